This design comes from an exercise in tuning for small area and a short achievable clock period on the open sky130 flow, not from production work.
Where RTL was checked, it was by simulation tests only, not by an equivalence proof against the original.
Runs are listed by start time; runs that overlapped did not see each other's results, and the first one shown may already differ from the original design.
Not every run is shown, and edits may drop behaviour that the tests do not exercise.
Function not checked in runs 2 to 7, 16, 19, 20, 28, 36, 38, 40 and 44: the RTL went through the layout flow alone.
No activity file was given, so power comes from the tool's default toggle rates.

[flow/constraint.sdc]
create_clock -name core_clock -period 8.5 [get_ports {clk}]
set_input_delay 1.7000 -clock core_clock [delete_from_list [all_inputs] [get_ports {clk}]]
set_output_delay 1.7000 -clock core_clock [all_outputs]
set_load 0.01 [all_outputs]
[flow/config.mk]
export PLATFORM = sky130hd
export DESIGN_NAME = xcore
export DESIGN_NICKNAME = xcore
export VERILOG_FILES = /design/flow/design.v
export SDC_FILE = /design/flow/constraint.sdc
export NUM_CORES = 4
export LEC_CHECK = 0
export CAP_MARGIN = 20
export CORE_MARGIN = 2
export CORE_UTILIZATION = 40
export SLEW_MARGIN = 20
[flow/design.v]
`timescale 1ns / 1ps
module xctrl (
	      input                    clk,
	      input                    rst,
	      output reg [10-2:0] pc,
	      input [32-1:0]     instruction,
	      output                   mem_sel,
	      output                   mem_we,
	      output reg [10-1:0] mem_addr,
	      input [32-1:0]      mem_data_from,
	      output [32-1:0]     mem_data_to
	      );
   wire [4-1 :0] 		  opcode;
   wire signed [32-1:0] 		  imm;
   reg [32-1:0] 			  operand;
   reg [32-1:0] 			  regA;
   reg [32-1:0] 			  regB;
   reg [2:0]                              regC;
   reg [32-1:0]                      alu_result;
   reg                                    alu_carry;
   reg                                    alu_overflow;
   reg                                    alu_negative;
   wire                                   load_imm_ops = (opcode == 6 || opcode == 7);
   wire                                   load_mem_ops = (opcode == 8 || opcode == 10);
   wire                                   load_ops = load_imm_ops | load_mem_ops;
   wire                                   store_mem_ops = (opcode == 9 || opcode == 11);
   wire                                   alu_imm_ops = (opcode == 0 || opcode == 3);
   wire                                   alu_arith_ops  = (opcode == 0 || opcode == 1 || opcode == 2);
   wire                                   alu_logic_ops  = (opcode == 4 || opcode == 5);
   wire                                   alu_mem_ops  = (alu_arith_ops && opcode != 0) || alu_logic_ops;
   wire                                   alu_ops  = alu_imm_ops | alu_logic_ops | alu_arith_ops ;
   wire                                   imm_ops = load_imm_ops | alu_imm_ops;
   wire                                   branch_ops = (opcode == 12 || opcode == 14 || opcode == 13 || opcode == 15);
   assign opcode  = instruction[32-1 -: 4];
   assign imm  = (opcode == 7)?                 
                 {instruction[32/2-1:0], regA[32/2-1:0]} :
                 { { (32-28) {instruction[28-1]} }, instruction[28-1:0]};
   assign mem_sel = (store_mem_ops | load_mem_ops | alu_mem_ops) && mem_addr != (512+2**4) && mem_addr != (512+2**4+1);
   assign mem_we = store_mem_ops;
   assign mem_data_to = regA;
   always @ * begin
      if(opcode == 10 || opcode == 11)
        mem_addr = regB[10-1:0];
      else
        mem_addr = imm[10-1:0];
   end
   always @ * begin
      operand = 0;
      if(load_ops || alu_ops) begin
         if (mem_addr == ((512+2**4)))
           operand = regB;
         else if (mem_addr == ((512+2**4+1)))
	   operand = regC | 0;
         else if (imm_ops)
           operand = imm;
         else if (mem_sel)
           operand = mem_data_from;
      end
   end
   always @(posedge clk, posedge rst)
      if(rst)
        pc  <= 0;
      else begin
         pc <= pc + 1'b1;
         if (opcode == 12 && regA == 0) begin 
	    pc <= imm[10-1:0];
         end else if (opcode == 14 && regA != 0) begin
	    pc <= imm[10-1:0];
         end else if (opcode == 13 && regA == 0) begin 
	    pc <= regB[10-1:0];
         end else if (opcode == 15 && regA != 0) begin
	    pc <= regB[10-1:0];
         end
      end
   always @(posedge clk, posedge rst)
      if(rst)
        regA <= 0;
      else if (load_ops)
	regA <= operand;
      else if(alu_ops)
	regA <= alu_result;
      else if(branch_ops)
        regA <= regA-1'b1;
   always @(posedge clk, posedge rst)
     if(rst)
       regB <= 0;
     else if (mem_addr == (512+2**4) && mem_we) 
       regB <= regA;
   always @(posedge clk, posedge rst)
      if(rst)
        regC <= 3'b0;
      else if (alu_ops)
        regC <= {alu_negative, alu_overflow, alu_carry};
   reg [32-1:0] carry_res_n_1;
   reg               carry_res_n;
   reg [32-1:0] adder_res;
   always @*
     if(opcode == 2)
       carry_res_n_1 = {1'b0, regA[32-2:0]} - {1'b0,operand[32-2:0]};
     else
       carry_res_n_1 = {1'b0, regA[32-2:0]} + {1'b0,operand[32-2:0]};
   always @*
     if(opcode == 2)
       carry_res_n = (regA[32-1] & ~operand[32-1]) +  (regA[32-1] ^ ~operand[32-1]) & carry_res_n_1[32-1];
     else
       carry_res_n = (regA[32-1] & operand[32-1]) +  (regA[32-1] ^ operand[32-1]) & carry_res_n_1[32-1];
   always @*
     if(opcode == 2)
       adder_res = carry_res_n_1 + {regA[32-1], {32-1{1'b0}}} - {operand[32-1],{32-1{1'b0}}};
     else
       adder_res = carry_res_n_1 + {regA[32-1], {32-1{1'b0}}} + {operand[32-1],{32-1{1'b0}}};
   wire [32-1:0] and_res = regA & operand;
   wire [32-1:0] xor_res = regA ^ operand;
   always @* begin
      alu_result = 0;
      alu_carry = 0;
      alu_negative = 0;
      alu_overflow = 0;
      if(alu_arith_ops) begin
         alu_result = adder_res[32-1:0];
         alu_carry = carry_res_n;
         alu_overflow = carry_res_n ^ carry_res_n_1[32-1];
         alu_negative = adder_res[32-1];
      end else if(opcode == 3)
        if(operand[32-1]) begin  
           alu_result = regA << 1;
           alu_carry = regA[32-1];
           alu_overflow = regA[32-1] ^ regA[32-2];
           alu_negative = regA[32-2];
        end else begin  
           alu_result = {regA[32-1], regA[32-1:1]};
           alu_carry = 0;
           alu_overflow = 0;
           alu_negative = regA[32-1];
        end
      else if(opcode == 4) begin
         alu_result = and_res;
         alu_carry = 0;
         alu_negative = and_res[32-1];
         alu_overflow = 0;
      end
      else if(opcode == 5) begin
         alu_result = xor_res;
         alu_carry = 0;
         alu_negative = xor_res[32-1];
         alu_overflow = 0;
      end   
   end
endmodule
`timescale 1ns / 1ps
module xregf (
	      input                    clk,
	      input                    sel,
	      input                    we,
	      input [4-1:0] addr,
	      input [32-1:0]      data_in,
	      output [32-1:0]     data_out
	      );
   reg [32-1:0]                   regf [2**4-1:0];
   assign data_out = sel? regf[addr] : 32'h0;
   always @ (posedge clk)
      if (sel && we)
	 regf[addr] <= data_in;
endmodule
`timescale 1ns / 1ps
module xaddr_decoder (
	              input [10-1:0] addr,
                      input               sel,
	              output reg          mem_sel,
                input [31:0]        mem_data_to_rd,
	              output reg          regf_sel,
                input [31:0]        regf_data_to_rd,
                output reg          trap_sel,
                output reg [31:0]   data_to_rd
                     );
   always @* begin
      mem_sel = 1'b0;
      regf_sel = 1'b0;
      trap_sel = 1'b0;
      if ( (addr & {  {10-9{1'b1}}, {9{1'b0}}  }) == 0)
        mem_sel = sel;
      else if ( (addr & {  {10-4{1'b1}}, {4{1'b0}}  }) == 512)
        regf_sel = sel;
      else
          trap_sel = sel;
   end
   always @(*) begin
      data_to_rd = 32'd0;
      if(mem_sel)
        data_to_rd = mem_data_to_rd;
      else if(regf_sel)
        data_to_rd = regf_data_to_rd;
   end
endmodule
`timescale 1ns / 1ps
module xcore (
      input                 clk,
      input                 rst,
      output [10-2:0]  pc,
      input [32-1:0]  instruction,
      output                ram_sel,
      output                ram_we,
      output [10-2:0]  ram_addr,
      output [32-1:0]  ram_wdata,
      input [32-1:0]   ram_rdata,
      output                trap
      );
   wire                   data_sel;
   wire                   data_we;
   wire [10-1:0]     data_addr;
   wire [32-1:0]     data_to_rd;
   wire [32-1:0]     data_to_wr;
   wire                   mem_sel;
   wire                   regf_sel;
   wire [32-1:0]     regf_data_to_rd;
   xctrl controller (
                     .clk(clk),
                     .rst(rst),
                     .pc(pc),
                     .instruction(instruction),
                     .mem_sel(data_sel),
                     .mem_we (data_we),
                     .mem_addr(data_addr),
                     .mem_data_from(data_to_rd),
                     .mem_data_to(data_to_wr)
                     );
   assign ram_sel   = mem_sel;
   assign ram_we    = data_we;
   assign ram_addr  = data_addr[10-2 : 0];
   assign ram_wdata = data_to_wr;
   xregf regf (
               .clk(clk),
               .sel(regf_sel),
               .we(data_we),
               .addr(data_addr[4-1:0]),
               .data_in(data_to_wr),
               .data_out(regf_data_to_rd)
               );
   xaddr_decoder addr_decoder (
                               .sel(data_sel),
                               .addr(data_addr),
                               .mem_sel(mem_sel),
                               .mem_data_to_rd(ram_rdata),
                               .regf_sel(regf_sel),
                               .regf_data_to_rd(regf_data_to_rd),
                               .trap_sel(trap),
                               .data_to_rd(data_to_rd)
                               );
endmodule
[flow/run.sh]
#!/bin/bash
# synth_recipe.tcl (not shown) runs the flow's synth.tcl, then flattens the netlist and writes it again
# the make line also repeats each setting of config.mk as NAME=value (left out here)
make -C /OpenROAD-flow-scripts/flow DESIGN_CONFIG=/design/flow/config.mk WORK_HOME=/design/flow/orfs CLKGATE_MAP_FILE= SYNTH_SCRIPT=/design/flow/synth_recipe.tcl finish
==> run notes, run 1 <==
The run finished with no timing, DRC or antenna violations. On the final layout, the worst hold slack is 0.510 ns. The tightest min-delay check is of the flop to flop type.

The run gives 37.9% as the met1 layer usage reported by global route. For the leakage component of the power, the log shows 0.0147 uW. The largest individual stage delay along the critical path comes from the cell a21oi_1.

The origin of the worst min-delay path was controller.regB[26]. In this run the critical register-to-register path is launched from controller.regA[1]. Data on the critical path is required at its endpoint by 9.03 ns. Yosys mapped a number of flops with a built-in enable equal to 512. The die covers 84,000 um^2. TritonCTS built the clock tree. The count of nets left with antenna violations once routing finished came out at 0.

Measured along the y axis, the die boundary spans 290 um. For this block, the via count after detailed routing is 27,305. The max-capacitance violation count is 0. Yosys attributes the largest share of cell area to edfxtp_1 47%, dfrtp_1 5.8%, mux4_2 4.3%. For this run, design rule violations remaining after detail routing come to 0. For this design the top-level I/O count stands at 119. The count of buffers added on input and output ports is 118. Maximum achievable frequency: 125 MHz.

The worst hold path terminates at controller.regB[26]. Synthesis inferred 588 register bits. The fraction of the yosys area taken by sequential cells is 52.8%, and the power density normalized to cell area is 226 nW/um^2. The number of cells on the worst hold path is 1. The most repeated library cell on the critical path was buf_4.

Synthesis produced 2,784 cells. The clock arrives with 0.0322 ns of skew. For this run, the slowest stage of the critical path takes 0.39 ns.

The area of the mapped netlist came out at 32,700 um^2. During synthesis, Yosys emitted a total of 3 warnings. In the synthesized netlist the async set-or-reset flop fraction comes to 12.9%.

The worst pin sits at a relative slew slack of 28.2%. Depth of the worst register-to-register path: 32. Global routing used 28.9% of the available tracks across all layers. Yosys instantiated no cell more often than edfxtp_1. The finished cells cover 40,200 um^2. The initial utilization of the core area, before any placement, comes to 40.5%. Setup repair after global routing left no endpoint under its margin. Summed over all instances, the cell type with the most area after synthesis is edfxtp_1. The top cell type by area accounts for 47.0% of the synthesized area. The total routed wirelength came out at 124,000 um. The count of endpoints failing hold in the final timing report is 0.

The per-cell via count in the routed design was 6.30; the fraction of final layout cells with drive strength greater than 1 was 24.5%. The tools report the final weighted congestion in routability-driven placement as 0.976. The clock net in this run drives a total of 588 sinks. The run gives 0.143 mV as the largest vdd supply drop.

Counting both buffers and inverters, the worst setup path holds a total of 8. A synthesized cell averages 11.7 um^2. The first global-routing pass estimated 181,000 um of wire.

In this run the number of H-tree levels came out at 3. The share of the clock period used by the worst path was 94.2%; the setup slack of the most critical reg-to-reg path was 1.04 ns. Buffers inserted during clock tree synthesis total 66. The largest net degree at the start of global routing is 56, and the clock-pin slew on the worst setup and hold paths is 0.06 ns. The commonest cells after synthesis are 512 x edfxtp_1, 228 x nand2_1, 206 x nor2_1, 159 x a21oi_1, 139 x nor3_1. In the final design database the tool counted 3,354 nets.

Buffers inserted to repair hold after CTS numbered 0. The number of buffers between clock root and the deepest sink was 3; the number of standard-cell rows in the floorplan was 104. The tools report the sort of element at the start of the critical path as an input pin. On the critical path the largest part of the delay comes from compound AO/OA/AOI/OAI gates. The number of antenna violations at the first check in global routing was 5; the area added between synthesis and finish was 22.9%. The logs give 45.5% for the routing usage on met2 and 7,161 for the count of filler cells inserted in the layout. The largest fanout on the critical path is 10.

For this run, global-route usage on met3 was measured as 5.61%. Dividing the detail-routed wire length by the instance count gives 28.6 um. For this run, the detailed router's first-pass iteration total came to 8. The post-placement cell area was 38,000 um^2. The final critical-path required period works out to 8.01 ns. STA classifies the critical path endpoint as a flop.

The violation count after the first detailed-route iteration came out at 3,150. Top flip-flop cell by instance count after synthesis: edfxtp_1. The type of the worst setup path is input pin to flop. For the pin with the worst max-slew slack, the measured transition is 1.08 ns. The residual overflow from global routing was 0; the final-report setup violation count was 0.

The root buffer cell chosen for the clock tree is clkbuf_16. The tools report the number of max-slew violations in the final report as 0. The endpoint identified for the worst register-to-register timing path is controller.regA[31]. In this run the most used layer during global routing was met2. For the via count of the first global-routing pass, the log shows 27,132. At the later pin of the worst-skew pair, clock insertion delay measures 0.63 ns.

The run gives 109 as the count of cell types in the netlist. Total power for the finished layout comes to 9070 uW. Detailed placement finished with a half-perimeter wire length of 85,800 um. In this run the horizontal extent of the chip is 290 um. Data on the critical path arrives at its endpoint at 8.53 ns.

In this run the standard cell core region covers 80,700 um^2.
[area by class of cell]
type / instances / area [um^2] / area share (%)
Sequential cell: 588 / 17300 / 43.0
Multi-Input combinational cell: 1934 / 14400 / 35.8
Timing Repair Buffer: 580 / 4910 / 12.2
Clock buffer: 81 / 1780 / 4.43
Tap cell: 1060 / 1330 / 3.30
Clock inverter: 40 / 298 / 0.741
Inverter: 48 / 186 / 0.464
Antenna cell: 1 / 2.50 / 0.00623
[cell usage in the layout (no fill, tap or decap), types with 11 or more instances in the layout]
cell	Yosys	final
edfxtp_1	512	512
buf_4	23	442
nand2_1	228	228
nor2_1	206	186
a21oi_1	159	155
nor3_1	139	135
clkdlybuf4s50_1	0	114
mux2i_1	109	109
o22ai_1	103	103
dfrtp_1	76	73
mux2_2	72	72
o21ai_0	73	72
ha_1	69	69
clkbuf_16	0	68
xnor2_1	63	63
mux4_2	62	62
nand3_1	46	45
inv_1	45	44
a221oi_1	44	43
nand2b_1	32	32
xor2_1	32	32
a21o_1	28	28
or3_1	29	28
o31ai_1	31	28
o41ai_1	27	26
o2bb2ai_1	21	21
a31oi_1	22	21
nor2_4	1	18
buf_12	2	18
o22a_1	16	16
a211oi_1	16	16
o211ai_1	16	16
o21ai_1	16	15
clkinv_1	0	15
nand4_1	13	13
nor4_1	15	13
and3_1	13	13
o41a_1	11	11
clkinv_2	0	11
[per-stage QoR]
step / cells / util (%) / setup slack, ns / setup TNS (ns)
final: 4332 / 49.8 / 0.494 / 0
after global routing: 4331 / 49.8 / 0.170 / 0
after CTS: 4330 / 49.6 / 0.0468 / 0
after detailed placement: 4209 / 47.0 / -0.894 / -4.25
after global placement: 4207 / 47.0 / -0.857 / -4.33
after floorplan: 2784 / - / 0.642 / 0
[cell families (layout without fill, tap and decap cells)]
group,count (synthesis),count (layout),share of synthesized area (%)
AND/OR/NAND/NOR,790,790,11.7
flip-flops,588,588,52.8
XOR/XNOR,97,97,2.66
buffers and inverters,262,749,4.19
multiplexers,247,247,10.3
other,0,1,0
adder cells (fa/ha/maj),70,70,2.70
AO/OA/AOI/OAI,730,730,15.6
[repair_timing]
item,CTS,global route
pin swaps,0,3
cloned,0,0
endpoints found under the setup margin,2,7
gates resized for setup,3,22
setup buffers,0,0
[registers in the layout, summed over array words and instances, names as in the netlist]
register         count
controller.pc        9
regf.regf          512
controller.regB     32
controller.regA     32
controller.regC      3
[how the worst max path moves through the flow]
stage / from / to / slack, ns / cells after the start
2_1_floorplan: instruction[30] / controller.regA[31] / 0.64 / 28
3_3_place_gp: instruction[30] / controller.regA[31] / -0.86 / 28
3_5_place_dp: instruction[30] / controller.regA[31] / -0.89 / 29
4_1_cts: instruction[30] / controller.regA[31] / 0.05 / 30
5_1_grt: instruction[6] / controller.regA[31] / 0.17 / 32
6_report: instruction[28] / controller.regA[31] / 0.49 / 35
[layer usage]
layer  wire, um  share of wire, %
met1      49400                40
met2      56400                45
met3      11500               9.3
met4       6730               5.4
met5         43             0.035
[report_power, final]
group	internal (uW)	switching (uW)
sequential	3410	167
clock	1560	1210
combinational	1160	1570
total	6130	2950
==> run 2, diff against run 1 <==
==> flow/design.v (replaced) <==
`timescale 1ns / 1ps
module xcore (
      input             clk,
      input             rst,
      output reg [8:0]  pc,
      input [31:0]      instruction,
      output            ram_sel,
      output            ram_we,
      output [8:0]      ram_addr,
      output [31:0]     ram_wdata,
      input [31:0]      ram_rdata,
      output            trap
      );
   reg [31:0] regA, regB;
   reg [2:0]  regC;
   reg [31:0] regf [0:15];
   wire [3:0] op = instruction[31:28];
   wire op_addi = op == 4'd0;
   wire op_sub  = op == 4'd2;
   wire op_shft = op == 4'd3;
   wire op_and  = op == 4'd4;
   wire op_xor  = op == 4'd5;
   wire op_ldih = op == 4'd7;
   wire arith   = op == 4'd0 || op == 4'd1 || op == 4'd2;
   wire alu     = op[3:1] == 3'b000 || op[3:1] == 3'b001 || op[3:1] == 3'b010;   
   wire load    = op == 4'd6 || op == 4'd7 || op == 4'd8 || op == 4'd10;
   wire store   = op == 4'd9 || op == 4'd11;
   wire branch  = op[3:2] == 2'b11;
   wire immop   = op == 4'd0 || op == 4'd3 || op == 4'd6 || op == 4'd7;
   wire busop   = op == 4'd1 || op == 4'd2 || op == 4'd4 || op == 4'd5 || op[3:2] == 2'b10;
   wire viab    = op[3:1] == 3'b101;   
   wire [9:0] addr = viab ? regB[9:0] : (op_ldih ? regA[9:0] : instruction[9:0]);
   wire hi      = addr[9] && addr[8:5] == 4'd0;
   wire is_rf   = hi && !addr[4];
   wire is_rb   = hi && addr[4:0] == 5'd16;
   wire is_rc   = hi && addr[4:0] == 5'd17;
   wire is_trap = addr[9] && !hi || hi && addr[4] && addr[3:1] != 3'd0;
   assign ram_sel   = busop && !addr[9];
   assign trap      = busop && is_trap;
   assign ram_we    = store;
   assign ram_addr  = addr[8:0];
   assign ram_wdata = regA;
   wire [31:0] imm = op_ldih ? {instruction[15:0], regA[15:0]} : {{4{instruction[27]}}, instruction[27:0]};
   wire [31:0] rf_rd = regf[addr[3:0]];
   reg  [31:0] operand;
   always @* begin
      if (is_rb)
        operand = regB;
      else if (is_rc)
        operand = {29'd0, regC};
      else if (immop)
        operand = imm;
      else if (busop && !addr[9])
        operand = ram_rdata;
      else if (busop && is_rf)
        operand = rf_rd;
      else
        operand = 32'd0;
   end
   wire [31:0] bx = op_sub ? ~operand : operand;
   wire [31:0] sum = regA + bx + {31'd0, op_sub};
   wire k31 = sum[31] ^ regA[31] ^ bx[31];
   wire c31 = k31 ^ op_sub;
   wire ac  = (regA[31] | bx[31]) & c31;
   reg [31:0] res;
   reg [2:0]  flags;
   always @* begin
      if (arith) begin
         res = sum;
         flags = {sum[31], ac ^ c31, ac};
      end else if (op_shft) begin
         if (operand[31]) begin
            res = {regA[30:0], 1'b0};
            flags = {regA[30], regA[31] ^ regA[30], regA[31]};
         end else begin
            res = {regA[31], regA[31:1]};
            flags = {regA[31], 2'b00};
         end
      end else if (op_and) begin
         res = regA & operand;
         flags = {res[31], 2'b00};
      end else begin
         res = regA ^ operand;
         flags = {res[31], 2'b00};
      end
   end
   wire a_zero = regA == 32'd0;
   wire taken = branch && (op[1] ? !a_zero : a_zero);
   always @(posedge clk, posedge rst)
     if (rst) begin
        pc <= 9'd0;
        regA <= 32'd0;
        regB <= 32'd0;
        regC <= 3'd0;
     end else begin
        pc <= taken ? (op[0] ? regB[8:0] : instruction[8:0]) : pc + 9'd1;
        if (load)
          regA <= operand;
        else if (alu)
          regA <= res;
        else if (branch)
          regA <= regA - 32'd1;
        if (alu)
          regC <= flags;
        if (store && is_rb)
          regB <= regA;
     end
   always @(posedge clk)
     if (store && is_rf)
       regf[addr[3:0]] <= regA;
endmodule
==> run 2 against run 1 <==
Cell count down 11%; synthesized area down 9.4%; critical endpoint is now regA[28]; utilization down 2.3 points; register-to-register slack better by 1.2 ns; sequential power up 1%; fmax up 3.7%; first-iteration DRC count down 7.4%.
==> run notes, run 2 <==
The cell at the root of the clock tree was clkbuf_16. The initial core utilization is 40.5% (-0.045 points). The tools report the post-cts hold buffer count as 0 (unchanged). The flip-flop count of the largest register after layout is 512 (unchanged), and the via count of the first global-routing pass is 22,443 (-17%). The run gives 4 (-1) as the number of antenna violations at the first check in global routing. The power density normalized to cell area works out to 255 nW/um^2 (+13%). The half-perimeter wire length after placement is 66,800 um (-22%), and the violation count after the first detailed-route iteration is 2,918 (-7.4%). The run gives 0.0131 uW (-11%) as the leakage component of the power. The clock-pin slew on the worst setup and hold paths works out to 0.06 ns (about the same). The per-cell via count in the routed design works out to 6.10 (-3.2%).

Counting instances in the post-synthesis netlist gives the leading cell types as 564 x nand2_1, 512 x edfxtp_1, 226 x a21oi_1, 187 x nand3_1, 114 x clkbuf_1. The tightest min-delay check is of the flop to flop type. In the post-synthesis netlist, the biggest area contributors are edfxtp_1 52%, nand2_1 7.1%, dfrtp_1 6.4%.

TritonCTS built the clock tree. The logs give 0.199 mV (+39%) for the largest vdd supply drop and 1 (-2) for the count of warnings emitted by yosys. The mean cell area of the mapped netlist works out to 10.9 um^2 (-7.1%).

The number of standard-cell rows in the floorplan was 99 (-4.8%). Among all flip-flop cells after synthesis, the most frequent one is edfxtp_1. The number of synthesized flops with an enable pin was 512 (unchanged); the largest fanout on the critical path was 25 (+15). Fraction of registers with async set or reset after synthesis: 12.9% (unchanged). Die footprint: 76,300 um^2 (-9.2%). The residual DRC count is 0 (unchanged), and the number of flip-flops and latches in the synthesized netlist is 588 (unchanged). The count of endpoints failing hold in the final timing report was 0 (unchanged); the total via count in the routed design was 23,509 (-14%).

The run gives 73,200 um^2 (-9.3%) as the core area. For the maximum level of the CTS H-tree, the log shows 3 (unchanged). The largest stage delay on the critical path was 0.60 ns (+0.21 ns); the maximum achievable frequency was 130 MHz (+3.7%).

The number of nets in the layout was 2,981 (-11%); the die extent in x was 276 um (-4.7%). The number of buffers between clock root and the deepest sink is 3 (unchanged), and the number of clock sinks seen by CTS is 588 (unchanged). The height of the die is 276 um (-4.7%), and the largest net degree at the start of global routing is 109 (+95%). The tools report the number of max-slew violations in the final report as 0 (unchanged).

End-of-flow core utilization: 47.6% (-2.3 points). For the count of cell types in the netlist, the log shows 84 (-23%). Share of the clock period used by the worst path: 90.8% (-3.4 points).

The final critical-path required period was 7.72 ns (-0.286 ns); the final-report setup violation count was 0 (unchanged). The run gives 0 (unchanged) as the post-CTS setup buffer count. Critical path arrival: 8.22 ns (-0.31 ns). The run gives 0.65 ns (+0.02 ns) as the clock latency on the worst-skew pair. The required time at the endpoint of the critical path is 9.00 ns (-0.03 ns), and the count of filler cells inserted in the layout is 6,541 (-8.7%). For the residual overflow from global routing, the log shows 0 (unchanged). The summed negative setup slack over all endpoints came out at 0 ns (unchanged). Fraction of final layout cells with drive strength greater than 1: 12.1% (-12 points).

In the layout the commonest cells are 564 x nand2_1, 512 x edfxtp_1, 225 x a21oi_1. Clock tree skew after final layout: 0.0465 ns (+0.0143 ns). The share of Yosys cell area claimed by the top area cell type came out at 51.9% (+4.9 points). Yosys instantiated no cell more often than nand2_1. In this design, the critical path's most frequently occurring cell is a21oi_1. The signal on the critical path passes through clkdlybuf4s50_1 > buf_4 > and3b_1 > and3_1 > a31oi_4 > a21oi_1 > or4_1 > o21ai_0 > buf_4 > xnor2_1 > inv_1 > fa_1 > nor2b_1 > o21ai_0 > a21boi_0 > o31ai_1 > a21oi_1 > o41a_1 > a21oi_1 > nor2b_1 > and3b_1 > o31ai_1 > a31oi_1 > a221o_1. STA classifies the critical path startpoint as an input pin. Type of the worst setup path: input pin to flop.

The run gives 6 (-2) as the length of the first detailed-routing pass in iterations. Compared with the post-synthesis result, the final layout area differs by 17.5%. The tools report the instance count after placement with tap cells included as 3,739 (-11%). The fraction of the yosys area taken by sequential cells is 58.3% (+5.5 points).

Critical-path cell with the highest stage delay: or4_1. The actual slew at the worst max-slew pin was 1.16 ns (+0.0859 ns). Most common cell after layout, fill and taps aside: nand2_1. The total routed wirelength is 104,000 um (-16%). STA classifies the critical path endpoint as a flop. The tools report the overall track demand over capacity in global routing as 26.6% (-2.3 points). Final weighted congestion in routability-driven placement: 0.992 (+1.7%).

For the CTS buffer count, the log shows 66 (unchanged). The count of instances resized after the clock tree is built was 0 (-3). The logs give 29,600 um^2 (-9.4%) for the area of the mapped netlist and 22.2% (-5.9 points) for the headroom to the max-slew limit. Number of port buffers: 118 (unchanged). The flow ran to the end and the layout has no timing, DRC or antenna violations. Max-capacitance violation count: 0 (unchanged).

The gate count after technology mapping was 2,717 (-2.4%). The tools report the antenna diode count as 0 (-1). The per-cell routed wire length is 27.0 um (-5.9%), and the number of top-level pins is 119 (unchanged). Post-layout instance count excluding filler cells: 3,855 (-11%). Setup repair after global routing left no endpoint under its margin. The logs give 151,000 um (-16%) for the wire length of the first global-routing pass and 0 (unchanged) for the remaining antenna violation count after routing. edfxtp_1 takes more of the synthesized area than any other cell.
[run 2: cell types whose count changed in the layout (fill, tap and decap cells not counted), sizes merged, moves of 49 or more]
| cell | change |
|---|---|
| nand3 | +141 |
| mux2i | -49 |
| nor2 | -104 |
| a21oi | +63 |
| nor3 | -122 |
| o22ai | -82 |
| nand2 | +335 |
| buf | -328 |
[run 2: logic make-up (layout without fill, tap and decap cells)]
group / after synthesis / after routing / share of synthesized area, %
and+or+nand+nor: 1022 / 1022 / 15.4
DFF: 588 / 588 / 58.3
AOI/OAI and AO/OA: 583 / 583 / 12.1
buffers and inverters: 239 / 418 / 3.31
muxes: 131 / 131 / 5.40
xor gates and xnor gates: 87 / 87 / 2.62
adders and majority gates: 67 / 67 / 2.85
[run 2: routing by layer]
metal  part of all wire, %  vias to the layer above  global-route usage [%]
li1                      -                    10240                       -
met1                    43                    11823                    37.7
met2                    45                     1237                    41.1
met3                   8.7                      207                    4.37
met4                   3.9                        2                    9.81
met5                 0.013                        -                       0
[run 2: cell type report]
class / count / area [um^2] / area share, %
flip-flops and latches: 588 / 17300 / 49.6
multi-input cells: 1890 / 11600 / 33.4
repair buffers: 254 / 2310 / 6.64
clock buffers: 79 / 1720 / 4.94
well taps: 959 / 1200 / 3.45
clock inverters: 37 / 482 / 1.38
inverters: 48 / 189 / 0.543
[run 2: final timing paths]
| check | startpoint | to | slack (ns) | cells after the start |
|---|---|---|---|---|
| worst max-delay path | instruction[30] | regA[28] | 0.78 | 24 |
| max in group asynchronous | rst | regA[27] | 5.88 | 3 |
| worst min register to register | regB[19] | regB[19] | 0.50 | 1 |
| worst min-delay path | regB[19] | regB[19] | 0.50 | 1 |
| min in group asynchronous | rst | pc[8] | 1.33 | 2 |
| worst max register to register | regA[3] | regA[28] | 2.28 | 22 |
[run 2: stage by stage]
step / worst slack (ns) / cell area, um^2 / power (uW) / hold slack [ns]
3_3_place_gp: 0.284 / 32600 / 5940 / 0.483
2_1_floorplan: 1.41 / 29600 / 4990 / 0.467
5_1_grt: 0.556 / 34800 / 9200 / 0.516
4_1_cts: 0.888 / 34800 / 8870 / 0.500
3_5_place_dp: 0.298 / 32600 / 5990 / 0.487
6_report: 0.780 / 34800 / 8880 / 0.499
[run 2: power by group]
part / internal, uW / switching [uW] / total, uW
registers: 3450 / 166 / 3610
clock network: 1660 / 1240 / 2900
logic: 861 / 1510 / 2370
[run 2: critical path: cells and delay by family]
family	cells	cell delay (ns)
simple gates	6	1.59
xor+xnor	1	0.10
compound gates	12	3.29
buf+inv	4	1.30
fa+ha+maj	1	0.22
==> run 3, diff against run 2 <==
--- a/flow/config.mk
+++ b/flow/config.mk
@@ -6,6 +6,8 @@
 export NUM_CORES = 4
 export LEC_CHECK = 0
+export ABC_CLOCK_PERIOD_IN_PS = 4000
 export CAP_MARGIN = 20
 export CORE_MARGIN = 2
 export CORE_UTILIZATION = 40
+export SETUP_SLACK_MARGIN = 4.0
 export SLEW_MARGIN = 20
==> run 3 against run 2 <==
Still clean on timing, DRC and antenna; register-to-register slack improved by 0.49 ns; worst setup slack improved by 1.2 ns; hold slack gained 0.0058 ns; fmax grew 18%; via count rose by 5.5%; non-clock buffer count is 173 higher; clock skew fell by 0.023 ns; wire length rose by 11%; power grew 6.5%; cell area up 10%; combinational power up 26%; largest power group unchanged; highest routed layer unchanged.
==> run notes, run 3 <==
The count of filler cells inserted in the layout is 6,266 (-4.2%). The core area is 73,200 um^2 (unchanged). The tools report the overall track demand over capacity in global routing as 29.1% (+2.5 points). The final critical-path required period was 6.52 ns (-1.20 ns).

The maximum achievable frequency was 153 MHz (+18%); the number of port buffers was 118 (unchanged). Wire length of the first global-routing pass: 164,000 um (+8.3%). Per-cell routed wire length: 28.6 um (+6.2%).

For the net switching power, the log shows 3160 uW (+8.5%). The per-cell via count in the routed design was 6.14 (+0.71%). The slowest stage of the critical path belongs to the cell a2111o_2. Length of the first detailed-routing pass in iterations: 7 (+1). The max-capacitance violation count was 0 (unchanged); the fraction of registers with async set or reset after synthesis was 12.9% (unchanged). The share of the clock period used by the worst path is 76.7% (-14 points), and the residual DRC count is 0 (unchanged). The tools report the critical path arrival as 7.01 ns (-1.21 ns). Most common cell after layout, fill and taps aside: nand2_1. The number of synthesized flops with an enable pin is 512 (unchanged). For hold timing, the worst endpoint is regB[15]. The mean cell area of the mapped netlist was 10.9 um^2 (unchanged); the CTS buffer count was 66 (unchanged). The run gives 1.01 (+1.9%) as the final weighted congestion in routability-driven placement. For the share of power burned in the clock network, the log shows 30.1% (-2.6 points). The number of max-slew violations in the final report was 0 (unchanged). The final-report setup violation count was 0 (unchanged); the die extent in x was 276 um (unchanged). The actual slew at the worst max-slew pin works out to 1.17 ns (+0.00419 ns).

The largest total area in the synthesized netlist belongs to edfxtp_1. The run gives 588 (unchanged) as the number of clock sinks seen by CTS. The required time at the endpoint of the critical path is 8.99 ns (about the same).

The tools report the clock tree skew after final layout as 0.0236 ns (-0.0228 ns). Largest fanout on the critical path: 5 (-80%). In this run the critical register-to-register path is launched from regB[8]. The endpoint identified for the worst register-to-register timing path is regA[28]. TritonCTS built the clock tree.

The most frequent cell after synthesis is nand2_1. The run gives 31.5% (+4.9 points) as the combinational cell fraction of total power. The min-delay analysis places its worst path in the category flop to flop.

For the half-perimeter wire length after placement, the log shows 68,100 um (+2.0%). By count the netlist is led by 564 x nand2_1, 512 x edfxtp_1, 226 x a21oi_1, 187 x nand3_1, 114 x clkbuf_1. The tools report the count of endpoints failing hold in the final timing report as 0 (unchanged).

The logs give 23,435 (+4.4%) for the via count of the first global-routing pass and 0.218 mV (+9.7%) for the largest vdd supply drop. The logs give 0.61 ns (-0.04 ns) for the clock latency on the worst-skew pair and 1 (unchanged) for the count of warnings emitted by yosys. The design area is 38,400 um^2 (+10%). Sequential standard cell area: 17,300 um^2 (about the same). The worst setup path is of the input pin to flop kind.

The cell-internal power was 6300 uW (+5.6%); the height of the die was 276 um (unchanged). The power density normalized to cell area was 246 nW/um^2 (-3.5%). The most repeated library cell on the critical path was a21o_1. The run gives 52 (-52%) as the largest net degree at the start of global routing.

Setup repair after global routing could not meet its margin everywhere. The run gives 116,000 um (+11%) as the total routed wirelength. The run gives 9460 uW (+6.5%) as the total power. For the number of nets in the layout, the log shows 3,158 (+5.9%). Residual overflow from global routing: 0 (unchanged).

Number of cells on the worst hold path: 1 (unchanged). The number of antenna violations at the first check in global routing was 4 (unchanged). The sort of element at the end of the critical path is a flop. The number of top-level pins is 119 (unchanged). The logs give 24,794 (+5.5%) for the total via count in the routed design and 0 (unchanged) for the post-cts hold buffer count. The area added between synthesis and finish is 29.7%, and the post-placement cell area is 32,900 um^2 (+1.0%). Largest stage delay on the critical path: 0.62 ns (+0.02 ns). The depth of the worst register-to-register path was 20 (-9.1%); the maximum level of the CTS H-tree was 3 (unchanged). The leakage component of the power is 0.0147 uW (+12%), and the violation count after the first detailed-route iteration is 2,904 (-0.48%). The worst setup path is launched from an input pin. The gate count after technology mapping was 2,717 (unchanged); the fraction of power consumed by sequential logic was 38.4% (-2.3 points). The clock-pin slew on the worst setup and hold paths works out to 0.07 ns (about the same).

The setup slack of the most critical reg-to-reg path was 2.77 ns (+0.49 ns). The most used flip-flop cell after synthesis is edfxtp_1. The switching share of power was 33.4% (+0.61 points).

The die footprint is 76,300 um^2 (unchanged), and the fraction of final layout cells with drive strength greater than 1 is 23.5% (+11 points). The logs give 58.3% (unchanged) for the fraction of the yosys area taken by sequential cells and 84 (unchanged) for the count of cell types in the netlist. The tools report the origin of the worst min-delay path as regB[15].

The headroom to the max-slew limit is 21.4% (-0.81 points). The share of Yosys cell area claimed by the top area cell type works out to 51.9% (unchanged). The area of the mapped netlist was 29,600 um^2 (unchanged). The area used by multi-input combinational logic is 12,900 um^2 (+11%). The tree is rooted in a clkbuf_16.

In the post-synthesis netlist, the biggest area contributors are edfxtp_1 52%, nand2_1 7.1%, dfrtp_1 6.4%. For the number of buffers between clock root and the deepest sink, the log shows 3 (unchanged). The signal on the critical path passes through buf_8 > buf_6 > nand2b_4 > or3b_4 > or4_4 > a2111o_2 > buf_6 > a2111oi_4 > a211oi_2 > xnor2_1 > ha_1 > a21o_1 > a21o_1 > a21o_1 > a211oi_2 > a21oi_2 > o41a_1 > a21oi_2 > nor2b_1 > and3b_1 > o31ai_2 > a31oi_1 > a221o_1. The logs give 0 (unchanged) for the remaining antenna violation count after routing and 40.5% (unchanged) for the initial core utilization. The number of flip-flops and latches in the synthesized netlist works out to 588 (unchanged). The run finished with no timing, DRC or antenna violations. The number of standard-cell rows in the floorplan is 99 (unchanged). The top cell types in the final layout, fill and taps aside, are 555 x nand2_1, 512 x edfxtp_1, 206 x buf_4. Flip-flop count of the largest register after layout: 512 (unchanged).
run 3: cells by family after synthesis:
| logic type | synth area share, % |
|---|---|
| AND/OR/NAND/NOR | 15.4 |
| XOR/XNOR | 2.62 |
| AO/OA/AOI/OAI | 12.1 |
| adder cells (fa/ha/maj) | 2.85 |
| buffers and inverters | 3.31 |
| multiplexers | 5.40 |
| flip-flops | 58.3 |
run 3: layout make-up:
cell class                 count  share of cell area, %
sequential                   588                   44.9
clock buffer                  79                   4.59
timing repair buffer         427                   12.2
clock inverter                41                  0.967
antenna                        1                0.00651
tap                          959                   3.12
timing repair inverter         2                 0.0521
multi-input combinational   1892                   33.5
inverter                      48                  0.583
run 3: critical path: cells and delay by family:
family	cells	cell delay (ns)
buffers and inverters	3	0.37
AND/OR/NAND/NOR	5	1.13
adder cells (fa/ha/maj)	1	0.30
AO/OA/AOI/OAI	13	3.35
XOR/XNOR	1	0.16
run 3: how the worst max path moves through the flow:
stage | start | end | cells past startpoint
global route | instruction[29] | regA[28] | 23
detailed placement | instruction[30] | regA[28] | 23
floorplan | instruction[28] | regA[28] | 25
CTS | instruction[31] | regA[30] | 23
global placement | instruction[29] | regA[28] | 22
finish | instruction[29] | regA[28] | 23
run 3: repair_timing:
action,in CTS,in global routing
gates resized for setup,271,124
buffers inserted,101,43
gates cloned,21,8
endpoints found under the setup margin,588,134
pin swaps,65,83
run 3: stage by stage:
| stage | std cells | setup WS [ns] | hold slack (ns) | util, % | setup TNS, ns |
|---|---|---|---|---|---|
| 2_1_floorplan | 2717 | 2.00 | 0.467 | - | 0 |
| 3_3_place_gp | 3743 | -0.305 | 0.481 | 45.0 | -0.488 |
| 3_5_place_dp | 3743 | -0.0359 | 0.491 | 45.0 | -0.0359 |
| 4_1_cts | 3985 | 2.16 | 0.505 | 51.0 | 0 |
| 5_1_grt | 4036 | 1.88 | 0.523 | 52.5 | 0 |
| 6_report | 4037 | 1.98 | 0.505 | 52.5 | 0 |
run 3: power groups by stage:
stage               logic (uW)  clock network [uW]  registers (uW)
detailed placement        2400                   0            3680
finish                    2980                2850            3630
global route              3150                2990            3640
global placement          2360                   0            3670
CTS                       2700                2870            3620
floorplan                 1340                   0            3750
run 3: metal layers:
| metal | up-vias | GRT usage [%] | routed length [um] |
|---|---|---|---|
| met1 | 12485 | 40.4 | 46700 |
| met5 | - | 0 | 10 |
| met2 | 1418 | 45.6 | 53100 |
| met4 | 2 | 11.8 | 4850 |
| li1 | 10638 | - | - |
| met3 | 251 | 4.86 | 11000 |
==> run 4, diff against run 3 <==
==> flow/design.v (replaced) <==
`timescale 1ns / 1ps
module xcore (
      input             clk,
      input             rst,
      output reg [8:0]  pc,
      input [31:0]      instruction,
      output            ram_sel,
      output            ram_we,
      output [8:0]      ram_addr,
      output [31:0]     ram_wdata,
      input [31:0]      ram_rdata,
      output            trap
      );
   reg [31:0] regA, regB;
   reg [2:0]  regC;
   reg [31:0] regf [0:15];
   wire [3:0] op = instruction[31:28];
   wire op_add  = op == 4'd0 || op == 4'd1;
   wire op_sub  = op == 4'd2;
   wire op_shft = op == 4'd3;
   wire op_and  = op == 4'd4;
   wire op_xor  = op == 4'd5;
   wire op_ldih = op == 4'd7;
   wire alu     = op[3:1] == 3'b000 || op[3:1] == 3'b001 || op[3:1] == 3'b010;   
   wire load    = op == 4'd6 || op == 4'd7 || op == 4'd8 || op == 4'd10;
   wire store   = op == 4'd9 || op == 4'd11;
   wire branch  = op[3:2] == 2'b11;
   wire immop   = op == 4'd0 || op == 4'd3 || op == 4'd6 || op == 4'd7;
   wire busop   = op == 4'd1 || op == 4'd2 || op == 4'd4 || op == 4'd5 || op[3:2] == 2'b10;
   wire viab    = op[3:1] == 3'b101;   
   wire [9:0] ai = op_ldih ? regA[9:0] : instruction[9:0];
   wire [9:0] ab = regB[9:0];
   wire ai_hi = ai[9] && ai[8:5] == 4'd0;
   wire ab_hi = ab[9] && ab[8:5] == 4'd0;
   wire ai_rf = ai_hi && !ai[4];
   wire ab_rf = ab_hi && !ab[4];
   wire ai_rb = ai_hi && ai[4:0] == 5'd16;
   wire ab_rb = ab_hi && ab[4:0] == 5'd16;
   wire ai_rc = ai_hi && ai[4:0] == 5'd17;
   wire ab_rc = ab_hi && ab[4:0] == 5'd17;
   wire ai_tr = ai[9] && !ai_hi || ai_hi && ai[4] && ai[3:1] != 3'd0;
   wire ab_tr = ab[9] && !ab_hi || ab_hi && ab[4] && ab[3:1] != 3'd0;
   wire is_rf  = viab ? ab_rf : ai_rf;
   wire is_rb  = viab ? ab_rb : ai_rb;
   wire is_rc  = viab ? ab_rc : ai_rc;
   wire is_ram = viab ? !ab[9] : !instruction[9];
   assign ram_sel   = busop && is_ram;
   assign trap      = busop && (viab ? ab_tr : ai_tr);
   assign ram_we    = store;
   assign ram_addr  = viab ? ab[8:0] : instruction[8:0];
   assign ram_wdata = regA;
   wire [31:0] imm = op_ldih ? {instruction[15:0], regA[15:0]} : {{4{instruction[27]}}, instruction[27:0]};
   wire [3:0]  ra = viab ? regB[3:0] : instruction[3:0];
   wire [31:0] rf_rd = regf[ra];
   wire s_rb  = is_rb;
   wire s_rc  = is_rc;
   wire s_imm = immop && !is_rb && !is_rc;
   wire s_ram = busop && is_ram;
   wire s_rf  = busop && is_rf;
   wire [31:0] operand = ({32{s_rb}} & regB) | ({32{s_rc}} & {29'd0, regC}) |
                         ({32{s_imm}} & imm) | ({32{s_ram}} & ram_rdata) |
                         ({32{s_rf}} & rf_rd) | {32{branch}};
   wire [31:0] aa  = load ? 32'd0 : (op_sub ? ~regA : regA);
   wire [31:0] s   = aa + operand;
   wire c31 = s[31] ^ aa[31] ^ operand[31];    
   wire ac  = (op_sub ? ~(aa[31] & operand[31]) : (aa[31] | operand[31])) & c31;
   reg [31:0] nA;
   reg [2:0]  flags;
   always @* begin
      flags = {s[31] ^ op_sub, ac ^ c31, ac};
      if (op_shft) begin
         if (operand[31]) begin
            nA = {regA[30:0], 1'b0};
            flags = {regA[30], regA[31] ^ regA[30], regA[31]};
         end else begin
            nA = {regA[31], regA[31:1]};
            flags = {regA[31], 2'b00};
         end
      end else if (op_and) begin
         nA = regA & operand;
         flags = {nA[31], 2'b00};
      end else if (op_xor) begin
         nA = regA ^ operand;
         flags = {nA[31], 2'b00};
      end else if (store)
         nA = regA;
      else if (op_sub)
         nA = ~s;
      else
         nA = s;
   end
   wire a_zero = regA == 32'd0;
   wire taken = branch && (op[1] ? !a_zero : a_zero);
   always @(posedge clk, posedge rst)
     if (rst) begin
        pc <= 9'd0;
        regA <= 32'd0;
        regB <= 32'd0;
        regC <= 3'd0;
     end else begin
        pc <= taken ? (op[0] ? regB[8:0] : instruction[8:0]) : pc + 9'd1;
        regA <= nA;
        if (alu)
          regC <= flags;
        if (store && is_rb)
          regB <= regA;
     end
   always @(posedge clk)
     if (store && is_rf)
       regf[ra] <= regA;
endmodule
--- a/flow/config.mk
+++ b/flow/config.mk
@@ -6,5 +6,5 @@
 export NUM_CORES = 4
 export LEC_CHECK = 0
-export ABC_CLOCK_PERIOD_IN_PS = 4000
+export ABC_AREA = 1
 export CAP_MARGIN = 20
 export CORE_MARGIN = 2
==> run 4 against run 3 <==
Utilization is 1.8 points higher; sequential cell count stayed put; sequential share of layout area is 0.43 points lower; wire length is 3.9% higher; highest routed layer unchanged; register-to-register slack better by 0.76 ns; critical path type unchanged.
==> run notes, run 4 <==
The tools report the residual DRC count as 0 (unchanged). The run gives 5.49% (+0.63 points) as the met3 track utilization from global routing. The fraction of power consumed by sequential logic was 36.7% (-1.7 points); the max-capacitance violation count was 0 (unchanged).

The tools report the core area as 71,500 um^2 (-2.4%). The combinational cell fraction of total power is 36.8% (+5.3 points). The number of standard-cell rows in the floorplan was 98 (-1.0%). The flow ran to the end and the layout has no timing, DRC or antenna violations. The overall track demand over capacity in global routing came out at 31.4% (+2.3 points). The share of the clock period used by the worst path was 63.0% (-14 points).

The fraction of final layout cells with drive strength greater than 1 works out to 26.9% (+3.4 points). The worst register-to-register path ends at regA[16]. The number of clock sinks seen by CTS came out at 588 (unchanged).

The compound-gate portion of the synthesized area is 12.2% (+0.10 points), and the power density normalized to cell area is 269 nW/um^2 (+9.3%). For the half-perimeter wire length after placement, the log shows 69,800 um (+2.5%). The kind of cell with the highest combined delay along the critical path is simple AND/OR/NAND/NOR gates. For the gate count after technology mapping, the log shows 2,838 (+4.5%). The worst setup path is captured at a flop. The share of power burned in the clock network was 26.4% (-3.7 points); the via count of the first global-routing pass was 24,538 (+4.7%). For the final weighted congestion in routability-driven placement, the log shows 0.965 (-4.5%). Count of endpoints failing hold in the final timing report: 0 (unchanged). The number of top-level pins was 119 (unchanged); the number of flip-flops and latches in the synthesized netlist was 588 (unchanged). The run gives 0 (unchanged) as the final-report setup violation count. The per-cell via count in the routed design is 6.09 (-0.79%). The tools report the count of filler cells inserted in the layout as 6,077 (-3.0%). The dominant combinational cell family by area after synthesis is simple AND/OR/NAND/NOR gates. The die extent in x is 273 um (-1.3%).

The maximum level of the CTS H-tree came out at 3 (unchanged). Per-cell routed wire length: 28.4 um (-0.74%). The height of the die came out at 273 um (-1.3%).

For the count of warnings emitted by yosys, the log shows 1 (unchanged). After synthesis, the cell types taking the most area are edfxtp_1 53%, dfrtp_1 6.6%, nand2_1 6.4%. The number of buffer and inverter instances along the worst setup path came out at 9 (+6). The flip-flop count of the largest register after layout was 512 (unchanged).

The clock latency on the worst-skew pair was 0.63 ns (+0.02 ns); the share of synthesized area spent on multiplexers was 0.0781% (-5.3 points). The clock tree skew after final layout was 0.0398 ns (+0.0162 ns); the total via count in the routed design was 25,750 (+3.9%). The logs give 3,847 (+2.8%) for the instance count after placement with tap cells included and 0.0148 uW (+0.58%) for the leakage component of the power.

The slowest stage of the critical path belongs to the cell fa_2. The run gives 3,351 (+15%) as the violation count after the first detailed-route iteration. The worst setup path is launched from an input pin. The logs give 74,300 um^2 (-2.6%) for the die footprint and 8.98 ns (about the same) for the required time at the endpoint of the critical path.

The mean cell area of the mapped netlist is 10.2 um^2 (-6.8%). The most common cell after layout, fill and taps aside is edfxtp_1. Final critical-path required period: 5.36 ns (-1.16 ns). The tree is rooted in a clkbuf_16.

Remaining antenna violation count after routing: 0 (unchanged). The largest net degree at the start of global routing came out at 68 (+31%). For the initial core utilization, the log shows 40.4% (-0.13 points). The maximum achievable frequency was 187 MHz (+22%).

The biggest area contributor in the post-synthesis netlist is edfxtp_1. The number of max-slew violations in the final report was 0 (unchanged); the number of port buffers was 118 (unchanged). For the total routed wirelength, the log shows 120,000 um (+3.9%).

The number of cells on the worst hold path was 2 (+1); the headroom to the max-slew limit was 23.4% (+1.9 points). The critical path depth in cells came out at 31 (+35%). The largest stage delay on the critical path was 0.38 ns (-0.24 ns); the largest vdd supply drop was 0.248 mV (+14%).

By count the netlist is led by 512 x edfxtp_1, 494 x nand2_1, 262 x nor3_1, 197 x nor2_1, 193 x inv_1. The logs give 3.53 ns (+0.76 ns) for the setup slack of the most critical reg-to-reg path and 8 (+1) for the length of the first detailed-routing pass in iterations. For the post-layout instance count excluding filler cells, the log shows 4,226 (+4.7%). The area of the mapped netlist is 28,800 um^2 (-2.7%).

The met1 layer usage reported by global route was 41.3% (+0.91 points). The origin of the worst min-delay path is regB[16]. The xor/xnor cell area share of the yosys netlist is 1.46% (-1.2 points), and the depth of the worst register-to-register path is 25 (+25%). The switching share of power is 36.6% (+3.1 points). Setup repair after global routing could not meet its margin everywhere.

The clock-pin slew on the worst setup and hold paths was 0.07 ns (about the same); the share of Yosys cell area claimed by the top area cell type was 53.3% (+1.4 points). The number of nets in the layout is 3,360 (+6.4%), and the net switching power is 3820 uW (+21%). The fraction of registers with async set or reset after synthesis was 12.9% (unchanged); the number of antenna violations at the first check in global routing was 4 (unchanged). The fraction of the yosys area taken by sequential cells was 59.9% (+1.6 points); the critical path arrival was 5.84 ns (-1.17 ns). The end-of-flow core utilization was 54.3% (+1.8 points).

The startpoint identified for the worst register-to-register timing path is regA[4]. TritonCTS built the clock tree. The wire length of the first global-routing pass came out at 169,000 um (+3.4%).

edfxtp_1 is the most common cell in the netlist. The largest fanout on the critical path was 7 (+2); the adder-cell area share of the yosys netlist was 2.98% (+0.12 points). The routing usage on met2 came out at 50.3% (+4.7 points).

The path category of the worst min-delay check was flop to flop. The run gives 31,900 um^2 (-3.2%) as the post-placement cell area. The simple-gate share of the synthesized area works out to 18.2% (+2.8 points). The run gives 6620 uW (+5.1%) as the cell-internal power. The design area came out at 38,800 um^2 (+0.98%). The top flip-flop cell by instance count after synthesis is edfxtp_1. The path with the worst hold slack has its endpoint at regB[16].

The residual overflow from global routing came out at 0 (unchanged). Layer with the highest usage after global routing: met2. The top cell types in the final layout, fill and taps aside, are 512 x edfxtp_1, 421 x nand2_1, 254 x buf_4.

The area added between synthesis and finish is 34.6%, and the CTS buffer count is 66 (unchanged). The summed negative setup slack over all endpoints came out at 0 ns (unchanged). The critical path in this run is classified as input pin to flop. The number of synthesized flops with an enable pin is 512 (unchanged). The run gives 57 (-32%) as the count of cell types in the netlist. The actual slew at the worst max-slew pin is 1.15 ns (-0.0183 ns), and the number of buffers between clock root and the deepest sink is 3 (unchanged).
[run 4: timing repair]
item                                    in CTS  in global routing
buffers inserted                           161                 62
pin swaps                                  194                139
endpoints found under the setup margin     589                 50
hold buffers                                 0                  0
resized for setup                          418                165
gates cloned                                32                  6
[run 4: layout make-up]
type / count / area, um^2 / area share [%]
clock inverter: 32 / 304 / 0.783
antenna: 2 / 5.00 / 0.0129
timing repair inverter: 4 / 40.0 / 0.103
sequential: 588 / 17300 / 44.5
tap: 950 / 1190 / 3.06
clock buffer: 84 / 1760 / 4.54
inverter: 206 / 838 / 2.16
multi-input combinational: 1893 / 12500 / 32.1
timing repair buffer: 467 / 4930 / 12.7
[run 4: power groups by stage]
stage / Sequential [uW] / Combinational, uW / Clock, uW
after global routing: 3850 / 4080 / 2900
after CTS: 3830 / 3520 / 2780
after global placement: 3880 / 2910 / 0
after floorplan: 4030 / 1480 / 0
after detailed placement: 3890 / 2940 / 0
final: 3840 / 3840 / 2760
[run 4: cells by family after synthesis]
kind of cell	count (synthesis)
xor gates and xnor gates	48
AOI/OAI and AO/OA	591
buffers and inverters	368
muxes	2
adders and majority gates	68
DFF	588
and+or+nand+nor	1173
[run 4: routing by layer]
layer	vias to the layer above	routed length, um	share of wire [%]
met2	1624	55400	46
met4	2	7350	6.1
met3	381	11900	9.9
met5	-	8	0.0067
met1	12694	45500	38
li1	11049	-	-
[run 4: worst max-delay path by stage]
stage	from	endpoint	slack, ns
global route	instruction[30]	regA[24]	3.02
detailed placement	instruction[31]	regC[2]	0.80
finish	instruction[30]	regA[18]	3.14
global placement	instruction[31]	regC[2]	0.91
floorplan	instruction[31]	regA[30]	3.41
CTS	instruction[30]	regC[2]	3.32
[run 4: worst reg2reg max path, stage by stage (launching register included)]
cell and delay (ns):
dfrtp_1 0.93, inv_1 0.37, o21ai_4 0.37, nand2_1 0.14
nor2_4 0.14, nand3_2 0.12, nand3_4 0.16, nor2_4 0.10
buf_8 0.16, nand2_2 0.07, o21ai_2 0.06, a21oi_2 0.19
nand3_4 0.16, ha_4 0.29, buf_4 0.14, a21oi_4 0.13
o21ai_4 0.09, a21boi_4 0.21, buf_12 0.16, o21ai_4 0.08
buf_4 0.15, a21oi_2 0.13, xor2_1 0.21, nand2_1 0.08
a21oi_1 0.15, a21oi_1 0.07
[run 4: stage by stage]
| stage | hold slack [ns] | power, uW | setup slack, ns |
|---|---|---|---|
| 4_1_cts | 0.496 | 10100 | 3.32 |
| 6_report | 0.495 | 10400 | 3.14 |
| 3_5_place_dp | 0.481 | 6830 | 0.805 |
| 2_1_floorplan | 0.453 | 5520 | 3.41 |
| 5_1_grt | 0.523 | 10800 | 3.02 |
| 3_3_place_gp | 0.468 | 6790 | 0.913 |
==> run 5, diff against run 4 <==
--- a/flow/config.mk
+++ b/flow/config.mk
@@ -6,5 +6,4 @@
 export NUM_CORES = 4
 export LEC_CHECK = 0
-export ABC_AREA = 1
 export CAP_MARGIN = 20
 export CORE_MARGIN = 2
==> run 5 against run 4 <==
Worst setup slack worse by 0.71 ns; first-iteration DRC count is 4.1% lower; sequential cell count stayed put; sequential share of layout area is 1.9 points higher; still clean on timing, DRC and antenna; wire length is 1.9% lower; cell area is 4.2% lower; synthesized area is 1.2% higher; utilization is 3.1 points lower; highest routed layer unchanged; count of clock-buffer cells in the layout is 3 higher; register-to-register slack worse by 0.44 ns; power is 3.6% lower.
==> run notes, run 5 <==
The depth of the worst register-to-register path is 16 (-36%), and the area added between synthesis and finish is 27.4%. The per-cell routed wire length was 30.4 um (+7.0%). The count of cell types in the netlist came out at 82 (+44%). Critical-path cell with the highest stage delay: a2111o_1. The origin of the worst min-delay path was regB[18]. The clock-pin slew on the worst setup and hold paths came out at 0.06 ns (about the same). The max-capacitance violation count was 0 (unchanged). The number of antenna violations at the first check in global routing was 5 (+1). The share of the clock period used by the worst path was 71.4% (+8.4 points).

The layer flagged by global routing as most heavily used is met2. The logs give 2,998 (-11%) for the number of nets in the layout and 28.7% (+2.3 points) for the share of power burned in the clock network. The core area came out at 72,600 um^2 (+1.5%). For the number of standard-cell rows in the floorplan, the log shows 99 (+1.0%). The remaining antenna violation count after routing is 0 (unchanged). The minimum hold slack was 0.509 ns (+0.0147 ns). For hold timing, the worst endpoint is regB[18]. Length of the first detailed-routing pass in iterations: 6 (-2). In this run the critical register-to-register path is launched from regA[1]. The area of the mapped netlist was 29,200 um^2 (+1.2%); the headroom to the max-slew limit was 25.0% (+1.7 points). The routing usage on met2 was 47.4% (-2.9 points). The mean cell area of the mapped netlist works out to 11.3 um^2 (+11%). Sort of element at the end of the critical path: a flop.

Final critical-path required period: 6.07 ns (+0.711 ns). The die footprint was 75,200 um^2 (+1.2%). The number of synthesized flops with an enable pin is 512 (unchanged). Setup repair after global routing could not meet its margin everywhere. The run gives 3460 uW (-9.2%) as the net switching power. The final weighted congestion in routability-driven placement came out at 0.974 (+0.86%). The logs give 0 (unchanged) for the number of max-slew violations in the final report and 0.63 ns (about the same) for the clock latency on the worst-skew pair. The biggest area contributor in the post-synthesis netlist is edfxtp_1. Sorting the synthesized cells by area gives the leading types as edfxtp_1 53%, nand2_1 7.2%, dfrtp_1 6.5%. The tools report the total via count in the routed design as 24,542 (-4.7%).

The count of endpoints failing hold in the final timing report is 0 (unchanged), and the cell-internal power is 6600 uW (-0.28%). For the number of clock sinks seen by CTS, the log shows 588 (unchanged). The total routed wirelength was 118,000 um (-1.9%); the combinational cell fraction of total power was 33.3% (-3.5 points). The fraction of registers with async set or reset after synthesis is 12.9% (unchanged), and the count of filler cells inserted in the layout is 6,343 (+4.4%). For this run, the leading register cell type out of synthesis is edfxtp_1.

The worst setup path is launched from an input pin. The fraction of final layout cells with drive strength greater than 1 was 21.3% (-5.6 points). Cell at the root of the clock tree: clkbuf_16. CTS buffer count: 68 (+3.0%).

The tools report the violation count after the first detailed-route iteration as 3,213 (-4.1%). The total power came out at 10,100 uW (-3.6%). Largest fanout on the critical path: 20 (+13). The fraction of the yosys area taken by sequential cells was 59.2% (-0.72 points); the height of the die was 274 um (+0.60%). The run gives 41.6% (+0.29 points) as the met1 layer usage reported by global route.

The per-cell via count in the routed design was 6.33 (+3.9%). The largest net degree at the start of global routing came out at 50 (-26%). The share of Yosys cell area claimed by the top area cell type was 52.7% (-0.64 points). The flip-flop count of the largest register after layout is 512 (unchanged). Leaving out fill and tap cells, the most frequent cell in the layout is nand2_1.

The power density normalized to cell area came out at 271 nW/um^2 (+0.65%). For the gate count after technology mapping, the log shows 2,578 (-9.2%). The final-report setup violation count was 0 (unchanged). The met3 track utilization from global routing was 5.67% (+0.18 points); the initial core utilization was 40.2% (-0.13 points).

The logs give 6.57 ns (+0.73 ns) for the critical path arrival and 0 (unchanged) for the residual DRC count. In the layout the commonest cells are 560 x nand2_1, 512 x edfxtp_1, 179 x buf_4. The run gives 1 (unchanged) as the count of warnings emitted by yosys.

The largest vdd supply drop was 0.171 mV (-31%); the setup slack of the most critical reg-to-reg path was 3.09 ns (-0.44 ns). The die extent in x is 274 um (+0.60%). The flow ran to the end and the layout has no timing, DRC or antenna violations. The via count of the first global-routing pass was 23,064 (-6.0%). Number of flip-flops and latches in the synthesized netlist: 588 (unchanged). The largest stage delay on the critical path works out to 0.47 ns (+0.09 ns). By instance count, the leading cell after synthesis is nand2_1. The number of cells on the worst hold path was 1 (-1); the required time at the endpoint of the critical path was 9.00 ns (+0.02 ns). The switching share of power is 34.4% (-2.2 points), and the summed negative setup slack over all endpoints is 0 ns (unchanged). Fraction of power consumed by sequential logic: 38.0% (+1.3 points). The logs give 165 MHz (-12%) for the maximum achievable frequency and 3 (unchanged) for the number of buffers between clock root and the deepest sink. The residual overflow from global routing was 0 (unchanged). The signal on the critical path passes through clkdlybuf4s15_2 > nor4_2 > mux2_2 > o21ai_2 > o2bb2ai_2 > buf_4 > nand2b_4 > buf_12 > nor3_2 > buf_4 > nand4b_1 > ha_1 > a21o_1 > a2111o_1 > a41oi_2 > o211ai_1 > a41oi_2 > xnor3_1 > a221o_1 > mux2_4. The maximum level of the CTS H-tree came out at 3 (unchanged). The actual slew at the worst max-slew pin works out to 1.12 ns (-0.0263 ns).

The overall track demand over capacity in global routing is 30.5% (-0.91 points). The half-perimeter wire length after placement was 63,600 um (-8.9%). The clock tree skew after final layout came out at 0.0268 ns (-0.0130 ns).

TritonCTS built the clock tree. The commonest cells after synthesis are 562 x nand2_1, 512 x edfxtp_1, 137 x clkbuf_1, 135 x and3_1, 128 x a311oi_1. The path category of the worst min-delay check was flop to flop.

The number of top-level pins is 119 (unchanged). The number of port buffers was 118 (unchanged). The run gives 166,000 um (-2.2%) as the wire length of the first global-routing pass.

The worst register-to-register path ends at regA[31]. The type of the worst setup path is input pin to flop. For the antenna diode count, the log shows 0 (-2).

The leakage component of the power is 0.0139 uW (-6.0%).
==> run 5: cell types whose count changed in the layout (fill, tap and decap cells not counted), moves of 104 or more <==
| cell | before | now |
|---|---|---|
| a311oi_1 | 0 | 107 |
| and3_1 | 0 | 129 |
| inv_1 | 167 | 26 |
| nand2_1 | 421 | 560 |
| nor3_1 | 240 | 60 |
| o22ai_1 | 113 | 9 |
==> run 5: worst max path at each step <==
stage / startpoint / end / cells past startpoint
2_1_floorplan: instruction[31] / regA[31] / 21
3_3_place_gp: instruction[30] / regA[30] / 22
3_5_place_dp: instruction[30] / regA[18] / 22
4_1_cts: instruction[30] / regA[31] / 22
5_1_grt: instruction[30] / regA[31] / 21
6_report: instruction[7] / regA[31] / 20
==> run 5: area by class of cell <==
class                      instances  area (um^2)  share of cell area (%)
timing repair buffer             387         4200                    11.3
clock buffer                      87         1800                    4.85
clock inverter                    35          348                   0.935
timing repair inverter             8          150                   0.404
multi-input combinational       1776        12000                    32.3
tap                              959         1200                    3.23
inverter                          35          183                   0.491
sequential                       588        17300                    46.5
==> run 5: cell families (layout without fill, tap and decap cells) <==
family	count (synthesis)	after routing	synth area share, %
simple gates	1024	1034	16.1
buf+inv	224	552	3.08
compound gates	479	479	12.1
fa+ha+maj	68	68	2.94
flops	588	588	59.2
xor+xnor	97	97	3.00
mux	98	98	3.62
==> run 5: timing repair <==
action	4_1_cts	5_1_grt
gates cloned	36	6
endpoints found under the setup margin	573	266
resized for setup	267	102
buffers inserted	123	22
pin swaps	67	67
hold buffers	0	0
==> run 5: critical path, delay by kind of cell <==
kind	cells	cell delay, ns
adder cells (fa/ha/maj)	1	0.25
AO/OA/AOI/OAI	8	2.09
multiplexers	2	0.50
XOR/XNOR	1	0.26
buffers and inverters	4	0.90
AND/OR/NAND/NOR	4	0.85
==> run 5: power groups by stage <==
stage,logic (uW),registers [uW],clock network [uW]
after floorplan,1470,4050,0
after global placement,2820,3870,0
after detailed placement,2850,3880,0
after CTS,3110,3820,2920
after global routing,3550,3840,3020
final,3350,3830,2890
==> run 5: metal layers <==
metal	vias to the layer above	share of wire, %
li1	10273	-
met1	12332	40
met2	1588	45
met3	345	10
met4	4	5.2
met5	-	0.023
==> run 5: through the flow <==
step / instance area, um^2 / util (%) / worst slack [ns] / std cells
after CTS: 36400 / 50.2 / 2.47 / 3847
final: 37200 / 51.2 / 2.43 / 3875
after global placement: 31900 / 43.9 / 0.644 / 3566
after floorplan: 29600 / - / 2.55 / 2578
after detailed placement: 31900 / 43.9 / 0.624 / 3566
after global routing: 37200 / 51.2 / 2.44 / 3875
==> run 6, diff against run 5 <==
--- a/flow/design.v
+++ b/flow/design.v
@@ -62,6 +62,20 @@
                          ({32{s_rf}} & rf_rd) | {32{branch}};
    wire [31:0] aa  = load ? 32'd0 : (op_sub ? ~regA : regA);
-   wire [31:0] s   = aa + operand;
-   wire c31 = s[31] ^ aa[31] ^ operand[31];    
+   wire [31:0] pg_p = aa ^ operand;
+   wire [31:0] pg_g = aa & operand;
+   reg  [31:0] gk, pk;
+   integer l, j;
+   always @* begin
+      gk = pg_g;
+      pk = pg_p;
+      for (l = 1; l < 32; l = l * 2)
+        for (j = 31; j >= l; j = j - 1) begin
+           gk[j] = gk[j] | (pk[j] & gk[j-l]);
+           pk[j] = pk[j] & pk[j-l];
+        end
+   end
+   wire [31:0] cin_v = {gk[30:0], 1'b0};    
+   wire [31:0] s   = pg_p ^ cin_v;
+   wire c31 = cin_v[31];    
    wire ac  = (op_sub ? ~(aa[31] & operand[31]) : (aa[31] | operand[31])) & c31;
    reg [31:0] nA;
--- a/flow/config.mk
+++ b/flow/config.mk
@@ -6,7 +6,8 @@
 export NUM_CORES = 4
 export LEC_CHECK = 0
+export ABC_AREA = 1
 export CAP_MARGIN = 20
 export CORE_MARGIN = 2
-export CORE_UTILIZATION = 40
+export CORE_UTILIZATION = 60
 export SETUP_SLACK_MARGIN = 4.0
 export SLEW_MARGIN = 20
==> run 6 against run 5 <==
Cell count down 5.3%; combinational power up 2%; clock skew up 0.044 ns; wire length up 6.4%; critical path depth up 5; power down 0.33%; synthesized area down 3.5%; non-clock buffer count up 72; global-route usage up 16 points; still clean.
==> run notes, run 6 <==
The run finished with no timing, DRC or antenna violations. For the count of endpoints failing hold in the final timing report, the log shows 0 (unchanged). The worst path setup slack after routing came out at 3.11 ns (+0.680 ns). Setup repair after global routing could not meet its margin everywhere. The number of clock sinks seen by CTS was 588 (unchanged); the remaining antenna violation count after routing was 0 (unchanged). The per-cell routed wire length was 34.2 um (+12%). The run gives 119 (unchanged) as the number of top-level pins. The run gives 0 (unchanged) as the residual DRC count. The die footprint was 48,700 um^2 (-35%).

The violation count after the first detailed-route iteration is 5,365 (+67%). By area the synthesized netlist is led by edfxtp_1 55%, dfrtp_1 6.8%, nand2_1 4.6%. The sequential standard cell area came out at 17,300 um^2 (unchanged). The number of flip-flops and latches in the synthesized netlist was 588 (unchanged); the fraction of the yosys area taken by sequential cells was 61.3% (+2.2 points).

By startpoint and endpoint, the worst setup path is classified as input pin to flop. The path class of the tightest hold or removal check is flop to flop. The tools report the overall track demand over capacity in global routing as 46.4% (+16 points). The run gives 0 (unchanged) as the number of max-slew violations in the final report. The number of buffer and inverter instances along the worst setup path is 9 (+5), and the clock latency on the worst-skew pair is 0.68 ns (+0.05 ns).

The clock-pin slew on the worst setup and hold paths was 0.06 ns (about the same). For the area used by multi-input combinational logic, the log shows 11,700 um^2 (-2.7%). Largest fanout on the critical path: 13 (-35%). The flip-flop count of the largest register after layout is 512 (unchanged). The run gives 0.0140 uW (+0.67%) as the leakage component of the power. The fraction of final layout cells with drive strength greater than 1 was 26.7% (+5.4 points). Among cell families on the critical path, the largest total delay comes from simple AND/OR/NAND/NOR gates. The switching share of power came out at 36.8% (+2.4 points). The wire length of the first global-routing pass was 161,000 um (-2.7%). TritonCTS built the clock tree.

The logs give 9 (+3) for the length of the first detailed-routing pass in iterations and 63,400 um (-0.23%) for the half-perimeter wire length after placement. The residual overflow from global routing was 0 (unchanged); the number of synthesized flops with an enable pin was 512 (unchanged). The fraction of registers with async set or reset after synthesis works out to 12.9% (unchanged).

The tools report the total routed wirelength as 126,000 um (+6.4%). For the worst setup slack before clock tree synthesis, the log shows 1.16 ns (+0.535 ns). The mean cell area of the mapped netlist works out to 10.7 um^2 (-5.5%). The tools report the final-report setup violation count as 0 (unchanged). Depth of the worst register-to-register path: 20 (+4).

The tools report the CTS buffer count as 57 (-16%). For the gate count after technology mapping, the log shows 2,632 (+2.1%). Among all stages on the critical path, the largest delay is contributed by nand4_1. The clock tree skew after final layout was 0.0704 ns (+0.0436 ns); the number of cells on the worst hold path was 2 (+1). By count the netlist is led by 512 x edfxtp_1, 348 x nand2_1, 262 x nor2_1, 144 x inv_1. The share of the clock period used by the worst path works out to 63.4% (-8.0 points). The power density normalized to cell area was 269 nW/um^2 (-0.51%); the count of filler cells inserted in the layout was 2,575 (-59%). The post-cts hold buffer count is 0 (unchanged), and the final critical-path required period is 5.39 ns (-0.680 ns). The die extent in x came out at 221 um (-20%).

The run gives 0 ns (unchanged) as the summed negative setup slack over all endpoints. The total power came out at 10,000 uW (-0.33%). The fraction of power consumed by sequential logic was 39.7% (+1.7 points); the via count of the first global-routing pass was 24,429 (+5.9%).

The net switching power came out at 3700 uW (+6.7%). STA classifies the critical path endpoint as a flop. The tools report the largest vdd supply drop as 0.278 mV (+62%). Most repeated library cell on the critical path: buf_12.

The tools report the number of nets in the layout as 3,154 (+5.2%). The sort of element at the start of the critical path is an input pin. The count of cell types in the netlist is 51 (-38%), and the actual slew at the worst max-slew pin is 1.29 ns (+0.169 ns).

The maximum achievable frequency came out at 186 MHz (+13%). For the share of power burned in the clock network, the log shows 26.1% (-2.6 points). The largest net degree at the start of global routing is 77 (+54%). The run gives 6340 uW (-4.0%) as the cell-internal power. The run gives 60.6% (+20 points) as the initial core utilization. In the synthesized netlist the dominant register cell turns out to be edfxtp_1. For the critical path arrival, the log shows 5.89 ns (-0.68 ns). Most common cell after layout, fill and taps aside: edfxtp_1. The combinational cell fraction of total power is 34.1% (+0.8 points), and the number of buffers between clock root and the deepest sink is 3 (unchanged). Critical path depth in cells: 25 (+25%). The post-placement cell area is 30,500 um^2 (-4.4%). The logs give 0 (unchanged) for the max-capacitance violation count and 27,035 (+10%) for the total via count in the routed design. The height of the die works out to 221 um (-20%).

The top cell types in the final layout, fill and taps aside, are 512 x edfxtp_1, 286 x nand2_1, 237 x buf_4. Number of port buffers: 118 (unchanged). The largest stage delay on the critical path came out at 0.47 ns (about the same). Cell at the root of the clock tree: clkbuf_16. The run gives 1.05 (+7.6%) as the final weighted congestion in routability-driven placement.

The logs give 2 (-1) for the maximum level of the CTS H-tree and 6 (+1) for the number of antenna violations at the first check in global routing. The area added between synthesis and finish is 32.3%, and the area of the mapped netlist is 28,200 um^2 (-3.5%). The tools report the core area as 46,500 um^2 (-36%).

The logs give 79 (-20%) for the number of standard-cell rows in the floorplan and 9.00 ns (about the same) for the required time at the endpoint of the critical path. The per-cell via count in the routed design was 7.37 (+16%). For the headroom to the max-slew limit, the log shows 13.5% (-12 points).

The most frequent cell after synthesis was edfxtp_1. The synthesized design spends more area on one cell type than any other, namely edfxtp_1. The share of Yosys cell area claimed by the top area cell type is 54.6% (+1.9 points), and the design area is 37,300 um^2 (+0.18%). The run gives 1 (unchanged) as the count of warnings emitted by yosys.
run 6: changes by cell type after synthesis, moves of 113 or more:
cell / before / now
a311oi_1: 128 / 0
nand2_1: 562 / 348
o31ai_1: 6 / 124
inv_1: 31 / 144
nand3_1: 14 / 143
and3_1: 135 / 4
nor2_1: 125 / 262
run 6: metal layers:
layer / up-vias / global-route usage (%) / part of all wire [%]
met1: 12577 / 57.5 / 31
met4: 4 / 32.7 / 10
met5: - / 0 / 0.018
met2: 2976 / 70.6 / 42
li1: 10498 / - / -
met3: 980 / 12.9 / 16
run 6: final cells by class:
class / count / area share, %
sequential: 588 / 46.4
antenna: 3 / 0.0201
multi-input combinational: 1748 / 31.4
inverter: 158 / 1.74
timing repair inverter: 1 / 0.0168
clock inverter: 36 / 0.913
clock buffer: 70 / 4.04
timing repair buffer: 459 / 13.4
tap: 607 / 2.04
run 6: power by group through the flow:
stage	clock network (uW)	registers, uW	logic [uW]
final	2620	3990	3430
after global routing	2680	3990	3570
after CTS	2520	3940	2940
after detailed placement	0	4000	2480
after global placement	0	3990	2450
after floorplan	0	4010	1300
run 6: final timing paths:
check / startpoint / end / slack (ns)
worst max-delay path: instruction[30] / regA[21] / 3.11
worst min-delay path: regB[16] / regB[16] / 0.49
worst max register to register: regA[4] / regA[21] / 3.51
worst min register to register: regB[16] / regB[16] / 0.49
max in group asynchronous: rst / regB[23] / 6.27
min in group asynchronous: rst / regB[8] / 1.54
run 6: worst min-delay path, delay by kind of cell (launching register included):
family | cells | cell delay [ns]
flip-flops | 1 | 0.35
AO/OA/AOI/OAI | 1 | 0.06
AND/OR/NAND/NOR | 1 | 0.05
run 6: repair_timing:
| item | in CTS | in global routing |
|---|---|---|
| endpoints found under the setup margin | 591 | 273 |
| pin swaps | 135 | 140 |
| gates cloned | 31 | 8 |
| setup buffers | 133 | 97 |
| gates resized for setup | 347 | 197 |
run 6: metrics by stage:
step           utilization, %  hold WS (ns)  std cells
5_1_grt                  80.2         0.504       3667
4_1_cts                  76.0         0.489       3562
3_3_place_gp             65.6         0.467       3292
6_report                 80.2         0.488       3670
2_1_floorplan               -         0.453       2632
3_5_place_dp             65.6         0.476       3292
run 6: cells by family after synthesis:
family | Yosys count | share of synthesized area, %
and+or+nand+nor | 985 | 15.3
AOI/OAI and AO/OA | 624 | 14.1
DFF | 588 | 61.3
buffers and inverters | 311 | 4.38
adders and majority gates | 75 | 3.36
xor gates and xnor gates | 48 | 1.49
muxes | 1 | 0.0355
==> run 7, diff against run 6 <==
--- a/flow/config.mk
+++ b/flow/config.mk
@@ -9,5 +9,5 @@
 export CAP_MARGIN = 20
 export CORE_MARGIN = 2
-export CORE_UTILIZATION = 60
+export CORE_UTILIZATION = 40
 export SETUP_SLACK_MARGIN = 4.0
 export SLEW_MARGIN = 20
==> run 7 against run 6 <==
Via count shrank 7.3%; fmax grew 5.1%; count of clock-buffer cells in the layout grew 14; critical path depth grew 1; sequential share of layout area shrank 2.4 points; hold slack gained 0.0040 ns; die area grew 49%; clock skew shrank 0.031 ns; sequential cell count is the same; still clean on timing, DRC and antenna; global-route usage shrank 15 points.
==> run notes, run 7 <==
The run finished with no timing, DRC or antenna violations. The number of buffers between clock root and the deepest sink is 3 (unchanged). The run gives 3.37 ns (+0.260 ns) as the worst path setup slack after routing. The per-cell routed wire length works out to 29.5 um (-14%). The logs give 1 (unchanged) for the count of warnings emitted by yosys and 11.1% (-2.3 points) for the headroom to the max-slew limit. The number of max-slew violations in the final report was 0 (unchanged). The fraction of registers with async set or reset after synthesis is 12.9% (unchanged). The clock tree skew after final layout was 0.0398 ns (-0.0307 ns). Number of synthesized flops with an enable pin: 512 (unchanged). By area the synthesized netlist is led by edfxtp_1 55%, dfrtp_1 6.8%, nand2_1 4.6%. The logs give 97 (+23%) for the number of standard-cell rows in the floorplan and 40.3% (-20 points) for the initial core utilization.

The share of Yosys cell area claimed by the top area cell type works out to 54.6% (unchanged). TritonCTS built the clock tree. The tools report the antenna diode count as 0 (-3).

Path category of the worst min-delay check: flop to flop. The per-cell via count in the routed design is 6.17 (-16%), and the total via count in the routed design is 25,049 (-7.3%). CTS buffer count: 66 (+16%). The startpoint of the lowest-slack register-to-register path was regA[4]. Among all stages on the critical path, the largest delay is contributed by a221oi_4.

The number of flip-flops and latches in the synthesized netlist came out at 588 (unchanged). The tools report the number of antenna violations at the first check in global routing as 3 (-3). The clock-pin slew on the worst setup and hold paths is 0.06 ns (about the same). The wire length of the first global-routing pass was 167,000 um (+3.8%). The setup path with the least slack is of type input pin to flop.

The area added between synthesis and finish is 39.5%, and the power density normalized to cell area is 270 nW/um^2 (+0.17%). The endpoint with the worst hold slack was regB[26]. The die extent in x is 269 um (+22%).

The largest fanout on the critical path was 9 (-4); the number of cells on the worst hold path was 2 (unchanged). The logs give 5.62 ns (-0.27 ns) for the critical path arrival and 30,900 um^2 (+1.5%) for the post-placement cell area. The flip-flop count of the largest register after layout was 512 (unchanged). The final critical-path required period was 5.13 ns (-0.260 ns); the gate count after technology mapping was 2,632 (unchanged). The tools report the core area as 69,900 um^2 (+50%).

The length of the first detailed-routing pass in iterations was 6 (-3); the residual overflow from global routing was 0 (unchanged). For the area of the mapped netlist, the log shows 28,200 um^2 (unchanged). The max-capacitance violation count was 0 (unchanged); the violation count after the first detailed-route iteration was 3,708 (-31%). Share of the clock period used by the worst path: 60.4% (-3.1 points). The actual slew at the worst max-slew pin was 1.33 ns (+0.0394 ns).

The tools report the number of nets in the layout as 3,212 (+1.8%). The maximum level of the CTS H-tree is 3 (+1), and the design area is 39,300 um^2 (+5.5%). For the minimum hold slack, the log shows 0.492 ns (+0.00404 ns).

The tools report the largest net degree at the start of global routing as 65 (-16%). Setup repair after global routing could not meet its margin everywhere. The post-layout instance count excluding filler cells is 4,061 (+11%), and the residual DRC count is 0 (unchanged). Worst setup slack before clock tree synthesis: 0.744 ns (-0.415 ns). The total routed wirelength came out at 120,000 um (-4.4%). The number of clock sinks seen by CTS was 588 (unchanged); the depth of the worst register-to-register path was 25 (+25%). The worst setup path is launched from an input pin. The largest stage delay on the critical path is 0.33 ns (-0.14 ns).

The instance count after placement with tap cells included is 3,626 (+10%), and the height of the die is 269 um (+22%). The fraction of the yosys area taken by sequential cells came out at 61.3% (unchanged). The most used flip-flop cell after synthesis is edfxtp_1.

In this run the critical register-to-register path is captured at regA[19]. The required time at the endpoint of the critical path was 8.99 ns (about the same). Origin of the worst min-delay path: regB[26].

Setup slack of the most critical reg-to-reg path: 3.62 ns (+0.11 ns). STA classifies the critical path endpoint as a flop. The tools report the maximum achievable frequency as 195 MHz (+5.1%). The biggest area consumer among synthesized cells was edfxtp_1. In the layout the commonest cells are 512 x edfxtp_1, 274 x nand2_1, 255 x buf_4.

The tools report the cell at the root of the clock tree as clkbuf_16. The library cell used most frequently in the layout, excluding fill and tap cells, is edfxtp_1. Number of top-level pins: 119 (unchanged). The cell family contributing the most delay on the critical path is compound AO/OA/AOI/OAI gates. The logs give 0.167 mV (-40%) for the largest vdd supply drop and 0 (unchanged) for the remaining antenna violation count after routing. The overall track demand over capacity in global routing was 31.4% (-15 points). By instance count, the leading cell after synthesis is edfxtp_1. Clock latency on the worst-skew pair: 0.63 ns (-0.05 ns).

The number of port buffers is 118 (unchanged). The commonest cells after synthesis are 512 x edfxtp_1, 348 x nand2_1, 262 x nor2_1, 144 x inv_1. The mean cell area of the mapped netlist is 10.7 um^2 (unchanged), and the half-perimeter wire length after placement is 67,800 um (+6.9%). The fraction of final layout cells with drive strength greater than 1 works out to 30.3% (+3.6 points). The count of cell types in the netlist was 51 (unchanged); the summed negative setup slack over all endpoints was 0 ns (unchanged). For the final-report setup violation count, the log shows 0 (unchanged). The via count of the first global-routing pass is 23,689 (-3.0%), and the leakage component of the power is 0.0147 uW (+5.4%). The tools report the count of endpoints failing hold in the final timing report as 0 (unchanged).

The number of buffer and inverter instances along the worst setup path was 10 (+1); the die footprint was 72,600 um^2 (+49%). For the final weighted congestion in routability-driven placement, the log shows 0.999 (-4.7%).
## run 7: report_power, final
part | total, uW | leakage [uW] | internal (uW) | switching [uW]
Sequential | 4010 | 0.00557 | 3620 | 390
Combinational | 3700 | 0.00809 | 1500 | 2200
Clock | 2900 | 0.00106 | 1690 | 1210
## run 7: worst max path at each step
stage / from / to / slack (ns) / cells after the start
final: instruction[30] / regA[17] / 3.37 / 26
after floorplan: instruction[29] / regA[30] / 3.68 / 29
after global placement: instruction[29] / regA[29] / 0.83 / 26
after detailed placement: instruction[29] / regA[29] / 0.74 / 26
after global routing: instruction[30] / regA[30] / 3.27 / 28
after CTS: instruction[30] / trap / 3.51 / 13
## run 7: stage by stage
stage | util, % | total power [uW]
after floorplan | - | 5310
after CTS | 53.8 | 10200
after global routing | 56.2 | 10900
final | 56.2 | 10600
after detailed placement | 44.3 | 6540
after global placement | 44.2 | 6510
## run 7: cells by family after synthesis
kind of cell | count (synthesis) | synth area share [%]
simple gates | 985 | 15.3
compound gates | 624 | 14.1
fa+ha+maj | 75 | 3.36
mux | 1 | 0.0355
xor+xnor | 48 | 1.49
flops | 588 | 61.3
buf+inv | 311 | 4.38
## run 7: final cells by class
class                           instances  area, um^2
Timing Repair inverter                  2        13.8
Inverter                              158         636
Clock buffer                           84        1800
Timing Repair Buffer                  509        5670
Fill cell                            5802       30600
Multi-Input combinational cell       1746       12400
Tap cell                              940        1180
Sequential cell                       588       17300
Clock inverter                         34         367
## run 7: worst min-delay path, delay by kind of cell (launching register included)
| kind | cells | cell delay (ns) |
|---|---|---|
| flops | 1 | 0.35 |
| compound gates | 1 | 0.06 |
| simple gates | 1 | 0.05 |
## run 7: what timing repair did
action	4_1_cts	5_1_grt
hold buffers	0	0
pin swaps	202	187
gates cloned	32	10
gates resized for setup	512	195
setup buffers	197	77
endpoints found under the setup margin	589	185
## run 7: routing by layer
layer / vias up / track usage [%] / wire length, um
met2: 1639 / 50.2 / 55600
met1: 12435 / 42.7 / 46400
met5: - / 0 / 13
met4: 2 / 13.1 / 5920
li1: 10640 / - / -
met3: 333 / 5.16 / 12000
==> run 8, diff against run 7 <==
==> flow/design.v (replaced) <==
`timescale 1ns / 1ps
module xcore (
      input             clk,
      input             rst,
      output reg [8:0]  pc,
      input [31:0]      instruction,
      output            ram_sel,
      output            ram_we,
      output [8:0]      ram_addr,
      output [31:0]     ram_wdata,
      input [31:0]      ram_rdata,
      output            trap
      );
   reg [31:0] regA, regB;
   reg [2:0]  regC;
   reg [31:0] regf [0:15];
   wire [3:0] op = instruction[31:28];
   wire op_sub  = op == 4'd2;
   wire op_shft = op == 4'd3;
   wire op_and  = op == 4'd4;
   wire op_xor  = op == 4'd5;
   wire op_ldih = op == 4'd7;
   wire alu     = op[3:1] == 3'b000 || op[3:1] == 3'b001 || op[3:1] == 3'b010;   
   wire load    = op == 4'd6 || op == 4'd7 || op == 4'd8 || op == 4'd10;
   wire store   = op == 4'd9 || op == 4'd11;
   wire branch  = op[3:2] == 2'b11;
   wire immop   = op == 4'd0 || op == 4'd3 || op == 4'd6 || op == 4'd7;
   wire busop   = op == 4'd1 || op == 4'd2 || op == 4'd4 || op == 4'd5 || op[3:2] == 2'b10;
   wire viab    = op[3:1] == 3'b101;   
   wire sumop   = !(op_shft || op_and || op_xor || store);   
   function [4:0] dec;    
      input [9:0] a;
      reg hi;
      begin
         hi = a[9] && a[8:5] == 4'd0;
         dec = {a[9] && !hi || hi && a[4] && a[3:1] != 3'd0,
                hi && !a[4], hi && a[4:0] == 5'd16, hi && a[4:0] == 5'd17, hi};
      end
   endfunction
   wire [4:0] di = dec(instruction[9:0]);
   wire [4:0] dh = dec(regA[9:0]);
   wire [4:0] db = dec(regB[9:0]);
   assign ram_sel   = viab ? !regB[9] : busop && !instruction[9];
   assign trap      = viab ? db[4] : busop && di[4];
   assign ram_we    = store;
   assign ram_addr  = viab ? regB[8:0] : instruction[8:0];
   assign ram_wdata = regA;
   wire is_rf = viab ? db[3] : di[3];
   wire is_rb = viab ? db[2] : op_ldih ? dh[2] : di[2];
   wire is_rc = viab ? db[1] : op_ldih ? dh[1] : di[1];
   wire [31:0] imm = op_ldih ? {instruction[15:0], regA[15:0]} : {{4{instruction[27]}}, instruction[27:0]};
   wire [3:0]  ra = viab ? regB[3:0] : instruction[3:0];
   wire [31:0] m0 = ra[3] ? (ra[2] ? regf[12] : regf[8]) : (ra[2] ? regf[4] : regf[0]);
   wire [31:0] m1 = ra[3] ? (ra[2] ? regf[13] : regf[9]) : (ra[2] ? regf[5] : regf[1]);
   wire [31:0] m2 = ra[3] ? (ra[2] ? regf[14] : regf[10]) : (ra[2] ? regf[6] : regf[2]);
   wire [31:0] m3 = ra[3] ? (ra[2] ? regf[15] : regf[11]) : (ra[2] ? regf[7] : regf[3]);
   wire [31:0] rf_rd = ra[1] ? (ra[0] ? m3 : m2) : (ra[0] ? m1 : m0);
   wire s_imm = immop && !is_rb && !is_rc;
   wire s_ram = ram_sel;
   wire s_rf  = busop && is_rf;
   wire [31:0] operand = ({32{is_rb}} & regB) | ({32{is_rc}} & {29'd0, regC}) |
                         ({32{s_imm}} & imm) | ({32{s_ram}} & ram_rdata) |
                         ({32{s_rf}} & rf_rd) | {32{branch}};
   wire [31:0] aa = load ? 32'd0 : (op_sub ? ~regA : regA);
   wire [31:0] p  = aa ^ operand;
   wire [31:0] g  = aa & operand;
   reg  [31:0] gk, pk;
   integer l, j;
   always @* begin
      gk = g;
      pk = p;
      for (l = 1; l < 32; l = l * 2)
        for (j = 31; j >= l; j = j - 1) begin
           gk[j] = gk[j] | (pk[j] & gk[j-l]);
           pk[j] = pk[j] & pk[j-l];
        end
   end
   wire [31:0] c = {gk[30:0], 1'b0};    
   wire [31:0] ps = p ^ {32{op_sub}};
   wire shl = is_rb ? regB[31] : !is_rc && instruction[27];    
   reg [31:0] e;
   always @* begin
      if (op_shft)
        e = shl ? {regA[30:0], 1'b0} : {regA[31], regA[31:1]};
      else if (op_and)
        e = g;
      else if (op_xor)
        e = p;
      else
        e = regA;
   end
   wire [31:0] x0 = sumop ? ps : e;
   wire [31:0] x1 = sumop ? ~ps : e;
   wire [31:0] nA;
   genvar k;
   generate for (k = 0; k < 32; k = k + 1) begin : sel
      assign nA[k] = c[k] ? x1[k] : x0[k];
   end endgenerate
   wire fx = op_sub ? ~(aa[31] & operand[31]) : (aa[31] | operand[31]);
   wire [2:0] fa0 = {ps[31], 2'b00};
   wire [2:0] fa1 = {~ps[31], ~fx, fx};
   wire [2:0] farith = c[31] ? fa1 : fa0;
   reg  [2:0] flags;
   always @* begin
      if (op_shft)
        flags = shl ? {regA[30], regA[31] ^ regA[30], regA[31]} : {regA[31], 2'b00};
      else if (op_and)
        flags = {g[31], 2'b00};
      else if (op_xor)
        flags = {p[31], 2'b00};
      else
        flags = farith;
   end
   wire a_zero = regA == 32'd0;
   wire taken = branch && (op[1] ? !a_zero : a_zero);
   always @(posedge clk, posedge rst)
     if (rst) begin
        pc <= 9'd0;
        regA <= 32'd0;
        regB <= 32'd0;
        regC <= 3'd0;
     end else begin
        pc <= taken ? (op[0] ? regB[8:0] : instruction[8:0]) : pc + 9'd1;
        regA <= nA;
        if (alu)
          regC <= flags;
        if (store && is_rb)
          regB <= regA;
     end
   always @(posedge clk)
     if (store && is_rf)
       regf[ra] <= regA;
endmodule
--- a/flow/config.mk
+++ b/flow/config.mk
@@ -9,5 +9,6 @@
 export CAP_MARGIN = 20
 export CORE_MARGIN = 2
-export CORE_UTILIZATION = 40
+export CORE_UTILIZATION = 55
 export SETUP_SLACK_MARGIN = 4.0
 export SLEW_MARGIN = 20
+export TNS_END_PERCENT = 5
==> run 8 against run 7 <==
Largest power group unchanged; global-route usage is 9.1 points higher; combinational power fell by 14%; critical path depth stayed put; sequential share of layout area grew 5.3 points; still clean.
==> run notes, run 8 <==
The mean cell area of the mapped netlist was 10.3 um^2 (-3.6%). The final critical-path required period is 4.82 ns (-0.306 ns), and the minimum hold slack is 0.490 ns (-0.00194 ns). The largest vdd supply drop came out at 0.197 mV (+18%). Residual DRC count: 0 (unchanged).

Setup repair after global routing could not meet its margin everywhere. The number of top-level pins is 119 (unchanged). The largest total area in the synthesized netlist belongs to edfxtp_1.

The run gives 23,714 (-5.3%) as the total via count in the routed design. The number of synthesized flops with an enable pin was 512 (unchanged). The post-cts hold buffer count is 0 (unchanged), and the fraction of the yosys area taken by sequential cells is 62.1% (+0.81 points).

The worst setup path is captured at a flop. The tools report the overall track demand over capacity in global routing as 40.6% (+9.1 points). The headroom to the max-slew limit came out at 21.8% (+11 points). The run gives 0.0130 uW (-12%) as the leakage component of the power. The total routed wirelength is 108,000 um (-10%), and the per-cell via count in the routed design is 6.49 (+5.2%). Number of standard-cell rows in the floorplan: 82 (-15%). The summed negative setup slack over all endpoints was 0 ns (unchanged); the share of Yosys cell area claimed by the top area cell type was 55.3% (+0.72 points). The clock-pin slew on the worst setup and hold paths was 0.06 ns (about the same); the final-report setup violation count was 0 (unchanged). Count of warnings emitted by yosys: 1 (unchanged). The worst hold path belongs to the class flop to flop.

The run gives 0 (unchanged) as the max-capacitance violation count. Leaving out fill and tap cells, the most frequent cell in the layout is edfxtp_1. The most used flip-flop cell after synthesis is edfxtp_1. The fraction of final layout cells with drive strength greater than 1 came out at 20.2% (-10 points). The actual slew at the worst max-slew pin is 1.17 ns (-0.161 ns). The die footprint is 52,400 um^2 (-28%). The flow ran to the end and the layout has no timing, DRC or antenna violations.

The violation count after the first detailed-route iteration was 3,424 (-7.7%); the number of antenna violations at the first check in global routing was 2 (-1). The post-placement cell area came out at 29,700 um^2 (-3.9%). The core area was 50,100 um^2 (-28%); the die extent in x was 229 um (-15%). The number of port buffers came out at 118 (unchanged).

The setup slack of the most critical reg-to-reg path was 4.13 ns (+0.51 ns); the residual overflow from global routing was 0 (unchanged). The final weighted congestion in routability-driven placement is 0.988 (-1.1%), and the power density normalized to cell area is 286 nW/um^2 (+6.2%). The initial core utilization was 55.5% (+15 points). The number of cells on the worst hold path was 2 (unchanged); the length of the first detailed-routing pass in iterations was 6 (unchanged). The per-cell routed wire length was 29.5 um (-0.20%).

CTS placed an instance of clkbuf_16 at the clock tree root. The largest fanout on the critical path is 8 (-1), and the half-perimeter wire length after placement is 62,400 um (-8.0%). The tools report the end-of-flow core utilization as 70.1% (+14 points). The maximum level of the CTS H-tree came out at 2 (-1). The run gives 0 (unchanged) as the antenna diode count. The depth of the worst register-to-register path was 22 (-12%). STA classifies the critical path startpoint as an input pin. The largest net degree at the start of global routing is 68 (+4.6%), and the number of nets in the layout is 3,036 (-5.5%).

The share of the clock period used by the worst path is 56.8% (-3.6 points), and the clock latency on the worst-skew pair is 0.64 ns (about the same). The flip-flop count of the largest register after layout was 512 (unchanged). The path with the worst hold slack has its endpoint at regB[12].

TritonCTS built the clock tree. The run gives 9.06 ns (+0.07 ns) as the required time at the endpoint of the critical path. Area of the mapped netlist: 27,800 um^2 (-1.3%).

Number of max-slew violations in the final report: 0 (unchanged). The number of buffers between clock root and the deepest sink is 3 (unchanged). The fraction of registers with async set or reset after synthesis is 12.9% (unchanged).

Most frequent cell after synthesis: nand2_1. For the remaining antenna violation count after routing, the log shows 0 (unchanged). Ranked by instance count, the synthesized netlist is headed by 513 x nand2_1, 512 x edfxtp_1, 411 x nor2_1, 153 x o22ai_1, 140 x o21ai_0. The critical path arrival is 5.38 ns (-0.24 ns), and the design area is 35,100 um^2 (-11%). The count of endpoints failing hold in the final timing report is 0 (unchanged), and the count of cell types in the netlist is 56 (+9.8%). The maximum achievable frequency was 207 MHz (+6.3%); the height of the die was 229 um (-15%). The worst register-to-register path begins at regA[4]. The area added between synthesis and finish was 26.3%. Via count of the first global-routing pass: 22,784 (-3.8%).

Leaving out fill and tap cells, the most frequent cells in the layout are 512 x edfxtp_1, 443 x nand2_1, 356 x nor2_1. The critical path is of the input pin to flop type. The endpoint of the worst register-to-register path was regC[2]. The run gives 59 (-11%) as the CTS buffer count. After synthesis, the cell types taking the most area are edfxtp_1 55%, nand2_1 6.9%, dfrtp_1 6.8%. In this run the most critical hold path is launched from regB[12]. For the wire length of the first global-routing pass, the log shows 154,000 um (-7.9%). The run gives 588 (unchanged) as the number of clock sinks seen by CTS. The number of flip-flops and latches in the synthesized netlist came out at 588 (unchanged). The most critical setup path has its startpoint at instruction[30]. The gate count after technology mapping was 2,695 (+2.4%). The clock tree skew after final layout was 0.0114 ns (-0.0283 ns).
[run 8: changes by cell type after synthesis, moves of 24 or more]
cell,before,now
nand2_1,348,513
nor2_1,262,411
o31ai_1,124,4
nor3_1,134,34
o22a_1,0,52
clkbuf_1,101,50
ha_1,74,36
nand3_1,143,113
o22ai_1,124,153
xnor2_1,35,6
xor2_1,13,42
o221ai_1,1,29
nand4_1,57,33
[run 8: worst max-delay path by stage]
stage / slack (ns) / depth (start not counted) / endpoint
3_3_place_gp: 1.41 / 26 / regC[2]
6_report: 3.68 / 26 / regA[23]
3_5_place_dp: 1.39 / 24 / regA[18]
2_1_floorplan: 3.66 / 9 / regf[4][0]
4_1_cts: 3.85 / 5 / ram_we
5_1_grt: 3.57 / 28 / regC[2]
[run 8: what timing repair did]
action | 4_1_cts | 5_1_grt
pin swaps | 125 | 39
setup buffers | 95 | 16
gates cloned | 26 | 2
gates resized for setup | 473 | 48
endpoints found under the setup margin | 548 | 97
[run 8: logic make-up after synthesis]
group,after synthesis,synth area share [%]
and+or+nand+nor,1154,17.2
DFF,588,62.1
AOI/OAI and AO/OA,583,12.8
buffers and inverters,285,4.61
xor gates and xnor gates,48,1.51
adders and majority gates,36,1.62
muxes,1,0.0360
[run 8: report_power, final]
group	internal [uW]	switching (uW)	leakage, uW
combinational	1240	1950	0.00646
clock	1490	1150	0.000973
sequential	3670	565	0.00554
[run 8: layout make-up]
cell class,count,area (um^2)
timing repair buffer,302,3300
sequential,588,17300
timing repair inverter,7,70.1
clock inverter,40,372
fill,3690,15000
inverter,147,659
multi-input combinational,1829,11000
tap,672,841
clock buffer,71,1590
[run 8: stage by stage]
step / setup WS (ns) / power, uW / instances
floorplan: 3.66 / 5440 / 2695
global placement: 1.41 / 6610 / 3405
detailed placement: 1.39 / 6630 / 3405
CTS: 3.85 / 9860 / 3637
global route: 3.57 / 10400 / 3656
finish: 3.68 / 10100 / 3656
[run 8: worst max-delay path: stages]
cell     delay [ns]
buf_12         0.11
inv_8          0.06
nand3_4        0.20
buf_4          0.21
buf_6          0.11
nor2_2         0.14
a21oi_4        0.08
inv_2          0.13
nor2_4         0.05
buf_4          0.16
buf_6          0.15
a21oi_1        0.14
nand4_1        0.35
nand2_1        0.24
ha_4           0.25
a21o_1         0.24
a21oi_2        0.14
nand2_2        0.13
nand2_2        0.12
nand2_4        0.08
buf_4          0.14
nand2_2        0.05
nand2_2        0.05
o21ai_1        0.13
a21oi_1        0.05
a21oi_1        0.12
[run 8: layer usage]
layer	track usage (%)	share of wire, %
met5	0	0
met4	21.4	6.2
met3	8.21	12
met2	63.4	45
met1	53.9	36
==> run 9, diff against run 8 <==
--- a/flow/config.mk
+++ b/flow/config.mk
@@ -10,5 +10,5 @@
 export CORE_MARGIN = 2
 export CORE_UTILIZATION = 55
-export SETUP_SLACK_MARGIN = 4.0
+export SETUP_SLACK_MARGIN = 3.0
 export SLEW_MARGIN = 20
 export TNS_END_PERCENT = 5
==> run 9 against run 8 <==
Cell area is 6.7% lower; sequential cell count did not move; utilization fell by 4.7 points; worst setup slack got worse by 0.56 ns; clock power about the same; clock skew is 0.0061 ns higher.
==> run notes, run 9 <==
The logs give 2,973 (-13%) for the violation count after the first detailed-route iteration and 24.8% (+3.0 points) for the headroom to the max-slew limit. The net switching power came out at 3370 uW (-7.7%). The library cell used most frequently in the layout, excluding fill and tap cells, is edfxtp_1. The instance count after placement with tap cells included was 3,405 (unchanged). The endpoint identified for the worst register-to-register timing path is regA[26]. The number of max-slew violations in the final report is 0 (unchanged).

The clock latency on the worst-skew pair was 0.64 ns (about the same); the number of buffers between clock root and the deepest sink was 3 (unchanged). The half-perimeter wire length after placement came out at 62,400 um (unchanged). Setup repair after global routing left no endpoint under its margin. The flip-flop count of the largest register after layout is 512 (unchanged), and the number of nets in the layout is 2,945 (-3.0%).

The depth of the worst register-to-register path works out to 21 (-4.5%). The count of warnings emitted by yosys was 1 (unchanged); the combinational cell fraction of total power was 27.3% (-4.3 points). Largest fanout on the critical path: 15 (+7).

For the leakage component of the power, the log shows 0.0121 uW (-6.5%). By count the netlist is led by 513 x nand2_1, 512 x edfxtp_1, 411 x nor2_1, 153 x o22ai_1, 140 x o21ai_0. Switching share of power: 35.7% (-0.62 points). The run finished with no timing, DRC or antenna violations.

Largest stage delay on the critical path: 0.51 ns (+0.16 ns). The mean cell area of the mapped netlist came out at 10.3 um^2 (unchanged). Final weighted congestion in routability-driven placement: 0.988 (unchanged). The fraction of power consumed by sequential logic is 44.8% (+2.7 points), and the final critical-path required period is 5.38 ns (+0.557 ns). The actual slew at the worst max-slew pin came out at 1.13 ns (-0.0449 ns).

The path category of the worst min-delay check was flop to flop. The tools report the residual overflow from global routing as 0 (unchanged). The die footprint was 52,400 um^2 (unchanged); the fraction of the yosys area taken by sequential cells was 62.1% (unchanged).

The required time at the endpoint of the critical path was 6.80 ns (-2.26 ns); the antenna diode count was 0 (unchanged). The summed negative setup slack over all endpoints was 0 ns (unchanged); the via count of the first global-routing pass was 21,739 (-4.6%). The fraction of final layout cells with drive strength greater than 1 is 11.3% (-8.9 points), and the length of the first detailed-routing pass in iterations is 6 (unchanged). The tools report the final-report setup violation count as 0 (unchanged). Largest vdd supply drop: 0.193 mV (-2.2%). The signal on the critical path passes through clkbuf_4 > inv_1 > nand2_2 > nor2_4 > buf_12 > inv_6 > nand2_2 > o21ai_1 > nand3_2 > nand3_4 > clkinvlp_4 > clkdlybuf4s50_1. The sort of element at the end of the critical path is an output pin.

nand2_1 is the most common cell in the netlist. edfxtp_1 takes more of the synthesized area than any other cell. The power density normalized to cell area is 288 nW/um^2 (+0.64%). Tracing the worst setup path back leads to its startpoint at instruction[31]. For the post-layout instance count excluding filler cells, the log shows 3,565 (-2.5%). The share of Yosys cell area claimed by the top area cell type was 55.3% (unchanged).

TritonCTS built the clock tree. The run gives 56 (unchanged) as the count of cell types in the netlist. The run gives 0 (unchanged) as the post-cts hold buffer count. The run gives 0.0175 ns (+0.00609 ns) as the clock tree skew after final layout. The number of standard-cell rows in the floorplan is 82 (unchanged).

The library cells used most frequently in the layout, excluding fill and tap cells, are 512 x edfxtp_1, 501 x nand2_1, 381 x nor2_1. The run gives 186 MHz (-10%) as the maximum achievable frequency. The worst register-to-register path begins at regA[4].

The number of clock sinks seen by CTS was 588 (unchanged); the share of power burned in the clock network was 27.9% (+1.7 points). The number of port buffers came out at 118 (unchanged). The cell-internal power was 6070 uW (-5.2%); the share of the clock period used by the worst path was 63.3% (+6.6 points).

Yosys attributes the largest share of cell area to edfxtp_1 55%, nand2_1 6.9%, dfrtp_1 6.8%. Number of antenna violations at the first check in global routing: 4 (+2). The total via count in the routed design was 22,822 (-3.8%).

The maximum level of the CTS H-tree is 2 (unchanged). The height of the die works out to 229 um (unchanged). The worst setup path is launched from an input pin. The CTS buffer count is 59 (unchanged). The overall track demand over capacity in global routing is 37.6% (-3.0 points). The core area was 50,100 um^2 (unchanged). The number of cells on the worst hold path is 2 (unchanged). Among the stages of the critical path, the cell type that occurs most often is nand2_2.

The most critical setup path has its endpoint at ram_sel. Fraction of registers with async set or reset after synthesis: 12.9% (unchanged). For this run, the leading register cell type out of synthesis is edfxtp_1. The critical path arrival is 3.68 ns (-1.70 ns), and the total power is 9440 uW (-6.1%). The area added between synthesis and finish works out to 17.8%. The number of top-level pins was 119 (unchanged); the minimum hold slack was 0.490 ns (-0.000329 ns).

The per-cell via count in the routed design works out to 6.40 (-1.3%). The run gives 0 (unchanged) as the count of endpoints failing hold in the final timing report. The die extent in x is 229 um (unchanged). The number of synthesized flops with an enable pin came out at 512 (unchanged).

The area of the mapped netlist was 27,800 um^2 (unchanged); the clock-pin slew on the worst setup and hold paths was 0.06 ns (about the same). The remaining antenna violation count after routing is 0 (unchanged), and the wire length of the first global-routing pass is 144,000 um (-6.6%). Gate count after technology mapping: 2,695 (unchanged). The per-cell routed wire length works out to 28.6 um (-3.1%). The cell sitting at the root of the clock tree is a clkbuf_16. Among all stages on the critical path, the largest delay is contributed by clkdlybuf4s50_1. The total routed wirelength was 102,000 um (-5.5%); the number of flip-flops and latches in the synthesized netlist was 588 (unchanged). For the setup slack of the most critical reg-to-reg path, the log shows 3.77 ns (-0.36 ns). The max-capacitance violation count is 0 (unchanged), and the initial core utilization is 55.5% (unchanged). The residual DRC count came out at 0 (unchanged).

The tools report the largest net degree at the start of global routing as 68 (unchanged). By startpoint and endpoint, the worst setup path is classified as input pin to output pin.
-- run 9: power groups by stage --
stage / Clock (uW) / Sequential [uW] / Combinational (uW)
after floorplan: 0 / 4090 / 1350
after CTS: 2650 / 4200 / 2430
after global placement: 0 / 4250 / 2370
after global routing: 2760 / 4250 / 2770
final: 2640 / 4230 / 2580
after detailed placement: 0 / 4260 / 2370
-- run 9: timing repair --
action	4_1_cts	5_1_grt
endpoints found under the setup margin	67	30
pin swaps	7	22
hold endpoints to repair	0	0
gates cloned	6	8
setup buffers	18	15
resized for setup	50	82
-- run 9: worst max-delay path: cells and delay by family --
kind                   cells  cell delay (ns)
AND/OR/NAND/NOR            5             0.62
AO/OA/AOI/OAI              1             0.14
buffers and inverters      6             1.22
-- run 9: layer usage --
layer	wire [um]	global-route usage, %	share of wire [%]
met1	38300	49.5	38
met2	46800	60.0	46
met3	11200	7.77	11
met4	5420	18.1	5.3
met5	32	0	0.031
-- run 9: worst min path at each step --
stage	slack, ns	end	start
final	0.49	regB[25]	regB[25]
after global routing	0.52	regB[13]	regB[13]
after CTS	0.49	regB[12]	regB[12]
after detailed placement	0.47	regB[12]	regB[12]
after global placement	0.47	regB[15]	regB[15]
after floorplan	0.45	regB[10]	regB[10]
-- run 9: layout make-up --
| type | count | area [um^2] |
|---|---|---|
| multi-input cells | 1827 | 9750 |
| fillers | 3977 | 17300 |
| inverters | 147 | 641 |
| clock inverters | 40 | 372 |
| clock buffers | 71 | 1590 |
| well taps | 672 | 841 |
| repair buffers | 217 | 2250 |
| flip-flops and latches | 588 | 17300 |
| repair inverters | 3 | 25.0 |
-- run 9: cell families (layout without fill, tap and decap cells) --
group,after synthesis,after routing,synth area share (%)
buffers and inverters,285,478,4.61
adder cells (fa/ha/maj),36,36,1.62
multiplexers,1,1,0.0360
AO/OA/AOI/OAI,583,583,12.8
flip-flops,588,588,62.1
XOR/XNOR,48,48,1.51
AND/OR/NAND/NOR,1154,1159,17.2
-- run 9: per-stage QoR --
step / util [%] / setup slack [ns] / area, um^2
after detailed placement: 59.4 / 1.39 / 29700
after global routing: 65.4 / 3.01 / 32700
after floorplan: - / 3.66 / 27800
final: 65.4 / 3.12 / 32700
after CTS: 64.2 / 2.84 / 32200
after global placement: 59.4 / 1.41 / 29700
==> run 10, diff against run 9 <==
--- a/flow/config.mk
+++ b/flow/config.mk
@@ -10,5 +10,5 @@
 export CORE_MARGIN = 2
 export CORE_UTILIZATION = 55
-export SETUP_SLACK_MARGIN = 3.0
+export SETUP_SLACK_MARGIN = 3.8
 export SLEW_MARGIN = 20
-export TNS_END_PERCENT = 5
+export TNS_END_PERCENT = 100
==> run 10 against run 9 <==
Still clean on timing, DRC and antenna; utilization rose by 4.7 points; power rose by 6.0%; global-route usage grew 2.3 points; sequential cell count unchanged; clock skew increased by 0.028 ns; synthesized area is the same; non-clock buffer count is 92 higher; critical path type is now input pin to flop; largest cell class unchanged.
==> run notes, run 10 <==
The depth of the worst register-to-register path came out at 21 (unchanged). The number of antenna violations at the first check in global routing was 3 (-1); the max-capacitance violation count was 0 (unchanged). The actual slew at the worst max-slew pin works out to 1.18 ns (+0.0570 ns).

Setup repair after global routing could not meet its margin everywhere. The via count of the first global-routing pass was 22,653 (+4.2%); the initial core utilization was 55.5% (unchanged). From synthesis to final layout, the design area changed by 26.3%. The overall track demand over capacity in global routing was 39.9% (+2.3 points); the clock latency on the worst-skew pair was 0.66 ns (+0.02 ns). The run gives 3,650 (-8.2%) as the count of filler cells inserted in the layout. The final-report setup violation count was 0 (unchanged).

For the required time at the endpoint of the critical path, the log shows 9.01 ns (+2.21 ns). The final weighted congestion in routability-driven placement is 1.00 (+1.4%), and the sequential standard cell area is 17,300 um^2 (unchanged). The die extent in x came out at 229 um (unchanged).

The worst register-to-register path ends at regA[27]. The residual DRC count was 0 (unchanged); the post-placement cell area was 29,900 um^2 (+0.50%). Total via count in the routed design: 23,665 (+3.7%). The logs give 70.2% (+4.7 points) for the end-of-flow core utilization and 0 (unchanged) for the residual overflow from global routing. The maximum level of the CTS H-tree was 2 (unchanged). The logs give 208 MHz (+12%) for the maximum achievable frequency and 0 (unchanged) for the remaining antenna violation count after routing. Sorting the synthesized cells by how often they occur yields 513 x nand2_1, 512 x edfxtp_1, 411 x nor2_1, 153 x o22ai_1, 140 x o21ai_0. Half-perimeter wire length after placement: 63,400 um (+1.6%).

Power density normalized to cell area: 285 nW/um^2 (-1.2%). The run finished with no timing, DRC or antenna violations. The count of warnings emitted by yosys was 1 (unchanged); the count of endpoints failing hold in the final timing report was 0 (unchanged). The CTS buffer count was 60 (+1.7%). The total routed wirelength came out at 108,000 um (+6.0%). The final critical-path required period came out at 4.81 ns (-0.572 ns).

Fraction of final layout cells with drive strength greater than 1: 20.3% (+9.0 points). STA classifies the critical path endpoint as a flop. The clock-pin slew on the worst setup and hold paths works out to 0.07 ns (about the same). The tools report the area used by multi-input combinational logic as 10,900 um^2 (+12%). The number of clock sinks seen by CTS is 588 (unchanged), and the per-cell routed wire length is 29.5 um (+3.2%).

The number of synthesized flops with an enable pin works out to 512 (unchanged). The run gives 0.0459 ns (+0.0284 ns) as the clock tree skew after final layout. The gate count after technology mapping came out at 2,695 (unchanged). Yosys attributes the largest share of cell area to edfxtp_1 55%, nand2_1 6.9%, dfrtp_1 6.8%. The path category of the worst min-delay check was flop to flop. The summed negative setup slack over all endpoints is 0 ns (unchanged).

The number of nets in the layout is 3,042 (+3.3%), and the die footprint is 52,400 um^2 (unchanged). The run gives 0 (unchanged) as the number of max-slew violations in the final report. The cell at the root of the clock tree is clkbuf_16.

Most common cell after layout, fill and taps aside: edfxtp_1. The logs give 6 (unchanged) for the length of the first detailed-routing pass in iterations and 0.197 mV (+2.0%) for the largest vdd supply drop. The number of flip-flops and latches in the synthesized netlist was 588 (unchanged); the number of cells on the worst hold path was 2 (unchanged).

Fraction of the yosys area taken by sequential cells: 62.1% (unchanged). The logs give 35,100 um^2 (+7.3%) for the design area and 50,100 um^2 (unchanged) for the core area. Yosys instantiated no cell more often than nand2_1. TritonCTS built the clock tree.

Number of top-level pins: 119 (unchanged). For the antenna diode count, the log shows 0 (unchanged). The tools report the setup slack of the most critical reg-to-reg path as 4.15 ns (+0.38 ns). The wire length of the first global-routing pass came out at 152,000 um (+5.4%). The logs give 82 (unchanged) for the number of standard-cell rows in the floorplan and 0 (unchanged) for the post-cts hold buffer count. The library cells used most frequently in the layout, excluding fill and tap cells, are 512 x edfxtp_1, 447 x nand2_1, 351 x nor2_1. The type of the worst setup path was input pin to flop. The tools report the largest net degree at the start of global routing as 66 (-2.9%).

The critical path arrival was 5.32 ns (+1.64 ns). Largest fanout on the critical path: 9 (-6). The height of the die was 229 um (unchanged).

Summed over all instances, the cell type with the most area after synthesis is edfxtp_1. The worst hold path terminates at regB[13]. Startpoint of the lowest-slack register-to-register path: regA[3]. The share of the clock period used by the worst path is 56.6% (-6.7 points), and the area of the mapped netlist is 27,800 um^2 (unchanged). Origin of the worst min-delay path: regB[13]. The violation count after the first detailed-route iteration came out at 3,274 (+10%). The fraction of registers with async set or reset after synthesis was 12.9% (unchanged). The number of buffers between clock root and the deepest sink is 3 (unchanged). Sort of element at the start of the critical path: an input pin. The leakage component of the power came out at 0.0130 uW (+6.8%). The headroom to the max-slew limit was 20.9% (-3.8 points); the mean cell area of the mapped netlist was 10.3 um^2 (unchanged). For the count of cell types in the netlist, the log shows 56 (unchanged).

The flip-flop count of the largest register after layout was 512 (unchanged). The top flip-flop cell by instance count after synthesis is edfxtp_1. The number of port buffers was 118 (unchanged). The share of Yosys cell area claimed by the top area cell type is 55.3% (unchanged), and the per-cell via count in the routed design is 6.46 (+0.95%).
==> run 10: worst max-delay path by stage <==
stage / start / end
2_1_floorplan: instruction[29] / regf[4][0]
3_5_place_dp: instruction[29] / regA[22]
5_1_grt: instruction[30] / regA[18]
6_report: instruction[31] / regA[27]
3_3_place_gp: instruction[29] / regA[22]
4_1_cts: instruction[30] / regA[24]
==> run 10: cell families (layout without fill, tap and decap cells) <==
family / count (synthesis) / in the layout / share of synthesized area, %
AND/OR/NAND/NOR: 1154 / 1160 / 17.2
flip-flops: 588 / 588 / 62.1
AO/OA/AOI/OAI: 583 / 583 / 12.8
buffers and inverters: 285 / 574 / 4.61
XOR/XNOR: 48 / 48 / 1.51
adder cells (fa/ha/maj): 36 / 36 / 1.62
multiplexers: 1 / 1 / 0.0360
==> run 10: layout make-up <==
| cell class | count | area share, % |
|---|---|---|
| clock inverter | 35 | 0.965 |
| sequential | 588 | 49.2 |
| multi-input combinational | 1828 | 31.1 |
| timing repair buffer | 309 | 9.75 |
| clock buffer | 77 | 4.55 |
| inverter | 147 | 1.86 |
| tap | 672 | 2.39 |
| timing repair inverter | 6 | 0.160 |
==> run 10: per-stage QoR <==
| stage | setup slack (ns) | power [uW] | std cells | hold slack (ns) |
|---|---|---|---|---|
| detailed placement | 1.47 | 6640 | 3412 | 0.478 |
| global placement | 1.58 | 6620 | 3408 | 0.469 |
| global route | 3.62 | 10300 | 3662 | 0.526 |
| floorplan | 3.66 | 5440 | 2695 | 0.453 |
| CTS | 3.70 | 9580 | 3606 | 0.494 |
| finish | 3.69 | 10000 | 3662 | 0.497 |
==> run 10: where the power goes <==
| group | switching, uW | leakage, uW | total, uW | internal (uW) |
|---|---|---|---|---|
| combinational | 1950 | 0.00648 | 3180 | 1230 |
| sequential | 541 | 0.00554 | 4210 | 3670 |
| clock | 1160 | 0.000933 | 2610 | 1460 |
==> run 10: layer usage <==
metal,track usage (%),wire [um],vias up
met5,0,0,-
met4,19.0,5990,0
met3,7.19,12900,342
met2,63.8,49500,1735
met1,53.3,39500,11473
li1,-,-,10115
==> run 10: what timing repair did <==
action	4_1_cts	5_1_grt
pin swaps	58	105
setup endpoints to repair	537	70
cloned	22	5
buffers inserted	60	51
gates resized for setup	271	227
==> run 10: critical path, stage by stage <==
cell and delay (ns):
buf_8 0.13, nand3_4 0.19, inv_4 0.05, buf_4 0.13, or2_1 0.24, o21ai_4 0.12
inv_2 0.11, nor2_4 0.25, buf_8 0.21, buf_4 0.14, nand2_1 0.05, nand4_1 0.26
nand2_1 0.15, ha_4 0.34, nand2_2 0.09, inv_1 0.10, nand4_1 0.12, nand2_2 0.16
nand2_1 0.08, nand2_2 0.11, nand4_1 0.18, nand2_1 0.10, nand2_1 0.06, a21oi_2 0.16
a21oi_1 0.07
==> run 11, diff against run 10 <==
==> flow/flow/run.sh (new file) <==
#!/bin/bash
# The standard ORFS layout (standard.sh), with extra ORFS settings:
# plain buffers on the ports, power/area recovery after global routing,
# and no dummy loads in the clock tree. make's output goes to flow_make.log;
# each ORFS step keeps its own log under orfs/logs/.
set -euo pipefail
bash standard.sh \
  "BUFFER_PORTS_ARGS=-buffer_cell sky130_fd_sc_hd__buf_2" \
  "RECOVER_POWER=100" \
  "CTS_ARGS=-sink_clustering_enable -repair_clock_nets -dont_use_dummy_load" \
  finish > flow_make.log 2>&1
==> flow/standard.sh (new file) <==
#!/bin/bash
# synth_recipe.tcl (not shown) runs the flow's synth.tcl, then flattens the netlist and writes it again
# the make line also repeats each setting of config.mk as NAME=value (left out here)
make -C /OpenROAD-flow-scripts/flow DESIGN_CONFIG=/design/flow/config.mk WORK_HOME=/design/flow/orfs CLKGATE_MAP_FILE= SYNTH_SCRIPT=/design/flow/synth_recipe.tcl "${@:-finish}"
--- a/flow/config.mk
+++ b/flow/config.mk
@@ -10,5 +10,5 @@
 export CORE_MARGIN = 2
 export CORE_UTILIZATION = 55
-export SETUP_SLACK_MARGIN = 3.8
+export SETUP_SLACK_MARGIN = 3.5
 export SLEW_MARGIN = 20
-export TNS_END_PERCENT = 100
+export TNS_END_PERCENT = 5
removed: flow/run.sh
==> run 11 against run 10 <==
Now fails the layout checks on max-capacitance violations, max-slew violations; clock skew is 0.024 ns higher; cell count is 2.8% lower; first-iteration DRC count shrank 2.9%; largest power group unchanged; highest routed layer unchanged.
==> run notes, run 11 <==
The area of the mapped netlist came out at 27,800 um^2 (unchanged). STA classifies the critical path endpoint as a flop. Count of filler cells inserted in the layout: 4,069 (+11%). The switching share of power was 36.8% (+0.36 points); the largest fanout on the critical path was 27 (+18). The path category of the worst min-delay check was flop to flop. Per-cell routed wire length: 29.9 um (+1.5%). Maximum achievable frequency: 153 MHz (-26%).

The number of flip-flops and latches in the synthesized netlist was 588 (unchanged). For the headroom to the max-slew limit, the log shows -94.3% (-120 points). Residual overflow from global routing: 0 (unchanged). The sequential standard cell area was 17,300 um^2 (unchanged). The number of max-slew violations in the final report is 173 (+173). The share of power burned in the clock network was 24.2% (-1.9 points); the share of Yosys cell area claimed by the top area cell type was 55.3% (unchanged). The setup slack of the most critical reg-to-reg path is 2.68 ns (-1.47 ns). The run finished, with violations left. Compared with the post-synthesis result, the final layout area differs by 16.9%. The count of warnings emitted by yosys was 1 (unchanged); the final weighted congestion in routability-driven placement was 1.02 (+2.3%).

The endpoint identified for the worst register-to-register timing path is regA[22]. The fraction of final layout cells with drive strength greater than 1 came out at 15.4% (-4.9 points). The number of port buffers was 118 (unchanged); the leakage component of the power was 0.0119 uW (-8.1%). The type of the worst setup path is input pin to flop.

The total routed wirelength was 106,000 um (-1.4%); the depth of the worst register-to-register path was 22 (+4.8%). The tools report the core area as 50,100 um^2 (unchanged). The overall track demand over capacity in global routing was 38.7% (-1.2 points); the max-capacitance violation count was 5 (+5). The tools report the count of cell types in the netlist as 56 (unchanged). Ranked by instance count, the synthesized netlist is headed by 513 x nand2_1, 512 x edfxtp_1, 411 x nor2_1, 153 x o22ai_1, 140 x o21ai_0.

The tools report the net switching power as 3370 uW (-7.6%). The logs give 82 (unchanged) for the number of standard-cell rows in the floorplan and 6.69 ns (+1.37 ns) for the critical path arrival. For this run, the leading register cell type out of synthesis is edfxtp_1. The worst setup path is launched from an input pin.

In this run the clock root is driven by a clkbuf_16. The number of nets in the layout is 2,988 (-1.8%). The logs give 30.4% (-1.4 points) for the combinational cell fraction of total power and 588 (unchanged) for the number of clock sinks seen by CTS. For hold timing, the worst endpoint is regB[25].

The summed negative setup slack over all endpoints was 0 ns (unchanged). The CTS buffer count is 59 (-1.7%), and the worst setup slack before clock tree synthesis is 1.70 ns (+0.230 ns). The final-report setup violation count was 0 (unchanged); the initial core utilization was 55.5% (unchanged).

Yosys instantiated no cell more often than nand2_1. The wire length of the first global-routing pass was 148,000 um (-2.7%). The die extent in x works out to 229 um (unchanged). The remaining antenna violation count after routing came out at 0 (unchanged).

The count of endpoints failing hold in the final timing report is 0 (unchanged). Actual slew at the worst max-slew pin: 2.92 ns (+1.73 ns). Violation count after the first detailed-route iteration: 3,179 (-2.9%). Most common cell after layout, fill and taps aside: edfxtp_1.

Clock latency on the worst-skew pair: 0.64 ns (-0.02 ns). The tools report the fraction of the yosys area taken by sequential cells as 62.1% (unchanged). Origin of the worst min-delay path: regB[25]. The tools report the minimum hold slack as 0.483 ns (-0.0133 ns). TritonCTS built the clock tree.

The residual DRC count is 0 (unchanged). The share of the clock period used by the worst path is 76.9% (+20 points), and the via count of the first global-routing pass is 21,819 (-3.7%). The run gives 8.65 ns (-0.36 ns) as the required time at the endpoint of the critical path. The height of the die came out at 229 um (unchanged).

The number of buffers between clock root and the deepest sink is 3 (unchanged), and the fraction of registers with async set or reset after synthesis is 12.9% (unchanged). Setup repair after global routing could not meet its margin everywhere. The largest vdd supply drop is 0.232 mV (+18%), and the flip-flop count of the largest register after layout is 512 (unchanged). Total power: 9150 uW (-8.5%).

The logs give 2,695 (unchanged) for the gate count after technology mapping and 10,300 um^2 (-5.9%) for the area used by multi-input combinational logic. The biggest area consumer among synthesized cells was edfxtp_1. The reasons given for failing layout checks are max-capacitance violations, max-slew violations. The number of top-level pins is 119 (unchanged). The maximum level of the CTS H-tree was 2 (unchanged); the power density normalized to cell area was 282 nW/um^2 (-1.1%). For the total via count in the routed design, the log shows 23,245 (-1.8%).

The run gives 0.0702 ns (+0.0243 ns) as the clock tree skew after final layout. After synthesis, the cell types taking the most area are edfxtp_1 55%, nand2_1 6.9%, dfrtp_1 6.8%. For the largest net degree at the start of global routing, the log shows 50 (-24%). The tools report the half-perimeter wire length after placement as 62,400 um (-1.5%). For the die footprint, the log shows 52,400 um^2 (unchanged). Worst path setup slack after routing: 1.96 ns (-1.73 ns).

The fraction of power consumed by sequential logic is 45.4% (+3.3 points), and the length of the first detailed-routing pass in iterations is 5 (-1). In the layout the commonest cells are 512 x edfxtp_1, 485 x nand2_1, 380 x nor2_1. The number of antenna violations at the first check in global routing was 5 (+2); the number of synthesized flops with an enable pin was 512 (unchanged). The mean cell area of the mapped netlist was 10.3 um^2 (unchanged); the clock-pin slew on the worst setup and hold paths was 0.06 ns (about the same).

The final critical-path required period came out at 6.54 ns (+1.73 ns). The startpoint identified for the worst register-to-register timing path is regA[1]. The per-cell via count in the routed design is 6.53 (+1.1%). The cell-internal power was 5780 uW (-9.0%). The number of cells on the worst hold path is 2 (unchanged).
-- run 11: cell counts after synthesis --
Identical to the previous run, type by type.
-- run 11: stage by stage --
step	cell area, um^2	utilization (%)	std cells
3_3_place_gp	29200	58.3	3412
4_1_cts	31600	63.1	3521
2_1_floorplan	27800	-	2695
3_5_place_dp	29200	58.3	3412
5_1_grt	32500	64.9	3556
6_report	32500	64.9	3559
-- run 11: cells by family (layout without fill, tap and decap cells) --
| family | after synthesis | count (layout) | share of synthesized area (%) |
|---|---|---|---|
| and+or+nand+nor | 1154 | 1165 | 17.2 |
| DFF | 588 | 588 | 62.1 |
| AOI/OAI and AO/OA | 583 | 583 | 12.8 |
| buffers and inverters | 285 | 463 | 4.61 |
| xor gates and xnor gates | 48 | 48 | 1.51 |
| adders and majority gates | 36 | 36 | 1.62 |
| muxes | 1 | 1 | 0.0360 |
| other | 0 | 3 | 0 |
-- run 11: critical path, cell delays in order --
cell,delay (ns)
clkbuf_4,0.14
clkinvlp_2,0.19
nand3_1,0.47
o21ai_0,0.28
clkdlybuf4s25_1,0.34
nor2_1,0.34
clkbuf_1,0.45
nand4_1,0.41
nor2_1,0.65
clkbuf_1,1.69
-- run 11: area by class of cell --
class                   count  share of cell area, %
diodes                      3                 0.0231
clock buffers              59                   4.54
inverters                 147                   1.99
multi-input cells        1833                   31.7
flip-flops and latches    588                   53.2
well taps                 672                   2.59
repair buffers            249                   5.77
repair inverters            8                  0.258
-- run 11: power by group through the flow --
stage,clock (uW),combinational (uW),sequential (uW)
final,2210,2780,4160
after CTS,2220,2480,4120
after floorplan,0,1350,4090
after global placement,0,2350,4170
after detailed placement,0,2350,4180
after global routing,2320,2960,4180
-- run 11: worst max path at each step --
| stage | startpoint | end | slack (ns) | cells past startpoint |
|---|---|---|---|---|
| 2_1_floorplan | instruction[29] | regf[4][0] | 3.66 | 9 |
| 3_3_place_gp | instruction[28] | regC[2] | 1.62 | 27 |
| 3_5_place_dp | instruction[28] | regC[2] | 1.70 | 27 |
| 4_1_cts | instruction[30] | regA[29] | 3.46 | 26 |
| 5_1_grt | instruction[30] | regC[2] | 1.73 | 26 |
| 6_report | instruction[30] | regf[13][14] | 1.96 | 10 |
-- run 11: per-layer routing --
| metal | share of wire, % | track usage (%) | vias to the layer above |
|---|---|---|---|
| met5 | 0 | 0 | - |
| met4 | 4.8 | 16.5 | 0 |
| met3 | 11 | 7.16 | 315 |
| met2 | 47 | 62.3 | 1538 |
| met1 | 38 | 52.0 | 11430 |
| li1 | - | - | 9962 |
-- run 11: timing repair --
item | 4_1_cts | 5_1_grt
pin swaps | 19 | 41
gates cloned | 12 | 13
gates resized for setup | 101 | 182
hold buffers | 0 | 0
endpoints found under the setup margin | 33 | 27
setup buffers | 38 | 22
==> run 12, diff against run 11 <==
==> flow/run.sh (new file) <==
#!/bin/bash
# synth_recipe.tcl (not shown) runs the flow's synth.tcl, then flattens the netlist and writes it again
# the make line also repeats each setting of config.mk as NAME=value (left out here)
make -C /OpenROAD-flow-scripts/flow DESIGN_CONFIG=/design/flow/config.mk WORK_HOME=/design/flow/orfs CLKGATE_MAP_FILE= SYNTH_SCRIPT=/design/flow/synth_recipe.tcl finish
--- a/flow/config.mk
+++ b/flow/config.mk
@@ -10,4 +10,5 @@
 export CORE_MARGIN = 2
 export CORE_UTILIZATION = 55
+export CTS_BUF_LIST = sky130_fd_sc_hd__clkbuf_8
 export SETUP_SLACK_MARGIN = 3.5
 export SLEW_MARGIN = 20
removed: flow/flow/run.sh
removed: flow/standard.sh
==> run 12 against run 11 <==
Combinational power rose by 3%; global-route usage is 0.37 points higher; hold slack improved by 0.0073 ns; highest routed layer unchanged; worst setup slack improved by 1.5 ns; non-clock buffer count grew 3; cell count is 2.9% higher; die area unchanged; count of clock-buffer cells in the layout up 44; synthesized cell count unchanged; via count grew 1.8%; critical path type is now input pin to output pin; now clean on timing, DRC and antenna; critical endpoint is now ram_sel; utilization up 2.5 points.
==> run notes, run 12 <==
Among all stages on the critical path, the largest delay is contributed by dlygate4sd2_1. The number of synthesized flops with an enable pin came out at 512 (unchanged). Mean cell area of the mapped netlist: 10.3 um^2 (unchanged). The actual slew at the worst max-slew pin came out at 1.16 ns (-1.76 ns).

Largest fanout on the critical path: 15 (-44%). STA classifies the critical path startpoint as an input pin. The max-capacitance violation count is 0 (-5). On the critical path the largest part of the delay comes from buffers and inverters. The total routed wirelength was 105,000 um (-0.90%).

The number of antenna violations at the first check in global routing was 4 (-1); the residual overflow from global routing was 0 (unchanged). The fraction of the yosys area taken by sequential cells came out at 62.1% (unchanged). The number of standard-cell rows in the floorplan was 82 (unchanged). The tools report the count of cell types in the netlist as 56 (unchanged).

The number of port buffers was 118 (unchanged). The power density normalized to cell area is 280 nW/um^2 (-0.44%). Setup repair after global routing could not meet its margin everywhere. Initial core utilization: 55.5% (unchanged).

The fraction of registers with async set or reset after synthesis came out at 12.9% (unchanged). The routing usage on met2 is 60.7% (-1.6 points). The worst hold path begins at regB[12].

Area of the mapped netlist: 27,800 um^2 (unchanged). The run gives 6.80 ns (-1.85 ns) as the required time at the endpoint of the critical path. The biggest area contributor in the post-synthesis netlist is edfxtp_1. The share of the clock period used by the worst path is 59.6% (-17 points). The top flip-flop cell by instance count after synthesis was edfxtp_1.

The critical path arrival is 3.37 ns (-3.32 ns), and the clock-pin slew on the worst setup and hold paths is 0.06 ns (about the same). The clock tree skew after final layout is 0.0335 ns (-0.0368 ns). The maximum level of the CTS H-tree is 3 (+1), and the final weighted congestion in routability-driven placement is 0.988 (-3.6%). The area added between synthesis and finish was 21.4%; the setup slack of the most critical reg-to-reg path was 3.98 ns (+1.30 ns). The met3 track utilization from global routing was 8.48% (+1.3 points).

The die extent in x works out to 229 um (unchanged). Height of the die: 229 um (unchanged). Per-cell via count in the routed design: 6.46 (-1.1%). Met1 layer usage reported by global route: 51.8% (-0.16 points). The layer with the highest usage after global routing was met2.

The core area is 50,100 um^2 (unchanged). The most common cell after layout, fill and taps aside was edfxtp_1. The largest net degree at the start of global routing was 68 (+36%). By area the synthesized netlist is led by edfxtp_1 55%, nand2_1 6.9%, dfrtp_1 6.8%.

The antenna diode count came out at 0 (-3). CTS placed an instance of clkbuf_8 at the clock tree root. The largest vdd supply drop was 0.270 mV (+16%); the flip-flop count of the largest register after layout was 512 (unchanged).

The run finished with no timing, DRC or antenna violations. The run gives 0.0125 uW (+5.4%) as the leakage component of the power. The total via count in the routed design was 23,658 (+1.8%). The per-cell routed wire length was 28.8 um (-3.7%); the die footprint was 52,400 um^2 (unchanged). Largest stage delay on the critical path: 0.32 ns (-1.37 ns).

The run gives 0 (unchanged) as the final-report setup violation count. The number of cells on the worst hold path was 2 (unchanged). The worst hold path belongs to the class flop to flop. The commonest cells after synthesis are 513 x nand2_1, 512 x edfxtp_1, 411 x nor2_1, 153 x o22ai_1, 140 x o21ai_0.

The summed negative setup slack over all endpoints is 0 ns (unchanged), and the fraction of final layout cells with drive strength greater than 1 is 16.1% (+0.79 points). The cell that appears most often on the critical path is nand2_2. The sort of element at the end of the critical path is an output pin. In the post-synthesis netlist, the cell with the most instances is nand2_1. The gate count after technology mapping came out at 2,695 (unchanged). The clock latency on the worst-skew pair was 0.70 ns (+0.06 ns); the residual DRC count was 0 (unchanged). The overall track demand over capacity in global routing is 39.1% (+0.37 points). The run gives 62,400 um (about the same) as the half-perimeter wire length after placement. Number of buffers between clock root and the deepest sink: 3 (unchanged).

The library cells used most frequently in the layout, excluding fill and tap cells, are 512 x edfxtp_1, 473 x nand2_1, 371 x nor2_1. The via count of the first global-routing pass is 22,268 (+2.1%), and the count of warnings emitted by yosys is 1 (unchanged). The number of top-level pins is 119 (unchanged), and the headroom to the max-slew limit is 22.8% (+120 points).

The signal on the critical path passes through buf_4 > inv_1 > nand2_2 > nor2_4 > buf_12 > inv_6 > nand2_2 > o21ai_2 > nand3_2 > nand3_4 > clkinvlp_4 > dlygate4sd2_1. The end-of-flow core utilization is 67.4% (+2.5 points), and the final critical-path required period is 5.07 ns (-1.47 ns). The number of buffer and inverter instances along the worst setup path was 6 (+1); the share of Yosys cell area claimed by the top area cell type was 55.3% (unchanged). The endpoint of the worst register-to-register path is regA[17].

The count of endpoints failing hold in the final timing report was 0 (unchanged). The number of max-slew violations in the final report came out at 0 (-100%). Length of the first detailed-routing pass in iterations: 6 (+1). The path with the worst hold slack has its endpoint at regB[12]. The remaining antenna violation count after routing is 0 (unchanged).

The worst register-to-register path begins at regA[4]. The number of clock sinks seen by CTS is 588 (unchanged). The post-cts hold buffer count came out at 0 (unchanged). The depth of the worst register-to-register path is 23 (+4.5%). By startpoint and endpoint, the worst setup path is classified as input pin to output pin. The number of flip-flops and latches in the synthesized netlist came out at 588 (unchanged). The tools report the CTS buffer count as 92 (+56%). The tools report the wire length of the first global-routing pass as 148,000 um (+0.63%). For the number of nets in the layout, the log shows 3,019 (+1.0%). The tools report the violation count after the first detailed-route iteration as 3,475 (+9.3%). The run gives 197 MHz (+29%) as the maximum achievable frequency.

TritonCTS built the clock tree.
run 12: cell counts after synthesis:
Identical to the previous run, type by type.
run 12: worst reg2reg max path, stage by stage, from the launching register on:
cell and delay [ns]:
dfrtp_1 0.99, nand2_1 0.13, nor2_1 0.39, nand3_1 0.22, nand3_1 0.13, nand2_2 0.12, nand3_4 0.14, buf_6 0.21
a21oi_1 0.06, nor2_1 0.32, nand2_2 0.13, ha_4 0.26, buf_4 0.15, a21oi_4 0.19, inv_1 0.07, a21oi_2 0.17
o21ai_2 0.10, nand2b_4 0.18, nand2_1 0.07, nand2_1 0.11, nand2_1 0.09, nand2_1 0.05, nor2_1 0.10, a21oi_1 0.05
run 12: repair_timing:
item / CTS / global route
setup buffers: 29 / 37
setup endpoints to repair: 349 / 40
gates cloned: 15 / 8
pin swaps: 25 / 53
gates resized for setup: 154 / 140
run 12: how the worst max path moves through the flow:
stage / start / endpoint / slack (ns) / cells past startpoint
6_report: instruction[31] / ram_sel / 3.43 / 12
5_1_grt: instruction[31] / ram_sel / 3.36 / 12
4_1_cts: instruction[30] / ram_addr[8] / 3.33 / 6
3_5_place_dp: instruction[29] / regA[18] / 1.39 / 24
3_3_place_gp: instruction[29] / regC[2] / 1.41 / 26
2_1_floorplan: instruction[29] / regf[4][0] / 3.66 / 9
run 12: per-layer routing:
metal  wire (um)  part of all wire [%]
met1       38700                    37
met2       47800                    45
met3       12600                    12
met4        6450                   6.1
met5           0                     0
run 12: area by class of cell:
| class | instances | area [um^2] |
|---|---|---|
| inverters | 147 | 643 |
| multi-input cells | 1828 | 10400 |
| fillers | 3912 | 16300 |
| flip-flops and latches | 588 | 17300 |
| well taps | 672 | 841 |
| repair inverters | 8 | 78.8 |
| clock buffers | 103 | 1420 |
| clock inverters | 65 | 384 |
| repair buffers | 252 | 2700 |
run 12: cell families (layout without fill, tap and decap cells):
| kind of cell | after synthesis | count (layout) | share of synthesized area, % |
|---|---|---|---|
| simple gates | 1154 | 1160 | 17.2 |
| flops | 588 | 588 | 62.1 |
| compound gates | 583 | 583 | 12.8 |
| buf+inv | 285 | 575 | 4.61 |
| xor+xnor | 48 | 48 | 1.51 |
| fa+ha+maj | 36 | 36 | 1.62 |
| mux | 1 | 1 | 0.0360 |
run 12: stage by stage:
step	total power [uW]	setup WS [ns]	cells	area, um^2	hold WS (ns)
after detailed placement	6630	1.39	3405	29700	0.475
after floorplan	5440	3.66	2695	27800	0.453
after CTS	9120	3.33	3617	32600	0.489
after global placement	6610	1.41	3405	29700	0.470
final	9460	3.43	3663	33700	0.491
after global routing	9800	3.36	3663	33700	0.515
run 12: power breakdown:
group | switching, uW | internal, uW
logic | 1800 | 1070
clock network | 1140 | 1210
registers | 561 | 3670
==> run 13, diff against run 12 <==
--- a/flow/config.mk
+++ b/flow/config.mk
@@ -10,5 +10,4 @@
 export CORE_MARGIN = 2
 export CORE_UTILIZATION = 55
-export CTS_BUF_LIST = sky130_fd_sc_hd__clkbuf_8
 export SETUP_SLACK_MARGIN = 3.5
 export SLEW_MARGIN = 20
==> run 13 against run 12 <==
Cell count decreased by 1.7%; sequential power about the same; via count fell by 2.3%; worst setup slack improved by 0.082 ns; combinational power shrank 4%; sequential share of layout area up 0.27 points; sequential cell count did not move; non-clock buffer count shrank 4; synthesized area unchanged; clock skew fell by 0.019 ns; count of clock-buffer cells in the layout is 32 lower; critical path depth rose by 14; largest cell class unchanged; largest power group unchanged.
==> run notes, run 13 <==
The run finished with no timing, DRC or antenna violations. The flip-flop count of the largest register after layout was 512 (unchanged). The critical-path cell with the highest stage delay is bufbuf_16.

Instance count after placement with tap cells included: 3,405 (unchanged). The run gives 0 (unchanged) as the count of endpoints failing hold in the final timing report. TritonCTS built the clock tree.

The area added between synthesis and finish is 20.7%, and the max-capacitance violation count is 0 (unchanged). The maximum level of the CTS H-tree came out at 2 (-1). Origin of the worst min-delay path: regB[25]. STA classifies the critical path endpoint as a flop. The tools report the fraction of power consumed by sequential logic as 43.9% (-0.8 points). The path category of the worst min-delay check was flop to flop. The critical path arrival was 5.50 ns (+2.13 ns); the met3 track utilization from global routing was 7.73% (-0.75 points). The worst register-to-register path begins at regA[4]. The number of cells on the worst hold path works out to 2 (unchanged).

The library cell used most frequently in the layout, excluding fill and tap cells, is edfxtp_1. The die footprint is 52,400 um^2 (unchanged), and the setup slack of the most critical reg-to-reg path is 4.07 ns (+0.09 ns). The tools report the cell-internal power as 6180 uW (+3.8%). The tools report the largest vdd supply drop as 0.194 mV (-28%). The run gives 201 MHz (+1.7%) as the maximum achievable frequency. The tools report the number of top-level pins as 119 (unchanged).

The sort of element at the start of the critical path is an input pin. The depth of the worst register-to-register path was 22 (-4.3%). Setup repair after global routing could not meet its margin everywhere.

The most repeated library cell on the critical path was nand2_1. The per-cell routed wire length was 28.9 um (+0.38%); the routing usage on met2 was 61.0% (+0.25 points). The run gives 0 (unchanged) as the residual DRC count. The power density normalized to cell area is 287 nW/um^2 (+2.4%), and the initial core utilization is 55.5% (unchanged). The number of clock sinks seen by CTS is 588 (unchanged), and the fraction of registers with async set or reset after synthesis is 12.9% (unchanged). The largest fanout on the critical path came out at 14 (-1). Layer with the highest usage after global routing: met2. The share of the clock period used by the worst path was 58.6% (-0.97 points). The required time at the endpoint of the critical path is 9.02 ns (+2.22 ns), and the summed negative setup slack over all endpoints is 0 ns (unchanged). Largest net degree at the start of global routing: 68 (unchanged).

The logs give 6 (unchanged) for the length of the first detailed-routing pass in iterations and 0.0149 ns (-0.0186 ns) for the clock tree skew after final layout. For the count of warnings emitted by yosys, the log shows 1 (unchanged). The violation count after the first detailed-route iteration is 3,392 (-2.4%), and the total routed wirelength is 104,000 um (-1.3%).

The residual overflow from global routing was 0 (unchanged). For the sequential standard cell area, the log shows 17,300 um^2 (unchanged). The number of max-slew violations in the final report is 0 (unchanged). The tree is rooted in a clkbuf_16.

The die extent in x works out to 229 um (unchanged). The synthesized design spends more area on one cell type than any other, namely edfxtp_1. The area used by multi-input combinational logic was 10,200 um^2 (-2.2%). The number of flip-flops and latches in the synthesized netlist is 588 (unchanged), and the fraction of the yosys area taken by sequential cells is 62.1% (unchanged).

The largest stage delay on the critical path came out at 0.30 ns (-0.02 ns). Number of standard-cell rows in the floorplan: 82 (unchanged). The post-layout instance count excluding filler cells came out at 3,600 (-1.7%). The logs give 22,076 (-0.86%) for the via count of the first global-routing pass and 3.52 ns (+0.0823 ns) for the worst path setup slack after routing.

For the headroom to the max-slew limit, the log shows 22.6% (-0.23 points). The number of port buffers is 118 (unchanged), and the area of the mapped netlist is 27,800 um^2 (unchanged). The run gives 149,000 um (+0.12%) as the wire length of the first global-routing pass. The logs give 1.39 ns (unchanged) for the worst setup slack before clock tree synthesis and 52.2% (+0.39 points) for the met1 layer usage reported by global route.

The mean cell area of the mapped netlist works out to 10.3 um^2 (unchanged). The half-perimeter wire length after placement came out at 62,400 um (unchanged). The share of Yosys cell area claimed by the top area cell type came out at 55.3% (unchanged). The final critical-path required period came out at 4.98 ns (-0.0823 ns).

Ranked by instance count, the synthesized netlist is headed by 513 x nand2_1, 512 x edfxtp_1, 411 x nor2_1, 153 x o22ai_1, 140 x o21ai_0. The number of buffer and inverter instances along the worst setup path was 7 (+1). The actual slew at the worst max-slew pin is 1.16 ns (+0.00346 ns), and the number of nets in the layout is 2,979 (-1.3%). The overall track demand over capacity in global routing was 39.1% (about the same); the leakage component of the power was 0.0125 uW (-0.60%). The count of filler cells inserted in the layout was 3,912 (unchanged); the height of the die was 229 um (unchanged). Sorting the synthesized cells by area gives the leading types as edfxtp_1 55%, nand2_1 6.9%, dfrtp_1 6.8%. In the synthesized netlist the dominant register cell turns out to be edfxtp_1. The number of synthesized flops with an enable pin works out to 512 (unchanged).

The endpoint identified for the worst register-to-register timing path is regC[2]. For the number of buffers between clock root and the deepest sink, the log shows 3 (unchanged). CTS buffer count: 59 (-36%). Endpoint with the worst hold slack: regB[25]. The logs give 0 (unchanged) for the final-report setup violation count and 3450 uW (-1.5%) for the net switching power.

The tools report the count of cell types in the netlist as 56 (unchanged). The critical path in this run is classified as input pin to flop. The cell family with the largest share of critical-path delay is simple AND/OR/NAND/NOR gates.

The clock-pin slew on the worst setup and hold paths came out at 0.06 ns (about the same). For the total via count in the routed design, the log shows 23,111 (-2.3%). The per-cell via count in the routed design was 6.42 (-0.60%); the share of power burned in the clock network was 27.4% (+2.5 points). The remaining antenna violation count after routing came out at 0 (unchanged).

The library cells used most frequently in the layout, excluding fill and tap cells, are 512 x edfxtp_1, 482 x nand2_1, 370 x nor2_1. The combinational cell fraction of total power was 28.7% (-1.7 points). The final weighted congestion in routability-driven placement was 0.988 (unchanged); the minimum hold slack was 0.490 ns (-0.000298 ns). The core area is 50,100 um^2 (unchanged). Most frequent cell after synthesis: nand2_1.

The switching share of power is 35.8% (-1.2 points), and the clock latency on the worst-skew pair is 0.64 ns (-0.06 ns). The fraction of final layout cells with drive strength greater than 1 was 14.9% (-1.3 points); the total power was 9630 uW (+1.8%). The number of antenna violations at the first check in global routing is 2 (-2), and the gate count after technology mapping is 2,695 (unchanged).
## run 13: power by group through the flow
stage / clock network [uW] / logic (uW) / registers (uW)
finish: 2640 / 2760 / 4230
global route: 2750 / 2950 / 4250
CTS: 2650 / 2590 / 4200
detailed placement: 0 / 2370 / 4260
global placement: 0 / 2370 / 4250
floorplan: 0 / 1350 / 4090
## run 13: per-layer routing
| metal | up-vias | wire length, um | part of all wire [%] |
|---|---|---|---|
| met2 | 1627 | 47100 | 45 |
| met5 | - | 0 | 0 |
| met4 | 0 | 6240 | 6.0 |
| li1 | 9991 | - | - |
| met3 | 303 | 11800 | 11 |
| met1 | 11190 | 38800 | 37 |
## run 13: worst max-delay path by stage
stage | cells past startpoint | startpoint | end | slack, ns
after floorplan | 9 | instruction[29] | regf[4][0] | 3.66
after global placement | 26 | instruction[29] | regC[2] | 1.41
after detailed placement | 24 | instruction[29] | regA[18] | 1.39
after CTS | 11 | instruction[30] | ram_sel | 3.36
after global routing | 28 | instruction[30] | regC[2] | 3.39
final | 26 | instruction[30] | regA[27] | 3.52
## run 13: logic make-up after synthesis
kind of cell             Yosys count  synth area share, %
flip-flops                       588                 62.1
multiplexers                       1               0.0360
buffers and inverters            285                 4.61
XOR/XNOR                          48                 1.51
AND/OR/NAND/NOR                 1154                 17.2
AO/OA/AOI/OAI                    583                 12.8
adder cells (fa/ha/maj)           36                 1.62
## run 13: what timing repair did
| item | CTS | global route |
|---|---|---|
| gates resized for setup | 174 | 91 |
| hold buffers | 0 | 0 |
| gates cloned | 17 | 1 |
| setup buffers | 47 | 16 |
| setup endpoints to repair | 397 | 39 |
| pin swaps | 20 | 33 |
## run 13: stage by stage
stage | util [%] | instance area, um^2
finish | 67.0 | 33600
detailed placement | 59.4 | 29700
CTS | 66.0 | 33000
global placement | 59.4 | 29700
floorplan | - | 27800
global route | 67.0 | 33600
## run 13: tightest hold or removal path: stages, from the launching register on
cell and delay (ns):
dfrtp_1 0.34, nand2_1 0.05, o21ai_0 0.06
## run 13: area by class of cell
class                           instances  area share [%]
Clock inverter                         40            1.11
Inverter                              147            1.92
Tap cell                              672            2.51
Antenna cell                            1         0.00746
Timing Repair Buffer                  248            7.78
Multi-Input combinational cell       1827            30.3
Clock buffer                           71            4.75
Sequential cell                       588            51.5
Timing Repair inverter                  6           0.160
==> run 14, diff against run 13 <==
==> flow/flow/run.sh (new file) <==
#!/bin/bash
# The standard ORFS layout (standard.sh), with extra ORFS settings:
# synthesis with flow/synth.tcl (synth_recipe.tcl with another ABC script),
# plain buffers on the ports and no dummy loads in the clock tree.
# make's output goes to flow_make.log; each ORFS step keeps its own log
# under orfs/logs/.
set -euo pipefail
here=$(pwd)
export OWN_ABC_SCRIPT=$here/flow/abc.script
bash standard.sh \
  "SYNTH_SCRIPT=$here/flow/synth.tcl" \
  "BUFFER_PORTS_ARGS=-buffer_cell sky130_fd_sc_hd__buf_2" \
  "CTS_ARGS=-sink_clustering_enable -repair_clock_nets -dont_use_dummy_load -buf_list sky130_fd_sc_hd__clkbuf_8" \
  finish > flow_make.log 2>&1
==> flow/flow/abc.script (new file) <==
&get -n
&st
&dch
&nf
&put
buffer -c
topo
stime -c
upsize -c
dnsize -c
==> flow/flow/synth.tcl (new file) <==
# synth_recipe.tcl (the standard synthesis), with ABC's mapping script replaced
# by flow/abc.script. Registers are mapped before ABC runs, so they are the
# standard synthesis's.
proc synth {args} { yosys synth -nofsm -noshare {*}$args }
proc abc {args} {
  set i [lsearch -exact $args -script]
  if {$i >= 0} { lset args [expr {$i+1}] $::env(OWN_ABC_SCRIPT) }
  yosys abc {*}$args
}
source $::env(SCRIPTS_DIR)/synth.tcl
# left out here: clear keep_hierarchy, flatten, clean up, hide names made inside functions, write 1_2_yosys.v
==> flow/standard.sh (new file) <==
#!/bin/bash
# synth_recipe.tcl (not shown) runs the flow's synth.tcl, then flattens the netlist and writes it again
# the make line also repeats each setting of config.mk as NAME=value (left out here)
make -C /OpenROAD-flow-scripts/flow DESIGN_CONFIG=/design/flow/config.mk WORK_HOME=/design/flow/orfs CLKGATE_MAP_FILE= SYNTH_SCRIPT=/design/flow/synth_recipe.tcl "${@:-finish}"
--- a/flow/config.mk
+++ b/flow/config.mk
@@ -6,5 +6,4 @@
 export NUM_CORES = 4
 export LEC_CHECK = 0
-export ABC_AREA = 1
 export CAP_MARGIN = 20
 export CORE_MARGIN = 2
removed: flow/run.sh
==> run 14 against run 13 <==
Synthesized cell count down 22%; largest power group unchanged; count of clock-buffer cells in the layout is 24 higher; worst setup slack worse by 0.32 ns; clock power decreased by 26%; critical endpoint is now regA[28].
==> run notes, run 14 <==
Sequential standard cell area: 17,300 um^2 (unchanged). The height of the die is 223 um (-2.4%). The highest routed metal layer is met4.

The fraction of registers with async set or reset after synthesis came out at 12.9% (unchanged). edfxtp_1 is the most common cell in the netlist. Largest stage delay on the critical path: 0.36 ns (+0.06 ns). The logs give 10,200 um (-14%) for the length of routed met3 wiring and 3 (unchanged) for the number of buffers between clock root and the deepest sink.

The number of synthesized flops with an enable pin is 512 (unchanged). The maximum achievable frequency is 188 MHz (-6.1%), and the remaining antenna violation count after routing is 0 (unchanged). The tightest min-delay check is of the flop to flop type.

The CTS buffer count was 95 (+61%). The post-cts hold buffer count was 0 (unchanged). The tools report the clock tree skew after final layout as 0.0363 ns (+0.0214 ns). The tools report the die footprint as 49,900 um^2 (-4.8%). The tools report the headroom to the max-slew limit as 30.1% (+7.5 points).

Ranked by total cell area, the synthesized netlist is headed by edfxtp_1 58%, dfrtp_1 7.2%, o22ai_1 6.4%. For the final weighted congestion in routability-driven placement, the log shows 0.941 (-4.7%). The final critical-path required period was 5.31 ns (+0.322 ns); the number of flip-flops and latches in the synthesized netlist was 588 (unchanged).

The run gives 80 (-2.4%) as the number of standard-cell rows in the floorplan. Leakage component of the power: 0.0110 uW (-12%). The most common cell after layout, fill and taps aside is edfxtp_1. Residual overflow from global routing: 0 (unchanged).

The met2 wire length is 43,900 um (-6.8%). On the critical path, the stage with the largest delay is an instance of ha_1. STA classifies the critical path startpoint as an input pin.

Relative to the synthesized area, the layout overhead comes to 18.6%. The run gives 3,568 (-8.8%) as the count of filler cells inserted in the layout. Walking the worst path, the cells encountered are buf_4 > and4b_2 > a21oi_4 > clkinvlp_4 > nand2_8 > buf_12 > buf_16 > o22ai_1 > o21ai_0 > and3_1 > nand3_1 > nand3_1 > ha_1 > a21oi_1 > o21a_1 > o21ai_0 > a31oi_1 > o41ai_2 > xnor2_1 > mux2_2. The share of Yosys cell area claimed by the top area cell type is 58.1% (+2.8 points), and the wire length of the first global-routing pass is 137,000 um (-8.1%). The area used by multi-input combinational logic was 9350 um^2 (-8.0%). The mean cell area of the mapped netlist was 12.6 um^2 (+22%); the clock latency on the worst-skew pair was 0.67 ns (+0.03 ns). In the layout the commonest cells are 512 x edfxtp_1, 268 x o22ai_1, 188 x o21ai_0.

The run gives 0 (unchanged) as the number of max-slew violations in the final report. The number of clock sinks seen by CTS is 588 (unchanged). The share of the clock period used by the worst path is 62.4% (+3.8 points).

Type of the worst setup path: input pin to flop. The core area came out at 47,600 um^2 (-4.8%). The overall track demand over capacity in global routing was 38.3% (-0.79 points). The tools report the largest vdd supply drop as 0.204 mV (+5.4%). The total routed wirelength was 95,900 um (-7.8%); the flip-flop count of the largest register after layout was 512 (unchanged).

The residual DRC count was 0 (unchanged); the wire length on met1 was 37,600 um (-3.1%). Via count of the first global-routing pass: 19,726 (-11%). The clock-pin slew on the worst setup and hold paths came out at 0.05 ns (about the same). The max-capacitance violation count is 0 (unchanged). Setup repair after global routing could not meet its margin everywhere. The actual slew at the worst max-slew pin was 1.05 ns (-0.113 ns). Power density normalized to cell area: 279 nW/um^2 (-2.9%). The largest fanout on the critical path came out at 15 (+1).

The summed negative setup slack over all endpoints came out at 0 ns (unchanged). The fraction of final layout cells with drive strength greater than 1 is 24.8% (+9.9 points). Die extent in x: 223 um (-2.4%). The per-cell routed wire length works out to 32.5 um (+12%). The area of the mapped netlist is 26,400 um^2 (-4.9%).

The cell at the root of the clock tree was clkbuf_8. The required time at the endpoint of the critical path is 9.04 ns (+0.02 ns). Summed over all instances, the cell type with the most area after synthesis is edfxtp_1. The number of top-level pins was 119 (unchanged).

The flow ran to the end and the layout has no timing, DRC or antenna violations. The count of cell types in the netlist is 70 (+25%), and the half-perimeter wire length after placement is 53,200 um (-15%). Gate count after technology mapping: 2,104 (-22%). The tools report the number of antenna violations at the first check in global routing as 1 (-1). The final-report setup violation count was 0 (unchanged); the maximum level of the CTS H-tree was 3 (+1). Number of port buffers: 118 (unchanged).

TritonCTS built the clock tree. The end-of-flow core utilization was 65.8% (-1.2 points); the total via count in the routed design was 20,593 (-11%). For the largest net degree at the start of global routing, the log shows 55 (-19%). The number of nets in the layout is 2,439 (-18%). The per-cell via count in the routed design is 6.98 (+8.7%), and the length of the first detailed-routing pass in iterations is 6 (unchanged). The initial core utilization was 55.5% (about the same). STA classifies the critical path endpoint as a flop.

The top flip-flop cell by instance count after synthesis is edfxtp_1. After synthesis, the most frequently instantiated cells are 512 x edfxtp_1, 269 x o22ai_1, 201 x o21ai_0, 144 x nand2_1, 136 x nor2_1. The run gives 0 (unchanged) as the count of endpoints failing hold in the final timing report.

The logs give 1 (unchanged) for the count of warnings emitted by yosys and 2,629 (-22%) for the violation count after the first detailed-route iteration. The run gives 5.85 ns (+0.35 ns) as the critical path arrival. The fraction of the yosys area taken by sequential cells is 65.3% (+3.2 points).
-- run 14: changes by cell type after synthesis, moves of 23 or more --
| cell | previous run | this run |
|---|---|---|
| nor3_1 | 34 | 9 |
| nand3_1 | 113 | 58 |
| nand2_1 | 513 | 144 |
| nor2_1 | 411 | 136 |
| o22ai_1 | 153 | 269 |
| mux2_2 | 0 | 36 |
| o22a_1 | 52 | 9 |
| clkbuf_1 | 50 | 73 |
| inv_1 | 136 | 13 |
| xor2_1 | 42 | 15 |
| nand4_1 | 33 | 10 |
| a21oi_1 | 134 | 86 |
| o21ai_0 | 140 | 201 |
| xnor2_1 | 6 | 41 |
-- run 14: layout make-up --
class / instances / area share [%]
timing repair buffer: 286 / 8.25
multi-input combinational: 1351 / 29.8
tap: 615 / 2.45
inverter: 15 / 0.211
clock buffer: 95 / 4.17
antenna: 1 / 0.00798
sequential: 588 / 55.1
-- run 14: what timing repair did --
action	4_1_cts	5_1_grt
pin swaps	52	18
resized for setup	170	29
gates cloned	21	1
endpoints found under the setup margin	33	28
setup buffers	77	6
-- run 14: critical path, delay by kind of cell --
family	cells	cell delay, ns
muxes	1	0.27
adders and majority gates	1	0.36
AOI/OAI and AO/OA	8	1.45
xor gates and xnor gates	1	0.15
buffers and inverters	4	0.72
and+or+nand+nor	5	1.17
-- run 14: kinds of logic after synthesis --
| family | after synthesis | share of synthesized area, % |
|---|---|---|
| AND/OR/NAND/NOR | 425 | 7.37 |
| flip-flops | 588 | 65.3 |
| AO/OA/AOI/OAI | 759 | 17.8 |
| adder cells (fa/ha/maj) | 36 | 1.70 |
| multiplexers | 67 | 2.94 |
| buffers and inverters | 173 | 2.99 |
| XOR/XNOR | 56 | 1.85 |
-- run 14: power breakdown --
group	switching [uW]	total (uW)	leakage (uW)	internal [uW]
clock	984	1960	0.000683	980
combinational	1660	2680	0.00478	1020
sequential	418	4100	0.00554	3680
total	3060	8740	0.0110	5680
-- run 14: stage by stage --
step | setup slack (ns) | cells | hold WS (ns) | instance area (um^2) | total power (uW)
finish | 3.19 | 2951 | 0.510 | 31400 | 8740
global route | 3.14 | 2951 | 0.526 | 31400 | 9060
CTS | 3.38 | 2943 | 0.509 | 31100 | 8630
detailed placement | 1.59 | 2750 | 0.492 | 27900 | 6410
global placement | 1.69 | 2750 | 0.467 | 27900 | 6370
floorplan | 3.30 | 2104 | 0.450 | 26500 | 5450
-- run 14: worst paths after layout --
path	slack (ns)	end	depth (start not counted)	start
worst max-delay path	3.19	regA[28]	20	instruction[29]
worst min-delay path	0.51	regB[17]	1	regB[17]
worst max register to register	3.37	regA[29]	24	regA[1]
worst min register to register	0.51	regB[17]	1	regB[17]
max in group asynchronous	6.23	pc[3]	3	rst
min in group asynchronous	1.06	regB[16]	2	rst
-- run 14: layer usage --
metal,global-route usage [%],vias to the layer above
met4,16.0,0
met3,8.85,224
li1,-,8713
met2,59.1,1360
met5,0,-
met1,52.8,10296
==> run 15, diff against run 14 <==
==> flow/flow/run.sh (replaced) <==
#!/bin/bash
# The standard ORFS layout (standard.sh), with extra ORFS settings:
# plain buffers on the ports and no dummy loads in the clock tree.
# make's output goes to flow_make.log; each ORFS step keeps its own log
# under orfs/logs/.
set -euo pipefail
bash standard.sh \
  "BUFFER_PORTS_ARGS=-buffer_cell sky130_fd_sc_hd__buf_2" \
  "CTS_ARGS=-sink_clustering_enable -repair_clock_nets -dont_use_dummy_load -buf_list sky130_fd_sc_hd__clkbuf_8 -sink_clustering_size 18 -sink_clustering_max_diameter 60" \
  finish > flow_make.log 2>&1
--- a/flow/config.mk
+++ b/flow/config.mk
@@ -6,4 +6,5 @@
 export NUM_CORES = 4
 export LEC_CHECK = 0
+export ABC_AREA = 1
 export CAP_MARGIN = 20
 export CORE_MARGIN = 2
removed: flow/flow/abc.script
removed: flow/flow/synth.tcl
==> run 15 against run 14 <==
Clock power shrank about 30%; non-clock buffer count fell by 37; sequential share of layout area is 0.56 points lower; global-route usage grew 0.19 points; sequential power rose by 1%; cell area is 1.0% higher; utilization shrank 2.5 points; largest cell class unchanged; largest power group unchanged.
==> run notes, run 15 <==
The run finished with no timing, DRC or antenna violations. The final critical-path required period came out at 4.96 ns (-0.344 ns). The worst register-to-register path begins at regA[3]. The run gives 23,044 (+12%) as the total via count in the routed design.

The tools report the area of the mapped netlist as 27,800 um^2 (+5.1%). Path category of the worst min-delay check: flop to flop. The initial core utilization came out at 55.5% (about the same). The clock latency on the worst-skew pair was 0.71 ns (+0.04 ns). The number of clock sinks seen by CTS is 588 (unchanged).

The logs give 0 (unchanged) for the remaining antenna violation count after routing and 0.220 mV (+7.6%) for the largest vdd supply drop. The number of port buffers works out to 118 (unchanged). Via count of the first global-routing pass: 21,595 (+9.5%). The actual slew at the worst max-slew pin came out at 1.05 ns (+0.00575 ns).

The residual DRC count came out at 0 (unchanged). The count of endpoints failing hold in the final timing report is 0 (unchanged), and the number of standard-cell rows in the floorplan is 82 (+2.5%). Among all cell types in the netlist, the one instantiated most often is nand2_1.

The residual overflow from global routing is 0 (unchanged). The per-cell via count in the routed design was 6.50 (-6.8%). The sort of element at the end of the critical path was a flop.

For the violation count after the first detailed-route iteration, the log shows 3,188 (+21%). The worst setup slack before clock tree synthesis was 1.70 ns (+0.106 ns); the height of the die was 229 um (+2.5%). The number of flip-flops and latches in the synthesized netlist is 588 (unchanged).

STA classifies the critical path startpoint as an input pin. The critical-path cell with the highest stage delay is ha_2. For the number of max-slew violations in the final report, the log shows 0 (unchanged). The run gives 50,100 um^2 (+5.1%) as the core area. The die extent in x was 229 um (+2.5%); the gate count after technology mapping was 2,695 (+28%). The run gives 8260 uW (-5.6%) as the total power. The count of warnings emitted by yosys came out at 1 (unchanged). The summed negative setup slack over all endpoints was 0 ns (unchanged). The critical path arrival was 5.48 ns (-0.37 ns); the flip-flop count of the largest register after layout was 512 (unchanged). Leaving out fill and tap cells, the most frequent cells in the layout are 512 x edfxtp_1, 490 x nand2_1, 375 x nor2_1. The logs give 46 (-52%) for the CTS buffer count and 50 (-9.1%) for the largest net degree at the start of global routing. The number of buffer and inverter instances along the worst setup path is 6 (+2), and the post-cts hold buffer count is 0 (unchanged). The count of cell types in the netlist was 56 (-20%). The final-report setup violation count came out at 0 (unchanged). Final weighted congestion in routability-driven placement: 1.02 (+8.9%). Counting stages on the worst path, the most repeated cell is nand2_1.

The fraction of final layout cells with drive strength greater than 1 works out to 17.0% (-7.8 points). The tools report the die footprint as 52,400 um^2 (+5.0%). Yosys attributes the largest share of cell area to edfxtp_1 55%, nand2_1 6.9%, dfrtp_1 6.8%. The clock-pin slew on the worst setup and hold paths works out to 0.06 ns (about the same).

The commonest cells after synthesis are 513 x nand2_1, 512 x edfxtp_1, 411 x nor2_1, 153 x o22ai_1, 140 x o21ai_0. For the setup slack of the most critical reg-to-reg path, the log shows 3.97 ns (+0.60 ns). Largest stage delay on the critical path: 0.40 ns (+0.04 ns). Setup repair after global routing could not meet its margin everywhere. For the number of antenna violations at the first check in global routing, the log shows 4 (+3).

TritonCTS built the clock tree. The power density normalized to cell area works out to 261 nW/um^2 (-6.5%). The most used flip-flop cell after synthesis is edfxtp_1. The run gives 62,400 um (+17%) as the half-perimeter wire length after placement. The logs give 0.0117 uW (+6.4%) for the leakage component of the power and 105,000 um (+9.2%) for the total routed wirelength.

The count of filler cells inserted in the layout is 4,128 (+16%), and the per-cell routed wire length is 29.6 um (-9.0%). The max-capacitance violation count came out at 0 (unchanged). The number of nets in the layout is 2,973 (+22%), and the fraction of registers with async set or reset after synthesis is 12.9% (unchanged). Overall track demand over capacity in global routing: 38.5% (+0.19 points). The cell family contributing the most delay on the critical path is simple AND/OR/NAND/NOR gates. The mean cell area of the mapped netlist works out to 10.3 um^2 (-18%). The endpoint with the worst hold slack was regB[25]. The critical path is of the input pin to flop type. The number of top-level pins is 119 (unchanged), and the fraction of the yosys area taken by sequential cells is 62.1% (-3.2 points).

Share of Yosys cell area claimed by the top area cell type: 55.3% (-2.8 points). The number of cells on the worst hold path is 2 (+1), and the wire length of the first global-routing pass is 147,000 um (+7.3%). The headroom to the max-slew limit was 29.9% (-0.13 points); the area added between synthesis and finish was 14.0%. The share of the clock period used by the worst path is 58.4% (-4.1 points).

The depth of the worst register-to-register path came out at 25 (+4.2%). The worst register-to-register path ends at regC[2]. In this run the most critical hold path is launched from regB[25]. The most common cell after layout, fill and taps aside is edfxtp_1.

The cell at the root of the clock tree is clkbuf_8. The tools report the required time at the endpoint of the critical path as 9.02 ns (-0.02 ns). The tools report the maximum level of the CTS H-tree as 2 (-1).

The maximum achievable frequency came out at 201 MHz (+6.9%). The run gives 3.54 ns (+0.344 ns) as the worst path setup slack after routing. The number of synthesized flops with an enable pin is 512 (unchanged). The length of the first detailed-routing pass in iterations was 9 (+3). The clock tree skew after final layout came out at 0.0981 ns (+0.0617 ns).

Biggest area consumer among synthesized cells: edfxtp_1. The number of buffers between clock root and the deepest sink was 3 (unchanged); the largest fanout on the critical path was 22 (+7).
[run 15: worst max-delay path by stage]
stage | endpoint | from | cells after the start
floorplan | regf[4][0] | instruction[29] | 9
global placement | regC[2] | instruction[28] | 27
detailed placement | regC[2] | instruction[28] | 27
CTS | regA[29] | instruction[30] | 26
global route | regC[2] | instruction[30] | 28
finish | regC[2] | instruction[30] | 28
[run 15: area by class of cell]
class	instances	area [um^2]	area share (%)
multi-input combinational	1833	10200	32.1
tap	672	841	2.65
inverter	147	661	2.08
antenna	2	5.00	0.0158
timing repair buffer	249	2040	6.45
timing repair inverter	6	58.8	0.186
sequential	588	17300	54.5
clock buffer	46	633	2.00
[run 15: kinds of logic (layout without fill, tap and decap cells)]
kind of cell,Yosys count,count (layout),share of synthesized area (%)
AO/OA/AOI/OAI,583,583,12.8
XOR/XNOR,48,48,1.51
adder cells (fa/ha/maj),36,36,1.62
buffers and inverters,285,448,4.61
flip-flops,588,588,62.1
multiplexers,1,1,0.0360
other,0,2,0
AND/OR/NAND/NOR,1154,1165,17.2
[run 15: repair_timing]
item	CTS	global route
resized for setup	88	137
endpoints found under the setup margin	33	27
setup buffers	29	32
cloned	12	10
pin swaps	16	34
[run 15: worst register-to-register path: cells and delay by family, from the launching register on]
kind,cells,cell delay [ns]
flops,1,0.65
compound gates,1,0.06
simple gates,19,2.53
fa+ha+maj,1,0.40
buf+inv,4,0.76
[run 15: through the flow]
stage	cells	instance area [um^2]	hold slack, ns	utilization (%)
global route	3541	31700	0.512	63.3
CTS	3499	30600	0.487	61.2
finish	3543	31700	0.484	63.3
detailed placement	3412	29200	0.473	58.3
floorplan	2695	27800	0.453	-
global placement	3412	29200	0.470	58.3
[run 15: power by group]
part	switching (uW)	internal [uW]
clock network	898	484
registers	478	3670
logic	1840	892
[run 15: metal layers]
layer / routed length [um] / global-route usage, %
met1: 39600 / 51.9
met2: 48800 / 61.4
met3: 11600 / 7.71
met4: 4840 / 16.3
met5: 13 / 0
==> run 16, diff against run 15 <==
--- a/flow/design.v
+++ b/flow/design.v
@@ -1,2 +1,19 @@
+`timescale 1ns / 1ps
+module xregf (
+      input [3:0]    ra,
+      input [511:0]  words,
+      output [31:0]  q
+      );
+   wire [31:0] w [0:15];
+   genvar i;
+   generate for (i = 0; i < 16; i = i + 1) begin : unpack
+      assign w[i] = words[32*i +: 32];
+   end endgenerate
+   wire [31:0] m0 = ra[3] ? (ra[2] ? w[12] : w[8]) : (ra[2] ? w[4] : w[0]);
+   wire [31:0] m1 = ra[3] ? (ra[2] ? w[13] : w[9]) : (ra[2] ? w[5] : w[1]);
+   wire [31:0] m2 = ra[3] ? (ra[2] ? w[14] : w[10]) : (ra[2] ? w[6] : w[2]);
+   wire [31:0] m3 = ra[3] ? (ra[2] ? w[15] : w[11]) : (ra[2] ? w[7] : w[3]);
+   assign q = ra[1] ? (ra[0] ? m3 : m2) : (ra[0] ? m1 : m0);
+endmodule
 `timescale 1ns / 1ps
 module xcore (
@@ -51,9 +68,8 @@
    wire [31:0] imm = op_ldih ? {instruction[15:0], regA[15:0]} : {{4{instruction[27]}}, instruction[27:0]};
    wire [3:0]  ra = viab ? regB[3:0] : instruction[3:0];
-   wire [31:0] m0 = ra[3] ? (ra[2] ? regf[12] : regf[8]) : (ra[2] ? regf[4] : regf[0]);
-   wire [31:0] m1 = ra[3] ? (ra[2] ? regf[13] : regf[9]) : (ra[2] ? regf[5] : regf[1]);
-   wire [31:0] m2 = ra[3] ? (ra[2] ? regf[14] : regf[10]) : (ra[2] ? regf[6] : regf[2]);
-   wire [31:0] m3 = ra[3] ? (ra[2] ? regf[15] : regf[11]) : (ra[2] ? regf[7] : regf[3]);
-   wire [31:0] rf_rd = ra[1] ? (ra[0] ? m3 : m2) : (ra[0] ? m1 : m0);
+   wire [31:0] rf_rd;
+   xregf rdport (.ra(ra), .q(rf_rd),
+                 .words({regf[15], regf[14], regf[13], regf[12], regf[11], regf[10], regf[9], regf[8],
+                         regf[7], regf[6], regf[5], regf[4], regf[3], regf[2], regf[1], regf[0]}));
    wire s_imm = immop && !is_rb && !is_rc;
    wire s_ram = ram_sel;
==> flow/flow/run.sh (replaced) <==
#!/bin/bash
# The standard ORFS layout (standard.sh), with extra ORFS settings:
# synthesis with flow/synth.tcl (synth_recipe.tcl with ABC run per module),
# plain buffers on the ports and no dummy loads in the clock tree.
# make's output goes to flow_make.log; each ORFS step keeps its own log
# under orfs/logs/.
set -euo pipefail
here=$(pwd)
export ABC_SCRIPT_RF=$FLOW_HOME/scripts/abc_speed.script
export ABC_SCRIPT_TOP=$FLOW_HOME/scripts/abc_area.script
bash standard.sh \
  "SYNTH_SCRIPT=$here/flow/synth.tcl" \
  "SYNTH_KEEP_MODULES=xregf" \
  "BUFFER_PORTS_ARGS=-buffer_cell sky130_fd_sc_hd__buf_2" \
  "CTS_ARGS=-sink_clustering_enable -repair_clock_nets -dont_use_dummy_load -buf_list sky130_fd_sc_hd__clkbuf_8" \
  finish > flow_make.log 2>&1
==> flow/flow/synth.tcl (new file) <==
# synth_recipe.tcl (the standard synthesis), with ABC run per module: the register
# file read port (xregf, kept as a module until ABC has run) with the speed
# script and the rest with the area script. Registers are mapped before ABC
# runs and all live in xcore, so they are the standard synthesis's.
proc synth {args} { yosys synth -nofsm -noshare {*}$args }
proc abc {args} {
  set i [lsearch -exact $args -script]
  set a1 $args; lset a1 [expr {$i+1}] $::env(ABC_SCRIPT_RF)
  set a2 $args; lset a2 [expr {$i+1}] $::env(ABC_SCRIPT_TOP)
  yosys abc {*}$a1 xregf
  yosys abc {*}$a2 xcore
}
source $::env(SCRIPTS_DIR)/synth.tcl
# left out here: clear keep_hierarchy, flatten, clean up, hide names made inside functions, write 1_2_yosys.v
==> run 16 against run 15 <==
Highest routed layer is now met4; cell area increased by 4.7%; largest power group unchanged; clock skew decreased by 0.023 ns; critical endpoint is now regA[28]; largest cell class unchanged; count of clock-buffer cells in the layout increased by 48; wire length decreased by 14%; worst setup slack got worse by 0.23 ns.
==> run notes, run 16 <==
The tools report the count of warnings emitted by yosys as 2 (+1). The run finished with no timing, DRC or antenna violations. The mean cell area of the mapped netlist is 12.4 um^2 (+20%), and the depth of the worst register-to-register path is 24 (-4.0%). The share of power burned in the clock network is 22.3% (+5.6 points), and the setup slack of the most critical reg-to-reg path is 3.94 ns (-0.03 ns). The largest fanout on the critical path was 12 (-45%); the clock-pin slew on the worst setup and hold paths was 0.06 ns (about the same). The total via count in the routed design is 20,241 (-12%). For the required time at the endpoint of the critical path, the log shows 9.06 ns (+0.04 ns).

The largest vdd supply drop was 0.185 mV (-16%); the count of filler cells inserted in the layout was 3,761 (-8.9%). The path with the worst hold slack has its endpoint at regB[10]. The top flip-flop cell by instance count after synthesis is edfxtp_1.

The clock tree skew after final layout was 0.0755 ns (-0.0225 ns). The largest stage delay on the critical path is 0.50 ns (+0.10 ns). For the fraction of the yosys area taken by sequential cells, the log shows 62.3% (+0.15 points). The slowest stage of the critical path belongs to the cell mux4_2. The flip-flop count of the largest register after layout works out to 512 (unchanged). The power density normalized to cell area works out to 266 nW/um^2 (+2.0%).

The die extent in x came out at 229 um (-0.12%). The total power was 8820 uW (+6.8%). The combinational cell fraction of total power was 29.5% (-3.6 points). The run gives 5680 uW (+13%) as the cell-internal power.

Remaining antenna violation count after routing: 0 (unchanged). After synthesis, the cell types taking the most area are edfxtp_1 55%, mux4_2 10%, nand2_1 6.9%. The clock latency on the worst-skew pair is 0.70 ns (about the same).

The largest total area in the synthesized netlist belongs to edfxtp_1. The share of Yosys cell area claimed by the top area cell type was 55.4% (+0.14 points). The number of buffer and inverter instances along the worst setup path was 6 (unchanged); the switching share of power was 35.6% (-3.3 points).

The number of clock sinks seen by CTS was 588 (unchanged). The number of port buffers works out to 118 (unchanged). The logs give 3 (+1) for the maximum level of the CTS H-tree and 2,953 (-13%) for the instance count after placement with tap cells included. The violation count after the first detailed-route iteration is 2,229 (-30%).

The leakage component of the power came out at 0.0122 uW (+3.8%). The residual overflow from global routing came out at 0 (unchanged). In this run the critical register-to-register path is captured at regA[27].

The actual slew at the worst max-slew pin is 1.06 ns (+0.00845 ns), and the count of cell types in the netlist is 50 (-11%). The fraction of final layout cells with drive strength greater than 1 was 31.0% (+14 points). The tools report the critical path arrival as 5.76 ns (+0.28 ns).

The design area came out at 33,200 um^2 (+4.7%). The cell that appears most often on the critical path is nand2_1. The number of cells on the worst hold path was 2 (unchanged). In this run the most critical hold path is launched from regB[10].

The area growth from synthesis to layout is 19.7%. The run gives 82 (unchanged) as the number of standard-cell rows in the floorplan. The number of buffers between clock root and the deepest sink came out at 3 (unchanged). The net switching power is 3140 uW (-2.3%), and the post-layout instance count excluding filler cells is 3,152 (-11%). The gate count after technology mapping was 2,236 (-17%). Setup repair after global routing could not meet its margin everywhere. Most common cell after layout, fill and taps aside: edfxtp_1. For the headroom to the max-slew limit, the log shows 29.2% (-0.73 points). The tools report the number of max-slew violations in the final report as 0 (unchanged).

The run gives 52,200 um^2 (-0.24%) as the die footprint. TritonCTS built the clock tree. In the layout the commonest cells are 512 x edfxtp_1, 443 x nand2_1, 128 x mux4_2. The per-cell via count in the routed design was 6.42 (-1.3%); the post-cts hold buffer count was 0 (unchanged).

Maximum achievable frequency: 192 MHz (-4.5%). The length of the first detailed-routing pass in iterations came out at 6 (-3). Among all cell types in the netlist, the one instantiated most often is edfxtp_1. The number of antenna violations at the first check in global routing is 0 (-4). The fraction of registers with async set or reset after synthesis was 12.9% (unchanged); the final weighted congestion in routability-driven placement was 1.02 (-0.24%).

The initial core utilization is 55.5% (about the same), and the number of synthesized flops with an enable pin is 512 (unchanged). For the post-placement cell area, the log shows 29,300 um^2 (+0.37%). The worst setup path is of the input pin to flop kind. The worst setup path is launched from an input pin. Path category of the worst min-delay check: flop to flop. Startpoint of the lowest-slack register-to-register path: regA[2].

The logs give 66.4% (+3.1 points) for the end-of-flow core utilization and 11,000 um^2 (+8.2%) for the area used by multi-input combinational logic. Number of flip-flops and latches in the synthesized netlist: 588 (unchanged). The sort of element at the end of the critical path was a flop. Residual DRC count: 0 (unchanged). The antenna diode count is 0 (-2). The tools report the sequential standard cell area as 17,300 um^2 (unchanged). The share of the clock period used by the worst path came out at 61.1% (+2.7 points). For the largest net degree at the start of global routing, the log shows 65 (+30%).

Wire length of the first global-routing pass: 131,000 um (-11%). The run gives 52,400 um (-16%) as the half-perimeter wire length after placement. In the synthesized netlist, the cells that appear most often are 512 x edfxtp_1, 507 x nand2_1, 155 x a21oi_1, 146 x nor2_1, 128 x mux4_2. The core area was 50,000 um^2 (-0.20%); the total routed wirelength was 90,200 um (-14%). The cell at the root of the clock tree was clkbuf_8.

The run gives 2,584 (-13%) as the number of nets in the layout. The area of the mapped netlist was 27,700 um^2 (-0.25%). The CTS buffer count is 94 (+100%).

The height of the die works out to 229 um (-0.12%). The final-report setup violation count is 0 (unchanged), and the per-cell routed wire length is 28.6 um (-3.3%). For the summed negative setup slack over all endpoints, the log shows 0 ns (unchanged).

The logs give 34.6% (-3.9 points) for the overall track demand over capacity in global routing and 48.1% (-2.1 points) for the fraction of power consumed by sequential logic. The via count of the first global-routing pass was 19,731 (-8.6%). Max-capacitance violation count: 0 (unchanged). Cell family with the largest share of critical-path delay: simple AND/OR/NAND/NOR gates. The tools report the number of top-level pins as 119 (unchanged).

The final critical-path required period came out at 5.20 ns (+0.233 ns). The count of endpoints failing hold in the final timing report is 0 (unchanged).
## run 16: changes by cell type after synthesis, moves of 21 or more
cell | previous run | this run
nor2_1 | 411 | 146
o22ai_1 | 153 | 2
mux4_2 | 0 | 128
a22oi_1 | 0 | 64
o22a_1 | 52 | 0
o21ai_0 | 140 | 89
buf_2 | 62 | 25
inv_1 | 136 | 106
nor3_1 | 34 | 10
a21oi_1 | 134 | 155
## run 16: power by group through the flow
stage	Sequential [uW]	Combinational, uW	Clock (uW)
after detailed placement	4280	2020	0
after floorplan	4080	1370	0
final	4250	2610	1970
after global placement	4250	2010	0
after CTS	4220	2300	1990
after global routing	4280	2820	2110
## run 16: layout make-up
| class | instances | share of cell area [%] |
|---|---|---|
| Sequential cell | 588 | 52.1 |
| Multi-Input combinational cell | 1424 | 33.1 |
| Timing Repair Buffer | 254 | 6.58 |
| Clock buffer | 94 | 3.90 |
| Tap cell | 672 | 2.53 |
| Inverter | 114 | 1.47 |
| Timing Repair inverter | 6 | 0.317 |
## run 16: logic make-up after synthesis
family                     Yosys count  synth area share [%]
muxes                              135                  10.6
DFF                                588                  62.3
AOI/OAI and AO/OA                  395                  8.50
xor gates and xnor gates            49                  1.55
buffers and inverters              228                  3.47
and+or+nand+nor                    805                  11.9
adders and majority gates           36                  1.62
## run 16: how the worst max path moves through the flow
stage               slack, ns  endpoint  depth (start not counted)       startpoint
floorplan                3.39   regC[2]                         27  instruction[31]
global placement         1.64  regA[28]                         28  instruction[30]
detailed placement       1.61  regA[28]                         28  instruction[30]
CTS                      3.37  regA[28]                         28  instruction[31]
global route             3.14   regC[2]                         27  instruction[30]
finish                   3.30  regA[28]                         25  instruction[30]
## run 16: worst min-delay path, stage by stage, from the launching register on
cell and delay [ns]:
dfrtp_1 0.34, nand2_1 0.05, o21ai_0 0.06
## run 16: stage by stage
stage	hold slack (ns)	setup slack, ns
after detailed placement	0.473	1.61
after global placement	0.465	1.64
final	0.483	3.30
after CTS	0.487	3.37
after floorplan	0.453	3.39
after global routing	0.509	3.14
## run 16: layer usage
metal,track usage (%),wire [um],vias up
li1,-,-,8688
met1,49.4,36200,10229
met2,53.8,41900,1151
met3,6.54,9090,173
met4,12.4,2910,0
met5,0,0,-
## run 16: what timing repair did
item,4_1_cts,5_1_grt
cloned,18,2
pin swaps,50,94
buffers inserted,54,30
setup endpoints to repair,40,32
resized for setup,161,168
## run 16: Yosys stat by module (local to each module, per instance)
module,cells inside,times used,cell area [um^2]
xcore,1965,1,24000
xregf,271,1,3730
==> run 17, diff against run 16 <==
--- a/flow/design.v
+++ b/flow/design.v
@@ -1,19 +1,2 @@
-`timescale 1ns / 1ps
-module xregf (
-      input [3:0]    ra,
-      input [511:0]  words,
-      output [31:0]  q
-      );
-   wire [31:0] w [0:15];
-   genvar i;
-   generate for (i = 0; i < 16; i = i + 1) begin : unpack
-      assign w[i] = words[32*i +: 32];
-   end endgenerate
-   wire [31:0] m0 = ra[3] ? (ra[2] ? w[12] : w[8]) : (ra[2] ? w[4] : w[0]);
-   wire [31:0] m1 = ra[3] ? (ra[2] ? w[13] : w[9]) : (ra[2] ? w[5] : w[1]);
-   wire [31:0] m2 = ra[3] ? (ra[2] ? w[14] : w[10]) : (ra[2] ? w[6] : w[2]);
-   wire [31:0] m3 = ra[3] ? (ra[2] ? w[15] : w[11]) : (ra[2] ? w[7] : w[3]);
-   assign q = ra[1] ? (ra[0] ? m3 : m2) : (ra[0] ? m1 : m0);
-endmodule
 `timescale 1ns / 1ps
 module xcore (
@@ -68,8 +51,9 @@
    wire [31:0] imm = op_ldih ? {instruction[15:0], regA[15:0]} : {{4{instruction[27]}}, instruction[27:0]};
    wire [3:0]  ra = viab ? regB[3:0] : instruction[3:0];
-   wire [31:0] rf_rd;
-   xregf rdport (.ra(ra), .q(rf_rd),
-                 .words({regf[15], regf[14], regf[13], regf[12], regf[11], regf[10], regf[9], regf[8],
-                         regf[7], regf[6], regf[5], regf[4], regf[3], regf[2], regf[1], regf[0]}));
+   wire [31:0] m0 = ra[3] ? (ra[2] ? regf[12] : regf[8]) : (ra[2] ? regf[4] : regf[0]);
+   wire [31:0] m1 = ra[3] ? (ra[2] ? regf[13] : regf[9]) : (ra[2] ? regf[5] : regf[1]);
+   wire [31:0] m2 = ra[3] ? (ra[2] ? regf[14] : regf[10]) : (ra[2] ? regf[6] : regf[2]);
+   wire [31:0] m3 = ra[3] ? (ra[2] ? regf[15] : regf[11]) : (ra[2] ? regf[7] : regf[3]);
+   wire [31:0] rf_rd = ra[1] ? (ra[0] ? m3 : m2) : (ra[0] ? m1 : m0);
    wire s_imm = immop && !is_rb && !is_rc;
    wire s_ram = ram_sel;
==> flow/flow/run.sh (replaced) <==
#!/bin/bash
# The standard ORFS layout (standard.sh), with extra ORFS settings:
# plain buffers on the ports and no dummy loads in the clock tree.
# make's output goes to flow_make.log; each ORFS step keeps its own log
# under orfs/logs/.
set -euo pipefail
bash standard.sh \
  "BUFFER_PORTS_ARGS=-buffer_cell sky130_fd_sc_hd__buf_2" \
  "CTS_ARGS=-sink_clustering_enable -repair_clock_nets -dont_use_dummy_load -buf_list sky130_fd_sc_hd__clkbuf_8" \
  finish > flow_make.log 2>&1
--- a/flow/config.mk
+++ b/flow/config.mk
@@ -9,5 +9,5 @@
 export CAP_MARGIN = 20
 export CORE_MARGIN = 2
-export CORE_UTILIZATION = 55
+export CORE_UTILIZATION = 62
 export SETUP_SLACK_MARGIN = 3.5
 export SLEW_MARGIN = 20
removed: flow/flow/synth.tcl
==> run 17 against run 16 <==
First-iteration DRC count up 52%; fmax increased by 3.2%; sequential cell count is the same; sequential share of layout area rose by 2.1 points; count of clock-buffer cells in the layout shrank 3; hold slack improved by 0.0056 ns; synthesized area is 0.25% higher; cell area is 3.9% lower; sequential power is essentially flat; register-to-register slack improved by 0.03 ns; critical endpoint is now regA[21]; largest cell class unchanged.
==> run notes, run 17 <==
The critical path arrival came out at 5.58 ns (-0.18 ns). In this run the critical register-to-register path is captured at regA[26]. The height of the die is 216 um (-5.6%). The startpoint identified for the worst register-to-register timing path is regA[3]. Setup repair after global routing could not meet its margin everywhere.

In the layout the commonest cells are 512 x edfxtp_1, 494 x nand2_1, 370 x nor2_1. By area the synthesized netlist is led by edfxtp_1 55%, nand2_1 6.9%, dfrtp_1 6.8%. The count of filler cells inserted in the layout was 3,150 (-16%); the depth of the worst register-to-register path was 24 (unchanged).

For this run, the leading register cell type out of synthesis is edfxtp_1. The initial core utilization was 62.9% (+7.4 points); the number of flip-flops and latches in the synthesized netlist was 588 (unchanged). The endpoint with the worst hold slack was regB[17].

Overall track demand over capacity in global routing: 41.6% (+7.0 points). Sort of element at the start of the critical path: an input pin. The run gives 10,000 um^2 (-8.8%) as the area used by multi-input combinational logic.

The number of buffers between clock root and the deepest sink was 3 (unchanged); the end-of-flow core utilization was 72.1% (+5.7 points). For the required time at the endpoint of the critical path, the log shows 9.04 ns (-0.02 ns). The largest net degree at the start of global routing is 52 (-20%), and the clock latency on the worst-skew pair is 0.68 ns (-0.02 ns). The clock-pin slew on the worst setup and hold paths was 0.05 ns (about the same).

The run gives 77 (-6.1%) as the number of standard-cell rows in the floorplan. The residual DRC count was 0 (unchanged); the fraction of the yosys area taken by sequential cells was 62.1% (-0.15 points). The run finished with no timing, DRC or antenna violations. The logs give 0 ns (unchanged) for the summed negative setup slack over all endpoints and 1.05 (+2.4%) for the final weighted congestion in routability-driven placement.

The per-cell via count in the routed design works out to 6.70 (+4.3%). The tools report the cell at the root of the clock tree as clkbuf_8. Total via count in the routed design: 23,358 (+15%). The flip-flop count of the largest register after layout is 512 (unchanged), and the leakage component of the power is 0.0119 uW (-1.7%). The number of synthesized flops with an enable pin works out to 512 (unchanged). The min-delay analysis places its worst path in the category flop to flop. For the violation count after the first detailed-route iteration, the log shows 3,389 (+52%). The number of top-level pins was 119 (unchanged).

Number of nets in the layout: 2,997 (+16%). The actual slew at the worst max-slew pin was 1.06 ns (+0.00517 ns). The setup slack of the most critical reg-to-reg path was 3.97 ns (+0.03 ns); the power density normalized to cell area was 274 nW/um^2 (+3.0%). Post-placement cell area: 29,100 um^2 (-0.92%). For the area of the mapped netlist, the log shows 27,800 um^2 (+0.25%). The run gives 0 (unchanged) as the number of max-slew violations in the final report. The most common cell after layout, fill and taps aside is edfxtp_1. The setup path with the least slack is of type input pin to flop. The count of endpoints failing hold in the final timing report was 0 (unchanged). The count of warnings emitted by yosys was 1 (-1); the share of Yosys cell area claimed by the top area cell type was 55.3% (-0.14 points). The final-report setup violation count came out at 0 (unchanged). The half-perimeter wire length after placement was 58,800 um (+12%). Among all cell types in the netlist, the one instantiated most often is nand2_1. The run gives 44,200 um^2 (-11%) as the core area. CTS buffer count: 91 (-3.2%). The fraction of final layout cells with drive strength greater than 1 was 17.5% (-14 points). The die extent in x was 216 um (-5.6%). The wire length of the first global-routing pass is 141,000 um (+7.5%).

The largest total area in the synthesized netlist belongs to edfxtp_1. The fraction of registers with async set or reset after synthesis is 12.9% (unchanged). The clock tree skew after final layout is 0.0674 ns (-0.00808 ns), and the largest fanout on the critical path is 13 (+1). For the maximum achievable frequency, the log shows 199 MHz (+3.2%). The number of clock sinks seen by CTS was 588 (unchanged); the design area was 31,900 um^2 (-3.9%). For the maximum level of the CTS H-tree, the log shows 3 (unchanged). The run gives 7 (+1) as the length of the first detailed-routing pass in iterations.

The commonest cells after synthesis are 513 x nand2_1, 512 x edfxtp_1, 411 x nor2_1, 153 x o22ai_1, 140 x o21ai_0. The per-cell routed wire length was 28.8 um (+0.60%). The sort of element at the end of the critical path is a flop. The largest vdd supply drop is 0.243 mV (+31%). The number of cells on the worst hold path was 2 (unchanged). The sequential standard cell area is 17,300 um^2 (unchanged), and the share of the clock period used by the worst path is 59.2% (-1.9 points).

The via count of the first global-routing pass came out at 22,257 (+13%). For the die footprint, the log shows 46,600 um^2 (-11%). The residual overflow from global routing is 0 (unchanged), and the headroom to the max-slew limit is 29.0% (-0.17 points). The count of cell types in the netlist came out at 56 (+12%). The final critical-path required period works out to 5.03 ns (-0.162 ns). Origin of the worst min-delay path: regB[17]. The area added between synthesis and finish came out at 14.7%. The mean cell area of the mapped netlist was 10.3 um^2 (-17%); the remaining antenna violation count after routing was 0 (unchanged). The max-capacitance violation count is 0 (unchanged), and the number of port buffers is 118 (unchanged). TritonCTS built the clock tree.

The total routed wirelength is 100,000 um (+11%), and the number of antenna violations at the first check in global routing is 4 (+4). The run gives 2,695 (+21%) as the gate count after technology mapping.
-- run 17: cell types whose count changed after synthesis, moves of 10 or more --
cell and change:
nand4_1 +17, a21oi_1 -21, o21ai_0 +51, nand3_1 +13, buf_2 +37, clkbuf_1 -10, o22ai_1 +151, a211oi_1 +14
nor3_1 +24, inv_1 +30, mux4_2 -128, nor2_1 +265, o22a_1 +52, a22oi_1 -64
-- run 17: worst max-delay path by stage --
stage	slack, ns	from	to	cells after the start
CTS	3.50	instruction[30]	regC[2]	30
detailed placement	1.98	instruction[29]	regC[2]	24
finish	3.47	instruction[30]	regA[21]	26
global placement	2.01	instruction[29]	regC[2]	24
floorplan	3.66	instruction[29]	regf[4][0]	9
global route	3.32	instruction[30]	regC[2]	27
-- run 17: cells by family after synthesis --
logic type / synth area share (%)
xor+xnor: 1.51
mux: 0.0360
buf+inv: 4.61
compound gates: 12.8
fa+ha+maj: 1.62
flops: 62.1
simple gates: 17.2
-- run 17: critical path, cell delays in order --
cell	delay (ns)
buf_2	0.14
clkinv_4	0.09
nand3_4	0.19
buf_4	0.24
nor2_2	0.17
a21oi_4	0.09
nor2_4	0.17
buf_12	0.21
clkinvlp_4	0.10
buf_4	0.20
buf_4	0.17
nor2_1	0.13
nor2_1	0.07
nand3_2	0.16
nand2_1	0.08
ha_2	0.39
nand2_1	0.16
nor2_2	0.18
inv_1	0.08
nor2_1	0.24
nand3_1	0.14
nand2_1	0.14
nand2_1	0.06
inv_1	0.05
nor2_1	0.04
a21oi_1	0.15
-- run 17: what timing repair did --
item / 4_1_cts / 5_1_grt
buffers inserted: 28 / 21
gates resized for setup: 76 / 133
endpoints found under the setup margin: 32 / 29
hold buffers: 0 / 0
cloned: 10 / 8
pin swaps: 17 / 37
-- run 17: layout make-up --
type	count	share of cell area, %
repair inverters	5	0.141
clock buffers	91	3.93
multi-input cells	1829	31.5
flip-flops and latches	588	54.2
repair buffers	233	5.90
inverters	147	2.04
well taps	592	2.32
diodes	2	0.0157
-- run 17: metal layers --
metal / wire [um] / vias to the layer above / GRT usage (%) / share of wire, %
li1: - / 9941 / - / -
met1: 34800 / 11150 / 54.0 / 35
met2: 45700 / 1867 / 64.9 / 46
met3: 13300 / 396 / 8.94 / 13
met4: 6490 / 4 / 25.0 / 6.5
met5: 17 / - / 0 / 0.017
-- run 17: where the power goes --
group | leakage, uW | switching [uW] | internal [uW]
Combinational | 0.00575 | 1700 | 858
Sequential | 0.00554 | 561 | 3670
Clock | 0.000654 | 996 | 942
Total | 0.0119 | 3260 | 5470
-- run 17: through the flow --
step | total power (uW) | instances | worst slack, ns | hold slack [ns]
4_1_cts | 8430 | 3456 | 3.50 | 0.486
3_3_place_gp | 6420 | 3327 | 2.01 | 0.468
6_report | 8730 | 3487 | 3.47 | 0.489
3_5_place_dp | 6460 | 3327 | 1.98 | 0.474
2_1_floorplan | 5440 | 2695 | 3.66 | 0.453
5_1_grt | 9020 | 3486 | 3.32 | 0.496
==> run 18, diff against run 17 <==
--- a/flow/config.mk
+++ b/flow/config.mk
@@ -9,5 +9,5 @@
 export CAP_MARGIN = 20
 export CORE_MARGIN = 2
-export CORE_UTILIZATION = 62
+export CORE_UTILIZATION = 48
 export SETUP_SLACK_MARGIN = 3.5
 export SLEW_MARGIN = 20
==> run 18 against run 17 <==
Largest power group unchanged; still clean; global-route usage fell by 5.6 points; cell area rose by 2.6%; clock skew fell by 0.00082 ns; sequential power fell by 0.9%; largest cell class unchanged; first-iteration DRC count fell by 17%; critical path type unchanged; combinational power rose by 9.0%; utilization fell by 15 points.
==> run notes, run 18 <==
The post-cts hold buffer count is 0 (unchanged). The fraction of the yosys area taken by sequential cells was 62.1% (unchanged). By area the synthesized netlist is led by edfxtp_1 55%, nand2_1 6.9%, dfrtp_1 6.8%.

The area of the mapped netlist was 27,800 um^2 (unchanged); the maximum achievable frequency was 201 MHz (+1.3%). The most common cell after layout, fill and taps aside was edfxtp_1. The via count of the first global-routing pass was 21,918 (-1.5%); the number of clock sinks seen by CTS was 588 (unchanged). The number of flip-flops and latches in the synthesized netlist was 588 (unchanged); the half-perimeter wire length after placement was 66,900 um (+14%). The tools report the final weighted congestion in routability-driven placement as 0.987 (-5.7%). The run gives 88 (+14%) as the number of standard-cell rows in the floorplan. Overall track demand over capacity in global routing: 36.0% (-5.6 points). Final-report setup violation count: 0 (unchanged). The end-of-flow core utilization was 56.9% (-15 points); the length of the first detailed-routing pass in iterations was 6 (-1). The headroom to the max-slew limit was 30.6% (+1.6 points); the fraction of registers with async set or reset after synthesis was 12.9% (unchanged).

The largest fanout on the critical path came out at 8 (-5). The switching share of power was 37.6% (+0.25 points). The tools report the count of filler cells inserted in the layout as 5,043 (+60%). The maximum level of the CTS H-tree was 3 (unchanged); the final critical-path required period was 4.97 ns (-0.0633 ns). The highest routed metal layer is met5. Die extent in x: 245 um (+13%). The actual slew at the worst max-slew pin is 1.04 ns (-0.0242 ns), and the required time at the endpoint of the critical path is 9.04 ns (about the same).

The tools report the origin of the worst min-delay path as regB[30]. The max-capacitance violation count came out at 0 (unchanged). The tools report the met2 wire length as 53,200 um (+16%). The fraction of power consumed by sequential logic is 46.7% (-1.8 points), and the share of Yosys cell area claimed by the top area cell type is 55.3% (unchanged). The summed negative setup slack over all endpoints was 0 ns (unchanged). Clock-pin slew on the worst setup and hold paths: 0.05 ns (about the same). The run gives 0.173 mV (-29%) as the largest vdd supply drop.

The fraction of final layout cells with drive strength greater than 1 came out at 20.0% (+2.5 points). The critical path is of the input pin to flop type. The run gives 48.4% (-14 points) as the initial core utilization.

The wire length of the first global-routing pass is 154,000 um (+9.7%). Violation count after the first detailed-route iteration: 2,822 (-17%). The critical path arrival is 5.51 ns (-0.07 ns), and the share of the clock period used by the worst path is 58.5% (-0.74 points).

The leakage component of the power was 0.0122 uW (+2.2%). The count of warnings emitted by yosys was 1 (unchanged). The mean cell area of the mapped netlist works out to 10.3 um^2 (unchanged).

The launching instance or port of the critical path is instruction[30]. The sort of element at the start of the critical path was an input pin. TritonCTS built the clock tree. The residual DRC count came out at 0 (unchanged). For the combinational cell fraction of total power, the log shows 31.0% (+1.7 points). The most frequent cell after synthesis was nand2_1. The per-cell via count in the routed design came out at 6.25 (-6.7%). Number of buffers between clock root and the deepest sink: 3 (unchanged). The residual overflow from global routing was 0 (unchanged).

The CTS buffer count is 96 (+5.5%), and the cell-internal power is 5620 uW (+2.6%). The number of nets in the layout is 3,036 (+1.3%), and the number of antenna violations at the first check in global routing is 4 (unchanged). The flow ran to the end and the layout has no timing, DRC or antenna violations. The flip-flop count of the largest register after layout was 512 (unchanged); the per-cell routed wire length was 30.0 um (+4.4%). The number of max-slew violations in the final report came out at 0 (unchanged). The run gives 0 (unchanged) as the count of endpoints failing hold in the final timing report.

The sort of element at the end of the critical path was a flop. The tightest min-delay check is of the flop to flop type. The commonest cells after synthesis are 513 x nand2_1, 512 x edfxtp_1, 411 x nor2_1, 153 x o22ai_1, 140 x o21ai_0.

Setup repair after global routing could not meet its margin everywhere. Wire length on met1: 43,100 um (+24%). CTS placed an instance of clkbuf_8 at the clock tree root.

The power density normalized to cell area is 275 nW/um^2 (+0.43%). The run gives 57,500 um^2 (+30%) as the core area. Leaving out fill and tap cells, the most frequent cells in the layout are 512 x edfxtp_1, 480 x nand2_1, 370 x nor2_1. The total via count in the routed design was 23,125 (-1.0%). The tools report the clock tree skew after final layout as 0.0666 ns (-0.000821 ns). The net switching power was 3380 uW (+3.7%); the number of synthesized flops with an enable pin was 512 (unchanged). Number of top-level pins: 119 (unchanged). The clock latency on the worst-skew pair was 0.70 ns (+0.02 ns). For the largest net degree at the start of global routing, the log shows 71 (+37%).

The number of port buffers was 118 (unchanged). The height of the die is 245 um (+13%). The share of power burned in the clock network is 22.3% (about the same). The run gives 111,000 um (+11%) as the total routed wirelength. The startpoint of the lowest-slack register-to-register path is regA[3]. The run gives 0 (unchanged) as the remaining antenna violation count after routing. edfxtp_1 takes more of the synthesized area than any other cell. The tools report the die footprint as 59,900 um^2 (+29%). The gate count after technology mapping was 2,695 (unchanged). The top flip-flop cell by instance count after synthesis was edfxtp_1.

The count of cell types in the netlist was 56 (unchanged). The length of routed met3 wiring is 10,100 um (-24%), and the area added between synthesis and finish is 17.7%.
run 18: changes by cell type in the layout (fill, tap and decap cells not counted), moves of 4 or more:
cell | previous run | this run
clkbuf_8 | 91 | 96
buf_16 | 4 | 8
buf_4 | 83 | 105
ha_2 | 10 | 17
nand2_1 | 494 | 480
ha_1 | 17 | 8
a21oi_2 | 13 | 18
o21ai_0 | 128 | 122
o21ai_1 | 26 | 31
nand2_2 | 21 | 34
a21oi_1 | 121 | 114
inv_2 | 2 | 6
run 18: cell families after synthesis:
logic type,count (synthesis),share of synthesized area [%]
AOI/OAI and AO/OA,583,12.8
muxes,1,0.0360
DFF,588,62.1
and+or+nand+nor,1154,17.2
adders and majority gates,36,1.62
buffers and inverters,285,4.61
xor gates and xnor gates,48,1.51
run 18: final timing paths:
kind / slack (ns) / depth (start not counted) / end
max: 3.53 / 27 / regA[26]
max in group asynchronous: 6.58 / 3 / regA[24]
min in group asynchronous: 0.90 / 2 / pc[8]
max reg2reg: 4.09 / 21 / regA[24]
min: 0.48 / 2 / regB[30]
min reg2reg: 0.48 / 2 / regB[30]
run 18: layout make-up:
cell class | count | area (um^2) | area share (%)
repair buffers | 264 | 2230 | 6.82
repair inverters | 8 | 76.3 | 0.233
clock buffers | 96 | 1320 | 4.04
diodes | 3 | 7.51 | 0.0229
inverters | 147 | 637 | 1.95
flip-flops and latches | 588 | 17300 | 52.8
well taps | 765 | 957 | 2.93
multi-input cells | 1829 | 10200 | 31.2
run 18: timing repair:
action	4_1_cts	5_1_grt
resized for setup	108	156
cloned	14	10
setup buffers	34	36
endpoints found under the setup margin	33	28
pin swaps	28	46
run 18: critical path, stage by stage:
cell and delay [ns]:
buf_2 0.14, clkinv_4 0.08, nand3_4 0.14, buf_6 0.18, o21ai_4 0.24, buf_6 0.15
nor2_4 0.05, bufinv_16 0.25, buf_16 0.16, nor2_1 0.04, nor2_1 0.10, nand2_1 0.08
a21oi_1 0.14, nand4_1 0.32, nand2_1 0.23, ha_4 0.25, a21oi_2 0.20, o21a_1 0.16
nand2_2 0.13, nand2_2 0.09, nand2_2 0.08, nand4_1 0.18, o211ai_1 0.13, nand2_1 0.08
nand2_1 0.05, nand2_1 0.08, nand2_1 0.06
run 18: per-stage QoR:
stage	area, um^2	power, uW	std cells	hold WS (ns)	setup slack [ns]
floorplan	27800	5440	2695	0.453	3.66
detailed placement	29300	6560	3507	0.475	1.82
global route	32700	9350	3699	0.505	3.41
global placement	29300	6540	3507	0.470	1.80
finish	32700	9000	3700	0.485	3.53
CTS	31600	8690	3651	0.488	3.43
run 18: power groups by stage:
stage | logic [uW] | clock network (uW) | registers (uW)
2_1_floorplan | 1350 | 0 | 4090
3_3_place_gp | 2330 | 0 | 4210
3_5_place_dp | 2320 | 0 | 4240
4_1_cts | 2480 | 2020 | 4180
5_1_grt | 2990 | 2140 | 4230
6_report | 2790 | 2010 | 4200
run 18: routing by layer:
| layer | up-vias | track usage [%] |
|---|---|---|
| li1 | 10028 | - |
| met1 | 11478 | 48.1 |
| met2 | 1377 | 58.5 |
| met3 | 240 | 5.40 |
| met4 | 2 | 16.3 |
| met5 | - | 0 |
==> run 19, diff against run 18 <==
--- a/flow/design.v
+++ b/flow/design.v
@@ -70,9 +70,15 @@
       gk = g;
       pk = p;
-      for (l = 1; l < 32; l = l * 2)
-        for (j = 31; j >= l; j = j - 1) begin
+      for (j = 1; j < 32; j = j + 2) begin
+         gk[j] = gk[j] | (pk[j] & gk[j-1]);
+         pk[j] = pk[j] & pk[j-1];
+      end
+      for (l = 2; l < 32; l = l * 2)
+        for (j = 31; j >= l + 1; j = j - 2) begin
            gk[j] = gk[j] | (pk[j] & gk[j-l]);
            pk[j] = pk[j] & pk[j-l];
         end
+      for (j = 2; j < 32; j = j + 2)
+        gk[j] = gk[j] | (pk[j] & gk[j-1]);
    end
    wire [31:0] c = {gk[30:0], 1'b0};    
--- a/flow/config.mk
+++ b/flow/config.mk
@@ -9,5 +9,5 @@
 export CAP_MARGIN = 20
 export CORE_MARGIN = 2
-export CORE_UTILIZATION = 48
+export CORE_UTILIZATION = 55
 export SETUP_SLACK_MARGIN = 3.5
 export SLEW_MARGIN = 20
==> run 19 against run 18 <==
Still clean; power is 0.50% lower; global-route usage is 2.6 points higher; synthesized area hardly changed; utilization is 11 points higher; wire length is 2.5% lower; combinational power hardly changed; critical endpoint is now regf[14][19]; largest cell class unchanged.
==> run notes, run 19 <==
Relative to the synthesized area, the layout overhead comes to 21.8%. The top flip-flop cell by instance count after synthesis was edfxtp_1. CTS placed an instance of clkbuf_8 at the clock tree root. The required time at the endpoint of the critical path was 8.87 ns (-0.17 ns). The actual slew at the worst max-slew pin works out to 1.11 ns (+0.0675 ns). The launching instance or port of the critical path was instruction[28]. The share of Yosys cell area claimed by the top area cell type is 55.3% (about the same). The tools report the violation count after the first detailed-route iteration as 3,817 (+35%). The run gives 82 (-6.8%) as the number of standard-cell rows in the floorplan.

The die footprint was 52,300 um^2 (-13%); the number of flip-flops and latches in the synthesized netlist was 588 (unchanged). The fraction of registers with async set or reset after synthesis was 12.9% (unchanged); the number of synthesized flops with an enable pin was 512 (unchanged). TritonCTS built the clock tree. The logs give 0.0712 ns (+0.00453 ns) for the clock tree skew after final layout and 0 (unchanged) for the residual overflow from global routing. For the maximum level of the CTS H-tree, the log shows 3 (unchanged). The tools report the via count of the first global-routing pass as 22,409 (+2.2%). The per-cell routed wire length is 29.6 um (-1.5%).

Core area: 50,000 um^2 (-13%). The fraction of final layout cells with drive strength greater than 1 is 21.5% (+1.6 points), and the count of warnings emitted by yosys is 1 (unchanged). The logs give 119 (unchanged) for the number of top-level pins and 8 (+2) for the length of the first detailed-routing pass in iterations. The run gives 0 (-4) as the number of antenna violations at the first check in global routing. The logs give 0 (unchanged) for the remaining antenna violation count after routing and 55.6% (+7.2 points) for the initial core utilization.

The design area was 33,800 um^2 (+3.4%); the compound-gate portion of the synthesized area was 13.3% (+0.46 points). The per-cell via count in the routed design was 6.62 (+5.9%). STA classifies the critical path startpoint as an input pin. Worst setup slack before clock tree synthesis: 1.62 ns (-0.202 ns). Yosys attributes the largest share of cell area to edfxtp_1 55%, nand2_1 7.8%, dfrtp_1 6.8%. Overall track demand over capacity in global routing: 38.6% (+2.6 points).

The setup slack of the most critical reg-to-reg path was 3.88 ns (-0.21 ns); the final weighted congestion in routability-driven placement was 1.04 (+5.6%). Setup repair after global routing could not meet its margin everywhere. The xor/xnor cell area share of the yosys netlist is 1.17% (-0.35 points), and the worst path setup slack after routing is 3.22 ns (-0.306 ns). Count of cell types in the netlist: 46 (-18%). The number of buffers between clock root and the deepest sink is 3 (unchanged). The run finished with no timing, DRC or antenna violations. The critical path arrival is 5.65 ns (+0.14 ns), and the max-capacitance violation count is 0 (unchanged). The logs give 24,239 (+4.8%) for the total via count in the routed design and 10,700 um^2 (+4.5%) for the area used by multi-input combinational logic. The adder-cell area share of the yosys netlist is 1.58% (-0.044 points), and the half-perimeter wire length after placement is 58,500 um (-13%).

The power density normalized to cell area was 265 nW/um^2 (-3.8%). The antenna diode count was 0 (-3). STA classifies the critical path endpoint as a flop. The run gives 0.215 mV (+25%) as the largest vdd supply drop. The wire length of the first global-routing pass is 148,000 um (-4.3%), and the number of clock sinks seen by CTS is 588 (unchanged). The commonest cells after synthesis are 577 x nand2_1, 512 x edfxtp_1, 329 x nor2_1, 156 x o21ai_0, 154 x a21oi_1. The number of port buffers is 118 (unchanged), and the end-of-flow core utilization is 67.7% (+11 points).

The share of synthesized area spent on multiplexers is 0.0360% (about the same). The run gives 3,093 (+1.9%) as the number of nets in the layout. The most frequent cell after synthesis is nand2_1. The tools report the area of the mapped netlist as 27,800 um^2 (about the same). The tightest min-delay check is of the flop to flop type. The headroom to the max-slew limit was 26.1% (-4.5 points); the post-cts hold buffer count was 0 (unchanged). The die extent in x is 229 um (-6.5%). The clock latency on the worst-skew pair was 0.72 ns (+0.02 ns); the height of the die was 229 um (-6.5%).

The maximum achievable frequency is 190 MHz (-5.8%), and the count of endpoints failing hold in the final timing report is 0 (unchanged). The fraction of the yosys area taken by sequential cells came out at 62.2% (about the same). For the final-report setup violation count, the log shows 0 (unchanged). Summed over all instances, the cell type with the most area after synthesis is edfxtp_1. In the layout the commonest cells are 523 x nand2_1, 512 x edfxtp_1, 295 x nor2_1. The count of filler cells inserted in the layout is 3,866 (-23%), and the largest fanout on the critical path is 20 (+12). The simple-gate share of the synthesized area is 17.5% (+0.26 points). The worst hold path begins at regB[30].

By area, the combinational part of the netlist is dominated by simple AND/OR/NAND/NOR gates. The post-placement cell area is 29,200 um^2 (-0.40%), and the residual DRC count is 0 (unchanged). The final critical-path required period came out at 5.28 ns (+0.306 ns). The type of the worst setup path was input pin to flop.

Flip-flop count of the largest register after layout: 512 (unchanged). The tools report the sequential standard cell area as 17,300 um^2 (unchanged). The summed negative setup slack over all endpoints was 0 ns (unchanged). The CTS buffer count was 95 (-1.0%). The logs give 2,725 (+1.1%) for the gate count after technology mapping and 0.0127 uW (+4.3%) for the leakage component of the power.

The tools report the startpoint of the lowest-slack register-to-register path as regA[6]. The mean cell area of the mapped netlist is 10.2 um^2 (-1.2%), and the share of the clock period used by the worst path is 62.1% (+3.6 points). The number of max-slew violations in the final report was 0 (unchanged). For the total routed wirelength, the log shows 108,000 um (-2.5%).

Leaving out fill and tap cells, the most frequent cell in the layout is nand2_1. The clock-pin slew on the worst setup and hold paths was 0.05 ns (about the same); the largest net degree at the start of global routing was 68 (-4.2%).
==> run 19: cell count changes in the layout (fill, tap and decap cells not counted), moves of 21 or more <==
cell | previous run | this run
nand2_1 | 480 | 523
buf_12 | 16 | 37
xor2_1 | 42 | 21
o221ai_1 | 29 | 62
o22ai_1 | 151 | 82
nand4_1 | 33 | 9
o22a_1 | 52 | 0
nor2_1 | 370 | 295
o31ai_1 | 4 | 39
o21a_1 | 8 | 39
nor3_1 | 32 | 93
o21ai_0 | 122 | 147
==> run 19: power breakdown <==
part | switching (uW) | internal [uW] | total, uW
registers | 457 | 3680 | 4140
logic | 1800 | 1010 | 2810
clock network | 1030 | 980 | 2010
==> run 19: area by class of cell <==
class | count | share of cell area (%)
Multi-Input combinational cell | 1860 | 31.5
Clock buffer | 95 | 3.87
Timing Repair inverter | 2 | 0.0370
Sequential cell | 588 | 51.1
Tap cell | 672 | 2.49
Timing Repair Buffer | 315 | 9.35
Inverter | 130 | 1.66
==> run 19: path summary, 6_finish.rpt <==
check | end | depth (start not counted)
worst min-delay path | regB[30] | 2
min in group asynchronous | regA[18] | 2
worst max-delay path | regf[14][19] | 8
max in group asynchronous | regB[4] | 3
worst max register to register | regA[14] | 22
worst min register to register | regB[30] | 2
==> run 19: per-stage QoR <==
step	hold slack, ns	cells	total power, uW
after floorplan	0.453	2725	5370
after global placement	0.471	3415	6320
after detailed placement	0.477	3415	6350
after CTS	0.489	3574	8440
after global routing	0.514	3662	9280
final	0.497	3662	8950
==> run 19: logic make-up (layout without fill, tap and decap cells) <==
kind of cell,Yosys count,in the layout
simple gates,1171,1181
compound gates,606,606
flops,588,588
buf+inv,287,542
xor+xnor,37,37
fa+ha+maj,35,35
mux,1,1
==> run 19: metal layers <==
layer	vias to the layer above	GRT usage [%]	share of wire (%)
met5	-	0	0
met4	0	19.8	6.5
met3	392	8.36	12
met2	1900	57.4	43
met1	11750	53.7	38
li1	10197	-	-
==> run 19: what timing repair did <==
item	4_1_cts	5_1_grt
endpoints found under the hold margin	0	0
gates cloned	18	19
setup endpoints to repair	158	284
pin swaps	20	64
resized for setup	95	207
setup buffers	46	68
==> run 19: critical path, stage by stage <==
cell and delay, ns:
buf_4 0.21, inv_1 0.17, nor2_1 0.63, inv_1 0.21, nor2_1 0.69, nand3_1 0.71
nor2_4 0.91, buf_4 0.37
==> run 20, diff against run 19 <==
--- a/flow/design.v
+++ b/flow/design.v
@@ -70,15 +70,14 @@
       gk = g;
       pk = p;
-      for (j = 1; j < 32; j = j + 2) begin
-         gk[j] = gk[j] | (pk[j] & gk[j-1]);
-         pk[j] = pk[j] & pk[j-1];
-      end
-      for (l = 2; l < 32; l = l * 2)
-        for (j = 31; j >= l + 1; j = j - 2) begin
+      for (l = 1; l < 32; l = l * 2)
+        for (j = 2*l-1; j < 32; j = j + 2*l) begin
            gk[j] = gk[j] | (pk[j] & gk[j-l]);
            pk[j] = pk[j] & pk[j-l];
         end
-      for (j = 2; j < 32; j = j + 2)
-        gk[j] = gk[j] | (pk[j] & gk[j-1]);
+      for (l = 8; l >= 1; l = l / 2)
+        for (j = 3*l-1; j < 32; j = j + 2*l) begin
+           gk[j] = gk[j] | (pk[j] & gk[j-l]);
+           pk[j] = pk[j] & pk[j-l];
+        end
    end
    wire [31:0] c = {gk[30:0], 1'b0};    
==> run 20 against run 19 <==
Combinational power is 13% lower; non-clock buffer count is 36 lower; sequential share of layout area increased by 3.8 points; largest cell class unchanged; synthesized cell count shrank 15%; global-route usage up 0.52 points; utilization down 1.4 points; critical endpoint is now regA[14]; still clean on timing, DRC and antenna; count of clock-buffer cells in the layout did not move; cell count down 13%; first-iteration DRC count decreased by 23%; critical path type unchanged; highest routed layer unchanged.
==> run notes, run 20 <==
The clock tree skew after final layout came out at 0.0590 ns (-0.0122 ns). The area of the mapped netlist was 26,200 um^2 (-5.6%). The number of nets in the layout came out at 2,671 (-14%). Wire length of the first global-routing pass: 139,000 um (-6.1%). The number of antenna violations at the first check in global routing is 0 (unchanged), and the cell-internal power is 5530 uW (-2.5%).

The switching share of power was 35.4% (-1.3 points). Largest stage delay on the critical path: 0.39 ns (-0.52 ns). The critical path arrival was 5.57 ns (-0.08 ns). Summed negative setup slack over all endpoints: 0 ns (unchanged). Endpoint with the worst hold slack: regB[12]. Length of the first detailed-routing pass in iterations: 6 (-2). The largest vdd supply drop was 0.231 mV (+7.4%); the number of flip-flops and latches in the synthesized netlist was 588 (unchanged). The run gives 21,495 (-11%) as the total via count in the routed design. The cell at the root of the clock tree is clkbuf_8.

The area added between synthesis and finish is 20.0%, and the mean cell area of the mapped netlist is 11.4 um^2 (+12%). The minimum hold slack was 0.495 ns (-0.00266 ns). The core area is 47,400 um^2 (-5.0%), and the power density normalized to cell area is 272 nW/um^2 (+2.7%). Total power: 8550 uW (-4.4%). The run gives 49 (+6.5%) as the count of cell types in the netlist.

For the remaining antenna violation count after routing, the log shows 0 (unchanged). The tools report the endpoint of the worst register-to-register path as regA[14]. The logs give 3 (unchanged) for the maximum level of the CTS H-tree and 1.55 ns (-0.0712 ns) for the worst setup slack before clock tree synthesis. The number of buffers between clock root and the deepest sink was 3 (unchanged). In this design, the largest share of critical-path delay is due to simple AND/OR/NAND/NOR gates.

Ranked by total cell area, the synthesized netlist is headed by edfxtp_1 59%, dfrtp_1 7.3%, o22ai_1 6.2%. The per-cell via count in the routed design was 6.75 (+2.0%). The top flip-flop cell by instance count after synthesis is edfxtp_1. The clock-pin slew on the worst setup and hold paths was 0.06 ns (about the same). STA classifies the critical path endpoint as a flop. The gate count after technology mapping is 2,307 (-15%), and the maximum achievable frequency is 199 MHz (+5.1%). The tools report the combinational cell fraction of total power as 28.5% (-2.8 points).

The most common cell in the synthesized netlist is edfxtp_1. STA classifies the critical path startpoint as an input pin. The share of Yosys cell area claimed by the top area cell type works out to 58.6% (+3.3 points). In this run the critical register-to-register path is launched from regA[1]. The number of top-level pins was 119 (unchanged); the end-of-flow core utilization was 66.3% (-1.4 points).

The top cell types in the final layout, fill and taps aside, are 512 x edfxtp_1, 336 x nand2_1, 244 x o22ai_1. The number of max-slew violations in the final report came out at 0 (unchanged). The tools report the max-capacitance violation count as 0 (unchanged). The residual DRC count came out at 0 (unchanged).

The number of clock sinks seen by CTS is 588 (unchanged), and the violation count after the first detailed-route iteration is 2,932 (-23%). The count of filler cells inserted in the layout is 3,615 (-6.5%), and the final weighted congestion in routability-driven placement is 0.934 (-10%). Setup repair after global routing could not meet its margin everywhere.

The residual overflow from global routing is 0 (unchanged). The total routed wirelength was 99,800 um (-8.0%). The count of warnings emitted by yosys is 1 (unchanged).

The clock latency on the worst-skew pair came out at 0.70 ns (-0.02 ns). The run gives 23.2% (+0.8 points) as the share of power burned in the clock network. Leaving out fill and tap cells, the most frequent cell in the layout is edfxtp_1. The worst path setup slack after routing came out at 3.48 ns (+0.257 ns). CTS buffer count: 95 (unchanged).

The run gives 49,500 um^2 (-5.5%) as the die footprint. The setup slack of the most critical reg-to-reg path was 3.98 ns (+0.10 ns); the net switching power was 3030 uW (-7.8%). The run gives 65 (-4.4%) as the largest net degree at the start of global routing. The fraction of registers with async set or reset after synthesis works out to 12.9% (unchanged). Number of cells on the worst hold path: 2 (unchanged).

Number of synthesized flops with an enable pin: 512 (unchanged). The leakage component of the power is 0.0115 uW (-9.9%), and the half-perimeter wire length after placement is 55,300 um (-5.6%). The critical path is of the input pin to flop type. The fraction of power consumed by sequential logic is 48.3% (+2.1 points). The tools report the headroom to the max-slew limit as 7.75% (-18 points). The largest total area in the synthesized netlist belongs to edfxtp_1. The height of the die is 222 um (-2.8%). The path category of the worst min-delay check is flop to flop. The tools report the overall track demand over capacity in global routing as 39.1% (+0.52 points). The slowest stage of the critical path is the ha_2 cell.

Die extent in x: 222 um (-2.8%). The actual slew at the worst max-slew pin is 1.38 ns (+0.274 ns), and the fraction of final layout cells with drive strength greater than 1 is 23.4% (+1.9 points). The number of standard-cell rows in the floorplan was 80 (-2.4%).

The largest fanout on the critical path came out at 22 (+10%). Depth of the worst register-to-register path: 25 (+14%). The number of port buffers is 118 (unchanged). Fraction of the yosys area taken by sequential cells: 65.9% (+3.7 points). Counting stages on the worst path, the most repeated cell is nand2_1.

Via count of the first global-routing pass: 19,881 (-11%). The worst hold path begins at regB[12]. The run finished with no timing, DRC or antenna violations. The share of the clock period used by the worst path is 59.0% (-3.0 points), and the per-cell routed wire length is 31.3 um (+5.9%). The initial core utilization is 55.3% (-0.32 points), and the final critical-path required period is 5.02 ns (-0.257 ns). The number of buffer and inverter instances along the worst setup path came out at 4 (unchanged).

The commonest cells after synthesis are 512 x edfxtp_1, 373 x nand2_1, 261 x o22ai_1, 251 x o21ai_0, 135 x inv_1. The final-report setup violation count came out at 0 (unchanged). The required time at the endpoint of the critical path is 9.05 ns (+0.18 ns), and the flip-flop count of the largest register after layout is 512 (unchanged). TritonCTS built the clock tree.

The run gives 0 (unchanged) as the count of endpoints failing hold in the final timing report.
run 20: cell types whose count changed after synthesis, moves of 19 or more:
cell,before,now
o31ai_1,45,1
nand2_1,577,373
nor3_1,95,9
nand3_1,109,79
o21a_1,39,1
nor2_1,329,106
clkbuf_1,86,64
o221ai_1,63,23
nand3b_1,23,4
o21ai_0,156,251
o22ai_1,82,261
a21oi_1,154,121
a221oi_1,0,29
run 20: worst reg2reg max path: stages, from the launching register on:
cell and delay (ns):
dfrtp_1 0.88, inv_1 0.26, nand3_1 0.20, nor2_1 0.06, nand2_1 0.08, nand2_1 0.07
nand2_1 0.08, nand2_1 0.04, nand2_1 0.11, inv_1 0.12, a221oi_1 0.51, o221ai_2 0.18
ha_1 0.34, nand2_1 0.08, inv_1 0.04, nand2_2 0.06, nand2_4 0.08, nand2_2 0.09
a21oi_1 0.07, or2_2 0.32, nand3_2 0.09, nand3_2 0.09, xor2_1 0.18, or2_2 0.28
nand3_1 0.07, nand2_1 0.05
run 20: layout make-up:
cell class / count / area, um^2 / share of cell area (%)
Multi-Input combinational cell: 1455 / 9030 / 28.7
Timing Repair Buffer: 279 / 2360 / 7.50
Antenna cell: 1 / 2.50 / 0.00795
Clock buffer: 95 / 1310 / 4.15
Tap cell: 615 / 769 / 2.44
Sequential cell: 588 / 17300 / 54.9
Timing Repair inverter: 9 / 108 / 0.342
Inverter: 142 / 623 / 1.98
run 20: stage by stage:
step,area [um^2],instances
2_1_floorplan,26200,2307
3_3_place_gp,27600,2965
3_5_place_dp,27600,2965
4_1_cts,30300,3132
5_1_grt,31500,3183
6_report,31500,3184
run 20: cell families after synthesis:
kind of cell               synth area share, %
xor gates and xnor gates                  1.40
and+or+nand+nor                           9.55
adders and majority gates                 1.67
AOI/OAI and AO/OA                         17.0
DFF                                       65.9
buffers and inverters                     4.47
run 20: power groups by stage:
stage	combinational (uW)	clock, uW	sequential, uW
2_1_floorplan	1120	0	4090
3_3_place_gp	1930	0	4150
3_5_place_dp	1960	0	4160
4_1_cts	2170	1990	4110
5_1_grt	2610	2100	4150
6_report	2440	1980	4130
run 20: timing repair:
item / CTS / global route
cloned: 20 / 7
gates resized for setup: 143 / 191
hold buffers: 0 / 0
buffers inserted: 52 / 44
setup endpoints to repair: 34 / 31
pin swaps: 63 / 116
run 20: how the worst max path moves through the flow:
stage          cells past startpoint            start  slack, ns       end
6_report                          25  instruction[30]       3.48  regA[14]
5_1_grt                           28  instruction[30]       3.34  regA[31]
4_1_cts                           30  instruction[31]       3.47  regA[22]
3_5_place_dp                      31  instruction[28]       1.55  regA[31]
3_3_place_gp                      31  instruction[28]       1.68  regA[31]
2_1_floorplan                     26  instruction[29]       3.51  regA[14]
run 20: routing by layer:
| metal | GRT usage (%) | part of all wire (%) | vias to the layer above |
|---|---|---|---|
| li1 | - | - | 9097 |
| met1 | 55.1 | 39 | 10603 |
| met2 | 58.9 | 44 | 1546 |
| met3 | 8.70 | 12 | 249 |
| met4 | 17.2 | 5.1 | 0 |
| met5 | 0 | 0 | - |
==> run 21, diff against run 20 <==
--- a/flow/design.v
+++ b/flow/design.v
@@ -71,10 +71,5 @@
       pk = p;
       for (l = 1; l < 32; l = l * 2)
-        for (j = 2*l-1; j < 32; j = j + 2*l) begin
-           gk[j] = gk[j] | (pk[j] & gk[j-l]);
-           pk[j] = pk[j] & pk[j-l];
-        end
-      for (l = 8; l >= 1; l = l / 2)
-        for (j = 3*l-1; j < 32; j = j + 2*l) begin
+        for (j = 31; j >= l; j = j - 1) begin
            gk[j] = gk[j] | (pk[j] & gk[j-l]);
            pk[j] = pk[j] & pk[j-l];
==> run 21 against run 20 <==
Clock power barely moved; cell area rose by 2.1%; register-to-register slack got worse by 0.09 ns; non-clock buffer count fell by 43; synthesized cell count rose by 17%; power rose by 3.4%; cell count rose by 12%; utilization fell by 2.1 points; worst setup slack improved by 0.061 ns.
==> run notes, run 21 <==
The remaining antenna violation count after routing came out at 0 (unchanged). The die extent in x works out to 229 um (+2.9%). The max-capacitance violation count came out at 0 (unchanged). The run gives 4,103 (+13%) as the count of filler cells inserted in the layout. The tools report the count of cell types in the netlist as 56 (+14%).

The share of Yosys cell area claimed by the top area cell type came out at 55.3% (-3.3 points). The fraction of final layout cells with drive strength greater than 1 works out to 18.2% (-5.2 points). The path category of the worst min-delay check is flop to flop.

For the minimum hold slack, the log shows 0.486 ns (-0.00897 ns). The number of port buffers came out at 118 (unchanged). STA classifies the critical path startpoint as an input pin. The height of the die was 229 um (+2.9%); the number of cells on the worst hold path was 2 (unchanged). Leaving out fill and tap cells, the most frequent cell in the layout is edfxtp_1. The initial core utilization is 55.5% (+0.25 points), and the per-cell via count in the routed design is 6.48 (-4.0%).

The final critical-path required period was 4.96 ns (-0.0608 ns). The run gives 0.0120 uW (+4.3%) as the leakage component of the power. The setup slack of the most critical reg-to-reg path is 3.89 ns (-0.09 ns), and the fraction of registers with async set or reset after synthesis is 12.9% (unchanged). By startpoint and endpoint, the worst setup path is classified as input pin to output pin. The clock latency on the worst-skew pair is 0.70 ns (about the same). The number of flip-flops and latches in the synthesized netlist works out to 588 (unchanged).

The logs give 3.54 ns (+0.0608 ns) for the worst path setup slack after routing and 29,200 um^2 (+5.9%) for the post-placement cell area. Number of buffer and inverter instances along the worst setup path: 6 (+2). The startpoint identified for the worst hold timing path is regB[25]. The die footprint is 52,400 um^2 (+5.9%), and the wire length of the first global-routing pass is 147,000 um (+6.1%).

For the final-report setup violation count, the log shows 0 (unchanged). The residual DRC count was 0 (unchanged); the length of the first detailed-routing pass in iterations was 6 (unchanged). The per-cell routed wire length works out to 29.0 um (-7.4%).

For the largest vdd supply drop, the log shows 0.223 mV (-3.3%). Overall track demand over capacity in global routing: 38.7% (-0.37 points). The count of endpoints failing hold in the final timing report is 0 (unchanged), and the maximum level of the CTS H-tree is 3 (unchanged).

For the number of nets in the layout, the log shows 3,006 (+13%). The signal on the critical path passes through buf_4 > inv_1 > nand2_2 > nor2_4 > buf_12 > inv_12 > nand2_2 > o21ai_2 > nand3_2 > buf_4 > a32o_1 > buf_2. The CTS buffer count is 95 (unchanged), and the final weighted congestion in routability-driven placement is 1.02 (+9.7%). The power density normalized to cell area was 275 nW/um^2 (+1.2%); the post-cts hold buffer count was 0 (unchanged). The number of standard-cell rows in the floorplan was 82 (+2.5%); the core area was 50,100 um^2 (+5.5%).

The half-perimeter wire length after placement was 62,400 um (+13%); the clock tree skew after final layout was 0.0892 ns (+0.0302 ns). The critical path arrival is 3.26 ns (-2.31 ns). The tools report the design area as 32,100 um^2 (+2.1%). Setup repair after global routing could not meet its margin everywhere.

The tree is rooted in a clkbuf_8. The clock-pin slew on the worst setup and hold paths was 0.06 ns (about the same). The flow ran to the end and the layout has no timing, DRC or antenna violations.

For the number of antenna violations at the first check in global routing, the log shows 4 (+4). In this run the critical register-to-register path is captured at regC[2]. The headroom to the max-slew limit was 29.4% (+22 points); the gate count after technology mapping was 2,695 (+17%). The biggest area consumer among synthesized cells was edfxtp_1.

Critical-path cell with the highest stage delay: a32o_1. After synthesis, the most frequently instantiated cells are 513 x nand2_1, 512 x edfxtp_1, 411 x nor2_1, 153 x o22ai_1, 140 x o21ai_0. The sequential standard cell area was 17,300 um^2 (unchanged).

The area added between synthesis and finish was 15.6%; the share of the clock period used by the worst path was 58.3% (-0.72 points). Number of clock sinks seen by CTS: 588 (unchanged). The number of synthesized flops with an enable pin is 512 (unchanged), and the flip-flop count of the largest register after layout is 512 (unchanged).

The number of max-slew violations in the final report was 0 (unchanged); the fraction of the yosys area taken by sequential cells was 62.1% (-3.7 points). Launching instance or port of the critical path: instruction[31]. The run gives 3,017 (+2.9%) as the violation count after the first detailed-route iteration.

Largest net degree at the start of global routing: 50 (-23%). The depth of the worst register-to-register path was 25 (unchanged). The largest stage delay on the critical path is 0.23 ns (-0.16 ns).

The tools report the sort of element at the end of the critical path as an output pin. For hold timing, the worst endpoint is regB[25]. The area used by multi-input combinational logic came out at 10,100 um^2 (+12%). Sorting the synthesized cells by area gives the leading types as edfxtp_1 55%, nand2_1 6.9%, dfrtp_1 6.8%. Most frequent cell after synthesis: nand2_1.

The maximum achievable frequency came out at 202 MHz (+1.2%). The required time at the endpoint of the critical path was 6.80 ns (-2.25 ns). The area of the mapped netlist is 27,800 um^2 (+6.0%).

The number of top-level pins came out at 119 (unchanged). Cell family with the largest share of critical-path delay: buffers and inverters. The largest fanout on the critical path is 15 (-32%). The residual overflow from global routing is 0 (unchanged), and the number of buffers between clock root and the deepest sink is 3 (unchanged).

TritonCTS built the clock tree. The via count of the first global-routing pass is 21,911 (+10%). The tools report the total routed wirelength as 104,000 um (+4.0%). Leaving out fill and tap cells, the most frequent cells in the layout are 512 x edfxtp_1, 488 x nand2_1, 371 x nor2_1. The mean cell area of the mapped netlist works out to 10.3 um^2 (-9.3%). The tools report the total via count in the routed design as 23,159 (+7.7%). The count of warnings emitted by yosys is 1 (unchanged), and the actual slew at the worst max-slew pin is 1.06 ns (-0.325 ns). Top flip-flop cell by instance count after synthesis: edfxtp_1.

The summed negative setup slack over all endpoints was 0 ns (unchanged); the worst setup slack before clock tree synthesis was 1.70 ns (+0.147 ns). Startpoint of the lowest-slack register-to-register path: regA[3].
==> run 21: layout make-up <==
class                           instances  area share [%]
Sequential cell                       588            53.7
Multi-Input combinational cell       1831            31.5
Timing Repair Buffer                  236            5.83
Clock buffer                           95            4.07
Tap cell                              672            2.62
Inverter                              147            2.04
Timing Repair inverter                  5           0.140
Antenna cell                            1         0.00778
==> run 21: metrics by stage <==
step / utilization [%] / power [uW] / std cells
6_report: 64.2 / 8840 / 3575
3_5_place_dp: 58.3 / 6540 / 3412
3_3_place_gp: 58.3 / 6510 / 3412
5_1_grt: 64.2 / 9190 / 3574
4_1_cts: 62.5 / 8560 / 3549
2_1_floorplan: - / 5440 / 2695
==> run 21: power breakdown <==
part	switching, uW	total, uW	internal (uW)
combinational	1840	2720	881
sequential	473	4150	3670
clock	996	1980	979
total	3310	8840	5530
==> run 21: logic make-up after synthesis <==
| logic type | after synthesis | synth area share [%] |
|---|---|---|
| AOI/OAI and AO/OA | 583 | 12.8 |
| xor gates and xnor gates | 48 | 1.51 |
| adders and majority gates | 36 | 1.62 |
| buffers and inverters | 285 | 4.61 |
| DFF | 588 | 62.1 |
| muxes | 1 | 0.0360 |
| and+or+nand+nor | 1154 | 17.2 |
==> run 21: worst register-to-register path, delay by kind of cell, from the launching register on <==
kind,cells,cell delay [ns]
adder cells (fa/ha/maj),1,0.44
buffers and inverters,4,0.72
flip-flops,1,0.82
AND/OR/NAND/NOR,20,2.54
==> run 21: worst max path at each step <==
stage | to | depth (start not counted)
2_1_floorplan | regf[4][0] | 9
3_3_place_gp | regC[2] | 27
3_5_place_dp | regC[2] | 27
4_1_cts | regC[2] | 29
5_1_grt | regC[2] | 29
6_report | trap | 12
==> run 21: what timing repair did <==
item	CTS	global route
gates cloned	12	5
endpoints found under the setup margin	33	27
gates resized for setup	86	140
buffers inserted	30	20
pin swaps	15	33
==> run 21: per-layer routing <==
metal / routed length (um) / GRT usage [%]
met5: 0 / 0
met1: 39700 / 52.1
met3: 10900 / 7.65
met2: 48600 / 62.1
met4: 4610 / 16.2
==> run 22, diff against run 21 <==
--- a/flow/config.mk
+++ b/flow/config.mk
@@ -12,3 +12,3 @@
 export SETUP_SLACK_MARGIN = 3.5
 export SLEW_MARGIN = 20
-export TNS_END_PERCENT = 5
+export TNS_END_PERCENT = 100
==> run 22 against run 21 <==
Still clean; synthesized cell count unchanged; clock skew up 0.0047 ns; sequential share of layout area is 0.21 points lower; sequential cell count did not move; hold slack hardly changed; highest routed layer unchanged.
==> run notes, run 22 <==
The run gives 105,000 um (+0.92%) as the total routed wirelength. Leaving out fill and tap cells, the most frequent cell in the layout is edfxtp_1. The residual DRC count was 0 (unchanged); the fraction of the yosys area taken by sequential cells was 62.1% (unchanged).

The share of the clock period used by the worst path is 58.6% (+0.29 points), and the wire length of the first global-routing pass is 148,000 um (+0.13%). The violation count after the first detailed-route iteration is 2,975 (-1.4%), and the fraction of registers with async set or reset after synthesis is 12.9% (unchanged). The met2 wire length came out at 48,900 um (+0.52%). For the remaining antenna violation count after routing, the log shows 0 (unchanged). The largest net degree at the start of global routing came out at 50 (unchanged). The largest fanout on the critical path is 16 (+1). The initial core utilization came out at 55.5% (unchanged). The tools report the leakage component of the power as 0.0120 uW (+0.50%). By area, the combinational part of the netlist is dominated by simple AND/OR/NAND/NOR gates.

The die footprint came out at 52,400 um^2 (unchanged). The logs give 9.08 ns (+2.28 ns) for the required time at the endpoint of the critical path and 30.7% (about the same) for the combinational cell fraction of total power. For the number of top-level pins, the log shows 119 (unchanged). The number of cells on the worst hold path works out to 2 (unchanged). The wire length on met1 was 39,800 um (+0.24%). The residual overflow from global routing is 0 (unchanged). The mean cell area of the mapped netlist was 10.3 um^2 (unchanged); the fraction of power consumed by sequential logic was 46.9% (about the same). The tools report the cell-internal power as 5540 uW (+0.12%). The power density normalized to cell area works out to 274 nW/um^2 (-0.42%).

The number of buffers between clock root and the deepest sink came out at 3 (unchanged). The clock latency on the worst-skew pair came out at 0.69 ns (about the same). Broken down by cell family, the worst path's largest delay share belongs to compound AO/OA/AOI/OAI gates. The simple-gate share of the synthesized area is 17.2% (unchanged). The instance count after placement with tap cells included is 3,412 (unchanged). The highest metal layer carrying signal wires in the routed design is met4. Net switching power: 3300 uW (-0.26%). The compound-gate portion of the synthesized area is 12.8% (unchanged), and the gate count after technology mapping is 2,695 (unchanged). The share of Yosys cell area claimed by the top area cell type is 55.3% (unchanged). The via count of the first global-routing pass is 21,923 (+0.055%). The share of synthesized area spent on multiplexers is 0.0360% (unchanged), and the length of the first detailed-routing pass in iterations is 7 (+1).

The critical path arrival was 5.57 ns (+2.31 ns); the count of endpoints failing hold in the final timing report was 0 (unchanged). The final-report setup violation count was 0 (unchanged). The maximum achievable frequency is 201 MHz (-0.49%), and the height of the die is 229 um (unchanged). The tools report the CTS buffer count as 95 (unchanged). Count of cell types in the netlist: 56 (unchanged). The critical-path cell with the highest stage delay is ha_1. The run gives 0 (unchanged) as the number of max-slew violations in the final report. CTS placed an instance of clkbuf_8 at the clock tree root. The per-cell routed wire length is 29.2 um (+0.67%), and the post-layout instance count excluding filler cells is 3,584 (+0.25%). In the synthesized netlist, the cells that appear most often are 513 x nand2_1, 512 x edfxtp_1, 411 x nor2_1, 153 x o22ai_1, 140 x o21ai_0.

The run gives 50,100 um^2 (unchanged) as the core area. For the half-perimeter wire length after placement, the log shows 62,400 um (unchanged). The clock-pin slew on the worst setup and hold paths was 0.06 ns (about the same); the clock tree skew after final layout was 0.0939 ns (+0.00467 ns). The length of routed met3 wiring came out at 11,300 um (+4.2%).

For the number of standard-cell rows in the floorplan, the log shows 82 (unchanged). The path class of the tightest hold or removal check is flop to flop. The share of power burned in the clock network is 22.3% (about the same). The logs give 0 ns (unchanged) for the summed negative setup slack over all endpoints and 0 (unchanged) for the post-cts hold buffer count. The switching share of power is 37.3% (-0.088 points). The final critical-path required period came out at 4.98 ns (+0.0244 ns). The xor/xnor cell area share of the yosys netlist was 1.51% (unchanged); the headroom to the max-slew limit was 30.7% (+1.3 points). The number of synthesized flops with an enable pin works out to 512 (unchanged). The actual slew at the worst max-slew pin works out to 1.04 ns (-0.0189 ns). Per-cell via count in the routed design: 6.48 (about the same). Die extent in x: 229 um (unchanged). The area of the mapped netlist was 27,800 um^2 (unchanged).

The max-capacitance violation count was 0 (unchanged); the maximum level of the CTS H-tree was 3 (unchanged). Setup repair after global routing could not meet its margin everywhere. The biggest area contributor in the post-synthesis netlist is edfxtp_1.

The largest stage delay on the critical path is 0.39 ns (+0.16 ns), and the number of flip-flops and latches in the synthesized netlist is 588 (unchanged). Ranked by total cell area, the synthesized netlist is headed by edfxtp_1 55%, nand2_1 6.9%, dfrtp_1 6.8%. The tools report the total via count in the routed design as 23,216 (+0.25%). The flow ran to the end and the layout has no timing, DRC or antenna violations. The overall track demand over capacity in global routing came out at 38.8% (+0.048 points).

TritonCTS built the clock tree. The run gives 5 (+1) as the number of antenna violations at the first check in global routing. The signal on the critical path passes through buf_2 > clkinv_4 > nand3_4 > buf_4 > nor2_2 > a21oi_4 > inv_4 > nor2_4 > buf_12 > clkbuf_16 > o21ai_0 > nand4_1 > nand2_1 > ha_1 > a21oi_1 > nor2_1 > nor2_1 > o21ai_1 > a21oi_1 > nand2_1 > o21ai_0 > nor2_1 > a21oi_1. The critical path depth in cells was 23 (+11).

The number of buffer and inverter instances along the worst setup path came out at 6 (unchanged). The critical path is of the input pin to flop type. The worst setup path is captured at a flop. The final weighted congestion in routability-driven placement is 1.02 (unchanged), and the number of port buffers is 118 (unchanged). nand2_1 is the most common cell in the netlist. Depth of the worst register-to-register path: 24 (-4.0%). The fraction of final layout cells with drive strength greater than 1 was 18.1% (-0.12 points). The run gives 3,014 (+0.27%) as the number of nets in the layout. Adder-cell area share of the yosys netlist: 1.62% (unchanged). In the layout the commonest cells are 512 x edfxtp_1, 492 x nand2_1, 375 x nor2_1. The flip-flop count of the largest register after layout is 512 (unchanged), and the count of warnings emitted by yosys is 1 (unchanged). Top flip-flop cell by instance count after synthesis: edfxtp_1. The run gives 588 (unchanged) as the number of clock sinks seen by CTS. STA classifies the critical path startpoint as an input pin. Largest vdd supply drop: 0.225 mV (+0.81%). Compared with the post-synthesis result, the final layout area differs by 16.1%.
run 22: cell counts after synthesis:
No cell type changed its count.
run 22: stage by stage:
stage	power [uW]	utilization, %	worst slack [ns]	hold slack [ns]	instance area [um^2]
3_3_place_gp	6510	58.3	1.62	0.470	29200
6_report	8840	64.5	3.52	0.486	32300
4_1_cts	8570	62.6	3.50	0.489	31300
3_5_place_dp	6540	58.3	1.70	0.473	29200
2_1_floorplan	5440	-	3.66	0.453	27800
5_1_grt	9180	64.5	3.43	0.513	32300
run 22: what timing repair did:
action	CTS	global route
setup buffers	32	23
setup endpoints to repair	33	27
gates cloned	12	8
gates resized for setup	89	132
hold endpoints to repair	0	0
pin swaps	15	31
run 22: path summary, 6_finish.rpt:
path / from / to / slack [ns]
worst max-delay path: instruction[30] / regA[21] / 3.52
worst min-delay path: regB[25] / regB[25] / 0.49
worst max register to register: regA[3] / regC[2] / 3.95
worst min register to register: regB[25] / regB[25] / 0.49
max in group asynchronous: rst / regA[13] / 6.15
min in group asynchronous: rst / pc[8] / 1.14
run 22: cell type report:
type	instances	area, um^2
Antenna cell	2	5.00
Clock buffer	95	1310
Fill cell	4092	17800
Inverter	147	658
Multi-Input combinational cell	1832	10100
Sequential cell	588	17300
Tap cell	672	841
Timing Repair Buffer	242	1990
Timing Repair inverter	6	53.8
run 22: per-layer routing:
layer  global-route usage [%]  up-vias
met1                     51.8    11389
li1                         -     9997
met3                     7.98      297
met5                        0        -
met4                     16.6        0
met2                     62.1     1533
run 22: logic make-up after synthesis:
family | Yosys count
compound gates | 583
xor+xnor | 48
fa+ha+maj | 36
buf+inv | 285
flops | 588
mux | 1
simple gates | 1154
run 22: worst register-to-register path: cells and delay by family, from the launching register on:
family	cells	cell delay (ns)
buffers and inverters	5	0.90
AO/OA/AOI/OAI	1	0.39
adder cells (fa/ha/maj)	1	0.40
flip-flops	1	0.65
AND/OR/NAND/NOR	17	2.13
run 22: power groups by stage:
| stage | Combinational [uW] | Sequential (uW) | Clock [uW] |
|---|---|---|---|
| after floorplan | 1350 | 4090 | 0 |
| after global placement | 2350 | 4170 | 0 |
| after detailed placement | 2350 | 4180 | 0 |
| after CTS | 2450 | 4130 | 1990 |
| after global routing | 2910 | 4170 | 2100 |
| final | 2710 | 4150 | 1980 |
==> run 23, diff against run 22 <==
--- a/flow/config.mk
+++ b/flow/config.mk
@@ -10,5 +10,5 @@
 export CORE_MARGIN = 2
 export CORE_UTILIZATION = 55
-export SETUP_SLACK_MARGIN = 3.5
+export SETUP_SLACK_MARGIN = 3.3
 export SLEW_MARGIN = 20
 export TNS_END_PERCENT = 100
==> run 23 against run 22 <==
Still clean on timing, DRC and antenna; non-clock buffer count is 22 lower; global-route usage decreased by 0.66 points; synthesized area unchanged; power decreased by 1.9%; die area unchanged; wire length decreased by 2.3%; sequential power barely moved; cell area decreased by 2.3%; sequential share of layout area is 1.3 points higher; combinational power down 6%; largest power group unchanged.
==> run notes, run 23 <==
The count of cell types in the netlist came out at 56 (unchanged). The clock latency on the worst-skew pair came out at 0.70 ns (about the same). Sorting the synthesized cells by area gives the leading types as edfxtp_1 55%, nand2_1 6.9%, dfrtp_1 6.8%. The max-capacitance violation count was 0 (unchanged). After synthesis, the most frequently instantiated cells are 513 x nand2_1, 512 x edfxtp_1, 411 x nor2_1, 153 x o22ai_1, 140 x o21ai_0. The die footprint was 52,400 um^2 (unchanged).

The clock-pin slew on the worst setup and hold paths was 0.06 ns (about the same); the core area was 50,100 um^2 (unchanged). The share of Yosys cell area claimed by the top area cell type came out at 55.3% (unchanged). The logs give 0 (unchanged) for the remaining antenna violation count after routing and 82 (unchanged) for the number of standard-cell rows in the floorplan. Number of synthesized flops with an enable pin: 512 (unchanged).

The depth of the worst register-to-register path works out to 24 (unchanged). The flip-flop count of the largest register after layout is 512 (unchanged), and the residual overflow from global routing is 0 (unchanged). TritonCTS built the clock tree. The final-report setup violation count came out at 0 (unchanged). Violation count after the first detailed-route iteration: 3,093 (+4.0%). The largest vdd supply drop came out at 0.226 mV (+0.72%). The logs give 194 MHz (-3.4%) for the maximum achievable frequency and 145,000 um (-1.4%) for the wire length of the first global-routing pass.

Fraction of registers with async set or reset after synthesis: 12.9% (unchanged). The number of antenna violations at the first check in global routing came out at 4 (-1). The run gives 31,500 um^2 (-2.3%) as the design area.

The run gives 0.486 ns (-0.000637 ns) as the minimum hold slack. Per-cell routed wire length: 28.7 um (-1.6%). The cell sitting at the root of the clock tree is a clkbuf_8. The summed negative setup slack over all endpoints came out at 0 ns (unchanged). In the layout the commonest cells are 512 x edfxtp_1, 500 x nand2_1, 385 x nor2_1. The mean cell area of the mapped netlist was 10.3 um^2 (unchanged); the gate count after technology mapping was 2,695 (unchanged). The initial core utilization was 55.5% (unchanged); the number of max-slew violations in the final report was 0 (unchanged). For the setup slack of the most critical reg-to-reg path, the log shows 3.87 ns (-0.08 ns).

The path class of the tightest hold or removal check is flop to flop. The largest fanout on the critical path was 33 (+17). The headroom to the max-slew limit was 32.9% (+2.2 points); the maximum level of the CTS H-tree was 3 (unchanged).

Biggest area consumer among synthesized cells: edfxtp_1. Overall track demand over capacity in global routing: 38.1% (-0.66 points). The final weighted congestion in routability-driven placement was 1.02 (unchanged).

The number of port buffers works out to 118 (unchanged). Launching instance or port of the critical path: instruction[30]. The run finished with no timing, DRC or antenna violations. The run gives 3,412 (unchanged) as the instance count after placement with tap cells included. The area added between synthesis and finish was 13.4%; the fraction of final layout cells with drive strength greater than 1 was 15.6% (-2.5 points). Power density normalized to cell area: 275 nW/um^2 (+0.44%). The per-cell via count in the routed design came out at 6.45 (-0.43%).

The sort of element at the start of the critical path is an input pin. The critical path ends at regC[2]. The startpoint identified for the worst register-to-register timing path is regA[3]. The run gives 0.0928 ns (-0.00109 ns) as the clock tree skew after final layout. For the largest net degree at the start of global routing, the log shows 55 (+10%). The tools report the number of nets in the layout as 2,989 (-0.83%). The number of flip-flops and latches in the synthesized netlist is 588 (unchanged), and the fraction of the yosys area taken by sequential cells is 62.1% (unchanged). The area of the mapped netlist is 27,800 um^2 (unchanged), and the post-placement cell area is 29,200 um^2 (unchanged). The run gives 22,956 (-1.1%) as the total via count in the routed design. In this run the most critical hold path is launched from regB[25].

The run gives 0 (unchanged) as the residual DRC count. The share of the clock period used by the worst path was 60.7% (+2.0 points). STA classifies the critical path endpoint as a flop. The tools report the number of buffers between clock root and the deepest sink as 3 (unchanged).

Leakage component of the power: 0.0118 uW (-1.7%). Setup repair after global routing could not meet its margin everywhere. The final critical-path required period was 5.16 ns (+0.173 ns); the required time at the endpoint of the critical path was 9.02 ns (-0.06 ns). For the critical path arrival, the log shows 5.67 ns (+0.10 ns). Number of top-level pins: 119 (unchanged).

The most frequent cell after synthesis was nand2_1. The die extent in x works out to 229 um (unchanged). For the length of the first detailed-routing pass in iterations, the log shows 8 (+1). The most used flip-flop cell after synthesis is edfxtp_1. The half-perimeter wire length after placement was 62,400 um (unchanged).

The via count of the first global-routing pass came out at 21,780 (-0.65%). Most common cell after layout, fill and taps aside: edfxtp_1. The count of endpoints failing hold in the final timing report came out at 0 (unchanged). Actual slew at the worst max-slew pin: 1.01 ns (-0.0326 ns). The critical path is of the input pin to flop type.

For the post-layout instance count excluding filler cells, the log shows 3,559 (-0.70%). The tools report the number of clock sinks seen by CTS as 588 (unchanged). The height of the die was 229 um (unchanged).

The count of warnings emitted by yosys came out at 1 (unchanged). The total routed wirelength is 102,000 um (-2.3%), and the post-cts hold buffer count is 0 (unchanged). The endpoint identified for the worst register-to-register timing path is regC[2].

CTS buffer count: 95 (unchanged).
[run 23: cell type report]
type / count / area [um^2]
Clock buffer: 95 / 1310
Fill cell: 4162 / 18500
Antenna cell: 2 / 5.00
Timing Repair Buffer: 220 / 1650
Tap cell: 672 / 841
Multi-Input combinational cell: 1830 / 9770
Inverter: 147 / 643
Timing Repair inverter: 5 / 42.5
Sequential cell: 588 / 17300
[run 23: cells by family (layout without fill, tap and decap cells)]
kind of cell	count (synthesis)	count (layout)	share of synthesized area (%)
simple gates	1154	1162	17.2
flops	588	588	62.1
compound gates	583	583	12.8
buf+inv	285	467	4.61
xor+xnor	48	48	1.51
fa+ha+maj	36	36	1.62
mux	1	1	0.0360
other cells	0	2	0
[run 23: power breakdown]
group,internal (uW),leakage [uW],total (uW),switching [uW]
Combinational,801,0.00560,2560,1760
Clock,979,0.000683,1970,992
Sequential,3670,0.00554,4150,471
Total,5450,0.0118,8680,3220
[run 23: worst min path at each step]
stage                     endpoint  slack, ns  cells after the start
after global placement    regB[11]       0.47                      2
after CTS                 regB[25]       0.49                      2
after floorplan           regB[10]       0.45                      2
after global routing      regB[25]       0.51                      2
after detailed placement  regB[25]       0.47                      2
final                     regB[25]       0.49                      2
[run 23: routing by layer]
layer	global-route usage, %	part of all wire [%]	up-vias
met5	0	0	-
met4	16.6	4.7	0
met3	7.61	11	285
met2	61.0	47	1532
met1	51.1	38	11210
li1	-	-	9929
[run 23: repair_timing]
| item | CTS | global route |
|---|---|---|
| buffers inserted | 18 | 18 |
| resized for setup | 59 | 68 |
| cloned | 7 | 7 |
| pin swaps | 10 | 18 |
| endpoints found under the setup margin | 31 | 25 |
| endpoints found under the hold margin | 0 | 0 |
[run 23: per-stage QoR]
step / setup WS (ns) / total power [uW] / util [%]
finish: 3.34 / 8680 / 63.0
global placement: 1.62 / 6510 / 58.3
global route: 3.23 / 9030 / 63.0
detailed placement: 1.70 / 6540 / 58.3
floorplan: 3.66 / 5440 / -
CTS: 3.26 / 8530 / 62.0
[run 23: critical path: stages]
cell	delay (ns)
buf_2	0.14
inv_4	0.12
nand3_4	0.19
buf_4	0.22
a21oi_4	0.25
inv_2	0.17
nor2_2	0.19
buf_12	0.26
o21ai_0	0.16
nand4_1	0.28
nand2_1	0.10
ha_1	0.42
nand2_1	0.18
inv_1	0.13
nand4_1	0.15
nand2_2	0.17
nand2_1	0.08
nand2_2	0.13
nand3_2	0.14
nand2_2	0.11
nand2_1	0.07
nand3_1	0.07
nand3_1	0.09
nand2_1	0.07
inv_1	0.03
==> run 24, diff against run 23 <==
--- a/flow/design.v
+++ b/flow/design.v
@@ -12,7 +12,57 @@
       output            trap
       );
-   reg [31:0] regA, regB;
-   reg [2:0]  regC;
+   reg [31:0] regB;
    reg [31:0] regf [0:15];
+   reg [31:0] aa, pB;
+   reg [2:0]  pC;
+   reg        k_sub, k_shft, k_and, k_xor, k_hold, k_flags;
+   wire [31:0] p  = aa ^ pB;
+   wire [31:0] g  = aa & pB;
+   reg  [31:0] gk, pk;
+   integer l, j;
+   always @* begin
+      gk = g;
+      pk = p;
+      for (l = 1; l < 32; l = l * 2)
+        for (j = 31; j >= l; j = j - 1) begin
+           gk[j] = gk[j] | (pk[j] & gk[j-l]);
+           pk[j] = pk[j] & pk[j-l];
+        end
+   end
+   wire [31:0] c  = {gk[30:0], 1'b0};    
+   wire [31:0] ps = p ^ {32{k_sub}};     
+   wire shl = pB[31];                    
+   reg [31:0] e;
+   always @* begin
+      if (k_shft)
+        e = shl ? {aa[30:0], 1'b0} : {aa[31], aa[31:1]};
+      else if (k_and)
+        e = g;
+      else if (k_xor)
+        e = p;
+      else
+        e = aa;
+   end
+   wire sumop = !(k_shft || k_and || k_xor || k_hold);
+   wire [31:0] x0 = sumop ? ps : e;
+   wire [31:0] x1 = sumop ? ~ps : e;
+   wire [31:0] regA;
+   genvar k;
+   generate for (k = 0; k < 32; k = k + 1) begin : sel
+      assign regA[k] = c[k] ? x1[k] : x0[k];
+   end endgenerate
+   wire fx = k_sub ? ~(aa[31] & pB[31]) : (aa[31] | pB[31]);
+   reg  [2:0] flags;
+   always @* begin
+      if (k_shft)
+        flags = shl ? {aa[30], aa[31] ^ aa[30], aa[31]} : {aa[31], 2'b00};
+      else if (k_and)
+        flags = {g[31], 2'b00};
+      else if (k_xor)
+        flags = {p[31], 2'b00};
+      else
+        flags = c[31] ? {~ps[31], ~fx, fx} : {ps[31], 2'b00};
+   end
+   wire [2:0] regC = k_flags ? flags : pC;
    wire [3:0] op = instruction[31:28];
    wire op_sub  = op == 4'd2;
@@ -28,5 +78,4 @@
    wire busop   = op == 4'd1 || op == 4'd2 || op == 4'd4 || op == 4'd5 || op[3:2] == 2'b10;
    wire viab    = op[3:1] == 3'b101;   
-   wire sumop   = !(op_shft || op_and || op_xor || store);   
    function [4:0] dec;    
       input [9:0] a;
@@ -62,54 +111,4 @@
                          ({32{s_imm}} & imm) | ({32{s_ram}} & ram_rdata) |
                          ({32{s_rf}} & rf_rd) | {32{branch}};
-   wire [31:0] aa = load ? 32'd0 : (op_sub ? ~regA : regA);
-   wire [31:0] p  = aa ^ operand;
-   wire [31:0] g  = aa & operand;
-   reg  [31:0] gk, pk;
-   integer l, j;
-   always @* begin
-      gk = g;
-      pk = p;
-      for (l = 1; l < 32; l = l * 2)
-        for (j = 31; j >= l; j = j - 1) begin
-           gk[j] = gk[j] | (pk[j] & gk[j-l]);
-           pk[j] = pk[j] & pk[j-l];
-        end
-   end
-   wire [31:0] c = {gk[30:0], 1'b0};    
-   wire [31:0] ps = p ^ {32{op_sub}};
-   wire shl = is_rb ? regB[31] : !is_rc && instruction[27];    
-   reg [31:0] e;
-   always @* begin
-      if (op_shft)
-        e = shl ? {regA[30:0], 1'b0} : {regA[31], regA[31:1]};
-      else if (op_and)
-        e = g;
-      else if (op_xor)
-        e = p;
-      else
-        e = regA;
-   end
-   wire [31:0] x0 = sumop ? ps : e;
-   wire [31:0] x1 = sumop ? ~ps : e;
-   wire [31:0] nA;
-   genvar k;
-   generate for (k = 0; k < 32; k = k + 1) begin : sel
-      assign nA[k] = c[k] ? x1[k] : x0[k];
-   end endgenerate
-   wire fx = op_sub ? ~(aa[31] & operand[31]) : (aa[31] | operand[31]);
-   wire [2:0] fa0 = {ps[31], 2'b00};
-   wire [2:0] fa1 = {~ps[31], ~fx, fx};
-   wire [2:0] farith = c[31] ? fa1 : fa0;
-   reg  [2:0] flags;
-   always @* begin
-      if (op_shft)
-        flags = shl ? {regA[30], regA[31] ^ regA[30], regA[31]} : {regA[31], 2'b00};
-      else if (op_and)
-        flags = {g[31], 2'b00};
-      else if (op_xor)
-        flags = {p[31], 2'b00};
-      else
-        flags = farith;
-   end
    wire a_zero = regA == 32'd0;
    wire taken = branch && (op[1] ? !a_zero : a_zero);
@@ -117,12 +116,20 @@
      if (rst) begin
         pc <= 9'd0;
-        regA <= 32'd0;
         regB <= 32'd0;
-        regC <= 3'd0;
+        aa <= 32'd0;
+        pB <= 32'd0;
+        pC <= 3'd0;
+        {k_sub, k_shft, k_and, k_xor, k_hold, k_flags} <= 6'd0;
      end else begin
         pc <= taken ? (op[0] ? regB[8:0] : instruction[8:0]) : pc + 9'd1;
-        regA <= nA;
-        if (alu)
-          regC <= flags;
+        aa <= load ? 32'd0 : op_sub ? ~regA : regA;
+        pB <= operand;
+        pC <= regC;
+        k_sub   <= op_sub;
+        k_shft  <= op_shft;
+        k_and   <= op_and;
+        k_xor   <= op_xor;
+        k_hold  <= store;
+        k_flags <= alu;
         if (store && is_rb)
           regB <= regA;
--- a/flow/config.mk
+++ b/flow/config.mk
@@ -10,5 +10,5 @@
 export CORE_MARGIN = 2
 export CORE_UTILIZATION = 55
-export SETUP_SLACK_MARGIN = 3.3
+export SETUP_SLACK_MARGIN = 4.0
 export SLEW_MARGIN = 20
-export TNS_END_PERCENT = 100
+export TNS_END_PERCENT = 5
==> run 24 against run 23 <==
Still clean; global-route usage grew 0.42 points; sequential cell count increased by 38; combinational power is 96% higher; worst setup slack improved by 0.56 ns; critical path depth fell by 19; count of clock-buffer cells in the layout is 5 higher; via count is 7.2% higher; cell count rose by 8.1%; cell area is 11% higher; sequential power is 2% higher; critical endpoint is now ram_addr[5]; largest cell class unchanged; largest power group is now combinational cells.
==> run notes, run 24 <==
The flow ran to the end and the layout has no timing, DRC or antenna violations. Number of port buffers: 118 (unchanged). The count of filler cells inserted in the layout was 4,090 (-1.7%); the area of the mapped netlist was 29,300 um^2 (+5.2%). The largest net degree at the start of global routing is 73 (+33%), and the residual overflow from global routing is 0 (unchanged).

The biggest area contributor in the post-synthesis netlist is edfxtp_1. The tools report the number of top-level pins as 119 (unchanged). The per-cell routed wire length came out at 28.3 um (-1.6%). The fraction of registers with async set or reset after synthesis was 18.2% (+5.3 points). The library cell used most frequently in the layout, excluding fill and tap cells, is nand2_1. The largest stage delay on the critical path was 0.45 ns (+0.03 ns). The share of Yosys cell area claimed by the top area cell type works out to 52.5% (-2.8 points). Leakage component of the power: 0.0136 uW (+15%). Setup repair after global routing could not meet its margin everywhere. The largest fanout on the critical path works out to 6 (-82%). TritonCTS built the clock tree.

Number of standard-cell rows in the floorplan: 84 (+2.4%). The number of flip-flops and latches in the synthesized netlist is 626 (+6.5%), and the maximum level of the CTS H-tree is 3 (unchanged). The number of buffer and inverter instances along the worst setup path is 3 (-4), and the required time at the endpoint of the critical path is 6.80 ns (-2.22 ns). The top flip-flop cell by instance count after synthesis is edfxtp_1.

The clock latency on the worst-skew pair was 0.69 ns (about the same). Total routed wirelength: 109,000 um (+6.4%). For the number of buffers between clock root and the deepest sink, the log shows 3 (unchanged). The area added between synthesis and finish works out to 19.8%. Residual DRC count: 0 (unchanged).

CTS placed an instance of clkbuf_8 at the clock tree root. The area used by multi-input combinational logic was 11,000 um^2 (+13%); the count of endpoints failing hold in the final timing report was 0 (unchanged). The per-cell via count in the routed design came out at 6.40 (-0.81%). The tools report the sequential standard cell area as 18,200 um^2 (+5.6%). The top cell types in the final layout, fill and taps aside, are 615 x nand2_1, 512 x edfxtp_1, 246 x o22ai_1. Sorting the synthesized cells by area gives the leading types as edfxtp_1 53%, dfrtp_1 9.8%, nand2_1 8.9%.

The final weighted congestion in routability-driven placement is 1.14 (+11%). The tools report the critical path arrival as 2.90 ns (-2.77 ns). Wire length of the first global-routing pass: 155,000 um (+6.6%). The run gives 2 (-2) as the number of antenna violations at the first check in global routing. The worst hold path belongs to the class flop to flop. Among all cell types in the netlist, the one instantiated most often is nand2_1. The number of max-slew violations in the final report is 0 (unchanged), and the number of synthesized flops with an enable pin is 512 (unchanged). The end-of-flow core utilization is 66.7% (+3.7 points), and the gate count after technology mapping is 2,913 (+8.1%). The total via count in the routed design is 24,612 (+7.2%), and the flip-flop count of the largest register after layout is 512 (unchanged). Type of the worst setup path: input pin to output pin.

The violation count after the first detailed-route iteration is 3,559 (+15%), and the fraction of final layout cells with drive strength greater than 1 is 21.0% (+5.4 points). The tools report the count of warnings emitted by yosys as 1 (unchanged). The worst setup path is captured at an output pin. The die extent in x works out to 235 um (+2.5%). The height of the die is 235 um (+2.5%), and the fraction of the yosys area taken by sequential cells is 62.3% (+0.16 points). The share of the clock period used by the worst path was 54.1% (-6.6 points). The tools report the initial core utilization as 55.7% (+0.15 points). The logs give 0 (unchanged) for the remaining antenna violation count after routing and 0.0513 ns (-0.0415 ns) for the clock tree skew after final layout. The actual slew at the worst max-slew pin works out to 1.15 ns (+0.144 ns). After synthesis, the most frequently instantiated cells are 691 x nand2_1, 512 x edfxtp_1, 248 x o22ai_1, 225 x inv_1, 199 x o21ai_0. The half-perimeter wire length after placement came out at 65,500 um (+4.9%). CTS buffer count: 100 (+5.3%).

The run gives 6 (-2) as the length of the first detailed-routing pass in iterations. The die footprint was 55,100 um^2 (+5.1%); the final-report setup violation count was 0 (unchanged). The cell family with the largest share of critical-path delay is buffers and inverters. The maximum achievable frequency was 218 MHz (+12%). Clock-pin slew on the worst setup and hold paths: 0.06 ns (about the same).

The post-cts hold buffer count came out at 0 (unchanged). The via count of the first global-routing pass was 22,908 (+5.2%). For the count of cell types in the netlist, the log shows 45 (-20%). The tools report the minimum hold slack as 0.494 ns (+0.00884 ns). The largest vdd supply drop came out at 0.217 mV (-4.1%). Headroom to the max-slew limit: 23.2% (-9.7 points). The logs give 626 (+6.5%) for the number of clock sinks seen by CTS and 52,600 um^2 (+5.0%) for the core area. For the summed negative setup slack over all endpoints, the log shows 0 ns (unchanged). The mean cell area of the mapped netlist works out to 10.0 um^2 (-2.6%). The overall track demand over capacity in global routing was 38.6% (+0.42 points); the final critical-path required period was 4.60 ns (-0.560 ns). The critical-path cell with the highest stage delay was o21ai_0. The worst setup path is launched from an input pin.

The number of nets in the layout was 3,261 (+9.1%). Traced cell by cell, the critical path runs through buf_8 > clkinvlp_4 > nand2_4 > nor2_4 > o21ai_0 > buf_2. The power density normalized to cell area is 325 nW/um^2 (+18%). Max-capacitance violation count: 0 (unchanged).
==> run 24: cell types whose count changed in the layout (fill, tap and decap cells not counted), sizes merged, moves of 16 or more <==
cell,delta
inv,+83
dfrtp,+38
nor3,-24
o21ai,+124
nand2,+182
o221ai,-29
o22ai,+95
buf,+46
a21oi,+51
xnor2,+16
o22a,-47
xor2,-21
nor2,-222
==> run 24: cell type report <==
type,instances,area share (%)
inverters,236,2.84
multi-input cells,1918,31.4
repair inverters,1,0.0250
repair buffers,277,7.24
flip-flops and latches,626,52.1
diodes,1,0.00714
well taps,688,2.46
clock buffers,100,3.93
==> run 24: worst register-to-register path, delay by kind of cell, from the launching register on <==
family                 cells  cell delay (ns)
and+or+nand+nor           13             2.00
AOI/OAI and AO/OA          2             0.50
DFF                        1             0.43
buffers and inverters      5             0.98
==> run 24: timing repair <==
item                                    4_1_cts  5_1_grt
endpoints found under the setup margin      428       67
setup buffers                                55       31
resized for setup                           322       98
cloned                                       25        2
pin swaps                                    44       44
==> run 24: report_power, final <==
| part | leakage [uW] | total, uW | internal, uW | switching [uW] |
|---|---|---|---|---|
| Clock | 0.000719 | 2090 | 1030 | 1060 |
| Sequential | 0.00605 | 4250 | 4080 | 169 |
| Combinational | 0.00679 | 5030 | 1680 | 3350 |
==> run 24: final timing paths <==
kind	slack, ns	to	start	cells after the start
max in group asynchronous	5.97	pB[31]	rst	3
hold / removal	0.49	regB[30]	regB[30]	2
min in group asynchronous	1.21	pc[5]	rst	2
setup reg to reg	4.48	pB[4]	k_xor	20
hold reg to reg	0.49	regB[30]	regB[30]	2
setup / recovery	3.90	ram_addr[5]	instruction[30]	6
==> run 24: per-layer routing <==
| layer | part of all wire [%] | global-route usage [%] |
|---|---|---|
| met1 | 37 | 51.8 |
| met4 | 6.7 | 22.5 |
| met2 | 44 | 57.6 |
| met5 | 0.011 | 0 |
| met3 | 12 | 9.09 |
==> run 24: per-stage QoR <==
stage | instances | worst slack, ns | instance area [um^2] | total power [uW]
after floorplan | 2913 | 3.70 | 29300 | 6240
after global placement | 3630 | 2.87 | 30600 | 7660
after detailed placement | 3630 | 2.79 | 30600 | 7720
after CTS | 3810 | 3.91 | 34300 | 10900
after global routing | 3846 | 3.90 | 35000 | 11800
final | 3847 | 3.90 | 35000 | 11400
==> run 24: cell families after synthesis <==
family	synth area share, %
buffers and inverters	5.55
and+or+nand+nor	15.1
DFF	62.3
xor gates and xnor gates	1.29
AOI/OAI and AO/OA	14.1
adders and majority gates	1.50
muxes	0.103
==> run 25, diff against run 24 <==
--- a/flow/config.mk
+++ b/flow/config.mk
@@ -10,5 +10,5 @@
 export CORE_MARGIN = 2
 export CORE_UTILIZATION = 55
-export SETUP_SLACK_MARGIN = 4.0
+export SETUP_SLACK_MARGIN = 4.3
 export SLEW_MARGIN = 20
-export TNS_END_PERCENT = 5
+export TNS_END_PERCENT = 20
==> run 25 against run 24 <==
Count of clock-buffer cells in the layout fell by 8; critical path depth rose by 3; largest power group unchanged; combinational power rose by 32%; sequential cell count did not move; die area did not move; highest routed layer unchanged; still clean; fmax rose by 2.7%.
==> run notes, run 25 <==
The total via count in the routed design was 25,514 (+3.7%). The maximum achievable frequency was 223 MHz (+2.7%). The height of the die works out to 235 um (unchanged).

Critical-path cell with the highest stage delay: nor2_4. Number of max-slew violations in the final report: 0 (unchanged). The per-cell routed wire length was 29.0 um (+2.7%). The remaining antenna violation count after routing was 0 (unchanged). For the gate count after technology mapping, the log shows 2,913 (unchanged). The tools report the required time at the endpoint of the critical path as 6.80 ns (about the same). The top cell types in the final layout, fill and taps aside, are 520 x nand2_1, 512 x edfxtp_1, 246 x o22ai_1. The residual overflow from global routing was 0 (unchanged).

The max-capacitance violation count came out at 0 (unchanged). The number of standard-cell rows in the floorplan came out at 84 (unchanged). Most common cell after layout, fill and taps aside: nand2_1.

The run gives 0.218 mV (+0.23%) as the largest vdd supply drop. The headroom to the max-slew limit was 26.9% (+3.7 points); the mean cell area of the mapped netlist was 10.0 um^2 (unchanged). The tools report the sort of element at the end of the critical path as an output pin. The flow ran to the end and the layout has no timing, DRC or antenna violations. The tools report the final-report setup violation count as 0 (unchanged). The number of top-level pins came out at 119 (unchanged). The critical path arrival is 2.77 ns (-0.13 ns), and the die footprint is 55,100 um^2 (unchanged). The total routed wirelength was 115,000 um (+5.9%); the share of Yosys cell area claimed by the top area cell type was 52.5% (unchanged). The fraction of registers with async set or reset after synthesis works out to 18.2% (unchanged). By instance count, the leading cell after synthesis is nand2_1. The summed negative setup slack over all endpoints is 0 ns (unchanged), and the per-cell via count in the routed design is 6.43 (+0.50%). The power density normalized to cell area is 343 nW/um^2 (+5.7%), and the fraction of final layout cells with drive strength greater than 1 is 29.9% (+8.9 points). The area added between synthesis and finish works out to 28.0%. Walking the worst path, the cells encountered are buf_12 > inv_6 > nor2_4 > nor3_4 > inv_1 > nand2_2 > o22ai_4 > buf_12 > buf_6. The tightest min-delay check is of the flop to flop type. The cell sitting at the root of the clock tree is a clkbuf_8.

The fraction of the yosys area taken by sequential cells was 62.3% (unchanged). Largest stage delay on the critical path: 0.24 ns (-0.21 ns). The clock latency on the worst-skew pair is 0.70 ns (about the same), and the clock-pin slew on the worst setup and hold paths is 0.06 ns (about the same). The most used flip-flop cell after synthesis is edfxtp_1. The number of flip-flops and latches in the synthesized netlist is 626 (unchanged), and the area of the mapped netlist is 29,300 um^2 (unchanged).

The share of the clock period used by the worst path is 52.6% (-1.4 points). The flip-flop count of the largest register after layout works out to 512 (unchanged). The leakage component of the power was 0.0147 uW (+8.3%). The die extent in x works out to 235 um (unchanged). The maximum level of the CTS H-tree is 3 (unchanged).

The run gives 3,579 (+0.56%) as the violation count after the first detailed-route iteration. Core area: 52,600 um^2 (unchanged). The initial core utilization was 55.7% (unchanged); the half-perimeter wire length after placement was 64,900 um (-0.89%). Setup repair after global routing could not meet its margin everywhere. The run gives 0 (unchanged) as the residual DRC count. For the length of the first detailed-routing pass in iterations, the log shows 6 (unchanged). The critical path is of the input pin to output pin type. For the clock tree skew after final layout, the log shows 0.0648 ns (+0.0135 ns). By instance count, the cell type seen most on the critical path is buf_12. The CTS buffer count came out at 92 (-8.0%). The number of synthesized flops with an enable pin is 512 (unchanged), and the largest fanout on the critical path is 6 (unchanged). The biggest area consumer among synthesized cells was edfxtp_1.

TritonCTS built the clock tree. The overall track demand over capacity in global routing came out at 40.3% (+1.8 points). By area the synthesized netlist is led by edfxtp_1 53%, dfrtp_1 9.8%, nand2_1 8.9%. The count of warnings emitted by yosys was 1 (unchanged). The actual slew at the worst max-slew pin is 1.09 ns (-0.0561 ns), and the number of nets in the layout is 3,379 (+3.6%). Ranked by instance count, the synthesized netlist is headed by 691 x nand2_1, 512 x edfxtp_1, 248 x o22ai_1, 225 x inv_1, 199 x o21ai_0. The largest net degree at the start of global routing was 77 (+5.5%). The run gives 6 (+4) as the number of antenna violations at the first check in global routing. The run gives 45 (unchanged) as the count of cell types in the netlist. The number of buffers between clock root and the deepest sink was 3 (unchanged); the post-placement cell area was 30,700 um^2 (+0.36%). The tools report the count of endpoints failing hold in the final timing report as 0 (unchanged). The minimum hold slack is 0.488 ns (-0.00671 ns), and the final weighted congestion in routability-driven placement is 1.05 (-7.6%). The worst setup path is launched from an input pin. Via count of the first global-routing pass: 24,390 (+6.5%).

The wire length of the first global-routing pass is 162,000 um (+4.5%), and the design area is 37,400 um^2 (+6.8%). For the number of clock sinks seen by CTS, the log shows 626 (unchanged). The final critical-path required period is 4.47 ns (-0.121 ns).

The number of port buffers works out to 118 (unchanged). The setup slack of the most critical reg-to-reg path is 4.76 ns (+0.28 ns).
run 25: cell counts after synthesis:
No cell type changed its count.
run 25: what timing repair did:
item                       in CTS  in global routing
hold buffers                    0                  0
pin swaps                     155                116
gates resized for setup       620                161
gates cloned                   31                  3
buffers inserted              149                 56
setup endpoints to repair     462                232
run 25: path summary, 6_finish.rpt:
check,depth (start not counted),end,startpoint
worst max-delay path,9,ram_sel,instruction[31]
worst min-delay path,1,pC[0],pC[0]
worst max register to register,17,pB[5],pB[2]
worst min register to register,1,pC[0],pC[0]
max in group asynchronous,3,aa[2],rst
min in group asynchronous,2,pc[7],rst
run 25: routing by layer:
metal	up-vias	part of all wire, %	track usage, %
li1	10943	-	-
met1	12341	36	52.9
met2	1797	45	61.5
met3	427	12	9.68
met4	6	6.6	23.5
met5	-	0.023	0
run 25: area by class of cell:
type	instances	area, um^2
fillers	3804	15100
multi-input cells	1916	11900
diodes	4	10.0
repair buffers	402	4020
clock buffers	92	1270
flip-flops and latches	626	18300
well taps	688	861
inverters	236	1050
repair inverters	4	26.3
run 25: power breakdown:
group | internal, uW | switching, uW
clock network | 952 | 1010
logic | 2630 | 4000
registers | 4080 | 165
total | 7660 | 5180
run 25: cell families after synthesis:
| group | after synthesis | synth area share [%] |
|---|---|---|
| multiplexers | 3 | 0.103 |
| buffers and inverters | 381 | 5.55 |
| AND/OR/NAND/NOR | 1077 | 15.1 |
| flip-flops | 626 | 62.3 |
| XOR/XNOR | 43 | 1.29 |
| adder cells (fa/ha/maj) | 35 | 1.50 |
| AO/OA/AOI/OAI | 748 | 14.1 |
run 25: critical path: cells and delay by family:
kind	cells	cell delay (ns)
compound gates	1	0.16
buf+inv	5	0.49
simple gates	3	0.41
run 25: per-stage QoR:
step,power (uW),cells,util [%],setup slack (ns)
after CTS,12100,3904,69.1,4.07
after global routing,13200,3964,71.2,3.97
after global placement,7710,3626,58.2,2.34
after detailed placement,7780,3632,58.4,2.39
after floorplan,6240,2913,-,3.79
final,12800,3968,71.2,4.03
==> run 26, diff against run 25 <==
--- a/flow/config.mk
+++ b/flow/config.mk
@@ -10,5 +10,5 @@
 export CORE_MARGIN = 2
 export CORE_UTILIZATION = 55
-export SETUP_SLACK_MARGIN = 4.3
+export SETUP_SLACK_MARGIN = 3.8
 export SLEW_MARGIN = 20
-export TNS_END_PERCENT = 20
+export TNS_END_PERCENT = 5
==> run 26 against run 25 <==
Sequential power about the same; critical path depth rose by 2; utilization shrank 8.2 points; count of clock-buffer cells in the layout grew 8; wire length decreased by 12%; clock skew decreased by 0.0093 ns; fmax is 9.3% lower; sequential cell count is the same; synthesized area unchanged; largest power group is now registers.
==> run notes, run 26 <==
The flow ran to the end and the layout has no timing, DRC or antenna violations. Leakage component of the power: 0.0128 uW (-13%). The fraction of the yosys area taken by sequential cells was 62.3% (unchanged); the summed negative setup slack over all endpoints was 0 ns (unchanged). The mean cell area of the mapped netlist was 10.0 um^2 (unchanged).

Post-layout instance count excluding filler cells: 3,768 (-5.0%). Setup repair after global routing could not meet its margin everywhere. The most used flip-flop cell after synthesis is edfxtp_1.

The tools report the number of antenna violations at the first check in global routing as 4 (-2). The count of cell types in the netlist was 45 (unchanged). Number of standard-cell rows in the floorplan: 84 (unchanged). The violation count after the first detailed-route iteration was 3,313 (-7.4%); the residual DRC count was 0 (unchanged).

The height of the die is 235 um (unchanged), and the die footprint is 55,100 um^2 (unchanged). The type of the worst setup path is input pin to output pin. Sort of element at the start of the critical path: an input pin. Leaving out fill and tap cells, the most frequent cells in the layout are 660 x nand2_1, 512 x edfxtp_1, 246 x o22ai_1.

The cell-internal power was 6210 uW (-19%). The number of flip-flops and latches in the synthesized netlist is 626 (unchanged). The final weighted congestion in routability-driven placement was 1.14 (+8.2%); the actual slew at the worst max-slew pin was 1.13 ns (+0.0408 ns). The gate count after technology mapping is 2,913 (unchanged), and the worst path setup slack after routing is 3.57 ns (-0.460 ns). The run gives 24.2% (-2.7 points) as the headroom to the max-slew limit.

The combinational cell fraction of total power came out at 38.8% (-13 points). Yosys attributes the largest share of cell area to edfxtp_1 53%, dfrtp_1 9.8%, nand2_1 8.9%. The area of the mapped netlist is 29,300 um^2 (unchanged). Share of the clock period used by the worst path: 58.1% (+5.4 points).

The synthesized design spends more area on one cell type than any other, namely edfxtp_1. For the instance count after placement with tap cells included, the log shows 3,630 (-0.055%). The number of nets in the layout came out at 3,180 (-5.9%). Clock tree synthesis selected as its root buffer the cell clkbuf_8. For the remaining antenna violation count after routing, the log shows 0 (unchanged). The initial core utilization is 55.7% (unchanged), and the number of port buffers is 118 (unchanged).

The worst setup slack before clock tree synthesis was 2.79 ns (+0.406 ns); the number of top-level pins was 119 (unchanged). The sequential standard cell area is 18,200 um^2 (-0.16%). For the overall track demand over capacity in global routing, the log shows 36.3% (-4.0 points). The total routed wirelength was 102,000 um (-12%); the max-capacitance violation count was 0 (unchanged). The fraction of registers with async set or reset after synthesis works out to 18.2% (unchanged).

The tools report the total via count in the routed design as 23,717 (-7.0%). The per-cell routed wire length is 27.1 um (-6.9%). The minimum hold slack was 0.488 ns (+0.000531 ns).

The worst setup path is captured at an output pin. The library cell used most frequently in the layout, excluding fill and tap cells, is nand2_1. The length of the first detailed-routing pass in iterations was 6 (unchanged); the required time at the endpoint of the critical path was 6.80 ns (about the same).

The maximum achievable frequency was 203 MHz (-9.3%); the share of power burned in the clock network was 20.2% (+4.9 points). Power density normalized to cell area: 311 nW/um^2 (-9.3%). The largest net degree at the start of global routing is 73 (-5.2%), and the fraction of power consumed by sequential logic is 41.0% (+7.9 points). The run gives 65,500 um (+0.90%) as the half-perimeter wire length after placement. The share of Yosys cell area claimed by the top area cell type is 52.5% (unchanged), and the wire length of the first global-routing pass is 147,000 um (-9.3%).

The count of warnings emitted by yosys is 1 (unchanged), and the count of endpoints failing hold in the final timing report is 0 (unchanged). Number of max-slew violations in the final report: 0 (unchanged). The final-report setup violation count came out at 0 (unchanged).

The fraction of final layout cells with drive strength greater than 1 works out to 15.0% (-15 points). In the synthesized netlist, the cells that appear most often are 691 x nand2_1, 512 x edfxtp_1, 248 x o22ai_1, 225 x inv_1, 199 x o21ai_0. The die extent in x works out to 235 um (unchanged).

The worst hold path belongs to the class flop to flop. The via count of the first global-routing pass was 22,232 (-8.8%). The per-cell via count in the routed design is 6.29 (-2.1%). The most frequent cell after synthesis was nand2_1.

For the core area, the log shows 52,600 um^2 (unchanged). Clock tree skew after final layout: 0.0555 ns (-0.00927 ns). Residual overflow from global routing: 0 (unchanged).

Net switching power: 4100 uW (-21%). The switching share of power is 39.8% (-0.56 points). The critical path arrival was 3.23 ns (+0.46 ns); the maximum level of the CTS H-tree was 3 (unchanged).

The flip-flop count of the largest register after layout is 512 (unchanged). Compared with the post-synthesis result, the final layout area differs by 13.3%. The number of synthesized flops with an enable pin came out at 512 (unchanged). The area used by multi-input combinational logic came out at 10,200 um^2 (-15%).

The number of clock sinks seen by CTS was 626 (unchanged). The clock-pin slew on the worst setup and hold paths came out at 0.06 ns (about the same). TritonCTS built the clock tree. The total power was 10,300 uW (-20%); the count of filler cells inserted in the layout was 4,338 (+14%). The largest fanout on the critical path is 33 (+27). The CTS buffer count is 100 (+8.7%). The final critical-path required period was 4.93 ns (+0.460 ns). The clock latency on the worst-skew pair is 0.69 ns (about the same), and the largest vdd supply drop is 0.217 mV (-0.50%). The run gives 3 (unchanged) as the number of buffers between clock root and the deepest sink.
## run 26: cell counts after synthesis
No cell type changed its count.
## run 26: timing repair
item	in CTS	in global routing
hold buffers	0	0
resized for setup	129	43
setup endpoints to repair	230	109
pin swaps	12	3
setup buffers	19	1
cloned	12	0
## run 26: final timing paths
kind / from / end / slack, ns / cells past startpoint
min: regB[30] / regB[30] / 0.49 / 2
min reg2reg: regB[30] / regB[30] / 0.49 / 2
max in group asynchronous: rst / k_sub / 5.97 / 3
max: instruction[31] / ram_sel / 3.57 / 11
min in group asynchronous: rst / regB[27] / 1.20 / 2
max reg2reg: k_xor / pB[4] / 4.37 / 17
## run 26: power by group through the flow
stage               clock network [uW]  logic (uW)  registers (uW)
global placement                     0        3390            4260
global route                      2230        4290            4230
finish                            2090        4000            4220
CTS                               2100        3830            4210
detailed placement                   0        3460            4270
floorplan                            0        2020            4220
## run 26: cells by family after synthesis
kind of cell	Yosys count	share of synthesized area, %
adders and majority gates	35	1.50
xor gates and xnor gates	43	1.29
AOI/OAI and AO/OA	748	14.1
buffers and inverters	381	5.55
and+or+nand+nor	1077	15.1
DFF	626	62.3
muxes	3	0.103
## run 26: routing by layer
layer  global-route usage [%]  vias to the layer above  wire length (um)
li1                         -                    10539                 -
met1                     48.3                    11467             38700
met2                     56.0                     1412             46500
met3                     7.78                      299             10400
met4                     19.9                        0              6320
met5                        0                        -                 0
## run 26: through the flow
stage	util [%]	area [um^2]
after floorplan	-	29300
after global placement	58.2	30600
after detailed placement	58.2	30600
after CTS	62.6	32900
after global routing	63.0	33100
final	63.1	33100
## run 26: area by class of cell
| class | count | share of cell area (%) |
|---|---|---|
| Antenna cell | 3 | 0.0227 |
| Clock buffer | 100 | 4.15 |
| Inverter | 236 | 2.85 |
| Multi-Input combinational cell | 1912 | 30.7 |
| Sequential cell | 626 | 55.0 |
| Tap cell | 688 | 2.60 |
| Timing Repair Buffer | 202 | 4.67 |
| Timing Repair inverter | 1 | 0.0264 |
## run 26: critical path, cell delays in order
cell and delay [ns]:
buf_2 0.14, nor2_1 0.25, nand2_1 0.17, buf_12 0.15, clkinv_1 0.07, nor3_4 0.04
inv_1 0.06, nand2_1 0.09, o22ai_4 0.16, buf_12 0.22, buf_2 0.16
==> run 27, diff against run 26 <==
--- a/flow/config.mk
+++ b/flow/config.mk
@@ -10,5 +10,5 @@
 export CORE_MARGIN = 2
 export CORE_UTILIZATION = 55
-export SETUP_SLACK_MARGIN = 3.8
+export SETUP_SLACK_MARGIN = 3.9
 export SLEW_MARGIN = 20
-export TNS_END_PERCENT = 5
+export TNS_END_PERCENT = 100
==> run 27 against run 26 <==
Still clean; global-route usage increased by 1.5 points; synthesized area unchanged; power is 5.0% higher; cell area is 3.8% higher; register-to-register slack got worse by 0.20 ns.
==> run notes, run 27 <==
Critical path arrival: 2.96 ns (-0.27 ns). The critical path goes through buf_12 > clkinv_8 > nor2_4 > nand2_2 > buf_12 > clkinv_8 > buf_12 > nor3_4 > inv_2 > nand2_4 > o22ai_4 > buf_12 > buf_6. The number of clock sinks seen by CTS was 626 (unchanged). By count the netlist is led by 691 x nand2_1, 512 x edfxtp_1, 248 x o22ai_1, 225 x inv_1, 199 x o21ai_0. For the die footprint, the log shows 55,100 um^2 (unchanged). The die extent in x was 235 um (unchanged). The required time at the endpoint of the critical path came out at 6.80 ns (about the same).

The total routed wirelength came out at 108,000 um (+5.9%). Mean cell area of the mapped netlist: 10.0 um^2 (unchanged). The share of power burned in the clock network was 18.9% (-1.3 points). Combinational cell fraction of total power: 42.1% (+3.3 points). The maximum level of the CTS H-tree came out at 3 (unchanged). The count of cell types in the netlist is 45 (unchanged), and the maximum achievable frequency is 215 MHz (+6.0%). The cell-internal power is 6440 uW (+3.7%).

The remaining antenna violation count after routing was 0 (unchanged). The most frequent cell after synthesis is nand2_1. The tools report the fraction of power consumed by sequential logic as 39.1% (-1.9 points). The initial core utilization is 55.7% (unchanged), and the share of Yosys cell area claimed by the top area cell type is 52.5% (unchanged). The number of synthesized flops with an enable pin was 512 (unchanged); the number of standard-cell rows in the floorplan was 84 (unchanged).

Leaving out fill and tap cells, the most frequent cell in the layout is nand2_1. The number of max-slew violations in the final report came out at 0 (unchanged). The actual slew at the worst max-slew pin is 0.834 ns (-0.301 ns). Design area: 34,400 um^2 (+3.8%). The logs give 1.08 (-5.5%) for the final weighted congestion in routability-driven placement and 0 ns (unchanged) for the summed negative setup slack over all endpoints.

TritonCTS built the clock tree. The number of port buffers came out at 118 (unchanged). The headroom to the max-slew limit was 44.4% (+20 points). The power density normalized to cell area is 315 nW/um^2 (+1.1%).

Fraction of final layout cells with drive strength greater than 1: 18.8% (+3.8 points). Setup repair after global routing could not meet its margin everywhere. The largest stage delay on the critical path came out at 0.19 ns (-0.06 ns).

The tools report the half-perimeter wire length after placement as 64,800 um (-1.0%). Final critical-path required period: 4.66 ns (-0.279 ns). The number of flip-flops and latches in the synthesized netlist was 626 (unchanged). The logs give 2,913 (unchanged) for the gate count after technology mapping and 0 (unchanged) for the max-capacitance violation count. The core area was 52,600 um^2 (unchanged); the number of antenna violations at the first check in global routing was 3 (-1).

The post-placement cell area is 30,700 um^2 (+0.38%), and the height of the die is 235 um (unchanged). The via count of the first global-routing pass is 22,991 (+3.4%), and the per-cell via count in the routed design is 6.35 (+0.82%). Area of the mapped netlist: 29,300 um^2 (unchanged). The cell at the root of the clock tree is clkbuf_8. STA classifies the critical path endpoint as an output pin.

The flip-flop count of the largest register after layout works out to 512 (unchanged). Area used by multi-input combinational logic: 10,600 um^2 (+4.8%). The fraction of registers with async set or reset after synthesis was 18.2% (unchanged); the largest vdd supply drop was 0.208 mV (-4.1%). The largest fanout on the critical path was 3 (-91%); the count of warnings emitted by yosys was 1 (unchanged). The flow ran to the end and the layout has no timing, DRC or antenna violations.

The tools report the number of buffers between clock root and the deepest sink as 3 (unchanged). In the synthesized netlist the dominant register cell turns out to be edfxtp_1. Overall track demand over capacity in global routing: 37.7% (+1.5 points). The most repeated library cell on the critical path was buf_12. Share of the clock period used by the worst path: 54.8% (-3.3 points). The largest total area in the synthesized netlist belongs to edfxtp_1. For the CTS buffer count, the log shows 98 (-2.0%). The slowest stage of the critical path is the nor3_4 cell. In the post-synthesis netlist, the biggest area contributors are edfxtp_1 53%, dfrtp_1 9.8%, nand2_1 8.9%. The per-cell routed wire length was 28.3 um (+4.5%); the largest net degree at the start of global routing was 129 (+77%).

In the layout the commonest cells are 637 x nand2_1, 512 x edfxtp_1, 246 x o22ai_1. For the clock latency on the worst-skew pair, the log shows 0.69 ns (about the same). The net switching power is 4380 uW (+6.8%), and the fraction of the yosys area taken by sequential cells is 62.3% (unchanged). For the wire length of the first global-routing pass, the log shows 152,000 um (+3.3%). The length of the first detailed-routing pass in iterations was 7 (+1). The type of the worst setup path was input pin to output pin. Residual overflow from global routing: 0 (unchanged). The tools report the sort of element at the start of the critical path as an input pin. For the final-report setup violation count, the log shows 0 (unchanged). In this run the worst hold path is classified as flop to flop. The clock-pin slew on the worst setup and hold paths is 0.06 ns (about the same). The tools report the count of endpoints failing hold in the final timing report as 0 (unchanged). The total power is 10,800 uW (+5.0%), and the end-of-flow core utilization is 65.5% (+2.4 points). The violation count after the first detailed-route iteration was 3,348 (+1.1%); the switching share of power was 40.5% (+0.72 points). Sequential standard cell area: 18,200 um^2 (about the same). The logs give 4,171 (-3.8%) for the count of filler cells inserted in the layout and 0.0133 uW (+3.8%) for the leakage component of the power.

From synthesis to final layout, the design area changed by 17.6%. The number of nets in the layout is 3,230 (+1.6%), and the total via count in the routed design is 24,228 (+2.2%). The logs give 0.0817 ns (+0.0262 ns) for the clock tree skew after final layout and 119 (unchanged) for the number of top-level pins. The residual DRC count is 0 (unchanged).
-- run 27: changes by cell type in the layout (fill, tap and decap cells not counted), moves of 10 or more --
cell / previous run / this run
nand2_1: 660 / 637
inv_1: 220 / 210
nand2_2: 26 / 36
buf_4: 62 / 90
nand2_4: 14 / 26
nor2_1: 154 / 143
-- run 27: path summary, 6_finish.rpt --
path / startpoint / to / slack [ns] / cells after the start
setup reg to reg: k_xor / pB[4] / 4.17 / 21
setup / recovery: instruction[29] / ram_sel / 3.84 / 13
hold / removal: regB[29] / pB[29] / 0.49 / 2
hold reg to reg: regB[29] / pB[29] / 0.49 / 2
min in group asynchronous: rst / pc[6] / 1.15 / 3
max in group asynchronous: rst / pB[10] / 6.11 / 5
-- run 27: cells by family after synthesis --
group | Yosys count | synth area share (%)
simple gates | 1077 | 15.1
compound gates | 748 | 14.1
fa+ha+maj | 35 | 1.50
flops | 626 | 62.3
mux | 3 | 0.103
xor+xnor | 43 | 1.29
buf+inv | 381 | 5.55
-- run 27: metrics by stage --
step,worst slack (ns),cells,hold slack (ns)
after floorplan,3.70,2913,0.445
after global placement,2.72,3630,0.464
after detailed placement,2.77,3634,0.477
after CTS,3.79,3789,0.489
after global routing,3.81,3816,0.507
final,3.84,3818,0.491
-- run 27: cell type report --
| class | instances | area share (%) |
|---|---|---|
| Multi-Input combinational cell | 1916 | 30.9 |
| Timing Repair Buffer | 251 | 6.75 |
| Clock buffer | 98 | 3.92 |
| Antenna cell | 3 | 0.0218 |
| Inverter | 236 | 2.83 |
| Sequential cell | 626 | 53.0 |
| Tap cell | 688 | 2.50 |
-- run 27: critical path, delay by kind of cell --
kind | cells | cell delay (ns)
simple gates | 4 | 0.37
compound gates | 1 | 0.08
buf+inv | 8 | 0.79
-- run 27: repair_timing --
action	in CTS	in global routing
pin swaps	22	20
hold buffers	0	0
gates resized for setup	224	100
endpoints found under the setup margin	164	42
hold endpoints to repair	0	0
setup buffers	39	19
gates cloned	18	6
-- run 27: layer usage --
| layer | global-route usage [%] | share of wire, % |
|---|---|---|
| met1 | 48.9 | 37 |
| met2 | 58.3 | 45 |
| met3 | 7.95 | 11 |
| met4 | 23.7 | 7.4 |
| met5 | 0 | 0 |
-- run 27: power by group through the flow --
stage                     Combinational [uW]  Sequential, uW  Clock, uW
after floorplan                         2020            4220          0
after global placement                  3380            4270          0
after CTS                               4130            4210       2060
final                                   4550            4230       2040
after global routing                    4830            4240       2180
after detailed placement                3430            4270          0
==> run 28, diff against run 27 <==
--- a/flow/design.v
+++ b/flow/design.v
@@ -1,2 +1,20 @@
+`timescale 1ns / 1ps
+module xaddr_decoder (
+      input [3:0]  op,
+      input [9:0]  ia,
+      input [9:0]  rb,
+      output       ram_sel,
+      output       ram_we,
+      output [8:0] ram_addr,
+      output       trap
+      );
+   wire busop = op == 4'd1 || op == 4'd2 || op == 4'd4 || op == 4'd5 || op[3:2] == 2'b10;
+   wire viab  = op[3:1] == 3'b101;   
+   wire [9:0] a = viab ? rb : ia;
+   assign ram_sel  = busop && !a[9];
+   assign trap     = busop && a[9] && (a[8:5] != 4'd0 || a[4] && a[3:1] != 3'd0);
+   assign ram_we   = op == 4'd9 || op == 4'd11;
+   assign ram_addr = a[8:0];
+endmodule
 `timescale 1ns / 1ps
 module xcore (
@@ -90,12 +108,11 @@
    wire [4:0] dh = dec(regA[9:0]);
    wire [4:0] db = dec(regB[9:0]);
-   assign ram_sel   = viab ? !regB[9] : busop && !instruction[9];
-   assign trap      = viab ? db[4] : busop && di[4];
-   assign ram_we    = store;
-   assign ram_addr  = viab ? regB[8:0] : instruction[8:0];
+   xaddr_decoder outs (.op(op), .ia(instruction[9:0]), .rb(regB[9:0]),
+                       .ram_sel(ram_sel), .ram_we(ram_we), .ram_addr(ram_addr), .trap(trap));
    assign ram_wdata = regA;
-   wire is_rf = viab ? db[3] : di[3];
-   wire is_rb = viab ? db[2] : op_ldih ? dh[2] : di[2];
-   wire is_rc = viab ? db[1] : op_ldih ? dh[1] : di[1];
+   wire is_rf  = viab ? db[3] : di[3];
+   wire is_rb  = viab ? db[2] : op_ldih ? dh[2] : di[2];
+   wire is_rc  = viab ? db[1] : op_ldih ? dh[1] : di[1];
+   wire is_ram = viab ? !regB[9] : !instruction[9];
    wire [31:0] imm = op_ldih ? {instruction[15:0], regA[15:0]} : {{4{instruction[27]}}, instruction[27:0]};
    wire [3:0]  ra = viab ? regB[3:0] : instruction[3:0];
@@ -106,5 +123,5 @@
    wire [31:0] rf_rd = ra[1] ? (ra[0] ? m3 : m2) : (ra[0] ? m1 : m0);
    wire s_imm = immop && !is_rb && !is_rc;
-   wire s_ram = ram_sel;
+   wire s_ram = busop && is_ram;
    wire s_rf  = busop && is_rf;
    wire [31:0] operand = ({32{is_rb}} & regB) | ({32{is_rc}} & {29'd0, regC}) |
==> flow/flow/run.sh (replaced) <==
#!/bin/bash
# The standard ORFS layout (standard.sh), with extra ORFS settings:
# the bus-output logic (module xaddr_decoder, no registers) is kept as a
# module until ABC has mapped it, so its gates are not shared with the rest
# (synth_recipe.tcl flattens the design afterwards); plain buffers on the
# ports; no dummy loads in the clock tree.
# make's output goes to flow_make.log; each ORFS step keeps its own log
# under orfs/logs/.
set -euo pipefail
bash standard.sh \
  "SYNTH_KEEP_MODULES=xaddr_decoder" \
  "BUFFER_PORTS_ARGS=-buffer_cell sky130_fd_sc_hd__buf_2" \
  "CTS_ARGS=-sink_clustering_enable -repair_clock_nets -dont_use_dummy_load -buf_list sky130_fd_sc_hd__clkbuf_8" \
  finish > flow_make.log 2>&1
==> run 28 against run 27 <==
Still clean; first-iteration DRC count increased by 3.6%; utilization decreased by 1.6 points; cell count increased by 6.2%; clock power about the same; sequential share of layout area decreased by 0.96 points; hold slack got worse by 0.0051 ns; wire length increased by 5.4%; critical path type is now flop to output pin; largest power group unchanged; highest routed layer is now met5.
==> run notes, run 28 <==
The flow ran to the end and the layout has no timing, DRC or antenna violations. The share of Yosys cell area claimed by the top area cell type was 50.6% (-1.9 points). After synthesis, the cell types taking the most area are edfxtp_1 51%, nand2_1 10%, dfrtp_1 9.4%. The combinational cell fraction of total power came out at 41.9% (-0.2 points). The per-cell routed wire length works out to 28.0 um (-0.83%). Counting instances in the post-synthesis netlist gives the leading cell types as 848 x nand2_1, 512 x edfxtp_1, 253 x inv_1, 211 x nor3_1, 210 x nor2_1.

Power density normalized to cell area: 311 nW/um^2 (-1.2%). The clock-pin slew on the worst setup and hold paths was 0.06 ns (about the same); the gate count after technology mapping was 3,166 (+8.7%). The largest stage delay on the critical path came out at 0.43 ns (+0.24 ns).

The setup slack of the most critical reg-to-reg path is 4.28 ns (+0.11 ns), and the number of top-level pins is 119 (unchanged). TritonCTS built the clock tree. Most common cell after layout, fill and taps aside: nand2_1. Traced cell by cell, the critical path runs through ha_4 > nand2_1 > nor2_2 > nand2_1 > nor2_1 > nand2_2 > nand2_1 > nand2_2 > nand2_4 > buf_2. For the headroom to the max-slew limit, the log shows 39.0% (-5.4 points).

Count of endpoints failing hold in the final timing report: 0 (unchanged). The per-cell via count in the routed design works out to 6.36 (+0.15%). The number of nets in the layout was 3,454 (+6.9%).

The area added between synthesis and finish was 15.4%. The top cell types in the final layout, fill and taps aside, are 791 x nand2_1, 512 x edfxtp_1, 240 x inv_1. The total routed wirelength is 114,000 um (+5.4%). In this run the worst hold path is classified as flop to flop. The tools report the met3 track utilization from global routing as 7.74% (-0.22 points). The endpoint identified for the worst register-to-register timing path is pB[19].

The tools report the area of the mapped netlist as 30,400 um^2 (+3.8%). The tools report the final-report setup violation count as 0 (unchanged). The worst hold path begins at regB[28]. The final critical-path required period is 4.72 ns (+0.0661 ns), and the share of power burned in the clock network is 19.0% (about the same). Mean cell area of the mapped netlist: 9.60 um^2 (-4.5%). The tools report the number of max-slew violations in the final report as 0 (unchanged). The type of the worst setup path was flop to output pin.

The CTS buffer count is 99 (+1.0%). The fraction of registers with async set or reset after synthesis works out to 18.2% (unchanged). The height of the die came out at 239 um (+1.9%). The half-perimeter wire length after placement is 71,100 um (+9.7%). Leakage component of the power: 0.0140 uW (+4.8%). The max-capacitance violation count was 0 (unchanged). The violation count after the first detailed-route iteration is 3,469 (+3.6%), and the via count of the first global-routing pass is 24,304 (+5.7%). The logs give 212 MHz (-1.4%) for the maximum achievable frequency and 60.0% (-2.3 points) for the fraction of the yosys area taken by sequential cells.

The layer with the highest usage after global routing was met2. The run gives 3,877 (+6.7%) as the instance count after placement with tap cells included. The run gives 0.0981 ns (+0.0164 ns) as the clock tree skew after final layout. The run gives 3 (unchanged) as the maximum level of the CTS H-tree. The met1 layer usage reported by global route is 50.7% (+1.8 points).

The logs give 55.4% (-0.32 points) for the initial core utilization and 25,777 (+6.4%) for the total via count in the routed design. The run gives 8 (+1) as the length of the first detailed-routing pass in iterations. The minimum hold slack is 0.486 ns (-0.00510 ns).

The number of synthesized flops with an enable pin works out to 512 (unchanged). The die extent in x is 239 um (+1.9%), and the number of buffers between clock root and the deepest sink is 3 (unchanged). Startpoint of the lowest-slack register-to-register path: k_shft.

The number of port buffers was 118 (unchanged); the number of antenna violations at the first check in global routing was 3 (unchanged). The clock latency on the worst-skew pair came out at 0.72 ns (+0.03 ns). The largest fanout on the critical path is 10 (+7). The depth of the worst register-to-register path is 18 (-14%). Residual DRC count: 0 (unchanged). The post-cts hold buffer count was 0 (unchanged); the final weighted congestion in routability-driven placement was 1.05 (-3.0%).

For hold timing, the worst endpoint is pB[28]. The sort of element at the end of the critical path was an output pin. The wire length of the first global-routing pass is 161,000 um (+5.9%), and the core area is 54,900 um^2 (+4.4%).

The count of warnings emitted by yosys was 1 (unchanged); the summed negative setup slack over all endpoints was 0 ns (unchanged). The share of the clock period used by the worst path works out to 55.6% (+0.78 points). Setup repair after global routing could not meet its margin everywhere. Number of clock sinks seen by CTS: 626 (unchanged). Critical-path cell with the highest stage delay: dfrtp_1. The logs give 57,100 um^2 (+3.8%) for the die footprint and 4,056 (+6.2%) for the post-layout instance count excluding filler cells. The routing usage on met2 is 61.5% (+3.1 points). The logs give 0.206 mV (-0.68%) for the largest vdd supply drop and 6.80 ns (about the same) for the required time at the endpoint of the critical path.

Counting stages on the worst path, the most repeated cell is nand2_1. The fraction of final layout cells with drive strength greater than 1 works out to 17.4% (-1.4 points). Net switching power: 4430 uW (+1.1%).

The biggest area contributor in the post-synthesis netlist is edfxtp_1. The number of flip-flops and latches in the synthesized netlist was 626 (unchanged). The run gives 63.9% (-1.6 points) as the end-of-flow core utilization.

The residual overflow from global routing is 0 (unchanged). Among all flip-flop cells after synthesis, the most frequent one is edfxtp_1. The tools report the count of cell types in the netlist as 47 (+4.4%). The cell sitting at the root of the clock tree is a clkbuf_8. The flip-flop count of the largest register after layout is 512 (unchanged), and the cell-internal power is 6470 uW (+0.39%).

The most common cell in the synthesized netlist is nand2_1. The overall track demand over capacity in global routing was 39.1% (+1.4 points); the actual slew at the worst max-slew pin was 0.913 ns (+0.0796 ns). Fraction of power consumed by sequential logic: 39.1% (about the same).

The number of cells on the worst hold path is 2 (unchanged), and the largest net degree at the start of global routing is 71 (-45%). The critical path arrival is 3.02 ns (+0.06 ns). The tools report the sort of element at the start of the critical path as a flop. The number of standard-cell rows in the floorplan came out at 86 (+2.4%). The remaining antenna violation count after routing was 0 (unchanged); the switching share of power was 40.6% (+0.16 points).
==> run 28: power by group through the flow <==
stage                     clock network [uW]  logic, uW  registers (uW)
after global placement                     0       3470            4290
after CTS                               2080       4060            4240
after floorplan                            0       2020            4210
after global routing                    2210       4830            4260
final                                   2070       4560            4260
after detailed placement                   0       3520            4290
==> run 28: metal layers <==
metal,share of wire (%),vias up,wire length (um)
li1,-,11264,-
met2,46,1730,52600
met4,6.2,2,7000
met3,11,332,12600
met5,0.011,-,13
met1,37,12449,41500
==> run 28: repair_timing <==
action                     4_1_cts  5_1_grt
buffers inserted                29       34
setup endpoints to repair      375      249
pin swaps                       26       23
gates cloned                    11        5
resized for setup              178      116
==> run 28: critical path, delay by kind of cell, from the launching register on <==
family	cells	cell delay (ns)
buf+inv	1	0.18
fa+ha+maj	1	0.35
flops	1	0.43
simple gates	8	1.35
==> run 28: cells by family (layout without fill, tap and decap cells) <==
family / after synthesis / in the layout / share of synthesized area (%)
xor gates and xnor gates: 41 / 41 / 1.18
buffers and inverters: 431 / 605 / 5.92
and+or+nand+nor: 1507 / 1518 / 20.9
muxes: 2 / 2 / 0.0700
adders and majority gates: 35 / 35 / 1.44
other: 0 / 1 / 0
DFF: 626 / 626 / 60.0
AOI/OAI and AO/OA: 524 / 524 / 10.4
==> run 28: Yosys stat by module (local to each module, per instance) <==
| module | copies in the design | flip-flops and latches | cell area [um^2] | cells inside |
|---|---|---|---|---|
| xcore | 1 | 626 | 30100 | 3099 |
| xaddr_decoder | 1 | 0 | 307 | 67 |
==> run 28: how the worst max path moves through the flow <==
stage	to	cells past startpoint	slack [ns]	startpoint
detailed placement	regf[1][7]	7	2.45	instruction[29]
floorplan	regf[8][0]	9	3.71	instruction[31]
global route	ram_wdata[28]	10	3.74	aa[26]
global placement	regf[1][31]	7	2.50	instruction[29]
CTS	ram_wdata[28]	9	3.72	aa[25]
finish	ram_wdata[28]	10	3.78	aa[26]
==> run 28: per-stage QoR <==
step	power, uW	setup slack [ns]	cell area [um^2]
floorplan	6230	3.71	30400
global placement	7750	2.50	31700
detailed placement	7810	2.45	31700
CTS	10400	3.72	34300
global route	11300	3.74	35100
finish	10900	3.78	35100
==> run 28: area by class of cell <==
cell class | count | area, um^2
antenna | 1 | 2.50
clock buffer | 99 | 1360
fill | 4509 | 19800
inverter | 265 | 1080
multi-input combinational | 2120 | 11600
sequential | 626 | 18300
tap | 704 | 881
timing repair buffer | 240 | 1890
timing repair inverter | 1 | 7.51
==> run 29, diff against run 28 <==
--- a/flow/design.v
+++ b/flow/design.v
@@ -1,20 +1,2 @@
-`timescale 1ns / 1ps
-module xaddr_decoder (
-      input [3:0]  op,
-      input [9:0]  ia,
-      input [9:0]  rb,
-      output       ram_sel,
-      output       ram_we,
-      output [8:0] ram_addr,
-      output       trap
-      );
-   wire busop = op == 4'd1 || op == 4'd2 || op == 4'd4 || op == 4'd5 || op[3:2] == 2'b10;
-   wire viab  = op[3:1] == 3'b101;   
-   wire [9:0] a = viab ? rb : ia;
-   assign ram_sel  = busop && !a[9];
-   assign trap     = busop && a[9] && (a[8:5] != 4'd0 || a[4] && a[3:1] != 3'd0);
-   assign ram_we   = op == 4'd9 || op == 4'd11;
-   assign ram_addr = a[8:0];
-endmodule
 `timescale 1ns / 1ps
 module xcore (
@@ -108,11 +90,12 @@
    wire [4:0] dh = dec(regA[9:0]);
    wire [4:0] db = dec(regB[9:0]);
-   xaddr_decoder outs (.op(op), .ia(instruction[9:0]), .rb(regB[9:0]),
-                       .ram_sel(ram_sel), .ram_we(ram_we), .ram_addr(ram_addr), .trap(trap));
+   assign ram_sel   = viab ? !regB[9] : busop && !instruction[9];
+   assign trap      = viab ? db[4] : busop && di[4];
+   assign ram_we    = store;
+   assign ram_addr  = viab ? regB[8:0] : instruction[8:0];
    assign ram_wdata = regA;
-   wire is_rf  = viab ? db[3] : di[3];
-   wire is_rb  = viab ? db[2] : op_ldih ? dh[2] : di[2];
-   wire is_rc  = viab ? db[1] : op_ldih ? dh[1] : di[1];
-   wire is_ram = viab ? !regB[9] : !instruction[9];
+   wire is_rf = viab ? db[3] : di[3];
+   wire is_rb = viab ? db[2] : op_ldih ? dh[2] : di[2];
+   wire is_rc = viab ? db[1] : op_ldih ? dh[1] : di[1];
    wire [31:0] imm = op_ldih ? {instruction[15:0], regA[15:0]} : {{4{instruction[27]}}, instruction[27:0]};
    wire [3:0]  ra = viab ? regB[3:0] : instruction[3:0];
@@ -123,5 +106,5 @@
    wire [31:0] rf_rd = ra[1] ? (ra[0] ? m3 : m2) : (ra[0] ? m1 : m0);
    wire s_imm = immop && !is_rb && !is_rc;
-   wire s_ram = busop && is_ram;
+   wire s_ram = ram_sel;
    wire s_rf  = busop && is_rf;
    wire [31:0] operand = ({32{is_rb}} & regB) | ({32{is_rc}} & {29'd0, regC}) |
==> flow/flow/run.sh (replaced) <==
#!/bin/bash
# The standard ORFS layout (standard.sh), with extra ORFS settings:
# plain buffers on the ports and no dummy loads in the clock tree.
# make's output goes to flow_make.log; each ORFS step keeps its own log
# under orfs/logs/.
set -euo pipefail
bash standard.sh \
  "BUFFER_PORTS_ARGS=-buffer_cell sky130_fd_sc_hd__buf_2" \
  "CTS_ARGS=-sink_clustering_enable -repair_clock_nets -dont_use_dummy_load -buf_list sky130_fd_sc_hd__clkbuf_8" \
  finish > flow_make.log 2>&1
--- a/flow/config.mk
+++ b/flow/config.mk
@@ -6,5 +6,5 @@
 export NUM_CORES = 4
 export LEC_CHECK = 0
-export ABC_AREA = 1
+export ABC_AREA = 0
 export CAP_MARGIN = 20
 export CORE_MARGIN = 2
==> run 29 against run 28 <==
Cell area is 3.5% higher; non-clock buffer count is 127 higher; clock skew is 0.013 ns lower; count of clock-buffer cells in the layout is 2 higher.
==> run notes, run 29 <==
The flow ran to the end and the layout has no timing, DRC or antenna violations. The wire length on met1 was 42,300 um (+1.8%). The tools report the number of clock sinks seen by CTS as 626 (unchanged). The most common cell after layout, fill and taps aside is nand2_1.

For the share of power burned in the clock network, the log shows 17.3% (-1.7 points). The run gives 95 (+100%) as the count of cell types in the netlist. The core area was 53,700 um^2 (-2.1%); the required time at the endpoint of the critical path was 6.80 ns (about the same). Count of warnings emitted by yosys: 1 (unchanged).

The number of buffers between clock root and the deepest sink is 3 (unchanged), and the net switching power is 4550 uW (+2.9%). The run gives 0 (unchanged) as the count of endpoints failing hold in the final timing report. The via count of the first global-routing pass was 21,628 (-11%); the clock latency on the worst-skew pair was 0.71 ns (about the same).

For the largest net degree at the start of global routing, the log shows 189 (+170%). CTS buffer count: 101 (+2.0%). The number of antenna violations at the first check in global routing is 6 (+3).

The critical path is of the flop to output pin type. The residual overflow from global routing was 0 (unchanged). For the residual DRC count, the log shows 0 (unchanged). The overall track demand over capacity in global routing is 35.2% (-3.9 points), and the max-capacitance violation count is 0 (unchanged). Summed negative setup slack over all endpoints: 0 ns (unchanged). The logs give 7630 uW (+18%) for the cell-internal power and 0 (unchanged) for the number of max-slew violations in the final report.

The largest individual stage delay along the critical path comes from the cell or4_4. The critical path arrival is 3.50 ns (+0.48 ns). The total routed wirelength is 102,000 um (-10%). TritonCTS built the clock tree. Violation count after the first detailed-route iteration: 3,019 (-13%). The setup slack of the most critical reg-to-reg path came out at 3.87 ns (-0.41 ns). The top cell types in the final layout, fill and taps aside, are 632 x nand2_1, 512 x edfxtp_1, 170 x buf_4.

Highest routed metal layer: met5. The share of Yosys cell area claimed by the top area cell type was 51.5% (+0.90 points); the post-layout instance count excluding filler cells was 3,639 (-10%). The run gives 0 (unchanged) as the remaining antenna violation count after routing. The fraction of the yosys area taken by sequential cells came out at 61.1% (+1.1 points).

The instance count after placement with tap cells included was 3,345 (-14%). The met2 wire length was 44,600 um (-15%); the leakage component of the power was 0.0136 uW (-2.3%). The initial core utilization is 55.6% (+0.22 points), and the headroom to the max-slew limit is 34.2% (-4.8 points). The tools report the die footprint as 56,200 um^2 (-1.7%). Clock tree synthesis selected as its root buffer the cell clkbuf_8.

Compared with the post-synthesis result, the final layout area differs by 21.5%. The design area was 36,300 um^2 (+3.5%). The run gives 3 (unchanged) as the maximum level of the CTS H-tree. The final-report setup violation count was 0 (unchanged). The synthesized design spends more area on one cell type than any other, namely edfxtp_1. The tools report the half-perimeter wire length after placement as 54,900 um (-23%). The clock tree skew after final layout is 0.0847 ns (-0.0134 ns), and the flip-flop count of the largest register after layout is 512 (unchanged). The largest vdd supply drop is 0.222 mV (+7.4%).

The clock-pin slew on the worst setup and hold paths is 0.06 ns (about the same). The die extent in x came out at 237 um (-0.86%). The number of top-level pins was 119 (unchanged). Post-placement cell area: 31,400 um^2 (-0.96%). Yosys instantiated no cell more often than nand2_1.

Height of the die: 237 um (-0.86%). Per-cell routed wire length: 28.1 um (about the same). The number of standard-cell rows in the floorplan is 85 (-1.2%), and the total via count in the routed design is 23,493 (-8.9%). For the fraction of power consumed by sequential logic, the log shows 34.9% (-4.2 points).

The combinational cell fraction of total power came out at 47.8% (+5.9 points). The wire length of the first global-routing pass was 145,000 um (-9.9%). The signal on the critical path passes through ha_4 > a211oi_4 > o21bai_4 > o21a_4 > or2_4 > or4_4 > o211ai_4 > clkinvlp_4 > buf_2.

The switching share of power is 37.4% (-3.3 points), and the maximum achievable frequency is 192 MHz (-9.2%). The gate count after technology mapping was 2,665 (-16%); the minimum hold slack was 0.480 ns (-0.00607 ns). The length of routed met3 wiring is 11,600 um (-7.5%). The mean cell area of the mapped netlist is 11.2 um^2 (+17%), and the per-cell via count in the routed design is 6.46 (+1.6%). The actual slew at the worst max-slew pin was 0.988 ns (+0.0745 ns); the final weighted congestion in routability-driven placement was 0.923 (-12%).

The area of the mapped netlist was 29,900 um^2 (-1.7%); the largest fanout on the critical path was 4 (-6). Power density normalized to cell area: 336 nW/um^2 (+8.2%). After synthesis, the cell types taking the most area are edfxtp_1 52%, dfrtp_1 9.6%, nand2_1 8.0%.

The run gives 0 (unchanged) as the post-cts hold buffer count. STA classifies the critical path endpoint as an output pin. Sorting the synthesized cells by how often they occur yields 639 x nand2_1, 512 x edfxtp_1, 148 x clkbuf_1, 143 x nand3_1, 129 x a21oi_1. Setup repair after global routing could not meet its margin everywhere. The number of synthesized flops with an enable pin was 512 (unchanged). The fraction of registers with async set or reset after synthesis works out to 18.2% (unchanged). The number of port buffers was 118 (unchanged); the length of the first detailed-routing pass in iterations was 6 (-2). The tightest min-delay check is of the flop to flop type. Top flip-flop cell by instance count after synthesis: edfxtp_1. The largest stage delay on the critical path works out to 0.51 ns (+0.08 ns). The share of the clock period used by the worst path works out to 61.2% (+5.6 points).

For the number of nets in the layout, the log shows 3,044 (-12%). The number of flip-flops and latches in the synthesized netlist is 626 (unchanged), and the final critical-path required period is 5.20 ns (+0.480 ns). The fraction of final layout cells with drive strength greater than 1 was 24.1% (+6.8 points). The sort of element at the start of the critical path was a flop.
## run 29: cell types whose count changed in the layout (fill, tap and decap cells not counted), moves of 33 or more
| cell | change |
|---|---|
| nor2_1 | -89 |
| mux2i_1 | +88 |
| a31oi_1 | +33 |
| buf_4 | +81 |
| a311oi_1 | +96 |
| xnor2_1 | +39 |
| nand2_1 | -159 |
| o31ai_1 | -77 |
| o21ai_1 | -34 |
| nor3_1 | -198 |
| o22ai_1 | -99 |
| inv_1 | -225 |
| and3_1 | +65 |
## run 29: timing repair
action                     4_1_cts  5_1_grt
cloned                          24        4
pin swaps                       62       55
setup endpoints to repair      404      125
resized for setup              241       99
buffers inserted                97       66
## run 29: routing by layer
metal / global-route usage, % / vias to the layer above
li1: - / 10281
met5: 0 / -
met2: 51.0 / 1347
met4: 12.8 / 2
met3: 7.40 / 176
met1: 52.6 / 11687
## run 29: cell families after synthesis
group | Yosys count | synth area share, %
multiplexers | 124 | 4.33
buffers and inverters | 230 | 3.11
adder cells (fa/ha/maj) | 35 | 1.47
flip-flops | 626 | 61.1
XOR/XNOR | 96 | 2.84
AND/OR/NAND/NOR | 1028 | 15.0
AO/OA/AOI/OAI | 526 | 12.1
## run 29: worst max-delay path: cells and delay by family, from the launching register on
kind	cells	cell delay (ns)
AOI/OAI and AO/OA	4	0.93
adders and majority gates	1	0.30
buffers and inverters	2	0.39
DFF	1	0.43
and+or+nand+nor	2	0.77
## run 29: power groups by stage
stage | Clock [uW] | Sequential, uW | Combinational, uW
floorplan | 0 | 4260 | 2090
CTS | 2130 | 4240 | 5120
detailed placement | 0 | 4290 | 3400
finish | 2100 | 4260 | 5830
global route | 2250 | 4270 | 6070
global placement | 0 | 4290 | 3350
## run 29: final timing paths
path / startpoint / to / cells after the start
worst min-delay path: regB[13] / pB[13] / 2
worst max register to register: pB[1] / pc[1] / 17
worst max-delay path: pB[1] / ram_wdata[19] / 9
max in group asynchronous: rst / aa[18] / 3
worst min register to register: regB[13] / pB[13] / 2
min in group asynchronous: rst / k_xor / 2
## run 29: stage by stage
stage               utilization, %  power [uW]  setup WS [ns]
finish                        67.5       12200           3.30
floorplan                        -        6350           3.84
detailed placement            58.4        7700           2.70
global placement              58.2        7640           2.68
global route                  67.5       12600           3.23
CTS                           65.5       11500           3.38
## run 29: cell type report
class | instances | area [um^2]
Inverter | 32 | 211
Antenna cell | 2 | 5.00
Timing Repair inverter | 5 | 40.0
Timing Repair Buffer | 367 | 3510
Fill cell | 4067 | 17400
Multi-Input combinational cell | 1810 | 12000
Clock buffer | 101 | 1390
Tap cell | 696 | 871
Sequential cell | 626 | 18200
==> run 30, diff against run 29 <==
--- a/flow/flow/run.sh
+++ b/flow/flow/run.sh
@@ -7,4 +7,4 @@
 bash standard.sh \
   "BUFFER_PORTS_ARGS=-buffer_cell sky130_fd_sc_hd__buf_2" \
-  "CTS_ARGS=-sink_clustering_enable -repair_clock_nets -dont_use_dummy_load -buf_list sky130_fd_sc_hd__clkbuf_8" \
+  "CTS_ARGS=-sink_clustering_enable -repair_clock_nets -dont_use_dummy_load -buf_list sky130_fd_sc_hd__clkbuf_8 -sink_clustering_size 14 -sink_clustering_max_diameter 60" \
   finish > flow_make.log 2>&1
--- a/flow/config.mk
+++ b/flow/config.mk
@@ -6,5 +6,5 @@
 export NUM_CORES = 4
 export LEC_CHECK = 0
-export ABC_AREA = 0
+export ABC_AREA = 1
 export CAP_MARGIN = 20
 export CORE_MARGIN = 2
==> run 30 against run 29 <==
Fmax grew 10%; sequential cell count is the same; non-clock buffer count shrank 115; worst setup slack gained 0.49 ns; wire length grew 5.7%.
==> run notes, run 30 <==
The tools report the number of nets in the layout as 3,187 (+4.7%). The worst path setup slack after routing came out at 3.79 ns (+0.489 ns). The flow ran to the end and the layout has no timing, DRC or antenna violations. For the CTS buffer count, the log shows 53 (-48%). The post-layout instance count excluding filler cells was 3,776 (+3.8%); the depth of the worst register-to-register path was 21 (+4).

Total via count in the routed design: 24,131 (+2.7%). The worst setup path is launched from an input pin. The per-cell routed wire length was 28.6 um (+1.8%); the height of the die was 235 um (-0.98%). The number of buffers between clock root and the deepest sink came out at 3 (unchanged). The run gives 0.0130 uW (-4.9%) as the leakage component of the power.

The share of the clock period used by the worst path was 55.4% (-5.8 points). The tools report the remaining antenna violation count after routing as 0 (unchanged). The maximum achievable frequency came out at 212 MHz (+10%). The run gives 0 (unchanged) as the residual overflow from global routing. Cell at the root of the clock tree: clkbuf_8. The tools report the largest net degree at the start of global routing as 129 (-32%). Half-perimeter wire length after placement: 64,800 um (+18%). After synthesis, the cell types taking the most area are edfxtp_1 53%, dfrtp_1 9.8%, nand2_1 8.9%. The worst register-to-register path ends at pB[4].

The per-cell via count in the routed design was 6.39 (-1.0%). The final critical-path required period is 4.71 ns (-0.489 ns). The instance count after placement with tap cells included was 3,634 (+8.6%). The library cell used most frequently in the layout, excluding fill and tap cells, is nand2_1. The critical path arrival was 3.01 ns (-0.49 ns).

TritonCTS built the clock tree. The run gives 1 (unchanged) as the count of warnings emitted by yosys. The tools report the startpoint of the lowest-slack register-to-register path as k_xor. The gate count after technology mapping was 2,913 (+9.3%).

For the count of cell types in the netlist, the log shows 45 (-53%). The die footprint came out at 55,100 um^2 (-2.0%). The summed negative setup slack over all endpoints was 0 ns (unchanged); the clock tree skew after final layout was 0.0785 ns (-0.00620 ns).

For the count of filler cells inserted in the layout, the log shows 4,242 (+4.3%). By count the netlist is led by 691 x nand2_1, 512 x edfxtp_1, 248 x o22ai_1, 225 x inv_1, 199 x o21ai_0. The area of the mapped netlist is 29,300 um^2 (-2.0%), and the final-report setup violation count is 0 (unchanged). The die extent in x is 235 um (-0.98%).

In the layout the commonest cells are 632 x nand2_1, 512 x edfxtp_1, 246 x o22ai_1. The number of clock sinks seen by CTS came out at 626 (unchanged). Fraction of the yosys area taken by sequential cells: 62.3% (+1.2 points). The run gives 0 (unchanged) as the post-cts hold buffer count.

For this run, the leading register cell type out of synthesis is edfxtp_1. The most critical setup path has its endpoint at ram_sel. Length of the first detailed-routing pass in iterations: 8 (+2). The number of port buffers is 118 (unchanged). For the largest vdd supply drop, the log shows 0.178 mV (-20%). The number of flip-flops and latches in the synthesized netlist is 626 (unchanged). The actual slew at the worst max-slew pin works out to 0.846 ns (-0.142 ns). The initial core utilization was 55.7% (+0.096 points). STA classifies the critical path endpoint as an output pin. The mean cell area of the mapped netlist came out at 10.0 um^2 (-10%). The headroom to the max-slew limit was 43.6% (+9.4 points); the clock-pin slew on the worst setup and hold paths was 0.07 ns (about the same).

The max-capacitance violation count was 0 (unchanged). The flip-flop count of the largest register after layout was 512 (unchanged); the number of synthesized flops with an enable pin was 512 (unchanged). The power density normalized to cell area works out to 305 nW/um^2 (-9.3%).

In this run the worst setup path begins at instruction[30]. Largest fanout on the critical path: 5 (+1). The core area is 52,600 um^2 (-2.2%), and the share of Yosys cell area claimed by the top area cell type is 52.5% (+1.0 points).

The wire length of the first global-routing pass was 153,000 um (+5.3%); the number of antenna violations at the first check in global routing was 5 (-1). The required time at the endpoint of the critical path is 6.80 ns (about the same), and the fraction of registers with async set or reset after synthesis is 18.2% (unchanged). The run gives 2 (-1) as the maximum level of the CTS H-tree. The origin of the worst min-delay path is regB[12]. The area added between synthesis and finish was 15.5%.

Fraction of final layout cells with drive strength greater than 1: 18.0% (-6.1 points). The clock latency on the worst-skew pair was 0.68 ns (-0.03 ns). Setup repair after global routing could not meet its margin everywhere. The type of the worst setup path was input pin to output pin. The total routed wirelength was 108,000 um (+5.7%).

The number of max-slew violations in the final report was 0 (unchanged); the number of standard-cell rows in the floorplan was 84 (-1.2%). The final weighted congestion in routability-driven placement came out at 1.08 (+17%). The residual DRC count was 0 (unchanged). For the count of endpoints failing hold in the final timing report, the log shows 0 (unchanged).

The setup slack of the most critical reg-to-reg path came out at 4.12 ns (+0.25 ns). The run gives 22,696 (+4.9%) as the via count of the first global-routing pass. The overall track demand over capacity in global routing is 37.9% (+2.7 points).

The worst setup slack before clock tree synthesis is 2.77 ns (+0.0737 ns). Summed over all instances, the cell type with the most area after synthesis is edfxtp_1. The tools report the violation count after the first detailed-route iteration as 3,195 (+5.8%).

nand2_1 is the most common cell in the netlist. The min-delay analysis places its worst path in the category flop to flop. The number of top-level pins came out at 119 (unchanged).
==> run 30: worst min-delay path by stage <==
stage                     to  slack (ns)  cells after the start
floorplan              pC[2]        0.44                      2
global placement       pC[0]        0.46                      1
detailed placement  regB[30]        0.48                      2
CTS                   pB[31]        0.48                      2
global route        regB[14]        0.52                      2
finish              regB[12]        0.50                      2
==> run 30: what timing repair did <==
action                     4_1_cts  5_1_grt
cloned                          20        4
pin swaps                       28       18
resized for setup              217      116
buffers inserted                45       15
setup endpoints to repair      162      146
==> run 30: area by class of cell <==
cell class                 instances  area, um^2  share of cell area (%)
timing repair buffer             252        2320                    6.86
clock buffer                      53         729                    2.16
multi-input combinational       1916       10700                    31.6
antenna                            4        10.0                  0.0296
tap                              688         861                    2.55
timing repair inverter             1        5.00                  0.0148
sequential                       626       18200                    54.0
inverter                         236         955                    2.82
==> run 30: power by group <==
group          internal (uW)  switching (uW)
Combinational           1390            3190
Sequential              4070             163
Clock                    555             931
Total                   6010            4280
==> run 30: metrics by stage <==
stage                     util (%)  power (uW)  hold WS (ns)  cell area (um^2)
after CTS                     63.0        9910         0.482             33100
final                         64.3       10300         0.497             33800
after global routing          64.3       10700         0.522             33800
after detailed placement      58.4        7710         0.477             30700
after floorplan                  -        6240         0.445             29300
after global placement        58.3        7650         0.464             30600
==> run 30: per-layer routing <==
| layer | global-route usage, % | routed length (um) | up-vias |
|---|---|---|---|
| met5 | 0 | 0 | - |
| met4 | 22.8 | 8010 | 0 |
| met3 | 7.71 | 11800 | 351 |
| met2 | 58.4 | 48300 | 1557 |
| met1 | 50.0 | 39800 | 11702 |
| li1 | - | - | 10521 |
==> run 30: worst max-delay path, stage by stage <==
cell,delay [ns]
buf_4,0.15
nor2_4,0.15
nand2_2,0.10
buf_12,0.14
inv_4,0.05
buf_12,0.10
nor3_4,0.04
inv_2,0.07
nand2_4,0.06
o22ai_4,0.17
buf_12,0.15
buf_2,0.13
==> run 30: kinds of logic (layout without fill, tap and decap cells) <==
logic type               after synthesis  after routing  synth area share (%)
AND/OR/NAND/NOR                     1077           1087                  15.1
AO/OA/AOI/OAI                        748            748                  14.1
flip-flops                           626            626                  62.3
buffers and inverters                381            542                  5.55
XOR/XNOR                              43             43                  1.29
adder cells (fa/ha/maj)               35             35                  1.50
multiplexers                           3              3                 0.103
other                                  0              4                     0
==> run 31, diff against run 30 <==
--- a/flow/design.v
+++ b/flow/design.v
@@ -1,2 +1,32 @@
+`timescale 1ns / 1ps
+module xregf (
+      input [31:0]  c,
+      input [31:0]  x0,
+      input [31:0]  x1,
+      output [31:0] q
+      );
+   genvar k;
+   generate for (k = 0; k < 32; k = k + 1) begin : sel
+      assign q[k] = c[k] ? x1[k] : x0[k];
+   end endgenerate
+endmodule
+`timescale 1ns / 1ps
+module xaddr_decoder (
+      input [3:0]  op,
+      input [9:0]  ia,
+      input [9:0]  rb,
+      output       ram_sel,
+      output       ram_we,
+      output [8:0] ram_addr,
+      output       trap
+      );
+   wire ti = ia[9] && (ia[8:5] != 4'd0 || ia[4] && ia[3:1] != 3'd0);
+   wire tb = rb[9] && (rb[8:5] != 4'd0 || rb[4] && rb[3:1] != 3'd0);
+   wire bus_lo = op[2] ? !op[1] : op[1] ^ op[0];
+   assign ram_sel  = op[3] ? !op[2] && (op[1] ? !rb[9] : !ia[9]) : bus_lo && !ia[9];
+   assign trap     = op[3] ? !op[2] && (op[1] ? tb : ti) : bus_lo && ti;
+   assign ram_we   = op[3] && !op[2] && op[0];
+   assign ram_addr = op[3] && op[1] ? rb[8:0] : ia[8:0];
+endmodule
 `timescale 1ns / 1ps
 module xcore (
@@ -90,9 +120,7 @@
    wire [4:0] dh = dec(regA[9:0]);
    wire [4:0] db = dec(regB[9:0]);
-   assign ram_sel   = viab ? !regB[9] : busop && !instruction[9];
-   assign trap      = viab ? db[4] : busop && di[4];
-   assign ram_we    = store;
-   assign ram_addr  = viab ? regB[8:0] : instruction[8:0];
-   assign ram_wdata = regA;
+   xaddr_decoder outs (.op(op), .ia(instruction[9:0]), .rb(regB[9:0]),
+                       .ram_sel(ram_sel), .ram_we(ram_we), .ram_addr(ram_addr), .trap(trap));
+   xregf wdata (.c(c), .x0(x0), .x1(x1), .q(ram_wdata));
    wire is_rf = viab ? db[3] : di[3];
    wire is_rb = viab ? db[2] : op_ldih ? dh[2] : di[2];
@@ -106,5 +134,5 @@
    wire [31:0] rf_rd = ra[1] ? (ra[0] ? m3 : m2) : (ra[0] ? m1 : m0);
    wire s_imm = immop && !is_rb && !is_rc;
-   wire s_ram = ram_sel;
+   wire s_ram = busop && (viab ? !regB[9] : !instruction[9]);
    wire s_rf  = busop && is_rf;
    wire [31:0] operand = ({32{is_rb}} & regB) | ({32{is_rc}} & {29'd0, regC}) |
==> flow/flow/run.sh (replaced) <==
#!/bin/bash
# The standard ORFS layout (standard.sh), with extra ORFS settings:
# synthesis with flow/synth.tcl (synth_recipe.tcl with ABC's script replaced
# by flow/abc.script, an area-oriented mapping); the output logic (modules
# xaddr_decoder and xregf, no registers) kept as modules until ABC has mapped
# them, so their gates are not shared with the core's (synth_recipe.tcl
# flattens the design afterwards); plain buffers on the ports; no dummy loads
# in the clock tree. make's output goes to flow_make.log; each ORFS step keeps
# its own log under orfs/logs/.
set -euo pipefail
here=$(pwd)
export OWN_ABC_SCRIPT=$here/flow/abc.script
bash standard.sh \
  "SYNTH_SCRIPT=$here/flow/synth.tcl" \
  "SYNTH_KEEP_MODULES=xaddr_decoder xregf" \
  "BUFFER_PORTS_ARGS=-buffer_cell sky130_fd_sc_hd__buf_2" \
  "CTS_ARGS=-sink_clustering_enable -repair_clock_nets -dont_use_dummy_load -buf_list sky130_fd_sc_hd__clkbuf_8 -sink_clustering_size 14 -sink_clustering_max_diameter 60" \
  finish > flow_make.log 2>&1
==> flow/flow/abc.script (new file) <==
strash
dch
map -a
topo
stime -c
buffer -c
topo
stime -c
upsize -c
dnsize -c
==> flow/flow/synth.tcl (new file) <==
# synth_recipe.tcl (the standard synthesis), with ABC's mapping script replaced
# by flow/abc.script. Registers are mapped before ABC runs, so they are the
# standard synthesis's.
proc synth {args} { yosys synth -nofsm -noshare {*}$args }
proc abc {args} {
  set i [lsearch -exact $args -script]
  if {$i >= 0} { lset args [expr {$i+1}] $::env(OWN_ABC_SCRIPT) }
  yosys abc {*}$args
}
source $::env(SCRIPTS_DIR)/synth.tcl
# left out here: clear keep_hierarchy, flatten, clean up, hide names made inside functions, write 1_2_yosys.v
==> run 31 against run 30 <==
Combinational power down 13%; fmax down 4.9%; sequential share of layout area up 2.0 points; critical path type is now flop to output pin; sequential cell count unchanged; sequential power down 0.9%; synthesized cell count down 13%; worst setup slack worse by 0.24 ns; non-clock buffer count up 2; utilization down 0.81 points; still clean; first-iteration DRC count down 13%; largest power group is now registers; global-route usage down 3.1 points; largest cell class unchanged; hold slack better by 0.0016 ns.
==> run notes, run 31 <==
Setup slack of the most critical reg-to-reg path: 4.02 ns (-0.10 ns). Flip-flop count of the largest register after layout: 512 (unchanged). The count of warnings emitted by yosys is 1 (unchanged). The most used flip-flop cell after synthesis is edfxtp_1. The final-report setup violation count came out at 0 (unchanged).

The number of cells on the worst hold path was 2 (unchanged); the fraction of the yosys area taken by sequential cells was 63.9% (+1.6 points). TritonCTS built the clock tree. The tools report the via count of the first global-routing pass as 20,784 (-8.4%).

The top cell types in the final layout, fill and taps aside, are 512 x edfxtp_1, 337 x nand2_1, 281 x o22ai_1. The maximum level of the CTS H-tree was 2 (unchanged); the initial core utilization was 55.6% (-0.069 points). Final critical-path required period: 4.96 ns (+0.245 ns). The per-cell routed wire length was 28.0 um (-2.2%).

The mean cell area of the mapped netlist was 11.3 um^2 (+12%); the required time at the endpoint of the critical path was 6.80 ns (about the same). The number of max-slew violations in the final report came out at 0 (unchanged). The flow ran to the end and the layout has no timing, DRC or antenna violations. The residual DRC count came out at 0 (unchanged). For the wire length of the first global-routing pass, the log shows 137,000 um (-10%). For the area of the mapped netlist, the log shows 28,500 um^2 (-2.5%).

The number of synthesized flops with an enable pin was 512 (unchanged); the number of clock sinks seen by CTS was 626 (unchanged). The number of buffers between clock root and the deepest sink is 3 (unchanged), and the die extent in x is 232 um (-1.2%). The half-perimeter wire length after placement was 59,900 um (-7.5%); the clock-pin slew on the worst setup and hold paths was 0.09 ns (+0.02 ns). The gate count after technology mapping is 2,532 (-13%), and the number of flip-flops and latches in the synthesized netlist is 626 (unchanged).

The share of Yosys cell area claimed by the top area cell type is 53.9% (+1.3 points). Sorting the synthesized cells by area gives the leading types as edfxtp_1 54%, dfrtp_1 10%, o22ai_1 6.2%. The number of nets in the layout was 2,819 (-12%).

By instance count, the leading cell after synthesis is edfxtp_1. Leakage component of the power: 0.0117 uW (-9.5%). Launching instance or port of the critical path: pB[5].

The power density normalized to cell area is 295 nW/um^2 (-3.1%). Die footprint: 53,700 um^2 (-2.5%). The total routed wirelength is 95,100 um (-12%). Most common cell after layout, fill and taps aside: edfxtp_1.

The run gives 0.499 ns (+0.00163 ns) as the minimum hold slack. The tools report the cell-internal power as 5920 uW (-1.6%). The violation count after the first detailed-route iteration was 2,765 (-13%). By count the netlist is led by 512 x edfxtp_1, 356 x nand2_1, 282 x o22ai_1, 192 x nor2_1, 187 x o21ai_0. Biggest area consumer among synthesized cells: edfxtp_1.

The length of the first detailed-routing pass in iterations was 6 (-2). The fraction of final layout cells with drive strength greater than 1 works out to 21.5% (+3.5 points). Type of the worst setup path: flop to output pin. The run gives 0.66 ns (-0.02 ns) as the clock latency on the worst-skew pair. The number of antenna violations at the first check in global routing was 3 (-2). The CTS buffer count is 52 (-1.9%). The final weighted congestion in routability-driven placement was 0.980 (-9.2%).

The total via count in the routed design is 22,103 (-8.4%), and the depth of the worst register-to-register path is 24 (+14%). Maximum achievable frequency: 202 MHz (-4.9%). Share of power burned in the clock network: 15.2% (+0.8 points). Actual slew at the worst max-slew pin: 0.954 ns (+0.109 ns). The height of the die was 232 um (-1.2%). Setup repair after global routing could not meet its margin everywhere. The number of standard-cell rows in the floorplan was 83 (-1.2%); the switching share of power was 38.5% (-3.1 points). The count of filler cells inserted in the layout was 4,070 (-4.1%).

The clock tree skew after final layout is 0.0576 ns (-0.0209 ns). The tree is rooted in a clkbuf_8. For the max-capacitance violation count, the log shows 0 (unchanged). The core area was 51,300 um^2 (-2.4%); the number of top-level pins was 119 (unchanged).

The tools report the design area as 32,600 um^2 (-3.6%). The number of port buffers is 118 (unchanged), and the fraction of registers with async set or reset after synthesis is 18.2% (unchanged). The worst setup path is launched from a flop. The residual overflow from global routing was 0 (unchanged).

The post-placement cell area is 29,900 um^2 (-2.7%), and the per-cell via count in the routed design is 6.50 (+1.7%). The tools report the sort of element at the end of the critical path as an output pin. The largest vdd supply drop was 0.180 mV (+1.5%). Share of the clock period used by the worst path: 58.3% (+2.9 points).

For hold timing, the worst endpoint is regB[17]. The fraction of power consumed by sequential logic is 43.5% (+2.4 points). The run gives 0 (unchanged) as the count of endpoints failing hold in the final timing report. The worst register-to-register path begins at pB[2]. The largest net degree at the start of global routing is 88 (-32%), and the overall track demand over capacity in global routing is 34.8% (-3.1 points). The worst hold path begins at regB[17]. From synthesis to final layout, the design area changed by 14.2%. The headroom to the max-slew limit came out at 36.2% (-7.3 points). The path class of the tightest hold or removal check is flop to flop. The logs give 3700 uW (-14%) for the net switching power and 41.3% (-3.2 points) for the combinational cell fraction of total power.

Summed negative setup slack over all endpoints: 0 ns (unchanged). The run gives 69 (+53%) as the count of cell types in the netlist. The logs give 0 (unchanged) for the remaining antenna violation count after routing and 9620 uW (-6.6%) for the total power. The critical path arrival was 3.26 ns (+0.25 ns); the largest fanout on the critical path was 3 (-2). The worst register-to-register path ends at pc[6].
-- run 31: worst max path at each step --
| stage | endpoint | slack (ns) | cells past startpoint |
|---|---|---|---|
| finish | ram_wdata[31] | 3.54 | 17 |
| global route | ram_wdata[31] | 3.43 | 17 |
| CTS | ram_wdata[27] | 3.48 | 17 |
| detailed placement | regf[9][21] | 2.06 | 10 |
| global placement | regf[13][21] | 2.19 | 10 |
| floorplan | regf[11][0] | 3.54 | 10 |
-- run 31: worst max-delay path, cell delays in order (launching register included) --
cell,delay (ns)
dfrtp_2,0.47
ha_4,0.29
inv_4,0.07
nor2_1,0.04
inv_1,0.11
o21ai_2,0.07
nor2_2,0.14
inv_2,0.08
a21oi_2,0.15
inv_2,0.06
nand3_2,0.08
o2111ai_4,0.14
a21oi_4,0.20
inv_4,0.08
nand3_4,0.07
nand3_4,0.09
mux2_4,0.34
buf_6,0.13
-- run 31: layout make-up --
class | instances | area (um^2) | share of cell area [%]
Multi-Input combinational cell | 1576 | 9970 | 30.6
Inverter | 206 | 923 | 2.83
Sequential cell | 626 | 18200 | 56.0
Antenna cell | 3 | 7.51 | 0.0230
Tap cell | 680 | 851 | 2.61
Timing Repair Buffer | 254 | 1850 | 5.67
Timing Repair inverter | 3 | 22.5 | 0.0691
Clock buffer | 52 | 716 | 2.20
-- run 31: power by group through the flow --
stage | clock network (uW) | registers (uW) | logic [uW]
after floorplan | 0 | 4190 | 2020
after global placement | 0 | 4240 | 3130
after detailed placement | 0 | 4250 | 3180
after CTS | 1480 | 4180 | 3650
after global routing | 1580 | 4190 | 4240
final | 1460 | 4190 | 3970
-- run 31: through the flow --
| stage | cells | setup WS, ns | util [%] |
|---|---|---|---|
| floorplan | 2532 | 3.54 | - |
| global placement | 3236 | 2.19 | 58.2 |
| detailed placement | 3237 | 2.06 | 58.3 |
| CTS | 3369 | 3.48 | 62.4 |
| global route | 3400 | 3.43 | 63.5 |
| finish | 3400 | 3.54 | 63.5 |
-- run 31: per-layer routing --
metal | global-route usage (%) | vias to the layer above | part of all wire (%) | wire length [um]
met4 | 12.4 | 0 | 3.9 | 3730
met2 | 56.3 | 1205 | 48 | 45400
met1 | 48.8 | 10982 | 40 | 38100
met3 | 4.48 | 199 | 8.2 | 7810
met5 | 0 | - | 0 | 0
li1 | - | 9717 | - | -
-- run 31: kinds of logic (layout without fill, tap and decap cells) --
logic type	Yosys count	count (layout)	synth area share, %
other	1	4	0.0131
buffers and inverters	338	515	4.71
DFF	626	626	63.9
adders and majority gates	34	34	1.49
muxes	39	39	1.94
and+or+nand+nor	659	667	9.63
AOI/OAI and AO/OA	801	801	17.3
xor gates and xnor gates	34	34	1.04
-- run 31: timing repair --
action	4_1_cts	5_1_grt
setup endpoints to repair	541	383
resized for setup	177	96
gates cloned	8	3
setup buffers	72	25
pin swaps	35	35
hold buffers	0	0
endpoints found under the hold margin	0	0
-- run 31: Yosys stat by module, one instance, submodules excluded --
module,cells inside,area [um^2]
xregf,32,480
xaddr_decoder,46,244
xcore,2454,27800
==> run 32, diff against run 31 <==
==> flow/flow/run.sh (replaced) <==
#!/bin/bash
# The standard ORFS layout (standard.sh), with extra ORFS settings:
# the output logic (modules xaddr_decoder and xregf, no registers) is kept
# as modules until ABC has mapped them, so their gates are not shared with
# the core's (synth_recipe.tcl flattens the design afterwards); plain buffers
# on the ports; no dummy loads in the clock tree.
# make's output goes to flow_make.log; each ORFS step keeps its own log
# under orfs/logs/.
set -euo pipefail
bash standard.sh \
  "SYNTH_KEEP_MODULES=xaddr_decoder xregf" \
  "BUFFER_PORTS_ARGS=-buffer_cell sky130_fd_sc_hd__buf_2" \
  "CTS_ARGS=-sink_clustering_enable -repair_clock_nets -dont_use_dummy_load -buf_list sky130_fd_sc_hd__clkbuf_8 -sink_clustering_size 14 -sink_clustering_max_diameter 60" \
  finish > flow_make.log 2>&1
removed: flow/flow/abc.script
removed: flow/flow/synth.tcl
==> run 32 against run 31 <==
Sequential share of layout area down 2.1 points; hold slack got worse by 0.0037 ns; global-route usage down 0.88 points; synthesized cell count rose by 34%; power is 1.9% lower; critical path depth fell by 7; clock power hardly changed; highest routed layer is now met5.
==> run notes, run 32 <==
The final critical-path required period is 4.55 ns (-0.410 ns), and the die footprint is 58,500 um^2 (+8.9%). In this run the clock root is driven by a clkbuf_8. Largest net degree at the start of global routing: 129 (+47%). Fraction of registers with async set or reset after synthesis: 18.2% (unchanged). The tools report the endpoint with the worst hold slack as pB[18]. The share of the clock period used by the worst path works out to 53.5% (-4.8 points). The depth of the worst register-to-register path came out at 17 (-29%). The area used by multi-input combinational logic is 11,500 um^2 (+15%), and the clock tree skew after final layout is 0.108 ns (+0.0500 ns). For the area of the mapped netlist, the log shows 31,100 um^2 (+9.1%). The final weighted congestion in routability-driven placement came out at 0.983 (+0.30%). The per-cell via count in the routed design came out at 5.94 (-8.6%). The number of standard-cell rows in the floorplan was 87 (+4.8%); the via count of the first global-routing pass was 23,648 (+14%). The biggest area consumer among synthesized cells is edfxtp_1. The mean cell area of the mapped netlist was 9.15 um^2 (-19%). For the gate count after technology mapping, the log shows 3,402 (+34%). The sequential standard cell area is 18,200 um^2 (about the same). The number of clock sinks seen by CTS is 626 (unchanged). The endpoint of the worst register-to-register path was pB[16]. The run finished with no timing, DRC or antenna violations.

The number of synthesized flops with an enable pin was 512 (unchanged). For the leakage component of the power, the log shows 0.0138 uW (+18%). Setup repair after global routing could not meet its margin everywhere.

Maximum achievable frequency: 220 MHz (+9.0%). The length of the first detailed-routing pass in iterations is 6 (unchanged). The slowest stage of the critical path belongs to the cell nor2_4. For the wire length of the first global-routing pass, the log shows 149,000 um (+9.2%). The count of endpoints failing hold in the final timing report was 0 (unchanged).

The largest stage delay on the critical path came out at 0.71 ns (+0.24 ns). The largest fanout on the critical path is 33 (+30). The worst setup path is captured at a flop. The count of filler cells inserted in the layout is 4,976 (+22%), and the die extent in x is 242 um (+4.4%).

The post-cts hold buffer count is 0 (unchanged), and the number of cells on the worst hold path is 2 (unchanged). The flip-flop count of the largest register after layout came out at 512 (unchanged). In this run the critical register-to-register path is launched from k_hold. The tools report the number of max-slew violations in the final report as 0 (unchanged). The logs give 0 (unchanged) for the max-capacitance violation count and 0.70 ns (+0.04 ns) for the clock latency on the worst-skew pair. In this run the worst setup path begins at instruction[30].

The setup slack of the most critical reg-to-reg path is 4.06 ns (+0.04 ns). The run gives 32,500 um^2 (+8.7%) as the post-placement cell area. Leaving out fill and tap cells, the most frequent cells in the layout are 1,039 x nand2_1, 512 x edfxtp_1, 313 x inv_1. The per-cell routed wire length is 23.9 um (-14%). Final-report setup violation count: 0 (unchanged).

Leaving out fill and tap cells, the most frequent cell in the layout is nand2_1. Initial core utilization: 55.4% (-0.19 points). The remaining antenna violation count after routing was 0 (unchanged); the clock-pin slew on the worst setup and hold paths was 0.09 ns (about the same). For the CTS buffer count, the log shows 53 (+1.9%).

The core area is 56,200 um^2 (+9.5%), and the residual overflow from global routing is 0 (unchanged). Walking the worst path, the cells encountered are buf_2 > inv_1 > nand3_4 > o21ai_0 > inv_1 > nor2_4 > buf_4 > inv_1 > nor2_4 > buf_16. The origin of the worst min-delay path was regB[18].

The logs give 3,113 (+13%) for the violation count after the first detailed-route iteration and 2 (-1) for the number of antenna violations at the first check in global routing. The run gives 33.9% (-0.88 points) as the overall track demand over capacity in global routing. For the count of cell types in the netlist, the log shows 53 (-23%). The most frequent cell after synthesis is nand2_1. The run gives 0 (unchanged) as the residual DRC count. In this design, the critical path's most frequently occurring cell is inv_1. The half-perimeter wire length after placement is 67,300 um (+12%). The fraction of final layout cells with drive strength greater than 1 was 10.6% (-11 points). The number of port buffers is 118 (unchanged). STA classifies the critical path startpoint as an input pin. The headroom to the max-slew limit is 26.8% (-9.4 points), and the total routed wirelength is 102,000 um (+7.0%).

The power density normalized to cell area is 279 nW/um^2 (-5.5%). TritonCTS built the clock tree. The number of nets in the layout is 3,590 (+27%), and the summed negative setup slack over all endpoints is 0 ns (unchanged). In the post-synthesis netlist, the biggest area contributors are edfxtp_1 49%, nand2_1 13%, dfrtp_1 9.2%. The fraction of the yosys area taken by sequential cells was 58.6% (-5.3 points); the critical path arrival was 4.92 ns (+1.66 ns).

The count of warnings emitted by yosys is 1 (unchanged). In the synthesized netlist, the cells that appear most often are 1,052 x nand2_1, 512 x edfxtp_1, 321 x inv_1, 310 x nor2_1, 147 x o21ai_0. The logs give 2 (unchanged) for the maximum level of the CTS H-tree and 0.250 mV (+39%) for the largest vdd supply drop. Share of Yosys cell area claimed by the top area cell type: 49.4% (-4.5 points).

The top flip-flop cell by instance count after synthesis was edfxtp_1. The actual slew at the worst max-slew pin was 1.09 ns (+0.136 ns). The number of flip-flops and latches in the synthesized netlist came out at 626 (unchanged). By startpoint and endpoint, the worst setup path is classified as input pin to flop. The total via count in the routed design was 25,239 (+14%). The number of top-level pins was 119 (unchanged); the number of buffers between clock root and the deepest sink was 3 (unchanged). The logs give 33,800 um^2 (+3.8%) for the design area and 8.87 ns (+2.07 ns) for the required time at the endpoint of the critical path. The height of the die came out at 242 um (+4.4%). Area added between synthesis and finish: 8.67%. The path category of the worst min-delay check is flop to flop.
## run 32: changes by cell type in the layout (fill, tap and decap cells not counted), moves of 26 or more
cell	previous run	this run
nand2_1	337	1039
o22ai_1	281	49
inv_1	144	313
nor2_1	164	283
nand3_1	37	137
nor3_1	19	114
o221ai_1	13	74
buf_4	104	59
buf_6	39	3
inv_2	36	6
mux2_4	32	2
o211ai_1	38	9
o2111ai_1	26	0
## run 32: worst max path at each step
stage	end	cells past startpoint
after global routing	regf[0][7]	10
after global placement	pB[2]	17
after floorplan	regf[8][0]	9
final	regf[8][7]	10
after CTS	ram_wdata[0]	10
after detailed placement	pB[0]	13
## run 32: cell type report
| cell class | count | share of cell area [%] |
|---|---|---|
| multi-input cells | 2296 | 33.9 |
| inverters | 328 | 3.74 |
| clock buffers | 53 | 2.16 |
| diodes | 2 | 0.0148 |
| repair buffers | 185 | 3.47 |
| well taps | 756 | 2.80 |
| flip-flops and latches | 626 | 53.9 |
## run 32: stage by stage
stage	total power (uW)	util [%]	setup WS [ns]	std cells	hold WS, ns
global route	9910	60.2	3.90	4245	0.526
floorplan	6400	-	3.53	3403	0.445
global placement	7700	57.8	2.71	4161	0.463
finish	9440	60.2	3.95	4246	0.495
detailed placement	7780	57.8	2.59	4162	0.475
CTS	9280	59.5	3.86	4225	0.497
## run 32: layer usage
metal  share of wire (%)  track usage (%)
met1                  40             47.4
met2                  46             53.9
met3                 9.2             4.56
met4                 4.6             14.0
met5               0.012                0
## run 32: cells by family (layout without fill, tap and decap cells)
group,count (synthesis),after routing,synth area share [%]
flip-flops,626,626,58.6
AO/OA/AOI/OAI,513,514,10.0
other,1,4,0.0120
AND/OR/NAND/NOR,1700,1703,22.5
buffers and inverters,485,566,6.34
multiplexers,3,3,0.129
adder cells (fa/ha/maj),34,34,1.37
XOR/XNOR,40,40,1.13
## run 32: worst max-delay path, delay by kind of cell
kind	cells	cell delay, ns
buffers and inverters	6	1.53
AND/OR/NAND/NOR	3	1.12
AO/OA/AOI/OAI	1	0.52
## run 32: repair_timing
action | CTS | global route
cloned | 3 | 1
gates resized for setup | 35 | 54
setup buffers | 7 | 18
pin swaps | 4 | 11
setup endpoints to repair | 412 | 146
## run 32: modules after synthesis, one instance, submodules excluded
module | flops+latches | cells | copies in the design | area [um^2]
xregf | 0 | 128 | 1 | 480
xaddr_decoder | 0 | 64 | 1 | 323
xcore | 626 | 3210 | 1 | 30300
## run 32: power by group
part	internal, uW	switching (uW)	total, uW
clock network	555	938	1490
logic	961	2760	3720
registers	4080	149	4230
total	5590	3840	9440
==> run 33, diff against run 32 <==
--- a/flow/config.mk
+++ b/flow/config.mk
@@ -10,5 +10,5 @@
 export CORE_MARGIN = 2
 export CORE_UTILIZATION = 55
-export SETUP_SLACK_MARGIN = 3.9
+export SETUP_SLACK_MARGIN = 3.7
 export SLEW_MARGIN = 20
 export TNS_END_PERCENT = 100
==> run 33 against run 32 <==
Wire length shrank 2.6%; die area unchanged; fmax fell by 1.8%; combinational power fell by 2%; critical path type is now flop to output pin; synthesized cell count unchanged; highest routed layer unchanged; still clean on timing, DRC and antenna; utilization is 0.49 points lower; synthesized area stayed put; first-iteration DRC count is 9.8% lower; sequential power is essentially flat; cell area shrank 0.81%; via count fell by 0.69%; cell count shrank 0.47%; critical endpoint is now ram_wdata[31].
==> run notes, run 33 <==
For the number of buffers between clock root and the deepest sink, the log shows 3 (unchanged). Number of synthesized flops with an enable pin: 512 (unchanged). For the final weighted congestion in routability-driven placement, the log shows 0.941 (-4.3%). Actual slew at the worst max-slew pin: 1.00 ns (-0.0859 ns).

The startpoint identified for the worst hold timing path is regB[10]. Setup repair after global routing left no endpoint under its margin. Fraction of final layout cells with drive strength greater than 1: 8.97% (-1.6 points). The logs give 2,809 (-9.8%) for the violation count after the first detailed-route iteration and 58.6% (unchanged) for the fraction of the yosys area taken by sequential cells.

By area the synthesized netlist is led by edfxtp_1 49%, nand2_1 13%, dfrtp_1 9.2%. The half-perimeter wire length after placement is 67,300 um (about the same). For the maximum achievable frequency, the log shows 216 MHz (-1.8%). The length of the first detailed-routing pass in iterations was 6 (unchanged); the largest fanout on the critical path was 6 (-82%).

Type of the worst setup path: flop to output pin. The logs give 4,226 (-0.47%) for the post-layout instance count excluding filler cells and 4,159 (-0.072%) for the instance count after placement with tap cells included. The sequential standard cell area was 18,200 um^2 (about the same). The logs give 1 (unchanged) for the count of warnings emitted by yosys and 31,100 um^2 (unchanged) for the area of the mapped netlist. In the layout the commonest cells are 1,048 x nand2_1, 512 x edfxtp_1, 316 x inv_1. The clock-pin slew on the worst setup and hold paths works out to 0.10 ns (about the same). The power density normalized to cell area is 278 nW/um^2 (-0.40%), and the max-capacitance violation count is 0 (unchanged). The headroom to the max-slew limit is 32.9% (+6.0 points), and the fraction of registers with async set or reset after synthesis is 18.2% (unchanged). Leaving out fill and tap cells, the most frequent cell in the layout is nand2_1. The depth of the worst register-to-register path came out at 17 (unchanged).

The clock tree skew after final layout is 0.124 ns (+0.0164 ns), and the initial core utilization is 55.4% (unchanged). The via count of the first global-routing pass is 23,717 (+0.29%), and the share of the clock period used by the worst path is 54.5% (+0.96 points). The run gives 4,899 (-1.5%) as the count of filler cells inserted in the layout. TritonCTS built the clock tree.

The most used flip-flop cell after synthesis is edfxtp_1. The critical path arrival was 2.93 ns (-1.99 ns). The clock latency on the worst-skew pair is 0.70 ns (about the same), and the CTS buffer count is 53 (unchanged). The path category of the worst min-delay check was flop to flop.

The run gives 119 (unchanged) as the number of top-level pins. Per-cell via count in the routed design: 5.93 (-0.22%). The tools report the cell at the root of the clock tree as clkbuf_8. The logs give 626 (unchanged) for the number of clock sinks seen by CTS and 3,402 (unchanged) for the gate count after technology mapping. Maximum level of the CTS H-tree: 2 (unchanged). The die footprint was 58,500 um^2 (unchanged); the count of endpoints failing hold in the final timing report was 0 (unchanged). The number of cells on the worst hold path is 2 (unchanged). The mean cell area of the mapped netlist was 9.15 um^2 (unchanged).

The residual overflow from global routing was 0 (unchanged); the number of max-slew violations in the final report was 0 (unchanged). Die extent in x: 242 um (unchanged). The worst setup path is captured at an output pin. The number of flip-flops and latches in the synthesized netlist was 626 (unchanged). The leakage component of the power is 0.0138 uW (-0.18%), and the share of Yosys cell area claimed by the top area cell type is 49.4% (unchanged). The run gives 32,500 um^2 (+0.13%) as the post-placement cell area.

The tools report the total via count in the routed design as 25,066 (-0.69%). The most frequent cell after synthesis is nand2_1. The largest net degree at the start of global routing was 130 (+0.78%); the overall track demand over capacity in global routing was 33.5% (-0.44 points). The required time at the endpoint of the critical path is 6.80 ns (-2.07 ns), and the largest vdd supply drop is 0.166 mV (-33%).

The critical path starts at pB[6]. The worst setup path is launched from a flop. The flip-flop count of the largest register after layout works out to 512 (unchanged).

The logs give 56,200 um^2 (unchanged) for the core area and 148,000 um (-0.79%) for the wire length of the first global-routing pass. For the final-report setup violation count, the log shows 0 (unchanged). From synthesis to final layout, the design area changed by 7.79%. Area used by multi-input combinational logic: 11,200 um^2 (-2.1%). The logs give 33,600 um^2 (-0.81%) for the design area and 53 (unchanged) for the count of cell types in the netlist. The final critical-path required period is 4.63 ns (+0.0814 ns).

The number of port buffers is 118 (unchanged), and the height of the die is 242 um (unchanged). For the number of standard-cell rows in the floorplan, the log shows 87 (unchanged). The residual DRC count was 0 (unchanged).

The run finished with no timing, DRC or antenna violations. The run gives 99,100 um (-2.6%) as the total routed wirelength. The per-cell routed wire length is 23.4 um (-2.1%). The run gives 2 (unchanged) as the number of antenna violations at the first check in global routing. The run gives 3,571 (-0.53%) as the number of nets in the layout. The worst register-to-register path begins at aa[7]. Biggest area consumer among synthesized cells: edfxtp_1. Summed negative setup slack over all endpoints: 0 ns (unchanged).

Sorting the synthesized cells by how often they occur yields 1,052 x nand2_1, 512 x edfxtp_1, 321 x inv_1, 310 x nor2_1, 147 x o21ai_0. Remaining antenna violation count after routing: 0 (unchanged).
==> run 33: cell count changes in the layout (fill, tap and decap cells not counted), moves of 3 or more <==
cell,delta
ha_1,+16
nand2_2,-7
nand2_1,+9
ha_2,-8
inv_1,+3
nor2_2,-6
buf_12,+4
dfrtp_1,+3
buf_4,-23
nor3_2,-3
nor2_1,+6
buf_16,+3
nor3_1,+3
ha_4,-8
==> run 33: layout make-up <==
class,count,share of cell area (%)
Inverter,328,3.76
Timing Repair Buffer,168,3.44
Tap cell,756,2.82
Multi-Input combinational cell,2294,33.5
Clock buffer,53,2.17
Sequential cell,626,54.3
Antenna cell,1,0.00746
==> run 33: modules after synthesis (local to each module, per instance) <==
module / cells / copies in the design
xaddr_decoder: 64 / 1
xregf: 128 / 1
xcore: 3210 / 1
==> run 33: cell families (layout without fill, tap and decap cells) <==
kind of cell	count (synthesis)	count (layout)	synth area share, %
muxes	3	3	0.129
AOI/OAI and AO/OA	513	513	10.0
buffers and inverters	485	549	6.34
and+or+nand+nor	1700	1702	22.5
other	1	3	0.0120
DFF	626	626	58.6
adders and majority gates	34	34	1.37
xor gates and xnor gates	40	40	1.13
==> run 33: routing by layer <==
layer / share of wire (%) / global-route usage [%]
met1: 41 / 46.4
met2: 47 / 53.9
met3: 8.1 / 4.38
met4: 4.3 / 13.7
met5: 0.022 / 0
==> run 33: what timing repair did <==
item,4_1_cts,5_1_grt
resized for setup,14,20
hold buffers,0,0
endpoints found under the setup margin,264,273
pin swaps,4,1
cloned,2,0
buffers inserted,8,2
==> run 33: critical path, stage by stage (launching register included) <==
cell	delay (ns)
dfrtp_1	0.42
ha_2	0.43
nand2_1	0.12
nor2_1	0.15
nand3_1	0.15
nand2_4	0.16
nand2_1	0.08
nand2_1	0.12
nand2_1	0.12
nand2_2	0.15
inv_1	0.06
nand2_1	0.05
nand2_1	0.09
buf_2	0.16
==> run 33: where the power goes <==
part / internal (uW) / switching [uW] / total (uW)
sequential: 4080 / 125 / 4200
combinational: 905 / 2740 / 3640
clock: 554 / 926 / 1480
total: 5540 / 3790 / 9320
==> run 33: through the flow <==
stage / worst slack [ns] / utilization, % / hold WS (ns) / power [uW]
4_1_cts: 3.69 / 59.5 / 0.467 / 9240
5_1_grt: 3.69 / 59.7 / 0.516 / 9820
6_report: 3.87 / 59.7 / 0.481 / 9320
3_5_place_dp: 2.70 / 57.9 / 0.465 / 7790
3_3_place_gp: 2.71 / 57.7 / 0.469 / 7720
2_1_floorplan: 3.53 / - / 0.445 / 6400
==> run 33: path summary, 6_finish.rpt <==
kind | end | slack, ns
min in group asynchronous | regB[9] | 1.10
min reg2reg | pB[10] | 0.48
max reg2reg | regB[19] | 4.23
min | pB[10] | 0.48
max in group asynchronous | aa[22] | 5.93
max | ram_wdata[31] | 3.87
==> run 34, diff against run 33 <==
--- a/flow/config.mk
+++ b/flow/config.mk
@@ -10,5 +10,5 @@
 export CORE_MARGIN = 2
 export CORE_UTILIZATION = 55
-export SETUP_SLACK_MARGIN = 3.7
+export SETUP_SLACK_MARGIN = 4.3
 export SLEW_MARGIN = 20
 export TNS_END_PERCENT = 100
==> run 34 against run 33 <==
Hold slack lost 0.0021 ns; critical path depth grew 21; cell count grew 4.1%; fmax grew 7.1%; cell area grew 9.2%; first-iteration DRC count grew 14%; non-clock buffer count grew 164; power grew 11%; clock skew shrank 0.030 ns; register-to-register slack lost 0.05 ns; worst setup slack gained 0.31 ns; sequential power grew 1%.
==> run notes, run 34 <==
The run finished with no timing, DRC or antenna violations. The total routed wirelength came out at 104,000 um (+5.1%). The clock-pin slew on the worst setup and hold paths came out at 0.09 ns (about the same). The count of cell types in the netlist is 53 (unchanged). By area the synthesized netlist is led by edfxtp_1 49%, nand2_1 13%, dfrtp_1 9.2%. The tools report the clock latency on the worst-skew pair as 0.68 ns (-0.02 ns).

The logs give 44.7% (+5.7 points) for the combinational cell fraction of total power and 3,402 (unchanged) for the gate count after technology mapping. The number of flip-flops and latches in the synthesized netlist came out at 626 (unchanged). The cell-internal power came out at 6090 uW (+9.9%). The per-cell routed wire length is 23.7 um (+1.0%). The share of power burned in the clock network is 14.2% (-1.7 points), and the clock tree skew after final layout is 0.0943 ns (-0.0298 ns).

The largest stage delay on the critical path works out to 0.46 ns (+0.03 ns). The run gives 0 (unchanged) as the max-capacitance violation count. The most common cell in the synthesized netlist is nand2_1. The run gives 0 (unchanged) as the residual overflow from global routing. Leaving out fill and tap cells, the most frequent cell in the layout is nand2_1. The total via count in the routed design is 26,131 (+4.2%), and the power density normalized to cell area is 282 nW/um^2 (+1.4%). Share of the clock period used by the worst path: 50.8% (-3.6 points).

The critical path arrival was 4.84 ns (+1.91 ns); the switching share of power was 41.1% (+0.46 points). For the initial core utilization, the log shows 55.4% (unchanged). The slowest stage of the critical path is the dfrtp_2 cell. The run gives 626 (unchanged) as the number of clock sinks seen by CTS. The design area is 36,600 um^2 (+9.2%), and the area added between synthesis and finish is 17.7%. The final critical-path required period is 4.32 ns (-0.306 ns). The most repeated library cell on the critical path is buf_4. The height of the die was 242 um (unchanged); the flip-flop count of the largest register after layout was 512 (unchanged). The share of Yosys cell area claimed by the top area cell type was 49.4% (unchanged). Type of the worst setup path: flop to flop. The tools report the required time at the endpoint of the critical path as 9.02 ns (+2.22 ns). The run gives 1 (unchanged) as the count of warnings emitted by yosys. The fraction of power consumed by sequential logic is 41.1% (-4.0 points). The root buffer cell chosen for the clock tree is clkbuf_8. The total power was 10,300 uW (+11%). In the layout the commonest cells are 940 x nand2_1, 512 x edfxtp_1, 278 x inv_1. The overall track demand over capacity in global routing is 34.0% (+0.50 points), and the number of max-slew violations in the final report is 0 (unchanged).

After synthesis, the most frequently instantiated cells are 1,052 x nand2_1, 512 x edfxtp_1, 321 x inv_1, 310 x nor2_1, 147 x o21ai_0. Area of the mapped netlist: 31,100 um^2 (unchanged). For the instance count after placement with tap cells included, the log shows 4,160 (+0.024%). The summed negative setup slack over all endpoints is 0 ns (unchanged), and the maximum achievable frequency is 231 MHz (+7.1%). In the synthesized netlist the dominant register cell turns out to be edfxtp_1.

The number of cells on the worst hold path was 2 (unchanged). The endpoint with the worst hold slack was pB[31]. Number of standard-cell rows in the floorplan: 87 (unchanged). The worst register-to-register path begins at aa[6]. The path category of the worst min-delay check was flop to flop. The die footprint was 58,500 um^2 (unchanged); the number of nets in the layout was 3,743 (+4.8%). The origin of the worst min-delay path was regB[31].

The tools report the number of antenna violations at the first check in global routing as 2 (unchanged). The fraction of the yosys area taken by sequential cells is 58.6% (unchanged). The via count of the first global-routing pass was 24,350 (+2.7%). Number of top-level pins: 119 (unchanged). TritonCTS built the clock tree. The die extent in x is 242 um (unchanged). The run gives 4,398 (+4.1%) as the post-layout instance count excluding filler cells. The biggest area consumer among synthesized cells was edfxtp_1.

The number of synthesized flops with an enable pin is 512 (unchanged). Net switching power: 4240 uW (+12%). For the remaining antenna violation count after routing, the log shows 0 (unchanged).

The endpoint identified for the worst register-to-register timing path is pB[0]. The tools report the sort of element at the end of the critical path as a flop. The half-perimeter wire length after placement came out at 65,700 um (-2.3%). The tools report the wire length of the first global-routing pass as 150,000 um (+1.4%). The logs give 32,500 um^2 (about the same) for the post-placement cell area and 4.18 ns (-0.05 ns) for the setup slack of the most critical reg-to-reg path. The maximum level of the CTS H-tree is 2 (unchanged). The final weighted congestion in routability-driven placement is 0.973 (+3.5%), and the number of port buffers is 118 (unchanged).

The fraction of final layout cells with drive strength greater than 1 is 20.4% (+11 points), and the per-cell via count in the routed design is 5.94 (+0.17%). The depth of the worst register-to-register path came out at 34 (+17). For the residual DRC count, the log shows 0 (unchanged). The run gives 3 (unchanged) as the number of buffers between clock root and the deepest sink.

The CTS buffer count is 52 (-1.9%). The fraction of registers with async set or reset after synthesis is 18.2% (unchanged). Final-report setup violation count: 0 (unchanged). Headroom to the max-slew limit: 29.1% (-3.7 points). Core area: 56,200 um^2 (unchanged). The tools report the sort of element at the start of the critical path as a flop. The leakage component of the power was 0.0151 uW (+9.0%); the violation count after the first detailed-route iteration was 3,199 (+14%). The length of the first detailed-routing pass in iterations is 6 (unchanged), and the largest net degree at the start of global routing is 130 (unchanged). Largest fanout on the critical path: 4 (-2). The actual slew at the worst max-slew pin was 1.06 ns (+0.0560 ns).

The mean cell area of the mapped netlist came out at 9.15 um^2 (unchanged). Setup repair after global routing could not meet its margin everywhere. The count of endpoints failing hold in the final timing report came out at 0 (unchanged). The largest vdd supply drop was 0.196 mV (+18%).
## run 34: cell counts after synthesis
No cell type changed its count.
## run 34: worst max-delay path by stage
stage	from	cells past startpoint	endpoint
6_report	aa[6]	34	pB[0]
5_1_grt	pB[24]	32	pB[0]
4_1_cts	aa[11]	13	ram_wdata[25]
3_5_place_dp	instruction[29]	7	regf[5][8]
3_3_place_gp	instruction[29]	7	regf[5][3]
2_1_floorplan	instruction[31]	9	regf[12][0]
## run 34: area by class of cell
cell class	count	area, um^2
antenna	1	2.50
multi-input combinational	2302	12700
clock buffer	52	716
timing repair inverter	1	7.51
fill	4650	19500
inverter	328	1350
sequential	626	18300
tap	756	946
timing repair buffer	332	2710
## run 34: power by group through the flow
stage / Combinational [uW] / Clock, uW / Sequential [uW]
final: 4620 / 1470 / 4240
after global routing: 4980 / 1590 / 4250
after CTS: 4040 / 1490 / 4230
after detailed placement: 3520 / 0 / 4270
after global placement: 3460 / 0 / 4260
after floorplan: 2200 / 0 / 4200
## run 34: metal layers
| metal | routed length [um] | vias up | GRT usage, % |
|---|---|---|---|
| met5 | 0 | - | 0 |
| met4 | 6040 | 0 | 15.3 |
| met3 | 8540 | 291 | 5.10 |
| met2 | 48400 | 1334 | 54.7 |
| met1 | 41200 | 12584 | 46.1 |
| li1 | - | 11922 | - |
## run 34: timing repair
action	4_1_cts	5_1_grt
buffers inserted	88	82
setup endpoints to repair	628	287
hold buffers	0	0
resized for setup	219	257
pin swaps	41	103
gates cloned	6	9
## run 34: worst max-delay path, delay by kind of cell, from the launching register on
kind | cells | cell delay (ns)
adder cells (fa/ha/maj) | 1 | 0.29
AO/OA/AOI/OAI | 2 | 0.23
AND/OR/NAND/NOR | 11 | 0.85
buffers and inverters | 20 | 2.35
flip-flops | 1 | 0.46
## run 34: cells by family after synthesis
kind of cell,after synthesis,share of synthesized area (%)
AOI/OAI and AO/OA,513,10.0
xor gates and xnor gates,40,1.13
adders and majority gates,34,1.37
buffers and inverters,485,6.34
DFF,626,58.6
muxes,3,0.129
other,1,0.0120
and+or+nand+nor,1700,22.5
## run 34: through the flow
step	hold slack, ns	worst slack [ns]	utilization [%]
after CTS	0.472	4.20	62.2
after global placement	0.468	2.68	57.7
after floorplan	0.445	3.94	-
after global routing	0.518	4.12	65.2
final	0.479	4.18	65.2
after detailed placement	0.472	2.60	57.9
## run 34: Yosys stat by module, one instance, submodules excluded
module / cells inside / times used / cell area, um^2 / flops+latches
xaddr_decoder: 64 / 1 / 323 / 0
xcore: 3210 / 1 / 30300 / 626
xregf: 128 / 1 / 480 / 0
==> run 35, diff against run 34 <==
--- a/flow/config.mk
+++ b/flow/config.mk
@@ -10,5 +10,5 @@
 export CORE_MARGIN = 2
 export CORE_UTILIZATION = 55
-export SETUP_SLACK_MARGIN = 4.3
+export SETUP_SLACK_MARGIN = 4.5
 export SLEW_MARGIN = 20
 export TNS_END_PERCENT = 100
==> run 35 against run 34 <==
Still clean on timing, DRC and antenna; global-route usage increased by 2.8 points; clock power about the same; sequential cell count unchanged; synthesized area unchanged; fmax increased by 0.57%; via count increased by 4.2%; clock skew decreased by 0.015 ns; cell area increased by 4.9%; synthesized cell count unchanged; wire length increased by 7.3%; sequential power about the same; largest cell class unchanged; largest power group unchanged; highest routed layer is now met5.
==> run notes, run 35 <==
In the post-synthesis netlist, the biggest area contributors are edfxtp_1 49%, nand2_1 13%, dfrtp_1 9.2%. The run gives 58,500 um^2 (unchanged) as the die footprint. The largest fanout on the critical path is 5 (+1).

Setup repair after global routing could not meet its margin everywhere. The actual slew at the worst max-slew pin is 1.08 ns (+0.0190 ns), and the via count of the first global-routing pass is 25,703 (+5.6%). The height of the die came out at 242 um (unchanged). The final critical-path required period is 4.30 ns (-0.0244 ns), and the critical path arrival is 2.60 ns (-2.24 ns). The run gives 32,500 um^2 (about the same) as the post-placement cell area. The share of synthesized area spent on multiplexers is 0.129% (unchanged). The run finished with no timing, DRC or antenna violations. The per-cell routed wire length was 24.9 um (+5.1%); the post-cts hold buffer count was 0 (unchanged). The clock latency on the worst-skew pair is 0.68 ns (about the same), and the number of nets in the layout is 3,836 (+2.5%). The tools report the leakage component of the power as 0.0159 uW (+5.6%). The area added between synthesis and finish works out to 23.5%. The number of synthesized flops with an enable pin was 512 (unchanged); the total routed wirelength was 112,000 um (+7.3%). The die extent in x works out to 242 um (unchanged). The xor/xnor cell area share of the yosys netlist came out at 1.13% (unchanged). The sort of element at the end of the critical path was an output pin. The run gives 31,100 um^2 (unchanged) as the area of the mapped netlist.

The number of buffer and inverter instances along the worst setup path came out at 4 (-80%). The fraction of the yosys area taken by sequential cells is 58.6% (unchanged), and the number of max-slew violations in the final report is 0 (unchanged). The largest stage delay on the critical path works out to 0.47 ns (about the same). The maximum achievable frequency came out at 233 MHz (+0.57%).

The tools report the maximum level of the CTS H-tree as 2 (unchanged). The run gives 0 ns (unchanged) as the summed negative setup slack over all endpoints. Type of the worst setup path: flop to output pin.

The compound-gate portion of the synthesized area came out at 10.0% (unchanged). The run gives 3,383 (+5.8%) as the violation count after the first detailed-route iteration. Clock-pin slew on the worst setup and hold paths: 0.11 ns (+0.02 ns). Fraction of final layout cells with drive strength greater than 1: 26.2% (+5.8 points).

The worst hold path belongs to the class flop to flop. The run gives 0 (unchanged) as the remaining antenna violation count after routing. The slowest stage of the critical path is the dfrtp_2 cell. The tools report the count of warnings emitted by yosys as 1 (unchanged). The flip-flop count of the largest register after layout works out to 512 (unchanged). The number of buffers between clock root and the deepest sink is 3 (unchanged), and the setup slack of the most critical reg-to-reg path is 4.53 ns (+0.35 ns). The overall track demand over capacity in global routing came out at 36.7% (+2.8 points). Number of flip-flops and latches in the synthesized netlist: 626 (unchanged). The per-cell via count in the routed design came out at 6.07 (+2.1%). Cell family with the largest share of critical-path delay: simple AND/OR/NAND/NOR gates.

After synthesis, the largest family of logic cells by area is simple AND/OR/NAND/NOR gates. The simple-gate share of the synthesized area works out to 22.5% (unchanged). The final-report setup violation count is 0 (unchanged). The headroom to the max-slew limit came out at 27.9% (-1.2 points).

Worst setup slack before clock tree synthesis: 2.31 ns (-0.296 ns). The run gives 3,402 (unchanged) as the gate count after technology mapping. For the wire length of the first global-routing pass, the log shows 162,000 um (+7.8%). The number of port buffers was 118 (unchanged).

The instance count after placement with tap cells included is 4,163 (+0.072%), and the post-layout instance count excluding filler cells is 4,490 (+2.1%). The count of filler cells inserted in the layout was 4,311 (-7.3%); the design area was 38,400 um^2 (+4.9%). TritonCTS built the clock tree.

The share of the clock period used by the worst path works out to 50.6% (-0.29 points). The tools report the number of clock sinks seen by CTS as 626 (unchanged). Most frequent cell after synthesis: nand2_1.

The max-capacitance violation count came out at 0 (unchanged). The share of Yosys cell area claimed by the top area cell type works out to 49.4% (unchanged). Summed over all instances, the cell type with the most area after synthesis is edfxtp_1. The run gives 0 (unchanged) as the residual overflow from global routing.

The fraction of registers with async set or reset after synthesis was 18.2% (unchanged); the residual DRC count was 0 (unchanged). The number of top-level pins was 119 (unchanged). The tools report the clock tree skew after final layout as 0.0795 ns (-0.0148 ns). The power density normalized to cell area works out to 286 nW/um^2 (+1.4%).

The logs give 6.80 ns (-2.22 ns) for the required time at the endpoint of the critical path and 56,200 um^2 (unchanged) for the core area. The tools report the largest vdd supply drop as 0.276 mV (+41%). The mean cell area of the mapped netlist came out at 9.15 um^2 (unchanged). Clock tree synthesis selected as its root buffer the cell clkbuf_8. The run gives 0 (unchanged) as the count of endpoints failing hold in the final timing report. The worst setup path is launched from a flop. The top flip-flop cell by instance count after synthesis is edfxtp_1. For the final weighted congestion in routability-driven placement, the log shows 0.987 (+1.4%).

The library cells used most frequently in the layout, excluding fill and tap cells, are 854 x nand2_1, 512 x edfxtp_1, 256 x nor2_1. The adder-cell area share of the yosys netlist was 1.37% (unchanged); the number of antenna violations at the first check in global routing was 2 (unchanged). The signal on the critical path passes through ha_4 > nand2_4 > nor2_4 > nand3_2 > nand3_4 > buf_4 > buf_6 > inv_2 > nand2_2 > nand2_2 > buf_6. The run gives 55.4% (unchanged) as the initial core utilization.

The half-perimeter wire length after placement came out at 67,200 um (+2.2%). The logs give 27,241 (+4.2%) for the total via count in the routed design and 53 (unchanged) for the count of cell types in the netlist. Most common cell after layout, fill and taps aside: nand2_1. Largest net degree at the start of global routing: 87 (-33%). The antenna diode count was 0 (-1).

The logs give 4.20 ns (+0.0244 ns) for the worst path setup slack after routing and 52 (unchanged) for the CTS buffer count. After synthesis, the most frequently instantiated cells are 1,052 x nand2_1, 512 x edfxtp_1, 321 x inv_1, 310 x nor2_1, 147 x o21ai_0. For the number of standard-cell rows in the floorplan, the log shows 87 (unchanged). The run gives 6 (unchanged) as the length of the first detailed-routing pass in iterations.
## run 35: cell counts after synthesis
Identical to the previous run, type by type.
## run 35: final cells by class
type                       instances  area [um^2]  area share, %
multi-input combinational       2310        13400           34.9
sequential                       626        18300           47.5
inverter                         328         1360           3.53
clock buffer                      52          716           1.86
timing repair buffer             415         3720           9.68
timing repair inverter             3         25.0         0.0651
tap                              756          946           2.46
## run 35: per-layer routing
layer  vias up  routed length, um  global-route usage [%]
met1     13054              42200                    48.9
met2      1635              51400                    58.5
met4         2               7440                    19.8
met3       423              10700                    5.74
met5         -                 12                       0
li1      12127                  -                       -
## run 35: timing repair
action	in CTS	in global routing
gates resized for setup	484	270
setup buffers	196	54
pin swaps	171	132
setup endpoints to repair	629	298
gates cloned	22	3
## run 35: per-stage QoR
stage | util, % | hold WS (ns) | power, uW
6_report | 68.4 | 0.482 | 11000
5_1_grt | 68.4 | 0.524 | 11500
4_1_cts | 65.9 | 0.480 | 10300
3_5_place_dp | 57.9 | 0.469 | 7740
3_3_place_gp | 57.7 | 0.469 | 7670
2_1_floorplan | - | 0.445 | 6400
## run 35: worst paths after layout
| path | end | start | cells past startpoint |
|---|---|---|---|
| min | pB[10] | regB[10] | 2 |
| min reg2reg | pB[10] | regB[10] | 2 |
| min in group asynchronous | pc[8] | rst | 3 |
| max reg2reg | aa[14] | pB[11] | 23 |
| max in group asynchronous | k_sub | rst | 4 |
| max | ram_wdata[9] | pB[5] | 11 |
## run 35: kinds of logic after synthesis
| family | count (synthesis) |
|---|---|
| other | 1 |
| DFF | 626 |
| and+or+nand+nor | 1700 |
| adders and majority gates | 34 |
| muxes | 3 |
| AOI/OAI and AO/OA | 513 |
| xor gates and xnor gates | 40 |
| buffers and inverters | 485 |
## run 35: modules after synthesis (local to each module, per instance)
| module | flip-flops and latches | cells | copies in the design | cell area [um^2] |
|---|---|---|---|---|
| xaddr_decoder | 0 | 64 | 1 | 323 |
| xcore | 626 | 3210 | 1 | 30300 |
| xregf | 0 | 128 | 1 | 480 |
## run 35: worst min-delay path, cell delays in order, from the launching register on
cell and delay (ns):
dfrtp_1 0.36, a21oi_1 0.07, nand2_1 0.05
## run 35: report_power, final
part | switching (uW) | leakage [uW] | total, uW | internal (uW)
Clock | 916 | 0.000374 | 1460 | 544
Sequential | 157 | 0.00603 | 4240 | 4080
Combinational | 3430 | 0.00950 | 5280 | 1860
Total | 4500 | 0.0159 | 11000 | 6480
==> run 36, diff against run 35 <==
--- a/flow/design.v
+++ b/flow/design.v
@@ -46,5 +46,5 @@
    reg [31:0] aa, pB;
    reg [2:0]  pC;
-   reg        k_sub, k_shft, k_and, k_xor, k_hold, k_flags;
+   reg        k_sub, k_shft, k_and, k_xor, k_e, k_flags;
    wire [31:0] p  = aa ^ pB;
    wire [31:0] g  = aa & pB;
@@ -74,7 +74,6 @@
         e = aa;
    end
-   wire sumop = !(k_shft || k_and || k_xor || k_hold);
-   wire [31:0] x0 = sumop ? ps : e;
-   wire [31:0] x1 = sumop ? ~ps : e;
+   wire [31:0] x0 = k_e ? e : ps;
+   wire [31:0] x1 = k_e ? e : ~ps;
    wire [31:0] regA;
    genvar k;
@@ -148,5 +147,5 @@
         pB <= 32'd0;
         pC <= 3'd0;
-        {k_sub, k_shft, k_and, k_xor, k_hold, k_flags} <= 6'd0;
+        {k_sub, k_shft, k_and, k_xor, k_e, k_flags} <= 6'd0;
      end else begin
         pc <= taken ? (op[0] ? regB[8:0] : instruction[8:0]) : pc + 9'd1;
@@ -158,5 +157,5 @@
         k_and   <= op_and;
         k_xor   <= op_xor;
-        k_hold  <= store;
+        k_e     <= op_shft || op_and || op_xor || store;    
         k_flags <= alu;
         if (store && is_rb)
--- a/flow/config.mk
+++ b/flow/config.mk
@@ -10,5 +10,5 @@
 export CORE_MARGIN = 2
 export CORE_UTILIZATION = 55
-export SETUP_SLACK_MARGIN = 4.5
+export SETUP_SLACK_MARGIN = 4.0
 export SLEW_MARGIN = 20
 export TNS_END_PERCENT = 100
==> run 36 against run 35 <==
Critical path depth shrank 1; synthesized cell count grew 1.1%; non-clock buffer count shrank 243; die area grew 0.39%; sequential cell count is the same; cell count shrank 5.2%; utilization shrank 7.9 points; fmax shrank 5.1%; sequential share of layout area grew 6.0 points; combinational power shrank 27%; clock skew shrank 0.0017 ns; critical path type unchanged; critical endpoint is now ram_wdata[31]; largest cell class unchanged; highest routed layer is now met4.
==> run notes, run 36 <==
The slowest stage of the critical path belongs to the cell dfrtp_1. The run finished with no timing, DRC or antenna violations. The max-capacitance violation count is 0 (unchanged). The area of the mapped netlist came out at 31,200 um^2 (+0.40%). Relative to the synthesized area, the layout overhead comes to 9.00%. Total routed wirelength: 97,900 um (-12%). The logs give 3,440 (+1.1%) for the gate count after technology mapping and 0.0138 uW (-13%) for the leakage component of the power. Ranked by instance count, the synthesized netlist is headed by 1,012 x nand2_1, 512 x edfxtp_1, 313 x inv_1, 311 x nor2_1, 192 x nand3_1. The tools report the sort of element at the end of the critical path as an output pin. The clock-pin slew on the worst setup and hold paths is 0.10 ns (about the same), and the number of buffers between clock root and the deepest sink is 3 (unchanged). For the remaining antenna violation count after routing, the log shows 0 (unchanged). Die footprint: 58,700 um^2 (+0.39%). The fraction of final layout cells with drive strength greater than 1 is 11.0% (-15 points), and the violation count after the first detailed-route iteration is 3,102 (-8.3%). For the required time at the endpoint of the critical path, the log shows 6.80 ns (about the same). Share of Yosys cell area claimed by the top area cell type: 49.2% (-0.20 points).

The power density normalized to cell area is 280 nW/um^2 (-2.1%), and the fraction of the yosys area taken by sequential cells is 58.3% (-0.23 points). Sort of element at the start of the critical path: a flop. The number of antenna violations at the first check in global routing is 1 (-1), and the count of endpoints failing hold in the final timing report is 0 (unchanged). The length of the first detailed-routing pass in iterations came out at 8 (+2). The headroom to the max-slew limit is 28.7% (+0.78 points), and the total via count in the routed design is 25,101 (-7.9%). The initial core utilization was 55.5% (+0.11 points).

The clock latency on the worst-skew pair was 0.68 ns (about the same); the final critical-path required period was 4.53 ns (+0.229 ns). Die extent in x: 242 um (+0.20%). By area the synthesized netlist is led by edfxtp_1 49%, nand2_1 12%, dfrtp_1 9.1%. The core area is 56,300 um^2 (+0.19%).

Top flip-flop cell by instance count after synthesis: edfxtp_1. The CTS buffer count was 52 (unchanged). Critical path arrival: 2.83 ns (+0.23 ns). The tools report the fraction of power consumed by sequential logic as 44.4% (+5.8 points).

The switching share of power is 40.9% (-0.098 points). The tree is rooted in a clkbuf_8. The number of flip-flops and latches in the synthesized netlist came out at 626 (unchanged). Setup repair after global routing could not meet its margin everywhere. In the layout the commonest cells are 995 x nand2_1, 512 x edfxtp_1, 304 x inv_1.

The run gives 0.0778 ns (-0.00169 ns) as the clock tree skew after final layout. The path category of the worst min-delay check is flop to flop. The number of synthesized flops with an enable pin came out at 512 (unchanged). The per-cell routed wire length came out at 23.0 um (-7.5%).

TritonCTS built the clock tree. The logs give 0 (unchanged) for the post-cts hold buffer count and 0.204 mV (-26%) for the largest vdd supply drop. The run gives 23,426 (-8.9%) as the via count of the first global-routing pass. The maximum achievable frequency is 221 MHz (-5.1%), and the flip-flop count of the largest register after layout is 512 (unchanged).

The most common cell after layout, fill and taps aside was nand2_1. The share of the clock period used by the worst path came out at 53.3% (+2.7 points). Summed over all instances, the cell type with the most area after synthesis is edfxtp_1. The height of the die was 242 um (+0.20%).

The per-cell via count in the routed design is 5.90 (-2.8%), and the number of clock sinks seen by CTS is 626 (unchanged). The tools report the net switching power as 3900 uW (-13%). Yosys instantiated no cell more often than nand2_1.

The number of standard-cell rows in the floorplan is 87 (unchanged). The combinational cell fraction of total power is 40.1% (-8.0 points). The share of power burned in the clock network came out at 15.5% (+2.2 points).

The run gives 119 (unchanged) as the number of top-level pins. Cell-internal power: 5640 uW (-13%). The logs give 144,000 um (-11%) for the wire length of the first global-routing pass and 0 (unchanged) for the residual overflow from global routing.

The number of max-slew violations in the final report came out at 0 (unchanged). The largest stage delay on the critical path was 0.35 ns (-0.12 ns); the overall track demand over capacity in global routing was 32.4% (-4.3 points). Largest fanout on the critical path: 36 (+31).

The count of warnings emitted by yosys was 1 (unchanged). Walking the worst path, the cells encountered are buf_4 > inv_1 > buf_6 > ha_1 > xnor2_1 > inv_1 > o21ai_1 > nand2_1 > nand2_1 > buf_2. The logs give 65,600 um (-2.4%) for the half-perimeter wire length after placement and 49 (-7.5%) for the count of cell types in the netlist. The number of port buffers is 118 (unchanged).

The run gives 0 ns (unchanged) as the summed negative setup slack over all endpoints. The residual DRC count came out at 0 (unchanged). The worst setup path is of the flop to output pin kind. The largest net degree at the start of global routing was 94 (+8.0%). The mean cell area of the mapped netlist came out at 9.08 um^2 (-0.71%).

For the maximum level of the CTS H-tree, the log shows 2 (unchanged). Number of nets in the layout: 3,600 (-6.2%). The fraction of registers with async set or reset after synthesis is 18.2% (unchanged), and the end-of-flow core utilization is 60.5% (-7.9 points). For the final weighted congestion in routability-driven placement, the log shows 0.992 (+0.43%). Actual slew at the worst max-slew pin: 1.07 ns (-0.0116 ns). The final-report setup violation count came out at 0 (unchanged).
run 36: cell count changes in the layout (fill, tap and decap cells not counted), sizes merged, moves of 10 or more:
cell / delta
nand2: -55
o22ai: +14
nand3: +49
xnor2: -15
o21a: +26
o22a: +10
buf: -244
o221ai: -22
a21oi: +27
run 36: cell type report:
type,instances,area [um^2]
clock buffer,52,716
timing repair buffer,172,1130
tap,756,946
inverter,319,1250
fill,4895,22200
sequential,626,18200
antenna,1,2.50
multi-input combinational,2329,11800
run 36: modules after synthesis (local to each module, per instance):
module | area [um^2] | copies in the design
xaddr_decoder | 323 | 1
xregf | 480 | 1
xcore | 30400 | 1
run 36: power by group through the flow:
stage | Sequential, uW | Combinational [uW] | Clock, uW
6_report | 4230 | 3830 | 1480
5_1_grt | 4240 | 4190 | 1600
4_1_cts | 4210 | 3620 | 1500
3_5_place_dp | 4260 | 3540 | 0
3_3_place_gp | 4260 | 3470 | 0
2_1_floorplan | 4200 | 2210 | 0
run 36: what timing repair did:
action | CTS | global route
gates cloned | 2 | 0
endpoints found under the setup margin | 374 | 276
endpoints found under the hold margin | 0 | 0
pin swaps | 3 | 3
gates resized for setup | 59 | 90
setup buffers | 3 | 6
run 36: cells by family after synthesis:
| group | after synthesis | share of synthesized area (%) |
|---|---|---|
| AOI/OAI and AO/OA | 570 | 11.0 |
| other | 1 | 0.0120 |
| and+or+nand+nor | 1700 | 22.4 |
| muxes | 2 | 0.0961 |
| adders and majority gates | 34 | 1.36 |
| buffers and inverters | 488 | 6.30 |
| xor gates and xnor gates | 19 | 0.533 |
| DFF | 626 | 58.3 |
run 36: critical path, delay by kind of cell, from the launching register on:
| kind | cells | cell delay (ns) |
|---|---|---|
| compound gates | 1 | 0.16 |
| xor+xnor | 1 | 0.23 |
| buf+inv | 5 | 0.87 |
| simple gates | 2 | 0.19 |
| flops | 1 | 0.35 |
| fa+ha+maj | 1 | 0.33 |
run 36: metal layers:
metal	routed length (um)	up-vias	global-route usage [%]
li1	-	11717	-
met1	40500	12081	45.8
met2	45900	1141	52.0
met3	8110	162	4.25
met4	3430	0	11.0
met5	0	-	0
run 36: final timing paths:
| path | cells after the start | to | startpoint | slack, ns |
|---|---|---|---|---|
| worst max-delay path | 10 | ram_wdata[31] | pB[31] | 3.97 |
| worst min-delay path | 2 | pB[12] | regB[12] | 0.44 |
| worst max register to register | 17 | pB[17] | k_xor | 4.41 |
| worst min register to register | 2 | pB[12] | regB[12] | 0.44 |
| max in group asynchronous | 4 | aa[17] | rst | 5.84 |
| min in group asynchronous | 3 | pc[8] | rst | 1.17 |
run 36: metrics by stage:
stage | power [uW] | setup slack (ns) | instance area [um^2] | cells | hold WS (ns)
final | 9530 | 3.97 | 34100 | 4255 | 0.435
after global routing | 10000 | 3.84 | 34100 | 4255 | 0.456
after CTS | 9320 | 3.85 | 33600 | 4247 | 0.431
after detailed placement | 7800 | 2.62 | 32600 | 4190 | 0.476
after global placement | 7730 | 2.70 | 32500 | 4188 | 0.460
after floorplan | 6410 | 3.74 | 31300 | 3441 | 0.447
==> run 37, diff against run 36 <==
--- a/flow/design.v
+++ b/flow/design.v
@@ -46,5 +46,5 @@
    reg [31:0] aa, pB;
    reg [2:0]  pC;
-   reg        k_sub, k_shft, k_and, k_xor, k_e, k_flags;
+   reg        k_sub, k_shft, k_and, k_xor, k_hold, k_flags;
    wire [31:0] p  = aa ^ pB;
    wire [31:0] g  = aa & pB;
@@ -74,6 +74,7 @@
         e = aa;
    end
-   wire [31:0] x0 = k_e ? e : ps;
-   wire [31:0] x1 = k_e ? e : ~ps;
+   wire sumop = !(k_shft || k_and || k_xor || k_hold);
+   wire [31:0] x0 = sumop ? ps : e;
+   wire [31:0] x1 = sumop ? ~ps : e;
    wire [31:0] regA;
    genvar k;
@@ -147,5 +148,5 @@
         pB <= 32'd0;
         pC <= 3'd0;
-        {k_sub, k_shft, k_and, k_xor, k_e, k_flags} <= 6'd0;
+        {k_sub, k_shft, k_and, k_xor, k_hold, k_flags} <= 6'd0;
      end else begin
         pc <= taken ? (op[0] ? regB[8:0] : instruction[8:0]) : pc + 9'd1;
@@ -157,5 +158,5 @@
         k_and   <= op_and;
         k_xor   <= op_xor;
-        k_e     <= op_shft || op_and || op_xor || store;    
+        k_hold  <= store;
         k_flags <= alu;
         if (store && is_rb)
--- a/flow/config.mk
+++ b/flow/config.mk
@@ -10,5 +10,5 @@
 export CORE_MARGIN = 2
 export CORE_UTILIZATION = 55
-export SETUP_SLACK_MARGIN = 4.0
+export SETUP_SLACK_MARGIN = 4.2
 export SLEW_MARGIN = 20
 export TNS_END_PERCENT = 100
==> run 37 against run 36 <==
Global-route usage rose by 2.3 points; sequential cell count did not move; wire length rose by 6.3%; clock power barely moved; highest routed layer is now met5; hold slack improved by 0.034 ns; register-to-register slack improved by 0.10 ns; die area fell by 0.39%; count of clock-buffer cells in the layout rose by 2; critical path depth rose by 4; cell area rose by 4.2%; still clean on timing, DRC and antenna; synthesized cell count fell by 1.1%; via count rose by 3.7%.
==> run notes, run 37 <==
The run finished with no timing, DRC or antenna violations. For the final weighted congestion in routability-driven placement, the log shows 1.01 (+2.0%). Clock tree skew after final layout: 0.121 ns (+0.0427 ns). The logs give 0 (unchanged) for the remaining antenna violation count after routing and 6.80 ns (about the same) for the required time at the endpoint of the critical path. The tools report the largest vdd supply drop as 0.230 mV (+13%).

edfxtp_1 takes more of the synthesized area than any other cell. The cell sitting at the root of the clock tree is a clkbuf_8. The half-perimeter wire length after placement is 65,500 um (about the same), and the net switching power is 4110 uW (+5.4%).

The worst setup path is captured at an output pin. The core area is 56,200 um^2 (-0.19%), and the setup slack of the most critical reg-to-reg path is 4.51 ns (+0.10 ns). The height of the die is 242 um (-0.20%), and the clock-pin slew on the worst setup and hold paths is 0.10 ns (about the same). TritonCTS built the clock tree. From synthesis to final layout, the design area changed by 14.0%. The per-cell via count in the routed design came out at 6.01 (+1.8%). The tools report the endpoint of the worst register-to-register path as pB[20]. The run gives 0 (unchanged) as the post-cts hold buffer count. The number of port buffers is 118 (unchanged).

The critical path is of the flop to output pin type. The final critical-path required period was 4.29 ns (-0.237 ns); the gate count after technology mapping was 3,402 (-1.1%). Count of filler cells inserted in the layout: 4,706 (-3.9%).

The end-of-flow core utilization was 63.2% (+2.6 points). Share of Yosys cell area claimed by the top area cell type: 49.4% (+0.20 points). For the combinational cell fraction of total power, the log shows 42.8% (+2.7 points).

For the final-report setup violation count, the log shows 0 (unchanged). The number of clock sinks seen by CTS was 626 (unchanged). The count of endpoints failing hold in the final timing report was 0 (unchanged). The origin of the worst min-delay path is regB[23]. The number of synthesized flops with an enable pin came out at 512 (unchanged).

The actual slew at the worst max-slew pin was 1.01 ns (-0.0611 ns). Setup repair after global routing could not meet its margin everywhere. The run gives 119 (unchanged) as the number of top-level pins.

The logs give 1 (unchanged) for the count of warnings emitted by yosys and 0 ns (unchanged) for the summed negative setup slack over all endpoints. The number of cells on the worst hold path was 2 (unchanged); the length of the first detailed-routing pass in iterations was 8 (unchanged). The switching share of power is 40.8% (about the same). The critical path goes through ha_4 > buf_4 > nand2_4 > inv_1 > nand2_1 > nand2_1 > inv_1 > nand2_2 > a21oi_4 > nand2_4 > inv_1 > nand2_1 > nand2_2 > buf_6. The number of antenna violations at the first check in global routing came out at 2 (+1). The depth of the worst register-to-register path was 19 (+2); the residual overflow from global routing was 0 (unchanged). The area used by multi-input combinational logic was 12,400 um^2 (+4.9%); the largest net degree at the start of global routing was 130 (+38%).

The run gives 104,000 um (+6.3%) as the total routed wirelength. Most common cell after layout, fill and taps aside: nand2_1. The run gives 3,675 (+2.1%) as the number of nets in the layout. The leakage component of the power was 0.0145 uW (+4.9%); the mean cell area of the mapped netlist was 9.15 um^2 (+0.72%).

The overall track demand over capacity in global routing was 34.7% (+2.3 points); the fraction of final layout cells with drive strength greater than 1 was 17.4% (+6.4 points). The max-capacitance violation count was 0 (unchanged); the flip-flop count of the largest register after layout was 512 (unchanged). Critical path arrival: 2.59 ns (-0.24 ns). The share of power burned in the clock network came out at 15.0% (-0.5 points). The tools report the sequential standard cell area as 18,300 um^2 (+0.12%). The maximum level of the CTS H-tree is 2 (unchanged). The maximum achievable frequency came out at 233 MHz (+5.5%).

The minimum hold slack is 0.469 ns (+0.0336 ns), and the fraction of the yosys area taken by sequential cells is 58.6% (+0.23 points). The worst register-to-register path begins at k_shft. The wire length of the first global-routing pass was 153,000 um (+5.9%); the largest stage delay on the critical path was 0.45 ns (+0.10 ns). The area of the mapped netlist came out at 31,100 um^2 (-0.40%). The run gives 4.21 ns (+0.237 ns) as the worst path setup slack after routing. The tools report the headroom to the max-slew limit as 32.8% (+4.1 points).

The die extent in x came out at 242 um (-0.20%). The fraction of power consumed by sequential logic was 42.1% (-2.3 points); the number of flip-flops and latches in the synthesized netlist was 626 (unchanged). In the layout the commonest cells are 956 x nand2_1, 512 x edfxtp_1, 296 x inv_1. The run gives 87 (unchanged) as the number of standard-cell rows in the floorplan. The number of buffers between clock root and the deepest sink is 3 (unchanged). Power density normalized to cell area: 283 nW/um^2 (+1.2%). Among all cell types in the netlist, the one instantiated most often is nand2_1.

The fraction of registers with async set or reset after synthesis came out at 18.2% (unchanged). The via count of the first global-routing pass was 24,653 (+5.2%). The path class of the tightest hold or removal check is flop to flop. Endpoint with the worst hold slack: pB[23].

After synthesis, the most frequently instantiated cells are 1,052 x nand2_1, 512 x edfxtp_1, 321 x inv_1, 310 x nor2_1, 147 x o21ai_0. The number of max-slew violations in the final report was 0 (unchanged). The launching instance or port of the critical path is pB[21]. Sorting the synthesized cells by area gives the leading types as edfxtp_1 49%, nand2_1 13%, dfrtp_1 9.2%. The violation count after the first detailed-route iteration came out at 2,910 (-6.2%). The worst setup slack before clock tree synthesis was 2.51 ns (-0.113 ns); the total via count in the routed design was 26,018 (+3.7%). The tools report the cell-internal power as 5950 uW (+5.5%).

The per-cell routed wire length was 24.0 um (+4.5%); the residual DRC count was 0 (unchanged). Top flip-flop cell by instance count after synthesis: edfxtp_1. The critical-path cell with the highest stage delay was dfrtp_2.

Largest fanout on the critical path: 4 (-89%). The tools report the die footprint as 58,500 um^2 (-0.39%). The count of cell types in the netlist came out at 53 (+8.2%).

The share of the clock period used by the worst path was 50.5% (-2.8 points). For the CTS buffer count, the log shows 54 (+3.8%). The worst setup path is launched from a flop. The tools report the initial core utilization as 55.4% (-0.11 points). The run gives 0.69 ns (about the same) as the clock latency on the worst-skew pair.
## run 37: cells by family after synthesis
logic type / count (synthesis) / synth area share, %
and+or+nand+nor: 1700 / 22.5
DFF: 626 / 58.6
AOI/OAI and AO/OA: 513 / 10.0
buffers and inverters: 485 / 6.34
xor gates and xnor gates: 40 / 1.13
adders and majority gates: 34 / 1.37
muxes: 3 / 0.129
other: 1 / 0.0120
## run 37: power by group through the flow
stage                     logic [uW]  clock network, uW  registers [uW]
after floorplan                 2200                  0            4200
after global placement          3410                  0            4260
after detailed placement        3480                  0            4270
after CTS                       3810               1530            4230
after global routing            4640               1630            4250
final                           4300               1510            4230
## run 37: worst max path at each step
stage	endpoint	slack (ns)	cells past startpoint
global route	ram_wdata[17]	4.09	13
floorplan	regf[12][0]	3.94	9
detailed placement	pB[27]	2.51	16
finish	ram_wdata[31]	4.21	14
global placement	pB[2]	2.60	16
CTS	ram_wdata[29]	4.09	13
## run 37: cell type report
cell class                      instances  area share [%]
Antenna cell                            2          0.0141
Clock buffer                           54            2.09
Inverter                              328            3.67
Multi-Input combinational cell       2301            34.8
Sequential cell                       626            51.5
Tap cell                              756            2.67
Timing Repair Buffer                  263            5.28
Timing Repair inverter                  1          0.0247
## run 37: per-layer routing
layer / share of wire, % / wire length, um / GRT usage [%]
met5: 0.012 / 13 / 0
met4: 5.7 / 5910 / 16.3
met3: 9.0 / 9340 / 5.38
met2: 46 / 48200 / 55.7
met1: 39 / 40600 / 46.7
## run 37: through the flow
step                      cell area, um^2  instances  power, uW
after floorplan                     31200       3403       6400
after global placement              32500       4162       7670
after detailed placement            32500       4162       7750
after CTS                           34500       4279       9580
after global routing                35500       4330      10500
final                               35500       4331      10100
## run 37: worst max-delay path, delay by kind of cell, from the launching register on
kind,cells,cell delay [ns]
AOI/OAI and AO/OA,1,0.20
adders and majority gates,1,0.26
buffers and inverters,5,0.44
DFF,1,0.45
and+or+nand+nor,7,0.57
## run 37: what timing repair did
action                     CTS  global route
cloned                       8             2
setup endpoints to repair  581           240
pin swaps                   30            58
gates resized for setup    160           185
setup buffers               55            47
## run 37: per-module statistics from Yosys, one instance, submodules excluded
module         flops+latches  cells  copies in the design
xcore                    626   3210                     1
xregf                      0    128                     1
xaddr_decoder              0     64                     1
==> run 38, diff against run 37 <==
--- a/flow/design.v
+++ b/flow/design.v
@@ -46,5 +46,5 @@
    reg [31:0] aa, pB;
    reg [2:0]  pC;
-   reg        k_sub, k_shft, k_and, k_xor, k_hold, k_flags;
+   reg        k_sub, k_shft, k_and, k_xor, k_e, k_flags;
    wire [31:0] p  = aa ^ pB;
    wire [31:0] g  = aa & pB;
@@ -74,7 +74,6 @@
         e = aa;
    end
-   wire sumop = !(k_shft || k_and || k_xor || k_hold);
-   wire [31:0] x0 = sumop ? ps : e;
-   wire [31:0] x1 = sumop ? ~ps : e;
+   wire [31:0] x0 = k_e ? e : ps;
+   wire [31:0] x1 = k_e ? e : ~ps;
    wire [31:0] regA;
    genvar k;
@@ -148,5 +147,5 @@
         pB <= 32'd0;
         pC <= 3'd0;
-        {k_sub, k_shft, k_and, k_xor, k_hold, k_flags} <= 6'd0;
+        {k_sub, k_shft, k_and, k_xor, k_e, k_flags} <= 6'd0;
      end else begin
         pc <= taken ? (op[0] ? regB[8:0] : instruction[8:0]) : pc + 9'd1;
@@ -158,5 +157,5 @@
         k_and   <= op_and;
         k_xor   <= op_xor;
-        k_hold  <= store;
+        k_e     <= op_shft || op_and || op_xor || store;    
         k_flags <= alu;
         if (store && is_rb)
--- a/flow/config.mk
+++ b/flow/config.mk
@@ -10,5 +10,5 @@
 export CORE_MARGIN = 2
 export CORE_UTILIZATION = 55
-export SETUP_SLACK_MARGIN = 4.2
+export SETUP_SLACK_MARGIN = 4.1
 export SLEW_MARGIN = 20
 export TNS_END_PERCENT = 100
==> run 38 against run 37 <==
Still clean on timing, DRC and antenna; die area increased by 0.39%; sequential cell count unchanged; critical path depth fell by 3; via count fell by 1.8%; count of clock-buffer cells in the layout did not move; synthesized cell count increased by 1.1%; clock skew fell by 0.020 ns; critical path type unchanged.
==> run notes, run 38 <==
The flow ran to the end and the layout has no timing, DRC or antenna violations. The flip-flop count of the largest register after layout is 512 (unchanged), and the setup slack of the most critical reg-to-reg path is 4.47 ns (-0.04 ns). Count of filler cells inserted in the layout: 4,828 (+2.6%). Startpoint of the lowest-slack register-to-register path: k_xor. Number of nets in the layout: 3,656 (-0.52%). The die extent in x was 242 um (+0.20%). The height of the die was 242 um (+0.20%); the number of cells on the worst hold path was 2 (unchanged). The number of flip-flops and latches in the synthesized netlist came out at 626 (unchanged).

The headroom to the max-slew limit is 30.7% (-2.1 points). For the total power, the log shows 9760 uW (-2.9%). The die footprint is 58,700 um^2 (+0.39%), and the actual slew at the worst max-slew pin is 1.03 ns (+0.0267 ns).

Depth of the worst register-to-register path: 16 (-3). The run gives 4,311 (-0.46%) as the post-layout instance count excluding filler cells. The wire length of the first global-routing pass is 148,000 um (-3.1%). The gate count after technology mapping was 3,440 (+1.1%). Remaining antenna violation count after routing: 0 (unchanged). The tools report the endpoint with the worst hold slack as pB[12]. The logs give 119 (unchanged) for the number of top-level pins and 0 (unchanged) for the post-cts hold buffer count. The final critical-path required period works out to 4.36 ns (+0.0751 ns). The minimum hold slack is 0.466 ns (-0.00248 ns). The logs give 2.66 ns (+0.07 ns) for the critical path arrival and 100,000 um (-3.7%) for the total routed wirelength. STA classifies the critical path startpoint as a flop. The cell at the root of the clock tree is clkbuf_8.

The simple-gate share of the synthesized area was 22.4% (-0.049 points); the mean cell area of the mapped netlist was 9.08 um^2 (-0.71%). The number of clock sinks seen by CTS was 626 (unchanged); the fraction of the yosys area taken by sequential cells was 58.3% (-0.23 points). The most common cell in the synthesized netlist is nand2_1.

The fraction of final layout cells with drive strength greater than 1 was 13.7% (-3.7 points). The adder-cell area share of the yosys netlist works out to 1.36% (-0.0054 points). The biggest area contributor in the post-synthesis netlist is edfxtp_1.

The residual DRC count came out at 0 (unchanged). The xor/xnor cell area share of the yosys netlist is 0.533% (-0.59 points). The largest vdd supply drop came out at 0.202 mV (-13%). For the worst setup slack before clock tree synthesis, the log shows 2.67 ns (+0.167 ns). In the layout the commonest cells are 978 x nand2_1, 512 x edfxtp_1, 305 x inv_1.

The CTS buffer count came out at 54 (unchanged). The number of standard-cell rows in the floorplan is 87 (unchanged). For the overall track demand over capacity in global routing, the log shows 33.3% (-1.4 points).

In the synthesized netlist the dominant register cell turns out to be edfxtp_1. The power density normalized to cell area is 279 nW/um^2 (-1.4%). The logs give 2 (unchanged) for the maximum level of the CTS H-tree and 18,300 um^2 (about the same) for the sequential standard cell area. The violation count after the first detailed-route iteration was 2,772 (-4.7%).

Yosys attributes the largest share of cell area to edfxtp_1 49%, nand2_1 12%, dfrtp_1 9.1%. For the maximum achievable frequency, the log shows 229 MHz (-1.7%). Setup repair after global routing could not meet its margin everywhere. The number of synthesized flops with an enable pin is 512 (unchanged). The per-cell routed wire length works out to 23.3 um (-3.2%).

The most common cell after layout, fill and taps aside was nand2_1. The origin of the worst min-delay path was regB[12]. The instance count after placement with tap cells included is 4,187 (+0.60%). The tools report the summed negative setup slack over all endpoints as 0 ns (unchanged).

Residual overflow from global routing: 0 (unchanged). The path category of the worst min-delay check was flop to flop. STA classifies the critical path endpoint as an output pin. The count of endpoints failing hold in the final timing report is 0 (unchanged), and the count of warnings emitted by yosys is 1 (unchanged).

TritonCTS built the clock tree. The area used by multi-input combinational logic came out at 12,100 um^2 (-2.0%). The leakage component of the power came out at 0.0141 uW (-2.4%). The max-capacitance violation count was 0 (unchanged); the core area was 56,300 um^2 (+0.19%). The per-cell via count in the routed design was 5.93 (-1.3%); the final weighted congestion in routability-driven placement was 0.987 (-2.4%). The initial core utilization was 55.5% (+0.11 points). The logs give 66,100 um (+0.87%) for the half-perimeter wire length after placement and 3 (unchanged) for the number of buffers between clock root and the deepest sink. For the clock tree skew after final layout, the log shows 0.100 ns (-0.0201 ns).

The largest net degree at the start of global routing came out at 93 (-28%). Ranked by instance count, the synthesized netlist is headed by 1,012 x nand2_1, 512 x edfxtp_1, 313 x inv_1, 311 x nor2_1, 192 x nand3_1. The fraction of registers with async set or reset after synthesis is 18.2% (unchanged), and the number of antenna violations at the first check in global routing is 2 (unchanged). The length of the first detailed-routing pass in iterations came out at 5 (-3). The tools report the area of the mapped netlist as 31,200 um^2 (+0.40%).

Largest fanout on the critical path: 6 (+2). Compound-gate portion of the synthesized area: 11.0% (+0.95 points). The via count of the first global-routing pass was 24,209 (-1.8%). The type of the worst setup path was flop to output pin.

The required time at the endpoint of the critical path came out at 6.80 ns (about the same). Compared with the post-synthesis result, the final layout area differs by 11.9%. The clock-pin slew on the worst setup and hold paths was 0.09 ns (about the same); the worst path setup slack after routing was 4.14 ns (-0.0751 ns). The share of synthesized area spent on multiplexers works out to 0.0961% (-0.033 points). The number of max-slew violations in the final report was 0 (unchanged). The endpoint of the worst register-to-register path was pB[26]. The total via count in the routed design is 25,552 (-1.8%), and the clock latency on the worst-skew pair is 0.71 ns (+0.02 ns).

The final-report setup violation count came out at 0 (unchanged). The number of port buffers works out to 118 (unchanged). After synthesis, the largest family of logic cells by area is simple AND/OR/NAND/NOR gates. The share of Yosys cell area claimed by the top area cell type was 49.2% (-0.20 points). The count of cell types in the netlist was 49 (-7.5%); the share of the clock period used by the worst path was 51.4% (+0.88 points).
run 38: worst max-delay path: stages, from the launching register on:
cell and delay [ns]:
dfrtp_2 0.46, ha_4 0.33, nand2_1 0.11, nor2_2 0.13, inv_1 0.12, nor2_4 0.18
nand3_1 0.16, nand3_2 0.13, inv_1 0.05, nand2_1 0.05, nand2_1 0.11, buf_2 0.16
run 38: logic make-up after synthesis:
| family | count (synthesis) |
|---|---|
| DFF | 626 |
| and+or+nand+nor | 1700 |
| muxes | 2 |
| buffers and inverters | 488 |
| other | 1 |
| xor gates and xnor gates | 19 |
| adders and majority gates | 34 |
| AOI/OAI and AO/OA | 570 |
run 38: power breakdown:
group          internal [uW]  switching [uW]  total (uW)
Clock                    564             932        1500
Sequential              4080             153        4230
Combinational           1110            2920        4030
Total                   5760            4000        9760
run 38: routing by layer:
| metal | vias up | global-route usage (%) | wire length, um |
|---|---|---|---|
| met5 | - | 0 | 0 |
| met4 | 0 | 13.1 | 4470 |
| met3 | 213 | 4.44 | 7920 |
| met2 | 1134 | 54.6 | 47300 |
| met1 | 12352 | 45.3 | 40600 |
| li1 | 11853 | - | - |
run 38: area by class of cell:
cell class,instances,area share (%)
well taps,756,2.71
diodes,1,0.00716
clock buffers,54,2.13
inverters,319,3.59
multi-input cells,2338,34.6
flip-flops and latches,626,52.2
repair buffers,217,4.74
run 38: per-module statistics from Yosys (local to each module, per instance):
module,cells,area [um^2],flip-flops and latches,times used
xcore,3248,30400,626,1
xregf,128,480,0,1
xaddr_decoder,64,323,0,1
run 38: worst max path at each step:
stage,to,from,slack [ns]
after global placement,pB[6],instruction[29],2.80
after CTS,ram_wdata[0],k_xor,3.95
final,ram_wdata[21],pB[18],4.14
after floorplan,regf[0][0],instruction[30],3.74
after detailed placement,pB[15],instruction[29],2.67
after global routing,ram_wdata[31],aa[5],4.04
run 38: metrics by stage:
| step | cell area (um^2) | util, % |
|---|---|---|
| finish | 35000 | 62.1 |
| global route | 35000 | 62.1 |
| CTS | 34200 | 60.8 |
| detailed placement | 32600 | 58.0 |
| global placement | 32500 | 57.7 |
| floorplan | 31300 | - |
run 38: timing repair:
item | 4_1_cts | 5_1_grt
endpoints found under the setup margin | 535 | 213
buffers inserted | 22 | 34
gates cloned | 10 | 2
resized for setup | 118 | 99
pin swaps | 22 | 27
==> run 39, diff against run 38 <==
--- a/flow/design.v
+++ b/flow/design.v
@@ -46,5 +46,5 @@
    reg [31:0] aa, pB;
    reg [2:0]  pC;
-   reg        k_sub, k_shft, k_and, k_xor, k_e, k_flags;
+   reg        k_sub, k_shft, k_and, k_xor, k_hold, k_flags;
    wire [31:0] p  = aa ^ pB;
    wire [31:0] g  = aa & pB;
@@ -74,6 +74,7 @@
         e = aa;
    end
-   wire [31:0] x0 = k_e ? e : ps;
-   wire [31:0] x1 = k_e ? e : ~ps;
+   wire sumop = !(k_shft || k_and || k_xor || k_hold);
+   wire [31:0] x0 = sumop ? ps : e;
+   wire [31:0] x1 = sumop ? ~ps : e;
    wire [31:0] regA;
    genvar k;
@@ -147,5 +148,5 @@
         pB <= 32'd0;
         pC <= 3'd0;
-        {k_sub, k_shft, k_and, k_xor, k_e, k_flags} <= 6'd0;
+        {k_sub, k_shft, k_and, k_xor, k_hold, k_flags} <= 6'd0;
      end else begin
         pc <= taken ? (op[0] ? regB[8:0] : instruction[8:0]) : pc + 9'd1;
@@ -157,5 +158,5 @@
         k_and   <= op_and;
         k_xor   <= op_xor;
-        k_e     <= op_shft || op_and || op_xor || store;    
+        k_hold  <= store;
         k_flags <= alu;
         if (store && is_rb)
==> run 39 against run 38 <==
Die area fell by 0.39%; largest power group unchanged; critical path depth grew 2; clock power hardly changed; global-route usage rose by 0.54 points; sequential cell count stayed put; non-clock buffer count fell by 14; combinational power fell by 4%; first-iteration DRC count is 12% higher; utilization decreased by 0.60 points.
==> run notes, run 39 <==
The flow ran to the end and the layout has no timing, DRC or antenna violations. The sort of element at the start of the critical path is a flop. The tools report the number of standard-cell rows in the floorplan as 87 (unchanged).

Grouping stages by cell kind, the critical path spends the most delay in simple AND/OR/NAND/NOR gates. The per-cell via count in the routed design is 5.91 (-0.31%), and the per-cell routed wire length is 23.7 um (+2.0%). The tools report the gate count after technology mapping as 3,402 (-1.1%). The flip-flop count of the largest register after layout was 512 (unchanged).

For the design area, the log shows 34,600 um^2 (-1.2%). The remaining antenna violation count after routing is 0 (unchanged). The overall track demand over capacity in global routing was 33.8% (+0.54 points). The tools report the total via count in the routed design as 25,188 (-1.4%). The critical path arrival is 2.67 ns (about the same).

Final critical-path required period: 4.37 ns (+0.00882 ns). The required time at the endpoint of the critical path is 6.80 ns (about the same), and the power density normalized to cell area is 278 nW/um^2 (-0.42%). The number of top-level pins is 119 (unchanged). The run gives 31,100 um^2 (-0.40%) as the area of the mapped netlist. By area the synthesized netlist is led by edfxtp_1 49%, nand2_1 13%, dfrtp_1 9.2%.

The tools report the via count of the first global-routing pass as 23,844 (-1.5%). The max-capacitance violation count was 0 (unchanged); the number of synthesized flops with an enable pin was 512 (unchanged). By count the netlist is led by 1,052 x nand2_1, 512 x edfxtp_1, 321 x inv_1, 310 x nor2_1, 147 x o21ai_0.

The run gives 0.0140 uW (-0.78%) as the leakage component of the power. In the layout the commonest cells are 1,022 x nand2_1, 512 x edfxtp_1, 309 x inv_1. For the number of nets in the layout, the log shows 3,608 (-1.3%).

The run gives 53 (-1.9%) as the CTS buffer count. For the final-report setup violation count, the log shows 0 (unchanged). The fraction of registers with async set or reset after synthesis was 18.2% (unchanged).

The min-delay analysis places its worst path in the category flop to flop. The residual DRC count was 0 (unchanged). The most numerous cell type found on the critical path is nand2_1.

The clock latency on the worst-skew pair was 0.69 ns (-0.02 ns); the post-placement cell area was 32,600 um^2 (about the same). Setup repair after global routing could not meet its margin everywhere. The top flip-flop cell by instance count after synthesis was edfxtp_1.

The largest fanout on the critical path is 5 (-1), and the count of endpoints failing hold in the final timing report is 0 (unchanged). The number of flip-flops and latches in the synthesized netlist works out to 626 (unchanged). The critical-path cell with the highest stage delay is dfrtp_2. The core area was 56,200 um^2 (-0.19%).

The count of warnings emitted by yosys is 1 (unchanged). The most common cell after layout, fill and taps aside was nand2_1. The cell at the root of the clock tree is clkbuf_8.

The residual overflow from global routing came out at 0 (unchanged). The maximum level of the CTS H-tree was 2 (unchanged); the number of antenna violations at the first check in global routing was 2 (unchanged). The largest stage delay on the critical path came out at 0.48 ns (+0.02 ns). Biggest area consumer among synthesized cells: edfxtp_1.

STA classifies the critical path endpoint as an output pin. The tools report the number of max-slew violations in the final report as 0 (unchanged). The fraction of final layout cells with drive strength greater than 1 works out to 12.7% (-1.1 points). The tools report the total routed wirelength as 101,000 um (+0.90%). The critical path goes through ha_4 > nand2_1 > nor2_2 > nand3_2 > nand2_4 > nand2_1 > nand2_1 > nand2_1 > nand2_2 > inv_1 > nand2_1 > nand2_1 > buf_2. The share of Yosys cell area claimed by the top area cell type works out to 49.4% (+0.20 points). Most frequent cell after synthesis: nand2_1. The tools report the final weighted congestion in routability-driven placement as 0.984 (-0.25%). For the length of the first detailed-routing pass in iterations, the log shows 6 (+1).

The tools report the wire length of the first global-routing pass as 149,000 um (+0.67%). The largest vdd supply drop was 0.170 mV (-16%). The logs give 58,500 um^2 (-0.39%) for the die footprint and 67,300 um (+1.8%) for the half-perimeter wire length after placement. The critical path is of the flop to output pin type. The share of the clock period used by the worst path is 51.5% (+0.10 points), and the actual slew at the worst max-slew pin is 1.02 ns (-0.0146 ns). The number of port buffers came out at 118 (unchanged).

TritonCTS built the clock tree. The count of cell types in the netlist was 53 (+8.2%); the number of buffers between clock root and the deepest sink was 3 (unchanged). The initial core utilization was 55.4% (-0.11 points). The post-cts hold buffer count was 0 (unchanged); the clock-pin slew on the worst setup and hold paths was 0.09 ns (about the same). The height of the die was 242 um (-0.20%); the die extent in x was 242 um (-0.20%). The headroom to the max-slew limit was 31.6% (+0.98 points). The tools report the violation count after the first detailed-route iteration as 3,095 (+12%). Mean cell area of the mapped netlist: 9.15 um^2 (+0.72%).

For the summed negative setup slack over all endpoints, the log shows 0 ns (unchanged). The clock tree skew after final layout is 0.106 ns (+0.00569 ns), and the largest net degree at the start of global routing is 101 (+8.6%). The run gives 626 (unchanged) as the number of clock sinks seen by CTS. The area added between synthesis and finish is 11.0%.

The number of buffer and inverter instances along the worst setup path is 2 (-1), and the fraction of the yosys area taken by sequential cells is 58.6% (+0.23 points). For the maximum achievable frequency, the log shows 229 MHz (-0.20%).
## run 39: cell types whose count changed after synthesis, moves of 11 or more
| cell | previous run | this run |
|---|---|---|
| buf_2 | 79 | 50 |
| clkbuf_1 | 67 | 83 |
| xnor2_1 | 6 | 21 |
| nand3_1 | 192 | 143 |
| or2_2 | 14 | 3 |
| or2_1 | 0 | 12 |
| o22ai_1 | 63 | 49 |
| nand2_1 | 1012 | 1052 |
| o221ai_1 | 52 | 74 |
| o21a_1 | 26 | 0 |
| a21oi_1 | 139 | 113 |
## run 39: stage by stage
stage	setup slack, ns	util [%]	std cells	hold slack, ns	power (uW)
floorplan	3.62	-	3403	0.445	6400
global placement	2.84	57.7	4154	0.470	7680
detailed placement	2.76	58.1	4162	0.475	7760
CTS	3.98	60.4	4234	0.495	9370
global route	3.98	61.5	4263	0.522	10100
finish	4.13	61.5	4263	0.497	9610
## run 39: cell type report
type	instances	area, um^2
antenna	1	2.50
clock buffer	53	729
fill	4795	21600
inverter	328	1280
multi-input combinational	2296	11800
sequential	626	18300
tap	756	946
timing repair buffer	203	1540
## run 39: per-module statistics from Yosys, one instance, submodules excluded
module         cells  times used  area, um^2
xcore           3210           1       30300
xregf            128           1         480
xaddr_decoder     64           1         323
## run 39: repair_timing
action | 4_1_cts | 5_1_grt
gates cloned | 3 | 3
gates resized for setup | 95 | 83
setup endpoints to repair | 518 | 104
buffers inserted | 16 | 25
pin swaps | 13 | 11
## run 39: power by group
group	total [uW]	switching (uW)	internal, uW
combinational	3880	2800	1080
sequential	4240	158	4080
clock	1480	927	555
## run 39: tightest hold or removal path, stage by stage, from the launching register on
cell,delay (ns)
dfrtp_1,0.35
a21oi_1,0.07
nand2_1,0.05
## run 39: worst paths after layout
| kind | start | to | slack (ns) | cells after the start |
|---|---|---|---|---|
| setup / recovery | pB[4] | ram_wdata[31] | 4.13 | 13 |
| hold / removal | regB[25] | pB[25] | 0.50 | 2 |
| setup reg to reg | k_shft | pB[17] | 4.31 | 19 |
| hold reg to reg | regB[25] | pB[25] | 0.50 | 2 |
| max in group asynchronous | rst | aa[16] | 5.82 | 4 |
| min in group asynchronous | rst | pc[1] | 1.25 | 3 |
## run 39: logic make-up (layout without fill, tap and decap cells)
logic type                 Yosys count  after routing  synth area share (%)
buffers and inverters              485            584                  6.34
other                                1              3                0.0120
DFF                                626            626                  58.6
AOI/OAI and AO/OA                  513            513                  10.0
and+or+nand+nor                   1700           1704                  22.5
adders and majority gates           34             34                  1.37
xor gates and xnor gates            40             40                  1.13
muxes                                3              3                 0.129
## run 39: routing by layer
| metal | up-vias | global-route usage (%) | part of all wire, % |
|---|---|---|---|
| met5 | - | 0 | 0 |
| met4 | 0 | 12.9 | 4.6 |
| met3 | 230 | 5.07 | 8.6 |
| met2 | 1237 | 55.2 | 47 |
| met1 | 12080 | 46.1 | 40 |
| li1 | 11641 | - | - |
==> run 40, diff against run 39 <==
--- a/flow/design.v
+++ b/flow/design.v
@@ -1,14 +1,2 @@
-`timescale 1ns / 1ps
-module xregf (
-      input [31:0]  c,
-      input [31:0]  x0,
-      input [31:0]  x1,
-      output [31:0] q
-      );
-   genvar k;
-   generate for (k = 0; k < 32; k = k + 1) begin : sel
-      assign q[k] = c[k] ? x1[k] : x0[k];
-   end endgenerate
-endmodule
 `timescale 1ns / 1ps
 module xaddr_decoder (
@@ -122,5 +110,5 @@
    xaddr_decoder outs (.op(op), .ia(instruction[9:0]), .rb(regB[9:0]),
                        .ram_sel(ram_sel), .ram_we(ram_we), .ram_addr(ram_addr), .trap(trap));
-   xregf wdata (.c(c), .x0(x0), .x1(x1), .q(ram_wdata));
+   assign ram_wdata = regA;
    wire is_rf = viab ? db[3] : di[3];
    wire is_rb = viab ? db[2] : op_ldih ? dh[2] : di[2];
==> flow/flow/run.sh (replaced) <==
#!/bin/bash
# The standard ORFS layout (standard.sh), with extra ORFS settings:
# the bus-output logic (module xaddr_decoder, no registers) is kept as a
# module until ABC has mapped it, so its gates are not shared with the
# core's (synth_recipe.tcl flattens the design afterwards); plain buffers
# on the ports; no dummy loads in the clock tree.
# make's output goes to flow_make.log; each ORFS step keeps its own log
# under orfs/logs/.
set -euo pipefail
bash standard.sh \
  "SYNTH_KEEP_MODULES=xaddr_decoder" \
  "BUFFER_PORTS_ARGS=-buffer_cell sky130_fd_sc_hd__buf_2" \
  "CTS_ARGS=-sink_clustering_enable -repair_clock_nets -dont_use_dummy_load -buf_list sky130_fd_sc_hd__clkbuf_8 -sink_clustering_size 14 -sink_clustering_max_diameter 60" \
  finish > flow_make.log 2>&1
==> run 40 against run 39 <==
Worst setup slack lost 0.30 ns; first-iteration DRC count up 35%; highest routed layer is now met5; count of clock-buffer cells in the layout grew 1; sequential cell count is the same; non-clock buffer count rose by 212; sequential power hardly changed; critical path depth decreased by 1; cell count shrank 1.5%; hold slack worse by 0.022 ns; via count grew 7.7%; still clean on timing, DRC and antenna.
==> run notes, run 40 <==
The run finished with no timing, DRC or antenna violations. Cell at the root of the clock tree: clkbuf_8. The mean cell area of the mapped netlist is 9.61 um^2 (+5.0%), and the actual slew at the worst max-slew pin is 1.02 ns (-0.00362 ns). The max-capacitance violation count was 0 (unchanged); the overall track demand over capacity in global routing was 41.9% (+8.1 points). Area of the mapped netlist: 30,400 um^2 (-2.3%). The run gives 4,174 (+35%) as the violation count after the first detailed-route iteration.

Worst path setup slack after routing: 3.82 ns (-0.304 ns). Largest vdd supply drop: 0.214 mV (+26%). The cell family with the largest share of critical-path delay was simple AND/OR/NAND/NOR gates. The run gives 4,224 (-12%) as the count of filler cells inserted in the layout. The tools report the fraction of the yosys area taken by sequential cells as 60.0% (+1.4 points). Setup repair after global routing could not meet its margin everywhere. TritonCTS built the clock tree. The number of top-level pins came out at 119 (unchanged). The last element of the critical path was ram_wdata[28]. The type of the worst setup path was flop to output pin. The gate count after technology mapping is 3,163 (-7.0%). The minimum hold slack is 0.475 ns (-0.0225 ns), and the length of routed met3 wiring is 17,000 um (+96%). The critical path depth in cells was 12 (-1); the via count of the first global-routing pass was 25,261 (+5.9%).

The area used by multi-input combinational logic was 12,400 um^2 (+5.4%). The final critical-path required period is 4.68 ns (+0.304 ns), and the number of antenna violations at the first check in global routing is 13 (+11). Yosys instantiated no cell more often than nand2_1.

The remaining antenna violation count after routing was 0 (unchanged); the area added between synthesis and finish was 23.4%. The sequential standard cell area was 18,300 um^2 (about the same). The endpoint of the worst register-to-register path is pc[0]. Number of standard-cell rows in the floorplan: 86 (-1.1%).

The library cell used most frequently in the layout, excluding fill and tap cells, is nand2_1. The length of the first detailed-routing pass in iterations is 8 (+2), and the per-cell via count in the routed design is 6.47 (+9.4%). The worst hold path belongs to the class flop to flop. For the total via count in the routed design, the log shows 27,136 (+7.7%).

The depth of the worst register-to-register path is 33 (+14). The per-cell routed wire length works out to 30.0 um (+27%). Yosys attributes the largest share of cell area to edfxtp_1 51%, nand2_1 10%, dfrtp_1 9.4%.

The end-of-flow core utilization is 68.3% (+6.8 points). The summed negative setup slack over all endpoints is 0 ns (unchanged). For this run, the leading register cell type out of synthesis is edfxtp_1. The share of the clock period used by the worst path was 55.0% (+3.6 points); the number of max-slew violations in the final report was 0 (unchanged).

The residual overflow from global routing is 0 (unchanged). The clock-pin slew on the worst setup and hold paths was 0.09 ns (about the same). The number of synthesized flops with an enable pin came out at 512 (unchanged).

The tools report the core area as 54,900 um^2 (-2.3%). For the worst setup slack before clock tree synthesis, the log shows 2.56 ns (-0.197 ns). The signal on the critical path passes through ha_4 > buf_6 > a21oi_4 > nor2_2 > nor2_4 > nand2_2 > a21oi_4 > buf_12 > nand2_1 > nand2_1 > nand2_2 > buf_6.

Largest fanout on the critical path: 5 (unchanged). The height of the die works out to 239 um (-1.2%). The sort of element at the start of the critical path was a flop. Final-report setup violation count: 0 (unchanged). The number of port buffers works out to 118 (unchanged).

The tools report the residual DRC count as 0 (unchanged). The number of buffer and inverter instances along the worst setup path was 3 (+1). The number of buffers between clock root and the deepest sink is 3 (unchanged), and the headroom to the max-slew limit is 32.2% (+0.52 points). The largest individual stage delay along the critical path comes from the cell dfrtp_2. The most critical setup path has its startpoint at pB[25]. Setup slack of the most critical reg-to-reg path: 4.21 ns (-0.10 ns). The run gives 126,000 um (+25%) as the total routed wirelength. The number of flip-flops and latches in the synthesized netlist is 626 (unchanged), and the number of clock sinks seen by CTS is 626 (unchanged). The share of Yosys cell area claimed by the top area cell type was 50.6% (+1.2 points); the flip-flop count of the largest register after layout was 512 (unchanged). Wire length of the first global-routing pass: 171,000 um (+14%). Counting instances in the post-synthesis netlist gives the leading cell types as 850 x nand2_1, 512 x edfxtp_1, 248 x inv_1, 212 x nor2_1, 212 x nor3_1.

The die footprint came out at 57,200 um^2 (-2.3%). The clock tree skew after final layout was 0.0856 ns (-0.0206 ns). The run gives 1.01 (+2.2%) as the final weighted congestion in routability-driven placement. The count of cell types in the netlist was 46 (-13%); the die extent in x was 239 um (-1.2%).

Initial core utilization: 55.4% (about the same). The number of nets in the layout came out at 3,588 (-0.55%). The run gives 54 (+1.9%) as the CTS buffer count.

The count of endpoints failing hold in the final timing report came out at 0 (unchanged). The half-perimeter wire length after placement is 69,800 um (+3.8%), and the required time at the endpoint of the critical path is 6.80 ns (about the same). The worst setup path is captured at an output pin. For the clock latency on the worst-skew pair, the log shows 0.71 ns (+0.02 ns). Largest stage delay on the critical path: 0.50 ns (+0.02 ns). The largest net degree at the start of global routing is 113 (+12%). The run gives 43,500 um (+7.5%) as the wire length on met1.

The fraction of registers with async set or reset after synthesis is 18.2% (unchanged), and the power density normalized to cell area is 325 nW/um^2 (+17%). The critical path arrival is 2.98 ns (+0.31 ns), and the fraction of final layout cells with drive strength greater than 1 is 25.1% (+12 points). The leakage component of the power was 0.0151 uW (+7.4%). Leaving out fill and tap cells, the most frequent cells in the layout are 720 x nand2_1, 512 x edfxtp_1, 215 x inv_1. The tools report the met2 wire length as 54,200 um (+14%). The highest routed metal layer was met5. The maximum achievable frequency was 214 MHz (-6.5%); the count of warnings emitted by yosys was 1 (unchanged). Of all cell types, the one taking the most synthesized area is edfxtp_1. The startpoint identified for the worst register-to-register timing path is pB[10]. The tools report the maximum level of the CTS H-tree as 2 (unchanged).
run 40: cell count changes after synthesis, moves of 8 or more:
cell	before	now
o21a_1	0	10
o22ai_1	49	100
o221ai_1	74	21
o31ai_1	32	77
o21ai_1	52	39
buf_2	50	42
or2_1	12	3
nor2_1	310	212
nor3_1	117	212
nand3_1	143	164
o21ai_0	147	112
inv_1	321	248
nand2_1	1052	850
run 40: worst min-delay path by stage:
stage | slack, ns | endpoint | cells after the start | start
2_1_floorplan | 0.45 | pB[10] | 2 | regB[10]
5_1_grt | 0.52 | pB[13] | 2 | regB[13]
6_report | 0.47 | pB[28] | 2 | regB[28]
4_1_cts | 0.47 | pB[28] | 2 | regB[28]
3_3_place_gp | 0.47 | pB[28] | 2 | regB[28]
3_5_place_dp | 0.48 | pB[18] | 2 | regB[18]
run 40: metal layers:
metal / track usage, % / vias to the layer above
li1: - / 11586
met1: 52.3 / 13071
met2: 62.6 / 1928
met3: 12.7 / 535
met4: 29.5 / 16
met5: 0 / -
run 40: power by group:
| part | leakage, uW | switching, uW | internal [uW] |
|---|---|---|---|
| Combinational | 0.00864 | 3920 | 2470 |
| Clock | 0.000388 | 962 | 564 |
| Sequential | 0.00604 | 193 | 4060 |
| Total | 0.0151 | 5070 | 7100 |
run 40: timing repair:
item                                    4_1_cts  5_1_grt
hold buffers                                  0        0
gates resized for setup                     360      253
hold endpoints to repair                      0        0
pin swaps                                    82       98
endpoints found under the setup margin      357      350
setup buffers                               149       65
gates cloned                                 24       13
run 40: per-module statistics from Yosys, one instance, submodules excluded:
module | cells inside | area (um^2) | copies in the design
xcore | 3099 | 30100 | 1
xaddr_decoder | 64 | 323 | 1
run 40: cell type report:
class	instances	area share [%]
sequential	626	48.7
multi-input combinational	2129	33.2
timing repair buffer	415	10.6
inverter	258	3.00
tap	704	2.35
clock buffer	54	1.98
timing repair inverter	3	0.0734
antenna	8	0.0534
run 40: kinds of logic (layout without fill, tap and decap cells):
group,after synthesis,count (layout),synth area share [%]
flip-flops,626,626,60.0
XOR/XNOR,40,40,1.15
multiplexers,3,3,0.132
other,0,8,0
buffers and inverters,423,730,5.79
adder cells (fa/ha/maj),35,35,1.44
AND/OR/NAND/NOR,1506,1521,20.9
AO/OA/AOI/OAI,530,530,10.6
run 40: worst min-delay path, stage by stage, from the launching register on:
cell and delay, ns:
dfrtp_1 0.35, a21oi_1 0.06, nand2_1 0.05
run 40: per-stage QoR:
step | instance area, um^2 | cells | power [uW]
final | 37500 | 4197 | 12200
after global routing | 37500 | 4192 | 12500
after CTS | 35700 | 4110 | 11100
after detailed placement | 31800 | 3883 | 7760
after global placement | 31700 | 3883 | 7710
after floorplan | 30400 | 3163 | 6230
==> run 41, diff against run 40 <==
--- a/flow/design.v
+++ b/flow/design.v
@@ -1,2 +1,14 @@
+`timescale 1ns / 1ps
+module xregf (
+      input [31:0]  c,
+      input [31:0]  x0,
+      input [31:0]  x1,
+      output [31:0] q
+      );
+   genvar k;
+   generate for (k = 0; k < 32; k = k + 1) begin : sel
+      assign q[k] = c[k] ? x1[k] : x0[k];
+   end endgenerate
+endmodule
 `timescale 1ns / 1ps
 module xaddr_decoder (
@@ -110,5 +122,5 @@
    xaddr_decoder outs (.op(op), .ia(instruction[9:0]), .rb(regB[9:0]),
                        .ram_sel(ram_sel), .ram_we(ram_we), .ram_addr(ram_addr), .trap(trap));
-   assign ram_wdata = regA;
+   xregf wdata (.c(c), .x0(x0), .x1(x1), .q(ram_wdata));
    wire is_rf = viab ? db[3] : di[3];
    wire is_rb = viab ? db[2] : op_ldih ? dh[2] : di[2];
==> flow/flow/run.sh (replaced) <==
#!/bin/bash
# The standard ORFS layout (standard.sh), with extra ORFS settings:
# the output logic (modules xaddr_decoder and xregf, no registers) is kept
# as modules until ABC has mapped them, so their gates are not shared with
# the core's (synth_recipe.tcl flattens the design afterwards); plain buffers
# on the ports; no dummy loads in the clock tree.
# make's output goes to flow_make.log; each ORFS step keeps its own log
# under orfs/logs/.
set -euo pipefail
bash standard.sh \
  "SYNTH_KEEP_MODULES=xaddr_decoder xregf" \
  "BUFFER_PORTS_ARGS=-buffer_cell sky130_fd_sc_hd__buf_2" \
  "CTS_ARGS=-sink_clustering_enable -repair_clock_nets -dont_use_dummy_load -buf_list sky130_fd_sc_hd__clkbuf_8 -sink_clustering_size 14 -sink_clustering_max_diameter 60" \
  finish > flow_make.log 2>&1
--- a/flow/config.mk
+++ b/flow/config.mk
@@ -9,5 +9,5 @@
 export CAP_MARGIN = 20
 export CORE_MARGIN = 2
-export CORE_UTILIZATION = 55
+export CORE_UTILIZATION = 60
 export SETUP_SLACK_MARGIN = 4.1
 export SLEW_MARGIN = 20
==> run 41 against run 40 <==
Synthesized cell count up 7.6%; critical path type is now input pin to output pin; largest power group is now registers; global-route usage shrank 5.8 points; synthesized area is 2.4% higher; highest routed layer unchanged; cell count decreased by 0.31%.
==> run notes, run 41 <==
The logs give 63,700 um (-8.8%) for the half-perimeter wire length after placement and 0.66 ns (-0.05 ns) for the clock latency on the worst-skew pair. Headroom to the max-slew limit: 30.7% (-1.4 points). For the die footprint, the log shows 53,700 um^2 (-6.0%).

The run gives 83 (-3.5%) as the number of standard-cell rows in the floorplan. The combinational cell fraction of total power is 40.2% (-12 points), and the required time at the endpoint of the critical path is 6.80 ns (about the same). The tools report the setup slack of the most critical reg-to-reg path as 4.34 ns (+0.13 ns). Maximum level of the CTS H-tree: 2 (unchanged). The remaining antenna violation count after routing is 0 (unchanged), and the end-of-flow core utilization is 66.9% (-1.4 points). The top flip-flop cell by instance count after synthesis was edfxtp_1. The largest fanout on the critical path works out to 16 (+11).

nand2_1 is the most common cell in the netlist. For the maximum achievable frequency, the log shows 226 MHz (+5.7%). The number of port buffers was 118 (unchanged); the total power was 9550 uW (-22%). The run gives 25,679 (-5.4%) as the total via count in the routed design.

The mean cell area of the mapped netlist came out at 9.15 um^2 (-4.8%). The origin of the worst min-delay path is pC[2]. The per-cell routed wire length is 23.5 um (-22%). By instance count, the cell type seen most on the critical path is buf_2.

Count of cell types in the netlist: 53 (+15%). The logs give 0.0728 ns (-0.0128 ns) for the clock tree skew after final layout and 5700 uW (-20%) for the cell-internal power. The core area was 51,300 um^2 (-6.5%).

TritonCTS built the clock tree. The leakage component of the power is 0.0140 uW (-7.2%), and the via count of the first global-routing pass is 23,703 (-6.2%). The final-report setup violation count is 0 (unchanged). The count of warnings emitted by yosys is 1 (unchanged). The power density normalized to cell area works out to 278 nW/um^2 (-14%). The number of synthesized flops with an enable pin is 512 (unchanged). The residual DRC count is 0 (unchanged), and the largest net degree at the start of global routing is 130 (+15%). Share of Yosys cell area claimed by the top area cell type: 49.4% (-1.2 points). Switching share of power: 40.3% (-1.4 points).

Fraction of final layout cells with drive strength greater than 1: 12.6% (-12 points). The overall track demand over capacity in global routing is 36.1% (-5.8 points). Sort of element at the end of the critical path: an output pin. The run finished with no timing, DRC or antenna violations. The library cell used most frequently in the layout, excluding fill and tap cells, is nand2_1. The critical path arrival is 2.73 ns (-0.25 ns), and the actual slew at the worst max-slew pin is 1.03 ns (+0.0171 ns).

The depth of the worst register-to-register path works out to 17 (-48%). Setup repair after global routing could not meet its margin everywhere. The number of flip-flops and latches in the synthesized netlist works out to 626 (unchanged). Yosys attributes the largest share of cell area to edfxtp_1 49%, nand2_1 13%, dfrtp_1 9.2%. The tree is rooted in a clkbuf_8.

The total routed wirelength is 98,500 um (-22%), and the flip-flop count of the largest register after layout is 512 (unchanged). The run gives 0 (unchanged) as the post-cts hold buffer count. The tools report the fraction of power consumed by sequential logic as 44.4% (+9.5 points). The final critical-path required period is 4.43 ns (-0.252 ns), and the max-capacitance violation count is 0 (unchanged). For the number of antenna violations at the first check in global routing, the log shows 4 (-9). The path with the worst hold slack has its endpoint at pC[2]. The residual overflow from global routing was 0 (unchanged); the number of cells on the worst hold path was 2 (unchanged). In the synthesized netlist, the cells that appear most often are 1,052 x nand2_1, 512 x edfxtp_1, 321 x inv_1, 310 x nor2_1, 147 x o21ai_0. Initial core utilization: 60.7% (+5.3 points). The fraction of registers with async set or reset after synthesis was 18.2% (unchanged). The worst register-to-register path begins at k_hold. For the area of the mapped netlist, the log shows 31,100 um^2 (+2.4%).

The worst setup path is launched from an input pin. The number of top-level pins was 119 (unchanged). Number of max-slew violations in the final report: 0 (unchanged).

The share of power burned in the clock network was 15.3% (+2.8 points). The critical path goes through buf_2 > nand2_2 > mux2_4 > buf_2. The biggest area consumer among synthesized cells is edfxtp_1.

The CTS buffer count is 52 (-3.7%). The summed negative setup slack over all endpoints is 0 ns (unchanged), and the gate count after technology mapping is 3,402 (+7.6%). The number of clock sinks seen by CTS is 626 (unchanged), and the violation count after the first detailed-route iteration is 3,489 (-16%).

Leaving out fill and tap cells, the most frequent cells in the layout are 1,018 x nand2_1, 512 x edfxtp_1, 312 x inv_1. The clock-pin slew on the worst setup and hold paths is 0.05 ns (-0.04 ns). The number of buffers between clock root and the deepest sink came out at 3 (unchanged). Relative to the synthesized area, the layout overhead comes to 10.2%. The largest vdd supply drop was 0.199 mV (-7.0%); the die extent in x was 232 um (-3.1%). The tools report the fraction of the yosys area taken by sequential cells as 58.6% (-1.4 points). The critical path in this run is classified as input pin to output pin. The length of the first detailed-routing pass in iterations came out at 6 (-2).

The height of the die was 232 um (-3.1%); the largest stage delay on the critical path was 0.37 ns (-0.13 ns). The share of the clock period used by the worst path came out at 52.1% (-3.0 points). The net switching power came out at 3850 uW (-24%).

The final weighted congestion in routability-driven placement was 0.998 (-0.86%); the wire length of the first global-routing pass was 144,000 um (-15%). The worst register-to-register path ends at pB[19]. The count of endpoints failing hold in the final timing report is 0 (unchanged). The per-cell via count in the routed design came out at 6.14 (-5.1%). Among all stages on the critical path, the largest delay is contributed by mux2_4. For the number of nets in the layout, the log shows 3,605 (+0.47%). The path category of the worst min-delay check is flop to flop.
## run 41: cell types whose count changed in the layout (fill, tap and decap cells not counted), sizes merged, moves of 10 or more
cell	change
inv	+70
o22ai	-51
nand2	+198
nand3	-22
nor3	-96
buf	-202
o221ai	+53
o21ai	+48
o31ai	-45
nor2	+92
o21a	-10
bufbuf	-11
## run 41: final cells by class
cell class / count / area [um^2]
fillers: 4017 / 17000
clock buffers: 52 / 716
repair inverters: 1 / 5.00
repair buffers: 199 / 1400
diodes: 1 / 2.50
well taps: 680 / 851
inverters: 328 / 1270
multi-input cells: 2297 / 11800
flip-flops and latches: 626 / 18200
## run 41: power groups by stage
stage / logic [uW] / clock network (uW) / registers [uW]
floorplan: 2200 / 0 / 4200
global placement: 3340 / 0 / 4260
detailed placement: 3430 / 0 / 4260
CTS: 3580 / 1480 / 4210
global route: 4190 / 1580 / 4250
finish: 3840 / 1460 / 4240
## run 41: kinds of logic after synthesis
kind of cell | after synthesis | share of synthesized area (%)
AND/OR/NAND/NOR | 1700 | 22.5
multiplexers | 3 | 0.129
flip-flops | 626 | 58.6
XOR/XNOR | 40 | 1.13
other | 1 | 0.0120
buffers and inverters | 485 | 6.34
adder cells (fa/ha/maj) | 34 | 1.37
AO/OA/AOI/OAI | 513 | 10.0
## run 41: modules after synthesis (local to each module, per instance)
module	cells	times used	flip-flops and latches
xcore	3210	1	626
xaddr_decoder	64	1	0
xregf	128	1	0
## run 41: how the worst max path moves through the flow
stage | depth (start not counted) | slack, ns | end | start
global placement | 12 | 2.54 | pB[8] | instruction[29]
detailed placement | 13 | 2.62 | pB[17] | instruction[30]
CTS | 10 | 3.96 | ram_wdata[0] | k_shft
floorplan | 7 | 3.62 | regf[10][0] | instruction[31]
finish | 4 | 4.07 | ram_addr[4] | instruction[29]
global route | 13 | 3.95 | ram_wdata[31] | aa[3]
## run 41: worst max-delay path, delay by kind of cell
kind,cells,cell delay [ns]
buffers and inverters,2,0.37
multiplexers,1,0.37
AND/OR/NAND/NOR,1,0.28
## run 41: what timing repair did
action | 4_1_cts | 5_1_grt
setup endpoints to repair | 456 | 253
pin swaps | 13 | 20
gates resized for setup | 76 | 100
buffers inserted | 16 | 25
gates cloned | 4 | 2
## run 41: routing by layer
layer	track usage, %	share of wire, %
met1	49.4	39
met2	57.1	47
met3	5.11	9.6
met4	17.9	5.2
met5	0	0.013
## run 41: through the flow
stage	area [um^2]	hold slack (ns)	setup WS, ns	cells
global placement	32300	0.463	2.54	4078
floorplan	31200	0.445	3.62	3403
CTS	33700	0.493	3.96	4155
finish	34300	0.493	4.07	4184
global route	34300	0.522	3.95	4184
detailed placement	32400	0.479	2.62	4083
==> run 42, diff against run 41 <==
--- a/flow/config.mk
+++ b/flow/config.mk
@@ -9,6 +9,6 @@
 export CAP_MARGIN = 20
 export CORE_MARGIN = 2
-export CORE_UTILIZATION = 60
+export CORE_UTILIZATION = 55
 export SETUP_SLACK_MARGIN = 4.1
 export SLEW_MARGIN = 20
-export TNS_END_PERCENT = 100
+export TNS_END_PERCENT = 20
==> run 42 against run 41 <==
Worst setup slack got worse by 0.21 ns; critical endpoint is now pB[18]; non-clock buffer count fell by 21; clock power is essentially flat; sequential cell count unchanged; still clean; highest routed layer is now met4.
==> run notes, run 42 <==
The flow ran to the end and the layout has no timing, DRC or antenna violations. TritonCTS built the clock tree. The height of the die is 242 um (+4.4%), and the maximum achievable frequency is 216 MHz (-4.6%). For the count of warnings emitted by yosys, the log shows 1 (unchanged). The per-cell via count in the routed design is 5.96 (-2.9%). The share of the clock period used by the worst path works out to 54.6% (+2.5 points).

The logs give 5660 uW (-0.77%) for the cell-internal power and 34.2% (-1.9 points) for the overall track demand over capacity in global routing. The core area was 56,200 um^2 (+9.5%); the actual slew at the worst max-slew pin was 1.12 ns (+0.0862 ns). The total routed wirelength was 102,000 um (+3.8%). For the area of the mapped netlist, the log shows 31,100 um^2 (unchanged). The length of the first detailed-routing pass in iterations is 9 (+3), and the number of buffer and inverter instances along the worst setup path is 4 (+2). Simple-gate share of the synthesized area: 22.5% (unchanged).

Critical path arrival: 5.19 ns (+2.46 ns). The share of synthesized area spent on multiplexers was 0.129% (unchanged). The top flip-flop cell by instance count after synthesis is edfxtp_1. The critical-path cell with the highest stage delay was nor3_1. The combinational cell fraction of total power was 40.7% (+0.5 points). The dominant combinational cell family by area after synthesis is simple AND/OR/NAND/NOR gates. In this run the most used layer during global routing was met2.

The worst hold path begins at regB[24]. The max-capacitance violation count is 0 (unchanged), and the met1 layer usage reported by global route is 47.3% (-2.1 points). The per-cell routed wire length works out to 24.1 um (+2.2%).

The number of cells on the worst hold path is 2 (unchanged). The residual DRC count came out at 0 (unchanged). The most frequent cell after synthesis was nand2_1. For the net switching power, the log shows 3960 uW (+3.0%).

Leaving out fill and tap cells, the most frequent cell in the layout is nand2_1. The summed negative setup slack over all endpoints is 0 ns (unchanged). The number of synthesized flops with an enable pin was 512 (unchanged). The design area came out at 34,300 um^2 (+0.10%). For hold timing, the worst endpoint is pB[24].

The number of port buffers is 118 (unchanged). STA classifies the critical path startpoint as an input pin. The adder-cell area share of the yosys netlist is 1.37% (unchanged). The routing usage on met2 was 54.2% (-2.9 points).

In this design, the largest share of critical-path delay is due to compound AO/OA/AOI/OAI gates. The number of antenna violations at the first check in global routing is 1 (-3), and the via count of the first global-routing pass is 23,638 (-0.27%). The run gives 32,400 um^2 (-0.16%) as the post-placement cell area. For the violation count after the first detailed-route iteration, the log shows 2,863 (-18%). From synthesis to final layout, the design area changed by 10.3%. The clock-pin slew on the worst setup and hold paths is 0.09 ns (+0.04 ns).

The number of top-level pins was 119 (unchanged); the xor/xnor cell area share of the yosys netlist was 1.13% (unchanged). The logs give 25.3% (-5.4 points) for the headroom to the max-slew limit and 55.4% (-5.3 points) for the initial core utilization. The depth of the worst register-to-register path is 19 (+2), and the switching share of power is 41.2% (+0.90 points). The setup slack of the most critical reg-to-reg path is 4.17 ns (-0.17 ns), and the count of endpoints failing hold in the final timing report is 0 (unchanged). The run gives 626 (unchanged) as the number of clock sinks seen by CTS. The leakage component of the power was 0.0139 uW (-0.84%); the clock latency on the worst-skew pair was 0.69 ns (+0.03 ns). The critical path goes through buf_2 > inv_1 > nand3_4 > o21ai_4 > buf_8 > nor2_1 > bufinv_16 > o22ai_1 > nor3_1 > o21ai_0 > o21bai_1 > a21oi_1 > nand2_1. For the final weighted congestion in routability-driven placement, the log shows 1.03 (+3.3%). The final critical-path required period works out to 4.64 ns (+0.212 ns). Biggest area consumer among synthesized cells: edfxtp_1. Counting instances in the post-synthesis netlist gives the leading cell types as 1,052 x nand2_1, 512 x edfxtp_1, 321 x inv_1, 310 x nor2_1, 147 x o21ai_0. The worst setup path is captured at a flop. The largest fanout on the critical path works out to 85 (+69). Cell at the root of the clock tree: clkbuf_8. The count of cell types in the netlist was 53 (unchanged).

The path category of the worst min-delay check was flop to flop. The wire length of the first global-routing pass is 150,000 um (+3.8%), and the largest stage delay on the critical path is 0.48 ns (+0.11 ns). Number of standard-cell rows in the floorplan: 87 (+4.8%). Power density normalized to cell area: 280 nW/um^2 (+0.65%). The half-perimeter wire length after placement came out at 66,500 um (+4.5%). The number of flip-flops and latches in the synthesized netlist was 626 (unchanged); the CTS buffer count was 52 (unchanged). The total via count in the routed design was 25,321 (-1.4%). The tools report the gate count after technology mapping as 3,402 (unchanged). The compound-gate portion of the synthesized area works out to 10.0% (unchanged). The remaining antenna violation count after routing came out at 0 (unchanged). For the number of max-slew violations in the final report, the log shows 0 (unchanged). The die extent in x is 242 um (+4.4%), and the maximum level of the CTS H-tree is 2 (unchanged). The tools report the met3 track utilization from global routing as 4.61% (-0.50 points).

The tools report the required time at the endpoint of the critical path as 9.06 ns (+2.26 ns). The top cell types in the final layout, fill and taps aside, are 1,034 x nand2_1, 512 x edfxtp_1, 311 x inv_1. The logs give 3 (unchanged) for the number of buffers between clock root and the deepest sink and 58,500 um^2 (+8.9%) for the die footprint.

The tools report the largest net degree at the start of global routing as 113 (-13%). Share of power burned in the clock network: 15.2% (about the same). Startpoint of the lowest-slack register-to-register path: k_shft. Yosys attributes the largest share of cell area to edfxtp_1 49%, nand2_1 13%, dfrtp_1 9.2%. The tools report the fraction of power consumed by sequential logic as 44.1% (-0.3 points). The flip-flop count of the largest register after layout works out to 512 (unchanged). The clock tree skew after final layout is 0.0977 ns (+0.0250 ns), and the final-report setup violation count is 0 (unchanged).

The endpoint of the worst register-to-register path was pB[16]. Setup repair after global routing could not meet its margin everywhere. Share of Yosys cell area claimed by the top area cell type: 49.4% (unchanged).

Type of the worst setup path: input pin to flop. The residual overflow from global routing came out at 0 (unchanged). The run gives 0.251 mV (+26%) as the largest vdd supply drop. Fraction of the yosys area taken by sequential cells: 58.6% (unchanged).

The number of nets in the layout was 3,596 (-0.25%); the fraction of final layout cells with drive strength greater than 1 was 11.6% (-1.0 points). The fraction of registers with async set or reset after synthesis was 18.2% (unchanged); the mean cell area of the mapped netlist was 9.15 um^2 (unchanged).
==> run 42: changes by cell type in the layout (fill, tap and decap cells not counted), moves of 3 or more <==
cell / change
nand2_1: +16
nor2_4: +16
buf_12: +6
nor2_1: +6
nand3_2: +3
nor2_2: -9
buf_4: -23
a21oi_1: +5
a21oi_2: -5
nand2_2: -14
nand3_4: -3
==> run 42: layout make-up <==
class,count,area (um^2)
clock buffers,52,716
diodes,1,2.50
flip-flops and latches,626,18200
well taps,756,946
multi-input cells,2310,11900
inverters,328,1270
repair buffers,178,1290
fillers,4823,21800
==> run 42: per-layer routing <==
layer | routed length [um] | vias up
li1 | - | 11620
met1 | 40500 | 12154
met2 | 47300 | 1322
met3 | 9240 | 225
met4 | 5180 | 0
met5 | 0 | -
==> run 42: worst register-to-register path, stage by stage (launching register included) <==
cell        delay [ns]
dfrtp_4           0.59
inv_4             0.14
nand2_4           0.09
nor2_8            0.15
buf_4             0.19
nand2_4           0.26
nand2_1           0.21
nand3_1           0.10
nand2_2           0.19
clkinvlp_4        0.42
nand2_1           0.18
nor2_1            0.08
nand3_1           0.07
nand2_1           0.10
nand2_1           0.14
nand2_4           0.29
nor2_4            0.51
buf_4             0.30
nand2_1           0.19
nand2_1           0.10
==> run 42: how the worst max path moves through the flow <==
stage,startpoint,end,slack [ns],cells past startpoint
floorplan,instruction[31],regf[10][0],3.62,7
global placement,instruction[29],pB[18],2.40,12
detailed placement,instruction[29],pB[18],2.39,12
CTS,pB[4],ram_wdata[31],3.78,13
global route,pB[4],ram_wdata[31],3.82,13
finish,instruction[30],pB[18],3.86,13
==> run 42: cells by family (layout without fill, tap and decap cells) <==
group	count (synthesis)	after routing
simple gates	1700	1717
fa+ha+maj	34	34
compound gates	513	514
mux	3	3
other cells	1	3
flops	626	626
buf+inv	485	558
xor+xnor	40	40
==> run 42: power groups by stage <==
stage               registers, uW  clock network (uW)  logic [uW]
floorplan                    4200                   0        2200
finish                       4240                1470        3910
CTS                          4200                1480        3640
global placement             4260                   0        3510
detailed placement           4260                   0        3580
global route                 4250                1580        4230
==> run 42: repair_timing <==
item | CTS | global route
setup buffers | 28 | 8
hold buffers | 0 | 0
setup endpoints to repair | 609 | 433
resized for setup | 55 | 101
pin swaps | 26 | 13
gates cloned | 18 | 0
==> run 42: through the flow <==
step	hold slack, ns	utilization (%)	std cells	setup slack, ns	power, uW
finish	0.489	61.1	4251	3.86	9620
detailed placement	0.467	57.6	4143	2.39	7840
global route	0.516	61.1	4251	3.82	10100
global placement	0.470	57.5	4141	2.40	7770
floorplan	0.445	-	3403	3.62	6400
CTS	0.493	60.1	4241	3.78	9320
==> run 42: modules after synthesis (local to each module, per instance) <==
module         cell area, um^2  cells
xcore                    30300   3210
xregf                      480    128
xaddr_decoder              323     64
==> run 43, diff against run 42 <==
--- a/flow/config.mk
+++ b/flow/config.mk
@@ -12,3 +12,3 @@
 export SETUP_SLACK_MARGIN = 4.1
 export SLEW_MARGIN = 20
-export TNS_END_PERCENT = 20
+export TNS_END_PERCENT = 5
==> run 43 against run 42 <==
Synthesized cell count unchanged; sequential cell count unchanged; sequential power barely moved; global-route usage increased by 0.063 points; die area did not move; still clean on timing, DRC and antenna; count of clock-buffer cells in the layout grew 1; largest power group unchanged.
==> run notes, run 43 <==
The design area was 34,100 um^2 (-0.76%); the number of buffers between clock root and the deepest sink was 3 (unchanged). The run gives 103,000 um (+0.42%) as the total routed wirelength. The run gives 0.0139 uW (+0.23%) as the leakage component of the power.

The number of flip-flops and latches in the synthesized netlist is 626 (unchanged). The run gives 3,402 (unchanged) as the gate count after technology mapping. The fraction of registers with async set or reset after synthesis was 18.2% (unchanged). The run gives 0 (unchanged) as the final-report setup violation count. For the number of clock sinks seen by CTS, the log shows 626 (unchanged). The cell family with the largest share of critical-path delay was simple AND/OR/NAND/NOR gates.

Among the stages of the critical path, the cell type that occurs most often is nand2_1. The total via count in the routed design is 25,212 (-0.43%). From synthesis to final layout, the design area changed by 9.51%. Path category of the worst min-delay check: flop to flop.

The run finished with no timing, DRC or antenna violations. The depth of the worst register-to-register path came out at 19 (unchanged). The power density normalized to cell area was 280 nW/um^2 (about the same). The logs give 34.2% (+0.063 points) for the overall track demand over capacity in global routing and 67,000 um (+0.68%) for the half-perimeter wire length after placement. The mean cell area of the mapped netlist is 9.15 um^2 (unchanged), and the die footprint is 58,500 um^2 (unchanged).

In this run the most critical hold path is launched from regB[14]. For the residual overflow from global routing, the log shows 0 (unchanged). TritonCTS built the clock tree. The clock latency on the worst-skew pair is 0.70 ns (about the same).

The top flip-flop cell by instance count after synthesis was edfxtp_1. The violation count after the first detailed-route iteration was 2,899 (+1.3%); the area of the mapped netlist was 31,100 um^2 (unchanged). The most frequent cell after synthesis is nand2_1.

The logs give 0 (-1) for the number of antenna violations at the first check in global routing and 0 (unchanged) for the remaining antenna violation count after routing. The worst setup path is captured at an output pin. The logs give 4.20 ns (+0.03 ns) for the setup slack of the most critical reg-to-reg path and 0 (unchanged) for the max-capacitance violation count. The count of filler cells inserted in the layout came out at 4,834 (+0.23%). The tree is rooted in a clkbuf_8. Leaving out fill and tap cells, the most frequent cells in the layout are 1,031 x nand2_1, 512 x edfxtp_1, 312 x inv_1. Height of the die: 242 um (unchanged). The tools report the core area as 56,200 um^2 (unchanged).

The share of the clock period used by the worst path works out to 54.2% (-0.40 points). The tools report the maximum level of the CTS H-tree as 2 (unchanged). Summed over all instances, the cell type with the most area after synthesis is edfxtp_1. Count of warnings emitted by yosys: 1 (unchanged).

The number of cells on the worst hold path works out to 2 (unchanged). The worst setup path is launched from a flop. Antenna diode count: 0 (-1). The run gives 119 (unchanged) as the number of top-level pins. In the post-synthesis netlist, the biggest area contributors are edfxtp_1 49%, nand2_1 13%, dfrtp_1 9.2%. The headroom to the max-slew limit is 29.2% (+3.9 points). The critical path arrival was 2.90 ns (-2.29 ns); the final weighted congestion in routability-driven placement was 0.961 (-6.8%). The number of buffer and inverter instances along the worst setup path came out at 4 (unchanged). The logs give 150,000 um (+0.24%) for the wire length of the first global-routing pass and 0 (unchanged) for the count of endpoints failing hold in the final timing report. The residual DRC count is 0 (unchanged), and the number of standard-cell rows in the floorplan is 87 (unchanged). In this run the critical register-to-register path is launched from k_shft. The largest stage delay on the critical path works out to 0.50 ns (+0.02 ns). The minimum hold slack is 0.493 ns (+0.00338 ns), and the die extent in x is 242 um (unchanged). The per-cell via count in the routed design came out at 5.92 (-0.57%).

The clock-pin slew on the worst setup and hold paths came out at 0.09 ns (about the same). For the via count of the first global-routing pass, the log shows 23,571 (-0.28%). Setup repair after global routing could not meet its margin everywhere.

The most common cell after layout, fill and taps aside is nand2_1. The endpoint of the worst register-to-register path was pB[20]. The signal on the critical path passes through ha_4 > buf_4 > nand2_1 > inv_1 > nand2_1 > nand2_1 > a21oi_1 > nand2_1 > nand2_1 > nand2_1 > inv_1 > nand2_1 > nand2_1 > buf_2.

The number of synthesized flops with an enable pin came out at 512 (unchanged). The post-cts hold buffer count came out at 0 (unchanged). The worst hold path terminates at pB[14]. The share of Yosys cell area claimed by the top area cell type was 49.4% (unchanged); the number of nets in the layout was 3,603 (+0.19%).

The flip-flop count of the largest register after layout is 512 (unchanged), and the largest net degree at the start of global routing is 86 (-24%). For the initial core utilization, the log shows 55.4% (unchanged). The fraction of the yosys area taken by sequential cells is 58.6% (unchanged), and the largest fanout on the critical path is 5 (-94%). The run gives 53 (+1.9%) as the CTS buffer count. The tools report the clock tree skew after final layout as 0.128 ns (+0.0303 ns).

The logs give 0 (unchanged) for the number of max-slew violations in the final report and 53 (unchanged) for the count of cell types in the netlist. The critical-path cell with the highest stage delay is dfrtp_2. By count the netlist is led by 1,052 x nand2_1, 512 x edfxtp_1, 321 x inv_1, 310 x nor2_1, 147 x o21ai_0.

The summed negative setup slack over all endpoints was 0 ns (unchanged); the maximum achievable frequency was 217 MHz (+0.74%). The type of the worst setup path is flop to output pin. The per-cell routed wire length is 24.1 um (+0.27%). The actual slew at the worst max-slew pin is 1.06 ns (-0.0577 ns), and the required time at the endpoint of the critical path is 6.80 ns (-2.26 ns). The largest vdd supply drop is 0.185 mV (-26%), and the final critical-path required period is 4.60 ns (-0.0341 ns). The number of port buffers works out to 118 (unchanged). The post-placement cell area was 32,400 um^2 (+0.22%); the length of the first detailed-routing pass in iterations was 6 (-3).

The fraction of final layout cells with drive strength greater than 1 is 11.7% (+0.18 points).
-- run 43: cell counts after synthesis --
Identical to the previous run, type by type.
-- run 43: worst reg2reg max path, delay by kind of cell (launching register included) --
| kind | cells | cell delay [ns] |
|---|---|---|
| buf+inv | 4 | 1.13 |
| flops | 1 | 0.37 |
| simple gates | 15 | 2.68 |
-- run 43: kinds of logic (layout without fill, tap and decap cells) --
kind of cell	Yosys count	after routing	synth area share (%)
mux	3	3	0.129
simple gates	1700	1707	22.5
fa+ha+maj	34	34	1.37
xor+xnor	40	40	1.13
compound gates	513	513	10.0
other cells	1	2	0.0120
flops	626	626	58.6
buf+inv	485	576	6.34
-- run 43: metrics by stage --
step                worst slack, ns  instances  total power [uW]  util (%)
floorplan                      3.62       3403              6400         -
global route                   3.75       4257             10000      60.7
detailed placement             2.53       4161              7750      57.7
CTS                            3.88       4231              9260      59.6
finish                         3.90       4257              9550      60.7
global placement               2.63       4161              7690      57.7
-- run 43: metal layers --
layer,up-vias,wire length (um),GRT usage [%]
met4,0,4110,13.2
li1,11624,-,-
met5,-,0,0
met1,12126,41000,47.4
met3,214,8720,4.69
met2,1248,48800,55.3
-- run 43: what timing repair did --
action	4_1_cts	5_1_grt
endpoints found under the setup margin	571	380
buffers inserted	11	24
pin swaps	12	15
gates resized for setup	46	87
gates cloned	6	2
endpoints found under the hold margin	0	0
-- run 43: layout make-up --
class | count | area, um^2 | share of cell area (%)
timing repair inverter | 1 | 7.51 | 0.0220
clock buffer | 53 | 729 | 2.14
tap | 756 | 946 | 2.78
multi-input combinational | 2299 | 11700 | 34.3
inverter | 328 | 1280 | 3.76
timing repair buffer | 194 | 1200 | 3.53
sequential | 626 | 18200 | 53.5
-- run 43: worst max path at each step --
stage / slack, ns / endpoint / cells after the start / from
floorplan: 3.62 / regf[10][0] / 7 / instruction[31]
global placement: 2.63 / pB[27] / 15 / instruction[29]
detailed placement: 2.53 / pB[21] / 13 / instruction[29]
CTS: 3.88 / ram_wdata[31] / 13 / aa[6]
global route: 3.75 / ram_wdata[30] / 14 / pB[8]
finish: 3.90 / ram_wdata[30] / 14 / pB[8]
-- run 43: power by group --
part           switching [uW]  internal [uW]
Sequential                153           4080
Combinational            2780           1040
Clock                     931            555
-- run 43: modules after synthesis (local to each module, per instance) --
module,flops+latches,times used
xaddr_decoder,0,1
xregf,0,1
xcore,626,1
==> run 44, diff against run 43 <==
--- a/flow/design.v
+++ b/flow/design.v
@@ -1,2 +1,15 @@
+`timescale 1ns / 1ps
+module xwe (
+      input [3:0]   op,
+      input [9:0]   ia,
+      input [9:0]   rb,
+      output [15:0] we
+      );
+   wire store = op == 4'd9 || op == 4'd11;
+   wire viab  = op[3:1] == 3'b101;   
+   wire [9:0] a = viab ? rb : ia;
+   wire rf = a[9] && a[8:4] == 5'd0;
+   assign we = {16{store && rf}} & (16'd1 << a[3:0]);
+endmodule
 `timescale 1ns / 1ps
 module xregf (
@@ -163,6 +176,10 @@
           regB <= regA;
      end
+   wire [15:0] we;
+   xwe wdec (.op(op), .ia(instruction[9:0]), .rb(regB[9:0]), .we(we));
+   integer w;
    always @(posedge clk)
-     if (store && is_rf)
-       regf[ra] <= regA;
+     for (w = 0; w < 16; w = w + 1)
+       if (we[w])
+         regf[w] <= regA;
 endmodule
==> flow/flow/run.sh (replaced) <==
#!/bin/bash
# The standard ORFS layout (standard.sh), with extra ORFS settings:
# the output logic (modules xaddr_decoder and xregf) and the register file
# write enables (xwe), none holding registers, are kept as modules until ABC
# has mapped them, so their gates are not shared with the core's (synth_recipe.tcl flattens the design afterwards); plain buffers
# on the ports; no dummy loads in the clock tree.
# make's output goes to flow_make.log; each ORFS step keeps its own log
# under orfs/logs/.
set -euo pipefail
bash standard.sh \
  "SYNTH_KEEP_MODULES=xaddr_decoder xregf xwe" \
  "BUFFER_PORTS_ARGS=-buffer_cell sky130_fd_sc_hd__buf_2" \
  "CTS_ARGS=-sink_clustering_enable -repair_clock_nets -dont_use_dummy_load -buf_list sky130_fd_sc_hd__clkbuf_8 -sink_clustering_size 14 -sink_clustering_max_diameter 60" \
  finish > flow_make.log 2>&1
--- a/flow/config.mk
+++ b/flow/config.mk
@@ -12,3 +12,3 @@
 export SETUP_SLACK_MARGIN = 4.1
 export SLEW_MARGIN = 20
-export TNS_END_PERCENT = 5
+export TNS_END_PERCENT = 100
==> run 44 against run 43 <==
Power is 4.5% higher; clock power hardly changed; largest power group unchanged; critical path depth is 5 lower; clock skew is 0.029 ns lower; critical endpoint unchanged; first-iteration DRC count is 1.4% higher; sequential cell count stayed put; fmax is 5.7% higher; largest cell class unchanged; still clean on timing, DRC and antenna.
==> run notes, run 44 <==
The area of the mapped netlist was 32,500 um^2 (+4.4%). STA classifies the critical path startpoint as a flop. The initial core utilization is 55.4% (about the same), and the count of warnings emitted by yosys is 2 (+1).

For the number of clock sinks seen by CTS, the log shows 626 (unchanged). The overall track demand over capacity in global routing was 32.6% (-1.6 points). The flip-flop count of the largest register after layout was 512 (unchanged). The number of buffers between clock root and the deepest sink is 3 (unchanged), and the gate count after technology mapping is 3,850 (+13%). The top cell types in the final layout, fill and taps aside, are 1,485 x nand2_1, 512 x edfxtp_1, 474 x nand3_1.

The final weighted congestion in routability-driven placement came out at 0.983 (+2.3%). The max-capacitance violation count is 0 (unchanged). The number of synthesized flops with an enable pin is 512 (unchanged). Traced cell by cell, the critical path runs through inv_1 > o21ai_0 > nand2_1 > nand2_1 > nand2_1 > o21ai_1 > nand2_1 > nand2_1 > buf_2.

The core area was 58,700 um^2 (+4.5%). The via count of the first global-routing pass was 25,240 (+7.1%); the number of cells on the worst hold path was 2 (unchanged). For the number of standard-cell rows in the floorplan, the log shows 89 (+2.3%).

The fraction of registers with async set or reset after synthesis is 18.2% (unchanged), and the number of buffer and inverter instances along the worst setup path is 2 (-2). In the post-synthesis netlist, the biggest area contributors are edfxtp_1 47%, nand2_1 17%, dfrtp_1 8.8%. The count of endpoints failing hold in the final timing report came out at 0 (unchanged). Required time at the endpoint of the critical path: 6.80 ns (about the same). The actual slew at the worst max-slew pin came out at 0.989 ns (-0.0715 ns). The end-of-flow core utilization came out at 60.7% (+0.061 points). The largest net degree at the start of global routing is 213 (+150%), and the largest vdd supply drop is 0.238 mV (+29%).

The number of nets in the layout is 4,014 (+11%), and the fraction of power consumed by sequential logic is 44.3% (about the same). STA classifies the critical path endpoint as an output pin. The per-cell routed wire length was 21.6 um (-10%). Most repeated library cell on the critical path: nand2_1. The combinational cell fraction of total power came out at 41.0% (+0.9 points).

The worst hold path terminates at regB[27]. The final critical-path required period was 4.36 ns (-0.248 ns). The cell-internal power is 5910 uW (+4.1%), and the area added between synthesis and finish is 9.70%.

The die extent in x works out to 247 um (+2.1%). The share of the clock period used by the worst path is 51.2% (-2.9 points), and the number of flip-flops and latches in the synthesized netlist is 626 (unchanged). TritonCTS built the clock tree. The tools report the share of power burned in the clock network as 14.8% (-0.8 points).

For the half-perimeter wire length after placement, the log shows 62,600 um (-6.5%). For the total via count in the routed design, the log shows 27,012 (+7.1%). Counting instances in the post-synthesis netlist gives the leading cell types as 1,512 x nand2_1, 512 x edfxtp_1, 482 x nand3_1, 377 x inv_1, 234 x a21oi_1. For the critical path arrival, the log shows 2.66 ns (-0.24 ns). The die footprint is 61,000 um^2 (+4.3%), and the power density normalized to cell area is 280 nW/um^2 (about the same).

For the remaining antenna violation count after routing, the log shows 0 (unchanged). Among all flip-flop cells after synthesis, the most frequent one is edfxtp_1. The endpoint of the worst register-to-register path was regB[19]. The path class of the tightest hold or removal check is flop to flop. The clock tree skew after final layout was 0.0991 ns (-0.0289 ns); the largest fanout on the critical path was 12 (+7). The CTS buffer count was 52 (-1.9%); the number of top-level pins was 119 (unchanged). The flow ran to the end and the layout has no timing, DRC or antenna violations. The residual DRC count came out at 0 (unchanged). For the maximum achievable frequency, the log shows 230 MHz (+5.7%). Switching share of power: 40.8% (+0.24 points). The tools report the clock latency on the worst-skew pair as 0.71 ns (about the same). The cell family with the largest share of critical-path delay is compound AO/OA/AOI/OAI gates. Leaving out fill and tap cells, the most frequent cell in the layout is nand2_1. The type of the worst setup path is flop to output pin. For the total power, the log shows 9980 uW (+4.5%). For this design, the slowest cell found on the critical path is dfrtp_2. For the headroom to the max-slew limit, the log shows 34.0% (+4.8 points). The tools report the post-placement cell area as 33,700 um^2 (+4.1%). The worst register-to-register path begins at pB[7]. The per-cell via count in the routed design was 5.76 (-2.7%). The number of max-slew violations in the final report was 0 (unchanged); the final-report setup violation count was 0 (unchanged). The largest stage delay on the critical path works out to 0.57 ns (+0.07 ns).

The fraction of final layout cells with drive strength greater than 1 was 11.4% (-0.34 points). The logs give 149,000 um (-0.87%) for the wire length of the first global-routing pass and 0.0152 uW (+9.4%) for the leakage component of the power. Yosys instantiated no cell more often than nand2_1. The biggest area contributor in the post-synthesis netlist is edfxtp_1.

The net switching power was 4070 uW (+5.1%). Setup repair after global routing could not meet its margin everywhere. The cell sitting at the root of the clock tree is a clkbuf_8. The depth of the worst register-to-register path is 20 (+1). The origin of the worst min-delay path was regB[27]. Violation count after the first detailed-route iteration: 2,939 (+1.4%). The mean cell area of the mapped netlist was 8.44 um^2 (-7.7%); the summed negative setup slack over all endpoints was 0 ns (unchanged). The worst setup slack before clock tree synthesis is 3.00 ns (+0.477 ns), and the worst path setup slack after routing is 4.14 ns (+0.248 ns). The post-cts hold buffer count is 0 (unchanged).

The tools report the design area as 35,600 um^2 (+4.6%). The residual overflow from global routing was 0 (unchanged). The run gives 49 (-7.5%) as the count of cell types in the netlist. The height of the die was 247 um (+2.1%); the setup slack of the most critical reg-to-reg path was 4.59 ns (+0.39 ns). The number of port buffers was 118 (unchanged); the clock-pin slew on the worst setup and hold paths was 0.09 ns (about the same).

The maximum level of the CTS H-tree is 2 (unchanged), and the number of antenna violations at the first check in global routing is 2 (+2). The total routed wirelength was 101,000 um (-1.5%). The logs give 6 (unchanged) for the length of the first detailed-routing pass in iterations and 56.1% (-2.5 points) for the fraction of the yosys area taken by sequential cells.

The share of Yosys cell area claimed by the top area cell type was 47.3% (-2.1 points).
==> run 44: cell count changes after synthesis, moves of 15 or more <==
cell / previous run / this run
a21oi_1: 113 / 234
nand3_1: 143 / 482
o221ai_1: 74 / 0
buf_1: 9 / 24
o21ai_0: 147 / 60
nor2_1: 310 / 127
o22ai_1: 49 / 0
inv_1: 321 / 377
nor3_1: 117 / 11
nand2_1: 1052 / 1512
o31ai_1: 32 / 2
==> run 44: cell type report <==
type	instances	area, um^2
timing repair inverter	1	7.51
timing repair buffer	187	1350
antenna	1	2.50
tap	773	967
inverter	386	1500
multi-input combinational	2660	12900
sequential	626	18200
fill	5135	23000
clock buffer	52	716
==> run 44: worst max-delay path by stage <==
stage                     slack, ns             to            start  cells after the start
after floorplan                4.46    regf[12][0]  instruction[30]                      5
after global placement         3.03         pB[18]  instruction[29]                     18
after detailed placement       3.00         pB[18]  instruction[29]                     18
after CTS                      4.10  ram_wdata[27]           aa[14]                     13
after global routing           4.05  ram_wdata[26]            pB[3]                     13
final                          4.14  ram_wdata[30]           pB[31]                      9
==> run 44: cells by family after synthesis <==
| kind of cell | Yosys count | share of synthesized area, % |
|---|---|---|
| compound gates | 365 | 5.86 |
| xor+xnor | 40 | 1.08 |
| fa+ha+maj | 34 | 1.31 |
| buf+inv | 565 | 7.10 |
| flops | 626 | 56.1 |
| mux | 2 | 0.0924 |
| other cells | 1 | 0.0115 |
| simple gates | 2217 | 28.5 |
==> run 44: power groups by stage <==
stage	Sequential (uW)	Combinational (uW)	Clock, uW
final	4420	4090	1470
after global routing	4440	4520	1600
after CTS	4380	3840	1500
after detailed placement	4430	3670	0
after global placement	4430	3610	0
after floorplan	4330	2440	0
==> run 44: repair_timing <==
action,CTS,global route
setup endpoints to repair,100,97
pin swaps,6,15
setup buffers,8,14
cloned,2,4
gates resized for setup,103,102
==> run 44: worst reg2reg max path, delay by kind of cell (launching register included) <==
kind / cells / cell delay [ns]
buf+inv: 5 / 1.08
fa+ha+maj: 1 / 0.35
compound gates: 1 / 0.08
simple gates: 13 / 1.82
flops: 1 / 0.45
==> run 44: layer usage <==
metal  routed length, um  vias to the layer above  global-route usage [%]
met2               46400                     1274                    51.6
met1               42500                    12874                    46.6
met3                8490                      212                    3.97
li1                    -                    12652                       -
met5                   0                        -                       0
met4                3840                        0                    11.3
==> run 44: stage by stage <==
step / hold WS, ns / instances
final: 0.477 / 4686
after global routing: 0.516 / 4686
after global placement: 0.461 / 4604
after detailed placement: 0.459 / 4604
after CTS: 0.482 / 4666
after floorplan: 0.442 / 3851
==> run 44: modules after synthesis (local to each module, per instance) <==
module | cells inside | times used
xregf | 128 | 1
xwe | 65 | 1
xaddr_decoder | 64 | 1
xcore | 3593 | 1

==> static timing again, ports no longer ideal <==
No port has a modelled driver above. Below, the same layouts with a new extraction and two added sets of constraints.
Step 1: set_driving_cell puts a clkbuf_16 on clk and a buf_2 on each other input, an assumption about the parent block.
Step 2 moves the port delays by t, midway between the first and last clock arrival at a register: inputs arrive t later, outputs are due t later. That takes back most of the time a late clock gives input paths.
Slacks: no drivers / after step 1 / after step 2; pairs: no drivers / after step 1.
run	t, ns	setup WS [ns]	worst register clock-pin slew, ns	worst data-port slew with drivers (ns)
run 1	0.682	0.494 / 0.538 / -0.144	0.07 / 0.07	0.05
run 2	0.690	0.780 / 0.820 / 0.130	0.07 / 0.07	0.05
run 3	0.665	1.980 / 1.994 / 1.329	0.07 / 0.07	0.06
run 4	0.675	3.141 / 3.153 / 2.478	0.07 / 0.07	0.06
run 5	0.682	2.430 / 2.476 / 1.794	0.07 / 0.07	0.07
run 6	0.706	3.110 / 3.103 / 2.397	0.08 / 0.08	0.10
run 7	0.672	3.370 / 3.389 / 2.717	0.07 / 0.07	0.07
run 8	0.696	3.676 / 3.692 / 2.996	0.07 / 0.07	0.07
run 9	0.688	3.119 / 3.092 / 2.529	0.07 / 0.07	0.07
run 10	0.699	3.691 / 3.700 / 3.002	0.07 / 0.07	0.07
run 11	0.664	1.960 / 1.988 / 1.324	0.07 / 0.07	0.06
run 12	0.740	3.433 / 3.405 / 2.737	0.07 / 0.07	0.07
run 13	0.695	3.515 / 3.519 / 2.861	0.07 / 0.07	0.07
run 14	0.710	3.193 / 3.223 / 2.513	0.07 / 0.07	0.06
run 15	0.720	3.537 / 3.531 / 2.842	0.12 / 0.12	0.07
run 16	0.716	3.304 / 3.322 / 2.606	0.07 / 0.07	0.05
run 17	0.705	3.466 / 3.503 / 2.798	0.07 / 0.07	0.04
run 18	0.728	3.529 / 3.515 / 2.833	0.06 / 0.06	0.07
run 19	0.746	3.224 / 3.254 / 2.508	0.06 / 0.06	0.06
run 20	0.722	3.481 / 3.497 / 2.777	0.06 / 0.06	0.06
run 21	0.711	3.542 / 3.516 / 2.863	0.07 / 0.07	0.06
run 22	0.706	3.517 / 3.513 / 2.838	0.07 / 0.07	0.06
run 23	0.709	3.344 / 3.376 / 2.667	0.07 / 0.07	0.07
run 24	0.718	3.904 / 3.849 / 3.334	0.07 / 0.07	0.11
run 25	0.717	4.026 / 3.880 / 3.461	0.07 / 0.07	0.17
run 26	0.718	3.565 / 3.539 / 3.200	0.06 / 0.06	0.12
run 27	0.715	3.844 / 3.665 / 3.317	0.06 / 0.06	0.20
run 28	0.731	3.778 / 3.718 / 3.186	0.07 / 0.07	0.06
run 29	0.725	3.298 / 3.244 / 3.281	0.07 / 0.07	0.09
run 30	0.696	3.787 / 3.748 / 3.296	0.09 / 0.09	0.06
run 31	0.689	3.543 / 3.486 / 3.282	0.10 / 0.10	0.09
run 32	0.703	3.953 / 3.968 / 3.286	0.10 / 0.10	0.04
run 33	0.695	3.872 / 3.811 / 3.247	0.10 / 0.10	0.04
run 34	0.691	4.178 / 4.162 / 3.717	0.11 / 0.11	0.14
run 35	0.697	4.202 / 4.143 / 3.808	0.11 / 0.11	0.13
run 36	0.697	3.973 / 3.914 / 3.500	0.10 / 0.10	0.04
run 37	0.688	4.210 / 4.151 / 3.642	0.10 / 0.10	0.04
run 38	0.719	4.135 / 4.071 / 3.492	0.09 / 0.09	0.04
run 39	0.695	4.126 / 4.066 / 3.631	0.10 / 0.10	0.04
run 40	0.725	3.822 / 3.763 / 3.420	0.10 / 0.10	0.10
run 41	0.682	4.074 / 4.034 / 3.522	0.10 / 0.10	0.04
run 42	0.697	3.862 / 3.859 / 3.205	0.10 / 0.10	0.04
run 43	0.696	3.896 / 3.839 / 3.285	0.10 / 0.10	0.04
run 44	0.711	4.144 / 4.089 / 3.628	0.10 / 0.10	0.04
With both steps, setup timing fails in run 1, where it was met with ideal ports. The setup slack of run 19, which loses most, moves by +0.030 ns with the drivers and by -0.716 ns with both steps.
